Background: an optimization exercise with open tools, aiming at small area, a short achievable clock period and few clock cycles per item. Do not read the settings as production practice. At most, simulation tests tie the RTL to the original design; equivalence was not proved. The runs stand in the order in which they began. Some may have run side by side, so a run need not build on the results above it, and the first need not be the original design. The series may have gaps, and a smaller design here may also do less where the tests do not look. Only the layout flow was run in runs 2 to 5, 9 to 11, 13, 14, 17, 21 and 30; the RTL was not checked for function there.

[flow/run.sh]
#!/bin/bash
# synth_recipe.tcl (not shown) runs the flow's synth.tcl, then flattens the netlist and writes it again
# the make line also repeats each setting of config.mk as NAME=value (left out here)
make -C /OpenROAD-flow-scripts/flow DESIGN_CONFIG=/design/flow/config.mk WORK_HOME=/design/flow/orfs CLKGATE_MAP_FILE= SYNTH_SCRIPT=/design/flow/synth_recipe.tcl finish
[flow/config.mk]
export PLATFORM = sky130hd
export DESIGN_NAME = fft16
export DESIGN_NICKNAME = fft16
export VERILOG_FILES = /design/flow/design.v
export SDC_FILE = /design/flow/constraint.sdc
export NUM_CORES = 4
export LEC_CHECK = 0
export CAP_MARGIN = 20
export CORE_MARGIN = 2
export CORE_UTILIZATION = 40
export SLEW_MARGIN = 20
[flow/constraint.sdc]
create_clock -name core_clock -period 10.0 [get_ports {clk}]
set_input_delay 2.0000 -clock core_clock [delete_from_list [all_inputs] [get_ports {clk}]]
set_output_delay 2.0000 -clock core_clock [all_outputs]
set_load 0.01 [all_outputs]
[flow/design.v]
module mux #(parameter ADDR_WIDTH = 16) (
    output reg  [ADDR_WIDTH -1 :0] out,
    input  wire [ADDR_WIDTH -1 :0] a,
    input  wire [ADDR_WIDTH -1 :0] b,
    input  wire                    sel
);
always @(*) begin
    if (sel) begin
        out = a;
    end
    else begin
        out = b;
    end
end
endmodule
module demux #(parameter ADDR_WIDTH = 16) (
    output reg  [ADDR_WIDTH -1 :0] out1,
    output reg  [ADDR_WIDTH -1 :0] out2,
    input  wire [ADDR_WIDTH -1 :0] in,
    input  wire                    sel
);
always @(*) begin
    out1 = 'd0;
    out2 = 'd0;
    if (sel) begin
        out1 = in;
    end
    else begin
        out2 = in;
    end
end
endmodule
module RoundSaturate #(parameter    IN_WORD_LENGTH    = 9,  IN_INT_LENGTH    = 0, IN_FLOAT_LENGTH    = 8, 
                                    OUT_WORD_LENGTH   = 8, OUT_INT_LENGTH   = 0, OUT_FLOAT_LENGTH   = 7) (
    output reg  signed [OUT_WORD_LENGTH-1:0] i_round_saturated,
    output reg  signed [OUT_WORD_LENGTH-1:0] q_round_saturated,
    input  wire signed [IN_WORD_LENGTH -1:0] i_in,
    input  wire signed [IN_WORD_LENGTH -1:0] q_in
);
wire round_half_up_i;
wire round_half_up_q;
reg saturate_i;
reg saturate_q;
generate
    if (OUT_INT_LENGTH) begin
        assign round_half_up_i    = i_in[IN_FLOAT_LENGTH - OUT_FLOAT_LENGTH -1] && (~i_in[IN_FLOAT_LENGTH + OUT_INT_LENGTH -1 : IN_FLOAT_LENGTH - OUT_FLOAT_LENGTH ]);
        assign round_half_up_q    = q_in[IN_FLOAT_LENGTH - OUT_FLOAT_LENGTH -1] && (~q_in[IN_FLOAT_LENGTH + OUT_INT_LENGTH -1 : IN_FLOAT_LENGTH - OUT_FLOAT_LENGTH ]);
    end
    else begin
        assign round_half_up_i    = i_in[IN_FLOAT_LENGTH - OUT_FLOAT_LENGTH -1] && (~i_in[IN_FLOAT_LENGTH -1 : IN_FLOAT_LENGTH - OUT_FLOAT_LENGTH]); 
        assign round_half_up_q    = q_in[IN_FLOAT_LENGTH - OUT_FLOAT_LENGTH -1] && (~q_in[IN_FLOAT_LENGTH -1 : IN_FLOAT_LENGTH - OUT_FLOAT_LENGTH]);
    end
endgenerate
generate
        if (IN_INT_LENGTH>0 && OUT_INT_LENGTH >0) begin
            always @(*) begin                   
                i_round_saturated = round_half_up_i + {i_in[IN_WORD_LENGTH -1] ,    i_in[IN_FLOAT_LENGTH + OUT_INT_LENGTH -1 : IN_FLOAT_LENGTH ] ,   i_in[ IN_FLOAT_LENGTH -1 : IN_FLOAT_LENGTH - OUT_FLOAT_LENGTH ]};
                q_round_saturated = round_half_up_q + {q_in[IN_WORD_LENGTH -1] ,    q_in[IN_FLOAT_LENGTH + OUT_INT_LENGTH -1 : IN_FLOAT_LENGTH ] ,   q_in[ IN_FLOAT_LENGTH -1 : IN_FLOAT_LENGTH - OUT_FLOAT_LENGTH ]};
                if (i_in[IN_WORD_LENGTH -1]) begin
                    if (!(i_in[IN_FLOAT_LENGTH + IN_INT_LENGTH -1 : IN_FLOAT_LENGTH] == 'd0 || i_in[IN_INT_LENGTH  + IN_FLOAT_LENGTH -1 : IN_FLOAT_LENGTH + OUT_INT_LENGTH] == { ( IN_INT_LENGTH - OUT_INT_LENGTH ) {1'b1} }  )) begin
                        i_round_saturated = {i_in[IN_WORD_LENGTH -1] , { (OUT_WORD_LENGTH -1) {1'b0}} } ;
                    end
                end
                else begin
                    if (i_in[IN_INT_LENGTH  + IN_FLOAT_LENGTH -1 : IN_FLOAT_LENGTH + OUT_INT_LENGTH] ) begin
                       i_round_saturated [OUT_WORD_LENGTH -2:0] = { (OUT_WORD_LENGTH -1) {1'b1}} ;
                    end
                end
                if (q_in[IN_WORD_LENGTH -1]) begin
                    if ((!(q_in[IN_FLOAT_LENGTH + IN_INT_LENGTH -1 : IN_FLOAT_LENGTH] == 'd0 || q_in[IN_INT_LENGTH  + IN_FLOAT_LENGTH -1 : IN_FLOAT_LENGTH + OUT_INT_LENGTH] == { ( IN_INT_LENGTH - OUT_INT_LENGTH ) {1'b1} }  ))) begin
                        q_round_saturated = {q_in[IN_WORD_LENGTH -1] , { (OUT_WORD_LENGTH -1) {1'b0}} } ;
                    end
                end
                else begin
                    if (q_in[IN_INT_LENGTH + IN_FLOAT_LENGTH -1 : IN_FLOAT_LENGTH + OUT_INT_LENGTH]) begin
                       q_round_saturated [OUT_WORD_LENGTH -2:0] = { (OUT_WORD_LENGTH -1) {1'b1}};
                    end
                end 
                if (i_in == { (IN_WORD_LENGTH -1) {1'b1}}) begin
                    i_round_saturated = { (OUT_WORD_LENGTH -1) {1'b0}} ;
                end
                if (q_in == { (IN_WORD_LENGTH -1) {1'b1}}) begin
                    q_round_saturated = { (OUT_WORD_LENGTH -1) {1'b0}};
                end
            end
        end
        else if ((IN_INT_LENGTH>0) && (OUT_INT_LENGTH == 0)) begin
            always @(*) begin
                i_round_saturated = round_half_up_i + {i_in[IN_WORD_LENGTH -1] ,   i_in[ IN_FLOAT_LENGTH -1 : IN_FLOAT_LENGTH - OUT_FLOAT_LENGTH ]};
                q_round_saturated = round_half_up_q + {q_in[IN_WORD_LENGTH -1] ,   q_in[ IN_FLOAT_LENGTH -1 : IN_FLOAT_LENGTH - OUT_FLOAT_LENGTH ]};
                if (i_in[IN_WORD_LENGTH -1]) begin
                    if (!(&i_in[IN_FLOAT_LENGTH + IN_INT_LENGTH -1 : IN_FLOAT_LENGTH])) begin
                        i_round_saturated = {i_in[IN_WORD_LENGTH -1] , { (OUT_WORD_LENGTH -1) {1'b0}} };
                    end
                    if (&i_in[IN_FLOAT_LENGTH + IN_INT_LENGTH -1 : IN_FLOAT_LENGTH - OUT_FLOAT_LENGTH -1]) begin
                        i_round_saturated = { (OUT_WORD_LENGTH -1) {1'b0}};
                    end
                end
                else begin
                    if (i_in[IN_INT_LENGTH  + IN_FLOAT_LENGTH -1 : IN_FLOAT_LENGTH ]) begin
                       i_round_saturated [OUT_WORD_LENGTH -2:0] = { (OUT_WORD_LENGTH -1) {1'b1}}; 
                    end
                    if (&i_in[IN_FLOAT_LENGTH + IN_INT_LENGTH -1 : IN_FLOAT_LENGTH - OUT_FLOAT_LENGTH]) begin
                        i_round_saturated = { (OUT_WORD_LENGTH -1) {1'b1}};
                    end
                end
                if (q_in[IN_WORD_LENGTH -1]) begin
                    if (!(&q_in[IN_FLOAT_LENGTH + IN_INT_LENGTH -1 : IN_FLOAT_LENGTH])) begin
                        q_round_saturated = {q_in[IN_WORD_LENGTH -1] , { (OUT_WORD_LENGTH -1) {1'b0}} };
                    end
                    if (&q_in[IN_FLOAT_LENGTH + IN_INT_LENGTH -1 : IN_FLOAT_LENGTH - OUT_FLOAT_LENGTH -1]) begin
                        q_round_saturated = {(OUT_WORD_LENGTH -1){1'b0}};
                    end
                end
                else begin
                    if (q_in[IN_INT_LENGTH + IN_FLOAT_LENGTH -1 : IN_FLOAT_LENGTH]) begin
                       q_round_saturated [OUT_WORD_LENGTH -2:0] = { (OUT_WORD_LENGTH -1) {1'b1}};
                    end
                    if (&q_in[IN_FLOAT_LENGTH + IN_INT_LENGTH -1 : IN_FLOAT_LENGTH - OUT_FLOAT_LENGTH]) begin
                        q_round_saturated = {(OUT_WORD_LENGTH -1){1'b1}};
                    end
                end  
            end
        end
        else begin
            always @(*) begin
                i_round_saturated =   round_half_up_i +  {i_in[IN_WORD_LENGTH -1] ,i_in[ IN_FLOAT_LENGTH -1 : IN_FLOAT_LENGTH - OUT_FLOAT_LENGTH ]};
                q_round_saturated =   round_half_up_q +  {q_in[IN_WORD_LENGTH -1] ,q_in[ IN_FLOAT_LENGTH -1 : IN_FLOAT_LENGTH - OUT_FLOAT_LENGTH ]};
                if (&i_in[1+ IN_FLOAT_LENGTH -1 : IN_FLOAT_LENGTH - OUT_FLOAT_LENGTH -1]) begin
                    i_round_saturated = { (OUT_WORD_LENGTH -1) {1'b0}};
                end
                if (&q_in[1+ IN_FLOAT_LENGTH -1 : IN_FLOAT_LENGTH - OUT_FLOAT_LENGTH -1]) begin
                    q_round_saturated = { (OUT_WORD_LENGTH -1) {1'b0}};
                end
            end
        end
endgenerate
endmodule
module cmplx_mul #(parameter    IN1_WORD_LENGTH = 16, IN1_INT_LENGTH = 0, IN1_FLOAT_LENGTH = 15,         
                                IN2_WORD_LENGTH = 5,  IN2_INT_LENGTH = 0, IN2_FLOAT_LENGTH = 4,         
                                OUT_WORD_LENGTH = 12, OUT_INT_LENGTH = 0, OUT_FLOAT_LENGTH = 11 ) (     
    output wire signed [OUT_WORD_LENGTH-1:0]    out_i,
    output wire signed [OUT_WORD_LENGTH-1:0]    out_q,
    input  wire signed [IN1_WORD_LENGTH-1:0]    in1_i,
    input  wire signed [IN1_WORD_LENGTH-1:0]    in1_q,
    input  wire signed [IN2_WORD_LENGTH-1:0]    in2_i,
    input  wire signed [IN2_WORD_LENGTH-1:0]    in2_q
);
reg signed [1 + IN1_INT_LENGTH + IN2_INT_LENGTH + 2 + IN1_FLOAT_LENGTH + IN2_FLOAT_LENGTH -1:0] mul_i;
reg signed [1 + IN1_INT_LENGTH + IN2_INT_LENGTH + 2 + IN1_FLOAT_LENGTH + IN2_FLOAT_LENGTH -1:0] mul_q;
reg signed [IN2_WORD_LENGTH-1 +1 :0]    temp1;  
reg signed [IN1_WORD_LENGTH-1 +1 :0]    temp2;  
reg signed [IN1_WORD_LENGTH-1 +1 :0]    temp3;  
reg signed [1 + IN1_INT_LENGTH + IN2_INT_LENGTH + 1 + IN1_FLOAT_LENGTH + IN2_FLOAT_LENGTH -1:0]    temp11;  
reg signed [1 + IN1_INT_LENGTH + IN2_INT_LENGTH + 1 + IN1_FLOAT_LENGTH + IN2_FLOAT_LENGTH -1:0]    temp22; 
reg signed [1 + IN1_INT_LENGTH + IN2_INT_LENGTH + 1 + IN1_FLOAT_LENGTH + IN2_FLOAT_LENGTH -1:0]    temp33; 
always @(*) begin
        temp1 = in2_i + in2_q;
        temp2 = in1_i + in1_q;
        temp3 = in1_q - in1_i;
        temp11 = temp1 * in1_i;
        temp22 = temp2 * in2_q;
        temp33 = temp3 * in2_i;
        mul_i = temp11 - temp22;
        mul_q = temp11 + temp33;
end
RoundSaturate #(    .IN_WORD_LENGTH(1 + IN1_INT_LENGTH + IN2_INT_LENGTH + 2 + IN1_FLOAT_LENGTH + IN2_FLOAT_LENGTH) ,
                    .IN_INT_LENGTH(IN1_INT_LENGTH + IN2_INT_LENGTH + 2),
                    .IN_FLOAT_LENGTH(IN1_FLOAT_LENGTH + IN2_FLOAT_LENGTH),
                    .OUT_WORD_LENGTH(OUT_WORD_LENGTH), 
                    .OUT_INT_LENGTH(OUT_INT_LENGTH), 
                    .OUT_FLOAT_LENGTH(OUT_FLOAT_LENGTH) ) U0_RoundSaturate (
    .i_in(mul_i),
    .q_in(mul_q),
    .i_round_saturated(out_i),
    .q_round_saturated(out_q)
);
endmodule
module radix2 #(parameter   SAMPLE_WORD_LENGTH  = 8, SAMPLE_INT_LENGTH  = 0, SAMPLE_FLOAT_LENGTH  = 7, 
                            TWIDDLE_WORD_LENGTH = 8, TWIDDLE_INT_LENGTH = 0, TWIDDLE_FLOAT_LENGTH = 7) (
    output reg  signed [SAMPLE_WORD_LENGTH -1 :0] out1_i_reg,
    output reg  signed [SAMPLE_WORD_LENGTH -1 :0] out1_q_reg,
    output reg  signed [SAMPLE_WORD_LENGTH -1 :0] out2_i_reg,
    output reg  signed [SAMPLE_WORD_LENGTH -1 :0] out2_q_reg,
    input  wire signed [SAMPLE_WORD_LENGTH -1 :0] in1_i,
    input  wire signed [SAMPLE_WORD_LENGTH -1 :0] in1_q,
    input  wire signed [SAMPLE_WORD_LENGTH -1 :0] in2_i,
    input  wire signed [SAMPLE_WORD_LENGTH -1 :0] in2_q,
    input  wire signed [TWIDDLE_WORD_LENGTH-1 :0] twiddle1_i,
    input  wire signed [TWIDDLE_WORD_LENGTH-1 :0] twiddle1_q,
    input  wire signed [TWIDDLE_WORD_LENGTH-1 :0] twiddle2_i,
    input  wire signed [TWIDDLE_WORD_LENGTH-1 :0] twiddle2_q,
    input  wire                                   ff_en,
    input  wire                                   rst,
    input  wire                                   clk
);
reg  signed [SAMPLE_WORD_LENGTH+1 -1 :0] adder_i_out1,adder_q_out1,adder_i_out2,adder_q_out2;
wire signed [SAMPLE_WORD_LENGTH   -1 :0] out1_i,out1_q,out2_i,out2_q;
always @(posedge clk or negedge rst) begin
    if (!rst) begin
        out1_i_reg <= 'd0;
        out1_q_reg <= 'd0;
        out2_i_reg <= 'd0;
        out2_q_reg <= 'd0;
    end
    else begin
        if (ff_en) begin
            out1_i_reg <= out1_i;
            out1_q_reg <= out1_q;
            out2_i_reg <= out2_i;
            out2_q_reg <= out2_q;
        end
    end
end
always @(*) begin
    adder_i_out1  = in1_i + in2_i;
    adder_q_out1  = in1_q + in2_q;
    adder_i_out2  = in1_i - in2_i;
    adder_q_out2  = in1_q - in2_q;
end
cmplx_mul #(    .IN1_WORD_LENGTH(SAMPLE_WORD_LENGTH+1) , .IN1_INT_LENGTH(SAMPLE_INT_LENGTH+1) , .IN1_FLOAT_LENGTH(SAMPLE_FLOAT_LENGTH ) ,
                .IN2_WORD_LENGTH(TWIDDLE_WORD_LENGTH ) , .IN2_INT_LENGTH(TWIDDLE_INT_LENGTH ) , .IN2_FLOAT_LENGTH(TWIDDLE_FLOAT_LENGTH) ,
                .OUT_WORD_LENGTH(SAMPLE_WORD_LENGTH  ) , .OUT_INT_LENGTH(SAMPLE_INT_LENGTH  ) , .OUT_FLOAT_LENGTH(SAMPLE_FLOAT_LENGTH ) ) 
U1 (
    .out_i (out1_i),
    .out_q (out1_q),
    .in1_i (adder_i_out1),
    .in1_q (adder_q_out1),
    .in2_i (twiddle1_i),
    .in2_q (twiddle1_q)
);
cmplx_mul #(    .IN1_WORD_LENGTH(SAMPLE_WORD_LENGTH+1) , .IN1_INT_LENGTH(SAMPLE_INT_LENGTH+1) , .IN1_FLOAT_LENGTH(SAMPLE_FLOAT_LENGTH ) ,
                .IN2_WORD_LENGTH(TWIDDLE_WORD_LENGTH ) , .IN2_INT_LENGTH(TWIDDLE_INT_LENGTH ) , .IN2_FLOAT_LENGTH(TWIDDLE_FLOAT_LENGTH) ,
                .OUT_WORD_LENGTH(SAMPLE_WORD_LENGTH  ) , .OUT_INT_LENGTH(SAMPLE_INT_LENGTH  ) , .OUT_FLOAT_LENGTH(SAMPLE_FLOAT_LENGTH ) ) 
U2 (                    
    .out_i (out2_i),
    .out_q (out2_q),
    .in1_i (adder_i_out2),
    .in1_q (adder_q_out2),
    .in2_i (twiddle2_i),
    .in2_q (twiddle2_q)
);
endmodule
module fifo #(parameter WORD_LENGTH  = 8, FIFO_DEPTH = 8) (
    output reg  signed [WORD_LENGTH         -1 : 0] data_out,
    output wire                                     empty,
    output wire                                     full,
    output wire        [$clog2(FIFO_DEPTH)  -1 : 0] r_ptr_reg,
    output wire        [$clog2(FIFO_DEPTH)  -1 : 0] w_ptr_reg,
    input  wire signed [WORD_LENGTH         -1 : 0] data_in,
    input  wire                                     w_en,
    input  wire                                     r_en,
    input  wire                                     fft_done,
    input  wire                                     rst,
    input  wire                                     clk
);
localparam PTR_WIDTH = $clog2(FIFO_DEPTH)+1;
reg signed  [WORD_LENGTH -1 : 0] fifo [FIFO_DEPTH -1 : 0];
reg         [PTR_WIDTH   -1 : 0] w_ptr,w_ptr_temp;
reg         [PTR_WIDTH   -1 : 0] r_ptr,r_ptr_temp;
wire                             write;
wire                             read;
always @(posedge clk or negedge rst) begin
    if (!rst) begin
        data_out  <= 'd0;
        w_ptr_temp <= 'd0;
        r_ptr_temp <= 'd0;
    end
    else begin
        w_ptr_temp <= w_ptr;
        r_ptr_temp <= r_ptr;
        if (write) begin
            fifo[w_ptr_temp[PTR_WIDTH-2:0]] <= data_in;
        end
        if (read) begin
            data_out <= fifo[r_ptr_temp[PTR_WIDTH-2:0]];
        end
    end
end
always @(*) begin
    w_ptr = w_ptr_temp;
    r_ptr = r_ptr_temp;
    if (write) begin
        w_ptr = w_ptr_temp + 1'b1;
    end
    if (fft_done) begin
        r_ptr = 'd0;
    end else if (read) begin
        r_ptr = r_ptr_temp + 1'b1;
    end
end
assign full  = (w_ptr_temp[PTR_WIDTH-2:0] == r_ptr_temp[PTR_WIDTH-2:0]) &&  (w_ptr_temp[PTR_WIDTH-1] ^ r_ptr_temp[PTR_WIDTH-1]);
assign empty = (r_ptr_temp == w_ptr_temp);
assign write = w_en && !full;
assign read  = r_en && !empty;
assign w_ptr_reg = w_ptr_temp[$clog2(FIFO_DEPTH)-1 : 0];
assign r_ptr_reg = r_ptr_temp[$clog2(FIFO_DEPTH)-1 : 0];
endmodule
module twiddles #(parameter TWIDDLE_WORD_LENGTH = 8, TWIDDLE_INT_LENGTH = 0, TWIDDLE_FLOAT_LENGTH = 7) (
    output reg  signed  [TWIDDLE_WORD_LENGTH -1 : 0] twiddle_i_reg,
    output reg  signed  [TWIDDLE_WORD_LENGTH -1 : 0] twiddle_q_reg,
    input  wire         [3                   -1 : 0] address,
    input  wire         clk,
    input  wire         rst
);
reg signed [TWIDDLE_WORD_LENGTH -1 : 0] twiddle_i;
reg signed [TWIDDLE_WORD_LENGTH -1 : 0] twiddle_q;
always @(posedge clk or negedge rst) begin
    if (!rst) begin
        twiddle_i_reg <= 'd0;
        twiddle_q_reg <= 'd0;
    end
    else begin
        twiddle_i_reg <= twiddle_i;
        twiddle_q_reg <= twiddle_q;
    end
end
always @(*) begin
    case (address)
        'd0 :   begin 
                    twiddle_i = 8'b01111111; 
                    twiddle_q = 8'b00000000; 
                end
        'd1 :   begin
                    twiddle_i = 8'b01110110;  
                    twiddle_q = 8'b11001111;  
                end
        'd2 :   begin
                    twiddle_i = 8'b01011011;
                    twiddle_q = 8'b10100101;
                end 
        'd3 :   begin
                    twiddle_i = 8'b00110001;  
                    twiddle_q = 8'b10001010;  
                end
        'd4 :   begin
                    twiddle_i = 8'b00000000; 
                    twiddle_q = 8'b10000000; 
                end 
        'd5 :   begin
                    twiddle_i = 8'b11001111; 
                    twiddle_q = 8'b10001010; 
                end 
        'd6 :   begin
                    twiddle_i = 8'b10100101; 
                    twiddle_q = 8'b10100101; 
                end 
        'd7 :   begin
                    twiddle_i = 8'b10001010; 
                    twiddle_q = 8'b11001111; 
                end   
    endcase
end
endmodule
module ctrl #( parameter FIFO_DEPTH = 8) (
    output reg   [3                  -1:0]  twiddle_addr,
    output reg   [5                  -1:0]  counter_r,
    output reg                              fifo1_w_en,
    output reg                              fifo2_w_en,
    output reg                              twiddle_sel,
    output reg                              fifo1_r_en,
    output reg                              fifo2_r_en,
    output wire                             stage_num,
    output wire                             fft_done,
    output wire                             stage4,
    output wire                             idle,
    input  wire  [$clog2(FIFO_DEPTH)  -1:0] r_ptr1,
    input  wire  [$clog2(FIFO_DEPTH)  -1:0] r_ptr2,
    input  wire  [$clog2(FIFO_DEPTH)  -1:0] w_ptr1,
    input  wire  [$clog2(FIFO_DEPTH)  -1:0] w_ptr2,
    input  wire                             fft_strt,
    input  wire                             fifo1_full,
    input  wire                             fifo2_full,
    input  wire                             fifo1_empty,
    input  wire                             fifo2_empty,
    input  wire                             rst,
    input  wire                             clk
);
reg [3 -1 : 0] current_state,next_state;
reg [5 -1 : 0] counter;
reg [2 -1 : 0] stg2_counter,stg2_counter_r;
reg stage1_done, stage2_done, stage3_done, stage4_done ;
localparam  IDLE   = 3'b000,
            STAGE1 = 3'b001,
            STAGE2 = 3'b010,
            STAGE3 = 3'b011,
            STAGE4 = 3'b100;
always @(posedge clk or negedge rst) begin
    if (!rst) begin
        current_state  <= 'd0;
        counter_r      <= 'd0;
        stg2_counter_r <= 'd0;
    end
    else begin
        current_state  <= next_state;
        counter_r      <= counter;
        stg2_counter_r <= stg2_counter;
    end
end
always @(*) begin
    case (current_state)
        IDLE :      begin
                        if (fft_strt) begin
                            next_state = STAGE1;
                            counter = counter_r + 'd1;
                        end
                        else begin
                            next_state = IDLE;
                            counter    = 'd0;
                        end
                        stg2_counter   =  'd0;
                        twiddle_sel    = 1'b1;
                        twiddle_addr   =  'd0;
                        fifo1_w_en     =  'd0;
                        fifo2_w_en     =  'd0;
                        fifo1_r_en     =  'd0;
                        fifo2_r_en     =  'd0;
                        stage1_done    = 1'b0;
                        stage2_done    = 1'b0;
                        stage3_done    = 1'b0;
                        stage4_done    = 1'b0;
                    end
        STAGE1:     begin
                        stage1_done  = (w_ptr2 == 'd8);
                        stage2_done  = 1'b0;
                        stage3_done  = 1'b0;
                        stage4_done  = 1'b0;
                        twiddle_sel  = 1'b0;
                        stg2_counter =  'd0;
                        if (stage1_done) begin
                            next_state = STAGE2;
                            counter    = 'd31;
                        end
                        else begin
                            next_state = STAGE1;
                            counter    = counter_r + 1'b1;
                        end
                        if (counter_r[1:0] == 'd2) begin
                            twiddle_addr = 'd4;
                        end
                        else begin
                            twiddle_addr = 'd0;
                        end
                        fifo1_w_en  =  counter_r[1] && (w_ptr1 != 'd8);
                        fifo2_w_en  = ~counter_r[1] && (counter_r != 'd1);
                        fifo1_r_en  =  'd0;
                        fifo2_r_en  =  'd0; 
                    end
        STAGE2:     begin
                        stage1_done = 1'b0;
                        stage2_done = (r_ptr2 == 'd9) ;
                        stage3_done = 1'b0;
                        stage4_done = 1'b0;
                        if (stage2_done) begin
                            next_state = STAGE3;
                            counter    = 'd0;
                            stg2_counter = 'd0;
                        end
                        else begin
                            next_state = STAGE2;
                            counter    = counter_r + 1'b1;
                            if (stg2_counter_r < 'd3) begin  
                                stg2_counter = stg2_counter_r + 1'b1;
                            end
                            else begin
                                stg2_counter = stg2_counter_r;
                            end
                        end
                        case (counter_r[2:0])
                            'd3:  twiddle_addr = 'd0;
                            'd4:  twiddle_addr = 'd4;
                            'd5:  twiddle_addr = 'd2;
                            'd6:  twiddle_addr = 'd6; 
                            default: twiddle_addr = 'd0;
                        endcase
                        if (counter_r[2:0] > 'd5 ) begin
                            twiddle_sel  = ~counter_r[0];
                        end
                        else begin
                            twiddle_sel  = !(|counter_r[2:0]);
                        end
                        fifo1_w_en   = (counter_r[2:0] > 'd1) && (counter_r[2:0] < 'd6); 
                        fifo2_w_en   = ((counter_r[2:0] > 'd5) || (counter_r[2:0] < 'd2)) && (stg2_counter_r > 'd2);  
                        fifo1_r_en   =  counter_r[0];
                        fifo2_r_en   = ~counter_r[0];
                    end
        STAGE3:     begin
                        stage1_done  = 1'b0;
                        stage2_done  = 1'b0;
                        stage3_done  = (w_ptr2 == 'd7);
                        stage4_done  = 1'b0;
                        if (stage3_done) begin
                            next_state = STAGE4;
                            counter = 'd0;
                        end
                        else begin
                            next_state = STAGE3;
                            counter = counter_r + 'd1;
                        end
                        case (counter_r)
                            'd06:    twiddle_addr = 'd4;
                            'd07:    twiddle_addr = 'd2;
                            'd08:    twiddle_addr = 'd6;
                            'd09:    twiddle_addr = 'd1;
                            'd10:    twiddle_addr = 'd5;
                            'd11:    twiddle_addr = 'd3;
                            'd12:    twiddle_addr = 'd7;
                            default: twiddle_addr = 'd0;
                        endcase
                        stg2_counter =  'd0;
                        if (counter_r > 'd5) begin
                            twiddle_sel  = ~counter_r[0];
                        end 
                        else begin
                            twiddle_sel  = !(|counter_r);
                        end
                        fifo1_w_en   =  (counter_r < 'd8); 
                        fifo2_w_en   =  (counter_r > 'd7) && (counter_r < 'd16);
                        fifo1_r_en   =  counter_r[0];
                        fifo2_r_en   = ~counter_r[0];
                    end
        STAGE4:     begin
                        stage1_done  = 1'b0;
                        stage2_done  = 1'b0;
                        stage3_done  = 1'b0;
                        stage4_done  = (w_ptr2 == 'd0);
                        if (stage4_done) begin
                            next_state  = IDLE;
                            counter     = 'd0;
                        end
                        else begin
                            next_state  = STAGE4;
                            counter     = counter_r + 'd1;
                        end
                        twiddle_addr = 'd0;
                        twiddle_sel  = 'd0;
                        stg2_counter = 'd0;
                        fifo1_w_en   =  (counter_r < 'd8); 
                        fifo2_w_en   =  (counter_r > 'd7) && (counter_r < 'd16);
                        fifo1_r_en   =  counter_r[0];
                        fifo2_r_en   = ~counter_r[0];
                    end
        default:    begin
                        stage1_done  = 1'b0;
                        stage2_done  = 1'b0;
                        stage3_done  = 1'b0;
                        stage4_done  = 1'b0;
                        next_state   = IDLE;
                        counter      = 'd0;
                        twiddle_addr = 'd0;
                        twiddle_sel  = 'd0;
                        stg2_counter = 'd0;
                        fifo1_w_en   = 1'b0; 
                        fifo2_w_en   = 1'b0;
                        fifo1_r_en   = 1'b0;
                        fifo2_r_en   = 1'b0;
        end
    endcase
end
assign stage_num = (current_state[1] | current_state[2]);  
assign fft_done  = stage4_done;
assign stage4    = (current_state == STAGE4);
assign idle      = (current_state == IDLE);
endmodule
module fft #(parameter SAMPLE_WORD_LENGTH  = 8, SAMPLE_INT_LENGTH  = 0, SAMPLE_FLOAT_LENGTH  = 7, FIFO_DEPTH = 16) (
    output wire signed [SAMPLE_WORD_LENGTH -1 : 0]  fifo1_dout_i,
    output wire signed [SAMPLE_WORD_LENGTH -1 : 0]  fifo1_dout_q,
    output wire signed [SAMPLE_WORD_LENGTH -1 : 0]  fifo2_dout_i,
    output wire signed [SAMPLE_WORD_LENGTH -1 : 0]  fifo2_dout_q,
    input  wire signed [SAMPLE_WORD_LENGTH -1 : 0]  din_i,
    input  wire signed [SAMPLE_WORD_LENGTH -1 : 0]  din_q,
    input  wire                                     strt_pulse,
    input  wire                                     valid_in,
    input  wire                                     rst,
    input  wire                                     clk,
    output wire                                     idle,
    output wire                                     res_valid,
    output wire signed [SAMPLE_WORD_LENGTH -1 : 0]  res_i,
    output wire signed [SAMPLE_WORD_LENGTH -1 : 0]  res_q
);
localparam  TWIDDLE_WORD_LENGTH  = 8, 
            TWIDDLE_INT_LENGTH   = 0, 
            TWIDDLE_FLOAT_LENGTH = 7,
            PTR_WIDTH            = $clog2(FIFO_DEPTH);
wire in_sel;
wire signed [SAMPLE_WORD_LENGTH -1 :0] out1_i_reg;
wire signed [SAMPLE_WORD_LENGTH -1 :0] out1_q_reg;
wire signed [SAMPLE_WORD_LENGTH -1 :0] out2_i_reg;
wire signed [SAMPLE_WORD_LENGTH -1 :0] out2_q_reg;
wire signed [SAMPLE_WORD_LENGTH -1 :0] in1_i;
wire signed [SAMPLE_WORD_LENGTH -1 :0] in1_q;
wire signed [SAMPLE_WORD_LENGTH -1 :0] in2_i;
wire signed [SAMPLE_WORD_LENGTH -1 :0] in2_q;
wire signed [SAMPLE_WORD_LENGTH -1 :0] fifo1_din_i;
wire signed [SAMPLE_WORD_LENGTH -1 :0] fifo1_din_q;
wire signed [SAMPLE_WORD_LENGTH -1 :0] fifo2_din_i;
wire signed [SAMPLE_WORD_LENGTH -1 :0] fifo2_din_q;
reg  signed [SAMPLE_WORD_LENGTH -1 :0] din_i_r;
reg  signed [SAMPLE_WORD_LENGTH -1 :0] din_q_r;
wire signed [TWIDDLE_WORD_LENGTH-1 :0] twiddle1_i;
wire signed [TWIDDLE_WORD_LENGTH-1 :0] twiddle1_q;
wire signed [TWIDDLE_WORD_LENGTH-1 :0] twiddle2_i;
wire signed [TWIDDLE_WORD_LENGTH-1 :0] twiddle2_q;
wire signed [SAMPLE_WORD_LENGTH -1 :0] in_i,in_fb_i;
wire signed [SAMPLE_WORD_LENGTH -1 :0] in_q,in_fb_q;
reg valid_in_r,valid_in_r_r,valid_in_r_r_r,strt_pulse_r;
wire [5                  -1 : 0] counter;
wire [SAMPLE_WORD_LENGTH -1 : 0] temp_i, temp_q;
wire [PTR_WIDTH          -1 : 0] r_ptr1,r_ptr2,w_ptr1,w_ptr2;
mux #(.ADDR_WIDTH(SAMPLE_WORD_LENGTH)) mux_U3 (
    .out(in_fb_i),
    .a  (fifo2_dout_i),
    .b  (fifo1_dout_i),
    .sel(counter[0])
);
mux #(.ADDR_WIDTH(SAMPLE_WORD_LENGTH)) mux_U4 (
    .out(in_fb_q),
    .a  (fifo2_dout_q),
    .b  (fifo1_dout_q),
    .sel(counter[0])
);
wire stage_num;
mux #(.ADDR_WIDTH(SAMPLE_WORD_LENGTH)) mux_U5 (
    .out(in_i),
    .a  (in_fb_i),
    .b  (din_i_r),
    .sel(stage_num)
);
mux #(.ADDR_WIDTH(SAMPLE_WORD_LENGTH)) mux_U6 (
    .out(in_q),
    .a  (in_fb_q),
    .b  (din_q_r),
    .sel(stage_num)
);
demux #(.ADDR_WIDTH(SAMPLE_WORD_LENGTH)) demux_U0 (
    .out1(in2_i ),
    .out2(in1_i ),
    .in  (in_i ),
    .sel (counter[0])
);
demux #(.ADDR_WIDTH(SAMPLE_WORD_LENGTH)) demux_U1 (
    .out1(in2_q ),
    .out2(in1_q ),
    .in  (in_q  ),
    .sel (counter[0])
);
reg signed [TWIDDLE_WORD_LENGTH -1 : 0] twiddle1_i_r,twiddle1_q_r;
reg signed [SAMPLE_WORD_LENGTH  -1 : 0] in1_i_r,in1_q_r;
radix2 #(   .SAMPLE_WORD_LENGTH (SAMPLE_WORD_LENGTH), .SAMPLE_INT_LENGTH (SAMPLE_INT_LENGTH), .SAMPLE_FLOAT_LENGTH (SAMPLE_FLOAT_LENGTH),
            .TWIDDLE_WORD_LENGTH(TWIDDLE_WORD_LENGTH), .TWIDDLE_INT_LENGTH(TWIDDLE_INT_LENGTH), .TWIDDLE_FLOAT_LENGTH(TWIDDLE_FLOAT_LENGTH)) radix2_U0 (
    .out1_i_reg(out1_i_reg),
    .out1_q_reg(out1_q_reg),
    .out2_i_reg(out2_i_reg),
    .out2_q_reg(out2_q_reg),
    .in1_i     (in1_i_r),
    .in1_q     (in1_q_r),
    .in2_i     (in2_i),
    .in2_q     (in2_q),
    .twiddle1_i(twiddle1_i_r),
    .twiddle1_q(twiddle1_q_r),
    .twiddle2_i(twiddle2_i),
    .twiddle2_q(twiddle2_q),
    .ff_en     (counter[0]),
    .rst       (rst),
    .clk       (clk)
);
mux #(.ADDR_WIDTH(SAMPLE_WORD_LENGTH)) mux_U0 (
    .out(temp_i),
    .a  (out2_i_reg),
    .b  (out1_i_reg),
    .sel(counter[0])
);
mux #(.ADDR_WIDTH(SAMPLE_WORD_LENGTH)) mux_U1 (
    .out(temp_q),
    .a  (out2_q_reg ),
    .b  (out1_q_reg ),
    .sel(counter[0])
);
wire [SAMPLE_WORD_LENGTH*2 -1 : 0] fifo1_dout,fifo2_dout;
wire fifo1_full,fifo2_full,fifo1_w_en,fifo2_w_en,fifo1_r_en,fifo2_r_en,fifo1_empty,fifo2_empty;
demux #(.ADDR_WIDTH(SAMPLE_WORD_LENGTH)) demux_U2 (
    .out1(fifo1_din_i),
    .out2(fifo2_din_i),
    .in  (temp_i ),
    .sel (fifo1_w_en)
);
demux #(.ADDR_WIDTH(SAMPLE_WORD_LENGTH)) demux_U3 (
    .out1(fifo1_din_q),
    .out2(fifo2_din_q),
    .in  (temp_q ),
    .sel (fifo1_w_en)
);
wire fft_done;
fifo #(.WORD_LENGTH(2 * SAMPLE_WORD_LENGTH), .FIFO_DEPTH(FIFO_DEPTH)) fifo_U0 (
    .data_out  (fifo1_dout),
    .empty     (fifo1_empty),
    .full      (fifo1_full),
    .r_ptr_reg (r_ptr1),
    .w_ptr_reg (w_ptr1),
    .data_in   ({fifo1_din_i,fifo1_din_q}),
    .w_en      (fifo1_w_en && valid_in_r_r_r),
    .r_en      (fifo1_r_en),
    .fft_done  (fft_done),
    .rst       (rst),
    .clk       (clk)
); 
fifo #(.WORD_LENGTH(2 * SAMPLE_WORD_LENGTH), .FIFO_DEPTH(FIFO_DEPTH)) fifo_U1 (
    .data_out  (fifo2_dout),
    .empty     (fifo2_empty),
    .full      (fifo2_full),
    .r_ptr_reg (r_ptr2),
    .w_ptr_reg (w_ptr2),
    .data_in   ({fifo2_din_i,fifo2_din_q}),
    .w_en      (fifo2_w_en && valid_in_r_r_r),
    .r_en      (fifo2_r_en),
    .fft_done  (fft_done),
    .rst       (rst),
    .clk       (clk)
);
wire [TWIDDLE_WORD_LENGTH -1 : 0] twiddle_i_reg,twiddle_q_reg;
wire [3                   -1 : 0] address;
twiddles #(.TWIDDLE_WORD_LENGTH(TWIDDLE_WORD_LENGTH), .TWIDDLE_INT_LENGTH(TWIDDLE_INT_LENGTH), .TWIDDLE_FLOAT_LENGTH(TWIDDLE_FLOAT_LENGTH) ) twiddles_U0 (
    .twiddle_i_reg (twiddle_i_reg),
    .twiddle_q_reg (twiddle_q_reg),
    .address       (address),
    .clk           (clk),
    .rst           (rst)
);
wire            twiddle_sel;
wire            stage4;
ctrl #(.FIFO_DEPTH (FIFO_DEPTH)) ctrl_U0 (
    .twiddle_addr  (address),
    .counter_r     (counter),
    .fifo1_w_en    (fifo1_w_en),
    .fifo2_w_en    (fifo2_w_en),
    .r_ptr1        (r_ptr1),
    .r_ptr2        (r_ptr2),
    .w_ptr1        (w_ptr1),
    .w_ptr2        (w_ptr2),
    .twiddle_sel   (twiddle_sel),
    .fifo1_r_en    (fifo1_r_en),
    .fifo2_r_en    (fifo2_r_en),
    .stage_num     (stage_num),
    .stage4        (stage4),
    .idle          (idle),
    .fft_done      (fft_done),
    .fft_strt   (strt_pulse_r),
    .fifo1_full    (fifo1_full),
    .fifo2_full    (fifo2_full),
    .fifo1_empty   (fifo1_empty),
    .fifo2_empty   (fifo2_empty),
    .rst           (rst),
    .clk           (clk)
);
demux #(.ADDR_WIDTH(TWIDDLE_WORD_LENGTH)) demux_U4 (
    .out1(twiddle1_i ),
    .out2(twiddle2_i ),
    .in  (twiddle_i_reg),
    .sel (twiddle_sel)
);
demux #(.ADDR_WIDTH(TWIDDLE_WORD_LENGTH)) demux_U5 (
    .out1(twiddle1_q ),
    .out2(twiddle2_q ),
    .in  (twiddle_q_reg),
    .sel (twiddle_sel)
);
always @(posedge clk or negedge rst) begin
    if (!rst) begin
        twiddle1_i_r    <= 'd0;
        twiddle1_q_r    <= 'd0;
        in1_i_r         <= 'd0;
        in1_q_r         <= 'd0;
        din_i_r         <= 'd0;
        din_q_r         <= 'd0;
        valid_in_r      <= 'd0;
        valid_in_r_r    <= 'd0;
        valid_in_r_r_r  <= 'd0;
        strt_pulse_r    <= 'd0;
    end
    else begin
        if (twiddle_sel) begin
            twiddle1_i_r <= twiddle1_i;
            twiddle1_q_r <= twiddle1_q;
        end
        in1_i_r        <= in1_i;
        in1_q_r        <= in1_q;
        din_i_r        <= din_i;
        din_q_r        <= din_q;
        valid_in_r     <= valid_in;
        valid_in_r_r   <= valid_in_r;
        valid_in_r_r_r <= valid_in_r_r;
        strt_pulse_r   <= strt_pulse;
    end
end
assign fifo1_dout_i = $signed(fifo1_dout[2*SAMPLE_WORD_LENGTH -1 : SAMPLE_WORD_LENGTH]);
assign fifo1_dout_q = $signed(fifo1_dout[  SAMPLE_WORD_LENGTH -1 : 0                 ]);
assign fifo2_dout_i = $signed(fifo2_dout[2*SAMPLE_WORD_LENGTH -1 : SAMPLE_WORD_LENGTH]);
assign fifo2_dout_q = $signed(fifo2_dout[  SAMPLE_WORD_LENGTH -1 : 0                 ]);
assign res_valid = stage4 && valid_in_r_r_r && ((fifo1_w_en && !fifo1_full) || (fifo2_w_en && !fifo2_full));
assign res_i     = temp_i;
assign res_q     = temp_q;
endmodule
module fft16 (
    input  wire              clk,
    input  wire              rst_n,
    input  wire              start,
    input  wire signed [8:0] din_i,
    input  wire signed [8:0] din_q,
    output wire              ready,
    output wire              dout_valid,
    output wire signed [8:0] dout_i,
    output wire signed [8:0] dout_q
);
wire signed [8:0] fifo1_dout_i, fifo1_dout_q, fifo2_dout_i, fifo2_dout_q;
fft #(.SAMPLE_WORD_LENGTH(9), .SAMPLE_INT_LENGTH(0), .SAMPLE_FLOAT_LENGTH(8), .FIFO_DEPTH(16)) u_fft (
    .fifo1_dout_i (fifo1_dout_i),
    .fifo1_dout_q (fifo1_dout_q),
    .fifo2_dout_i (fifo2_dout_i),
    .fifo2_dout_q (fifo2_dout_q),
    .din_i        (din_i),
    .din_q        (din_q),
    .strt_pulse   (start),
    .valid_in     (1'b1),
    .rst          (rst_n),
    .clk          (clk),
    .idle         (ready),
    .res_valid    (dout_valid),
    .res_i        (dout_i),
    .res_q        (dout_q)
);
endmodule
==> out/results.txt, run 1 <==
Dominant synthesized flop cell = edfxtp_1
Outcome = finished clean
Maximum clock path buffer count = 3
Total grt overflow = 0
Worst slew slack as a fraction of its limit = 24.92%
Post-route non-filler standard cell count = 7193
Area of combinational cells with multiple inputs = 29780 sq um
Cell chosen for the clock root = clkbuf_16
Fin Clk Skew = 0.01555 ns
Total clock buffers created by CTS = 77
First-pass GRT wire length = 236.0 mm
Top cells by area, synth = edfxtp_1, fa_1, ha_1
Post-Syn Instances = 4821
Total of flip-flops plus latches after synthesis = 744
HPWL Detailed = 115.1 mm
Mean routed wirelength per cell = 21.80 um
First-pass iteration count of the detailed router = 6
Final hold slack = 0.3552 ns
FF-to-FF setup slack = 0.22 ns
Final worst-path cycle share = 97.82%
Worst EP arrival = 10.33 ns
Clock insertion delay at the later pin of the skew report = 0.64 ns
Die outline width = 367.7 um
Vertical extent of the die = 367.7 um
Area of the die = 135200 sq um
TritonCTS Sinks = 744
IO Port Bufs = 40
Number of flops mapped to enable cells by yosys = 576
# Max-Cap Violations = 0
Tightest Hold Check Type = reg -> reg
Setup violation total in the final timing report = 0
Count of hold buffers inserted by post-cts repair = 0
Antenna violations before repair = 8
Final Worst Setup Slack = 0.2181 ns
Cell accounting for the most synthesized area = edfxtp_1
Detailed-route wire length = 156.8 mm
Proportion of netlist area held by the largest area contributor = 32.69%
Worst-path fanout max = 5
Total area of sequential cells = 21510 sq um
Core Rows = 133
Post-Place Cells = 7016
Share of layout cells above drive strength 1 = 18.84%
Floorplan Core Area = 131300 sq um
RSZ-0062 raised after global routing = yes
Number of hold-slack violations in the final timing report = 0
Setup TNS Final = 0 ns
Kind of cell with the highest combined delay on the critical path = adder cells
Post-synthesis cell type count = 107
Fill cell instance count of the final layout = 11.90k
Tightest Pin Transition = 1.124 ns
Worst-path clk slew = 0.06 ns
Routed via count divided by cell count = 5.363
Avg Inst Size Synth = 10.97 sq um
Number of nets with antenna violations after detailed routing = 0
Final slew viol count = 0
TritonCTS clock tree = built
H-Tree Depth = 3
Element type at the critical path start = flop
Pin count of the biggest net entering global routing = 85
GP Congestion = 0.9296
Starting density of the core = 40.29%
Drt initial violations = 3836
Worst Path Class, Setup = reg -> reg
Worst setup EP type = flop
Data required, critical path = 10.55 ns
Most frequent cell after synthesis = inv_1
Detailed-route via count = 38.58k
Overall track demand over capacity in global routing = 23.02%
Portion of the post-synthesis area used by sequential elements = 40.64%
Final period demand of the worst path = 9.782 ns
Critical Path Slowest Stage Cell = fa_1
Count of nets after finishing = 6198
Number of global-route vias before repair = 38.40k
Most used standard cells in the synthesized netlist = inv_1, edfxtp_1, fa_1, ha_1, nand2_1
Mapped cell area = 52900 sq um
Top-Level Pins = 41
Critical Path Max Stage Delay = 0.51 ns
Post-route DRC = 0
Area growth from synthesis to final layout = 19.80%
Fmax achieved = 0.1022 GHz
Ys async rst share = 22.58%
Dpl ws = -0.2911 ns
Synthesis warning total = 11
Buffers & Inverters on Critical Path = 7
[layout make-up]
class | count | area share (%)
Inverter | 660 | 3.923
Timing Repair Buffer | 626 | 7.707
Antenna cell | 4 | 0.01579
Sequential cell | 744 | 33.93
Multi-Input combinational cell | 3264 | 47.00
Clock inverter | 39 | 0.6673
Clock buffer | 101 | 3.293
Tap cell | 1755 | 3.465
[layer usage]
layer  global-route usage [%]  share of wire, %  vias up
met4                    6.920               3.3        4
met1                    33.05                44    19433
met3                    3.029               7.0      230
li1                         -                 -    17648
met2                    36.28                46     1260
met5                        0             0.017        -
[placed cells by master, fill, tap and decap left out, types with 59 or more instances in the layout]
cell and instances:
inv_1 647, buf_4 576, edfxtp_1 576, fa_1 405
nand2_1 367, ha_1 350, nor2_1 319, xnor2_1 170
dfrtp_1 166, and2_1 130, a22oi_1 126, a21oi_1 122
o21ai_0 122, xor2_1 78, clkbuf_16 77, a22o_1 69
a221oi_1 65, nand3_1 64, nand2b_1 59
[cell families after synthesis]
kind of cell             synth area share [%]
AO/OA/AOI/OAI                           11.52
AND/OR/NAND/NOR                         11.44
XOR/XNOR                                4.910
buffers and inverters                   5.811
other                                0.007088
flip-flops                              40.64
multiplexers                           0.7710
adder cells (fa/ha/maj)                 24.89
[per-stage QoR]
step / area [sq um] / util, %
3_5_place_dp: 59500 / 45.32
5_1_grt: 63370 / 48.26
2_1_floorplan: 53160 / -
6_report: 63380 / 48.27
3_3_place_gp: 59500 / 45.32
4_1_cts: 62170 / 47.35
[what timing repair did]
item,CTS,global route
buffers inserted,1,32
pin swaps,2,111
resized for setup,31,216
endpoints found under the setup margin,12,36
[worst reg2reg max path: cells and delay by family, from the launching register on]
kind / cells / cell delay (ns)
fa+ha+maj: 9 / 3.30
buf+inv: 7 / 0.83
xor+xnor: 5 / 0.85
compound gates: 12 / 1.79
mux: 1 / 0.23
flops: 1 / 0.43
simple gates: 11 / 2.25
[path summary, 6_finish.rpt]
path	start	end	cells after the start
worst min-delay path	u_fft.valid_in_r$_DFF_PN0_	u_fft.valid_in_r_r$_DFF_PN0_	0
worst max register to register	u_fft.ctrl_U0.current_state[2]$_DFF_PN0_	u_fft.radix2_U0.out1_q_reg[7]$_DFFE_PN0P_	45
worst max-delay path	u_fft.ctrl_U0.current_state[2]$_DFF_PN0_	u_fft.radix2_U0.out1_q_reg[7]$_DFFE_PN0P_	45
min in group asynchronous	rst_n	u_fft.radix2_U0.out1_i_reg[4]$_DFFE_PN0P_	1
worst min register to register	u_fft.valid_in_r$_DFF_PN0_	u_fft.valid_in_r_r$_DFF_PN0_	0
max in group asynchronous	rst_n	u_fft.ctrl_U0.counter_r[0]$_DFF_PN0_	2
Testbench counts, summed over its fixed seeds: cycles 27,640, frames 384.
Power of run 1 is left out: the tool's default activity adds up to more than one toggle a clock period on the data nets, which glitch-free logic cannot reach.
==> inputs of run 2 (changes only) <==
==> flow/design.v (replaced) <==
module fft_rs #(parameter W = 20) (
    input  wire signed [W-1:0] p,
    output wire signed [8:0]   y
);
wire signed [W-1:0] t = (p + 64) >>> 7;
assign y = (t > 255) ? 9'sd255 : (t < -256) ? -9'sd256 : t[8:0];
endmodule
module fft_tw04 (
    input  wire              n4,
    input  wire signed [9:0] u,
    input  wire signed [9:0] v,
    output wire signed [8:0] y_i,
    output wire signed [8:0] y_q
);
wire signed [19:0] pu = u * 127;
wire signed [19:0] pv = v * 127;
wire signed [19:0] ri = n4 ? (v * 128) : pu;
wire signed [19:0] rq = n4 ? -(u * 128) : pv;
fft_rs #(.W(20)) r_i (.p(ri), .y(y_i));
fft_rs #(.W(20)) r_q (.p(rq), .y(y_q));
endmodule
module fft_tw2 (
    input  wire              clk,
    input  wire        [2:0] n,
    input  wire signed [9:0] u,
    input  wire signed [9:0] v,
    output reg  signed [8:0] y_i,
    output reg  signed [8:0] y_q
);
wire signed [19:0] pi, pq;
assign pi = (n == 3'd0) ? u * 127 :
            (n == 3'd2) ? (u + v) * 91 :
            (n == 3'd4) ? v * 128 :
                          (v - u) * 91;
assign pq = (n == 3'd0) ? v * 127 :
            (n == 3'd2) ? (v - u) * 91 :
            (n == 3'd4) ? -(u * 128) :
                          -((u + v) * 91);
reg signed [19:0] pi_r, pq_r;
always @(posedge clk) begin
    pi_r <= pi;
    pq_r <= pq;
end
wire signed [8:0] ri, rq;
fft_rs #(.W(20)) r_i (.p(pi_r), .y(ri));
fft_rs #(.W(20)) r_q (.p(pq_r), .y(rq));
always @(posedge clk) begin
    y_i <= ri;
    y_q <= rq;
end
endmodule
module fft_tw3 (
    input  wire              clk,
    input  wire        [2:0] n,
    input  wire signed [9:0] u,
    input  wire signed [9:0] v,
    output reg  signed [8:0] y_i,
    output reg  signed [8:0] y_q
);
reg signed [19:0] ti, tq;
always @(*) begin
    case (n[1:0])
        2'd0: begin ti = u * 127;          tq = v * 127;          end
        2'd1: begin ti = u * 118 + v * 49; tq = v * 118 - u * 49; end
        2'd2: begin ti = (u + v) * 91;     tq = (v - u) * 91;     end
        default: begin ti = u * 49 + v * 118; tq = v * 49 - u * 118; end
    endcase
end
wire signed [19:0] pi = (n == 3'd4) ? v * 128 : n[2] ? tq : ti;
wire signed [19:0] pq = (n == 3'd4) ? -(u * 128) : n[2] ? -ti : tq;
reg signed [19:0] pi_r, pq_r;
always @(posedge clk) begin
    pi_r <= pi;
    pq_r <= pq;
end
wire signed [8:0] ri, rq;
fft_rs #(.W(20)) r_i (.p(pi_r), .y(ri));
fft_rs #(.W(20)) r_q (.p(pq_r), .y(rq));
always @(posedge clk) begin
    y_i <= ri;
    y_q <= rq;
end
endmodule
module fft16 (
    input  wire              clk,
    input  wire              rst_n,
    input  wire              start,
    input  wire signed [8:0] din_i,
    input  wire signed [8:0] din_q,
    output wire              ready,
    output wire              dout_valid,
    output wire signed [8:0] dout_i,
    output wire signed [8:0] dout_q
);
localparam R1 = 2, R2 = 3, R3 = 3, R4 = 2;        
localparam OFF_Y1 = 1 + R1;                        
localparam OFF_S2 = OFF_Y1 + 7;                    
localparam OFF_Y2 = OFF_S2 + 2 + R2;               
localparam OFF_S3 = OFF_Y2 + 2;                    
localparam OFF_Y3 = OFF_S3 + 2 + R3;               
localparam OFF_Y4 = OFF_Y3 + 1 + R4;               
localparam Q  = OFF_Y4 / 16;
localparam SM = OFF_Y4 % 16;
reg  [3:0] cnt;
reg        ready_r;
reg        dv_r;
reg  [Q+1:0] hist;                                  
wire       acc    = start & ready_r;
wire [3:0] cnt_n  = cnt + 4'd1;
wire [Q+1:0] hist_n = (cnt == 4'd15) ? {hist[Q:0], acc} : hist;
wire       dv_n   = (cnt_n >= SM) ? hist_n[Q] : hist_n[Q+1];
always @(posedge clk or negedge rst_n) begin
    if (!rst_n) begin
        cnt     <= 4'd0;
        ready_r <= 1'b0;
        dv_r    <= 1'b0;
        hist    <= {(Q+2){1'b0}};
    end else begin
        cnt     <= cnt_n;
        ready_r <= (cnt == 4'd14);
        dv_r    <= dv_n;
        hist    <= hist_n;
    end
end
assign ready      = ready_r;
assign dout_valid = dv_r;
wire [3:0] ph1  = cnt;
wire [3:0] phw1 = cnt - OFF_Y1;
wire [3:0] ph2  = cnt - OFF_S2;
wire [3:0] phw2 = cnt - OFF_Y2;
wire [3:0] ph3  = cnt - OFF_S3;
wire [3:0] ph4  = cnt - OFF_Y3;
reg signed [8:0] x0_i, x0_q;
always @(posedge clk) begin
    x0_i <= din_i;
    x0_q <= din_q;
end
wire signed [9:0] b1_i, b1_q;
fft_sdf #(.D(1)) u_s1 (.clk(clk), .c(ph1[0]), .x_i(x0_i), .x_q(x0_q), .y_i(b1_i), .y_q(b1_q));
wire [3:0] p1 = ph1 - 4'd1;                        
reg signed [9:0] o1_i, o1_q;
reg              o1_n4;
always @(posedge clk) begin
    o1_i  <= b1_i;
    o1_q  <= b1_q;
    o1_n4 <= p1[0] & p1[1];
end
wire signed [8:0] y1_i_c, y1_q_c;
fft_tw04 u_tw1 (.n4(o1_n4), .u(o1_i), .v(o1_q), .y_i(y1_i_c), .y_q(y1_q_c));
reg signed [8:0] y1_i, y1_q;
always @(posedge clk) begin
    y1_i <= y1_i_c;
    y1_q <= y1_q_c;
end
wire [17:0] w1;
fft_swap #(.L(7)) u_w1 (.clk(clk), .xc(phw1[3] & ~phw1[0]), .d({y1_i, y1_q}), .q(w1));
wire signed [9:0] b2_i, b2_q;
fft_sdf #(.D(2)) u_s2 (.clk(clk), .c(ph2[1]), .x_i(w1[17:9]), .x_q(w1[8:0]), .y_i(b2_i), .y_q(b2_q));
wire [3:0] t2 = ph2 - 4'd2;
wire [2:0] n2 = t2[2] ? {t2[1], t2[3], 1'b0} : 3'd0;    
reg signed [9:0] o2_i, o2_q;
reg        [2:0] o2_n;
always @(posedge clk) begin
    o2_i <= b2_i;
    o2_q <= b2_q;
    o2_n <= n2;
end
wire signed [8:0] y2_i, y2_q;
fft_tw2 u_tw2 (.clk(clk), .n(o2_n), .u(o2_i), .v(o2_q), .y_i(y2_i), .y_q(y2_q));
wire [17:0] w2;
fft_swap #(.L(2)) u_w2 (.clk(clk), .xc(phw2[2] & ~phw2[1]), .d({y2_i, y2_q}), .q(w2));
wire signed [9:0] b3_i, b3_q;
fft_sdf #(.D(2)) u_s3 (.clk(clk), .c(ph3[1]), .x_i(w2[17:9]), .x_q(w2[8:0]), .y_i(b3_i), .y_q(b3_q));
wire [3:0] t3 = ph3 - 4'd2;
wire [2:0] n3 = t3[0] ? {t3[1], t3[2], t3[3]} : 3'd0;   
reg signed [9:0] o3_i, o3_q;
reg        [2:0] o3_n;
always @(posedge clk) begin
    o3_i <= b3_i;
    o3_q <= b3_q;
    o3_n <= n3;
end
wire signed [8:0] y3_i, y3_q;
fft_tw3 u_tw3 (.clk(clk), .n(o3_n), .u(o3_i), .v(o3_q), .y_i(y3_i), .y_q(y3_q));
wire signed [9:0] b4_i, b4_q;
fft_sdf #(.D(1)) u_s4 (.clk(clk), .c(ph4[0]), .x_i(y3_i), .x_q(y3_q), .y_i(b4_i), .y_q(b4_q));
reg signed [9:0] o4_i, o4_q;
always @(posedge clk) begin
    o4_i <= b4_i;
    o4_q <= b4_q;
end
wire signed [8:0] y4_i_c, y4_q_c;
fft_tw04 u_tw4 (.n4(1'b0), .u(o4_i), .v(o4_q), .y_i(y4_i_c), .y_q(y4_q_c));
reg signed [8:0] y4_i, y4_q;
always @(posedge clk) begin
    y4_i <= y4_i_c;
    y4_q <= y4_q_c;
end
assign dout_i = y4_i;
assign dout_q = y4_q;
endmodule
module fft_sdf #(parameter D = 1) (
    input  wire              clk,
    input  wire              c,
    input  wire signed [8:0] x_i,
    input  wire signed [8:0] x_q,
    output wire signed [9:0] y_i,
    output wire signed [9:0] y_q
);
reg [19:0] f [0:D-1];
wire signed [9:0] a_i = f[D-1][19:10];
wire signed [9:0] a_q = f[D-1][9:0];
wire signed [9:0] s_i = a_i + x_i;
wire signed [9:0] s_q = a_q + x_q;
wire signed [9:0] d_i = a_i - x_i;
wire signed [9:0] d_q = a_q - x_q;
wire signed [9:0] xe_i = x_i;
wire signed [9:0] xe_q = x_q;
integer k;
always @(posedge clk) begin
    f[0] <= c ? {d_i, d_q} : {xe_i, xe_q};
    for (k = 1; k < D; k = k + 1)
        f[k] <= f[k-1];
end
assign y_i = c ? s_i : a_i;
assign y_q = c ? s_q : a_q;
endmodule
module fft_swap #(parameter L = 1) (
    input  wire        clk,
    input  wire        xc,
    input  wire [17:0] d,
    output wire [17:0] q
);
reg [17:0] m [0:L-1];
integer k;
always @(posedge clk) begin
    m[0] <= xc ? m[L-1] : d;
    for (k = 1; k < L; k = k + 1)
        m[k] <= m[k-1];
end
assign q = xc ? d : m[L-1];
endmodule
==> out/results.txt, run 2 <==
Worst setup EP type = flop
Worst-path clk slew = 0.07 ns (about the same)
Vertical extent of the die = 382.0 um (+3.9%)
Final period demand of the worst path = 8.351 ns (-1.431 ns)
Fmax achieved = 0.1198 GHz (+17%)
Fin Clk Skew = 0.02972 ns (+0.01417 ns)
Final slew viol count = 0 (unchanged)
Cell accounting for the most synthesized area = ha_1
Critical Path Max Stage Delay = 0.87 ns (+0.36 ns)
Number of flops mapped to enable cells by yosys = 0 (-100%)
Ys async rst share = 1.721% (-21 points)
TritonCTS clock tree = built
Hold Path Depth = 0 (unchanged)
Cell chosen for the clock root = clkbuf_16
Post-CTS setup-driven buffer insertion count = 0 (-1)
Cells on worst reg2reg path = 22 (-51%)
Outcome = finished clean
Share of layout cells above drive strength 1 = 5.100% (-14 points)
Die outline width = 382.0 um (+3.9%)
Proportion of netlist area held by the largest area contributor = 19.31% (-13 points)
Clock insertion delay at the later pin of the skew report = 0.67 ns (+0.03 ns)
Post-route DRC = 0 (unchanged)
Maximum clock path buffer count = 3 (unchanged)
Mapped cell area = 57140 sq um (+8.0%)
Leading cell types in the layout, fill and taps excluded = inv_1, ha_1, fa_1
Routed via count divided by cell count = 5.011 (-6.6%)
Register ranked first by flip-flop count = u_w1.m
H-Tree Depth = 2 (-1)
Dominant synthesized flop cell = dfxtp_1
Cell seen most often among critical-path stages = ha_1
Sequence of cells on the critical path = inv_1, ha_1, a211oi_1, nor2_1, xnor2_1, ha_1, ha_1, fa_1, inv_1, fa_1, inv_1, ha_1, a2111o_1, a211oi_1, nor3_1, o31ai_1, a32oi_1, or2_2, or4_4, nor4b_2, xor2_1, o221ai_1
Antenna violations before repair = 0 (-8)
Floorplan Core Area = 141800 sq um (+8.0%)
Critical Path Slowest Stage Cell = dfxtp_1
Overall track demand over capacity in global routing = 18.61% (-4.4 points)
Setup violation total in the final timing report = 0 (unchanged)
Number of global-route vias before repair = 41.96k (+9.3%)
Count of hold buffers inserted by post-cts repair = 0 (unchanged)
Number of nets with antenna violations after detailed routing = 0 (unchanged)
Top cells by area, synth = ha_1, fa_1, dfxtp_1
TritonCTS Sinks = 523 (-30%)
Total of flip-flops plus latches after synthesis = 523 (-30%)
Number of inserted diodes = 0 (-4)
Drt initial violations = 2268 (-41%)
Number of instances resized during post-cts repair = 0 (-100%)
Mean routed wirelength per cell = 16.25 um (-25%)
Worst slew slack as a fraction of its limit = 27.90% (+3.0 points)
Top-Level Pins = 41 (unchanged)
Worst EP arrival = 8.86 ns (-1.47 ns)
Data required, critical path = 10.51 ns (-0.04 ns)
Worst Path Class, Setup = reg -> reg
Max reg flops = 126
Count of nets after finishing = 7748 (+25%)
Setup TNS Final = 0 ns (unchanged)
Detailed-route via count = 41.41k (+7.3%)
Area growth from synthesis to final layout = 8.047%
Total clock buffers created by CTS = 56 (-27%)
Tightest Hold Check Type = reg -> reg
Element type at the critical path start = flop
Most frequent cell after synthesis = inv_1
Avg Inst Size Synth = 9.030 sq um (-18%)
# Max-Cap Violations = 0 (unchanged)
Area of the die = 145900 sq um (+7.9%)
Starting density of the core = 40.31% (about the same)
Pin count of the biggest net entering global routing = 87 (+2.4%)
Core Rows = 138 (+3.8%)
Most used standard cells in the synthesized netlist = inv_1, ha_1, fa_1, dfxtp_1, xnor2_1
Portion of the post-synthesis area used by sequential elements = 18.40% (-22 points)
Synthesis warning total = 11 (unchanged)
Detailed-route wire length = 134.2 mm (-14%)
First-pass iteration count of the detailed router = 7 (+1)
First-pass GRT wire length = 221.8 mm (-6.0%)
Worst-path fanout max = 16 (+11)
HPWL Detailed = 110.4 mm (-4.0%)
Number of hold-slack violations in the final timing report = 0 (unchanged)
Post-Syn Instances = 6328 (+31%)
IO Port Bufs = 40 (unchanged)
Total grt overflow = 0 (unchanged)
GP Congestion = 0.9344 (+0.52%)
Tightest Pin Transition = 1.080 ns (-0.04376 ns)
Final worst-path cycle share = 83.51% (-14 points)
RSZ-0062 raised after global routing = no
End-of-flow core utilization = 43.56% (-4.7 points)
Post-synthesis cell type count = 100 (-6.5%)
Leading cell type in the layout, fill and taps excluded = inv_1
-- run 2: cell types whose count changed after synthesis, sizes merged, moves of 109 or more --
| cell | change |
|---|---|
| edfxtp | -576 |
| xnor2 | +189 |
| dfrtp | -159 |
| ha | +488 |
| a22oi | -118 |
| fa | +109 |
| dfxtp | +514 |
| inv | +514 |
| and2 | -127 |
| a21oi | +186 |
| nand2 | -112 |
| o21ai | +137 |
-- run 2: final timing paths --
path | from | end | slack, ns
worst min-delay path | u_w1.m[0][1]$_DFF_P_ | u_w1.m[1][1]$_DFF_P_ | 0.32
min in group asynchronous | rst_n | dv_r$_DFF_PN0_ | 1.66
worst min register to register | u_w1.m[0][1]$_DFF_P_ | u_w1.m[1][1]$_DFF_P_ | 0.32
worst max-delay path | o3_i[7]$_DFF_P_ | u_tw3.pq_r[19]$_DFF_P_ | 1.65
max in group asynchronous | rst_n | cnt[0]$_DFF_PN0_ | 7.93
worst max register to register | o3_i[7]$_DFF_P_ | u_tw3.pq_r[19]$_DFF_P_ | 1.65
-- run 2: cell type report --
class                      instances  area [sq um]
fill                           13737         80020
multi-input combinational       4488         41700
sequential                       523         10520
inverter                        1179          4425
tap                             1890          2365
clock buffer                      69          1550
timing repair buffer              78         685.7
clock inverter                    36         495.5
-- run 2: cells by family (layout without fill, tap and decap cells) --
logic type | Yosys count | in the layout | share of synthesized area (%)
xor+xnor | 541 | 541 | 8.316
mux | 175 | 175 | 3.748
compound gates | 1172 | 1172 | 13.18
buf+inv | 1317 | 1362 | 8.664
simple gates | 1197 | 1197 | 10.17
flops | 523 | 523 | 18.40
fa+ha+maj | 1403 | 1403 | 37.53
-- run 2: metrics by stage --
| step | instance area, sq um | std cells | worst slack, ns | hold slack, ns |
|---|---|---|---|---|
| 2_1_floorplan | 57140 | 6328 | 1.800 | 0.3096 |
| 3_3_place_gp | 59690 | 8158 | 1.844 | 0.3097 |
| 3_5_place_dp | 59690 | 8158 | 1.736 | 0.3121 |
| 4_1_cts | 61740 | 8263 | 1.627 | 0.3097 |
| 5_1_grt | 61740 | 8263 | 1.138 | 0.3231 |
| 6_report | 61740 | 8263 | 1.649 | 0.3161 |
-- run 2: metal layers --
layer	vias up	track usage (%)	part of all wire, %
met5	-	0	0
met4	0	4.819	2.5
met3	143	1.730	3.1
met2	598	31.55	47
met1	19890	25.36	47
li1	20774	-	-
-- run 2: worst max-delay path, delay by kind of cell (launching register included) --
kind                       cells  cell delay, ns
AOI/OAI and AO/OA              6            1.87
adders and majority gates      6            2.62
DFF                            1            0.87
xor gates and xnor gates       2            0.87
and+or+nand+nor                5            1.37
buffers and inverters          3            0.59
Power of run 2 is left out for the same reason.
==> inputs of run 3 (changes only) <==
--- a/flow/design.v
+++ b/flow/design.v
@@ -1,8 +1,33 @@
-module fft_rs #(parameter W = 20) (
-    input  wire signed [W-1:0] p,
+module fft_sat #(parameter W = 10) (
+    input  wire signed [W-1:0] x,
     output wire signed [8:0]   y
 );
-wire signed [W-1:0] t = (p + 64) >>> 7;
-assign y = (t > 255) ? 9'sd255 : (t < -256) ? -9'sd256 : t[8:0];
+wire hi = ~x[W-1] & (|x[W-2:8]);
+wire lo =  x[W-1] & ~(&x[W-2:8]);
+assign y = hi ? 9'sd255 : lo ? -9'sd256 : x[8:0];
+endmodule
+module fft_t0 (
+    input  wire signed [9:0] x,
+    output wire signed [8:0] y
+);
+wire              g  = x[6] & (|x[5:0]);
+wire signed [3:0] dl = -$signed({x[9], x[9:7]}) - $signed({3'b000, g});    
+wire        [4:0] lo = {1'b0, x[3:0]} + {1'b0, dl};                        
+wire        [4:0] up = x[8:4];
+wire        [4:0] upi = up + 5'd1;
+wire        [4:0] upd = up - 5'd1;
+wire        [4:0] upr = (lo[4] == dl[3]) ? up : (lo[4] ? upi : upd);
+wire hi = ~x[9] & x[8] & (|x[7:0]);             
+wire lw =  x[9] & ~x[8] & ~(&x[7:1]);           
+assign y = hi ? 9'sd255 : lw ? -9'sd256 : {upr, lo[3:0]};
+endmodule
+module fft_satneg (
+    input  wire signed [9:0] x,
+    output wire signed [8:0] y
+);
+wire [8:0] nx = ~x[8:0] + 9'd1;
+wire hi =  x[9] & (~x[8] | ~(|x[7:0]));         
+wire lw = ~x[9] & x[8] & (|x[7:0]);              
+assign y = hi ? 9'sd255 : lw ? -9'sd256 : nx;
 endmodule
 module fft_tw04 (
@@ -13,10 +38,26 @@
     output wire signed [8:0] y_q
 );
-wire signed [19:0] pu = u * 127;
-wire signed [19:0] pv = v * 127;
-wire signed [19:0] ri = n4 ? (v * 128) : pu;
-wire signed [19:0] rq = n4 ? -(u * 128) : pv;
-fft_rs #(.W(20)) r_i (.p(ri), .y(y_i));
-fft_rs #(.W(20)) r_q (.p(rq), .y(y_q));
+wire signed [8:0] a_i, a_q, b_i, b_q;
+fft_t0 t_i (.x(u), .y(a_i));
+fft_t0 t_q (.x(v), .y(a_q));
+fft_sat #(.W(10)) s_i (.x(v), .y(b_i));
+fft_satneg        s_q (.x(u), .y(b_q));
+assign y_i = n4 ? b_i : a_i;
+assign y_q = n4 ? b_q : a_q;
+endmodule
+module fft_p2 (
+    input  wire signed [10:0] w,
+    input  wire        [1:0]  k,
+    input  wire               ng,
+    output wire signed [8:0]  y
+);
+wire signed [18:0] we = w;
+wire        [7:0]  kc = k[1] ? 8'd155 : k[0] ? 8'd192 : 8'd191;
+wire signed [18:0] p  = (k[1] ? (we <<< 6) : (we <<< 7))
+                      + (k[1] ? (we <<< 5) : 19'sd0)
+                      - (k[1] ? (we <<< 2) : 19'sd0)
+                      - (k[0] ? 19'sd0 : we)
+                      + $signed({11'd0, ng ? kc : 8'd64});
+fft_sat #(.W(12)) s (.x(p[18:7]), .y(y));
 endmodule
 module fft_tw2 (
@@ -28,25 +69,49 @@
     output reg  signed [8:0] y_q
 );
-wire signed [19:0] pi, pq;
-assign pi = (n == 3'd0) ? u * 127 :
-            (n == 3'd2) ? (u + v) * 91 :
-            (n == 3'd4) ? v * 128 :
-                          (v - u) * 91;
-assign pq = (n == 3'd0) ? v * 127 :
-            (n == 3'd2) ? (v - u) * 91 :
-            (n == 3'd4) ? -(u * 128) :
-                          -((u + v) * 91);
-reg signed [19:0] pi_r, pq_r;
-always @(posedge clk) begin
-    pi_r <= pi;
-    pq_r <= pq;
-end
-wire signed [8:0] ri, rq;
-fft_rs #(.W(20)) r_i (.p(pi_r), .y(ri));
-fft_rs #(.W(20)) r_q (.p(pq_r), .y(rq));
-always @(posedge clk) begin
-    y_i <= ri;
-    y_q <= rq;
-end
+wire signed [10:0] s = u + v;
+wire signed [10:0] d = v - u;
+wire signed [10:0] wi = n[1] ? (n[2] ? d : s) : (n[2] ? v : u);
+wire signed [10:0] wq = n[1] ? (n[2] ? s : d) : (n[2] ? u : v);
+reg signed [10:0] wi_r, wq_r;
+reg        [1:0]  k_r;
+reg               ng_r;
+always @(posedge clk) begin
+    wi_r <= wi;
+    wq_r <= n[2] ? ~wq : wq;
+    k_r  <= n[1] ? 2'd2 : {1'b0, n[2]};
+    ng_r <= n[2];
+end
+wire signed [8:0] p_i, p_q;
+fft_p2 m_i (.w(wi_r), .k(k_r), .ng(1'b0), .y(p_i));
+fft_p2 m_q (.w(wq_r), .k(k_r), .ng(ng_r), .y(p_q));
+always @(posedge clk) begin
+    y_i <= p_i;
+    y_q <= p_q;
+end
+endmodule
+module fft_p3 (
+    input  wire signed [10:0] t,
+    input  wire signed [16:0] e,
+    input  wire        [1:0]  k,       
+    input  wire               ng,
+    output wire signed [8:0]  y
+);
+wire signed [18:0] te = t;
+wire signed [18:0] ee = e;
+reg         [7:0]  kc;
+always @(*) begin
+    case (k)
+        2'd0: kc = ng ? 8'd191 : 8'd64;
+        2'd1: kc = ng ? 8'd192 : 8'd64;
+        2'd2: kc = ng ? 8'd155 : 8'd64;
+        default: kc = ng ? 8'd114 : 8'd64;
+    endcase
+end
+wire signed [18:0] p = (k[1] ? (te <<< 6) : (te <<< 7))
+                     + (k == 2'd2 ? (te <<< 5) : k == 2'd3 ? -(te <<< 4) : 19'sd0)
+                     + (k == 2'd2 ? -(te <<< 2) : k == 2'd3 ? te : 19'sd0)
+                     + (k == 2'd3 ? ee : k == 2'd1 ? 19'sd0 : -te)
+                     + $signed({11'd0, kc});
+fft_sat #(.W(12)) s (.x(p[18:7]), .y(y));
 endmodule
 module fft_tw3 (
@@ -58,26 +123,36 @@
     output reg  signed [8:0] y_q
 );
-reg signed [19:0] ti, tq;
-always @(*) begin
-    case (n[1:0])
-        2'd0: begin ti = u * 127;          tq = v * 127;          end
-        2'd1: begin ti = u * 118 + v * 49; tq = v * 118 - u * 49; end
-        2'd2: begin ti = (u + v) * 91;     tq = (v - u) * 91;     end
-        default: begin ti = u * 49 + v * 118; tq = v * 49 - u * 118; end
-    endcase
-end
-wire signed [19:0] pi = (n == 3'd4) ? v * 128 : n[2] ? tq : ti;
-wire signed [19:0] pq = (n == 3'd4) ? -(u * 128) : n[2] ? -ti : tq;
-reg signed [19:0] pi_r, pq_r;
-always @(posedge clk) begin
-    pi_r <= pi;
-    pq_r <= pq;
-end
-wire signed [8:0] ri, rq;
-fft_rs #(.W(20)) r_i (.p(pi_r), .y(ri));
-fft_rs #(.W(20)) r_q (.p(pq_r), .y(rq));
-always @(posedge clk) begin
-    y_i <= ri;
-    y_q <= rq;
+wire        k3  = (n[1:0] == 2'd3);
+wire        gen = (n[1:0] != 2'd0);
+wire        swi = n[2] ^ k3;
+wire        ngi = n[2] & k3;
+wire        ngq = n[2] | k3;
+wire signed [9:0]  ai = swi ? v : u;
+wire signed [9:0]  aq = swi ? u : v;
+wire signed [9:0]  bi = gen ? (swi ? u : v) : 10'sd0;
+wire signed [9:0]  bq = gen ? (swi ? v : u) : 10'sd0;
+wire signed [10:0] ti = n[2] ? ai - bi : ai + bi;
+wire signed [10:0] tq = n[2] ? aq + bq : aq - bq;
+wire signed [16:0] ei = (ai <<< 6) + (ai <<< 2) + ai;
+wire signed [16:0] eq = (aq <<< 6) + (aq <<< 2) + aq;
+reg signed [10:0] ti_r, tq_r;
+reg signed [16:0] ei_r, eq_r;
+reg        [1:0]  k_r;
+reg               ngi_r, ngq_r;
+always @(posedge clk) begin
+    ti_r  <= ngi ? ~ti : ti;
+    tq_r  <= ngq ? ~tq : tq;
+    ei_r  <= ngi ? ~ei : ei;
+    eq_r  <= ngq ? ~eq : eq;
+    k_r   <= gen ? {1'b1, n[0]} : {1'b0, n[2]};
+    ngi_r <= ngi;
+    ngq_r <= ngq;
+end
+wire signed [8:0] p_i, p_q;
+fft_p3 m_i (.t(ti_r), .e(ei_r), .k(k_r), .ng(ngi_r), .y(p_i));
+fft_p3 m_q (.t(tq_r), .e(eq_r), .k(k_r), .ng(ngq_r), .y(p_q));
+always @(posedge clk) begin
+    y_i <= p_i;
+    y_q <= p_q;
 end
 endmodule
==> out/results.txt, run 3 <==
Outcome = finished clean
Final worst-path cycle share = 66.37% (-17 points)
Total grt overflow = 0 (unchanged)
Detailed-route wire length = 70.40 mm (-48%)
Hold Path Depth = 0 (unchanged)
TritonCTS clock tree = built
First-pass GRT wire length = 119.9 mm (-46%)
First-pass iteration count of the detailed router = 5 (-2)
Fin Clk Skew = 0.06367 ns (+0.03394 ns)
Antenna violations before repair = 0 (unchanged)
Top cells by area, synth = dfxtp_1, ha_1, fa_1
Max reg flops = 126 (unchanged)
TritonCTS Sinks = 552 (+5.5%)
Count of nets after finishing = 4417 (-43%)
FF-to-FF setup slack = 3.36 ns (+1.71 ns)
# Max-Cap Violations = 0 (unchanged)
End of the worst hold path = u_w1.m[4][7]$_DFF_P_
Setup TNS Final = 0 ns (unchanged)
Worst setup EP type = flop
Launch point of the worst reg-to-reg path = u_tw3.k_r[1]$_DFF_P_
Post-route DRC = 0 (unchanged)
Number of nets with antenna violations after detailed routing = 0 (unchanged)
Synthesis warning total = 12 (+1)
Most used standard cells in the synthesized netlist = dfxtp_1, ha_1, inv_1, a21oi_1, o21ai_0
Mean routed wirelength per cell = 14.00 um (-14%)
Worst Path Class, Setup = reg -> reg
Cell accounting for the most synthesized area = dfxtp_1
Share of layout cells above drive strength 1 = 6.171% (+1.1 points)
Avg Inst Size Synth = 9.211 sq um (+2.0%)
Die outline width = 300.6 um (-21%)
Leading cell types in the layout, fill and taps excluded = dfxtp_1, inv_1, ha_1
Post-Syn Instances = 3821 (-40%)
Cells on worst reg2reg path = 19 (-14%)
Cell chosen for the clock root = clkbuf_16
IO Port Bufs = 40 (unchanged)
Element type at the critical path start = flop
Count of hold buffers inserted by post-cts repair = 0 (unchanged)
Leading cell type in the layout, fill and taps excluded = dfxtp_1
Number of flops mapped to enable cells by yosys = 0 (unchanged)
Most frequent cell after synthesis = dfxtp_1
Ys async rst share = 1.630% (-0.090 points)
Setup violation total in the final timing report = 0 (unchanged)
Post-CTS setup-driven buffer insertion count = 0 (unchanged)
Drt initial violations = 1208 (-47%)
Core Rows = 108 (-22%)
Final slew viol count = 0 (unchanged)
Final period demand of the worst path = 6.637 ns (-1.714 ns)
Tightest Pin Transition = 0.9623 ns (-0.1178 ns)
Maximum clock path buffer count = 3 (unchanged)
Number of instances resized during post-cts repair = 0 (unchanged)
Proportion of netlist area held by the largest area contributor = 30.89% (+12 points)
Register ranked first by flip-flop count = u_w1.m
Number of hold-slack violations in the final timing report = 0 (unchanged)
Tightest Hold Check Type = reg -> reg
Routed via count divided by cell count = 4.939 (-1.4%)
Area growth from synthesis to final layout = 10.21%
Floorplan Core Area = 87020 sq um (-39%)
Portion of the post-synthesis area used by sequential elements = 31.53% (+13 points)
Area of the die = 90370 sq um (-38%)
Worst-path fanout max = 59 (+43)
Overall track demand over capacity in global routing = 15.73% (-2.9 points)
Worst slew slack as a fraction of its limit = 35.45% (+7.6 points)
RSZ-0062 raised after global routing = no
Data required, critical path = 10.50 ns (about the same)
Worst r2r dst = u_tw3.y_i[7]$_SDFF_PP1_
Vertical extent of the die = 300.6 um (-21%)
Total clock buffers created by CTS = 56 (unchanged)
Mapped cell area = 35190 sq um (-38%)
Fmax achieved = 0.1507 GHz (+26%)
Pin count of the biggest net entering global routing = 73 (-16%)
Detailed-route via count = 24.84k (-40%)
Worst EP arrival = 7.14 ns (-1.72 ns)
Worst-path clk slew = 0.06 ns (about the same)
Dominant synthesized flop cell = dfxtp_1
HPWL Detailed = 53.16 mm (-52%)
Startpoint of the worst hold path = u_w1.m[3][7]$_DFF_P_
Clock insertion delay at the later pin of the skew report = 0.66 ns (about the same)
Number of global-route vias before repair = 24.78k (-41%)
GP Congestion = 0.8487 (-9.2%)
Post-synthesis cell type count = 87 (-13%)
H-Tree Depth = 2 (unchanged)
Top-Level Pins = 41 (unchanged)
Total of flip-flops plus latches after synthesis = 552 (+5.5%)
Starting density of the core = 40.44% (+0.13 points)
==> run 3: worst max-delay path: stages, from the launching register on <==
cell      delay (ns)
dfxtp_2         0.31
buf_4           0.51
clkinv_1        0.97
nor2_2          0.35
buf_4           0.26
nor2b_1         0.09
fa_1            0.53
inv_1           0.05
fa_1            0.50
fa_1            0.55
inv_1           0.04
ha_1            0.21
nor2_1          0.08
o21ai_0         0.11
o221ai_1        0.40
o211ai_1        0.21
a21o_1          0.27
o32a_1          0.36
o211ai_1        0.41
a21bo_2         0.28
==> run 3: worst max-delay path by stage <==
stage / slack (ns) / start / to / cells past startpoint
2_1_floorplan: 4.52 / u_tw3.k_r[0]$_DFF_P_ / u_tw3.y_q[0]$_SDFF_PP1_ / 19
3_3_place_gp: 3.47 / u_tw3.k_r[1]$_DFF_P_ / u_tw3.y_i[4]$_SDFF_PP1_ / 19
3_5_place_dp: 3.37 / u_tw3.k_r[1]$_DFF_P_ / u_tw3.y_i[7]$_SDFF_PP1_ / 19
4_1_cts: 3.38 / u_tw3.k_r[1]$_DFF_P_ / u_tw3.y_i[7]$_SDFF_PP1_ / 19
5_1_grt: 2.89 / u_tw3.k_r[1]$_DFF_P_ / u_tw3.y_q[3]$_SDFF_PP1_ / 16
6_report: 3.36 / u_tw3.k_r[1]$_DFF_P_ / u_tw3.y_i[7]$_SDFF_PP1_ / 19
==> run 3: cell families after synthesis <==
kind of cell    synth area share, %
compound gates                14.23
xor+xnor                      8.451
fa+ha+maj                     23.66
buf+inv                       5.589
flops                         31.53
mux                           5.365
simple gates                  11.17
==> run 3: routing by layer <==
metal  wire length [um]  GRT usage, %  vias up
met5                  0             0        -
met4               1708         4.549        0
met3               2059         1.818      101
met2              32180         26.17      292
met1              34450         21.47    11583
li1                   -             -    12862
==> run 3: per-stage QoR <==
step           hold WS [ns]  setup slack [ns]  cell area (sq um)  utilization [%]  std cells
2_1_floorplan        0.3096             4.525              35190                -       3821
3_3_place_gp         0.3097             3.474              36760            42.24       4925
3_5_place_dp         0.3121             3.372              36760            42.24       4925
4_1_cts              0.3014             3.378              38790            44.57       5028
5_1_grt              0.2966             2.890              38790            44.57       5028
6_report             0.3071             3.363              38790            44.57       5029
==> run 3: layout make-up <==
| type | instances | area, sq um |
|---|---|---|
| antenna | 1 | 2.502 |
| clock buffer | 69 | 1520 |
| clock inverter | 34 | 503.0 |
| fill | 8493 | 48240 |
| inverter | 414 | 1554 |
| multi-input combinational | 2748 | 22140 |
| sequential | 552 | 11100 |
| tap | 1155 | 1445 |
| timing repair buffer | 56 | 520.5 |
Power of run 3 is left out for the same reason.
==> inputs of run 4 (changes only) <==
==> flow/design.v (replaced) <==
module fft_sat #(parameter W = 10) (
    input  wire signed [W-1:0] x,
    output wire signed [8:0]   y
);
wire hi = ~x[W-1] & (|x[W-2:8]);
wire lo =  x[W-1] & ~(&x[W-2:8]);
assign y = hi ? 9'sd255 : lo ? -9'sd256 : x[8:0];
endmodule
module fft_t0 (
    input  wire signed [9:0] x,
    output wire signed [8:0] y
);
wire       g  = x[6] & (|x[5:0]);
wire [9:0] hn = {{7{~x[9]}}, ~x[9:7]};
wire [9:0] z  = x + hn + {9'd0, ~g};
wire hi = ~x[9] & x[8] & (|x[7:0]);             
wire lw =  x[9] & ~x[8] & ~(&x[7:1]);           
assign y = hi ? 9'sd255 : lw ? -9'sd256 : z[8:0];
endmodule
module fft_satneg (
    input  wire signed [9:0] x,
    output wire signed [8:0] y
);
wire [8:0] nx = ~x[8:0] + 9'd1;
wire hi =  x[9] & (~x[8] | ~(|x[7:0]));         
wire lw = ~x[9] & x[8] & (|x[7:0]);              
assign y = hi ? 9'sd255 : lw ? -9'sd256 : nx;
endmodule
module fft_sdf #(parameter D = 1) (
    input  wire              clk,
    input  wire              c,
    input  wire signed [8:0] x_i,
    input  wire signed [8:0] x_q,
    output wire signed [9:0] y_i,
    output wire signed [9:0] y_q
);
reg [19:0] f [0:D-1];
wire signed [9:0] a_i = f[D-1][19:10];
wire signed [9:0] a_q = f[D-1][9:0];
wire signed [9:0] s_i = a_i + x_i;
wire signed [9:0] s_q = a_q + x_q;
wire signed [9:0] d_i = a_i - x_i;
wire signed [9:0] d_q = a_q - x_q;
wire signed [9:0] xe_i = x_i;
wire signed [9:0] xe_q = x_q;
integer k;
always @(posedge clk) begin
    f[0] <= c ? {d_i, d_q} : {xe_i, xe_q};
    for (k = 1; k < D; k = k + 1)
        f[k] <= f[k-1];
end
assign y_i = c ? s_i : a_i;
assign y_q = c ? s_q : a_q;
endmodule
module fft_swap #(parameter L = 1) (
    input  wire        clk,
    input  wire        xc,
    input  wire [17:0] d,
    output wire [17:0] q
);
reg [17:0] m [0:L-1];
integer k;
always @(posedge clk) begin
    m[0] <= xc ? m[L-1] : d;
    for (k = 1; k < L; k = k + 1)
        m[k] <= m[k-1];
end
assign q = xc ? d : m[L-1];
endmodule
module fft_tw04 (
    input  wire              n4,
    input  wire signed [9:0] u,
    input  wire signed [9:0] v,
    output wire signed [8:0] y_i,
    output wire signed [8:0] y_q
);
wire signed [8:0] a_i, a_q, b_i, b_q;
fft_t0 t_i (.x(u), .y(a_i));
fft_t0 t_q (.x(v), .y(a_q));
fft_sat #(.W(10)) s_i (.x(v), .y(b_i));
fft_satneg        s_q (.x(u), .y(b_q));
assign y_i = n4 ? b_i : a_i;
assign y_q = n4 ? b_q : a_q;
endmodule
module fft_mpart (
    input  wire              clk,
    input  wire signed [10:0] t,
    input  wire signed [9:0]  a,
    input  wire        [1:0]  k,
    input  wire               ng,
    output reg  signed [8:0]  y
);
wire signed [18:0] te = t;
wire signed [18:0] ae = a;
wire kf = (k == 2'd3);
wire kg = (k == 2'd2);
wire k0 = (k == 2'd0);
wire [18:0] s1 = k[1] ? (te <<< 6) : (te <<< 7);
wire [18:0] s2 = kf ? ~(te <<< 4) : kg ? (te <<< 5) : k0 ? ~te : 19'd0;
wire [18:0] s3 = kf ? te : kg ? ~(te <<< 2) : 19'd0;
wire [18:0] s4 = kf ? (ae <<< 6) : kg ? ~te : 19'd0;
wire [18:0] s5 = kf ? (ae <<< 2) : 19'd0;
wire [18:0] s6 = kf ? ae : 19'd0;
reg  [7:0]  kc;                        
always @(*) begin
    case (k)
        2'd0:    kc = ng ? 8'd192 : 8'd65;
        2'd1:    kc = ng ? 8'd192 : 8'd64;
        2'd2:    kc = ng ? 8'd157 : 8'd66;
        default: kc = ng ? 8'd183 : 8'd65;
    endcase
end
wire [9:0]  lo = s1[6:0] + s2[6:0] + s3[6:0] + s4[6:0] + s5[6:0] + s6[6:0] + kc[6:0];
wire [11:0] ha = s1[18:7] + s2[18:7] + s3[18:7];
wire [11:0] hb = s4[18:7] + s5[18:7] + s6[18:7] + {11'd0, kc[7]};
reg  [11:0] ha_r, hb_r;
reg  [2:0]  lc_r;
always @(posedge clk) begin
    ha_r <= ha;
    hb_r <= hb;
    lc_r <= lo[9:7];
end
wire [11:0] ph = ha_r + hb_r + {9'd0, lc_r};
wire signed [8:0] ys;
fft_sat #(.W(12)) s (.x(ph), .y(ys));
always @(posedge clk) y <= ys;
endmodule
module fft_tw2 (
    input  wire              clk,
    input  wire signed [9:0] u,
    input  wire signed [9:0] v,
    input  wire        [1:0] sel,      
    input  wire              ngq,
    input  wire        [1:0] k,
    output wire signed [8:0] y_i,
    output wire signed [8:0] y_q
);
wire signed [10:0] s = u + v;
wire signed [10:0] d = v - u;
reg  signed [10:0] wi, wq;
always @(*) begin
    case (sel)
        2'd0:    begin wi = u; wq = v; end
        2'd1:    begin wi = v; wq = u; end
        2'd2:    begin wi = s; wq = d; end
        default: begin wi = d; wq = s; end
    endcase
end
reg signed [10:0] wi_r, wq_r;
reg        [1:0]  k_r;
reg               ng_r;
always @(posedge clk) begin
    wi_r <= wi;
    wq_r <= ngq ? ~wq : wq;
    k_r  <= k;
    ng_r <= ngq;
end
fft_mpart m_i (.clk(clk), .t(wi_r), .a(10'sd0), .k(k_r), .ng(1'b0), .y(y_i));
fft_mpart m_q (.clk(clk), .t(wq_r), .a(10'sd0), .k(k_r), .ng(ng_r), .y(y_q));
endmodule
module fft_tw3 (
    input  wire              clk,
    input  wire signed [9:0] u,
    input  wire signed [9:0] v,
    input  wire              swi,      
    input  wire              gen,      
    input  wire              sgi,      
    input  wire              ngi,
    input  wire              ngq,
    input  wire        [1:0] k,
    output wire signed [8:0] y_i,
    output wire signed [8:0] y_q
);
wire signed [9:0]  ai = swi ? v : u;
wire signed [9:0]  aq = swi ? u : v;
wire signed [9:0]  bi = gen ? aq : 10'sd0;
wire signed [9:0]  bq = gen ? ai : 10'sd0;
wire signed [10:0] ti = sgi ? ai - bi : ai + bi;
wire signed [10:0] tq = sgi ? aq + bq : aq - bq;
reg signed [10:0] ti_r, tq_r;
reg signed [9:0]  ai_r, aq_r;
reg        [1:0]  k_r;
reg               ngi_r, ngq_r;
always @(posedge clk) begin
    ti_r  <= ngi ? ~ti : ti;
    tq_r  <= ngq ? ~tq : tq;
    ai_r  <= ngi ? ~ai : ai;
    aq_r  <= ngq ? ~aq : aq;
    k_r   <= k;
    ngi_r <= ngi;
    ngq_r <= ngq;
end
fft_mpart m_i (.clk(clk), .t(ti_r), .a(ai_r), .k(k_r), .ng(ngi_r), .y(y_i));
fft_mpart m_q (.clk(clk), .t(tq_r), .a(aq_r), .k(k_r), .ng(ngq_r), .y(y_q));
endmodule
module fft16 (
    input  wire              clk,
    input  wire              rst_n,
    input  wire              start,
    input  wire signed [8:0] din_i,
    input  wire signed [8:0] din_q,
    output wire              ready,
    output wire              dout_valid,
    output wire signed [8:0] dout_i,
    output wire signed [8:0] dout_q
);
localparam OFF_M1 = 1;             
localparam OFF_W1 = 3;             
localparam OFF_S2 = 10;            
localparam OFF_M2 = 12;            
localparam OFF_W2 = 16;            
localparam OFF_S3 = 18;            
localparam OFF_M3 = 20;            
localparam OFF_S4 = 24;            
localparam OFF_Y4 = 27;            
localparam Q  = OFF_Y4 / 16;
localparam SM = OFF_Y4 % 16;
reg  [3:0] cnt;
reg        ready_r;
reg        dv_r;
reg  [Q+1:0] hist;                 
wire       acc    = start & ready_r;
wire [3:0] cnt_n  = cnt + 4'd1;
wire [Q+1:0] hist_n = (cnt == 4'd15) ? {hist[Q:0], acc} : hist;
wire       dv_n   = (cnt_n >= SM) ? hist_n[Q] : hist_n[Q+1];
always @(posedge clk or negedge rst_n) begin
    if (!rst_n) begin
        cnt     <= 4'd0;
        ready_r <= 1'b0;
        dv_r    <= 1'b0;
        hist    <= {(Q+2){1'b0}};
    end else begin
        cnt     <= cnt_n;
        ready_r <= (cnt == 4'd14);
        dv_r    <= dv_n;
        hist    <= hist_n;
    end
end
assign ready      = ready_r;
assign dout_valid = dv_r;
wire [3:0] nw1 = cnt_n - OFF_W1;
wire [3:0] ns2 = cnt_n - OFF_S2;
wire [3:0] nw2 = cnt_n - OFF_W2;
wire [3:0] ns3 = cnt_n - OFF_S3;
wire [3:0] ns4 = cnt_n - OFF_S4;
wire [3:0] m1  = cnt - OFF_M1;     
wire [3:0] m2  = cnt - OFF_M2;
wire [3:0] m3  = cnt - OFF_M3;
reg c1, xc1, c2, xc2, c3, c4;
always @(posedge clk) begin
    c1  <= cnt_n[0];
    xc1 <= nw1[3] & ~nw1[0];
    c2  <= ns2[1];
    xc2 <= nw2[2] & ~nw2[1];
    c3  <= ns3[1];
    c4  <= ns4[0];
end
reg signed [8:0] x0_i, x0_q;
always @(posedge clk) begin
    x0_i <= din_i;
    x0_q <= din_q;
end
wire signed [9:0] b1_i, b1_q;
fft_sdf #(.D(1)) u_s1 (.clk(clk), .c(c1), .x_i(x0_i), .x_q(x0_q), .y_i(b1_i), .y_q(b1_q));
reg signed [9:0] o1_i, o1_q;
reg              o1_n4;
always @(posedge clk) begin
    o1_i  <= b1_i;
    o1_q  <= b1_q;
    o1_n4 <= m1[0] & m1[1];
end
wire signed [8:0] y1_i_c, y1_q_c;
fft_tw04 u_tw1 (.n4(o1_n4), .u(o1_i), .v(o1_q), .y_i(y1_i_c), .y_q(y1_q_c));
reg signed [8:0] y1_i, y1_q;
always @(posedge clk) begin
    y1_i <= y1_i_c;
    y1_q <= y1_q_c;
end
wire [17:0] w1;
fft_swap #(.L(7)) u_w1 (.clk(clk), .xc(xc1), .d({y1_i, y1_q}), .q(w1));
wire signed [9:0] b2_i, b2_q;
fft_sdf #(.D(2)) u_s2 (.clk(clk), .c(c2), .x_i(w1[17:9]), .x_q(w1[8:0]), .y_i(b2_i), .y_q(b2_q));
wire       p2_2 = m2[2], p2_1 = m2[1], p2_0 = m2[3];
reg signed [9:0] o2_i, o2_q;
reg        [1:0] o2_sel, o2_k;
reg              o2_ngq;
always @(posedge clk) begin
    o2_i   <= b2_i;
    o2_q   <= b2_q;
    o2_sel <= p2_2 ? {p2_0, p2_1} : 2'd0;
    o2_ngq <= p2_2 & p2_1;
    o2_k   <= p2_2 ? (p2_0 ? 2'd2 : {1'b0, p2_1}) : 2'd0;
end
wire signed [8:0] y2_i, y2_q;
fft_tw2 u_tw2 (.clk(clk), .u(o2_i), .v(o2_q), .sel(o2_sel), .ngq(o2_ngq), .k(o2_k), .y_i(y2_i), .y_q(y2_q));
wire [17:0] w2;
fft_swap #(.L(2)) u_w2 (.clk(clk), .xc(xc2), .d({y2_i, y2_q}), .q(w2));
wire signed [9:0] b3_i, b3_q;
fft_sdf #(.D(2)) u_s3 (.clk(clk), .c(c3), .x_i(w2[17:9]), .x_q(w2[8:0]), .y_i(b3_i), .y_q(b3_q));
wire [2:0] n3  = m3[0] ? {m3[1], m3[2], m3[3]} : 3'd0;
wire       k3  = (n3[1:0] == 2'd3);
wire       g3  = (n3[1:0] != 2'd0);
reg signed [9:0] o3_i, o3_q;
reg              o3_swi, o3_gen, o3_sgi, o3_ngi, o3_ngq;
reg        [1:0] o3_k;
always @(posedge clk) begin
    o3_i   <= b3_i;
    o3_q   <= b3_q;
    o3_swi <= n3[2] ^ k3;
    o3_gen <= g3;
    o3_sgi <= n3[2];
    o3_ngi <= n3[2] & k3;
    o3_ngq <= n3[2] | k3;
    o3_k   <= g3 ? {1'b1, n3[0]} : {1'b0, n3[2]};
end
wire signed [8:0] y3_i, y3_q;
fft_tw3 u_tw3 (.clk(clk), .u(o3_i), .v(o3_q), .swi(o3_swi), .gen(o3_gen), .sgi(o3_sgi),
               .ngi(o3_ngi), .ngq(o3_ngq), .k(o3_k), .y_i(y3_i), .y_q(y3_q));
wire signed [9:0] b4_i, b4_q;
fft_sdf #(.D(1)) u_s4 (.clk(clk), .c(c4), .x_i(y3_i), .x_q(y3_q), .y_i(b4_i), .y_q(b4_q));
reg signed [9:0] o4_i, o4_q;
always @(posedge clk) begin
    o4_i <= b4_i;
    o4_q <= b4_q;
end
wire signed [8:0] y4_i_c, y4_q_c;
fft_t0 u_t4i (.x(o4_i), .y(y4_i_c));
fft_t0 u_t4q (.x(o4_q), .y(y4_q_c));
reg signed [8:0] y4_i, y4_q;
always @(posedge clk) begin
    y4_i <= y4_i_c;
    y4_q <= y4_q_c;
end
assign dout_i = y4_i;
assign dout_q = y4_q;
endmodule
==> out/results.txt, run 4 <==
Outcome = finished clean
Met3 demand-to-capacity share in global routing = 2.374% (+0.56 points)
Mapped cell area = 40000 sq um (+14%)
Most congested layer reported by global routing = met2
Post-Synth XOR/XNOR Area = 7.205% (-1.2 points)
Number of flops mapped to enable cells by yosys = 0 (unchanged)
Data required, critical path = 10.54 ns (+0.04 ns)
Vertical extent of the die = 320.2 um (+6.5%)
Fin Clk Skew = 0.05016 ns (-0.01351 ns)
Worst r2r dst = u_tw3.m_i.lc_r[2]$_DFF_P_
Core Rows = 115 (+6.5%)
Share of layout cells above drive strength 1 = 6.378% (+0.21 points)
Leading cell types in the layout, fill and taps excluded = dfxtp_1, ha_1, inv_1
Floorplan Core Area = 98710 sq um (+13%)
HPWL Detailed = 61.05 mm (+15%)
Hold Path Depth = 0 (unchanged)
Overall track demand over capacity in global routing = 15.91% (+0.18 points)
First-pass iteration count of the detailed router = 5 (unchanged)
Fill cell instance count of the final layout = 9609 (+13%)
Drt initial violations = 1315 (+8.9%)
Setup violation total in the final timing report = 0 (unchanged)
Final slew viol count = 0 (unchanged)
Portion of the post-synthesis area used by sequential elements = 32.30% (+0.77 points)
Worst slew slack as a fraction of its limit = 28.86% (-6.6 points)
End of the worst hold path = u_s2.f[1][6]$_DFF_P_
Leading cell type in the layout, fill and taps excluded = dfxtp_1
Worst Path Class, Setup = reg -> reg
Routed via count divided by cell count = 5.028 (+1.8%)
Element type at the critical path start = flop
Final period demand of the worst path = 5.380 ns (-1.257 ns)
Top-Level Pins = 41 (unchanged)
TritonCTS clock tree = built
Cell accounting for the most synthesized area = dfxtp_1
Avg Inst Size Synth = 9.201 sq um (-0.11%)
Cells on worst reg2reg path = 17 (-2)
Simple logic cell fraction of the synthesized area = 13.17% (+2.0 points)
Post-route DRC = 0 (unchanged)
Synth Area in Compound Gates = 15.12% (+0.88 points)
Number of instances resized during post-cts repair = 0 (unchanged)
Setup TNS Final = 0 ns (unchanged)
Startpoint of the worst hold path = u_s2.f[0][6]$_DFF_P_
Synthesis warning total = 12 (unchanged)
Post-Syn Instances = 4347 (+14%)
Tightest Hold Check Type = reg -> reg
Total of flip-flops plus latches after synthesis = 643 (+16%)
Dominant synthesized flop cell = dfxtp_1
Area after detailed placement = 41460 sq um (+13%)
H-Tree Depth = 3 (+1)
Total grt overflow = 0 (unchanged)
Tightest Pin Transition = 1.067 ns (+0.1048 ns)
Detailed-route wire length = 81.04 mm (+15%)
IO Port Bufs = 40 (unchanged)
Worst setup EP type = flop
Top cells by area, synth = dfxtp_1, ha_1, fa_1
# Max-Cap Violations = 0 (unchanged)
Worst-path fanout max = 46 (-22%)
Antenna violations before repair = 0 (unchanged)
Total clock buffers created by CTS = 70 (+25%)
Die outline width = 320.2 um (+6.5%)
Multiplexer share of the synthesized area = 4.811% (-0.55 points)
Met2 layer usage reported by global route = 25.81% (-0.37 points)
Number of global-route vias before repair = 27.85k (+12%)
Proportion of netlist area held by the largest area contributor = 31.73% (+0.85 points)
Maximum clock path buffer count = 3 (unchanged)
Count of nets after finishing = 4924 (+11%)
FF-to-FF setup slack = 4.62 ns (+1.26 ns)
GRT met1 Usage = 22.02% (+0.55 points)
Area of the die = 102500 sq um (+13%)
Area growth from synthesis to final layout = 10.03%
Most frequent cell after synthesis = dfxtp_1
Detailed-route via count = 28.39k (+14%)
Worst-path clk slew = 0.06 ns (about the same)
Clock insertion delay at the later pin of the skew report = 0.65 ns (about the same)
Final design instance area without fill = 44010 sq um (+13%)
First-pass GRT wire length = 137.1 mm (+14%)
Combinational family with the most area after synthesis = adder cells
Cell chosen for the clock root = clkbuf_16
Register ranked first by flip-flop count = u_w1.m
Startpoint of the worst setup timing path = u_tw3.k_r[0]$_DFF_P_
Number of inserted diodes = 0 (-1)
TritonCTS Sinks = 643 (+16%)
Count of hold buffers inserted by post-cts repair = 0 (unchanged)
Post-synthesis cell type count = 101 (+16%)
Launch point of the worst reg-to-reg path = u_tw3.k_r[0]$_DFF_P_
Final worst-path cycle share = 53.80% (-13 points)
Starting density of the core = 40.52% (+0.078 points)
RSZ-0062 raised after global routing = no
Mean routed wirelength per cell = 14.35 um (+2.5%)
Most used standard cells in the synthesized netlist = dfxtp_1, ha_1, inv_1, nor2_1, a21oi_1
GP Congestion = 0.8460 (-0.32%)
Post-CTS setup-driven buffer insertion count = 0 (unchanged)
Number of nets with antenna violations after detailed routing = 0 (unchanged)
Number of hold-slack violations in the final timing report = 0 (unchanged)
Adder-cell area share of the yosys netlist = 21.95% (-1.7 points)
Fmax achieved = 0.1859 GHz (+23%)
Max reg flops = 126 (unchanged)
Ys async rst share = 1.400% (-0.23 points)
Worst EP arrival = 5.92 ns (-1.22 ns)
Pin count of the biggest net entering global routing = 112 (+53%)
==> run 4: cell types whose count changed after synthesis, sizes merged, moves of 19 or more <==
cell / delta
o21ai: -73
a21oi: +53
ha: +25
o21a: +33
nor3: +26
buf: +27
nand2: +40
nor2: +72
dfxtp: +91
clkbuf: +37
a21boi: +19
==> run 4: cell families (layout without fill, tap and decap cells) <==
| kind of cell | count (synthesis) | in the layout |
|---|---|---|
| AOI/OAI and AO/OA | 949 | 949 |
| buffers and inverters | 571 | 583 |
| and+or+nand+nor | 1081 | 1081 |
| xor gates and xnor gates | 329 | 329 |
| adders and majority gates | 602 | 602 |
| muxes | 172 | 172 |
| DFF | 643 | 643 |
==> run 4: critical path, stage by stage, from the launching register on <==
cell and delay (ns):
dfxtp_1 0.30, buf_4 0.25, inv_1 0.64, nand2_1 0.71, nor2_1 0.42, a21o_1 0.14
fa_1 0.43, fa_1 0.52, fa_1 0.41, ha_1 0.28, ha_1 0.27, nand2_1 0.08
nor3_1 0.04, o21a_1 0.17, o21a_1 0.18, o21a_1 0.19, o21ai_0 0.15, nand2b_1 0.06
==> run 4: worst max path at each step <==
stage	to	slack [ns]	cells past startpoint
after detailed placement	u_tw3.m_i.lc_r[2]$_DFF_P_	4.67	17
after global placement	u_tw3.m_i.lc_r[1]$_DFF_P_	4.68	17
final	u_tw3.m_i.lc_r[2]$_DFF_P_	4.62	17
after floorplan	u_tw3.m_i.lc_r[2]$_DFF_P_	5.78	17
after global routing	u_tw3.m_i.lc_r[2]$_DFF_P_	4.29	17
after CTS	u_tw3.m_i.lc_r[2]$_DFF_P_	4.64	17
==> run 4: through the flow <==
| step | hold slack (ns) | worst slack (ns) | std cells | util [%] |
|---|---|---|---|---|
| 5_1_grt | 0.3268 | 4.288 | 5646 | 44.58 |
| 2_1_floorplan | 0.3096 | 5.777 | 4347 | - |
| 6_report | 0.3127 | 4.620 | 5646 | 44.58 |
| 4_1_cts | 0.3084 | 4.643 | 5646 | 44.58 |
| 3_5_place_dp | 0.3121 | 4.671 | 5518 | 42.00 |
| 3_3_place_gp | 0.3098 | 4.675 | 5518 | 42.00 |
==> run 4: layout make-up <==
type | instances | area [sq um] | area share (%)
multi-input cells | 3133 | 24900 | 56.59
flip-flops and latches | 643 | 12930 | 29.38
clock buffers | 92 | 1944 | 4.418
well taps | 1287 | 1610 | 3.659
inverters | 400 | 1501 | 3.412
clock inverters | 36 | 608.1 | 1.382
repair buffers | 55 | 513.0 | 1.166
==> run 4: per-layer routing <==
layer	up-vias	part of all wire (%)
met3	124	3.2
met4	0	2.4
met1	13172	50
li1	14747	-
met5	-	0
met2	346	44
Power of run 4 is not shown: the default activity estimate is doubtful for this run.
==> inputs of run 5 (changes only) <==
--- a/flow/design.v
+++ b/flow/design.v
@@ -83,5 +83,15 @@
 assign y_q = n4 ? b_q : a_q;
 endmodule
-module fft_mpart (
+module fft_csa #(parameter W = 19) (
+    input  wire [W-1:0] x,
+    input  wire [W-1:0] y,
+    input  wire [W-1:0] z,
+    output wire [W-1:0] s,
+    output wire [W-1:0] c
+);
+assign s = x ^ y ^ z;
+assign c = {(x[W-2:0] & y[W-2:0]) | (x[W-2:0] & z[W-2:0]) | (y[W-2:0] & z[W-2:0]), 1'b0};
+endmodule
+module fft_mpart #(parameter HAS_F = 1) (
     input  wire              clk,
     input  wire signed [10:0] t,
@@ -93,33 +103,42 @@
 wire signed [18:0] te = t;
 wire signed [18:0] ae = a;
-wire kf = (k == 2'd3);
-wire kg = (k == 2'd2);
+wire kf = HAS_F ? (k == 2'd3) : 1'b0;
+wire kg = HAS_F ? (k == 2'd2) : k[1];
 wire k0 = (k == 2'd0);
-wire [18:0] s1 = k[1] ? (te <<< 6) : (te <<< 7);
+wire k1 = HAS_F ? (k == 2'd1) : (k[0] & ~k[1]);
+wire [18:0] s1 = (kf | kg) ? (te <<< 6) : (te <<< 7);
 wire [18:0] s2 = kf ? ~(te <<< 4) : kg ? (te <<< 5) : k0 ? ~te : 19'd0;
 wire [18:0] s3 = kf ? te : kg ? ~(te <<< 2) : 19'd0;
 wire [18:0] s4 = kf ? (ae <<< 6) : kg ? ~te : 19'd0;
-wire [18:0] s5 = kf ? (ae <<< 2) : 19'd0;
-wire [18:0] s6 = kf ? ae : 19'd0;
-reg  [7:0]  kc;                        
-always @(*) begin
-    case (k)
-        2'd0:    kc = ng ? 8'd192 : 8'd65;
-        2'd1:    kc = ng ? 8'd192 : 8'd64;
-        2'd2:    kc = ng ? 8'd157 : 8'd66;
-        default: kc = ng ? 8'd183 : 8'd65;
-    endcase
-end
-wire [9:0]  lo = s1[6:0] + s2[6:0] + s3[6:0] + s4[6:0] + s5[6:0] + s6[6:0] + kc[6:0];
-wire [11:0] ha = s1[18:7] + s2[18:7] + s3[18:7];
-wire [11:0] hb = s4[18:7] + s5[18:7] + s6[18:7] + {11'd0, kc[7]};
-reg  [11:0] ha_r, hb_r;
-reg  [2:0]  lc_r;
+wire [7:0]  kc = k0 ? (ng ? 8'd192 : 8'd65) :
+                 k1 ? (ng ? 8'd192 : 8'd64) :
+                 kg ? (ng ? 8'd157 : 8'd66) :
+                      (ng ? 8'd183 : 8'd65);
+wire [18:0] r1, r2;
+generate if (HAS_F) begin : g_f
+    wire [18:0] s5 = kf ? (ae <<< 2) : 19'd0;
+    wire [18:0] s6 = kf ? ae : 19'd0;
+    wire [18:0] a1, b1, a2, b2, a3, b3;
+    fft_csa c1 (.x(s1), .y(s2), .z(s3), .s(a1), .c(b1));
+    fft_csa c2 (.x(s4), .y(s5), .z(s6), .s(a2), .c(b2));
+    fft_csa c3 (.x(a1), .y(b1), .z(a2), .s(a3), .c(b3));
+    wire [18:0] a4, b4;
+    fft_csa c4 (.x(a3), .y(b3), .z(b2), .s(a4), .c(b4));
+    fft_csa c5 (.x(a4), .y(b4), .z({11'd0, kc}), .s(r1), .c(r2));
+end else begin : g_nf
+    wire [18:0] a1, b1, a2, b2;
+    fft_csa c1 (.x(s1), .y(s2), .z(s3), .s(a1), .c(b1));
+    fft_csa c2 (.x(a1), .y(b1), .z(s4), .s(a2), .c(b2));
+    fft_csa c3 (.x(a2), .y(b2), .z({11'd0, kc}), .s(r1), .c(r2));
+end endgenerate
+wire [7:0]  lo = {1'b0, r1[6:0]} + {1'b0, r2[6:0]};
+reg  [11:0] h1_r, h2_r;
+reg         lc_r;
 always @(posedge clk) begin
-    ha_r <= ha;
-    hb_r <= hb;
-    lc_r <= lo[9:7];
+    h1_r <= r1[18:7];
+    h2_r <= r2[18:7];
+    lc_r <= lo[7];
 end
-wire [11:0] ph = ha_r + hb_r + {9'd0, lc_r};
+wire [11:0] ph = h1_r + h2_r + {11'd0, lc_r};
 wire signed [8:0] ys;
 fft_sat #(.W(12)) s (.x(ph), .y(ys));
@@ -156,6 +175,6 @@
     ng_r <= ngq;
 end
-fft_mpart m_i (.clk(clk), .t(wi_r), .a(10'sd0), .k(k_r), .ng(1'b0), .y(y_i));
-fft_mpart m_q (.clk(clk), .t(wq_r), .a(10'sd0), .k(k_r), .ng(ng_r), .y(y_q));
+fft_mpart #(.HAS_F(0)) m_i (.clk(clk), .t(wi_r), .a(10'sd0), .k(k_r), .ng(1'b0), .y(y_i));
+fft_mpart #(.HAS_F(0)) m_q (.clk(clk), .t(wq_r), .a(10'sd0), .k(k_r), .ng(ng_r), .y(y_q));
 endmodule
 module fft_tw3 (
==> out/results.txt, run 5 <==
Leading cell types in the layout, fill and taps excluded = dfxtp_1, inv_1, ha_1
Worst setup EP type = flop
Final worst-path cycle share = 52.54% (-1.3 points)
TritonCTS clock tree = built
Core Rows = 114 (-0.87%)
Max reg flops = 126 (unchanged)
Avg Inst Size Synth = 9.169 sq um (-0.34%)
Fin Clk Skew = 0.02311 ns (-0.02705 ns)
Pin count of the biggest net entering global routing = 92 (-18%)
Cell chosen for the clock root = clkbuf_16
TritonCTS Sinks = 647 (+0.62%)
Post-Synth XOR/XNOR Area = 6.482% (-0.72 points)
GP Congestion = 0.8645 (+2.2%)
Die outline width = 315.9 um (-1.3%)
Final hold slack = 0.3037 ns (-0.008995 ns)
Synth Area in Compound Gates = 15.70% (+0.59 points)
Total clock buffers created by CTS = 74 (+5.7%)
Count of hold buffers inserted by post-cts repair = 0 (unchanged)
Overall track demand over capacity in global routing = 16.09% (+0.17 points)
Antenna violations before repair = 1 (+1)
Post-Syn Instances = 4244 (-2.4%)
Element type at the critical path start = flop
Proportion of netlist area held by the largest area contributor = 32.82% (+1.1 points)
Mapped cell area = 38910 sq um (-2.7%)
Total length of routed met3 wires = 2.595 mm (about the same)
Worst-path fanout max = 68 (+48%)
Worst Path Class, Setup = reg -> reg
Outcome = finished clean
Clock insertion delay at the later pin of the skew report = 0.63 ns (-0.02 ns)
Combinational family with the most area after synthesis = adder cells
Simple logic cell fraction of the synthesized area = 11.48% (-1.7 points)
Floorplan Core Area = 96570 sq um (-2.2%)
Cell accounting for the most synthesized area = dfxtp_1
Area growth from synthesis to final layout = 10.51%
Total grt overflow = 0 (unchanged)
Vertical extent of the die = 315.9 um (-1.3%)
Number of flops mapped to enable cells by yosys = 0 (unchanged)
Area of combinational cells with multiple inputs = 23560 sq um (-5.4%)
Post-synthesis cell type count = 79 (-22%)
Top routing layer in use = met4
Routed via count divided by cell count = 5.016 (-0.24%)
Number of instances resized during post-cts repair = 0 (unchanged)
First-pass GRT wire length = 133.8 mm (-2.4%)
Share of layout cells above drive strength 1 = 6.629% (+0.25 points)
Final slew viol count = 0 (unchanged)
H-Tree Depth = 3 (unchanged)
IO Port Bufs = 40 (unchanged)
Detailed-route wire length = 79.40 mm (-2.0%)
Worst slew slack as a fraction of its limit = 28.41% (-0.45 points)
Number of global-route vias before repair = 27.13k (-2.6%)
Detailed-route via count = 27.97k (-1.5%)
Total of flip-flops plus latches after synthesis = 647 (+0.62%)
Length of routed wiring on met1 = 39.26 mm (-3.0%)
RSZ-0062 raised after global routing = no
Ys async rst share = 1.391% (-0.0087 points)
Adder-cell area share of the yosys netlist = 22.16% (+0.21 points)
Drt initial violations = 1670 (+27%)
Most used standard cells in the synthesized netlist = dfxtp_1, inv_1, ha_1, a21oi_1, nor2_1
Fill cell instance count of the final layout = 9302 (-3.2%)
# Max-Cap Violations = 0 (unchanged)
Data required, critical path = 10.49 ns (-0.05 ns)
Tightest Pin Transition = 1.072 ns (+0.005326 ns)
Multiplexer share of the synthesized area = 4.601% (-0.21 points)
First-pass iteration count of the detailed router = 6 (+1)
Register ranked first by flip-flop count = u_w1.m
DR WL met2 = 35.70 mm (-0.75%)
Most frequent cell after synthesis = dfxtp_1
Post-route DRC = 0 (unchanged)
Top-Level Pins = 41 (unchanged)
Final period demand of the worst path = 5.254 ns (-0.1256 ns)
Worst-path clk slew = 0.06 ns (about the same)
Fmax achieved = 0.1903 GHz (+2.4%)
Leading cell type in the layout, fill and taps excluded = dfxtp_1
Starting density of the core = 40.30% (-0.22 points)
Total area of sequential cells = 13010 sq um (+0.63%)
Setup violation total in the final timing report = 0 (unchanged)
Maximum clock path buffer count = 3 (unchanged)
Count of nets after finishing = 4836 (-1.8%)
Tightest Hold Check Type = reg -> reg
Top cells by area, synth = dfxtp_1, ha_1, fa_1
Worst EP arrival = 5.75 ns (-0.17 ns)
Post-CTS setup-driven buffer insertion count = 0 (unchanged)
Area of the die = 99800 sq um (-2.7%)
Number of nets with antenna violations after detailed routing = 0 (unchanged)
Dominant synthesized flop cell = dfxtp_1
Number of hold-slack violations in the final timing report = 0 (unchanged)
Portion of the post-synthesis area used by sequential elements = 33.40% (+1.1 points)
Mean routed wirelength per cell = 14.24 um (-0.80%)
HPWL Detailed = 59.40 mm (-2.7%)
Setup TNS Final = 0 ns (unchanged)
Synthesis warning total = 13 (+1)
-- run 5: cell count changes in the layout (fill, tap and decap cells not counted), sizes merged, moves of 16 or more --
| cell | change |
|---|---|
| inv | +91 |
| and2 | -21 |
| nor2 | +24 |
| a21o | -23 |
| ha | -59 |
| fa | +30 |
| nand2 | -68 |
| mux2i | -16 |
| a21oi | +41 |
| xnor2 | -24 |
| o21ai | +55 |
| xor2 | -17 |
| a21boi | -22 |
-- run 5: per-stage QoR --
stage	cell area (sq um)	utilization (%)	cells	setup slack, ns
after floorplan	38950	-	4253	5.750
after global placement	40540	41.98	5444	4.804
after detailed placement	40540	41.98	5444	4.760
after CTS	43000	44.53	5575	4.766
after global routing	43000	44.53	5575	4.482
final	43000	44.53	5576	4.746
-- run 5: final timing paths --
check,slack (ns),from,end,depth (start not counted)
min in group asynchronous,1.77,rst_n,cnt[3]$_DFF_PN0_,1
min,0.30,u_s3.f[0][8]$_DFF_P_,u_s3.f[1][8]$_DFF_P_,0
max,4.75,u_tw3.k_r[0]$_DFF_P_,u_tw3.m_q.lc_r$_DFF_P_,18
max reg2reg,4.75,u_tw3.k_r[0]$_DFF_P_,u_tw3.m_q.lc_r$_DFF_P_,18
max in group asynchronous,7.83,rst_n,cnt[0]$_DFF_PN0_,1
min reg2reg,0.30,u_s3.f[0][8]$_DFF_P_,u_s3.f[1][8]$_DFF_P_,0
-- run 5: cell families (layout without fill, tap and decap cells) --
family | after synthesis | count (layout)
multiplexers | 154 | 154
other | 2 | 12
XOR/XNOR | 288 | 288
AO/OA/AOI/OAI | 995 | 995
adder cells (fa/ha/maj) | 571 | 571
AND/OR/NAND/NOR | 952 | 952
flip-flops | 647 | 647
buffers and inverters | 635 | 681
-- run 5: layer usage --
metal	GRT usage (%)	vias up
met5	0	-
met1	22.35	13102
met4	4.599	0
met3	2.243	108
li1	-	14327
met2	26.04	434
-- run 5: layout make-up --
| class | count | area share (%) |
|---|---|---|
| Multi-Input combinational cell | 2971 | 54.78 |
| Sequential cell | 647 | 30.25 |
| Clock buffer | 92 | 4.719 |
| Inverter | 495 | 4.321 |
| Tap cell | 1276 | 3.713 |
| Timing Repair Buffer | 55 | 1.193 |
| Clock inverter | 39 | 1.013 |
| Antenna cell | 1 | 0.005819 |
-- run 5: critical path: stages, from the launching register on --
cell,delay [ns]
dfxtp_2,0.31
buf_4,0.48
clkinv_1,0.65
buf_4,0.42
nand2_1,0.28
o21ai_0,0.13
ha_1,0.31
inv_1,0.05
fa_1,0.49
inv_1,0.05
fa_1,0.47
inv_1,0.05
fa_1,0.49
inv_1,0.04
ha_1,0.28
a41o_1,0.17
a21o_1,0.18
a21oi_1,0.14
o21ai_0,0.10
Power of run 5 is not shown: the default activity estimate is doubtful for this run.
==> inputs of run 6 (changes only) <==
--- a/flow/design.v
+++ b/flow/design.v
@@ -94,42 +94,29 @@
 endmodule
 module fft_mpart #(parameter HAS_F = 1) (
-    input  wire              clk,
+    input  wire               clk,
     input  wire signed [10:0] t,
-    input  wire signed [9:0]  a,
-    input  wire        [1:0]  k,
+    input  wire signed [16:0] e,
+    input  wire               k0,
+    input  wire               k1,
+    input  wire               kg,
+    input  wire               kf,
     input  wire               ng,
     output reg  signed [8:0]  y
 );
 wire signed [18:0] te = t;
-wire signed [18:0] ae = a;
-wire kf = HAS_F ? (k == 2'd3) : 1'b0;
-wire kg = HAS_F ? (k == 2'd2) : k[1];
-wire k0 = (k == 2'd0);
-wire k1 = HAS_F ? (k == 2'd1) : (k[0] & ~k[1]);
-wire [18:0] s1 = (kf | kg) ? (te <<< 6) : (te <<< 7);
-wire [18:0] s2 = kf ? ~(te <<< 4) : kg ? (te <<< 5) : k0 ? ~te : 19'd0;
-wire [18:0] s3 = kf ? te : kg ? ~(te <<< 2) : 19'd0;
-wire [18:0] s4 = kf ? (ae <<< 6) : kg ? ~te : 19'd0;
+wire signed [18:0] ee = e;
+wire f = HAS_F ? kf : 1'b0;
+wire [18:0] s1 = (f | kg) ? (te <<< 6) : (te <<< 7);
+wire [18:0] s2 = f ? ~(te <<< 4) : kg ? (te <<< 5) : k0 ? ~te : 19'd0;
+wire [18:0] s3 = f ? te : kg ? ~(te <<< 2) : 19'd0;
+wire [18:0] s4 = f ? ee : kg ? ~te : 19'd0;
 wire [7:0]  kc = k0 ? (ng ? 8'd192 : 8'd65) :
                  k1 ? (ng ? 8'd192 : 8'd64) :
                  kg ? (ng ? 8'd157 : 8'd66) :
-                      (ng ? 8'd183 : 8'd65);
-wire [18:0] r1, r2;
-generate if (HAS_F) begin : g_f
-    wire [18:0] s5 = kf ? (ae <<< 2) : 19'd0;
-    wire [18:0] s6 = kf ? ae : 19'd0;
-    wire [18:0] a1, b1, a2, b2, a3, b3;
-    fft_csa c1 (.x(s1), .y(s2), .z(s3), .s(a1), .c(b1));
-    fft_csa c2 (.x(s4), .y(s5), .z(s6), .s(a2), .c(b2));
-    fft_csa c3 (.x(a1), .y(b1), .z(a2), .s(a3), .c(b3));
-    wire [18:0] a4, b4;
-    fft_csa c4 (.x(a3), .y(b3), .z(b2), .s(a4), .c(b4));
-    fft_csa c5 (.x(a4), .y(b4), .z({11'd0, kc}), .s(r1), .c(r2));
-end else begin : g_nf
-    wire [18:0] a1, b1, a2, b2;
-    fft_csa c1 (.x(s1), .y(s2), .z(s3), .s(a1), .c(b1));
-    fft_csa c2 (.x(a1), .y(b1), .z(s4), .s(a2), .c(b2));
-    fft_csa c3 (.x(a2), .y(b2), .z({11'd0, kc}), .s(r1), .c(r2));
-end endgenerate
+                      (ng ? 8'd115 : 8'd65);
+wire [18:0] a1, b1, a2, b2, r1, r2;
+fft_csa c1 (.x(s1), .y(s2), .z(s3), .s(a1), .c(b1));
+fft_csa c2 (.x(a1), .y(b1), .z(s4), .s(a2), .c(b2));
+fft_csa c3 (.x(a2), .y(b2), .z({11'd0, kc}), .s(r1), .c(r2));
 wire [7:0]  lo = {1'b0, r1[6:0]} + {1'b0, r2[6:0]};
 reg  [11:0] h1_r, h2_r;
@@ -151,5 +138,5 @@
     input  wire        [1:0] sel,      
     input  wire              ngq,
-    input  wire        [1:0] k,
+    input  wire        [1:0] k,        
     output wire signed [8:0] y_i,
     output wire signed [8:0] y_q
@@ -167,49 +154,53 @@
 end
 reg signed [10:0] wi_r, wq_r;
-reg        [1:0]  k_r;
-reg               ng_r;
+reg               k0_r, k1_r, kg_r, ng_r;
 always @(posedge clk) begin
     wi_r <= wi;
     wq_r <= ngq ? ~wq : wq;
-    k_r  <= k;
+    k0_r <= (k == 2'd0);
+    k1_r <= (k == 2'd1);
+    kg_r <= k[1];
     ng_r <= ngq;
 end
-fft_mpart #(.HAS_F(0)) m_i (.clk(clk), .t(wi_r), .a(10'sd0), .k(k_r), .ng(1'b0), .y(y_i));
-fft_mpart #(.HAS_F(0)) m_q (.clk(clk), .t(wq_r), .a(10'sd0), .k(k_r), .ng(ng_r), .y(y_q));
+fft_mpart #(.HAS_F(0)) m_i (.clk(clk), .t(wi_r), .e(17'sd0), .k0(k0_r), .k1(k1_r), .kg(kg_r), .kf(1'b0),
+                            .ng(1'b0), .y(y_i));
+fft_mpart #(.HAS_F(0)) m_q (.clk(clk), .t(wq_r), .e(17'sd0), .k0(k0_r), .k1(k1_r), .kg(kg_r), .kf(1'b0),
+                            .ng(ng_r), .y(y_q));
 endmodule
 module fft_tw3 (
     input  wire              clk,
-    input  wire signed [9:0] u,
-    input  wire signed [9:0] v,
-    input  wire              swi,      
+    input  wire signed [9:0] ai,
+    input  wire signed [9:0] aq,
     input  wire              gen,      
     input  wire              sgi,      
     input  wire              ngi,
     input  wire              ngq,
-    input  wire        [1:0] k,
+    input  wire        [1:0] k,        
     output wire signed [8:0] y_i,
     output wire signed [8:0] y_q
 );
-wire signed [9:0]  ai = swi ? v : u;
-wire signed [9:0]  aq = swi ? u : v;
 wire signed [9:0]  bi = gen ? aq : 10'sd0;
 wire signed [9:0]  bq = gen ? ai : 10'sd0;
 wire signed [10:0] ti = sgi ? ai - bi : ai + bi;
 wire signed [10:0] tq = sgi ? aq + bq : aq - bq;
+wire signed [16:0] ei = (ai <<< 6) + (ai <<< 2) + ai;
+wire signed [16:0] eq = (aq <<< 6) + (aq <<< 2) + aq;
 reg signed [10:0] ti_r, tq_r;
-reg signed [9:0]  ai_r, aq_r;
-reg        [1:0]  k_r;
-reg               ngi_r, ngq_r;
+reg signed [16:0] ei_r, eq_r;
+reg               k0_r, k1_r, kg_r, kf_r, ngi_r, ngq_r;
 always @(posedge clk) begin
     ti_r  <= ngi ? ~ti : ti;
     tq_r  <= ngq ? ~tq : tq;
-    ai_r  <= ngi ? ~ai : ai;
-    aq_r  <= ngq ? ~aq : aq;
-    k_r   <= k;
+    ei_r  <= ngi ? ~ei : ei;
+    eq_r  <= ngq ? ~eq : eq;
+    k0_r  <= (k == 2'd0);
+    k1_r  <= (k == 2'd1);
+    kg_r  <= (k == 2'd2);
+    kf_r  <= (k == 2'd3);
     ngi_r <= ngi;
     ngq_r <= ngq;
 end
-fft_mpart m_i (.clk(clk), .t(ti_r), .a(ai_r), .k(k_r), .ng(ngi_r), .y(y_i));
-fft_mpart m_q (.clk(clk), .t(tq_r), .a(aq_r), .k(k_r), .ng(ngq_r), .y(y_q));
+fft_mpart m_i (.clk(clk), .t(ti_r), .e(ei_r), .k0(k0_r), .k1(k1_r), .kg(kg_r), .kf(kf_r), .ng(ngi_r), .y(y_i));
+fft_mpart m_q (.clk(clk), .t(tq_r), .e(eq_r), .k0(k0_r), .k1(k1_r), .kg(kg_r), .kf(kf_r), .ng(ngq_r), .y(y_q));
 endmodule
 module fft16 (
@@ -320,11 +311,11 @@
 wire       k3  = (n3[1:0] == 2'd3);
 wire       g3  = (n3[1:0] != 2'd0);
+wire       sw3 = n3[2] ^ k3;             
 reg signed [9:0] o3_i, o3_q;
-reg              o3_swi, o3_gen, o3_sgi, o3_ngi, o3_ngq;
+reg              o3_gen, o3_sgi, o3_ngi, o3_ngq;
 reg        [1:0] o3_k;
 always @(posedge clk) begin
-    o3_i   <= b3_i;
-    o3_q   <= b3_q;
-    o3_swi <= n3[2] ^ k3;
+    o3_i   <= sw3 ? b3_q : b3_i;
+    o3_q   <= sw3 ? b3_i : b3_q;
     o3_gen <= g3;
     o3_sgi <= n3[2];
@@ -334,5 +325,5 @@
 end
 wire signed [8:0] y3_i, y3_q;
-fft_tw3 u_tw3 (.clk(clk), .u(o3_i), .v(o3_q), .swi(o3_swi), .gen(o3_gen), .sgi(o3_sgi),
+fft_tw3 u_tw3 (.clk(clk), .ai(o3_i), .aq(o3_q), .gen(o3_gen), .sgi(o3_sgi),
                .ngi(o3_ngi), .ngq(o3_ngq), .k(o3_k), .y_i(y3_i), .y_q(y3_q));
 wire signed [9:0] b4_i, b4_q;
==> out/results.txt, run 6 <==
Dominant synthesized flop cell = dfxtp_1
Total of flip-flops plus latches after synthesis = 663 (+2.5%)
Total grt overflow = 0 (unchanged)
Setup violation total in the final timing report = 0 (unchanged)
First-pass GRT wire length = 132.3 mm (-1.2%)
Post-CTS setup-driven buffer insertion count = 0 (unchanged)
Register ranked first by flip-flop count = u_w1.m
Met2 layer usage reported by global route = 26.37% (+0.33 points)
GRT met1 Usage = 21.38% (-0.97 points)
Fin Clk Skew = 0.02180 ns (-0.001311 ns)
Worst r2r dst = u_tw2.m_q.lc_r$_DFF_P_
GP Congestion = 0.8464 (-2.1%)
Top cells by area, synth = dfxtp_1, ha_1, fa_1
HPWL Detailed = 59.25 mm (-0.26%)
Number of instances resized during post-cts repair = 0 (unchanged)
Core Rows = 114 (unchanged)
Count of nets after finishing = 4811 (-0.52%)
Proportion of netlist area held by the largest area contributor = 33.47% (+0.65 points)
Cells on worst reg2reg path = 12 (-6)
Worst-path fanout max = 60 (-12%)
Outcome = finished clean
Routed via count divided by cell count = 5.005 (-0.24%)
Launch point of the worst reg-to-reg path = u_tw2.kg_r$_DFF_P_
Setup TNS Final = 0 ns (unchanged)
Worst-path clk slew = 0.06 ns (about the same)
Synthesis warning total = 13 (unchanged)
Ys async rst share = 1.357% (-0.034 points)
Cell chosen for the clock root = clkbuf_16
Number of hold-slack violations in the final timing report = 0 (unchanged)
Avg Inst Size Synth = 9.298 sq um (+1.4%)
Post-synthesis cell type count = 85 (+7.6%)
End of the worst hold path = u_w1.m[5][0]$_DFF_P_
Hold Path Depth = 0 (unchanged)
TritonCTS clock tree = built
Worst EP arrival = 4.78 ns (-0.97 ns)
Number of global-route vias before repair = 26.92k (-0.80%)
Die outline width = 316.7 um (+0.26%)
First-pass iteration count of the detailed router = 5 (-1)
End-of-flow core utilization = 44.74% (+0.21 points)
Overall track demand over capacity in global routing = 15.81% (-0.27 points)
Tightest Hold Check Type = reg -> reg
Area after detailed placement = 40730 sq um (+0.47%)
Met3 demand-to-capacity share in global routing = 2.067% (-0.18 points)
Element type at the critical path start = flop
Worst setup EP type = flop
Final slew viol count = 0 (unchanged)
Mapped cell area = 39120 sq um (+0.52%)
Starting density of the core = 40.39% (+0.091 points)
Fmax achieved = 0.2333 GHz (+23%)
Portion of the post-synthesis area used by sequential elements = 34.05% (+0.65 points)
Final period demand of the worst path = 4.286 ns (-0.9688 ns)
Tightest Pin Transition = 0.9861 ns (-0.08633 ns)
Detailed-route via count = 27.72k (-0.92%)
Count of hold buffers inserted by post-cts repair = 0 (unchanged)
Floorplan Core Area = 96850 sq um (+0.30%)
Pin count of the biggest net entering global routing = 93 (+1.1%)
Data required, critical path = 10.49 ns (about the same)
Antenna violations before repair = 1 (unchanged)
Final hold slack = 0.3074 ns (+0.003662 ns)
Final worst-path cycle share = 42.86% (-9.7 points)
Vertical extent of the die = 316.7 um (+0.26%)
Most frequent cell after synthesis = dfxtp_1
H-Tree Depth = 3 (unchanged)
Most congested layer reported by global routing = met2
Post-route DRC = 0 (unchanged)
Number of nets with antenna violations after detailed routing = 0 (unchanged)
Worst Path Class, Setup = reg -> reg
Leading cell types in the layout, fill and taps excluded = dfxtp_1, inv_1, ha_1
Number of flops mapped to enable cells by yosys = 0 (unchanged)
Worst slew slack as a fraction of its limit = 32.38% (+4.0 points)
Total clock buffers created by CTS = 73 (-1.4%)
Detailed-route wire length = 78.86 mm (-0.68%)
Top-Level Pins = 41 (unchanged)
RSZ-0062 raised after global routing = no
FF-to-FF setup slack = 5.71 ns (+0.97 ns)
IO Port Bufs = 40 (unchanged)
Max reg flops = 126 (unchanged)
Leading cell type in the layout, fill and taps excluded = dfxtp_1
Final design instance area without fill = 43330 sq um (+0.77%)
Clock insertion delay at the later pin of the skew report = 0.62 ns (about the same)
Cell accounting for the most synthesized area = dfxtp_1
Area of the die = 100300 sq um (+0.51%)
Area growth from synthesis to final layout = 10.78%
Most used standard cells in the synthesized netlist = dfxtp_1, inv_1, ha_1, a21oi_1, nor2_1
# Max-Cap Violations = 0 (unchanged)
Number of inserted diodes = 0 (-1)
Startpoint of the worst hold path = u_w1.m[4][0]$_DFF_P_
Mean routed wirelength per cell = 14.24 um (about the same)
Share of layout cells above drive strength 1 = 6.499% (-0.13 points)
TritonCTS Sinks = 663 (+2.5%)
Maximum clock path buffer count = 3 (unchanged)
Drt initial violations = 1239 (-26%)
Post-Syn Instances = 4207 (-0.87%)
==> run 6: cell types whose count changed after synthesis, sizes merged, moves of 15 or more <==
| cell | change |
|---|---|
| fa | -25 |
| and2 | +15 |
| nor2 | -26 |
| nor3 | +15 |
| o21bai | +22 |
| dfxtp | +16 |
| ha | +40 |
| xor2 | +15 |
| a211oi | -16 |
| o31ai | +16 |
| inv | -42 |
==> run 6: routing by layer <==
layer  vias to the layer above  routed length, um
met5                         -                  0
met3                       118               2288
met2                       336              36280
met4                         0               1970
li1                      14250                  -
met1                     13011              38320
==> run 6: critical path, stage by stage (launching register included) <==
cell,delay (ns)
dfxtp_2,0.31
buf_4,0.47
inv_2,0.25
nand2_1,0.74
o21ai_0,0.27
fa_1,0.59
inv_1,0.05
fa_1,0.48
inv_1,0.05
fa_1,0.44
ha_1,0.33
a21oi_1,0.12
o21ai_1,0.07
==> run 6: how the worst max path moves through the flow <==
stage	from	to	slack, ns	cells past startpoint
6_report	u_tw2.kg_r$_DFF_P_	u_tw2.m_q.lc_r$_DFF_P_	5.71	12
5_1_grt	u_tw2.kg_r$_DFF_P_	u_tw2.m_q.lc_r$_DFF_P_	5.43	12
4_1_cts	u_tw2.kg_r$_DFF_P_	u_tw2.m_q.lc_r$_DFF_P_	5.74	12
3_5_place_dp	u_tw2.kg_r$_DFF_P_	u_tw2.m_q.lc_r$_DFF_P_	5.74	12
3_3_place_gp	u_tw2.kg_r$_DFF_P_	u_tw2.m_q.lc_r$_DFF_P_	5.83	12
2_1_floorplan	u_tw3.kg_r$_DFF_P_	u_tw3.m_q.lc_r$_DFF_P_	6.43	17
==> run 6: kinds of logic (layout without fill, tap and decap cells) <==
| family | Yosys count | after routing | synth area share (%) |
|---|---|---|---|
| adder cells (fa/ha/maj) | 586 | 586 | 22.05 |
| buffers and inverters | 584 | 635 | 5.614 |
| flip-flops | 663 | 663 | 34.05 |
| other | 2 | 6 | 0.01920 |
| XOR/XNOR | 317 | 317 | 7.136 |
| AND/OR/NAND/NOR | 917 | 917 | 10.99 |
| multiplexers | 154 | 154 | 4.654 |
| AO/OA/AOI/OAI | 984 | 984 | 15.50 |
==> run 6: area by class of cell <==
class | count | area [sq um]
Multi-Input combinational cell | 2964 | 23630
Sequential cell | 663 | 13330
Clock inverter | 32 | 498.0
Clock buffer | 101 | 2105
Inverter | 450 | 1689
Timing Repair Buffer | 52 | 490.5
Tap cell | 1276 | 1597
Fill cell | 9287 | 53520
==> run 6: through the flow <==
stage,instances,setup WS [ns]
floorplan,4211,6.429
finish,5538,5.714
detailed placement,5405,5.737
global route,5538,5.428
CTS,5538,5.742
global placement,5405,5.833
Testbench counts for the RTL of run 6, summed over its fixed seeds: cycles 6,368, frames 384.
Power of run 6 is not shown: the default activity estimate is doubtful for this run.
==> inputs of run 7 (changes only) <==
==> flow/flow/run.sh (new file) <==
#!/bin/bash
# The standard layout (standard.sh, unchanged synthesis and steps),
# with the port buffers made of sky130_fd_sc_hd__buf_2 cells instead of the
# delay-buffer cells buffer_ports picks by default.
export BUFFER_PORTS_ARGS="-buffer_cell sky130_fd_sc_hd__buf_2"
bash standard.sh > standard.log 2>&1
==> flow/standard.sh (new file) <==
#!/bin/bash
# synth_recipe.tcl (not shown) runs the flow's synth.tcl, then flattens the netlist and writes it again
# the make line also repeats each setting of config.mk as NAME=value (left out here)
make -C /OpenROAD-flow-scripts/flow DESIGN_CONFIG=/design/flow/config.mk WORK_HOME=/design/flow/orfs CLKGATE_MAP_FILE= SYNTH_SCRIPT=/design/flow/synth_recipe.tcl "${@:-finish}"
removed: flow/run.sh
==> out/results.txt, run 7 <==
Count of nets after finishing = 4813 (+0.042%)
Leading cell types in the layout, fill and taps excluded = dfxtp_1, inv_1, ha_1
Drt initial violations = 1238 (-0.081%)
Total of flip-flops plus latches after synthesis = 663 (unchanged)
Post-synthesis cell type count = 85 (unchanged)
Number of instances resized during post-cts repair = 0 (unchanged)
Post-route DRC = 0 (unchanged)
TritonCTS clock tree = built
Share of layout cells above drive strength 1 = 7.573% (+1.1 points)
Worst slew slack as a fraction of its limit = 27.93% (-4.4 points)
TritonCTS Sinks = 663 (unchanged)
Number of flops mapped to enable cells by yosys = 0 (unchanged)
RSZ-0062 raised after global routing = no
Cell seen most often among critical-path stages = fa_1
Critical Path Max Stage Delay = 0.72 ns (-0.02 ns)
Area growth from synthesis to final layout = 10.21%
Fill cell instance count of the final layout = 9350 (+0.68%)
Tightest Hold Check Type = reg -> reg
Setup TNS Final = 0 ns (unchanged)
Number of nets with antenna violations after detailed routing = 0 (unchanged)
Kind of cell with the highest combined delay on the critical path = adder cells
# Max-Cap Violations = 0 (unchanged)
Cell chosen for the clock root = clkbuf_16
Pin count of the biggest net entering global routing = 90 (-3.2%)
Worst Path Class, Setup = reg -> reg
Ys async rst share = 1.357% (unchanged)
Number of hold-slack violations in the final timing report = 0 (unchanged)
IO Port Bufs = 40 (unchanged)
Proportion of netlist area held by the largest area contributor = 33.47% (unchanged)
Routed via count divided by cell count = 4.956 (-0.97%)
Outcome = finished clean
Max reg flops = 126 (unchanged)
Final worst-path cycle share = 42.23% (-0.63 points)
Total grt overflow = 0 (unchanged)
Fin Clk Skew = 0.02277 ns (+0.0009667 ns)
Clock insertion delay at the later pin of the skew report = 0.63 ns (about the same)
Sequence of cells on the critical path = buf_4, inv_2, nand2_1, o21ai_0, fa_1, inv_1, fa_1, inv_1, fa_1, ha_1, a21oi_1, o21ai_1
Mapped cell area = 39120 sq um (unchanged)
Number of global-route vias before repair = 27.07k (+0.56%)
Post-CTS setup-driven buffer insertion count = 0 (unchanged)
Top cells by area, synth = dfxtp_1, ha_1, fa_1
Floorplan Core Area = 96850 sq um (unchanged)
First-pass iteration count of the detailed router = 5 (unchanged)
Leading cell type in the layout, fill and taps excluded = dfxtp_1
Vertical extent of the die = 316.7 um (unchanged)
Antenna violations before repair = 0 (-1)
Register ranked first by flip-flop count = u_w1.m
Most used standard cells in the synthesized netlist = dfxtp_1, inv_1, ha_1, a21oi_1, nor2_1
Mean routed wirelength per cell = 14.11 um (-0.88%)
Element type at the critical path start = flop
Critical Path Slowest Stage Cell = nand2_1
Worst setup EP type = flop
Buffers & Inverters on Critical Path = 4 (unchanged)
Maximum clock path buffer count = 3 (unchanged)
HPWL Detailed = 58.64 mm (-1.0%)
Total clock buffers created by CTS = 74 (+1.4%)
GP Congestion = 0.8444 (-0.24%)
Cell accounting for the most synthesized area = dfxtp_1
Area of the die = 100300 sq um (unchanged)
Core Rows = 114 (unchanged)
Portion of the post-synthesis area used by sequential elements = 34.05% (unchanged)
First-pass GRT wire length = 133.9 mm (+1.2%)
Overall track demand over capacity in global routing = 15.99% (+0.18 points)
Fmax achieved = 0.2368 GHz (+1.5%)
Dominant synthesized flop cell = dfxtp_1
Top-Level Pins = 41 (unchanged)
Setup violation total in the final timing report = 0 (unchanged)
Tightest Pin Transition = 1.051 ns (+0.06484 ns)
Synthesis warning total = 13 (unchanged)
Avg Inst Size Synth = 9.298 sq um (unchanged)
Post-Syn Instances = 4207 (unchanged)
Count of hold buffers inserted by post-cts repair = 0 (unchanged)
Final period demand of the worst path = 4.223 ns (-0.06282 ns)
Most frequent cell after synthesis = dfxtp_1
Starting density of the core = 40.39% (unchanged)
Die outline width = 316.7 um (unchanged)
Worst EP arrival = 4.74 ns (-0.04 ns)
Final slew viol count = 0 (unchanged)
Post-route non-filler standard cell count = 5542 (+0.072%)
Detailed-route wire length = 78.22 mm (-0.81%)
Worst-path fanout max = 60 (unchanged)
Detailed-route via count = 27.47k (-0.89%)
Total area of sequential cells = 13330 sq um (unchanged)
H-Tree Depth = 3 (unchanged)
Post-Place Cells = 5406 (+0.019%)
Data required, critical path = 10.52 ns (+0.03 ns)
Area of combinational cells with multiple inputs = 23630 sq um (unchanged)
Worst-path clk slew = 0.06 ns (about the same)
[run 7: cell types whose count changed in the layout (fill, tap and decap cells not counted), sizes merged]
cell / before / now
buf: 12 / 53
bufinv: 11 / 9
clkbuf: 101 / 92
clkdlybuf4s50: 40 / 0
clkinv: 15 / 24
clkinvlp: 2 / 7
diode: 0 / 1
inv: 454 / 453
[run 7: layout make-up]
| class | count | area share, % |
|---|---|---|
| diodes | 1 | 0.005805 |
| repair buffers | 53 | 0.6908 |
| clock buffers | 92 | 4.615 |
| inverters | 450 | 3.918 |
| multi-input cells | 2964 | 54.80 |
| flip-flops and latches | 663 | 30.92 |
| well taps | 1276 | 3.703 |
| clock inverters | 43 | 1.344 |
[run 7: per-layer routing]
metal	vias up	routed length, um	global-route usage, %	share of wire, %
li1	14293	-	-	-
met1	12817	39000	22.08	50
met2	262	35710	26.52	46
met3	95	2006	2.067	2.6
met4	0	1499	3.902	1.9
met5	-	0	0	0
[run 7: path summary, 6_finish.rpt]
| kind | slack [ns] | from | depth (start not counted) | to |
|---|---|---|---|---|
| worst max-delay path | 5.78 | u_tw2.kg_r$_DFF_P_ | 12 | u_tw2.m_q.lc_r$_DFF_P_ |
| max in group asynchronous | 8.48 | rst_n | 1 | dv_r$_DFF_PN0_ |
| worst min register to register | 0.31 | u_w1.m[0][1]$_DFF_P_ | 0 | u_w1.m[1][1]$_DFF_P_ |
| worst min-delay path | 0.31 | u_w1.m[0][1]$_DFF_P_ | 0 | u_w1.m[1][1]$_DFF_P_ |
| worst max register to register | 5.78 | u_tw2.kg_r$_DFF_P_ | 12 | u_tw2.m_q.lc_r$_DFF_P_ |
| min in group asynchronous | 1.27 | rst_n | 1 | cnt[3]$_DFF_PN0_ |
[run 7: through the flow]
| step | worst slack, ns | cell area (sq um) | hold slack (ns) | utilization (%) |
|---|---|---|---|---|
| after CTS | 5.762 | 43100 | 0.3167 | 44.50 |
| final | 5.777 | 43110 | 0.3129 | 44.51 |
| after global placement | 5.806 | 40530 | 0.3100 | 41.85 |
| after global routing | 5.387 | 43110 | 0.3241 | 44.51 |
| after floorplan | 6.429 | 39130 | 0.3096 | - |
| after detailed placement | 5.768 | 40530 | 0.3121 | 41.85 |
[run 7: worst reg2reg max path: stages (launching register included)]
cell,delay [ns]
dfxtp_2,0.31
buf_4,0.45
inv_2,0.27
nand2_1,0.72
o21ai_0,0.25
fa_1,0.58
inv_1,0.05
fa_1,0.47
inv_1,0.06
fa_1,0.43
ha_1,0.32
a21oi_1,0.13
o21ai_1,0.07
[run 7: kinds of logic (layout without fill, tap and decap cells)]
group | count (synthesis) | after routing | synth area share [%]
DFF | 663 | 663 | 34.05
buffers and inverters | 584 | 638 | 5.614
adders and majority gates | 586 | 586 | 22.05
and+or+nand+nor | 917 | 917 | 10.99
xor gates and xnor gates | 317 | 317 | 7.136
other | 2 | 7 | 0.01920
muxes | 154 | 154 | 4.654
AOI/OAI and AO/OA | 984 | 984 | 15.50
Power of run 7 is not shown: the default activity estimate is doubtful for this run.
==> inputs of run 8 (changes only) <==
==> flow/flow/run.sh (replaced) <==
#!/bin/bash
# The standard layout (standard.sh: unchanged synthesis and steps),
# with the port buffers made of sky130_fd_sc_hd__buf_2 cells instead of the
# delay-buffer cells buffer_ports picks by default, and timing repair asked
# to leave a setup margin of 6.9 ns (the clock period stays 10 ns).
export BUFFER_PORTS_ARGS="-buffer_cell sky130_fd_sc_hd__buf_2"
export SETUP_SLACK_MARGIN=6.9
bash standard.sh > standard.log 2>&1
==> out/results.txt, run 8 <==
Outcome = finished clean
Data required, critical path = 10.55 ns (+0.03 ns)
GP Congestion = 0.8353 (-1.1%)
Floorplan Core Area = 96850 sq um (unchanged)
Avg Inst Size Synth = 9.298 sq um (unchanged)
First-pass iteration count of the detailed router = 5 (unchanged)
Number of hold-slack violations in the final timing report = 0 (unchanged)
First-pass GRT wire length = 134.6 mm (+0.57%)
Die outline width = 316.7 um (unchanged)
Share of layout cells above drive strength 1 = 10.19% (+2.6 points)
Setup TNS Final = 0 ns (unchanged)
Final worst-path cycle share = 32.65% (-9.6 points)
Top cells by area, synth = dfxtp_1, ha_1, fa_1
Detailed-route wire length = 80.93 mm (+3.5%)
Top-Level Pins = 41 (unchanged)
Most frequent cell after synthesis = dfxtp_1
Post-route DRC = 0 (unchanged)
H-Tree Depth = 3 (unchanged)
Setup violation total in the final timing report = 0 (unchanged)
Mean routed wirelength per cell = 14.49 um (+2.7%)
Register ranked first by flip-flop count = u_w1.m
Final Worst Setup Slack = 6.735 ns (+0.9574 ns)
Dominant synthesized flop cell = dfxtp_1
Routed via count divided by cell count = 5.010 (+1.1%)
Hold Path Depth = 0 (unchanged)
Most used standard cells in the synthesized netlist = dfxtp_1, inv_1, ha_1, a21oi_1, nor2_1
Count of nets after finishing = 4859 (+0.96%)
Overall track demand over capacity in global routing = 16.19% (+0.20 points)
FF-to-FF setup slack = 6.73 ns (+0.96 ns)
Total clock buffers created by CTS = 74 (unchanged)
Number of inserted diodes = 0 (-1)
Maximum clock path buffer count = 3 (unchanged)
Worst-path fanout max = 11 (-82%)
Startpoint of the worst hold path = u_w1.m[5][1]$_DFF_P_
Core Rows = 114 (unchanged)
Clock insertion delay at the later pin of the skew report = 0.63 ns (about the same)
Number of flops mapped to enable cells by yosys = 0 (unchanged)
Mapped cell area = 39120 sq um (unchanged)
Max reg flops = 126 (unchanged)
# Max-Cap Violations = 0 (unchanged)
Cell accounting for the most synthesized area = dfxtp_1
Worst Path Class, Setup = reg -> reg
Post-synthesis cell type count = 85 (unchanged)
Final period demand of the worst path = 3.265 ns (-0.9574 ns)
Worst slew slack as a fraction of its limit = 34.24% (+6.3 points)
Leading cell types in the layout, fill and taps excluded = dfxtp_1, inv_1, ha_1
Portion of the post-synthesis area used by sequential elements = 34.05% (unchanged)
Element type at the critical path start = flop
Worst setup EP type = flop
End of the worst hold path = u_w1.m[6][1]$_DFF_P_
Post-Syn Instances = 4207 (unchanged)
Fin Clk Skew = 0.03189 ns (+0.009122 ns)
Area growth from synthesis to final layout = 12.84%
HPWL Detailed = 58.88 mm (+0.41%)
Antenna violations before repair = 0 (unchanged)
Worst-path clk slew = 0.07 ns (about the same)
Detailed-route via count = 27.99k (+1.9%)
Number of nets with antenna violations after detailed routing = 0 (unchanged)
RSZ-0062 raised after global routing = yes
Count of hold buffers inserted by post-cts repair = 0 (unchanged)
Fill cell instance count of the final layout = 9300 (-0.53%)
Tightest Hold Check Type = reg -> reg
Total of flip-flops plus latches after synthesis = 663 (unchanged)
Cells on worst reg2reg path = 16 (+4)
Worst EP arrival = 3.81 ns (-0.93 ns)
IO Port Bufs = 40 (unchanged)
TritonCTS clock tree = built
Vertical extent of the die = 316.7 um (unchanged)
Tightest Pin Transition = 0.9780 ns (-0.07296 ns)
Cell chosen for the clock root = clkbuf_16
Launch point of the worst reg-to-reg path = u_tw3.kf_r$_DFF_P_
Drt initial violations = 1471 (+19%)
Worst r2r dst = u_tw3.m_q.lc_r$_DFF_P_
Fmax achieved = 0.3062 GHz (+29%)
Number of global-route vias before repair = 27.10k (+0.13%)
Synthesis warning total = 13 (unchanged)
Proportion of netlist area held by the largest area contributor = 33.47% (unchanged)
Dpl ws = 5.412 ns (-0.3557 ns)
Area of the die = 100300 sq um (unchanged)
Pin count of the biggest net entering global routing = 77 (-14%)
Ys async rst share = 1.357% (unchanged)
Leading cell type in the layout, fill and taps excluded = dfxtp_1
Total grt overflow = 0 (unchanged)
Final slew viol count = 0 (unchanged)
TritonCTS Sinks = 663 (unchanged)
Starting density of the core = 40.39% (unchanged)
==> run 8: worst max-delay path by stage <==
stage	startpoint	to	depth (start not counted)
2_1_floorplan	u_tw3.kf_r$_DFF_P_	u_tw3.m_q.lc_r$_DFF_P_	17
3_3_place_gp	u_tw3.kf_r$_DFF_P_	u_tw3.m_q.lc_r$_DFF_P_	16
3_5_place_dp	u_tw3.kf_r$_DFF_P_	u_tw3.m_q.lc_r$_DFF_P_	16
4_1_cts	u_tw3.kf_r$_DFF_P_	u_tw3.m_q.lc_r$_DFF_P_	16
5_1_grt	u_tw3.kf_r$_DFF_P_	u_tw3.m_q.lc_r$_DFF_P_	16
6_report	u_tw3.kf_r$_DFF_P_	u_tw3.m_q.lc_r$_DFF_P_	16
==> run 8: metal layers <==
layer | GRT usage [%] | part of all wire (%)
met3 | 2.211 | 3.1
met5 | 0 | 0
met2 | 26.57 | 46
met1 | 21.97 | 48
met4 | 5.328 | 2.8
==> run 8: cells by family (layout without fill, tap and decap cells) <==
family | Yosys count | count (layout) | share of synthesized area (%)
AOI/OAI and AO/OA | 984 | 984 | 15.50
DFF | 663 | 663 | 34.05
buffers and inverters | 584 | 680 | 5.614
xor gates and xnor gates | 317 | 317 | 7.136
adders and majority gates | 586 | 586 | 22.05
and+or+nand+nor | 917 | 920 | 10.99
other | 2 | 6 | 0.01920
muxes | 154 | 154 | 4.654
==> run 8: worst max-delay path, cell delays in order, from the launching register on <==
cell,delay [ns]
dfxtp_4,0.37
buf_12,0.13
nand2b_4,0.16
buf_12,0.15
o21ai_1,0.11
ha_1,0.25
fa_1,0.48
inv_1,0.05
fa_1,0.49
inv_1,0.04
ha_1,0.28
nand2_2,0.07
a2111oi_4,0.24
o21ai_1,0.10
nand2b_1,0.08
a21oi_1,0.07
o21ai_1,0.12
==> run 8: metrics by stage <==
| step | hold WS, ns | instance area (sq um) | instances | utilization, % |
|---|---|---|---|---|
| 6_report | 0.3018 | 44140 | 5586 | 45.57 |
| 5_1_grt | 0.3027 | 44140 | 5586 | 45.57 |
| 4_1_cts | 0.2957 | 43710 | 5565 | 45.13 |
| 3_5_place_dp | 0.3121 | 40530 | 5404 | 41.84 |
| 2_1_floorplan | 0.3096 | 39220 | 4211 | - |
| 3_3_place_gp | 0.3096 | 40530 | 5404 | 41.84 |
==> run 8: timing repair <==
item	CTS	global route
pin swaps	13	11
resized for setup	64	72
gates cloned	9	0
buffers inserted	18	21
setup endpoints to repair	134	69
==> run 8: final cells by class <==
cell class	count	area, sq um	share of cell area [%]
timing repair buffer	96	942.2	2.135
inverter	450	1698	3.847
clock inverter	34	501.7	1.137
sequential	663	13390	30.33
clock buffer	100	2103	4.765
tap	1276	1597	3.617
multi-input combinational	2967	23910	54.17
Power of run 8 is not shown: the default activity estimate is doubtful for this run.
==> inputs of run 9 (changes only) <==
--- a/flow/design.v
+++ b/flow/design.v
@@ -38,8 +38,10 @@
 wire signed [9:0] a_i = f[D-1][19:10];
 wire signed [9:0] a_q = f[D-1][9:0];
-wire signed [9:0] s_i = a_i + x_i;
-wire signed [9:0] s_q = a_q + x_q;
-wire signed [9:0] d_i = a_i - x_i;
-wire signed [9:0] d_q = a_q - x_q;
+wire signed [8:0] h_i = f[D-1][18:10];
+wire signed [8:0] h_q = f[D-1][8:0];
+wire signed [9:0] s_i = h_i + x_i;
+wire signed [9:0] s_q = h_q + x_q;
+wire signed [9:0] d_i = h_i - x_i;
+wire signed [9:0] d_q = h_q - x_q;
 wire signed [9:0] xe_i = x_i;
 wire signed [9:0] xe_q = x_q;
@@ -107,25 +109,26 @@
 wire signed [18:0] ee = e;
 wire f = HAS_F ? kf : 1'b0;
-wire [18:0] s1 = (f | kg) ? (te <<< 6) : (te <<< 7);
-wire [18:0] s2 = f ? ~(te <<< 4) : kg ? (te <<< 5) : k0 ? ~te : 19'd0;
-wire [18:0] s3 = f ? te : kg ? ~(te <<< 2) : 19'd0;
-wire [18:0] s4 = f ? ee : kg ? ~te : 19'd0;
 wire [7:0]  kc = k0 ? (ng ? 8'd192 : 8'd65) :
                  k1 ? (ng ? 8'd192 : 8'd64) :
                  kg ? (ng ? 8'd157 : 8'd66) :
-                      (ng ? 8'd115 : 8'd65);
-wire [18:0] a1, b1, a2, b2, r1, r2;
+                      (ng ? 8'd183 : 8'd65);
+wire [18:0] s1 = ((f | kg) ? (te <<< 6) : (te <<< 7)) | {13'd0, kc[5:0]};
+wire [18:0] s2 = f ? ~(te <<< 4) : kg ? (te <<< 5) : k0 ? ~te : 19'd0;
+wire [18:0] s3 = f ? te : kg ? ~(te <<< 2) : 19'd0;
+wire [18:0] s4 = f ? ee : kg ? ~te : 19'd0;
+wire [18:0] a1, b1, r1, r2;
 fft_csa c1 (.x(s1), .y(s2), .z(s3), .s(a1), .c(b1));
-fft_csa c2 (.x(a1), .y(b1), .z(s4), .s(a2), .c(b2));
-fft_csa c3 (.x(a2), .y(b2), .z({11'd0, kc}), .s(r1), .c(r2));
-wire [7:0]  lo = {1'b0, r1[6:0]} + {1'b0, r2[6:0]};
+fft_csa c2 (.x(a1), .y(b1), .z(s4), .s(r1), .c(r2));
+wire [8:0]  lo = {2'b0, r1[6:0]} + {2'b0, r2[6:0]} + {2'b0, kc[6], 6'd0};
 reg  [11:0] h1_r, h2_r;
-reg         lc_r;
+reg  [1:0]  lc_r;
+reg         k7_r;
 always @(posedge clk) begin
     h1_r <= r1[18:7];
     h2_r <= r2[18:7];
-    lc_r <= lo[7];
+    lc_r <= lo[8:7];
+    k7_r <= kc[7];
 end
-wire [11:0] ph = h1_r + h2_r + {11'd0, lc_r};
+wire [11:0] ph = h1_r + h2_r + ({10'd0, lc_r} + {11'd0, k7_r});
 wire signed [8:0] ys;
 fft_sat #(.W(12)) s (.x(ph), .y(ys));
@@ -184,6 +187,8 @@
 wire signed [10:0] ti = sgi ? ai - bi : ai + bi;
 wire signed [10:0] tq = sgi ? aq + bq : aq - bq;
-wire signed [16:0] ei = (ai <<< 6) + (ai <<< 2) + ai;
-wire signed [16:0] eq = (aq <<< 6) + (aq <<< 2) + aq;
+wire signed [9:0]  ani = ngi ? ~ai : ai;
+wire signed [9:0]  anq = ngq ? ~aq : aq;
+wire signed [16:0] ei = (ani <<< 6) + (ani <<< 2) + ani;
+wire signed [16:0] eq = (anq <<< 6) + (anq <<< 2) + anq;
 reg signed [10:0] ti_r, tq_r;
 reg signed [16:0] ei_r, eq_r;
@@ -192,6 +197,6 @@
     ti_r  <= ngi ? ~ti : ti;
     tq_r  <= ngq ? ~tq : tq;
-    ei_r  <= ngi ? ~ei : ei;
-    eq_r  <= ngq ? ~eq : eq;
+    ei_r  <= ei;
+    eq_r  <= eq;
     k0_r  <= (k == 2'd0);
     k1_r  <= (k == 2'd1);
==> out/results.txt, run 9 <==
Detailed-route via count = 27.57k (-1.5%)
Starting density of the core = 40.47% (+0.085 points)
Synthesis warning total = 13 (unchanged)
Area of the die = 98920 sq um (-1.4%)
First-pass iteration count of the detailed router = 5 (unchanged)
GP Congestion = 0.8495 (+1.7%)
Worst setup EP type = flop
Avg Inst Size Synth = 9.458 sq um (+1.7%)
# Max-Cap Violations = 0 (unchanged)
Cell chosen for the clock root = clkbuf_16
Area growth from synthesis to final layout = 14.66%
Leading cell types in the layout, fill and taps excluded = dfxtp_1, inv_1, ha_1
Total area of sequential cells = 13550 sq um (+1.2%)
Area of combinational cells with multiple inputs = 23870 sq um (-0.18%)
Number of flops mapped to enable cells by yosys = 0 (unchanged)
Outcome = finished clean
Element type at the critical path start = flop
Worst-path clk slew = 0.06 ns (about the same)
Worst-path fanout max = 5 (-6)
TritonCTS clock tree = built
Ys async rst share = 1.343% (-0.014 points)
Dominant synthesized flop cell = dfxtp_1
Portion of the post-synthesis area used by sequential elements = 34.89% (+0.85 points)
Post-Syn Instances = 4078 (-3.1%)
Combinational family with the most area after synthesis = adder cells
Area after detailed placement = 40010 sq um (-1.3%)
Fill cell instance count of the final layout = 9003 (-3.2%)
Register ranked first by flip-flop count = u_w1.m
Critical Path Slowest Stage Cell = fa_2
Pin count of the biggest net entering global routing = 95 (+23%)
Fin Clk Skew = 0.02379 ns (-0.008096 ns)
TritonCTS Sinks = 670 (+1.1%)
Vertical extent of the die = 314.5 um (-0.69%)
Most used standard cells in the synthesized netlist = dfxtp_1, ha_1, inv_1, a21oi_1, nor2_1
Cell seen most often among critical-path stages = a21o_1
Floorplan Core Area = 95290 sq um (-1.6%)
Critical Path Max Stage Delay = 0.54 ns (+0.05 ns)
Top routing layer in use = met4
Final slew viol count = 0 (unchanged)
Post-route DRC = 0 (unchanged)
Detailed-route wire length = 81.21 mm (+0.35%)
DR WL met2 = 37.36 mm (+1.2%)
Multiplexer share of the synthesized area = 5.058% (+0.40 points)
Worst Path Class, Setup = reg -> reg
Top cells by area, synth = dfxtp_1, ha_1, fa_1
Top-Level Pins = 41 (unchanged)
Routed via count divided by cell count = 5.046 (+0.72%)
Final worst-path cycle share = 34.37% (+1.7 points)
IO Port Bufs = 40 (unchanged)
Final period demand of the worst path = 3.437 ns (+0.1717 ns)
Number of hold-slack violations in the final timing report = 0 (unchanged)
Synth Area in Compound Gates = 15.42% (-0.075 points)
Tightest Pin Transition = 0.9713 ns (-0.006708 ns)
HPWL Detailed = 57.31 mm (-2.7%)
Data required, critical path = 10.51 ns (-0.04 ns)
Total clock buffers created by CTS = 74 (unchanged)
Kind of cell with the highest combined delay on the critical path = adder cells
Simple logic cell fraction of the synthesized area = 11.02% (+0.036 points)
Length of routed wiring on met1 = 39.28 mm (+0.17%)
Post-synthesis cell type count = 88 (+3.5%)
Dpl ws = 5.614 ns (+0.2021 ns)
Tightest Hold Check Type = reg -> reg
Drt initial violations = 1308 (-11%)
Cell accounting for the most synthesized area = dfxtp_1
Number of nets with antenna violations after detailed routing = 0 (unchanged)
Mapped cell area = 38570 sq um (-1.4%)
Clock insertion delay at the later pin of the skew report = 0.63 ns (about the same)
Total grt overflow = 0 (unchanged)
First-pass GRT wire length = 133.1 mm (-1.2%)
Leading cell type in the layout, fill and taps excluded = dfxtp_1
RSZ-0062 raised after global routing = yes
Final Worst Setup Slack = 6.563 ns (-0.1717 ns)
Number of global-route vias before repair = 26.66k (-1.6%)
Setup TNS Final = 0 ns (unchanged)
Core Rows = 113 (-0.88%)
H-Tree Depth = 3 (unchanged)
Final design instance area without fill = 44220 sq um (+0.19%)
Post-Synth XOR/XNOR Area = 6.540% (-0.60 points)
Die outline width = 314.5 um (-0.69%)
Most frequent cell after synthesis = dfxtp_1
Total length of routed met3 wires = 2.710 mm (+7.8%)
Share of layout cells above drive strength 1 = 13.72% (+3.5 points)
Sequence of cells on the critical path = clkinvlp_4, buf_4, buf_4, nor2_4, a21oi_1, fa_2, fa_2, inv_2, ha_4, ha_4, nor2b_4, a41o_1, a21o_1, a21o_1, a21o_1, nor2b_1
Antenna violations before repair = 1 (+1)
Adder-cell area share of the yosys netlist = 21.70% (-0.35 points)
Proportion of netlist area held by the largest area contributor = 34.31% (+0.84 points)
Maximum clock path buffer count = 3 (unchanged)
Worst EP arrival = 3.95 ns (+0.14 ns)
Count of nets after finishing = 4727 (-2.7%)
Buffers & Inverters on Critical Path = 4 (unchanged)
Total of flip-flops plus latches after synthesis = 670 (+1.1%)
Max reg flops = 126 (unchanged)
Worst slew slack as a fraction of its limit = 34.70% (+0.45 points)
Setup violation total in the final timing report = 0 (unchanged)
Fmax achieved = 0.2909 GHz (-5.0%)
Overall track demand over capacity in global routing = 16.15% (-0.034 points)
Mean routed wirelength per cell = 14.86 um (+2.6%)
## run 9: cell type report
| cell class | instances | share of cell area (%) |
|---|---|---|
| clock buffers | 98 | 4.875 |
| diodes | 1 | 0.005659 |
| repair buffers | 128 | 2.583 |
| multi-input cells | 2865 | 53.97 |
| clock inverters | 38 | 0.9280 |
| flip-flops and latches | 670 | 30.65 |
| well taps | 1265 | 3.579 |
| inverters | 399 | 3.412 |
## run 9: kinds of logic after synthesis
kind of cell               count (synthesis)
muxes                                    156
adders and majority gates                568
buffers and inverters                    548
DFF                                      670
and+or+nand+nor                          891
AOI/OAI and AO/OA                        956
other                                      1
xor gates and xnor gates                 288
## run 9: through the flow
stage / hold WS [ns] / std cells / utilization (%)
6_report: 0.3125 / 5464 / 46.41
5_1_grt: 0.3189 / 5463 / 46.40
4_1_cts: 0.3062 / 5426 / 45.48
3_5_place_dp: 0.3121 / 5248 / 41.98
3_3_place_gp: 0.3098 / 5248 / 41.98
2_1_floorplan: 0.3096 / 4080 / -
## run 9: path summary, 6_finish.rpt
check	slack [ns]	startpoint	endpoint	cells past startpoint
setup / recovery	6.56	u_tw3.kg_r$_DFF_P_	u_tw3.m_q.lc_r[1]$_DFF_P_	16
hold / removal	0.31	u_w1.m[3][14]$_DFF_P_	u_w1.m[4][14]$_DFF_P_	0
setup reg to reg	6.56	u_tw3.kg_r$_DFF_P_	u_tw3.m_q.lc_r[1]$_DFF_P_	16
hold reg to reg	0.31	u_w1.m[3][14]$_DFF_P_	u_w1.m[4][14]$_DFF_P_	0
max in group asynchronous	8.56	rst_n	ready_r$_DFF_PN0_	1
min in group asynchronous	1.23	rst_n	hist[1]$_DFF_PN0_	1
## run 9: per-layer routing
layer,vias up,GRT usage [%]
met4,0,4.643
li1,14024,-
met2,374,26.39
met5,-,0
met3,133,2.352
met1,13040,22.16
## run 9: worst register-to-register path, cell delays in order (launching register included)
cell and delay, ns:
dfxtp_4 0.40, clkinvlp_4 0.14, buf_4 0.16, buf_4 0.13
nor2_4 0.11, a21oi_1 0.08, fa_2 0.42, fa_2 0.54
inv_2 0.04, ha_4 0.15, ha_4 0.23, nor2b_4 0.12
a41o_1 0.19, a21o_1 0.17, a21o_1 0.17, a21o_1 0.17
nor2b_1 0.13
## run 9: timing repair
item	CTS	global route
hold buffers	0	0
buffers inserted	39	32
gates resized for setup	105	142
pin swaps	48	71
cloned	3	5
endpoints found under the setup margin	92	96
Power of run 9 is not shown: the default activity estimate is doubtful for this run.
==> inputs of run 10 (changes only) <==
--- a/flow/config.mk
+++ b/flow/config.mk
@@ -8,4 +8,7 @@
 export CAP_MARGIN = 20
 export CORE_MARGIN = 2
-export CORE_UTILIZATION = 40
+export CORE_UTILIZATION = 55
+export CTS_BUF_LIST = sky130_fd_sc_hd__clkbuf_8
+export CTS_CLUSTER_DIAMETER = 60
+export CTS_CLUSTER_SIZE = 16
 export SLEW_MARGIN = 20
==> out/results.txt, run 10 <==
Outcome = finished clean
Pin count of the biggest net entering global routing = 95 (unchanged)
Cell seen most often among critical-path stages = a21o_1
Share of layout cells above drive strength 1 = 13.27% (-0.45 points)
Detailed-route wire length = 79.83 mm (-1.7%)
Starting density of the core = 55.27% (+15 points)
Core Rows = 97 (-14%)
Setup violation total in the final timing report = 0 (unchanged)
Dominant synthesized flop cell = dfxtp_1
Antenna violations before repair = 3 (+2)
Clock insertion delay at the later pin of the skew report = 0.74 ns (+0.11 ns)
Total area of sequential cells = 13560 sq um (about the same)
Number of nets with antenna violations after detailed routing = 0 (unchanged)
Hold Path Depth = 0 (unchanged)
Overall track demand over capacity in global routing = 21.82% (+5.7 points)
Most used standard cells in the synthesized netlist = dfxtp_1, ha_1, inv_1, a21oi_1, nor2_1
Data required, critical path = 10.59 ns (+0.08 ns)
Die outline width = 268.8 um (-15%)
Critical Path Max Stage Delay = 0.48 ns (-0.06 ns)
Worst slew slack as a fraction of its limit = 34.68% (about the same)
GP Congestion = 0.8240 (-3.0%)
Post-Syn Instances = 4078 (unchanged)
First-pass GRT wire length = 129.3 mm (-2.8%)
Fmax achieved = 0.2928 GHz (+0.62%)
Final Worst Setup Slack = 6.584 ns (+0.02130 ns)
Element type at the critical path start = flop
Register ranked first by flip-flop count = u_w1.m
RSZ-0062 raised after global routing = yes
Final slew viol count = 0 (unchanged)
Startpoint of the worst hold path = u_s2.f[0][13]$_DFF_P_
Mapped cell area = 38570 sq um (unchanged)
Ys async rst share = 1.343% (unchanged)
Area of the die = 72260 sq um (-27%)
Max reg flops = 126 (unchanged)
Number of global-route vias before repair = 26.00k (-2.5%)
Vertical extent of the die = 268.8 um (-15%)
Routed via count divided by cell count = 5.327 (+5.6%)
Top-Level Pins = 41 (unchanged)
Top cells by area, synth = dfxtp_1, ha_1, fa_1
Area growth from synthesis to final layout = 10.40%
Number of hold-slack violations in the final timing report = 0 (unchanged)
Maximum clock path buffer count = 3 (unchanged)
HPWL Detailed = 57.60 mm (+0.50%)
Worst-path fanout max = 8 (+3)
Dpl ws = 5.723 ns (+0.1083 ns)
Most frequent cell after synthesis = dfxtp_1
H-Tree Depth = 2 (-1)
Total grt overflow = 0 (unchanged)
Fin Clk Skew = 0.05294 ns (+0.02914 ns)
Worst EP arrival = 4.01 ns (+0.06 ns)
Avg Inst Size Synth = 9.458 sq um (unchanged)
Cell accounting for the most synthesized area = dfxtp_1
Sequence of cells on the critical path = clkinvlp_4, nand2_4, buf_4, buf_4, o31ai_2, fa_1, fa_1, ha_1, ha_1, a21o_1, a21o_1, a21o_1, xnor2_1
Tightest Hold Check Type = reg -> reg
Fill cell instance count of the final layout = 6181 (-31%)
Drt initial violations = 1430 (+9.3%)
TritonCTS clock tree = built
Tightest Pin Transition = 0.9715 ns (+0.0002635 ns)
Floorplan Core Area = 69790 sq um (-27%)
Kind of cell with the highest combined delay on the critical path = adder cells
Portion of the post-synthesis area used by sequential elements = 34.89% (unchanged)
Number of flops mapped to enable cells by yosys = 0 (unchanged)
FF-to-FF setup slack = 6.58 ns (+0.02 ns)
Worst setup EP type = flop
Launch point of the worst reg-to-reg path = u_tw3.kg_r$_DFF_P_
Total of flip-flops plus latches after synthesis = 670 (unchanged)
Worst-path clk slew = 0.10 ns (+0.04 ns)
Leading cell types in the layout, fill and taps excluded = dfxtp_1, inv_1, ha_1
Buffers & Inverters on Critical Path = 3 (-1)
Leading cell type in the layout, fill and taps excluded = dfxtp_1
Detailed-route via count = 27.22k (-1.3%)
Area after detailed placement = 39610 sq um (-0.98%)
IO Port Bufs = 40 (unchanged)
Proportion of netlist area held by the largest area contributor = 34.31% (unchanged)
Post-synthesis cell type count = 88 (unchanged)
Final period demand of the worst path = 3.416 ns (-0.02130 ns)
Final worst-path cycle share = 34.16% (-0.21 points)
Cells on worst reg2reg path = 13 (-3)
Total clock buffers created by CTS = 60 (-19%)
Count of nets after finishing = 4716 (-0.23%)
Area of combinational cells with multiple inputs = 23880 sq um (about the same)
Critical Path Slowest Stage Cell = fa_1
Worst Path Class, Setup = reg -> reg
Synthesis warning total = 13 (unchanged)
Worst r2r dst = u_tw3.m_i.lc_r[0]$_DFF_P_
End of the worst hold path = u_s2.f[1][13]$_DFF_P_
Final design instance area without fill = 42580 sq um (-3.7%)
TritonCTS Sinks = 670 (unchanged)
First-pass iteration count of the detailed router = 5 (unchanged)
Setup TNS Final = 0 ns (unchanged)
Cell chosen for the clock root = clkbuf_8
# Max-Cap Violations = 0 (unchanged)
Post-route DRC = 0 (unchanged)
Mean routed wirelength per cell = 15.62 um (+5.1%)
[run 10: metal layers]
metal	vias up	GRT usage, %	share of wire (%)
met5	-	0	0
met4	0	5.450	2.3
met3	121	2.393	3.3
met2	393	36.50	47
met1	12733	30.20	48
li1	13973	-	-
[run 10: kinds of logic (layout without fill, tap and decap cells)]
kind of cell,Yosys count,count (layout),synth area share [%]
AOI/OAI and AO/OA,956,956,15.42
and+or+nand+nor,891,894,11.02
DFF,670,670,34.89
adders and majority gates,568,568,21.70
buffers and inverters,548,633,5.356
xor gates and xnor gates,288,288,6.540
muxes,156,156,5.058
other,1,5,0.009723
[run 10: final cells by class]
cell class | instances | share of cell area [%]
Antenna cell | 2 | 0.01175
Clock buffer | 62 | 2.004
Clock inverter | 41 | 0.9227
Inverter | 399 | 3.556
Multi-Input combinational cell | 2865 | 56.09
Sequential cell | 670 | 31.85
Tap cell | 940 | 2.762
Timing Repair Buffer | 131 | 2.795
[run 10: stage by stage]
step	std cells	hold WS (ns)	utilization, %
finish	5110	0.3224	61.01
global route	5110	0.3279	61.01
CTS	5067	0.3263	59.63
detailed placement	4925	0.3121	56.77
global placement	4925	0.3096	56.77
floorplan	4080	0.3096	-
[run 10: worst max-delay path by stage]
stage	startpoint	to	slack [ns]	cells past startpoint
after detailed placement	u_tw3.kg_r$_DFF_P_	u_tw3.m_q.lc_r[0]$_DFF_P_	5.72	15
after floorplan	u_tw3.kf_r$_DFF_P_	u_tw3.m_q.lc_r[1]$_DFF_P_	6.52	17
after global routing	u_tw3.kg_r$_DFF_P_	u_tw3.m_i.lc_r[0]$_DFF_P_	6.42	13
final	u_tw3.kg_r$_DFF_P_	u_tw3.m_i.lc_r[0]$_DFF_P_	6.58	13
after CTS	ready_r$_DFF_PN0_	ready	6.58	1
after global placement	u_tw3.kg_r$_DFF_P_	u_tw3.m_q.lc_r[1]$_DFF_P_	5.76	15
[run 10: what timing repair did]
| item | 4_1_cts | 5_1_grt |
|---|---|---|
| cloned | 3 | 5 |
| pin swaps | 47 | 82 |
| resized for setup | 106 | 153 |
| setup endpoints to repair | 93 | 106 |
| buffers inserted | 36 | 36 |
| hold buffers | 0 | 0 |
Power of run 10 is not shown: the default activity estimate is doubtful for this run.
==> inputs of run 11 (changes only) <==
--- a/flow/design.v
+++ b/flow/design.v
@@ -120,17 +120,18 @@
 fft_csa c1 (.x(s1), .y(s2), .z(s3), .s(a1), .c(b1));
 fft_csa c2 (.x(a1), .y(b1), .z(s4), .s(r1), .c(r2));
-wire [8:0]  lo = {2'b0, r1[6:0]} + {2'b0, r2[6:0]} + {2'b0, kc[6], 6'd0};
-reg  [11:0] h1_r, h2_r;
+wire [7:0]  lo = {1'b0, r1[6:0]} + {1'b0, r2[6:0]};
+wire [1:0]  lc = {1'b0, lo[7]} + {1'b0, kc[6] & lo[6]};    
+reg  [10:0] h1_r, h2_r;
 reg  [1:0]  lc_r;
 reg         k7_r;
 always @(posedge clk) begin
-    h1_r <= r1[18:7];
-    h2_r <= r2[18:7];
-    lc_r <= lo[8:7];
+    h1_r <= r1[17:7];
+    h2_r <= r2[17:7];
+    lc_r <= lc;
     k7_r <= kc[7];
 end
-wire [11:0] ph = h1_r + h2_r + ({10'd0, lc_r} + {11'd0, k7_r});
+wire [10:0] ph = h1_r + h2_r + ({9'd0, lc_r} + {10'd0, k7_r});
 wire signed [8:0] ys;
-fft_sat #(.W(12)) s (.x(ph), .y(ys));
+fft_sat #(.W(11)) s (.x(ph), .y(ys));
 always @(posedge clk) y <= ys;
 endmodule
==> out/results.txt, run 11 <==
Synthesis warning total = 13 (unchanged)
Cell chosen for the clock root = clkbuf_8
Top-Level Pins = 41 (unchanged)
Portion of the post-synthesis area used by sequential elements = 35.40% (+0.51 points)
Mean routed wirelength per cell = 16.76 um (+7.3%)
Most used standard cells in the synthesized netlist = dfxtp_1, ha_1, inv_1, nor2_1, a21oi_1
Fin Clk Skew = 0.02770 ns (-0.02524 ns)
Pin count of the biggest net entering global routing = 89 (-6.3%)
Total grt overflow = 0 (unchanged)
Most frequent cell after synthesis = dfxtp_1
Startpoint of the worst hold path = u_w1.m[0][16]$_DFF_P_
Element type at the critical path start = flop
Max reg flops = 126 (unchanged)
Worst setup EP type = flop
Maximum clock path buffer count = 3 (unchanged)
Core Rows = 95 (-2.1%)
Starting density of the core = 55.74% (+0.47 points)
Worst EP arrival = 4.08 ns (+0.07 ns)
Post-synthesis cell type count = 86 (-2.3%)
Final slew viol count = 0 (unchanged)
Final worst-path cycle share = 34.21% (+0.048 points)
GP Congestion = 0.8655 (+5.0%)
Data required, critical path = 10.66 ns (+0.07 ns)
Leading cell types in the layout, fill and taps excluded = dfxtp_1, ha_1, inv_1
Count of nets after finishing = 4603 (-2.4%)
Vertical extent of the die = 265.3 um (-1.3%)
Tightest Hold Check Type = reg -> reg
Clock insertion delay at the later pin of the skew report = 0.71 ns (-0.03 ns)
Worst Path Class, Setup = reg -> reg
Area of the die = 70400 sq um (-2.6%)
Total of flip-flops plus latches after synthesis = 662 (-1.2%)
Final period demand of the worst path = 3.421 ns (+0.004810 ns)
Avg Inst Size Synth = 9.436 sq um (-0.23%)
Mapped cell area = 37560 sq um (-2.6%)
Fmax achieved = 0.2923 GHz (-0.14%)
First-pass iteration count of the detailed router = 5 (unchanged)
Total area of sequential cells = 13390 sq um (-1.3%)
TritonCTS Sinks = 662 (-1.2%)
Routed via count divided by cell count = 5.556 (+4.3%)
Top cells by area, synth = dfxtp_1, ha_1, fa_1
Setup violation total in the final timing report = 0 (unchanged)
Floorplan Core Area = 67400 sq um (-3.4%)
Drt initial violations = 1449 (+1.3%)
Outcome = finished clean
H-Tree Depth = 2 (unchanged)
Post-route DRC = 0 (unchanged)
Proportion of netlist area held by the largest area contributor = 34.80% (+0.49 points)
Worst-path fanout max = 6 (-2)
Launch point of the worst reg-to-reg path = u_tw3.kg_r$_DFF_P_
Number of flops mapped to enable cells by yosys = 0 (unchanged)
Antenna violations before repair = 4 (+1)
RSZ-0062 raised after global routing = yes
Number of hold-slack violations in the final timing report = 0 (unchanged)
Area of combinational cells with multiple inputs = 23000 sq um (-3.7%)
Share of layout cells above drive strength 1 = 12.80% (-0.47 points)
Dominant synthesized flop cell = dfxtp_1
Ys async rst share = 1.360% (+0.016 points)
Tightest Pin Transition = 0.9755 ns (+0.003984 ns)
IO Port Bufs = 40 (unchanged)
Leading cell type in the layout, fill and taps excluded = dfxtp_1
Setup TNS Final = 0 ns (unchanged)
Area growth from synthesis to final layout = 10.23%
Count of hold buffers inserted by post-cts repair = 0 (unchanged)
Total clock buffers created by CTS = 57 (-5.0%)
HPWL Detailed = 59.90 mm (+4.0%)
Fill cell instance count of the final layout = 5720 (-7.5%)
Worst-path clk slew = 0.09 ns (about the same)
First-pass GRT wire length = 135.2 mm (+4.5%)
Number of global-route vias before repair = 27.59k (+6.1%)
Post-Syn Instances = 3981 (-2.4%)
TritonCTS clock tree = built
Detailed-route wire length = 83.00 mm (+4.0%)
Cell accounting for the most synthesized area = dfxtp_1
Die outline width = 265.3 um (-1.3%)
Startpoint of the worst setup timing path = u_tw3.kg_r$_DFF_P_
Detailed-route via count = 27.52k (+1.1%)
Overall track demand over capacity in global routing = 23.15% (+1.3 points)
Register ranked first by flip-flop count = u_w1.m
Worst slew slack as a fraction of its limit = 34.41% (-0.27 points)
Number of nets with antenna violations after detailed routing = 0 (unchanged)
# Max-Cap Violations = 0 (unchanged)
## run 11: worst paths after layout
check	to	slack (ns)	depth (start not counted)
worst max-delay path	u_tw3.m_i.lc_r[0]$_DFF_P_	6.58	13
worst min-delay path	u_w1.m[1][16]$_DFF_P_	0.32	0
worst max register to register	u_tw3.m_i.lc_r[0]$_DFF_P_	6.58	13
worst min register to register	u_w1.m[1][16]$_DFF_P_	0.32	0
max in group asynchronous	ready_r$_DFF_PN0_	8.68	1
min in group asynchronous	hist[2]$_DFF_PN0_	1.12	1
## run 11: cell families (layout without fill, tap and decap cells)
logic type / count (synthesis) / in the layout / share of synthesized area, %
multiplexers: 154 / 154 / 4.953
AO/OA/AOI/OAI: 932 / 932 / 15.57
AND/OR/NAND/NOR: 898 / 901 / 11.04
XOR/XNOR: 283 / 283 / 6.692
other: 2 / 5 / 0.01999
adder cells (fa/ha/maj): 542 / 542 / 21.24
buffers and inverters: 508 / 601 / 5.086
flip-flops: 662 / 662 / 35.40
## run 11: timing repair
item,4_1_cts,5_1_grt
gates cloned,5,4
endpoints found under the setup margin,108,85
resized for setup,106,98
pin swaps,38,60
buffers inserted,42,34
## run 11: layer usage
metal  vias to the layer above  GRT usage, %  routed length (um)
li1                      13611             -                   -
met1                     13309         30.38               37650
met2                       462         40.36               40450
met3                       133         2.768                3086
met4                         2         6.199                1804
met5                         -             0                  13
## run 11: layout make-up
class	count	area share (%)
antenna	2	0.01209
clock buffer	66	2.194
clock inverter	30	0.8008
inverter	372	3.409
multi-input combinational	2815	55.54
sequential	662	32.35
tap	873	2.638
timing repair buffer	133	3.061
## run 11: per-stage QoR
stage                     std cells  setup slack (ns)  hold slack (ns)  utilization [%]  instance area [sq um]
after global placement         4770             5.847           0.3100            57.17                  38530
final                          4953             6.579           0.3150            61.44                  41400
after floorplan                3982             6.700           0.3096                -                  37780
after global routing           4953             6.485           0.3147            61.44                  41400
after CTS                      4913             6.581           0.3184            60.31                  40650
after detailed placement       4770             5.735           0.3121            57.17                  38530
## run 11: critical path, cell delays in order (launching register included)
cell and delay [ns]:
dfxtp_4 0.42, clkinvlp_4 0.17, nor2_4 0.21, a22oi_2 0.08, fa_1 0.50, inv_2 0.04
fa_1 0.56, ha_4 0.22, a41o_1 0.19, a21o_1 0.19, a21oi_2 0.16, nor2_2 0.06
a211o_1 0.30, ha_4 0.27
Power of run 11 is not shown: the default activity estimate is doubtful for this run.
==> inputs of run 12 (changes only) <==
==> flow/design.v: back to that of run 6 <==
==> flow/flow/run.sh (replaced) <==
#!/bin/bash
# The standard layout (standard.sh: unchanged synthesis and steps),
# with the port buffers made of sky130_fd_sc_hd__buf_2 cells instead of the
# delay-buffer cells buffer_ports picks by default, and timing repair asked
# to leave a setup margin of 7.2 ns (the clock period stays 10 ns).
export BUFFER_PORTS_ARGS="-buffer_cell sky130_fd_sc_hd__buf_2"
export SETUP_SLACK_MARGIN=7.2
bash standard.sh > standard.log 2>&1
--- a/flow/config.mk
+++ b/flow/config.mk
@@ -8,5 +8,5 @@
 export CAP_MARGIN = 20
 export CORE_MARGIN = 2
-export CORE_UTILIZATION = 55
+export CORE_UTILIZATION = 40
 export CTS_BUF_LIST = sky130_fd_sc_hd__clkbuf_8
 export CTS_CLUSTER_DIAMETER = 60
==> out/results.txt, run 12 <==
Outcome = finished clean
Met2 layer usage reported by global route = 28.03% (-12 points)
Worst EP arrival = 1.19 ns (-2.89 ns)
Portion of the post-synthesis area used by sequential elements = 34.05% (-1.4 points)
Antenna violations before repair = 1 (-3)
Number of flops mapped to enable cells by yosys = 0 (unchanged)
Post-route DRC = 0 (unchanged)
Detailed-route via count = 28.41k (+3.2%)
Count of hold buffers inserted by post-cts repair = 0 (unchanged)
GRT met1 Usage = 22.35% (-8.0 points)
Worst slew slack as a fraction of its limit = 33.42% (-0.99 points)
Final worst-path cycle share = 31.92% (-2.3 points)
Overall track demand over capacity in global routing = 16.60% (-6.5 points)
Leading cell types in the layout, fill and taps excluded = dfxtp_1, inv_1, ha_1
Routed via count divided by cell count = 5.027 (-9.5%)
Starting density of the core = 40.39% (-15 points)
Setup violation total in the final timing report = 0 (unchanged)
Critical Path Slowest Stage Cell = dfrtp_1
Most frequent cell after synthesis = dfxtp_1
Final hold slack = 0.3105 ns (-0.004557 ns)
HPWL Detailed = 58.93 mm (-1.6%)
Floorplan Core Area = 96850 sq um (+44%)
Worst setup EP type = output port
Maximum clock path buffer count = 3 (unchanged)
Post-synthesis cell type count = 85 (-1.2%)
TritonCTS clock tree = built
Dominant synthesized flop cell = dfxtp_1
Core Rows = 114 (+20%)
Most congested layer reported by global routing = met2
# Max-Cap Violations = 0 (unchanged)
Number of nets with antenna violations after detailed routing = 0 (unchanged)
Mapped cell area = 39120 sq um (+4.1%)
Critical Path Max Stage Delay = 0.38 ns (-0.18 ns)
Area of the die = 100300 sq um (+42%)
Number of global-route vias before repair = 27.64k (+0.18%)
Detailed-route wire length = 83.62 mm (+0.76%)
Total of flip-flops plus latches after synthesis = 663 (+0.15%)
Fin Clk Skew = 0.04299 ns (+0.01529 ns)
Worst-path clk slew = 0.09 ns (about the same)
Synthesis warning total = 13 (unchanged)
IO Port Bufs = 40 (unchanged)
Area growth from synthesis to final layout = 14.97%
Setup TNS Final = 0 ns (unchanged)
Share of layout cells above drive strength 1 = 16.35% (+3.5 points)
GP Congestion = 0.8399 (-3.0%)
Cell accounting for the most synthesized area = dfxtp_1
Mean routed wirelength per cell = 14.80 um (-12%)
Total clock buffers created by CTS = 66 (+16%)
Final design instance area without fill = 44970 sq um (+8.6%)
Register ranked first by flip-flop count = u_w1.m
Count of nets after finishing = 4934 (+7.2%)
Tightest Pin Transition = 0.9882 ns (+0.01270 ns)
Total grt overflow = 0 (unchanged)
H-Tree Depth = 3 (+1)
Worst Path Class, Setup = reg -> out
Cell chosen for the clock root = clkbuf_8
Buffers & Inverters on Critical Path = 1 (-1)
Proportion of netlist area held by the largest area contributor = 33.47% (-1.3 points)
Element type at the critical path start = flop
Fmax achieved = 0.3133 GHz (+7.2%)
TritonCTS Sinks = 663 (+0.15%)
Tightest Hold Check Type = reg -> reg
Clock insertion delay at the later pin of the skew report = 0.70 ns (about the same)
Data required, critical path = 8.00 ns (-2.66 ns)
Final period demand of the worst path = 3.192 ns (-0.2289 ns)
Sequence of cells on the critical path = buf_2
Top cells by area, synth = dfxtp_1, ha_1, fa_1
Leading cell type in the layout, fill and taps excluded = dfxtp_1
First-pass iteration count of the detailed router = 5 (unchanged)
Ys async rst share = 1.357% (-0.0021 points)
Pin count of the biggest net entering global routing = 85 (-4.5%)
Met3 demand-to-capacity share in global routing = 2.100% (-0.67 points)
Post-Syn Instances = 4207 (+5.7%)
Most used standard cells in the synthesized netlist = dfxtp_1, inv_1, ha_1, a21oi_1, nor2_1
Max reg flops = 126 (unchanged)
RSZ-0062 raised after global routing = yes
Area after detailed placement = 40580 sq um (+5.3%)
Die outline width = 316.7 um (+19%)
First-pass GRT wire length = 137.9 mm (+2.0%)
Number of hold-slack violations in the final timing report = 0 (unchanged)
Avg Inst Size Synth = 9.298 sq um (-1.5%)
Top-Level Pins = 41 (unchanged)
Kind of cell with the highest combined delay on the critical path = flip-flops
Final slew viol count = 0 (unchanged)
Worst-path fanout max = 2 (-4)
Vertical extent of the die = 316.7 um (+19%)
Drt initial violations = 1395 (-3.7%)
-- run 12: cell count changes after synthesis, sizes merged, moves of 12 or more --
cell and change:
a21oi +31, nand3 +20, xnor2 +45, nor2 -39, nor3 +20, buf -12, ha +33, a21o -22
fa +12, inv +78, o21ai +47, o21bai +27
-- run 12: layout make-up --
cell class / instances / area (sq um)
fill: 9192 / 51880
antenna: 2 / 5.005
multi-input combinational: 2969 / 25070
timing repair inverter: 1 / 5.005
timing repair buffer: 176 / 1725
sequential: 663 / 13430
inverter: 450 / 1725
clock inverter: 47 / 475.5
clock buffer: 68 / 935.9
tap: 1276 / 1597
-- run 12: final timing paths --
path	startpoint	endpoint	slack, ns	depth (start not counted)
max in group asynchronous	rst_n	dv_r$_DFF_PN0_	8.54	1
min in group asynchronous	rst_n	cnt[2]$_DFF_PN0_	1.19	1
worst min-delay path	u_w1.m[5][2]$_DFF_P_	u_w1.m[6][2]$_DFF_P_	0.31	0
worst min register to register	u_w1.m[5][2]$_DFF_P_	u_w1.m[6][2]$_DFF_P_	0.31	0
worst max register to register	u_tw3.kf_r$_DFF_P_	u_tw3.m_i.lc_r$_DFF_P_	6.85	13
worst max-delay path	ready_r$_DFF_PN0_	ready	6.81	1
-- run 12: metrics by stage --
stage	utilization (%)	cells	setup slack [ns]
after global placement	41.90	5403	5.833
final	46.44	5652	6.808
after global routing	46.43	5651	6.666
after floorplan	-	4211	6.759
after CTS	44.79	5592	6.739
after detailed placement	41.90	5403	5.862
-- run 12: cells by family after synthesis --
group,count (synthesis),synth area share [%]
fa+ha+maj,586,22.05
other cells,2,0.01920
buf+inv,584,5.614
flops,663,34.05
simple gates,917,10.99
mux,154,4.654
compound gates,984,15.50
xor+xnor,317,7.136
-- run 12: what timing repair did --
action | in CTS | in global routing
setup buffers | 59 | 58
setup endpoints to repair | 179 | 151
pin swaps | 66 | 133
resized for setup | 159 | 275
gates cloned | 15 | 0
-- run 12: routing by layer --
metal	vias up	wire (um)
met2	343	39610
met3	115	2451
met1	13453	39750
met4	0	1817
li1	14499	-
met5	-	0
Testbench counts for the RTL of run 12, summed over its fixed seeds: cycles 6,368, frames 384.
Power of run 12 is not shown: the default activity estimate is doubtful for this run.
==> inputs of run 13 (changes only) <==
--- a/flow/design.v
+++ b/flow/design.v
@@ -38,8 +38,10 @@
 wire signed [9:0] a_i = f[D-1][19:10];
 wire signed [9:0] a_q = f[D-1][9:0];
-wire signed [9:0] s_i = a_i + x_i;
-wire signed [9:0] s_q = a_q + x_q;
-wire signed [9:0] d_i = a_i - x_i;
-wire signed [9:0] d_q = a_q - x_q;
+wire signed [8:0] h_i = f[D-1][18:10];
+wire signed [8:0] h_q = f[D-1][8:0];
+wire signed [9:0] s_i = h_i + x_i;
+wire signed [9:0] s_q = h_q + x_q;
+wire signed [9:0] d_i = h_i - x_i;
+wire signed [9:0] d_q = h_q - x_q;
 wire signed [9:0] xe_i = x_i;
 wire signed [9:0] xe_q = x_q;
@@ -107,27 +109,33 @@
 wire signed [18:0] ee = e;
 wire f = HAS_F ? kf : 1'b0;
-wire [18:0] s1 = (f | kg) ? (te <<< 6) : (te <<< 7);
-wire [18:0] s2 = f ? ~(te <<< 4) : kg ? (te <<< 5) : k0 ? ~te : 19'd0;
-wire [18:0] s3 = f ? te : kg ? ~(te <<< 2) : 19'd0;
-wire [18:0] s4 = f ? ee : kg ? ~te : 19'd0;
 wire [7:0]  kc = k0 ? (ng ? 8'd192 : 8'd65) :
                  k1 ? (ng ? 8'd192 : 8'd64) :
                  kg ? (ng ? 8'd157 : 8'd66) :
-                      (ng ? 8'd115 : 8'd65);
-wire [18:0] a1, b1, a2, b2, r1, r2;
+                      (ng ? 8'd183 : 8'd65);
+wire [18:0] s1 = ({19{f | kg}} & (te <<< 6)) | ({19{~(f | kg)}} & (te <<< 7)) | {13'd0, kc[5:0]};
+wire [18:0] s2 = ({19{f}} & ~(te <<< 4)) | ({19{kg}} & (te <<< 5)) | ({19{k0}} & ~te);
+wire [18:0] s3 = ({19{f}} & te) | ({19{kg}} & ~(te <<< 2));
+wire [18:0] s4 = ({19{f}} & ee) | ({19{kg}} & ~te);
+wire [18:0] a1, b1, r1, r2;
 fft_csa c1 (.x(s1), .y(s2), .z(s3), .s(a1), .c(b1));
-fft_csa c2 (.x(a1), .y(b1), .z(s4), .s(a2), .c(b2));
-fft_csa c3 (.x(a2), .y(b2), .z({11'd0, kc}), .s(r1), .c(r2));
-wire [7:0]  lo = {1'b0, r1[6:0]} + {1'b0, r2[6:0]};
-reg  [11:0] h1_r, h2_r;
-reg         lc_r;
+fft_csa c2 (.x(a1), .y(b1), .z(s4), .s(r1), .c(r2));
+wire [6:0]  gg = r1[6:0] & r2[6:0];
+wire [6:0]  pp = r1[6:0] ^ r2[6:0];
+wire        c6 = gg[5] | (pp[5] & gg[4]) | (&pp[5:4] & gg[3]) | (&pp[5:3] & gg[2])
+               | (&pp[5:2] & gg[1]) | (&pp[5:1] & gg[0]);
+wire        c7 = gg[6] | (pp[6] & c6);
+wire [1:0]  lc = {1'b0, c7} + {1'b0, kc[6] & (pp[6] ^ c6)};
+reg  [10:0] h1_r, h2_r;
+reg  [1:0]  lc_r;
+reg         k7_r;
 always @(posedge clk) begin
-    h1_r <= r1[18:7];
-    h2_r <= r2[18:7];
-    lc_r <= lo[7];
+    h1_r <= r1[17:7];
+    h2_r <= r2[17:7];
+    lc_r <= lc;
+    k7_r <= kc[7];
 end
-wire [11:0] ph = h1_r + h2_r + {11'd0, lc_r};
+wire [10:0] ph = h1_r + h2_r + ({9'd0, lc_r} + {10'd0, k7_r});
 wire signed [8:0] ys;
-fft_sat #(.W(12)) s (.x(ph), .y(ys));
+fft_sat #(.W(11)) s (.x(ph), .y(ys));
 always @(posedge clk) y <= ys;
 endmodule
@@ -184,6 +192,8 @@
 wire signed [10:0] ti = sgi ? ai - bi : ai + bi;
 wire signed [10:0] tq = sgi ? aq + bq : aq - bq;
-wire signed [16:0] ei = (ai <<< 6) + (ai <<< 2) + ai;
-wire signed [16:0] eq = (aq <<< 6) + (aq <<< 2) + aq;
+wire signed [9:0]  ani = ngi ? ~ai : ai;
+wire signed [9:0]  anq = ngq ? ~aq : aq;
+wire signed [16:0] ei = (ani <<< 6) + (ani <<< 2) + ani;
+wire signed [16:0] eq = (anq <<< 6) + (anq <<< 2) + anq;
 reg signed [10:0] ti_r, tq_r;
 reg signed [16:0] ei_r, eq_r;
@@ -192,6 +202,6 @@
     ti_r  <= ngi ? ~ti : ti;
     tq_r  <= ngq ? ~tq : tq;
-    ei_r  <= ngi ? ~ei : ei;
-    eq_r  <= ngq ? ~eq : eq;
+    ei_r  <= ei;
+    eq_r  <= eq;
     k0_r  <= (k == 2'd0);
     k1_r  <= (k == 2'd1);
==> flow/flow/run.sh (replaced) <==
#!/bin/bash
# The standard layout (standard.sh: unchanged synthesis and steps),
# with the port buffers made of sky130_fd_sc_hd__buf_2 cells instead of the
# delay-buffer cells buffer_ports picks by default, and timing repair asked
# to leave a setup margin of 6.9 ns (the clock period stays 10 ns).
export BUFFER_PORTS_ARGS="-buffer_cell sky130_fd_sc_hd__buf_2"
export SETUP_SLACK_MARGIN=6.9
bash standard.sh > standard.log 2>&1
--- a/flow/config.mk
+++ b/flow/config.mk
@@ -8,5 +8,5 @@
 export CAP_MARGIN = 20
 export CORE_MARGIN = 2
-export CORE_UTILIZATION = 40
+export CORE_UTILIZATION = 55
 export CTS_BUF_LIST = sky130_fd_sc_hd__clkbuf_8
 export CTS_CLUSTER_DIAMETER = 60
==> out/results.txt, run 13 <==
Outcome = finished clean
Most used standard cells in the synthesized netlist = dfxtp_1, inv_1, ha_1, a21oi_1, nor2_1
Worst EP arrival = 4.42 ns (+3.23 ns)
Final worst-path cycle share = 38.08% (+6.2 points)
Dominant synthesized flop cell = dfxtp_1
Final period demand of the worst path = 3.808 ns (+0.6161 ns)
Proportion of netlist area held by the largest area contributor = 34.97% (+1.5 points)
Most frequent cell after synthesis = dfxtp_1
Leading cell types in the layout, fill and taps excluded = dfxtp_1, inv_1, ha_1
Portion of the post-synthesis area used by sequential elements = 35.57% (+1.5 points)
Starting density of the core = 55.56% (+15 points)
Ys async rst share = 1.360% (+0.0021 points)
Floorplan Core Area = 67280 sq um (-31%)
Total clock buffers created by CTS = 59 (-11%)
Core Rows = 95 (-17%)
Critical Path Max Stage Delay = 0.51 ns (+0.13 ns)
Max reg flops = 126 (unchanged)
Pin count of the biggest net entering global routing = 81 (-4.7%)
Worst-path fanout max = 5 (+3)
Clock insertion delay at the later pin of the skew report = 0.73 ns (+0.03 ns)
Mean routed wirelength per cell = 16.89 um (+14%)
Register ranked first by flip-flop count = u_w1.m
Tightest Hold Check Type = reg -> reg
Area of the die = 70060 sq um (-30%)
Post-synthesis cell type count = 84 (-1.2%)
Synthesis warning total = 13 (unchanged)
Top-Level Pins = 41 (unchanged)
# Max-Cap Violations = 0 (unchanged)
IO Port Bufs = 40 (unchanged)
Number of nets with antenna violations after detailed routing = 0 (unchanged)
Maximum clock path buffer count = 3 (unchanged)
Leading cell type in the layout, fill and taps excluded = dfxtp_1
TritonCTS Sinks = 662 (-0.15%)
Post-route DRC = 0 (unchanged)
Element type at the critical path start = flop
Worst-path clk slew = 0.10 ns (about the same)
Count of nets after finishing = 4581 (-7.2%)
Cell chosen for the clock root = clkbuf_8
Final slew viol count = 0 (unchanged)
Die outline width = 264.7 um (-16%)
Fmax achieved = 0.2626 GHz (-16%)
Data required, critical path = 10.61 ns (+2.61 ns)
Number of flops mapped to enable cells by yosys = 0 (unchanged)
H-Tree Depth = 2 (-1)
Kind of cell with the highest combined delay on the critical path = adder cells
TritonCTS clock tree = built
Vertical extent of the die = 264.7 um (-16%)
Detailed-route via count = 27.31k (-3.9%)
GP Congestion = 0.8617 (+2.6%)
Top cells by area, synth = dfxtp_1, ha_1, fa_1
Number of global-route vias before repair = 27.34k (-1.1%)
Cell accounting for the most synthesized area = dfxtp_1
Total of flip-flops plus latches after synthesis = 662 (-0.15%)
First-pass iteration count of the detailed router = 6 (+1)
Worst slew slack as a fraction of its limit = 37.40% (+4.0 points)
First-pass GRT wire length = 134.8 mm (-2.3%)
RSZ-0062 raised after global routing = yes
Fin Clk Skew = 0.03313 ns (-0.009868 ns)
Avg Inst Size Synth = 9.406 sq um (+1.2%)
Number of hold-slack violations in the final timing report = 0 (unchanged)
Post-Syn Instances = 3974 (-5.5%)
Mapped cell area = 37380 sq um (-4.4%)
Total grt overflow = 0 (unchanged)
Area growth from synthesis to final layout = 10.58%
Sequence of cells on the critical path = ha_4, or3_4, fa_2, fa_1, inv_1, ha_1, nor4b_4, o21a_1, o21a_1, o21ai_1, nand2b_1, fa_1, and2_4, ha_4
HPWL Detailed = 60.18 mm (+2.1%)
Setup TNS Final = 0 ns (unchanged)
Share of layout cells above drive strength 1 = 12.63% (-3.7 points)
Overall track demand over capacity in global routing = 23.23% (+6.6 points)
Antenna violations before repair = 1 (unchanged)
Setup violation total in the final timing report = 0 (unchanged)
Buffers & Inverters on Critical Path = 1 (unchanged)
Routed via count divided by cell count = 5.532 (+10%)
Drt initial violations = 1571 (+13%)
Worst setup EP type = flop
Detailed-route wire length = 83.37 mm (-0.31%)
Worst Path Class, Setup = reg -> reg
Tightest Pin Transition = 0.9311 ns (-0.05713 ns)
Critical Path Slowest Stage Cell = fa_1
## run 13: cell types whose count changed after synthesis, sizes merged, moves of 35 or more
cell,before,now
inv,449,400
ha,414,379
xnor2,232,175
a21oi,353,303
o21ai,261,224
## run 13: cell families (layout without fill, tap and decap cells)
| family | count (synthesis) | after routing | synth area share, % |
|---|---|---|---|
| buffers and inverters | 538 | 626 | 5.426 |
| and+or+nand+nor | 897 | 897 | 11.38 |
| DFF | 662 | 662 | 35.57 |
| muxes | 154 | 154 | 4.666 |
| xor gates and xnor gates | 288 | 288 | 6.785 |
| AOI/OAI and AO/OA | 897 | 898 | 14.97 |
| adders and majority gates | 538 | 538 | 21.20 |
| other | 0 | 1 | 0 |
## run 13: through the flow
stage,hold slack [ns],cells,cell area [sq um],setup slack [ns],utilization [%]
6_report,0.3273,4937,41330,6.192,61.44
4_1_cts,0.3272,4913,40570,6.166,60.30
3_3_place_gp,0.3097,4764,38390,5.300,57.06
5_1_grt,0.3317,4937,41330,6.116,61.44
2_1_floorplan,0.3096,3974,37700,6.306,-
3_5_place_dp,0.3121,4764,38390,5.250,57.06
## run 13: per-layer routing
| layer | up-vias | GRT usage (%) | routed length [um] |
|---|---|---|---|
| li1 | 13564 | - | - |
| met1 | 13123 | 30.28 | 37490 |
| met2 | 513 | 41.23 | 41100 |
| met3 | 111 | 2.387 | 3032 |
| met4 | 0 | 5.925 | 1744 |
| met5 | - | 0 | 0 |
## run 13: final cells by class
cell class / instances / area [sq um]
tap: 873 / 1092
multi-input combinational: 2775 / 22790
clock inverter: 38 / 404.1
sequential: 662 / 13410
inverter: 402 / 1563
clock buffer: 64 / 880.8
antenna: 1 / 2.502
fill: 5724 / 25940
timing repair buffer: 122 / 1195
## run 13: worst register-to-register path, delay by kind of cell (launching register included)
| family | cells | cell delay [ns] |
|---|---|---|
| buffers and inverters | 1 | 0.04 |
| adders and majority gates | 6 | 2.05 |
| AOI/OAI and AO/OA | 3 | 0.48 |
| DFF | 1 | 0.43 |
| and+or+nand+nor | 4 | 0.70 |
## run 13: final timing paths
kind	depth (start not counted)	end	slack, ns	from
setup / recovery	14	u_tw3.m_q.lc_r[0]$_DFF_P_	6.19	u_tw3.kg_r$_DFF_P_
hold / removal	0	u_s3.f[1][12]$_DFF_P_	0.33	u_s3.f[0][12]$_DFF_P_
setup reg to reg	14	u_tw3.m_q.lc_r[0]$_DFF_P_	6.19	u_tw3.kg_r$_DFF_P_
hold reg to reg	0	u_s3.f[1][12]$_DFF_P_	0.33	u_s3.f[0][12]$_DFF_P_
max in group asynchronous	1	cnt[2]$_DFF_PN0_	8.60	rst_n
min in group asynchronous	1	cnt[0]$_DFF_PN0_	1.15	rst_n
## run 13: repair_timing
item / 4_1_cts / 5_1_grt
endpoints found under the setup margin: 94 / 94
gates resized for setup: 109 / 130
hold buffers: 0 / 0
pin swaps: 37 / 42
buffers inserted: 42 / 20
cloned: 5 / 3
Power of run 13 is not shown: the default activity estimate is doubtful for this run.
==> inputs of run 14 (changes only) <==
--- a/flow/design.v
+++ b/flow/design.v
@@ -113,27 +113,21 @@
                  kg ? (ng ? 8'd157 : 8'd66) :
                       (ng ? 8'd183 : 8'd65);
-wire [18:0] s1 = ({19{f | kg}} & (te <<< 6)) | ({19{~(f | kg)}} & (te <<< 7)) | {13'd0, kc[5:0]};
-wire [18:0] s2 = ({19{f}} & ~(te <<< 4)) | ({19{kg}} & (te <<< 5)) | ({19{k0}} & ~te);
-wire [18:0] s3 = ({19{f}} & te) | ({19{kg}} & ~(te <<< 2));
-wire [18:0] s4 = ({19{f}} & ee) | ({19{kg}} & ~te);
-wire [18:0] a1, b1, r1, r2;
+wire [18:0] s1 = (f | kg) ? (te <<< 6) : (te <<< 7);
+wire [18:0] s2 = f ? ~(te <<< 4) : kg ? (te <<< 5) : k0 ? ~te : 19'd0;
+wire [18:0] s3 = f ? te : kg ? ~(te <<< 2) : 19'd0;
+wire [18:0] s4 = f ? ee : kg ? ~te : 19'd0;
+wire [18:0] a1, b1, a2, b2, r1, r2;
 fft_csa c1 (.x(s1), .y(s2), .z(s3), .s(a1), .c(b1));
-fft_csa c2 (.x(a1), .y(b1), .z(s4), .s(r1), .c(r2));
-wire [6:0]  gg = r1[6:0] & r2[6:0];
-wire [6:0]  pp = r1[6:0] ^ r2[6:0];
-wire        c6 = gg[5] | (pp[5] & gg[4]) | (&pp[5:4] & gg[3]) | (&pp[5:3] & gg[2])
-               | (&pp[5:2] & gg[1]) | (&pp[5:1] & gg[0]);
-wire        c7 = gg[6] | (pp[6] & c6);
-wire [1:0]  lc = {1'b0, c7} + {1'b0, kc[6] & (pp[6] ^ c6)};
+fft_csa c2 (.x(a1), .y(b1), .z(s4), .s(a2), .c(b2));
+fft_csa c3 (.x(a2), .y(b2), .z({11'd0, kc}), .s(r1), .c(r2));
+wire [7:0]  lo = {1'b0, r1[6:0]} + {1'b0, r2[6:0]};
 reg  [10:0] h1_r, h2_r;
-reg  [1:0]  lc_r;
-reg         k7_r;
+reg         lc_r;
 always @(posedge clk) begin
     h1_r <= r1[17:7];
     h2_r <= r2[17:7];
-    lc_r <= lc;
-    k7_r <= kc[7];
+    lc_r <= lo[7];
 end
-wire [10:0] ph = h1_r + h2_r + ({9'd0, lc_r} + {10'd0, k7_r});
+wire [10:0] ph = h1_r + h2_r + {10'd0, lc_r};
 wire signed [8:0] ys;
 fft_sat #(.W(11)) s (.x(ph), .y(ys));
==> out/results.txt, run 14 <==
Outcome = finished clean
Fill cell instance count of the final layout = 6184 (+8.0%)
Final period demand of the worst path = 3.332 ns (-0.4754 ns)
Critical Path Slowest Stage Cell = dfrtp_2
Register ranked first by flip-flop count = u_w1.m
Drt initial violations = 1449 (-7.8%)
Worst slew slack as a fraction of its limit = 36.75% (-0.64 points)
Starting density of the core = 55.78% (+0.21 points)
Element type at the critical path start = flop
Portion of the post-synthesis area used by sequential elements = 34.28% (-1.3 points)
HPWL Detailed = 58.77 mm (-2.3%)
Proportion of netlist area held by the largest area contributor = 33.69% (-1.3 points)
Number of nets with antenna violations after detailed routing = 0 (unchanged)
Total clock buffers created by CTS = 59 (unchanged)
Total area of sequential cells = 13240 sq um (-1.3%)
Critical Path Stages = 1 (-13)
Count of hold buffers inserted by post-cts repair = 0 (unchanged)
Detailed-route wire length = 81.06 mm (-2.8%)
Worst-path clk slew = 0.10 ns (about the same)
Sequence of cells on the critical path = buf_6
Leading cell type in the layout, fill and taps excluded = dfxtp_1
Post-Place Cells = 4999 (+4.9%)
Core Rows = 96 (+1.1%)
Buffers & Inverters on Critical Path = 1 (unchanged)
Floorplan Core Area = 68830 sq um (+2.3%)
Combinational family with the most area after synthesis = adder cells
Setup TNS Final = 0 ns (unchanged)
Final worst-path cycle share = 33.32% (-4.8 points)
Dominant synthesized flop cell = dfxtp_1
Leading cell types in the layout, fill and taps excluded = dfxtp_1, inv_1, ha_1
Clock insertion delay at the later pin of the skew report = 0.74 ns (about the same)
Cells on worst reg2reg path = 14 (unchanged)
Cell chosen for the clock root = clkbuf_8
Number of global-route vias before repair = 26.59k (-2.7%)
First-pass iteration count of the detailed router = 5 (-1)
# Max-Cap Violations = 0 (unchanged)
Tightest Pin Transition = 0.9406 ns (+0.009565 ns)
Count of nets after finishing = 4762 (+4.0%)
Fmax achieved = 0.3001 GHz (+14%)
Routed via count divided by cell count = 5.369 (-2.9%)
Area of combinational cells with multiple inputs = 23200 sq um (+1.8%)
Avg Inst Size Synth = 9.210 sq um (-2.1%)
Detailed-route via count = 27.69k (+1.4%)
Vertical extent of the die = 268.2 um (+1.3%)
Synthesis warning total = 13 (unchanged)
Hold Path Depth = 0 (unchanged)
Tightest Hold Check Type = reg -> reg
First-pass GRT wire length = 133.4 mm (-1.0%)
Most used standard cells in the synthesized netlist = dfxtp_1, inv_1, ha_1, a21oi_1, nor2_1
Post-synthesis cell type count = 110 (+31%)
Post-Synth XOR/XNOR Area = 6.088% (-0.70 points)
Number of flops mapped to enable cells by yosys = 0 (unchanged)
Top cells by area, synth = dfxtp_1, ha_1, fa_1
End-of-flow core utilization = 60.47% (-0.97 points)
Total grt overflow = 0 (unchanged)
Maximum clock path buffer count = 3 (unchanged)
Adder-cell area share of the yosys netlist = 21.09% (-0.11 points)
Multiplexer share of the synthesized area = 3.967% (-0.70 points)
Mean routed wirelength per cell = 15.72 um (-6.9%)
TritonCTS Sinks = 655 (-1.1%)
RSZ-0062 raised after global routing = yes
Die outline width = 268.2 um (+1.3%)
Worst-path fanout max = 2 (-3)
Number of hold-slack violations in the final timing report = 0 (unchanged)
Worst Path Class, Setup = reg -> out
Area growth from synthesis to final layout = 8.419%
IO Port Bufs = 40 (unchanged)
Kind of cell with the highest combined delay on the critical path = flip-flops
Final hold slack = 0.3189 ns (-0.008342 ns)
Cell accounting for the most synthesized area = dfxtp_1
Setup violation total in the final timing report = 0 (unchanged)
Critical Path Max Stage Delay = 0.46 ns (-0.05 ns)
Worst EP arrival = 1.33 ns (-3.09 ns)
Most frequent cell after synthesis = dfxtp_1
Max reg flops = 126 (unchanged)
Post-route DRC = 0 (unchanged)
Fin Clk Skew = 0.04220 ns (+0.009071 ns)
Post-Syn Instances = 4168 (+4.9%)
Ys async rst share = 1.374% (+0.015 points)
Antenna violations before repair = 2 (+1)
Post-route non-filler standard cell count = 5158 (+4.5%)
Simple logic cell fraction of the synthesized area = 11.77% (+0.40 points)
Top-Level Pins = 41 (unchanged)
Overall track demand over capacity in global routing = 22.52% (-0.71 points)
Final slew viol count = 0 (unchanged)
H-Tree Depth = 2 (unchanged)
Worst setup EP type = output port
GP Congestion = 0.8604 (-0.15%)
Mapped cell area = 38390 sq um (+2.7%)
Pin count of the biggest net entering global routing = 92 (+14%)
Data required, critical path = 8.00 ns (-2.61 ns)
Area of the die = 71930 sq um (+2.7%)
Total of flip-flops plus latches after synthesis = 655 (-1.1%)
Share of layout cells above drive strength 1 = 10.60% (-2.0 points)
TritonCTS clock tree = built
Synth Area in Compound Gates = 16.62% (+1.7 points)
run 14: cell types whose count changed after synthesis, moves of 20 or more:
cell / before / now
o21ai_1: 5 / 56
nand2_1: 231 / 265
a21o_1: 42 / 77
ha_1: 379 / 399
xor2_1: 112 / 89
mux2i_1: 73 / 43
inv_1: 399 / 455
run 14: stage by stage:
step,cell area (sq um),setup WS (ns)
after floorplan,38530,6.598
after global placement,39270,5.757
after detailed placement,39270,5.772
after CTS,41130,6.585
after global routing,41620,6.570
final,41620,6.668
run 14: routing by layer:
metal / vias to the layer above / wire length (um) / global-route usage, %
met4: 0 / 1472 / 5.330
met5: - / 0 / 0
li1: 14170 / - / -
met1: 13051 / 38710 / 30.79
met2: 366 / 38280 / 38.17
met3: 106 / 2598 / 2.492
run 14: cells by family after synthesis:
kind of cell             count (synthesis)
AO/OA/AOI/OAI                         1002
other                                    2
multiplexers                           128
XOR/XNOR                               266
adder cells (fa/ha/maj)                554
buffers and inverters                  619
AND/OR/NAND/NOR                        942
flip-flops                             655
run 14: worst paths after layout:
check	startpoint	endpoint	slack, ns
hold reg to reg	u_w1.m[1][4]$_DFF_P_	u_w1.m[2][4]$_DFF_P_	0.32
hold / removal	u_w1.m[1][4]$_DFF_P_	u_w1.m[2][4]$_DFF_P_	0.32
max in group asynchronous	rst_n	ready_r$_DFF_PN0_	8.66
setup / recovery	ready_r$_DFF_PN0_	ready	6.67
setup reg to reg	u_tw3.kf_r$_DFF_P_	u_tw3.m_q.lc_r$_DFF_P_	6.67
min in group asynchronous	rst_n	hist[0]$_DFFE_PN0P_	1.12
run 14: area by class of cell:
class | count | share of cell area [%]
Antenna cell | 1 | 0.006013
Clock buffer | 64 | 2.116
Clock inverter | 36 | 0.9109
Inverter | 459 | 4.158
Multi-Input combinational cell | 2904 | 55.75
Sequential cell | 655 | 31.80
Tap cell | 931 | 2.799
Timing Repair Buffer | 108 | 2.459
run 14: what timing repair did:
item | in CTS | in global routing
pin swaps | 5 | 19
buffers inserted | 22 | 23
resized for setup | 58 | 88
gates cloned | 11 | 2
setup endpoints to repair | 132 | 64
endpoints found under the hold margin | 0 | 0
Power of run 14 is not shown: the default activity estimate is doubtful for this run.
==> inputs of run 15 (changes only) <==
==> flow/design.v: back to that of run 6 <==
--- a/flow/config.mk
+++ b/flow/config.mk
@@ -8,5 +8,5 @@
 export CAP_MARGIN = 20
 export CORE_MARGIN = 2
-export CORE_UTILIZATION = 55
+export CORE_UTILIZATION = 40
 export CTS_BUF_LIST = sky130_fd_sc_hd__clkbuf_8
 export CTS_CLUSTER_DIAMETER = 60
==> out/results.txt, run 15 <==
Outcome = finished clean
Startpoint of the worst hold path = u_w1.m[2][17]$_DFF_P_
Antenna violations before repair = 1 (-1)
Fmax achieved = 0.3080 GHz (+2.7%)
GP Congestion = 0.8353 (-2.9%)
Detailed-route wire length = 80.22 mm (-1.0%)
Avg Inst Size Synth = 9.298 sq um (+0.95%)
Starting density of the core = 40.39% (-15 points)
Critical Path Slowest Stage Cell = fa_1
Startpoint of the worst setup timing path = u_tw3.kf_r$_DFF_P_
Number of hold-slack violations in the final timing report = 0 (unchanged)
Mapped cell area = 39120 sq um (+1.9%)
Critical Path Max Stage Delay = 0.49 ns (+0.03 ns)
Setup violation total in the final timing report = 0 (unchanged)
Mean routed wirelength per cell = 14.44 um (-8.1%)
# Max-Cap Violations = 0 (unchanged)
Proportion of netlist area held by the largest area contributor = 33.47% (-0.22 points)
RSZ-0062 raised after global routing = yes
Sequence of cells on the critical path = buf_12, nand2b_4, buf_12, o21ai_1, ha_1, fa_1, inv_1, fa_1, inv_1, ha_1, nand2_1, a2111oi_2, o21ai_1, nand2b_1, a21oi_1, o21ai_0
Area of the die = 100300 sq um (+39%)
Synthesis warning total = 13 (unchanged)
Clock insertion delay at the later pin of the skew report = 0.74 ns (about the same)
Total grt overflow = 0 (unchanged)
HPWL Detailed = 58.88 mm (+0.18%)
Post-route DRC = 0 (unchanged)
Max reg flops = 126 (unchanged)
Detailed-route via count = 27.82k (+0.44%)
Fin Clk Skew = 0.05558 ns (+0.01338 ns)
Launch point of the worst reg-to-reg path = u_tw3.kf_r$_DFF_P_
Share of layout cells above drive strength 1 = 9.633% (-0.97 points)
Post-route non-filler standard cell count = 5554 (+7.7%)
Post-synthesis cell type count = 85 (-23%)
Post-Syn Instances = 4207 (+0.94%)
Setup TNS Final = 0 ns (unchanged)
Cell accounting for the most synthesized area = dfxtp_1
Pin count of the biggest net entering global routing = 77 (-16%)
Core Rows = 114 (+19%)
IO Port Bufs = 40 (unchanged)
Portion of the post-synthesis area used by sequential elements = 34.05% (-0.23 points)
Total of flip-flops plus latches after synthesis = 663 (+1.2%)
Fill cell instance count of the final layout = 9448 (+53%)
Tightest Hold Check Type = reg -> reg
Drt initial violations = 1371 (-5.4%)
First-pass iteration count of the detailed router = 5 (unchanged)
Most used standard cells in the synthesized netlist = dfxtp_1, inv_1, ha_1, a21oi_1, nor2_1
Count of nets after finishing = 4843 (+1.7%)
Number of global-route vias before repair = 26.92k (+1.2%)
Total clock buffers created by CTS = 60 (+1.7%)
Worst setup EP type = flop
Maximum clock path buffer count = 3 (unchanged)
Worst Path Class, Setup = reg -> reg
Routed via count divided by cell count = 5.008 (-6.7%)
Final slew viol count = 0 (unchanged)
Most frequent cell after synthesis = dfxtp_1
Floorplan Core Area = 96850 sq um (+41%)
TritonCTS Sinks = 663 (+1.2%)
Dominant synthesized flop cell = dfxtp_1
Leading cell types in the layout, fill and taps excluded = dfxtp_1, inv_1, ha_1
Top cells by area, synth = dfxtp_1, ha_1, fa_1
Leading cell type in the layout, fill and taps excluded = dfxtp_1
Vertical extent of the die = 316.7 um (+18%)
Ys async rst share = 1.357% (-0.017 points)
Die outline width = 316.7 um (+18%)
Register ranked first by flip-flop count = u_w1.m
Worst-path clk slew = 0.09 ns (about the same)
First-pass GRT wire length = 133.6 mm (+0.18%)
Number of nets with antenna violations after detailed routing = 0 (unchanged)
Data required, critical path = 10.65 ns (+2.65 ns)
Overall track demand over capacity in global routing = 15.95% (-6.6 points)
Top-Level Pins = 41 (unchanged)
Worst EP arrival = 3.89 ns (+2.56 ns)
Post-Place Cells = 5404 (+8.1%)
TritonCTS clock tree = built
Number of flops mapped to enable cells by yosys = 0 (unchanged)
Area growth from synthesis to final layout = 9.571%
H-Tree Depth = 2 (unchanged)
Final period demand of the worst path = 3.246 ns (-0.08607 ns)
Tightest Pin Transition = 1.083 ns (+0.1424 ns)
Element type at the critical path start = flop
Final worst-path cycle share = 32.46% (-0.86 points)
Worst-path fanout max = 22 (+20)
Worst slew slack as a fraction of its limit = 25.73% (-11 points)
Cell chosen for the clock root = clkbuf_8
## run 15: through the flow
| stage | instance area, sq um | setup WS (ns) | util [%] | hold slack (ns) |
|---|---|---|---|---|
| after global placement | 40530 | 5.315 | 41.84 | 0.3096 |
| final | 42860 | 6.754 | 44.25 | 0.2945 |
| after floorplan | 39220 | 6.738 | - | 0.3096 |
| after CTS | 42420 | 6.666 | 43.80 | 0.3060 |
| after global routing | 42860 | 6.577 | 44.25 | 0.3012 |
| after detailed placement | 40530 | 5.412 | 41.84 | 0.3121 |
## run 15: worst paths after layout
| path | depth (start not counted) | endpoint | slack (ns) |
|---|---|---|---|
| max | 16 | u_tw3.m_q.lc_r$_DFF_P_ | 6.75 |
| max reg2reg | 16 | u_tw3.m_q.lc_r$_DFF_P_ | 6.75 |
| max in group asynchronous | 1 | hist[2]$_DFF_PN0_ | 8.60 |
| min reg2reg | 0 | u_w1.m[3][17]$_DFF_P_ | 0.29 |
| min in group asynchronous | 1 | hist[1]$_DFF_PN0_ | 1.15 |
| min | 0 | u_w1.m[3][17]$_DFF_P_ | 0.29 |
## run 15: cell type report
cell class              count  area (sq um)  area share (%)
flip-flops and latches    663         13390           31.25
clock buffers              63         867.1           2.023
inverters                 450          1698           3.961
multi-input cells        2967         23900           55.76
repair buffers             94         964.7           2.251
well taps                1276          1597           3.725
diodes                      1         2.502        0.005839
clock inverters            40         442.9           1.033
## run 15: metal layers
metal	global-route usage [%]	vias up	part of all wire (%)
li1	-	14304	-
met4	3.913	0	2.0
met3	1.846	104	3.4
met1	21.88	13027	49
met2	26.77	380	46
met5	0	-	0
## run 15: worst max-delay path, delay by kind of cell (launching register included)
family	cells	cell delay [ns]
adders and majority gates	4	1.49
AOI/OAI and AO/OA	5	0.62
buffers and inverters	4	0.38
DFF	1	0.37
and+or+nand+nor	3	0.30
## run 15: kinds of logic (layout without fill, tap and decap cells)
logic type      after synthesis  count (layout)  synth area share [%]
compound gates              984             984                 15.50
xor+xnor                    317             317                 7.136
fa+ha+maj                   586             586                 22.05
buf+inv                     584             647                 5.614
flops                       663             663                 34.05
mux                         154             154                 4.654
other cells                   2               7               0.01920
simple gates                917             920                 10.99
## run 15: what timing repair did
item	4_1_cts	5_1_grt
endpoints found under the setup margin	148	73
cloned	9	0
resized for setup	61	75
pin swaps	11	9
hold buffers	0	0
buffers inserted	20	17
Testbench counts for the RTL of run 15, summed over its fixed seeds: cycles 6,368, frames 384.
Power of run 15 is not shown: the default activity estimate is doubtful for this run.
==> inputs of run 16 (changes only) <==
--- a/flow/design.v
+++ b/flow/design.v
@@ -38,8 +38,10 @@
 wire signed [9:0] a_i = f[D-1][19:10];
 wire signed [9:0] a_q = f[D-1][9:0];
-wire signed [9:0] s_i = a_i + x_i;
-wire signed [9:0] s_q = a_q + x_q;
-wire signed [9:0] d_i = a_i - x_i;
-wire signed [9:0] d_q = a_q - x_q;
+wire signed [8:0] h_i = f[D-1][18:10];
+wire signed [8:0] h_q = f[D-1][8:0];
+wire signed [9:0] s_i = h_i + x_i;
+wire signed [9:0] s_q = h_q + x_q;
+wire signed [9:0] d_i = h_i - x_i;
+wire signed [9:0] d_q = h_q - x_q;
 wire signed [9:0] xe_i = x_i;
 wire signed [9:0] xe_q = x_q;
@@ -107,12 +109,12 @@
 wire signed [18:0] ee = e;
 wire f = HAS_F ? kf : 1'b0;
+wire [7:0]  kc = k0 ? (ng ? 8'd192 : 8'd65) :
+                 k1 ? (ng ? 8'd192 : 8'd64) :
+                 kg ? (ng ? 8'd157 : 8'd66) :
+                      (ng ? 8'd183 : 8'd65);
 wire [18:0] s1 = (f | kg) ? (te <<< 6) : (te <<< 7);
 wire [18:0] s2 = f ? ~(te <<< 4) : kg ? (te <<< 5) : k0 ? ~te : 19'd0;
 wire [18:0] s3 = f ? te : kg ? ~(te <<< 2) : 19'd0;
 wire [18:0] s4 = f ? ee : kg ? ~te : 19'd0;
-wire [7:0]  kc = k0 ? (ng ? 8'd192 : 8'd65) :
-                 k1 ? (ng ? 8'd192 : 8'd64) :
-                 kg ? (ng ? 8'd157 : 8'd66) :
-                      (ng ? 8'd115 : 8'd65);
 wire [18:0] a1, b1, a2, b2, r1, r2;
 fft_csa c1 (.x(s1), .y(s2), .z(s3), .s(a1), .c(b1));
@@ -120,14 +122,14 @@
 fft_csa c3 (.x(a2), .y(b2), .z({11'd0, kc}), .s(r1), .c(r2));
 wire [7:0]  lo = {1'b0, r1[6:0]} + {1'b0, r2[6:0]};
-reg  [11:0] h1_r, h2_r;
+reg  [10:0] h1_r, h2_r;
 reg         lc_r;
 always @(posedge clk) begin
-    h1_r <= r1[18:7];
-    h2_r <= r2[18:7];
+    h1_r <= r1[17:7];
+    h2_r <= r2[17:7];
     lc_r <= lo[7];
 end
-wire [11:0] ph = h1_r + h2_r + {11'd0, lc_r};
+wire [10:0] ph = h1_r + h2_r + {10'd0, lc_r};
 wire signed [8:0] ys;
-fft_sat #(.W(12)) s (.x(ph), .y(ys));
+fft_sat #(.W(11)) s (.x(ph), .y(ys));
 always @(posedge clk) y <= ys;
 endmodule
@@ -184,6 +186,8 @@
 wire signed [10:0] ti = sgi ? ai - bi : ai + bi;
 wire signed [10:0] tq = sgi ? aq + bq : aq - bq;
-wire signed [16:0] ei = (ai <<< 6) + (ai <<< 2) + ai;
-wire signed [16:0] eq = (aq <<< 6) + (aq <<< 2) + aq;
+wire signed [9:0]  ani = ngi ? ~ai : ai;
+wire signed [9:0]  anq = ngq ? ~aq : aq;
+wire signed [16:0] ei = (ani <<< 6) + (ani <<< 2) + ani;
+wire signed [16:0] eq = (anq <<< 6) + (anq <<< 2) + anq;
 reg signed [10:0] ti_r, tq_r;
 reg signed [16:0] ei_r, eq_r;
@@ -192,6 +196,6 @@
     ti_r  <= ngi ? ~ti : ti;
     tq_r  <= ngq ? ~tq : tq;
-    ei_r  <= ngi ? ~ei : ei;
-    eq_r  <= ngq ? ~eq : eq;
+    ei_r  <= ei;
+    eq_r  <= eq;
     k0_r  <= (k == 2'd0);
     k1_r  <= (k == 2'd1);
@@ -230,5 +234,5 @@
 reg        dv_r;
 reg  [Q+1:0] hist;                 
-wire       acc    = start & ready_r;
+wire       acc    = start & (cnt == 4'd15);    
 wire [3:0] cnt_n  = cnt + 4'd1;
 wire [Q+1:0] hist_n = (cnt == 4'd15) ? {hist[Q:0], acc} : hist;
--- a/flow/config.mk
+++ b/flow/config.mk
@@ -8,5 +8,5 @@
 export CAP_MARGIN = 20
 export CORE_MARGIN = 2
-export CORE_UTILIZATION = 40
+export CORE_UTILIZATION = 55
 export CTS_BUF_LIST = sky130_fd_sc_hd__clkbuf_8
 export CTS_CLUSTER_DIAMETER = 60
==> out/results.txt, run 16 <==
FF-to-FF setup slack = 6.66 ns (-0.09 ns)
Outcome = finished clean
Total clock buffers created by CTS = 58 (-3.3%)
Data required, critical path = 10.58 ns (-0.07 ns)
Synthesis warning total = 13 (unchanged)
Max reg flops = 126 (unchanged)
HPWL Detailed = 58.45 mm (-0.72%)
Count of hold buffers inserted by post-cts repair = 0 (unchanged)
Final slew viol count = 0 (unchanged)
Starting density of the core = 55.52% (+15 points)
RSZ-0062 raised after global routing = yes
Drt initial violations = 1478 (+7.8%)
Mapped cell area = 37290 sq um (-4.7%)
Number of global-route vias before repair = 26.44k (-1.8%)
First-pass GRT wire length = 131.5 mm (-1.6%)
Final worst-path cycle share = 33.38% (+0.92 points)
Cell chosen for the clock root = clkbuf_8
Number of hold-slack violations in the final timing report = 0 (unchanged)
Sequence of cells on the critical path = buf_12, nand2b_4, o21ai_2, ha_1, fa_1, inv_1, fa_1, inv_1, ha_1, nand2_1, nor3_1, o21a_1, o21a_1, o21ai_2, nand2b_1, a21o_1
Critical Path Slowest Stage Cell = fa_1
Worst-path clk slew = 0.10 ns (about the same)
Vertical extent of the die = 264.4 um (-17%)
Mean routed wirelength per cell = 16.12 um (+12%)
Most used standard cells in the synthesized netlist = dfxtp_1, inv_1, ha_1, a21oi_1, nand2_1
Total of flip-flops plus latches after synthesis = 655 (-1.2%)
Ys async rst share = 1.374% (+0.017 points)
TritonCTS clock tree = built
Startpoint of the worst setup timing path = u_tw3.kf_r$_DFF_P_
Launch point of the worst reg-to-reg path = u_tw3.kf_r$_DFF_P_
IO Port Bufs = 40 (unchanged)
Share of layout cells above drive strength 1 = 10.08% (+0.45 points)
Number of nets with antenna violations after detailed routing = 0 (unchanged)
Top-Level Pins = 41 (unchanged)
Core Rows = 95 (-17%)
Fmax achieved = 0.2996 GHz (-2.8%)
Buffers & Inverters on Critical Path = 3 (-1)
Worst Path Class, Setup = reg -> reg
Kind of cell with the highest combined delay on the critical path = adder cells
Floorplan Core Area = 67160 sq um (-31%)
Most frequent cell after synthesis = dfxtp_1
Top cells by area, synth = dfxtp_1, ha_1, fa_1
Setup violation total in the final timing report = 0 (unchanged)
Count of nets after finishing = 4623 (-4.5%)
Routed via count divided by cell count = 5.363 (+7.1%)
Detailed-route wire length = 80.02 mm (-0.25%)
Avg Inst Size Synth = 9.290 sq um (about the same)
Area growth from synthesis to final layout = 8.983%
Setup TNS Final = 0 ns (unchanged)
TritonCTS Sinks = 655 (-1.2%)
Worst setup EP type = flop
First-pass iteration count of the detailed router = 5 (unchanged)
Number of flops mapped to enable cells by yosys = 0 (unchanged)
Register ranked first by flip-flop count = u_w1.m
Antenna violations before repair = 3 (+2)
Post-Syn Instances = 4014 (-4.6%)
Detailed-route via count = 26.62k (-4.3%)
Area of the die = 69900 sq um (-30%)
Element type at the critical path start = flop
Maximum clock path buffer count = 3 (unchanged)
Leading cell type in the layout, fill and taps excluded = dfxtp_1
Critical Path Max Stage Delay = 0.51 ns (+0.02 ns)
Total grt overflow = 0 (unchanged)
Worst Setup EP = u_tw3.m_q.lc_r$_DFF_P_
Tightest Hold Check Type = reg -> reg
Portion of the post-synthesis area used by sequential elements = 35.29% (+1.2 points)
Cell accounting for the most synthesized area = dfxtp_1
GP Congestion = 0.8621 (+3.2%)
Leading cell types in the layout, fill and taps excluded = dfxtp_1, inv_1, ha_1
Post-route DRC = 0 (unchanged)
Post-synthesis cell type count = 76 (-11%)
Dominant synthesized flop cell = dfxtp_1
Proportion of netlist area held by the largest area contributor = 34.68% (+1.2 points)
Tightest Pin Transition = 1.168 ns (+0.08518 ns)
Pin count of the biggest net entering global routing = 100 (+30%)
Final period demand of the worst path = 3.338 ns (+0.09187 ns)
Worst-path fanout max = 11 (-50%)
H-Tree Depth = 2 (unchanged)
Die outline width = 264.4 um (-17%)
Worst slew slack as a fraction of its limit = 21.13% (-4.6 points)
# Max-Cap Violations = 0 (unchanged)
Worst r2r dst = u_tw3.m_q.lc_r$_DFF_P_
Clock insertion delay at the later pin of the skew report = 0.72 ns (-0.02 ns)
Worst EP arrival = 3.92 ns (+0.03 ns)
Overall track demand over capacity in global routing = 22.64% (+6.7 points)
Fin Clk Skew = 0.04637 ns (-0.009210 ns)
Cells on worst reg2reg path = 16 (unchanged)
Critical Path Stages = 16 (unchanged)
run 16: cell types whose count changed after synthesis, sizes merged, moves of 22 or more:
cell	delta
nor3	-22
nand2	+67
nor2	-81
a21oi	+34
or3	-22
xor2	+28
o21bai	+22
xnor2	-27
run 16: cell families (layout without fill, tap and decap cells):
kind of cell	after synthesis	count (layout)	synth area share, %
buf+inv	589	654	5.953
mux	148	148	4.728
simple gates	803	807	9.842
other cells	2	9	0.02014
compound gates	944	944	14.97
flops	655	655	35.29
xor+xnor	318	318	7.469
fa+ha+maj	555	555	21.74
run 16: worst register-to-register path, stage by stage, from the launching register on:
cell	delay, ns
dfxtp_4	0.39
buf_12	0.14
nand2b_4	0.18
o21ai_2	0.06
ha_1	0.31
fa_1	0.48
inv_1	0.06
fa_1	0.51
inv_1	0.04
ha_1	0.28
nand2_1	0.06
nor3_1	0.04
o21a_1	0.17
o21a_1	0.18
o21ai_2	0.10
nand2b_1	0.06
a21o_1	0.17
run 16: stage by stage:
step	setup WS [ns]	cell area (sq um)	hold slack, ns	std cells	util, %
floorplan	6.666	37470	0.3096	4019	-
global placement	5.804	38180	0.3097	4800	56.85
detailed placement	5.802	38180	0.3121	4800	56.85
CTS	6.645	39970	0.3228	4922	59.51
global route	6.477	40640	0.3218	4962	60.51
finish	6.662	40640	0.3204	4963	60.51
run 16: what timing repair did:
item	CTS	global route
endpoints found under the setup margin	133	71
pin swaps	5	25
buffers inserted	12	35
resized for setup	75	103
gates cloned	10	4
run 16: routing by layer:
| metal | routed length, um | part of all wire [%] | GRT usage (%) |
|---|---|---|---|
| met1 | 37730 | 47 | 30.26 |
| met2 | 38380 | 48 | 39.37 |
| met3 | 2540 | 3.2 | 2.620 |
| met4 | 1367 | 1.7 | 5.068 |
| met5 | 0 | 0 | 0 |
run 16: cell type report:
class	instances	area [sq um]
multi-input cells	2779	22290
diodes	2	5.005
clock inverters	35	317.8
clock buffers	65	894.6
flip-flops and latches	655	13260
inverters	444	1670
fillers	5812	26520
well taps	873	1092
repair buffers	110	1111
run 16: how the worst min path moves through the flow:
| stage | cells after the start | slack, ns | endpoint | start |
|---|---|---|---|---|
| floorplan | 0 | 0.31 | u_s2.f[1][0]$_DFF_P_ | u_s2.f[0][0]$_DFF_P_ |
| global placement | 0 | 0.31 | u_s3.f[1][18]$_DFF_P_ | u_s3.f[0][18]$_DFF_P_ |
| detailed placement | 0 | 0.31 | u_w1.m[1][13]$_DFF_P_ | u_w1.m[0][13]$_DFF_P_ |
| CTS | 0 | 0.32 | u_w1.m[5][15]$_DFF_P_ | u_w1.m[4][15]$_DFF_P_ |
| global route | 0 | 0.32 | u_s2.f[1][17]$_DFF_P_ | u_s2.f[0][17]$_DFF_P_ |
| finish | 0 | 0.32 | u_w1.m[5][15]$_DFF_P_ | u_w1.m[4][15]$_DFF_P_ |
Testbench counts for the RTL of run 16, summed over its fixed seeds: cycles 6,368, frames 384.
Power of run 16 is not shown: the default activity estimate is doubtful for this run.
==> inputs of run 17 (changes only) <==
--- a/flow/design.v
+++ b/flow/design.v
@@ -121,13 +121,18 @@
 fft_csa c2 (.x(a1), .y(b1), .z(s4), .s(a2), .c(b2));
 fft_csa c3 (.x(a2), .y(b2), .z({11'd0, kc}), .s(r1), .c(r2));
-wire [7:0]  lo = {1'b0, r1[6:0]} + {1'b0, r2[6:0]};
+wire [4:0]  lo = {1'b0, r1[3:0]} + {1'b0, r2[3:0]};
+wire [2:0]  gg = r1[6:4] & r2[6:4];
+wire [2:0]  pp = r1[6:4] | r2[6:4];
 reg  [10:0] h1_r, h2_r;
-reg         lc_r;
+reg         glo_r, ghi_r, phi_r;
 always @(posedge clk) begin
-    h1_r <= r1[17:7];
-    h2_r <= r2[17:7];
-    lc_r <= lo[7];
+    h1_r  <= r1[17:7];
+    h2_r  <= r2[17:7];
+    glo_r <= lo[4];
+    ghi_r <= gg[2] | (pp[2] & gg[1]) | (pp[2] & pp[1] & gg[0]);
+    phi_r <= &pp;
 end
-wire [10:0] ph = h1_r + h2_r + {10'd0, lc_r};
+wire        lc = ghi_r | (phi_r & glo_r);
+wire [10:0] ph = h1_r + h2_r + {10'd0, lc};
 wire signed [8:0] ys;
 fft_sat #(.W(11)) s (.x(ph), .y(ys));
==> out/results.txt, run 17 <==
Outcome = finished clean
Antenna violations before repair = 2 (-1)
Worst Path Class, Setup = reg -> out
First-pass GRT wire length = 129.5 mm (-1.5%)
Sequence of cells on the critical path = buf_6
Maximum clock path buffer count = 3 (unchanged)
Final slew viol count = 0 (unchanged)
Tightest Pin Transition = 0.9701 ns (-0.1981 ns)
Adder-cell area share of the yosys netlist = 21.03% (-0.71 points)
Worst-path clk slew = 0.10 ns (about the same)
Top routing layer in use = met5
Buffers & Inverters on Critical Path = 1 (-2)
Critical Path Slowest Stage Cell = dfrtp_1
Share of layout cells above drive strength 1 = 11.06% (+0.98 points)
Proportion of netlist area held by the largest area contributor = 34.50% (-0.19 points)
Number of global-route vias before repair = 26.01k (-1.6%)
Top-Level Pins = 41 (unchanged)
First-pass iteration count of the detailed router = 7 (+2)
Count of nets after finishing = 4697 (+1.6%)
Number of hold-slack violations in the final timing report = 0 (unchanged)
Die outline width = 266.7 um (+0.87%)
Worst slew slack as a fraction of its limit = 34.77% (+14 points)
Total of flip-flops plus latches after synthesis = 663 (+1.2%)
Leading cell types in the layout, fill and taps excluded = dfxtp_1, inv_1, ha_1
Post-synthesis cell type count = 88 (+16%)
Final worst-path cycle share = 32.25% (-1.1 points)
Synth Area in Compound Gates = 15.29% (+0.33 points)
Routed via count divided by cell count = 5.348 (-0.29%)
Post-route DRC = 0 (unchanged)
Pin count of the biggest net entering global routing = 74 (-26%)
Post-Synth XOR/XNOR Area = 6.577% (-0.89 points)
GP Congestion = 0.8521 (-1.2%)
Count of hold buffers inserted by post-cts repair = 0 (unchanged)
Register ranked first by flip-flop count = u_w1.m
Worst setup EP type = output port
Leading cell type in the layout, fill and taps excluded = dfxtp_1
Area of the die = 71120 sq um (+1.8%)
Top cells by area, synth = dfxtp_1, ha_1, fa_1
Number of nets with antenna violations after detailed routing = 0 (unchanged)
Total clock buffers created by CTS = 58 (unchanged)
Area after detailed placement = 38860 sq um (+1.8%)
Area growth from synthesis to final layout = 8.766%
Critical Path Max Stage Delay = 0.39 ns (-0.12 ns)
Dominant synthesized flop cell = dfxtp_1
Worst EP arrival = 1.23 ns (-2.69 ns)
Post-Syn Instances = 4100 (+2.1%)
IO Port Bufs = 40 (unchanged)
# Max-Cap Violations = 0 (unchanged)
Dpl ws = 5.727 ns (-0.07477 ns)
TritonCTS Sinks = 663 (+1.2%)
Tightest Hold Check Type = reg -> reg
Combinational family with the most area after synthesis = adder cells
Drt initial violations = 1276 (-14%)
Portion of the post-synthesis area used by sequential elements = 35.09% (-0.20 points)
Detailed-route via count = 27.02k (+1.5%)
Clock insertion delay at the later pin of the skew report = 0.71 ns (about the same)
Core Rows = 96 (+1.1%)
Number of flops mapped to enable cells by yosys = 0 (unchanged)
Detailed-route wire length = 79.76 mm (-0.31%)
Most frequent cell after synthesis = dfxtp_1
Fin Clk Skew = 0.03467 ns (-0.01170 ns)
Mapped cell area = 37950 sq um (+1.8%)
RSZ-0062 raised after global routing = yes
Floorplan Core Area = 68470 sq um (+1.9%)
Overall track demand over capacity in global routing = 22.12% (-0.52 points)
Multiplexer share of the synthesized area = 4.671% (-0.056 points)
Length of routed wiring on met1 = 38.64 mm (+2.4%)
HPWL Detailed = 57.74 mm (-1.2%)
Starting density of the core = 55.43% (-0.090 points)
Element type at the critical path start = flop
Cell accounting for the most synthesized area = dfxtp_1
Ys async rst share = 1.357% (-0.017 points)
Most used standard cells in the synthesized netlist = dfxtp_1, inv_1, ha_1, a21oi_1, nor2_1
Avg Inst Size Synth = 9.257 sq um (-0.35%)
Data required, critical path = 8.00 ns (-2.58 ns)
Total grt overflow = 0 (unchanged)
Final period demand of the worst path = 3.225 ns (-0.1132 ns)
H-Tree Depth = 2 (unchanged)
DR WL met2 = 37.61 mm (-2.0%)
Max reg flops = 126 (unchanged)
Kind of cell with the highest combined delay on the critical path = flip-flops
Final design instance area without fill = 41280 sq um (+1.6%)
Final Worst Setup Slack = 6.775 ns (+0.1132 ns)
Setup violation total in the final timing report = 0 (unchanged)
TritonCTS clock tree = built
Vertical extent of the die = 266.7 um (+0.87%)
Synthesis warning total = 13 (unchanged)
Cell chosen for the clock root = clkbuf_8
Mean routed wirelength per cell = 15.79 um (-2.1%)
Total length of routed met3 wires = 2.323 mm (-8.5%)
Worst-path fanout max = 1 (-10)
Setup TNS Final = 0 ns (unchanged)
Simple logic cell fraction of the synthesized area = 11.62% (+1.8 points)
Fmax achieved = 0.3101 GHz (+3.5%)
[run 17: cell types whose count changed in the layout (fill, tap and decap cells not counted), moves of 12 or more]
cell / before / now
o21bai_1: 77 / 33
xnor2_1: 202 / 177
a31oi_1: 14 / 29
nor2_1: 231 / 311
or3_1: 22 / 40
inv_1: 448 / 427
a21oi_1: 371 / 316
o21ai_1: 27 / 39
nand2_1: 270 / 233
[run 17: cells by family after synthesis]
logic type,count (synthesis)
compound gates,945
simple gates,931
flops,663
buf+inv,574
fa+ha+maj,546
xor+xnor,285
mux,154
other cells,2
[run 17: worst paths after layout]
path / start / end / slack [ns] / cells past startpoint
setup / recovery: ready_r$_DFF_PN0_ / ready / 6.77 / 1
hold / removal: u_s2.f[0][13]$_DFF_P_ / u_s2.f[1][13]$_DFF_P_ / 0.31 / 0
setup reg to reg: u_tw2.kg_r$_DFF_P_ / u_tw2.m_q.ghi_r$_DFF_P_ / 6.85 / 12
hold reg to reg: u_s2.f[0][13]$_DFF_P_ / u_s2.f[1][13]$_DFF_P_ / 0.31 / 0
max in group asynchronous: rst_n / ready_r$_DFF_PN0_ / 8.58 / 1
min in group asynchronous: rst_n / hist[0]$_DFFE_PN0P_ / 1.16 / 1
[run 17: final cells by class]
type | instances | area (sq um)
clock inverters | 32 | 369.1
flip-flops and latches | 663 | 13400
repair buffers | 109 | 1080
fillers | 6118 | 27190
multi-input cells | 2869 | 22810
inverters | 432 | 1629
diodes | 2 | 5.005
well taps | 882 | 1104
clock buffers | 64 | 880.8
[run 17: per-layer routing]
layer	vias up	GRT usage, %
li1	13883	-
met1	12742	30.54
met2	314	37.41
met3	81	2.390
met4	2	4.813
met5	-	0
[run 17: through the flow]
stage | std cells | util [%] | hold slack, ns
floorplan | 4103 | - | 0.3096
global placement | 4899 | 56.75 | 0.3098
detailed placement | 4899 | 56.75 | 0.3121
CTS | 5013 | 59.22 | 0.2970
global route | 5053 | 60.29 | 0.3015
finish | 5053 | 60.29 | 0.3060
[run 17: repair_timing]
item / CTS / global route
resized for setup: 72 / 101
setup endpoints to repair: 144 / 75
setup buffers: 12 / 31
pin swaps: 5 / 32
gates cloned: 6 / 7
endpoints found under the hold margin: 0 / 0
Power of run 17 is not shown: the default activity estimate is doubtful for this run.
==> inputs of run 18 (changes only) <==
--- a/flow/design.v
+++ b/flow/design.v
@@ -246,14 +246,14 @@
     if (!rst_n) begin
         cnt     <= 4'd0;
-        ready_r <= 1'b0;
-        dv_r    <= 1'b0;
         hist    <= {(Q+2){1'b0}};
     end else begin
         cnt     <= cnt_n;
-        ready_r <= (cnt == 4'd14);
-        dv_r    <= dv_n;
         hist    <= hist_n;
     end
 end
+always @(posedge clk) begin
+    ready_r <= rst_n & (cnt == 4'd14);
+    dv_r    <= rst_n & dv_n;
+end
 assign ready      = ready_r;
 assign dout_valid = dv_r;
==> out/results.txt, run 18 <==
Outcome = finished clean
Sequence of cells on the critical path = buf_6
Area of the die = 71230 sq um (+0.16%)
Leading cell type in the layout, fill and taps excluded = dfxtp_1
Data required, critical path = 8.00 ns (about the same)
HPWL Detailed = 57.30 mm (-0.76%)
Dominant synthesized flop cell = dfxtp_1
Starting density of the core = 55.52% (+0.088 points)
Total clock buffers created by CTS = 58 (unchanged)
Tightest Hold Check Type = reg -> reg
Top cells by area, synth = dfxtp_1, ha_1, fa_1
First-pass iteration count of the detailed router = 5 (-2)
Core Rows = 96 (unchanged)
Avg Inst Size Synth = 9.222 sq um (-0.38%)
RSZ-0062 raised after global routing = yes
Kind of cell with the highest combined delay on the critical path = flip-flops
Met3 demand-to-capacity share in global routing = 2.703% (+0.31 points)
Vertical extent of the die = 266.9 um (about the same)
First-pass GRT wire length = 127.0 mm (-2.0%)
Area growth from synthesis to final layout = 8.028%
Number of global-route vias before repair = 25.45k (-2.2%)
Die outline width = 266.9 um (about the same)
Clock insertion delay at the later pin of the skew report = 0.73 ns (+0.02 ns)
Final slew viol count = 0 (unchanged)
Setup TNS Final = 0 ns (unchanged)
Element type at the critical path start = flop
Cell chosen for the clock root = clkbuf_8
Ys async rst share = 1.056% (-0.30 points)
Register ranked first by flip-flop count = u_w1.m
Count of nets after finishing = 4696 (-0.021%)
Cells on worst reg2reg path = 13 (+1)
Post-route DRC = 0 (unchanged)
Mean routed wirelength per cell = 15.36 um (-2.7%)
Floorplan Core Area = 68470 sq um (unchanged)
Detailed-route wire length = 77.64 mm (-2.7%)
Routed via count divided by cell count = 5.308 (-0.74%)
Buffers & Inverters on Critical Path = 1 (unchanged)
Most used standard cells in the synthesized netlist = dfxtp_1, inv_1, ha_1, a21oi_1, nor2_1
Overall track demand over capacity in global routing = 21.59% (-0.54 points)
Pin count of the biggest net entering global routing = 89 (+20%)
Synthesis warning total = 13 (unchanged)
Critical Path Stages = 1 (unchanged)
Count of hold buffers inserted by post-cts repair = 0 (unchanged)
Hold Path Depth = 0 (unchanged)
Most congested layer reported by global routing = met2
Tightest Pin Transition = 0.8994 ns (-0.07072 ns)
Antenna violations before repair = 2 (unchanged)
Worst Path Class, Setup = reg -> out
Leading cell types in the layout, fill and taps excluded = dfxtp_1, inv_1, ha_1
Simple logic cell fraction of the synthesized area = 11.57% (-0.048 points)
Top-Level Pins = 41 (unchanged)
Share of layout cells above drive strength 1 = 10.12% (-0.94 points)
Most frequent cell after synthesis = dfxtp_1
Worst-path fanout max = 1 (unchanged)
Drt initial violations = 1496 (+17%)
Post-Synth XOR/XNOR Area = 6.567% (-0.010 points)
Worst-path clk slew = 0.10 ns (about the same)
Fin Clk Skew = 0.04459 ns (+0.009916 ns)
TritonCTS Sinks = 663 (unchanged)
Number of nets with antenna violations after detailed routing = 0 (unchanged)
Detailed-route via count = 26.83k (-0.72%)
Number of hold-slack violations in the final timing report = 0 (unchanged)
Proportion of netlist area held by the largest area contributor = 34.55% (+0.051 points)
Number of flops mapped to enable cells by yosys = 0 (unchanged)
Met2 layer usage reported by global route = 35.43% (-2.0 points)
GRT met1 Usage = 30.41% (-0.13 points)
Worst EP arrival = 1.22 ns (about the same)
Maximum clock path buffer count = 3 (unchanged)
GP Congestion = 0.8448 (-0.86%)
Fmax achieved = 0.3105 GHz (+0.13%)
Critical Path Slowest Stage Cell = dfxtp_4
Final worst-path cycle share = 32.21% (-0.042 points)
Total grt overflow = 0 (unchanged)
Setup violation total in the final timing report = 0 (unchanged)
Mapped cell area = 38010 sq um (+0.16%)
Worst setup EP type = output port
Adder-cell area share of the yosys netlist = 20.96% (-0.066 points)
TritonCTS clock tree = built
Post-synthesis cell type count = 78 (-11%)
Combinational family with the most area after synthesis = adder cells
Post-Syn Instances = 4122 (+0.54%)
Cell accounting for the most synthesized area = dfxtp_1
Critical Path Max Stage Delay = 0.38 ns (about the same)
Synth Area in Compound Gates = 15.39% (+0.10 points)
Multiplexer share of the synthesized area = 4.638% (-0.034 points)
Max reg flops = 126 (unchanged)
Total of flip-flops plus latches after synthesis = 663 (unchanged)
Final period demand of the worst path = 3.221 ns (-0.004160 ns)
H-Tree Depth = 2 (unchanged)
# Max-Cap Violations = 0 (unchanged)
Worst slew slack as a fraction of its limit = 39.53% (+4.8 points)
Portion of the post-synthesis area used by sequential elements = 35.01% (-0.082 points)
IO Port Bufs = 40 (unchanged)
==> run 18: cell types whose count changed after synthesis, sizes merged, moves of 7 or more <==
cell | before | now
nor2 | 315 | 334
nor3 | 63 | 52
a21oi | 332 | 341
nand3 | 35 | 42
o21bai | 34 | 41
or3 | 40 | 49
nand2 | 237 | 211
==> run 18: path summary, 6_finish.rpt <==
path | start | to | slack (ns)
worst max-delay path | ready_r$_DFF_P_ | ready | 6.78
worst max register to register | o1_i[1]$_DFF_P_ | y1_i[8]$_DFF_P_ | 7.02
worst min register to register | u_w1.m[5][7]$_DFF_P_ | u_w1.m[6][7]$_DFF_P_ | 0.31
min in group asynchronous | rst_n | hist[0]$_DFFE_PN0P_ | 1.14
max in group asynchronous | rst_n | hist[2]$_DFF_PN0_ | 8.64
worst min-delay path | u_w1.m[5][7]$_DFF_P_ | u_w1.m[6][7]$_DFF_P_ | 0.31
==> run 18: kinds of logic (layout without fill, tap and decap cells) <==
logic type,after synthesis,in the layout
buffers and inverters,587,630
DFF,663,663
muxes,152,152
and+or+nand+nor,931,934
AOI/OAI and AO/OA,957,957
xor gates and xnor gates,285,285
adders and majority gates,545,545
other,2,6
==> run 18: repair_timing <==
action | CTS | global route
resized for setup | 61 | 93
pin swaps | 3 | 21
setup endpoints to repair | 141 | 68
setup buffers | 8 | 24
endpoints found under the hold margin | 0 | 0
gates cloned | 2 | 7
==> run 18: cell type report <==
cell class	instances	area, sq um
multi-input cells	2878	22790
repair buffers	95	863.3
inverters	437	1652
flip-flops and latches	663	13390
clock buffers	65	894.6
fillers	6141	27400
clock inverters	33	365.4
well taps	882	1104
diodes	1	2.502
==> run 18: stage by stage <==
step                      std cells  hold slack, ns  area [sq um]  utilization, %  setup slack [ns]
after global routing           5054          0.3172         41060           59.98             6.707
after global placement         4914          0.3097         38880           56.79             5.791
final                          5054          0.3143         41060           59.98             6.779
after detailed placement       4914          0.3121         38880           56.79             5.701
after CTS                      5022          0.3141         40440           59.07             6.709
after floorplan                4125          0.3096         38050               -             6.900
==> run 18: layer usage <==
metal	vias up	wire length [um]
li1	13900	-
met1	12489	38560
met2	337	35180
met3	101	2362
met4	0	1526
met5	-	0
==> run 18: worst register-to-register path, stage by stage (launching register included) <==
cell and delay (ns):
dfxtp_4 0.37, inv_2 0.04, ha_4 0.16, nand3_4 0.07
nand2_2 0.07, fa_2 0.43, fa_2 0.40, a21o_1 0.20
a21oi_2 0.16, o21bai_2 0.12, a2111oi_4 0.37, nor3_2 0.09
mux2i_1 0.19, o221ai_1 0.16
Testbench counts for the RTL of run 18, summed over its fixed seeds: cycles 6,368, frames 384.
Power of run 18 is not shown: the default activity estimate is doubtful for this run.
==> inputs of run 19 (changes only) <==
--- a/flow/config.mk
+++ b/flow/config.mk
@@ -9,5 +9,5 @@
 export CORE_MARGIN = 2
 export CORE_UTILIZATION = 55
-export CTS_BUF_LIST = sky130_fd_sc_hd__clkbuf_8
+export CTS_BUF_LIST = sky130_fd_sc_hd__clkbuf_8 sky130_fd_sc_hd__clkbuf_16
 export CTS_CLUSTER_DIAMETER = 60
 export CTS_CLUSTER_SIZE = 16
==> out/results.txt, run 19 <==
Number of flops mapped to enable cells by yosys = 0 (unchanged)
Cells on worst reg2reg path = 12 (-1)
Register ranked first by flip-flop count = u_w1.m
Count of nets after finishing = 4690 (-0.13%)
RSZ-0062 raised after global routing = yes
Kind of cell with the highest combined delay on the critical path = flip-flops
Outcome = finished clean
Data required, critical path = 8.00 ns (about the same)
Antenna violations before repair = 1 (-1)
Final period demand of the worst path = 3.133 ns (-0.08816 ns)
Final slew viol count = 0 (unchanged)
Cell accounting for the most synthesized area = dfxtp_1
Total clock buffers created by CTS = 58 (unchanged)
Core Rows = 96 (unchanged)
Total of flip-flops plus latches after synthesis = 663 (unchanged)
IO Port Bufs = 40 (unchanged)
GP Congestion = 0.8448 (unchanged)
Worst Path Class, Setup = reg -> out
Post-Syn Instances = 4122 (unchanged)
Top cells by area, synth = dfxtp_1, ha_1, fa_1
Fin Clk Skew = 0.02569 ns (-0.01890 ns)
Proportion of netlist area held by the largest area contributor = 34.55% (unchanged)
Sequence of cells on the critical path = buf_6
TritonCTS clock tree = built
Top-Level Pins = 41 (unchanged)
Pin count of the biggest net entering global routing = 82 (-7.9%)
Ys async rst share = 1.056% (unchanged)
Routed via count divided by cell count = 5.328 (+0.37%)
Worst EP arrival = 1.13 ns (-0.09 ns)
Leading cell type in the layout, fill and taps excluded = dfxtp_1
Vertical extent of the die = 266.9 um (unchanged)
H-Tree Depth = 2 (unchanged)
Hold Path Depth = 0 (unchanged)
Portion of the post-synthesis area used by sequential elements = 35.01% (unchanged)
Critical Path Slowest Stage Cell = dfxtp_4
Starting density of the core = 55.52% (unchanged)
Count of hold buffers inserted by post-cts repair = 0 (unchanged)
Most frequent cell after synthesis = dfxtp_1
Clock insertion delay at the later pin of the skew report = 0.64 ns (-0.09 ns)
Worst setup EP type = output port
Area of the die = 71230 sq um (unchanged)
Mean routed wirelength per cell = 15.37 um (about the same)
Post-route DRC = 0 (unchanged)
Worst-path fanout max = 1 (unchanged)
Total grt overflow = 0 (unchanged)
First-pass GRT wire length = 127.8 mm (+0.66%)
Critical Path Max Stage Delay = 0.37 ns (about the same)
Maximum clock path buffer count = 3 (unchanged)
Detailed-route wire length = 77.58 mm (about the same)
Max reg flops = 126 (unchanged)
Final worst-path cycle share = 31.33% (-0.88 points)
# Max-Cap Violations = 0 (unchanged)
Detailed-route via count = 26.89k (+0.25%)
Floorplan Core Area = 68470 sq um (unchanged)
Number of global-route vias before repair = 25.51k (+0.22%)
Worst-path clk slew = 0.07 ns (-0.03 ns)
First-pass iteration count of the detailed router = 5 (unchanged)
Tightest Hold Check Type = reg -> reg
Share of layout cells above drive strength 1 = 9.916% (-0.20 points)
Element type at the critical path start = flop
Avg Inst Size Synth = 9.222 sq um (unchanged)
Cell chosen for the clock root = clkbuf_16
Post-synthesis cell type count = 78 (unchanged)
Mapped cell area = 38010 sq um (unchanged)
Die outline width = 266.9 um (unchanged)
Overall track demand over capacity in global routing = 21.75% (+0.16 points)
Most used standard cells in the synthesized netlist = dfxtp_1, inv_1, ha_1, a21oi_1, nor2_1
Buffers & Inverters on Critical Path = 1 (unchanged)
Area growth from synthesis to final layout = 9.565%
Drt initial violations = 1414 (-5.5%)
Leading cell types in the layout, fill and taps excluded = dfxtp_1, inv_1, ha_1
Fmax achieved = 0.3192 GHz (+2.8%)
Setup violation total in the final timing report = 0 (unchanged)
HPWL Detailed = 57.30 mm (unchanged)
Setup TNS Final = 0 ns (unchanged)
TritonCTS Sinks = 663 (unchanged)
Dominant synthesized flop cell = dfxtp_1
Number of hold-slack violations in the final timing report = 0 (unchanged)
Critical Path Stages = 1 (unchanged)
Synthesis warning total = 13 (unchanged)
Tightest Pin Transition = 0.8979 ns (-0.001543 ns)
Final hold slack = 0.3159 ns (+0.001623 ns)
Worst slew slack as a fraction of its limit = 39.63% (+0.10 points)
Number of nets with antenna violations after detailed routing = 0 (unchanged)
==> run 19: routing by layer <==
layer	vias to the layer above	part of all wire (%)	wire length, um	track usage, %
met5	-	0	0	0
met4	0	2.1	1640	5.405
met3	107	2.6	2045	2.260
met2	323	45	35220	35.79
met1	12561	50	38670	30.61
li1	13903	-	-	-
==> run 19: logic make-up (layout without fill, tap and decap cells) <==
group                    Yosys count  in the layout  synth area share (%)
adder cells (fa/ha/maj)          545            545                 20.96
multiplexers                     152            152                 4.638
AND/OR/NAND/NOR                  931            935                 11.57
AO/OA/AOI/OAI                    957            957                 15.39
XOR/XNOR                         285            285                 6.567
flip-flops                       663            663                 35.01
buffers and inverters            587            623                 5.842
other                              2              6               0.01976
==> run 19: final timing paths <==
check | end | slack (ns) | startpoint
max reg2reg | u_tw3.m_i.ghi_r$_DFF_P_ | 6.99 | u_tw3.kg_r$_DFF_P_
min | u_w1.m[6][7]$_DFF_P_ | 0.32 | u_w1.m[5][7]$_DFF_P_
min in group asynchronous | cnt[3]$_DFF_PN0_ | 1.23 | rst_n
min reg2reg | u_w1.m[6][7]$_DFF_P_ | 0.32 | u_w1.m[5][7]$_DFF_P_
max | ready | 6.87 | ready_r$_DFF_P_
max in group asynchronous | hist[2]$_DFF_PN0_ | 8.54 | rst_n
==> run 19: worst register-to-register path: stages (launching register included) <==
cell and delay [ns]:
dfxtp_4 0.40, clkinvlp_4 0.20, nand2_4 0.15, o21ai_0 0.08, and2_1 0.17, ha_1 0.27
inv_1 0.06, fa_1 0.53, inv_1 0.05, fa_1 0.49, maj3_1 0.38, a21oi_2 0.12
nor2_1 0.04
==> run 19: layout make-up <==
class | count | area [sq um]
sequential | 663 | 13380
timing repair buffer | 88 | 772.0
inverter | 437 | 1652
clock buffer | 65 | 1548
tap | 882 | 1104
fill | 6070 | 26820
clock inverter | 33 | 389.1
multi-input combinational | 2879 | 22800
antenna | 1 | 2.502
==> run 19: what timing repair did <==
item	in CTS	in global routing
hold endpoints to repair	0	0
pin swaps	4	18
setup endpoints to repair	137	58
setup buffers	7	20
cloned	4	4
gates resized for setup	58	84
==> run 19: metrics by stage <==
step	instances	utilization [%]	setup slack [ns]	instance area (sq um)
after floorplan	4125	-	6.900	38050
after global placement	4914	56.79	5.791	38880
after detailed placement	4914	56.79	5.701	38880
after CTS	5023	60.09	6.826	41140
after global routing	5047	60.83	6.808	41650
final	5048	60.83	6.867	41650
Power of run 19 is not shown: the default activity estimate is doubtful for this run.
==> inputs of run 20 (changes only) <==
--- a/flow/config.mk
+++ b/flow/config.mk
@@ -8,7 +8,8 @@
 export CAP_MARGIN = 20
 export CORE_MARGIN = 2
-export CORE_UTILIZATION = 55
+export CORE_UTILIZATION = 65
 export CTS_BUF_LIST = sky130_fd_sc_hd__clkbuf_8 sky130_fd_sc_hd__clkbuf_16
 export CTS_CLUSTER_DIAMETER = 60
 export CTS_CLUSTER_SIZE = 16
+export PLACE_DENSITY = 0.75
 export SLEW_MARGIN = 20
==> out/results.txt, run 20 <==
Element type at the critical path start = flop
Synthesis warning total = 13 (unchanged)
Cells on worst reg2reg path = 12 (unchanged)
Mean routed wirelength per cell = 15.75 um (+2.5%)
Cell accounting for the most synthesized area = dfxtp_1
Leading cell type in the layout, fill and taps excluded = dfxtp_1
Most used standard cells in the synthesized netlist = dfxtp_1, inv_1, ha_1, a21oi_1, nor2_1
Total grt overflow = 0 (unchanged)
TritonCTS Sinks = 663 (unchanged)
Leading cell types in the layout, fill and taps excluded = dfxtp_1, inv_1, ha_1
GP Congestion = 0.8869 (+5.0%)
Share of layout cells above drive strength 1 = 9.430% (-0.49 points)
First-pass GRT wire length = 127.0 mm (-0.62%)
Drt initial violations = 1742 (+23%)
Number of hold-slack violations in the final timing report = 0 (unchanged)
Clock insertion delay at the later pin of the skew report = 0.63 ns (about the same)
Pin count of the biggest net entering global routing = 84 (+2.4%)
Total of flip-flops plus latches after synthesis = 663 (unchanged)
Startpoint of the worst hold path = u_w1.m[5][6]$_DFF_P_
FF-to-FF setup slack = 6.95 ns (-0.04 ns)
Fmax achieved = 0.3251 GHz (+1.8%)
Worst EP arrival = 1.08 ns (-0.05 ns)
Portion of the post-synthesis area used by sequential elements = 35.01% (unchanged)
Tightest Pin Transition = 0.8763 ns (-0.02152 ns)
Post-route DRC = 0 (unchanged)
Count of nets after finishing = 4694 (+0.085%)
Dominant synthesized flop cell = dfxtp_1
Outcome = finished clean
Max reg flops = 126 (unchanged)
Detailed-route wire length = 77.53 mm (about the same)
Proportion of netlist area held by the largest area contributor = 34.55% (unchanged)
Data required, critical path = 8.00 ns (about the same)
Worst r2r dst = u_tw3.m_q.h1_r[10]$_DFF_P_
Worst slew slack as a fraction of its limit = 41.08% (+1.4 points)
H-Tree Depth = 2 (unchanged)
Most frequent cell after synthesis = dfxtp_1
Mapped cell area = 38010 sq um (unchanged)
Avg Inst Size Synth = 9.222 sq um (unchanged)
Top cells by area, synth = dfxtp_1, ha_1, fa_1
Final period demand of the worst path = 3.076 ns (-0.05656 ns)
Total clock buffers created by CTS = 55 (-5.2%)
Overall track demand over capacity in global routing = 25.13% (+3.4 points)
Worst-path fanout max = 1 (unchanged)
Final hold slack = 0.3184 ns (+0.002552 ns)
Number of nets with antenna violations after detailed routing = 0 (unchanged)
Fin Clk Skew = 0.01976 ns (-0.005930 ns)
TritonCTS clock tree = built
Die outline width = 245.8 um (-7.9%)
Setup TNS Final = 0 ns (unchanged)
Kind of cell with the highest combined delay on the critical path = flip-flops
Tightest Hold Check Type = reg -> reg
Buffers & Inverters on Critical Path = 1 (unchanged)
Sequence of cells on the critical path = buf_6
IO Port Bufs = 40 (unchanged)
Number of flops mapped to enable cells by yosys = 0 (unchanged)
Starting density of the core = 65.76% (+10 points)
Number of inserted diodes = 0 (-1)
End of the worst hold path = u_w1.m[6][6]$_DFF_P_
Setup violation total in the final timing report = 0 (unchanged)
Final Worst Setup Slack = 6.924 ns (+0.05656 ns)
Final slew viol count = 0 (unchanged)
Critical Path Slowest Stage Cell = dfxtp_2
Area growth from synthesis to final layout = 8.894%
Final worst-path cycle share = 30.76% (-0.57 points)
Launch point of the worst reg-to-reg path = u_tw3.kf_r$_DFF_P_
Number of global-route vias before repair = 26.45k (+3.7%)
Dpl ws = 5.786 ns (+0.08506 ns)
Critical Path Max Stage Delay = 0.32 ns (-0.05 ns)
Detailed-route via count = 27.60k (+2.6%)
Ys async rst share = 1.056% (unchanged)
Routed via count divided by cell count = 5.607 (+5.2%)
Top-Level Pins = 41 (unchanged)
Floorplan Core Area = 57810 sq um (-16%)
Register ranked first by flip-flop count = u_w1.m
# Max-Cap Violations = 0 (unchanged)
Hold Path Depth = 0 (unchanged)
Area of the die = 60430 sq um (-15%)
Worst Path Class, Setup = reg -> out
Post-synthesis cell type count = 78 (unchanged)
Post-Syn Instances = 4122 (unchanged)
Count of hold buffers inserted by post-cts repair = 0 (unchanged)
Antenna violations before repair = 1 (unchanged)
Core Rows = 88 (-8.3%)
Worst setup EP type = output port
RSZ-0062 raised after global routing = yes
HPWL Detailed = 54.58 mm (-4.8%)
Vertical extent of the die = 245.8 um (-7.9%)
Maximum clock path buffer count = 3 (unchanged)
First-pass iteration count of the detailed router = 8 (+3)
Worst-path clk slew = 0.07 ns (about the same)
Cell chosen for the clock root = clkbuf_16
run 20: through the flow:
stage / instances / utilization (%) / instance area [sq um]
after floorplan: 4125 / - / 38050
after global placement: 4794 / 66.98 / 38720
after detailed placement: 4794 / 66.98 / 38720
after CTS: 4887 / 70.53 / 40770
after global routing: 4922 / 71.61 / 41390
final: 4922 / 71.61 / 41390
run 20: kinds of logic (layout without fill, tap and decap cells):
kind of cell	Yosys count	count (layout)	synth area share, %
simple gates	931	934	11.57
buf+inv	587	616	5.842
compound gates	957	957	15.39
xor+xnor	285	285	6.567
flops	663	663	35.01
other cells	2	5	0.01976
mux	152	152	4.638
fa+ha+maj	545	545	20.96
run 20: metal layers:
metal	global-route usage, %	share of wire (%)	routed length, um	up-vias
met3	3.383	4.2	3269	146
met4	6.346	2.1	1642	2
met5	0	0.017	13	-
met2	42.80	48	36960	596
li1	-	-	-	13905
met1	33.71	46	35650	12947
run 20: worst max path at each step:
| stage | from | end | slack [ns] | depth (start not counted) |
|---|---|---|---|---|
| 6_report | dv_r$_DFF_P_ | dout_valid | 6.92 | 1 |
| 5_1_grt | u_tw3.kf_r$_DFF_P_ | u_tw3.m_q.h1_r[10]$_DFF_P_ | 6.78 | 12 |
| 4_1_cts | u_tw2.kg_r$_DFF_P_ | u_tw2.m_q.ghi_r$_DFF_P_ | 6.81 | 12 |
| 3_5_place_dp | u_tw2.kg_r$_DFF_P_ | u_tw2.m_q.ghi_r$_DFF_P_ | 5.79 | 12 |
| 3_3_place_gp | u_tw2.kg_r$_DFF_P_ | u_tw2.m_q.ghi_r$_DFF_P_ | 5.93 | 12 |
| 2_1_floorplan | o3_gen$_DFF_P_ | u_tw3.tq_r[10]$_DFF_P_ | 6.90 | 15 |
run 20: repair_timing:
| item | in CTS | in global routing |
|---|---|---|
| setup endpoints to repair | 118 | 51 |
| pin swaps | 0 | 16 |
| gates resized for setup | 62 | 75 |
| buffers inserted | 6 | 25 |
| gates cloned | 4 | 10 |
run 20: cell type report:
cell class              instances  area [sq um]
well taps                     765         957.2
flip-flops and latches        663         13380
inverters                     437          1652
clock buffers                  57          1404
fillers                      4407         16410
repair buffers                 96         991.0
clock inverters                26         294.0
multi-input cells            2878         22720
Power of run 20 is not shown: the default activity estimate is doubtful for this run.
==> inputs of run 21 (changes only) <==
--- a/flow/design.v
+++ b/flow/design.v
@@ -225,12 +225,12 @@
 );
 localparam OFF_M1 = 1;             
-localparam OFF_W1 = 3;             
-localparam OFF_S2 = 10;            
-localparam OFF_M2 = 12;            
-localparam OFF_W2 = 16;            
-localparam OFF_S3 = 18;            
-localparam OFF_M3 = 20;            
-localparam OFF_S4 = 24;            
-localparam OFF_Y4 = 27;            
+localparam OFF_W1 = 2;             
+localparam OFF_S2 = 9;             
+localparam OFF_M2 = 11;            
+localparam OFF_W2 = 15;            
+localparam OFF_S3 = 17;            
+localparam OFF_M3 = 19;            
+localparam OFF_S4 = 23;            
+localparam OFF_Y4 = 25;            
 localparam Q  = OFF_Y4 / 16;
 localparam SM = OFF_Y4 % 16;
@@ -263,10 +263,11 @@
 wire [3:0] ns3 = cnt_n - OFF_S3;
 wire [3:0] ns4 = cnt_n - OFF_S4;
-wire [3:0] m1  = cnt - OFF_M1;     
+wire [3:0] nm1 = cnt_n - OFF_M1;   
 wire [3:0] m2  = cnt - OFF_M2;
 wire [3:0] m3  = cnt - OFF_M3;
-reg c1, xc1, c2, xc2, c3, c4;
+reg c1, n41, xc1, c2, xc2, c3, c4;
 always @(posedge clk) begin
     c1  <= cnt_n[0];
+    n41 <= nm1[0] & nm1[1];           
     xc1 <= nw1[3] & ~nw1[0];
     c2  <= ns2[1];
@@ -282,13 +283,6 @@
 wire signed [9:0] b1_i, b1_q;
 fft_sdf #(.D(1)) u_s1 (.clk(clk), .c(c1), .x_i(x0_i), .x_q(x0_q), .y_i(b1_i), .y_q(b1_q));
-reg signed [9:0] o1_i, o1_q;
-reg              o1_n4;
-always @(posedge clk) begin
-    o1_i  <= b1_i;
-    o1_q  <= b1_q;
-    o1_n4 <= m1[0] & m1[1];
-end
 wire signed [8:0] y1_i_c, y1_q_c;
-fft_tw04 u_tw1 (.n4(o1_n4), .u(o1_i), .v(o1_q), .y_i(y1_i_c), .y_q(y1_q_c));
+fft_tw04 u_tw1 (.n4(n41), .u(b1_i), .v(b1_q), .y_i(y1_i_c), .y_q(y1_q_c));
 reg signed [8:0] y1_i, y1_q;
 always @(posedge clk) begin
@@ -338,12 +332,7 @@
 wire signed [9:0] b4_i, b4_q;
 fft_sdf #(.D(1)) u_s4 (.clk(clk), .c(c4), .x_i(y3_i), .x_q(y3_q), .y_i(b4_i), .y_q(b4_q));
-reg signed [9:0] o4_i, o4_q;
-always @(posedge clk) begin
-    o4_i <= b4_i;
-    o4_q <= b4_q;
-end
 wire signed [8:0] y4_i_c, y4_q_c;
-fft_t0 u_t4i (.x(o4_i), .y(y4_i_c));
-fft_t0 u_t4q (.x(o4_q), .y(y4_q_c));
+fft_t0 u_t4i (.x(b4_i), .y(y4_i_c));
+fft_t0 u_t4q (.x(b4_q), .y(y4_q_c));
 reg signed [8:0] y4_i, y4_q;
 always @(posedge clk) begin
==> out/results.txt, run 21 <==
Post-synthesis cell type count = 94 (+21%)
Share of layout cells above drive strength 1 = 16.66% (+7.2 points)
Post-route DRC = 0 (unchanged)
Dominant synthesized flop cell = dfxtp_1
Post-Synth XOR/XNOR Area = 6.508% (-0.059 points)
Proportion of netlist area held by the largest area contributor = 32.78% (-1.8 points)
Most frequent cell after synthesis = dfxtp_1
Register ranked first by flip-flop count = u_w1.m
Data required, critical path = 10.51 ns (+2.51 ns)
First-pass iteration count of the detailed router = 8 (unchanged)
Launch point of the worst reg-to-reg path = x0_i[6]$_DFF_P_
Floorplan Core Area = 57480 sq um (-0.57%)
Final slew viol count = 0 (unchanged)
Element type at the critical path start = flop
Drt initial violations = 2018 (+16%)
H-Tree Depth = 2 (unchanged)
Final hold slack = 0.3182 ns (-0.0002660 ns)
HPWL Detailed = 57.66 mm (+5.6%)
Routed via count divided by cell count = 5.777 (+3.0%)
Worst Path Class, Setup = reg -> reg
Startpoint of the worst hold path = u_w1.m[5][2]$_DFF_P_
Area of the die = 59920 sq um (-0.85%)
Vertical extent of the die = 244.8 um (-0.43%)
Worst slew slack as a fraction of its limit = 33.02% (-8.1 points)
IO Port Bufs = 40 (unchanged)
Cell accounting for the most synthesized area = dfxtp_1
TritonCTS clock tree = built
Number of global-route vias before repair = 27.70k (+4.7%)
Pin count of the biggest net entering global routing = 69 (-18%)
Area growth from synthesis to final layout = 14.89%
Detailed-route via count = 29.04k (+5.2%)
Maximum clock path buffer count = 3 (unchanged)
Portion of the post-synthesis area used by sequential elements = 33.24% (-1.8 points)
Simple logic cell fraction of the synthesized area = 12.12% (+0.55 points)
Adder-cell area share of the yosys netlist = 21.12% (+0.16 points)
Fill cell instance count of the final layout = 4020 (-8.8%)
First-pass GRT wire length = 136.7 mm (+7.6%)
Final period demand of the worst path = 3.972 ns (+0.8956 ns)
Most used standard cells in the synthesized netlist = dfxtp_1, inv_1, ha_1, a21oi_1, o21ai_0
Tightest Pin Transition = 0.9962 ns (+0.1199 ns)
Worst setup EP type = flop
Core Rows = 88 (unchanged)
End-of-flow core utilization = 75.33% (+3.7 points)
Detailed-route wire length = 86.88 mm (+12%)
Worst EP arrival = 4.48 ns (+3.40 ns)
Antenna violations before repair = 4 (+3)
Die outline width = 244.8 um (-0.43%)
Total of flip-flops plus latches after synthesis = 624 (-5.9%)
Leading cell types in the layout, fill and taps excluded = dfxtp_1, inv_1, ha_1
Avg Inst Size Synth = 9.162 sq um (-0.65%)
Total grt overflow = 0 (unchanged)
Starting density of the core = 65.57% (-0.19 points)
Count of nets after finishing = 4789 (+2.0%)
Number of hold-slack violations in the final timing report = 0 (unchanged)
Synth Area in Compound Gates = 16.18% (+0.78 points)
Worst-path clk slew = 0.07 ns (about the same)
Mean routed wirelength per cell = 17.28 um (+9.7%)
Fmax achieved = 0.2518 GHz (-23%)
Tightest Hold Check Type = reg -> reg
GP Congestion = 0.8799 (-0.79%)
Setup violation total in the final timing report = 0 (unchanged)
RSZ-0062 raised after global routing = yes
Number of flops mapped to enable cells by yosys = 0 (unchanged)
Post-Syn Instances = 4113 (-0.22%)
Final worst-path cycle share = 39.72% (+9.0 points)
Mapped cell area = 37680 sq um (-0.86%)
Area after detailed placement = 38640 sq um (-0.20%)
Worst-path fanout max = 6 (+5)
TritonCTS Sinks = 624 (-5.9%)
Overall track demand over capacity in global routing = 27.62% (+2.5 points)
Clock insertion delay at the later pin of the skew report = 0.62 ns (about the same)
Fin Clk Skew = 0.02466 ns (+0.004896 ns)
Number of nets with antenna violations after detailed routing = 0 (unchanged)
Multiplexer share of the synthesized area = 4.585% (-0.053 points)
Top-Level Pins = 41 (unchanged)
Top cells by area, synth = dfxtp_1, ha_1, fa_1
Synthesis warning total = 13 (unchanged)
# Max-Cap Violations = 0 (unchanged)
Leading cell type in the layout, fill and taps excluded = dfxtp_1
Combinational family with the most area after synthesis = adder cells
Ys async rst share = 1.122% (+0.066 points)
Startpoint of the worst setup timing path = x0_i[6]$_DFF_P_
Outcome = finished clean
Setup TNS Final = 0 ns (unchanged)
Cell chosen for the clock root = clkbuf_16
Final design instance area without fill = 43300 sq um (+4.6%)
Max reg flops = 126 (unchanged)
Total clock buffers created by CTS = 54 (-1.8%)
-- run 21: cell type report --
cell class,instances,area [sq um],share of cell area (%)
sequential,624,12620,29.14
clock inverter,32,259.0,0.5982
clock buffer,56,1379,3.185
inverter,457,1749,4.040
tap,765,957.2,2.211
timing repair buffer,208,1984,4.583
antenna,1,2.502,0.005780
multi-input combinational,2884,24350,56.24
-- run 21: path summary, 6_finish.rpt --
kind	to	slack (ns)	cells after the start
max	y1_i[8]$_DFF_P_	6.03	18
min	u_w1.m[6][2]$_DFF_P_	0.32	0
max reg2reg	y1_i[8]$_DFF_P_	6.03	18
min reg2reg	u_w1.m[6][2]$_DFF_P_	0.32	0
max in group asynchronous	cnt[0]$_DFF_PN0_	8.61	1
min in group asynchronous	cnt[3]$_DFF_PN0_	1.21	1
-- run 21: layer usage --
metal  GRT usage, %  up-vias  wire (um)
met5              0        -          0
met1          37.25    13862      38840
li1               -    14237          -
met3          4.395      175       4822
met4          7.981        0       2363
met2          45.83      769      40850
-- run 21: worst max-delay path, cell delays in order, from the launching register on --
cell and delay, ns:
dfxtp_1 0.36, inv_1 0.08, ha_1 0.37, inv_1 0.15, nor2_1 0.22, a22oi_1 0.18, and2_4 0.23, inv_2 0.06
o31a_1 0.18, inv_2 0.05, fa_2 0.36, fa_2 0.35, a21o_1 0.17, a21oi_2 0.16, o21ai_2 0.09, o41ai_2 0.37
xor2_1 0.23, nand2_2 0.06, a22o_1 0.19
-- run 21: timing repair --
item,4_1_cts,5_1_grt
setup buffers,83,59
pin swaps,101,92
hold buffers,0,0
gates resized for setup,179,211
gates cloned,13,5
setup endpoints to repair,144,117
-- run 21: kinds of logic (layout without fill, tap and decap cells) --
family | after synthesis | in the layout
flip-flops | 624 | 624
adder cells (fa/ha/maj) | 545 | 545
buffers and inverters | 615 | 753
AND/OR/NAND/NOR | 949 | 954
AO/OA/AOI/OAI | 951 | 953
multiplexers | 147 | 147
other | 2 | 6
XOR/XNOR | 280 | 280
-- run 21: metrics by stage --
stage / setup slack [ns] / std cells
5_1_grt: 5.874 / 5026
2_1_floorplan: 6.197 / 4116
3_3_place_gp: 5.653 / 4778
3_5_place_dp: 5.555 / 4778
6_report: 6.028 / 5027
4_1_cts: 6.094 / 4962
Power of run 21 is not shown: the default activity estimate is doubtful for this run.
==> inputs of run 22 (changes only) <==
--- a/flow/design.v
+++ b/flow/design.v
@@ -225,12 +225,12 @@
 );
 localparam OFF_M1 = 1;             
-localparam OFF_W1 = 2;             
-localparam OFF_S2 = 9;             
-localparam OFF_M2 = 11;            
-localparam OFF_W2 = 15;            
-localparam OFF_S3 = 17;            
-localparam OFF_M3 = 19;            
-localparam OFF_S4 = 23;            
-localparam OFF_Y4 = 25;            
+localparam OFF_W1 = 3;             
+localparam OFF_S2 = 10;            
+localparam OFF_M2 = 12;            
+localparam OFF_W2 = 16;            
+localparam OFF_S3 = 18;            
+localparam OFF_M3 = 20;            
+localparam OFF_S4 = 24;            
+localparam OFF_Y4 = 27;            
 localparam Q  = OFF_Y4 / 16;
 localparam SM = OFF_Y4 % 16;
@@ -263,11 +263,10 @@
 wire [3:0] ns3 = cnt_n - OFF_S3;
 wire [3:0] ns4 = cnt_n - OFF_S4;
-wire [3:0] nm1 = cnt_n - OFF_M1;   
+wire [3:0] m1  = cnt - OFF_M1;     
 wire [3:0] m2  = cnt - OFF_M2;
 wire [3:0] m3  = cnt - OFF_M3;
-reg c1, n41, xc1, c2, xc2, c3, c4;
+reg c1, xc1, c2, xc2, c3, c4;
 always @(posedge clk) begin
     c1  <= cnt_n[0];
-    n41 <= nm1[0] & nm1[1];           
     xc1 <= nw1[3] & ~nw1[0];
     c2  <= ns2[1];
@@ -283,6 +282,13 @@
 wire signed [9:0] b1_i, b1_q;
 fft_sdf #(.D(1)) u_s1 (.clk(clk), .c(c1), .x_i(x0_i), .x_q(x0_q), .y_i(b1_i), .y_q(b1_q));
+reg signed [9:0] o1_i, o1_q;
+reg              o1_n4;
+always @(posedge clk) begin
+    o1_i  <= b1_i;
+    o1_q  <= b1_q;
+    o1_n4 <= m1[0] & m1[1];
+end
 wire signed [8:0] y1_i_c, y1_q_c;
-fft_tw04 u_tw1 (.n4(n41), .u(b1_i), .v(b1_q), .y_i(y1_i_c), .y_q(y1_q_c));
+fft_tw04 u_tw1 (.n4(o1_n4), .u(o1_i), .v(o1_q), .y_i(y1_i_c), .y_q(y1_q_c));
 reg signed [8:0] y1_i, y1_q;
 always @(posedge clk) begin
@@ -332,7 +338,12 @@
 wire signed [9:0] b4_i, b4_q;
 fft_sdf #(.D(1)) u_s4 (.clk(clk), .c(c4), .x_i(y3_i), .x_q(y3_q), .y_i(b4_i), .y_q(b4_q));
+reg signed [9:0] o4_i, o4_q;
+always @(posedge clk) begin
+    o4_i <= b4_i;
+    o4_q <= b4_q;
+end
 wire signed [8:0] y4_i_c, y4_q_c;
-fft_t0 u_t4i (.x(b4_i), .y(y4_i_c));
-fft_t0 u_t4q (.x(b4_q), .y(y4_q_c));
+fft_t0 u_t4i (.x(o4_i), .y(y4_i_c));
+fft_t0 u_t4q (.x(o4_q), .y(y4_q_c));
 reg signed [8:0] y4_i, y4_q;
 always @(posedge clk) begin
==> flow/flow/run.sh (replaced) <==
#!/bin/bash
# The standard layout (standard.sh: unchanged synthesis and steps),
# with the port buffers made of sky130_fd_sc_hd__buf_2 cells instead of the
# delay-buffer cells buffer_ports picks by default, and timing repair asked
# to leave a setup margin of 7.05 ns (the clock period stays 10 ns).
export BUFFER_PORTS_ARGS="-buffer_cell sky130_fd_sc_hd__buf_2"
export SETUP_SLACK_MARGIN=7.05
bash standard.sh > standard.log 2>&1
==> out/results.txt, run 22 <==
Post-route DRC = 0 (unchanged)
Most frequent cell after synthesis = dfxtp_1
Total of flip-flops plus latches after synthesis = 663 (+6.3%)
H-Tree Depth = 2 (unchanged)
Worst EP arrival = 1.09 ns (-3.39 ns)
Number of global-route vias before repair = 26.53k (-4.3%)
Leading cell type in the layout, fill and taps excluded = dfxtp_1
Maximum clock path buffer count = 3 (unchanged)
Fmax achieved = 0.3232 GHz (+28%)
Worst-path fanout max = 1 (-5)
Detailed-route via count = 27.85k (-4.1%)
Final worst-path cycle share = 30.94% (-8.8 points)
Area of the die = 60430 sq um (+0.86%)
Routed via count divided by cell count = 5.616 (-2.8%)
Count of nets after finishing = 4727 (-1.3%)
Proportion of netlist area held by the largest area contributor = 34.55% (+1.8 points)
Count of hold buffers inserted by post-cts repair = 0 (unchanged)
Clock insertion delay at the later pin of the skew report = 0.63 ns (about the same)
Post-route non-filler standard cell count = 4958 (-1.4%)
Launch point of the worst reg-to-reg path = u_tw3.kg_r$_DFF_P_
TritonCTS clock tree = built
Final Worst Setup Slack = 6.906 ns (+0.8782 ns)
Core Rows = 88 (unchanged)
Worst Setup EP = ready
HPWL Detailed = 54.37 mm (-5.7%)
TritonCTS Sinks = 663 (+6.3%)
Outcome = finished clean
Final slew viol count = 0 (unchanged)
Number of flops mapped to enable cells by yosys = 0 (unchanged)
Post-Syn Instances = 4122 (+0.22%)
Tightest Hold Check Type = reg -> reg
Most used standard cells in the synthesized netlist = dfxtp_1, inv_1, ha_1, a21oi_1, nor2_1
Number of inserted diodes = 0 (-1)
Ys async rst share = 1.056% (-0.066 points)
Register ranked first by flip-flop count = u_w1.m
Final period demand of the worst path = 3.094 ns (-0.8782 ns)
Area growth from synthesis to final layout = 10.45%
Post-synthesis cell type count = 78 (-17%)
Setup violation total in the final timing report = 0 (unchanged)
Kind of cell with the highest combined delay on the critical path = flip-flops
Number of nets with antenna violations after detailed routing = 0 (unchanged)
GP Congestion = 0.8574 (-2.6%)
Detailed-route wire length = 78.21 mm (-10%)
RSZ-0062 raised after global routing = yes
Leading cell types in the layout, fill and taps excluded = dfxtp_1, inv_1, ha_1
Element type at the critical path start = flop
Fin Clk Skew = 0.03103 ns (+0.006370 ns)
Top cells by area, synth = dfxtp_1, ha_1, fa_1
Post-Place Cells = 4794 (+0.33%)
Buffers & Inverters on Critical Path = 1 (-3)
Data required, critical path = 8.00 ns (-2.51 ns)
FF-to-FF setup slack = 7.01 ns (+0.98 ns)
Max reg flops = 126 (unchanged)
Die outline width = 245.8 um (+0.43%)
Tightest Pin Transition = 0.9149 ns (-0.08135 ns)
Sequence of cells on the critical path = buf_6
Cell chosen for the clock root = clkbuf_16
Total grt overflow = 0 (unchanged)
Critical Path Slowest Stage Cell = dfxtp_2
Critical Path Stages = 1 (-17)
Area after detailed placement = 38750 sq um (+0.29%)
Worst Path Class, Setup = reg -> out
Total clock buffers created by CTS = 55 (+1.9%)
First-pass GRT wire length = 127.0 mm (-7.1%)
Starting density of the core = 65.76% (+0.19 points)
Worst-path clk slew = 0.07 ns (about the same)
# Max-Cap Violations = 0 (unchanged)
Mean routed wirelength per cell = 15.77 um (-8.7%)
Worst setup EP type = output port
Mapped cell area = 38010 sq um (+0.87%)
Dominant synthesized flop cell = dfxtp_1
IO Port Bufs = 40 (unchanged)
Startpoint of the worst setup timing path = ready_r$_DFF_P_
Hold Path Depth = 0 (unchanged)
Antenna violations before repair = 1 (-3)
Cells on worst reg2reg path = 11 (-7)
Setup TNS Final = 0 ns (unchanged)
Final design instance area without fill = 41980 sq um (-3.0%)
Vertical extent of the die = 245.8 um (+0.43%)
Number of hold-slack violations in the final timing report = 0 (unchanged)
Portion of the post-synthesis area used by sequential elements = 35.01% (+1.8 points)
Floorplan Core Area = 57810 sq um (+0.57%)
Cell accounting for the most synthesized area = dfxtp_1
Dpl ws = 5.762 ns (+0.2065 ns)
Worst r2r dst = u_tw3.m_q.ghi_r$_DFF_P_
Top-Level Pins = 41 (unchanged)
First-pass iteration count of the detailed router = 7 (-1)
Synthesis warning total = 13 (unchanged)
Worst slew slack as a fraction of its limit = 38.49% (+5.5 points)
Share of layout cells above drive strength 1 = 12.09% (-4.6 points)
Critical Path Max Stage Delay = 0.37 ns (about the same)
Drt initial violations = 1980 (-1.9%)
Pin count of the biggest net entering global routing = 89 (+29%)
Overall track demand over capacity in global routing = 25.11% (-2.5 points)
Avg Inst Size Synth = 9.222 sq um (+0.65%)
## run 22: cell type report
type | instances | area (sq um)
clock buffers | 59 | 1443
repair buffers | 129 | 1291
fillers | 4317 | 15820
well taps | 765 | 957.2
inverters | 437 | 1655
clock inverters | 27 | 261.5
flip-flops and latches | 663 | 13410
multi-input cells | 2878 | 22960
## run 22: per-layer routing
metal	GRT usage [%]	wire, um
met1	33.96	35990
met3	2.827	3080
met4	7.540	2274
met5	0	17
met2	42.29	36850
## run 22: stage by stage
step	util (%)	hold WS, ns
after floorplan	-	0.3096
after global placement	67.04	0.3096
after detailed placement	67.04	0.3121
after CTS	70.98	0.3264
after global routing	72.63	0.3307
final	72.63	0.3227
## run 22: worst min path at each step
stage / start / end
after floorplan: u_s2.f[0][0]$_DFF_P_ / u_s2.f[1][0]$_DFF_P_
after detailed placement: u_s2.f[0][3]$_DFF_P_ / u_s2.f[1][3]$_DFF_P_
final: u_w2.m[0][10]$_DFF_P_ / u_w2.m[1][10]$_DFF_P_
after CTS: u_w1.m[3][6]$_DFF_P_ / u_w1.m[4][6]$_DFF_P_
after global routing: u_w1.m[1][12]$_DFF_P_ / u_w1.m[2][12]$_DFF_P_
after global placement: u_s3.f[0][2]$_DFF_P_ / u_s3.f[1][2]$_DFF_P_
## run 22: logic make-up after synthesis
logic type,Yosys count,share of synthesized area (%)
adder cells (fa/ha/maj),545,20.96
XOR/XNOR,285,6.567
multiplexers,152,4.638
other,2,0.01976
buffers and inverters,587,5.842
AND/OR/NAND/NOR,931,11.57
flip-flops,663,35.01
AO/OA/AOI/OAI,957,15.39
## run 22: repair_timing
| item | 4_1_cts | 5_1_grt |
|---|---|---|
| endpoints found under the hold margin | 0 | 0 |
| setup buffers | 11 | 52 |
| cloned | 7 | 8 |
| pin swaps | 5 | 53 |
| endpoints found under the setup margin | 125 | 89 |
| gates resized for setup | 92 | 147 |
Testbench counts for the RTL of run 22, summed over its fixed seeds: cycles 6,368, frames 384.
Power of run 22 is not shown: the default activity estimate is doubtful for this run.
==> inputs of run 23 (changes only) <==
==> flow/flow/run.sh (replaced) <==
#!/bin/bash
# The standard layout (standard.sh: unchanged synthesis and steps),
# with the port buffers made of sky130_fd_sc_hd__buf_2 cells instead of the
# delay-buffer cells buffer_ports picks by default, and timing repair asked
# to leave a setup margin of 6.9 ns (the clock period stays 10 ns).
export BUFFER_PORTS_ARGS="-buffer_cell sky130_fd_sc_hd__buf_2"
export SETUP_SLACK_MARGIN=6.9
bash standard.sh > standard.log 2>&1
--- a/flow/config.mk
+++ b/flow/config.mk
@@ -9,7 +9,7 @@
 export CORE_MARGIN = 2
 export CORE_UTILIZATION = 65
-export CTS_BUF_LIST = sky130_fd_sc_hd__clkbuf_8 sky130_fd_sc_hd__clkbuf_16
-export CTS_CLUSTER_DIAMETER = 60
-export CTS_CLUSTER_SIZE = 16
+export CTS_BUF_LIST = sky130_fd_sc_hd__clkbuf_16
+export CTS_CLUSTER_DIAMETER = 100
+export CTS_CLUSTER_SIZE = 30
 export PLACE_DENSITY = 0.75
 export SLEW_MARGIN = 20
==> out/results.txt, run 23 <==
Dominant synthesized flop cell = dfxtp_1
Tightest Pin Transition = 0.8934 ns (-0.02144 ns)
TritonCTS Sinks = 663 (unchanged)
Kind of cell with the highest combined delay on the critical path = flip-flops
Max reg flops = 126 (unchanged)
Total clock buffers created by CTS = 27 (-51%)
Avg Inst Size Synth = 9.222 sq um (unchanged)
Register ranked first by flip-flop count = u_w1.m
Post-route DRC = 0 (unchanged)
Mapped cell area = 38010 sq um (unchanged)
Number of inserted diodes = 0 (unchanged)
Floorplan Core Area = 57810 sq um (unchanged)
Vertical extent of the die = 245.8 um (unchanged)
Final design instance area without fill = 40540 sq um (-3.4%)
Overall track demand over capacity in global routing = 24.56% (-0.55 points)
H-Tree Depth = 1 (-1)
First-pass iteration count of the detailed router = 8 (+1)
Ys async rst share = 1.056% (unchanged)
TritonCTS clock tree = built
Adder-cell area share of the yosys netlist = 20.96% (unchanged)
Starting density of the core = 65.76% (unchanged)
Multiplexer share of the synthesized area = 4.638% (unchanged)
Worst EP arrival = 1.08 ns (about the same)
Number of hold-slack violations in the final timing report = 0 (unchanged)
Tightest Hold Check Type = reg -> reg
Outcome = finished clean
Number of nets with antenna violations after detailed routing = 0 (unchanged)
Detailed-route via count = 27.26k (-2.1%)
End-of-flow core utilization = 70.13% (-2.5 points)
GP Congestion = 0.8869 (+3.4%)
HPWL Detailed = 54.58 mm (+0.38%)
Post-Synth XOR/XNOR Area = 6.567% (unchanged)
Number of global-route vias before repair = 26.04k (-1.8%)
Worst Path Class, Setup = reg -> out
Total of flip-flops plus latches after synthesis = 663 (unchanged)
Simple logic cell fraction of the synthesized area = 11.57% (unchanged)
Routed via count divided by cell count = 5.589 (-0.49%)
Fmax achieved = 0.3251 GHz (+0.58%)
Area of the die = 60430 sq um (unchanged)
Detailed-route wire length = 75.86 mm (-3.0%)
Cell chosen for the clock root = clkbuf_16
Final slew viol count = 0 (unchanged)
Synthesis warning total = 13 (unchanged)
First-pass GRT wire length = 124.9 mm (-1.6%)
Core Rows = 88 (unchanged)
Post-synthesis cell type count = 78 (unchanged)
Most used standard cells in the synthesized netlist = dfxtp_1, inv_1, ha_1, a21oi_1, nor2_1
Share of layout cells above drive strength 1 = 8.680% (-3.4 points)
Setup violation total in the final timing report = 0 (unchanged)
Buffers & Inverters on Critical Path = 1 (unchanged)
Critical Path Slowest Stage Cell = dfxtp_2
Total grt overflow = 0 (unchanged)
Worst slew slack as a fraction of its limit = 40.37% (+1.9 points)
Pin count of the biggest net entering global routing = 84 (-5.6%)
IO Port Bufs = 40 (unchanged)
Proportion of netlist area held by the largest area contributor = 34.55% (unchanged)
Final period demand of the worst path = 3.076 ns (-0.01799 ns)
Sequence of cells on the critical path = buf_6
Cell accounting for the most synthesized area = dfxtp_1
Final hold slack = 0.3213 ns (-0.001378 ns)
Top cells by area, synth = dfxtp_1, ha_1, fa_1
Worst-path clk slew = 0.11 ns (+0.04 ns)
Area growth from synthesis to final layout = 6.649%
Antenna violations before repair = 1 (unchanged)
Maximum clock path buffer count = 3 (unchanged)
Portion of the post-synthesis area used by sequential elements = 35.01% (unchanged)
Leading cell types in the layout, fill and taps excluded = dfxtp_1, inv_1, ha_1
Post-Syn Instances = 4122 (unchanged)
Area after detailed placement = 38720 sq um (about the same)
Number of flops mapped to enable cells by yosys = 0 (unchanged)
Count of hold buffers inserted by post-cts repair = 0 (unchanged)
Combinational family with the most area after synthesis = adder cells
Count of nets after finishing = 4664 (-1.3%)
Worst setup EP type = output port
Data required, critical path = 8.00 ns (about the same)
Most frequent cell after synthesis = dfxtp_1
Top-Level Pins = 41 (unchanged)
Setup TNS Final = 0 ns (unchanged)
Worst-path fanout max = 1 (unchanged)
Die outline width = 245.8 um (unchanged)
Mean routed wirelength per cell = 15.55 um (-1.4%)
Fin Clk Skew = 0.01566 ns (-0.01537 ns)
Final worst-path cycle share = 30.76% (-0.18 points)
# Max-Cap Violations = 0 (unchanged)
Element type at the critical path start = flop
Clock insertion delay at the later pin of the skew report = 0.62 ns (about the same)
Drt initial violations = 1599 (-19%)
Leading cell type in the layout, fill and taps excluded = dfxtp_1
RSZ-0062 raised after global routing = yes
Critical Path Max Stage Delay = 0.34 ns (-0.03 ns)
Synth Area in Compound Gates = 15.39% (unchanged)
## run 23: cell count changes in the layout (fill, tap and decap cells not counted), moves of 9 or more
cell and change:
buf_4 -30, clkbuf_16 -25, inv_1 +12, dfxtp_1 +11, inv_2 -11, o21ai_0 +11
o21ai_1 -9
## run 23: stage by stage
step	cells	setup WS, ns
2_1_floorplan	4125	6.900
3_3_place_gp	4794	5.935
3_5_place_dp	4794	5.786
4_1_cts	4844	6.825
5_1_grt	4878	6.802
6_report	4878	6.924
## run 23: layout make-up
| type | instances | area, sq um |
|---|---|---|
| Multi-Input combinational cell | 2877 | 22740 |
| Sequential cell | 663 | 13390 |
| Inverter | 437 | 1652 |
| Timing Repair Buffer | 95 | 987.2 |
| Fill cell | 4553 | 17270 |
| Clock buffer | 28 | 700.7 |
| Tap cell | 765 | 957.2 |
| Clock inverter | 13 | 113.9 |
## run 23: repair_timing
| action | in CTS | in global routing |
|---|---|---|
| resized for setup | 70 | 80 |
| setup buffers | 5 | 24 |
| pin swaps | 2 | 16 |
| hold endpoints to repair | 0 | 0 |
| endpoints found under the setup margin | 120 | 55 |
| gates cloned | 4 | 10 |
## run 23: cells by family (layout without fill, tap and decap cells)
| logic type | count (synthesis) | count (layout) |
|---|---|---|
| AOI/OAI and AO/OA | 957 | 957 |
| xor gates and xnor gates | 285 | 285 |
| adders and majority gates | 545 | 545 |
| buffers and inverters | 587 | 573 |
| DFF | 663 | 663 |
| muxes | 152 | 152 |
| other | 2 | 5 |
| and+or+nand+nor | 931 | 933 |
## run 23: final timing paths
check,startpoint,endpoint,slack [ns],cells after the start
worst max-delay path,dv_r$_DFF_P_,dout_valid,6.92,1
max in group asynchronous,rst_n,hist[1]$_DFF_PN0_,8.63,1
worst min register to register,u_w1.m[3][4]$_DFF_P_,u_w1.m[4][4]$_DFF_P_,0.32,0
min in group asynchronous,rst_n,cnt[2]$_DFF_PN0_,1.21,1
worst max register to register,u_tw3.kg_r$_DFF_P_,u_tw3.m_q.h1_r[6]$_DFF_P_,6.95,10
worst min-delay path,u_w1.m[3][4]$_DFF_P_,u_w1.m[4][4]$_DFF_P_,0.32,0
## run 23: routing by layer
layer | vias up | wire (um) | track usage, %
met1 | 12851 | 35490 | 33.53
met2 | 477 | 36220 | 42.47
met4 | 2 | 1517 | 4.759
li1 | 13808 | - | -
met3 | 124 | 2620 | 2.423
met5 | - | 13 | 0
Power of run 23 is not shown: the default activity estimate is doubtful for this run.
==> inputs of run 24 (changes only) <==
--- a/flow/config.mk
+++ b/flow/config.mk
@@ -8,8 +8,8 @@
 export CAP_MARGIN = 20
 export CORE_MARGIN = 2
-export CORE_UTILIZATION = 65
+export CORE_UTILIZATION = 75
 export CTS_BUF_LIST = sky130_fd_sc_hd__clkbuf_16
 export CTS_CLUSTER_DIAMETER = 100
 export CTS_CLUSTER_SIZE = 30
-export PLACE_DENSITY = 0.75
+export PLACE_DENSITY = 0.85
 export SLEW_MARGIN = 20
==> out/results.txt, run 24 <==
Total grt overflow = 0 (unchanged)
Worst EP arrival = 1.12 ns (+0.04 ns)
Fin Clk Skew = 0.03775 ns (+0.02209 ns)
Top-Level Pins = 41 (unchanged)
Number of flops mapped to enable cells by yosys = 0 (unchanged)
Most frequent cell after synthesis = dfxtp_1
Starting density of the core = 75.92% (+10 points)
Ys async rst share = 1.056% (unchanged)
Top cells by area, synth = dfxtp_1, ha_1, fa_1
TritonCTS clock tree = built
Buffers & Inverters on Critical Path = 1 (unchanged)
Avg Inst Size Synth = 9.222 sq um (unchanged)
Worst r2r dst = u_tw3.m_q.h1_r[8]$_DFF_P_
Sequence of cells on the critical path = buf_6
Max reg flops = 126 (unchanged)
# Max-Cap Violations = 0 (unchanged)
Element type at the critical path start = flop
Count of nets after finishing = 4651 (-0.28%)
GP Congestion = 0.8916 (+0.53%)
Fill cell instance count of the final layout = 3164 (-31%)
Worst setup EP type = output port
Setup TNS Final = 0 ns (unchanged)
Worst-path fanout max = 1 (unchanged)
Post-route non-filler standard cell count = 4771 (-2.2%)
FF-to-FF setup slack = 6.92 ns (-0.03 ns)
Pin count of the biggest net entering global routing = 81 (-3.6%)
Critical Path Slowest Stage Cell = dfxtp_4
Maximum clock path buffer count = 3 (unchanged)
Tightest Pin Transition = 0.9113 ns (+0.01789 ns)
Detailed-route wire length = 78.73 mm (+3.8%)
Area of the die = 52500 sq um (-13%)
Mean routed wirelength per cell = 16.50 um (+6.1%)
Post-Place Cells = 4700 (-2.0%)
Overall track demand over capacity in global routing = 28.83% (+4.3 points)
Vertical extent of the die = 229.1 um (-6.8%)
Critical Path Max Stage Delay = 0.38 ns (+0.04 ns)
Routed via count divided by cell count = 5.894 (+5.5%)
TritonCTS Sinks = 663 (unchanged)
Area growth from synthesis to final layout = 6.135%
Detailed-route via count = 28.12k (+3.1%)
Critical Path Stages = 1 (unchanged)
RSZ-0062 raised after global routing = yes
Clock insertion delay at the later pin of the skew report = 0.64 ns (+0.02 ns)
Post-synthesis cell type count = 78 (unchanged)
Number of inserted diodes = 0 (unchanged)
Number of hold-slack violations in the final timing report = 0 (unchanged)
DR WL met2 = 38.17 mm (+5.4%)
Worst slew slack as a fraction of its limit = 38.73% (-1.6 points)
Cell chosen for the clock root = clkbuf_16
Most used standard cells in the synthesized netlist = dfxtp_1, inv_1, ha_1, a21oi_1, nor2_1
Count of hold buffers inserted by post-cts repair = 0 (unchanged)
Leading cell type in the layout, fill and taps excluded = dfxtp_1
Total of flip-flops plus latches after synthesis = 663 (unchanged)
IO Port Bufs = 40 (unchanged)
Data required, critical path = 8.00 ns (about the same)
Final period demand of the worst path = 3.118 ns (+0.04213 ns)
Kind of cell with the highest combined delay on the critical path = flip-flops
Mapped cell area = 38010 sq um (unchanged)
Final worst-path cycle share = 31.18% (+0.42 points)
Launch point of the worst reg-to-reg path = u_tw3.kg_r$_DFF_P_
HPWL Detailed = 55.89 mm (+2.4%)
Post-Syn Instances = 4122 (unchanged)
Leading cell types in the layout, fill and taps excluded = dfxtp_1, inv_1, ha_1
Synthesis warning total = 13 (unchanged)
First-pass GRT wire length = 128.1 mm (+2.5%)
Length of routed wiring on met1 = 34.40 mm (-3.1%)
Worst Path Class, Setup = reg -> out
Fmax achieved = 0.3207 GHz (-1.4%)
H-Tree Depth = 1 (unchanged)
Floorplan Core Area = 50070 sq um (-13%)
Total clock buffers created by CTS = 28 (+3.7%)
Worst Setup EP = ready
Startpoint of the worst hold path = u_w1.m[1][8]$_DFF_P_
Setup violation total in the final timing report = 0 (unchanged)
Dominant synthesized flop cell = dfxtp_1
Cell accounting for the most synthesized area = dfxtp_1
Register ranked first by flip-flop count = u_w1.m
Startpoint of the worst setup timing path = ready_r$_DFF_P_
Top routing layer in use = met5
Antenna violations before repair = 1 (unchanged)
Share of layout cells above drive strength 1 = 8.465% (-0.21 points)
Worst-path clk slew = 0.11 ns (about the same)
Number of global-route vias before repair = 27.08k (+4.0%)
Post-route DRC = 0 (unchanged)
Drt initial violations = 2110 (+32%)
Final slew viol count = 0 (unchanged)
Total length of routed met3 wires = 3.741 mm (+43%)
First-pass iteration count of the detailed router = 6 (-2)
Tightest Hold Check Type = reg -> reg
Cells on worst reg2reg path = 10 (unchanged)
Proportion of netlist area held by the largest area contributor = 34.55% (unchanged)
Core Rows = 82 (-6.8%)
Outcome = finished clean
Die outline width = 229.1 um (-6.8%)
Number of nets with antenna violations after detailed routing = 0 (unchanged)
Portion of the post-synthesis area used by sequential elements = 35.01% (unchanged)
-- run 24: cell families (layout without fill, tap and decap cells) --
logic type,count (synthesis),in the layout,synth area share [%]
xor gates and xnor gates,285,285,6.567
AOI/OAI and AO/OA,957,957,15.39
other,2,5,0.01976
DFF,663,663,35.01
adders and majority gates,545,545,20.96
muxes,152,152,4.638
buffers and inverters,587,557,5.842
and+or+nand+nor,931,935,11.57
-- run 24: layout make-up --
cell class | count | area [sq um] | area share [%]
Multi-Input combinational cell | 2879 | 22800 | 56.52
Sequential cell | 663 | 13390 | 33.19
Inverter | 437 | 1648 | 4.084
Tap cell | 672 | 840.8 | 2.084
Timing Repair Buffer | 79 | 803.3 | 1.991
Clock buffer | 28 | 700.7 | 1.737
Clock inverter | 13 | 160.2 | 0.3970
-- run 24: how the worst min path moves through the flow --
stage | end | slack, ns | depth (start not counted)
after floorplan | u_s2.f[1][0]$_DFF_P_ | 0.31 | 0
after global placement | u_w2.m[1][15]$_DFF_P_ | 0.31 | 0
after detailed placement | u_s3.f[1][6]$_DFF_P_ | 0.31 | 0
after CTS | u_w1.m[2][8]$_DFF_P_ | 0.32 | 0
after global routing | u_w1.m[6][6]$_DFF_P_ | 0.33 | 0
final | u_w1.m[2][8]$_DFF_P_ | 0.32 | 0
-- run 24: through the flow --
stage,worst slack [ns],hold slack [ns],util [%],area (sq um)
after floorplan,6.900,0.3096,-,38050
after global placement,5.826,0.3097,77.08,38590
after detailed placement,5.751,0.3121,77.08,38590
after CTS,6.864,0.3228,79.54,39820
after global routing,6.797,0.3256,80.58,40340
final,6.882,0.3157,80.58,40340
-- run 24: layer usage --
metal,track usage (%),vias to the layer above
met5,0,-
li1,-,13800
met4,7.792,2
met2,50.45,798
met3,3.000,210
met1,38.13,13309
-- run 24: timing repair --
item / 4_1_cts / 5_1_grt
setup endpoints to repair: 123 / 42
buffers inserted: 6 / 11
hold endpoints to repair: 0 / 0
cloned: 5 / 8
pin swaps: 1 / 27
gates resized for setup: 61 / 94
Power of run 24 is not shown: the default activity estimate is doubtful for this run.
==> inputs of run 25 (changes only) <==
--- a/flow/config.mk
+++ b/flow/config.mk
@@ -6,10 +6,11 @@
 export NUM_CORES = 4
 export LEC_CHECK = 0
+export ABC_AREA = 1
 export CAP_MARGIN = 20
 export CORE_MARGIN = 2
-export CORE_UTILIZATION = 75
+export CORE_UTILIZATION = 65
 export CTS_BUF_LIST = sky130_fd_sc_hd__clkbuf_16
 export CTS_CLUSTER_DIAMETER = 100
 export CTS_CLUSTER_SIZE = 30
-export PLACE_DENSITY = 0.85
+export PLACE_DENSITY = 0.75
 export SLEW_MARGIN = 20
==> out/results.txt, run 25 <==
Final period demand of the worst path = 3.128 ns (+0.01065 ns)
Max reg flops = 126 (unchanged)
Worst slew slack as a fraction of its limit = 44.40% (+5.7 points)
Area growth from synthesis to final layout = 5.401%
Final slew viol count = 0 (unchanged)
Cell chosen for the clock root = clkbuf_16
Data required, critical path = 8.00 ns (about the same)
Post-route DRC = 0 (unchanged)
Worst-path clk slew = 0.11 ns (about the same)
HPWL Detailed = 61.95 mm (+11%)
Dominant synthesized flop cell = dfxtp_1
Setup violation total in the final timing report = 0 (unchanged)
Fin Clk Skew = 0.02569 ns (-0.01206 ns)
Share of layout cells above drive strength 1 = 5.602% (-2.9 points)
# Max-Cap Violations = 0 (unchanged)
Number of nets with antenna violations after detailed routing = 0 (unchanged)
First-pass GRT wire length = 134.7 mm (+5.2%)
Starting density of the core = 65.78% (-10 points)
Cell accounting for the most synthesized area = dfxtp_1
Portion of the post-synthesis area used by sequential elements = 34.21% (-0.80 points)
Sequence of cells on the critical path = buf_6
Mapped cell area = 38900 sq um (+2.3%)
Ys async rst share = 1.056% (unchanged)
Post-route non-filler standard cell count = 5753 (+21%)
Die outline width = 248.6 um (+8.5%)
Most frequent cell after synthesis = nand2_1
Detailed-route via count = 30.59k (+8.8%)
TritonCTS clock tree = built
Overall track demand over capacity in global routing = 25.66% (-3.2 points)
Critical Path Max Stage Delay = 0.38 ns (about the same)
Worst-path fanout max = 1 (unchanged)
Number of hold-slack violations in the final timing report = 0 (unchanged)
Antenna violations before repair = 0 (-1)
Floorplan Core Area = 59130 sq um (+18%)
Synthesis warning total = 13 (unchanged)
Setup TNS Final = 0 ns (unchanged)
Final worst-path cycle share = 31.28% (+0.11 points)
Core Rows = 89 (+8.5%)
Worst Path Class, Setup = reg -> out
Post-Place Cells = 5670 (+21%)
Leading cell types in the layout, fill and taps excluded = nand2_1, inv_1, dfxtp_1
Area of the die = 61820 sq um (+18%)
Clock insertion delay at the later pin of the skew report = 0.64 ns (about the same)
Post-Syn Instances = 4982 (+21%)
GP Congestion = 0.9231 (+3.5%)
Tightest Pin Transition = 0.8340 ns (-0.07735 ns)
Critical Path Slowest Stage Cell = dfxtp_4
Top cells by area, synth = dfxtp_1, ha_1, nand2_1
Most used standard cells in the synthesized netlist = nand2_1, inv_1, dfxtp_1, ha_1, o21ai_0
Detailed-route wire length = 81.13 mm (+3.1%)
Tightest Hold Check Type = reg -> reg
Total grt overflow = 0 (unchanged)
Leading cell type in the layout, fill and taps excluded = nand2_1
Drt initial violations = 2277 (+7.9%)
Number of inserted diodes = 0 (unchanged)
Maximum clock path buffer count = 3 (unchanged)
RSZ-0062 raised after global routing = yes
Mean routed wirelength per cell = 14.10 um (-15%)
Kind of cell with the highest combined delay on the critical path = flip-flops
Final hold slack = 0.3168 ns (+0.001150 ns)
Pin count of the biggest net entering global routing = 85 (+4.9%)
Worst EP arrival = 1.13 ns (about the same)
H-Tree Depth = 1 (unchanged)
Number of flops mapped to enable cells by yosys = 0 (unchanged)
Count of hold buffers inserted by post-cts repair = 0 (unchanged)
Post-synthesis cell type count = 64 (-18%)
Proportion of netlist area held by the largest area contributor = 33.76% (-0.79 points)
Routed via count divided by cell count = 5.317 (-9.8%)
Fmax achieved = 0.3197 GHz (-0.34%)
Avg Inst Size Synth = 7.808 sq um (-15%)
Worst setup EP type = output port
Element type at the critical path start = flop
TritonCTS Sinks = 663 (unchanged)
Outcome = finished clean
IO Port Bufs = 40 (unchanged)
Total of flip-flops plus latches after synthesis = 663 (unchanged)
Vertical extent of the die = 248.6 um (+8.5%)
Count of nets after finishing = 5528 (+19%)
Buffers & Inverters on Critical Path = 1 (unchanged)
Number of global-route vias before repair = 28.61k (+5.6%)
Top-Level Pins = 41 (unchanged)
First-pass iteration count of the detailed router = 5 (-1)
Total clock buffers created by CTS = 29 (+3.6%)
Register ranked first by flip-flop count = u_w1.m
## run 25: what timing repair did
item,4_1_cts,5_1_grt
cloned,2,5
setup buffers,9,21
resized for setup,19,38
setup endpoints to repair,110,52
pin swaps,1,7
## run 25: layer usage
layer | routed length (um) | global-route usage [%] | up-vias | part of all wire, %
met3 | 3149 | 2.397 | 173 | 3.9
met2 | 36940 | 43.17 | 643 | 46
li1 | - | - | 15830 | -
met1 | 38370 | 35.19 | 13941 | 47
met5 | 0 | 0 | - | 0
met4 | 2668 | 7.688 | 0 | 3.3
## run 25: final timing paths
check,start,endpoint,slack [ns],cells past startpoint
worst max-delay path,ready_r$_DFF_P_,ready,6.87,1
worst min-delay path,u_w1.m[3][2]$_DFF_P_,u_w1.m[4][2]$_DFF_P_,0.32,0
worst max register to register,u_tw3.ti_r[6]$_DFF_P_,u_tw3.m_i.ghi_r$_DFF_P_,6.93,11
worst min register to register,u_w1.m[3][2]$_DFF_P_,u_w1.m[4][2]$_DFF_P_,0.32,0
max in group asynchronous,rst_n,hist[1]$_DFF_PN0_,8.63,1
min in group asynchronous,rst_n,cnt[0]$_DFF_PN0_,1.19,1
## run 25: layout make-up
type | count | area, sq um
Multi-Input combinational cell | 3438 | 22280
Clock buffer | 29 | 725.7
Tap cell | 773 | 967.2
Timing Repair inverter | 1 | 8.758
Sequential cell | 663 | 13350
Timing Repair Buffer | 83 | 661.9
Inverter | 749 | 2836
Clock inverter | 17 | 175.2
Fill cell | 4925 | 18130
## run 25: cells by family (layout without fill, tap and decap cells)
kind of cell             after synthesis  in the layout  synth area share [%]
adder cells (fa/ha/maj)              542            542                 20.41
multiplexers                           5              5                0.1319
AND/OR/NAND/NOR                     1814           1817                 19.48
XOR/XNOR                             212            212                 4.880
flip-flops                           663            663                 34.21
AO/OA/AOI/OAI                        857            857                 12.01
other                                  2              5               0.01931
buffers and inverters                887            879                 8.865
## run 25: stage by stage
step | setup WS (ns) | cell area (sq um) | utilization, %
after floorplan | 6.915 | 38990 | -
after CTS | 6.844 | 40600 | 68.67
after detailed placement | 6.122 | 39570 | 66.92
after global routing | 6.722 | 41000 | 69.34
final | 6.872 | 41000 | 69.34
after global placement | 6.211 | 39570 | 66.92
Power of run 25 is not shown: the default activity estimate is doubtful for this run.
==> inputs of run 26 (changes only) <==
--- a/flow/design.v
+++ b/flow/design.v
@@ -111,8 +111,8 @@
 wire [7:0]  kc = k0 ? (ng ? 8'd192 : 8'd65) :
                  k1 ? (ng ? 8'd192 : 8'd64) :
-                 kg ? (ng ? 8'd157 : 8'd66) :
+                 kg ? (ng ? 8'd158 : 8'd67) :
                       (ng ? 8'd183 : 8'd65);
-wire [18:0] s1 = (f | kg) ? (te <<< 6) : (te <<< 7);
-wire [18:0] s2 = f ? ~(te <<< 4) : kg ? (te <<< 5) : k0 ? ~te : 19'd0;
+wire [18:0] s1 = f ? (te <<< 6) : (te <<< 7);
+wire [18:0] s2 = f ? ~(te <<< 4) : kg ? ~(te <<< 5) : k0 ? ~te : 19'd0;
 wire [18:0] s3 = f ? te : kg ? ~(te <<< 2) : 19'd0;
 wire [18:0] s4 = f ? ee : kg ? ~te : 19'd0;
--- a/flow/config.mk
+++ b/flow/config.mk
@@ -6,5 +6,4 @@
 export NUM_CORES = 4
 export LEC_CHECK = 0
-export ABC_AREA = 1
 export CAP_MARGIN = 20
 export CORE_MARGIN = 2
==> out/results.txt, run 26 <==
Buffers & Inverters on Critical Path = 1 (unchanged)
Total clock buffers created by CTS = 27 (-6.9%)
Critical Path Max Stage Delay = 0.38 ns (about the same)
Antenna violations before repair = 0 (unchanged)
TritonCTS clock tree = built
Setup TNS Final = 0 ns (unchanged)
Final worst-path cycle share = 31.20% (-0.080 points)
Final slew viol count = 0 (unchanged)
Area after detailed placement = 37980 sq um (-4.0%)
Most used standard cells in the synthesized netlist = dfxtp_1, inv_1, ha_1, a21oi_1, nor2_1
Core Rows = 87 (-2.2%)
Post-Synth XOR/XNOR Area = 6.738% (+1.9 points)
Leading cell type in the layout, fill and taps excluded = dfxtp_1
Area of the die = 59330 sq um (-4.0%)
First-pass GRT wire length = 120.8 mm (-10%)
Routed via count divided by cell count = 5.591 (+5.2%)
Clock insertion delay at the later pin of the skew report = 0.62 ns (-0.02 ns)
Final hold slack = 0.3227 ns (+0.005805 ns)
Cell accounting for the most synthesized area = dfxtp_1
# Max-Cap Violations = 0 (unchanged)
Drt initial violations = 1640 (-28%)
Combinational family with the most area after synthesis = adder cells
Most frequent cell after synthesis = dfxtp_1
First-pass iteration count of the detailed router = 6 (+1)
Proportion of netlist area held by the largest area contributor = 35.20% (+1.4 points)
Tightest Hold Check Type = reg -> reg
Dominant synthesized flop cell = dfxtp_1
Post-synthesis cell type count = 82 (+28%)
Number of flops mapped to enable cells by yosys = 0 (unchanged)
Post-Syn Instances = 4016 (-19%)
Final period demand of the worst path = 3.120 ns (-0.007960 ns)
GP Congestion = 0.8828 (-4.4%)
Register ranked first by flip-flop count = u_w1.m
HPWL Detailed = 53.90 mm (-13%)
RSZ-0062 raised after global routing = yes
Number of global-route vias before repair = 25.39k (-11%)
Mapped cell area = 37310 sq um (-4.1%)
Multiplexer share of the synthesized area = 4.159% (+4.0 points)
Die outline width = 243.6 um (-2.0%)
Share of layout cells above drive strength 1 = 8.360% (+2.8 points)
Overall track demand over capacity in global routing = 24.04% (-1.6 points)
Detailed-route via count = 26.63k (-13%)
Number of hold-slack violations in the final timing report = 0 (unchanged)
Simple logic cell fraction of the synthesized area = 11.75% (-7.7 points)
Tightest Pin Transition = 0.9863 ns (+0.1523 ns)
TritonCTS Sinks = 663 (unchanged)
Maximum clock path buffer count = 3 (unchanged)
Top cells by area, synth = dfxtp_1, ha_1, fa_1
Max reg flops = 126 (unchanged)
Detailed-route wire length = 73.15 mm (-9.8%)
Total grt overflow = 0 (unchanged)
Data required, critical path = 8.00 ns (about the same)
Fin Clk Skew = 0.02220 ns (-0.003486 ns)
Worst-path clk slew = 0.11 ns (about the same)
Worst-path fanout max = 1 (unchanged)
Worst Path Class, Setup = reg -> out
Mean routed wirelength per cell = 15.36 um (+8.9%)
Portion of the post-synthesis area used by sequential elements = 35.67% (+1.5 points)
Outcome = finished clean
Post-route DRC = 0 (unchanged)
Floorplan Core Area = 56600 sq um (-4.3%)
End-of-flow core utilization = 69.91% (+0.58 points)
Area growth from synthesis to final layout = 6.081%
Count of nets after finishing = 4541 (-18%)
Top-Level Pins = 41 (unchanged)
Synth Area in Compound Gates = 15.21% (+3.2 points)
IO Port Bufs = 40 (unchanged)
Critical Path Slowest Stage Cell = dfxtp_4
Synthesis warning total = 13 (unchanged)
Adder-cell area share of the yosys netlist = 20.75% (+0.35 points)
Total of flip-flops plus latches after synthesis = 663 (unchanged)
Worst EP arrival = 1.12 ns (about the same)
Cell chosen for the clock root = clkbuf_16
Element type at the critical path start = flop
Final design instance area without fill = 39570 sq um (-3.5%)
Sequence of cells on the critical path = buf_6
Vertical extent of the die = 243.6 um (-2.0%)
Avg Inst Size Synth = 9.289 sq um (+19%)
Number of nets with antenna violations after detailed routing = 0 (unchanged)
Worst setup EP type = output port
Worst slew slack as a fraction of its limit = 33.69% (-11 points)
H-Tree Depth = 1 (unchanged)
Leading cell types in the layout, fill and taps excluded = dfxtp_1, inv_1, ha_1
Ys async rst share = 1.056% (unchanged)
Fmax achieved = 0.3205 GHz (+0.25%)
Starting density of the core = 65.91% (+0.12 points)
Kind of cell with the highest combined delay on the critical path = flip-flops
Number of inserted diodes = 0 (unchanged)
Pin count of the biggest net entering global routing = 91 (+7.1%)
Setup violation total in the final timing report = 0 (unchanged)
-- run 26: cell count changes after synthesis, moves of 40 or more --
cell	previous run	this run
mux2i_1	4	47
or2_2	54	8
o21ai_0	365	250
or3_1	0	41
inv_1	729	412
xnor2_1	74	192
mux2_2	1	68
nand2b_1	4	82
nand2_1	1043	207
nor2b_1	0	69
nand3_1	251	47
xor2_1	135	95
buf_2	54	10
-- run 26: area by class of cell --
cell class                      count  area (sq um)
Multi-Input combinational cell   2802         22100
Fill cell                        4472         17030
Sequential cell                   663         13390
Inverter                          416          1573
Tap cell                          756         945.9
Timing Repair Buffer               84         759.5
Clock buffer                       27         675.6
Clock inverter                     15         130.1
-- run 26: logic make-up (layout without fill, tap and decap cells) --
group,count (synthesis),count (layout)
DFF,663,663
and+or+nand+nor,922,926
xor gates and xnor gates,287,287
other,1,2
buffers and inverters,556,542
muxes,129,129
adders and majority gates,528,528
AOI/OAI and AO/OA,930,930
-- run 26: worst paths after layout --
check / endpoint / cells after the start / startpoint / slack, ns
max in group asynchronous: hist[2]$_DFF_PN0_ / 1 / rst_n / 8.53
setup / recovery: ready / 1 / ready_r$_DFF_P_ / 6.88
hold reg to reg: u_w2.m[1][4]$_DFF_P_ / 0 / u_w2.m[0][4]$_DFF_P_ / 0.32
hold / removal: u_w2.m[1][4]$_DFF_P_ / 0 / u_w2.m[0][4]$_DFF_P_ / 0.32
setup reg to reg: u_tw3.m_i.ghi_r$_DFF_P_ / 13 / u_tw3.kg_r$_DFF_P_ / 6.99
min in group asynchronous: cnt[1]$_DFF_PN0_ / 1 / rst_n / 1.24
-- run 26: timing repair --
item / CTS / global route
setup endpoints to repair: 85 / 77
hold buffers: 0 / 0
resized for setup: 42 / 101
gates cloned: 3 / 7
buffers inserted: 3 / 25
pin swaps: 1 / 18
hold endpoints to repair: 0 / 0
-- run 26: through the flow --
step | instances | setup WS (ns)
floorplan | 4017 | 6.911
global placement | 4683 | 6.193
detailed placement | 4683 | 6.159
CTS | 4731 | 6.847
global route | 4763 | 6.834
finish | 4763 | 6.880
-- run 26: metal layers --
layer | part of all wire [%] | up-vias | global-route usage (%)
met1 | 47 | 12545 | 33.09
li1 | - | 13501 | -
met5 | 0 | - | 0
met3 | 3.6 | 104 | 2.005
met2 | 47 | 480 | 41.49
met4 | 1.8 | 0 | 5.057
Testbench counts for the RTL of run 26, summed over its fixed seeds: cycles 6,368, frames 384.
Power of run 26 is not shown: the default activity estimate is doubtful for this run.
==> inputs of run 27 (changes only) <==
--- a/flow/config.mk
+++ b/flow/config.mk
@@ -8,8 +8,8 @@
 export CAP_MARGIN = 20
 export CORE_MARGIN = 2
-export CORE_UTILIZATION = 65
+export CORE_UTILIZATION = 70
 export CTS_BUF_LIST = sky130_fd_sc_hd__clkbuf_16
 export CTS_CLUSTER_DIAMETER = 100
 export CTS_CLUSTER_SIZE = 30
-export PLACE_DENSITY = 0.75
+export PLACE_DENSITY = 0.8
 export SLEW_MARGIN = 20
==> out/results.txt, run 27 <==
Floorplan Core Area = 52660 sq um (-7.0%)
End-of-flow core utilization = 75.34% (+5.4 points)
First-pass iteration count of the detailed router = 5 (-1)
Vertical extent of the die = 234.9 um (-3.6%)
Fin Clk Skew = 0.04777 ns (+0.02556 ns)
Hold Path Depth = 0 (unchanged)
Detailed-route via count = 27.12k (+1.8%)
Die outline width = 234.9 um (-3.6%)
Final worst-path cycle share = 31.60% (+0.40 points)
Total clock buffers created by CTS = 28 (+3.7%)
Top-Level Pins = 41 (unchanged)
Setup violation total in the final timing report = 0 (unchanged)
Number of flops mapped to enable cells by yosys = 0 (unchanged)
Count of nets after finishing = 4545 (+0.088%)
Routed via count divided by cell count = 5.771 (+3.2%)
Number of hold-slack violations in the final timing report = 0 (unchanged)
TritonCTS clock tree = built
Worst setup EP type = flop
Mean routed wirelength per cell = 15.94 um (+3.8%)
GP Congestion = 0.8898 (+0.79%)
Total grt overflow = 0 (unchanged)
Clock insertion delay at the later pin of the skew report = 0.65 ns (+0.03 ns)
IO Port Bufs = 40 (unchanged)
Tightest Hold Check Type = reg -> reg
Final slew viol count = 0 (unchanged)
Pin count of the biggest net entering global routing = 81 (-11%)
HPWL Detailed = 54.72 mm (+1.5%)
Post-route DRC = 0 (unchanged)
Worst Path Class, Setup = reg -> reg
Cell chosen for the clock root = clkbuf_16
Startpoint of the worst setup timing path = u_tw3.kg_r$_DFF_P_
Area growth from synthesis to final layout = 6.345%
Worst-path clk slew = 0.11 ns (about the same)
Register ranked first by flip-flop count = u_w1.m
Max reg flops = 126 (unchanged)
Worst r2r dst = u_tw3.m_i.ghi_r$_DFF_P_
Maximum clock path buffer count = 3 (unchanged)
Post-Syn Instances = 4016 (unchanged)
Top cells by area, synth = dfxtp_1, ha_1, fa_1
Starting density of the core = 70.85% (+4.9 points)
Fmax achieved = 0.3164 GHz (-1.3%)
# Max-Cap Violations = 0 (unchanged)
Element type at the critical path start = flop
Final period demand of the worst path = 3.160 ns (+0.03975 ns)
Area after detailed placement = 37900 sq um (-0.20%)
Detailed-route wire length = 74.91 mm (+2.4%)
Tightest Pin Transition = 0.9239 ns (-0.06239 ns)
Final design instance area without fill = 39670 sq um (+0.25%)
Count of hold buffers inserted by post-cts repair = 0 (unchanged)
Antenna violations before repair = 1 (+1)
RSZ-0062 raised after global routing = yes
Synthesis warning total = 13 (unchanged)
Worst EP arrival = 3.67 ns (+2.55 ns)
Area of the die = 55160 sq um (-7.0%)
FF-to-FF setup slack = 6.84 ns (-0.15 ns)
Leading cell type in the layout, fill and taps excluded = dfxtp_1
Avg Inst Size Synth = 9.289 sq um (unchanged)
Launch point of the worst reg-to-reg path = u_tw3.kg_r$_DFF_P_
TritonCTS Sinks = 663 (unchanged)
Most frequent cell after synthesis = dfxtp_1
Core Rows = 84 (-3.4%)
Share of layout cells above drive strength 1 = 8.329% (-0.031 points)
Cell accounting for the most synthesized area = dfxtp_1
Most used standard cells in the synthesized netlist = dfxtp_1, inv_1, ha_1, a21oi_1, nor2_1
First-pass GRT wire length = 122.8 mm (+1.7%)
Drt initial violations = 1894 (+15%)
Portion of the post-synthesis area used by sequential elements = 35.67% (unchanged)
Number of nets with antenna violations after detailed routing = 0 (unchanged)
Post-synthesis cell type count = 82 (unchanged)
Total of flip-flops plus latches after synthesis = 663 (unchanged)
Dominant synthesized flop cell = dfxtp_1
Worst Setup EP = u_tw3.m_i.ghi_r$_DFF_P_
Mapped cell area = 37310 sq um (unchanged)
Outcome = finished clean
Worst slew slack as a fraction of its limit = 37.88% (+4.2 points)
Worst-path fanout max = 7 (+6)
Dpl ws = 6.102 ns (-0.05706 ns)
Leading cell types in the layout, fill and taps excluded = dfxtp_1, inv_1, ha_1
Overall track demand over capacity in global routing = 26.08% (+2.0 points)
Final Worst Setup Slack = 6.840 ns (-0.03975 ns)
Proportion of netlist area held by the largest area contributor = 35.20% (unchanged)
Number of global-route vias before repair = 26.15k (+3.0%)
Data required, critical path = 10.51 ns (+2.51 ns)
H-Tree Depth = 1 (unchanged)
Setup TNS Final = 0 ns (unchanged)
Cells on worst reg2reg path = 13 (unchanged)
Ys async rst share = 1.056% (unchanged)
[run 27: cell counts after synthesis]
Identical to the previous run, type by type.
[run 27: worst min-delay path by stage]
| stage | endpoint | slack [ns] | from |
|---|---|---|---|
| 6_report | u_w1.m[3][7]$_DFF_P_ | 0.29 | u_w1.m[2][7]$_DFF_P_ |
| 5_1_grt | u_w1.m[3][7]$_DFF_P_ | 0.29 | u_w1.m[2][7]$_DFF_P_ |
| 4_1_cts | u_w1.m[3][7]$_DFF_P_ | 0.29 | u_w1.m[2][7]$_DFF_P_ |
| 3_5_place_dp | u_s2.f[1][3]$_DFF_P_ | 0.31 | u_s2.f[0][3]$_DFF_P_ |
| 3_3_place_gp | u_w1.m[2][16]$_DFF_P_ | 0.31 | u_w1.m[1][16]$_DFF_P_ |
| 2_1_floorplan | u_s2.f[1][0]$_DFF_P_ | 0.31 | u_s2.f[0][0]$_DFF_P_ |
[run 27: layer usage]
layer	up-vias	wire length [um]	track usage (%)
met4	0	1825	6.041
met1	12801	33580	35.19
li1	13495	-	-
met2	663	36090	45.34
met5	-	0	0
met3	158	3410	2.491
[run 27: repair_timing]
item,in CTS,in global routing
setup endpoints to repair,82,62
gates cloned,4,7
gates resized for setup,46,88
pin swaps,0,13
buffers inserted,3,26
[run 27: critical path, stage by stage, from the launching register on]
cell	delay, ns
dfxtp_4	0.40
buf_12	0.13
nand2b_4	0.16
nor2_1	0.05
nor3_1	0.22
a21oi_1	0.07
ha_1	0.29
inv_1	0.06
fa_1	0.53
inv_1	0.06
fa_1	0.51
maj3_1	0.39
a21oi_1	0.14
nor2_1	0.05
[run 27: logic make-up (layout without fill, tap and decap cells)]
kind of cell	count (synthesis)	after routing	share of synthesized area [%]
AO/OA/AOI/OAI	930	930	15.21
XOR/XNOR	287	287	6.738
adder cells (fa/ha/maj)	528	528	20.75
buffers and inverters	556	546	5.708
flip-flops	663	663	35.67
multiplexers	129	129	4.159
other	1	3	0.01005
AND/OR/NAND/NOR	922	925	11.75
[run 27: stage by stage]
step	hold slack, ns	cells
after global placement	0.3096	4616
final	0.2895	4699
after detailed placement	0.3121	4616
after floorplan	0.3096	4017
after global routing	0.2886	4698
after CTS	0.2942	4665
[run 27: final cells by class]
type                       instances  area (sq um)
timing repair buffer              88         847.1
tap                              688         860.8
clock buffer                      28         700.7
sequential                       663         13400
fill                            3728         12980
inverter                         416          1569
clock inverter                    14         230.2
antenna                            1         2.502
multi-input combinational       2801         22070
Power of run 27 is not shown: the default activity estimate is doubtful for this run.
==> inputs of run 28 (changes only) <==
--- a/flow/config.mk
+++ b/flow/config.mk
@@ -8,8 +8,8 @@
 export CAP_MARGIN = 20
 export CORE_MARGIN = 2
-export CORE_UTILIZATION = 70
+export CORE_UTILIZATION = 65
 export CTS_BUF_LIST = sky130_fd_sc_hd__clkbuf_16
-export CTS_CLUSTER_DIAMETER = 100
-export CTS_CLUSTER_SIZE = 30
-export PLACE_DENSITY = 0.8
+export CTS_CLUSTER_DIAMETER = 80
+export CTS_CLUSTER_SIZE = 24
+export PLACE_DENSITY = 0.75
 export SLEW_MARGIN = 20
==> out/results.txt, run 28 <==
Outcome = finished clean
Pin count of the biggest net entering global routing = 91 (+12%)
Mapped cell area = 37310 sq um (unchanged)
Startpoint of the worst hold path = u_w1.m[5][15]$_DFF_P_
Hold Path Depth = 0 (unchanged)
Post-synthesis cell type count = 82 (unchanged)
Worst EP arrival = 1.09 ns (-2.58 ns)
Number of flops mapped to enable cells by yosys = 0 (unchanged)
Area growth from synthesis to final layout = 7.080%
Number of global-route vias before repair = 25.61k (-2.1%)
IO Port Bufs = 40 (unchanged)
Mean routed wirelength per cell = 15.46 um (-3.0%)
Total grt overflow = 0 (unchanged)
Starting density of the core = 65.91% (-4.9 points)
Most frequent cell after synthesis = dfxtp_1
Critical Path Max Stage Delay = 0.37 ns (-0.16 ns)
Top cells by area, synth = dfxtp_1, ha_1, fa_1
Launch point of the worst reg-to-reg path = u_tw3.kf_r$_DFF_P_
Core Rows = 87 (+3.6%)
Total of flip-flops plus latches after synthesis = 663 (unchanged)
Final worst-path cycle share = 30.94% (-0.66 points)
Number of nets with antenna violations after detailed routing = 0 (unchanged)
Top-Level Pins = 41 (unchanged)
First-pass iteration count of the detailed router = 9 (+4)
Worst-path fanout max = 1 (-6)
Met3 demand-to-capacity share in global routing = 2.699% (+0.21 points)
Antenna violations before repair = 0 (-1)
H-Tree Depth = 2 (+1)
Worst setup EP type = output port
Detailed-route wire length = 73.93 mm (-1.3%)
Synthesis warning total = 13 (unchanged)
Element type at the critical path start = flop
Overall track demand over capacity in global routing = 24.48% (-1.6 points)
Die outline width = 243.6 um (+3.7%)
FF-to-FF setup slack = 6.97 ns (+0.13 ns)
Total clock buffers created by CTS = 39 (+39%)
# Max-Cap Violations = 0 (unchanged)
Most used standard cells in the synthesized netlist = dfxtp_1, inv_1, ha_1, a21oi_1, nor2_1
Met2 layer usage reported by global route = 42.22% (-3.1 points)
Proportion of netlist area held by the largest area contributor = 35.20% (unchanged)
TritonCTS Sinks = 663 (unchanged)
Share of layout cells above drive strength 1 = 8.619% (+0.29 points)
Avg Inst Size Synth = 9.289 sq um (unchanged)
Number of hold-slack violations in the final timing report = 0 (unchanged)
Max reg flops = 126 (unchanged)
Register ranked first by flip-flop count = u_w1.m
Kind of cell with the highest combined delay on the critical path = flip-flops
Setup TNS Final = 0 ns (unchanged)
Post-Synth XOR/XNOR Area = 6.738% (unchanged)
End-of-flow core utilization = 70.57% (-4.8 points)
Routed via count divided by cell count = 5.600 (-3.0%)
Portion of the post-synthesis area used by sequential elements = 35.67% (unchanged)
Sequence of cells on the critical path = buf_6
GRT met1 Usage = 33.08% (-2.1 points)
HPWL Detailed = 53.90 mm (-1.5%)
Worst r2r dst = u_tw3.m_q.h1_r[10]$_DFF_P_
Post-Syn Instances = 4016 (unchanged)
Final period demand of the worst path = 3.094 ns (-0.06636 ns)
Drt initial violations = 1582 (-16%)
Detailed-route via count = 26.78k (-1.2%)
Vertical extent of the die = 243.6 um (+3.7%)
Cell chosen for the clock root = clkbuf_16
Combinational family with the most area after synthesis = adder cells
End of the worst hold path = u_w1.m[6][15]$_DFF_P_
RSZ-0062 raised after global routing = yes
Cell accounting for the most synthesized area = dfxtp_1
Setup violation total in the final timing report = 0 (unchanged)
Final slew viol count = 0 (unchanged)
Most congested layer reported by global routing = met2
Post-route DRC = 0 (unchanged)
Worst Path Class, Setup = reg -> out
Final hold slack = 0.3217 ns (+0.03227 ns)
Adder-cell area share of the yosys netlist = 20.75% (unchanged)
Dominant synthesized flop cell = dfxtp_1
Floorplan Core Area = 56600 sq um (+7.5%)
Leading cell types in the layout, fill and taps excluded = dfxtp_1, inv_1, ha_1
Fin Clk Skew = 0.03091 ns (-0.01685 ns)
Leading cell type in the layout, fill and taps excluded = dfxtp_1
Buffers & Inverters on Critical Path = 1 (-2)
Count of nets after finishing = 4553 (+0.18%)
Worst slew slack as a fraction of its limit = 36.13% (-1.7 points)
Tightest Hold Check Type = reg -> reg
Cells on worst reg2reg path = 10 (-3)
First-pass GRT wire length = 122.1 mm (-0.57%)
Critical Path Slowest Stage Cell = dfxtp_4
Fill cell instance count of the final layout = 4425 (+19%)
Maximum clock path buffer count = 3 (unchanged)
Clock insertion delay at the later pin of the skew report = 0.60 ns (-0.05 ns)
Simple logic cell fraction of the synthesized area = 11.75% (unchanged)
Synth Area in Compound Gates = 15.21% (unchanged)
Data required, critical path = 8.00 ns (-2.51 ns)
Fmax achieved = 0.3232 GHz (+2.1%)
Number of inserted diodes = 0 (-1)
Ys async rst share = 1.056% (unchanged)
TritonCTS clock tree = built
GP Congestion = 0.8828 (-0.79%)
Area of the die = 59330 sq um (+7.6%)
Tightest Pin Transition = 0.9567 ns (+0.03280 ns)
Multiplexer share of the synthesized area = 4.159% (unchanged)
Worst-path clk slew = 0.09 ns (-0.02 ns)
[run 28: worst register-to-register path: stages (launching register included)]
cell and delay [ns]:
dfxtp_4 0.39, buf_12 0.16, nand2b_2 0.36, o21ai_1 0.29, inv_1 0.19, fa_1 0.54
inv_1 0.06, fa_1 0.43, xnor2_1 0.24, xnor2_1 0.18, xor2_1 0.15
[run 28: final cells by class]
cell class / count / area [sq um] / share of cell area, %
multi-input combinational: 2802 / 22060 / 55.22
clock inverter: 21 / 251.5 / 0.6296
sequential: 663 / 13390 / 33.51
clock buffer: 40 / 1001 / 2.506
inverter: 416 / 1573 / 3.937
timing repair buffer: 84 / 732.0 / 1.832
tap: 756 / 945.9 / 2.368
[run 28: worst max path at each step]
stage	start	to	slack (ns)	depth (start not counted)
3_5_place_dp	u_tw3.kf_r$_DFF_P_	u_tw3.m_q.ghi_r$_DFF_P_	6.16	11
6_report	ready_r$_DFF_P_	ready	6.91	1
4_1_cts	ready_r$_DFF_P_	ready	6.87	1
3_3_place_gp	u_tw3.kf_r$_DFF_P_	u_tw3.m_q.ghi_r$_DFF_P_	6.19	11
5_1_grt	u_tw3.kf_r$_DFF_P_	u_tw3.m_q.h1_r[10]$_DFF_P_	6.83	10
2_1_floorplan	o3_ngi$_DFF_P_	u_tw3.ei_r[15]$_DFF_P_	6.91	13
[run 28: logic make-up (layout without fill, tap and decap cells)]
family,after synthesis,after routing
buf+inv,556,561
mux,129,129
simple gates,922,926
other cells,1,2
compound gates,930,930
flops,663,663
xor+xnor,287,287
fa+ha+maj,528,528
[run 28: layer usage]
layer	routed length, um	vias up
li1	-	13526
met5	0	-
met1	34520	12606
met4	1653	0
met3	2722	135
met2	35040	513
[run 28: stage by stage]
stage	std cells	cell area [sq um]	setup WS, ns
finish	4782	39950	6.906
global route	4782	39950	6.827
CTS	4750	39420	6.873
detailed placement	4683	37980	6.159
global placement	4683	37980	6.193
floorplan	4017	37340	6.911
[run 28: what timing repair did]
item / 4_1_cts / 5_1_grt
gates resized for setup: 38 / 83
gates cloned: 3 / 7
hold buffers: 0 / 0
buffers inserted: 3 / 25
endpoints found under the setup margin: 82 / 60
pin swaps: 1 / 18
endpoints found under the hold margin: 0 / 0
Power of run 28 is not shown: the default activity estimate is doubtful for this run.
==> inputs of run 29 (changes only) <==
--- a/flow/config.mk
+++ b/flow/config.mk
@@ -6,10 +6,11 @@
 export NUM_CORES = 4
 export LEC_CHECK = 0
+export ABC_CLOCK_PERIOD_IN_PS = 3000
 export CAP_MARGIN = 20
 export CORE_MARGIN = 2
 export CORE_UTILIZATION = 65
 export CTS_BUF_LIST = sky130_fd_sc_hd__clkbuf_16
-export CTS_CLUSTER_DIAMETER = 80
-export CTS_CLUSTER_SIZE = 24
+export CTS_CLUSTER_DIAMETER = 100
+export CTS_CLUSTER_SIZE = 30
 export PLACE_DENSITY = 0.75
 export SLEW_MARGIN = 20
==> out/results.txt, run 29 <==
Outcome = finished clean
Mean routed wirelength per cell = 15.36 um (-0.66%)
Fin Clk Skew = 0.02220 ns (-0.008710 ns)
Leading cell types in the layout, fill and taps excluded = dfxtp_1, inv_1, ha_1
Area of the die = 59330 sq um (unchanged)
Dominant synthesized flop cell = dfxtp_1
Sequence of cells on the critical path = buf_6
Number of flops mapped to enable cells by yosys = 0 (unchanged)
Top-Level Pins = 41 (unchanged)
Total of flip-flops plus latches after synthesis = 663 (unchanged)
Ys async rst share = 1.056% (unchanged)
Kind of cell with the highest combined delay on the critical path = flip-flops
Most used standard cells in the synthesized netlist = dfxtp_1, inv_1, ha_1, a21oi_1, nor2_1
Final period demand of the worst path = 3.120 ns (+0.02661 ns)
Starting density of the core = 65.91% (unchanged)
Post-route DRC = 0 (unchanged)
Share of layout cells above drive strength 1 = 8.360% (-0.26 points)
Count of hold buffers inserted by post-cts repair = 0 (unchanged)
First-pass iteration count of the detailed router = 6 (-3)
TritonCTS Sinks = 663 (unchanged)
Total clock buffers created by CTS = 27 (-31%)
Overall track demand over capacity in global routing = 24.04% (-0.44 points)
Mapped cell area = 37310 sq um (unchanged)
RSZ-0062 raised after global routing = yes
Most frequent cell after synthesis = dfxtp_1
Max reg flops = 126 (unchanged)
Worst-path fanout max = 1 (unchanged)
Worst slew slack as a fraction of its limit = 33.69% (-2.4 points)
Final worst-path cycle share = 31.20% (+0.27 points)
Top cells by area, synth = dfxtp_1, ha_1, fa_1
Vertical extent of the die = 243.6 um (unchanged)
Pin count of the biggest net entering global routing = 91 (unchanged)
Number of inserted diodes = 0 (unchanged)
Final slew viol count = 0 (unchanged)
Clock insertion delay at the later pin of the skew report = 0.62 ns (+0.02 ns)
Core Rows = 87 (unchanged)
Setup violation total in the final timing report = 0 (unchanged)
Count of nets after finishing = 4541 (-0.26%)
TritonCTS clock tree = built
Worst EP arrival = 1.12 ns (+0.03 ns)
Simple logic cell fraction of the synthesized area = 11.75% (unchanged)
Final Worst Setup Slack = 6.880 ns (-0.02661 ns)
Synth Area in Compound Gates = 15.21% (unchanged)
IO Port Bufs = 40 (unchanged)
Drt initial violations = 1640 (+3.7%)
Combinational family with the most area after synthesis = adder cells
Critical Path Slowest Stage Cell = dfxtp_4
Maximum clock path buffer count = 3 (unchanged)
Worst Path Class, Setup = reg -> out
Critical Path Max Stage Delay = 0.38 ns (about the same)
Total grt overflow = 0 (unchanged)
Leading cell type in the layout, fill and taps excluded = dfxtp_1
Post-Syn Instances = 4016 (unchanged)
HPWL Detailed = 53.90 mm (unchanged)
Detailed-route wire length = 73.15 mm (-1.1%)
Element type at the critical path start = flop
Number of nets with antenna violations after detailed routing = 0 (unchanged)
Proportion of netlist area held by the largest area contributor = 35.20% (unchanged)
Number of global-route vias before repair = 25.39k (-0.85%)
Data required, critical path = 8.00 ns (about the same)
Cell accounting for the most synthesized area = dfxtp_1
Dpl ws = 6.159 ns (unchanged)
Adder-cell area share of the yosys netlist = 20.75% (unchanged)
H-Tree Depth = 1 (-1)
Cell chosen for the clock root = clkbuf_16
# Max-Cap Violations = 0 (unchanged)
Worst-path clk slew = 0.11 ns (+0.02 ns)
Avg Inst Size Synth = 9.289 sq um (unchanged)
Fmax achieved = 0.3205 GHz (-0.85%)
Die outline width = 243.6 um (unchanged)
Antenna violations before repair = 0 (unchanged)
Routed via count divided by cell count = 5.591 (-0.16%)
Floorplan Core Area = 56600 sq um (unchanged)
Setup TNS Final = 0 ns (unchanged)
Detailed-route via count = 26.63k (-0.56%)
Tightest Pin Transition = 0.9863 ns (+0.02959 ns)
Tightest Hold Check Type = reg -> reg
First-pass GRT wire length = 120.8 mm (-1.1%)
Portion of the post-synthesis area used by sequential elements = 35.67% (unchanged)
Post-synthesis cell type count = 82 (unchanged)
Buffers & Inverters on Critical Path = 1 (unchanged)
Post-Synth XOR/XNOR Area = 6.738% (unchanged)
GP Congestion = 0.8828 (unchanged)
Area growth from synthesis to final layout = 6.081%
Synthesis warning total = 13 (unchanged)
Number of hold-slack violations in the final timing report = 0 (unchanged)
Worst setup EP type = output port
Register ranked first by flip-flop count = u_w1.m
Multiplexer share of the synthesized area = 4.159% (unchanged)
==> run 29: cell families (layout without fill, tap and decap cells) <==
family                     Yosys count  in the layout
muxes                              129            129
DFF                                663            663
and+or+nand+nor                    922            926
adders and majority gates          528            528
xor gates and xnor gates           287            287
other                                1              2
AOI/OAI and AO/OA                  930            930
buffers and inverters              556            542
==> run 29: layout make-up <==
| class | count | area, sq um |
|---|---|---|
| clock buffers | 27 | 675.6 |
| clock inverters | 15 | 130.1 |
| fillers | 4472 | 17030 |
| inverters | 416 | 1573 |
| multi-input cells | 2802 | 22100 |
| flip-flops and latches | 663 | 13390 |
| well taps | 756 | 945.9 |
| repair buffers | 84 | 759.5 |
==> run 29: metal layers <==
layer,up-vias,share of wire [%],GRT usage (%)
met5,-,0,0
met4,0,1.8,5.057
met3,104,3.6,2.005
met2,480,47,41.49
met1,12545,47,33.09
li1,13501,-,-
==> run 29: path summary, 6_finish.rpt <==
path,slack [ns],depth (start not counted),start,to
min in group asynchronous,1.24,1,rst_n,cnt[1]$_DFF_PN0_
setup reg to reg,6.99,13,u_tw3.kg_r$_DFF_P_,u_tw3.m_i.ghi_r$_DFF_P_
setup / recovery,6.88,1,ready_r$_DFF_P_,ready
hold reg to reg,0.32,0,u_w2.m[0][4]$_DFF_P_,u_w2.m[1][4]$_DFF_P_
hold / removal,0.32,0,u_w2.m[0][4]$_DFF_P_,u_w2.m[1][4]$_DFF_P_
max in group asynchronous,8.53,1,rst_n,hist[2]$_DFF_PN0_
==> run 29: stage by stage <==
stage	hold WS, ns	std cells	cell area [sq um]	util [%]
floorplan	0.3096	4017	37340	-
global placement	0.3097	4683	37980	67.10
detailed placement	0.3121	4683	37980	67.10
CTS	0.3192	4731	38980	68.87
global route	0.3191	4763	39570	69.91
finish	0.3227	4763	39570	69.91
==> run 29: timing repair <==
action	in CTS	in global routing
resized for setup	42	101
hold endpoints to repair	0	0
pin swaps	1	18
gates cloned	3	7
setup endpoints to repair	85	77
setup buffers	3	25
Power of run 29 is not shown: the default activity estimate is doubtful for this run.
==> inputs of run 30 (changes only) <==
--- a/flow/design.v
+++ b/flow/design.v
@@ -224,13 +224,14 @@
     output wire signed [8:0] dout_q
 );
-localparam OFF_M1 = 1;             
-localparam OFF_W1 = 3;             
-localparam OFF_S2 = 10;            
-localparam OFF_M2 = 12;            
-localparam OFF_W2 = 16;            
-localparam OFF_S3 = 18;            
-localparam OFF_M3 = 20;            
-localparam OFF_S4 = 24;            
-localparam OFF_Y4 = 27;            
+localparam OFF_S1 = 15;            
+localparam OFF_M1 = 0;             
+localparam OFF_W1 = 2;             
+localparam OFF_S2 = 9;             
+localparam OFF_M2 = 11;            
+localparam OFF_W2 = 15;            
+localparam OFF_S3 = 17;            
+localparam OFF_M3 = 19;            
+localparam OFF_S4 = 23;            
+localparam OFF_Y4 = 26;            
 localparam Q  = OFF_Y4 / 16;
 localparam SM = OFF_Y4 % 16;
@@ -258,4 +259,5 @@
 assign ready      = ready_r;
 assign dout_valid = dv_r;
+wire [3:0] ns1 = cnt_n - OFF_S1;
 wire [3:0] nw1 = cnt_n - OFF_W1;
 wire [3:0] ns2 = cnt_n - OFF_S2;
@@ -268,5 +270,5 @@
 reg c1, xc1, c2, xc2, c3, c4;
 always @(posedge clk) begin
-    c1  <= cnt_n[0];
+    c1  <= ns1[0];
     xc1 <= nw1[3] & ~nw1[0];
     c2  <= ns2[1];
@@ -275,11 +277,6 @@
     c4  <= ns4[0];
 end
-reg signed [8:0] x0_i, x0_q;
-always @(posedge clk) begin
-    x0_i <= din_i;
-    x0_q <= din_q;
-end
 wire signed [9:0] b1_i, b1_q;
-fft_sdf #(.D(1)) u_s1 (.clk(clk), .c(c1), .x_i(x0_i), .x_q(x0_q), .y_i(b1_i), .y_q(b1_q));
+fft_sdf #(.D(1)) u_s1 (.clk(clk), .c(c1), .x_i(din_i), .x_q(din_q), .y_i(b1_i), .y_q(b1_q));
 reg signed [9:0] o1_i, o1_q;
 reg              o1_n4;
--- a/flow/config.mk
+++ b/flow/config.mk
@@ -6,5 +6,4 @@
 export NUM_CORES = 4
 export LEC_CHECK = 0
-export ABC_CLOCK_PERIOD_IN_PS = 3000
 export CAP_MARGIN = 20
 export CORE_MARGIN = 2
==> out/results.txt, run 30 <==
Most used standard cells in the synthesized netlist = dfxtp_1, inv_1, ha_1, a21oi_1, nor2_1
Overall track demand over capacity in global routing = 24.48% (+0.44 points)
Tightest Pin Transition = 0.8925 ns (-0.09384 ns)
TritonCTS Sinks = 645 (-2.7%)
TritonCTS clock tree = built
Worst setup EP type = flop
IO Port Bufs = 40 (unchanged)
Total clock buffers created by CTS = 28 (+3.7%)
Leading cell types in the layout, fill and taps excluded = dfxtp_1, inv_1, ha_1
Mapped cell area = 36590 sq um (-1.9%)
Fin Clk Skew = 0.02755 ns (+0.005348 ns)
Tightest Hold Check Type = reg -> reg
Fmax achieved = 0.3171 GHz (-1.1%)
Worst-path fanout max = 3 (+2)
Worst slew slack as a fraction of its limit = 40.50% (+6.8 points)
Number of nets with antenna violations after detailed routing = 0 (unchanged)
Mean routed wirelength per cell = 15.45 um (+0.62%)
Synthesis warning total = 13 (unchanged)
Number of global-route vias before repair = 24.73k (-2.6%)
Count of nets after finishing = 4452 (-2.0%)
H-Tree Depth = 1 (unchanged)
Setup TNS Final = 0 ns (unchanged)
Top routing layer in use = met4
Outcome = finished clean
Area of the die = 58200 sq um (-1.9%)
Ys async rst share = 1.085% (+0.029 points)
Portion of the post-synthesis area used by sequential elements = 35.39% (-0.29 points)
Area after detailed placement = 37520 sq um (-1.2%)
Setup violation total in the final timing report = 0 (unchanged)
Clock insertion delay at the later pin of the skew report = 0.62 ns (about the same)
First-pass GRT wire length = 118.1 mm (-2.2%)
Register ranked first by flip-flop count = u_w1.m
GP Congestion = 0.8873 (+0.51%)
Final worst-path cycle share = 31.54% (+0.33 points)
Detailed-route via count = 25.84k (-3.0%)
Post-Syn Instances = 3911 (-2.6%)
Top cells by area, synth = dfxtp_1, ha_1, fa_1
Post-route DRC = 0 (unchanged)
Total area of sequential cells = 13030 sq um (-2.7%)
Number of inserted diodes = 0 (unchanged)
Cell chosen for the clock root = clkbuf_16
Number of flops mapped to enable cells by yosys = 0 (unchanged)
Length of routed wiring on met1 = 33.63 mm (-2.6%)
Most frequent cell after synthesis = dfxtp_1
Post-synthesis cell type count = 87 (+6.1%)
Startpoint of the worst setup timing path = din_q[0]
# Max-Cap Violations = 0 (unchanged)
Detailed-route wire length = 72.14 mm (-1.4%)
Element type at the critical path start = primary input
Final slew viol count = 0 (unchanged)
First-pass iteration count of the detailed router = 5 (-1)
Drt initial violations = 1472 (-10%)
Fill cell instance count of the final layout = 4247 (-5.0%)
Worst-path clk slew = 0.11 ns (about the same)
Launch point of the worst reg-to-reg path = u_tw3.m_i.h1_r[0]$_DFF_P_
Total of flip-flops plus latches after synthesis = 645 (-2.7%)
Floorplan Core Area = 55420 sq um (-2.1%)
Total grt overflow = 0 (unchanged)
Area of combinational cells with multiple inputs = 22000 sq um (-0.42%)
Maximum clock path buffer count = 3 (unchanged)
RSZ-0062 raised after global routing = yes
Startpoint of the worst hold path = u_s2.f[0][4]$_DFF_P_
Data required, critical path = 10.50 ns (+2.50 ns)
Worst EP arrival = 3.65 ns (+2.53 ns)
Vertical extent of the die = 241.3 um (-0.95%)
Top-Level Pins = 41 (unchanged)
Number of hold-slack violations in the final timing report = 0 (unchanged)
DR WL met2 = 34.58 mm (-0.44%)
Starting density of the core = 66.03% (+0.12 points)
Proportion of netlist area held by the largest area contributor = 34.91% (-0.30 points)
Area growth from synthesis to final layout = 7.458%
Final period demand of the worst path = 3.154 ns (+0.03334 ns)
HPWL Detailed = 52.49 mm (-2.6%)
Avg Inst Size Synth = 9.355 sq um (+0.71%)
Count of hold buffers inserted by post-cts repair = 0 (unchanged)
Max reg flops = 126 (unchanged)
Dominant synthesized flop cell = dfxtp_1
Share of layout cells above drive strength 1 = 9.821% (+1.5 points)
Die outline width = 241.3 um (-0.95%)
Antenna violations before repair = 0 (unchanged)
Total length of routed met3 wires = 2.337 mm (-10%)
Core Rows = 86 (-1.1%)
Pin count of the biggest net entering global routing = 97 (+6.6%)
Routed via count divided by cell count = 5.536 (-0.99%)
Final design instance area without fill = 39320 sq um (-0.65%)
Worst Path Class, Setup = in -> reg
Leading cell type in the layout, fill and taps excluded = dfxtp_1
Cell accounting for the most synthesized area = dfxtp_1
## run 30: cell count changes after synthesis, sizes merged, moves of 14 or more
cell,change
o21ai,+24
nor2,-57
xor2,+14
a211oi,-15
o21bai,+30
a21oi,+18
nand2b,-14
buf,-21
or3,-21
dfxtp,-18
## run 30: cell families (layout without fill, tap and decap cells)
group                    Yosys count  count (layout)  synth area share (%)
AO/OA/AOI/OAI                    943             943                 15.51
adder cells (fa/ha/maj)          530             530                 21.23
multiplexers                     132             132                 4.357
buffers and inverters            554             558                 5.704
other                              1               2               0.01025
AND/OR/NAND/NOR                  796             800                 10.38
XOR/XNOR                         310             310                 7.421
flip-flops                       645             645                 35.39
## run 30: layout make-up
type	instances	area share, %
clock buffers	28	1.782
multi-input cells	2717	55.97
well taps	748	2.380
clock inverters	19	0.4392
repair buffers	89	2.126
inverters	422	4.175
flip-flops and latches	645	33.13
## run 30: repair_timing
item,4_1_cts,5_1_grt
resized for setup,55,112
setup buffers,4,30
setup endpoints to repair,94,91
pin swaps,18,27
cloned,4,5
## run 30: per-layer routing
metal,track usage [%],vias to the layer above
met1,32.72,12150
met5,0,-
li1,-,13144
met3,2.051,97
met2,43.07,450
met4,5.911,0
## run 30: final timing paths
kind                                                   to  slack [ns]  depth (start not counted)
worst max-delay path                 u_s1.f[0][8]$_DFF_P_        6.85                         10
worst min-delay path                 u_s2.f[1][4]$_DFF_P_        0.31                          0
worst max register to register  u_tw3.m_i.y[2]$_SDFF_PP1_        6.97                         11
worst min register to register       u_s2.f[1][4]$_DFF_P_        0.31                          0
max in group asynchronous                cnt[0]$_DFF_PN0_        8.51                          1
min in group asynchronous               hist[2]$_DFF_PN0_        1.24                          1
## run 30: critical path: stages
cell,delay (ns)
buf_8,0.11
ha_4,0.16
fa_2,0.35
inv_1,0.06
a21oi_1,0.07
o21bai_1,0.22
a21oi_1,0.10
o21bai_1,0.20
a21oi_1,0.11
a211o_1,0.26
## run 30: per-stage QoR
| step | std cells | util, % | hold WS, ns | setup slack (ns) |
|---|---|---|---|---|
| after floorplan | 3912 | - | 0.3096 | 6.485 |
| after CTS | 4633 | 69.78 | 0.3085 | 6.859 |
| after global routing | 4668 | 70.95 | 0.3052 | 6.756 |
| after detailed placement | 4578 | 67.71 | 0.3121 | 6.106 |
| after global placement | 4578 | 67.71 | 0.3096 | 6.116 |
| final | 4668 | 70.95 | 0.3062 | 6.846 |
Power of run 30 is not shown: the default activity estimate is doubtful for this run.

-- static timing again, ports no longer ideal --
No port has a modelled driver above. Below, the same layouts with a new extraction and two added sets of constraints. Step 1 assumes that a clkbuf_16 drives the clock port and a buf_2 every other input. Step 2 moves the port delays by t, midway between the first and last clock arrival at a register: inputs arrive t later, outputs are due t later. That takes back most of the time a late clock gives input paths. Slacks: ideal ports / drivers / drivers and shift; pairs: ideal ports / drivers.
run	t, ns	setup slack, ns	hold slack, ns	worst slew at a driven data input, ns
run 1	0.704	0.218 / 0.218 / 0.218	0.355 / 0.355 / 0.355	0.17
run 2	0.726	1.649 / 1.649 / 1.649	0.316 / 0.316 / 0.316	0.06
run 3	0.696	3.363 / 3.363 / 3.363	0.307 / 0.307 / 0.307	0.04
run 4	0.690	4.620 / 4.620 / 4.620	0.313 / 0.313 / 0.313	0.04
run 5	0.679	4.746 / 4.746 / 4.746	0.304 / 0.304 / 0.304	0.04
run 6	0.675	5.714 / 5.714 / 5.714	0.307 / 0.307 / 0.307	0.06
run 7	0.682	5.777 / 5.777 / 5.777	0.313 / 0.313 / 0.313	0.06
run 8	0.669	6.735 / 6.735 / 6.735	0.302 / 0.302 / 0.302	0.04
run 9	0.687	6.563 / 6.563 / 6.563	0.313 / 0.313 / 0.313	0.12
run 10	0.782	6.584 / 6.584 / 6.584	0.322 / 0.322 / 0.322	0.10
run 11	0.765	6.579 / 6.579 / 6.579	0.315 / 0.315 / 0.315	0.09
run 12	0.734	6.808 / 6.750 / 6.848	0.310 / 0.310 / 0.310	0.05
run 13	0.774	6.192 / 6.192 / 6.192	0.327 / 0.327 / 0.327	0.05
run 14	0.781	6.668 / 6.603 / 6.669	0.319 / 0.319 / 0.319	0.10
run 15	0.768	6.754 / 6.699 / 6.754	0.294 / 0.295 / 0.295	0.04
run 16	0.764	6.662 / 6.662 / 6.662	0.320 / 0.320 / 0.320	0.11
run 17	0.754	6.775 / 6.717 / 6.847	0.306 / 0.306 / 0.306	0.10
run 18	0.766	6.779 / 6.717 / 7.019	0.314 / 0.314 / 0.314	0.06
run 19	0.691	6.867 / 6.804 / 6.990	0.316 / 0.316 / 0.316	0.06
run 20	0.680	6.924 / 6.863 / 6.946	0.318 / 0.318 / 0.318	0.10
run 21	0.669	6.028 / 6.028 / 6.028	0.318 / 0.318 / 0.318	0.04
run 22	0.679	6.906 / 6.844 / 7.014	0.323 / 0.323 / 0.323	0.10
run 23	0.667	6.924 / 6.863 / 6.953	0.321 / 0.321 / 0.321	0.10
run 24	0.681	6.882 / 6.822 / 6.917	0.316 / 0.316 / 0.316	0.11
run 25	0.693	6.872 / 6.808 / 6.928	0.317 / 0.317 / 0.317	0.10
run 26	0.670	6.880 / 6.816 / 6.986	0.323 / 0.323 / 0.323	0.04
run 27	0.678	6.840 / 6.830 / 6.840	0.289 / 0.289 / 0.289	0.10
run 28	0.652	6.906 / 6.843 / 6.970	0.322 / 0.322 / 0.322	0.04
run 29	0.670	6.880 / 6.816 / 6.986	0.323 / 0.323 / 0.323	0.04
run 30	0.669	6.846 / 6.855 / 6.187	0.306 / 0.306 / 0.306	0.07
After both steps every run listed still meets setup and hold. The setup slack of run 30, which loses most, moves by +0.009 ns with the drivers and by -0.659 ns with both steps.
